Source: an optimization exercise on an open RTL-to-GDS flow (aim: small area). Production flows keep margins and buffers that such runs may drop. Where RTL was checked, it was by simulation tests only, not by an equivalence proof against the original. Order is by start time. A run may have started before the one above it ended, and the first run may already hold edits. Some runs may be left out. An edit can pass the tests and still lose a function that they never use. No functional check of the RTL was part of runs 3 to 20, 29, 31 to 35 and 39 to 41. The clock cells of runs 15 to 43 come from the design's own scripts or RTL, not from TritonCTS. No driver is modelled on the clock port, so clock power and skew are understated where the tree is cut down; a real chip needs a root buffer or a tree. Power is estimated from default activity; no workload was simulated.

**design.v**
```verilog
module i2s(
    input               rst_i,
    input               mck_i,
    input               lrck_i,
    input               bck_i,
    input               data_i,
    output              mck_o,
    output              lrck_o,
    output              data_o,
    output reg          sdo,
    output reg          sync
);
localparam  BIT = 24;
localparam  B= 0;
localparam  E = B+BIT;
localparam  IDLE = 0;
localparam  R_START = 1;
localparam  R_TRANSFER = 2;
localparam  R_DONE = 3;
localparam  L_START = 4;
localparam  L_TRANSFER = 5;
localparam  L_DONE = 6;
localparam  FLASH = 7;
wire    rstn;
assign  rstn = rst_i;
assign  mck_o = mck_i;
assign  lrck_o = lrck_i;
assign  data_o = data_i;
reg     lrck_r;
reg     lrck_rr;
wire    left_start;
wire    right_start;
assign  left_start = lrck_r & ~lrck_rr;
assign  right_start = ~lrck_r & lrck_rr;
always @(negedge bck_i) begin
    if (!rstn) begin
        lrck_r <= 0;
        lrck_rr <= 0;
    end
    else begin
        lrck_r <= lrck_i;
        lrck_rr <= lrck_r;
    end
end
reg             data_r;
reg[3:0]        state_r;
reg[8:0]        count;
reg[BIT-1:0]    val;
reg[BIT-1:0]    val_r;
reg[BIT-1:0]    val_rr;
reg[BIT-1:0]    l_val;
reg[BIT-1:0]    r_val;
always @(negedge bck_i) begin
    if (!rstn) begin
        state_r <= IDLE;
        count <= 0;
        val <= 0;
        val_r <= 0;
        val_rr <= 0;
        l_val <= 0;
        r_val <= 0;
        data_r <= 0;
    end
    else begin
        data_r <= data_i;
        if (right_start)
            state_r <= R_TRANSFER;
        else if (left_start)
            state_r <= L_TRANSFER;
        else begin
            case(state_r)
                IDLE:
                    val <= 0;
                R_TRANSFER: begin
                    if (count == E) begin
                        count <= 0;
                        state_r <= R_DONE;
                    end
                    else if (count < E) begin
                        val <= {val, data_i};
                        count <= count + 1;
                    end
                end
                R_DONE: begin
                    val_r <= val;
                    val_rr <= val_r;
                    r_val <= {~val[BIT-1], val[BIT-2:0]};
                    state_r <= IDLE;
                end
                L_TRANSFER: begin
                    if (count == E) begin
                        count <= 0;
                        state_r <= L_DONE;
                    end
                    else if (count < E) begin
                        val <= {val, data_i};
                        count <= count + 1;
                    end
                end
                L_DONE: begin
                    l_val <= {~val[BIT-1], val[BIT-2:0]};
                    state_r <= IDLE;
                end
            endcase
        end
    end
end
localparam  WORD = 24;
reg [3:0]       state_w;
reg [5:0]       count_w;
reg [31:0]      key;
always @(posedge bck_i) begin
    if (!rstn)  begin
        count_w <= 0;
        key <= {8'h06, 24'hffffff};
        state_w <= FLASH;
    end
    else if (left_start) begin
        key <= {8'h08, l_val};
        state_w <= FLASH;
        sync <= 0;
    end
    else if (right_start) begin
        key <= {8'h09, r_val};
        state_w <= FLASH;
        sync <= 0;
    end
    else if (state_w == FLASH) begin
        if (count_w == WORD) begin
            state_w <= IDLE;
            count_w <= 0;
            sync <= 1;
            sdo <= 0;
        end
        else begin
            sync <= 0;
            sdo <= key[31 - count_w];
            count_w <= count_w + 1;
        end
    end
end
endmodule
```
**run.sh**
```bash
#!/bin/bash
# synth_recipe.tcl (not shown) runs the flow's synth.tcl, then flattens the netlist and writes it again
# the make line also repeats each setting of config.mk as NAME=value (left out here)
make -C /OpenROAD-flow-scripts/flow DESIGN_CONFIG=/design/flow/config.mk WORK_HOME=/design/flow/orfs CLKGATE_MAP_FILE= SYNTH_SCRIPT=/design/flow/synth_recipe.tcl finish
```
**config.mk**
```make
export PLATFORM = sky130hd
export DESIGN_NAME = i2s
export DESIGN_NICKNAME = i2s
export VERILOG_FILES = /design/flow/design.v
export SDC_FILE = /design/flow/constraint.sdc
export NUM_CORES = 4
export LEC_CHECK = 0
export CAP_MARGIN = 20
export CORE_MARGIN = 2
export CORE_UTILIZATION = 40
export SLEW_MARGIN = 20
```
**constraint.sdc**
```tcl
create_clock -name core_clock -period 10.0 [get_ports {bck_i}]
set_input_delay 2.0000 -clock core_clock [delete_from_list [all_inputs] [get_ports {bck_i}]]
set_output_delay 2.0000 -clock core_clock [all_outputs]
set_load 0.01 [all_outputs]
```
==> results of run 1 <==
## synth_stat cells, drive strengths merged, types with 12 or more instances
cell type and count:
nand2 207, dfxtp 120, a21boi 50, nor2 40
clkbuf 30, mux2i 29, a21oi 26, o211ai 25
buf 23, and2 13, inv 12
## metal layers
metal / up-vias / GRT usage [%]
met1: 2136 / 21.0
met2: 76 / 29.5
met3: 9 / 6.23
li1: 2284 / -
met4: 0 / 9.16
met5: - / 0
## layout make-up
cell class	count	area, um^2
Tap cell	176	220
Inverter	11	41.3
Clock inverter	99	444
Sequential cell	122	2460
Clock buffer	19	475
Timing Repair Buffer	11	95.1
Multi-Input combinational cell	461	2650
Fill cell	1293	6860
## sequential cells by signal, indices dropped and copies added, names as in the netlist
name and count:
key 27, l_val 24, r_val 24, val 24, count 9, count_w 6
state_r 3, lrck_r 1, lrck_rr 1, sdo 1, state_w 1, sync 1
## worst min-delay path, cell delays in order, from the launching register on
cell,delay [ps]
dfxtp_1,300
nand2_1,50
a21boi_1,50
## power groups by stage
stage / Sequential (mW) / Clock, mW / Combinational (mW)
4_1_cts: 0.520 / 0.761 / 0.0925
5_1_grt: 0.522 / 0.814 / 0.102
2_1_floorplan: 0.518 / 0.0527 / 0.0842
3_3_place_gp: 0.526 / 0.0527 / 0.0896
3_5_place_dp: 0.527 / 0.0527 / 0.0916
6_report: 0.520 / 0.741 / 0.0916
## final timing paths
path | from | to | cells past startpoint
setup / recovery | rst_i | val[18] | 4
hold / removal | l_val[13] | l_val[13] | 2
setup reg to reg | lrck_r | count_w[5] | 8
hold reg to reg | l_val[13] | l_val[13] | 2
## cells by family (layout without fill, tap and decap cells)
| family | Yosys count | in the layout |
|---|---|---|
| AOI/OAI and AO/OA | 120 | 120 |
| DFF | 122 | 122 |
| buffers and inverters | 65 | 140 |
| xor gates and xnor gates | 8 | 8 |
| muxes | 34 | 34 |
| adders and majority gates | 6 | 6 |
| and+or+nand+nor | 293 | 293 |
==> impl_metrics.csv, run 1 <==
group,metric,value,unit
run_status,status,"no timing/DRC/antenna violations",
synth,synth-seq-cells,122,
place,dp_worst_setup_slack,1390,ps
cts,htreeDepth,4,
layout,diodes,0,
sta,slew_viol_final,0,
global_route,grt_pass1_vias,4608,
cts,cts_hold_buffers,0,
sta,maxSlewHeadroom,27.2,%
synth,synth_edf_count,2,
place,io_buffers,7,
layout,stdcell_area,6390,um^2
sta,fin_tns_setup,0,ps
sta,worst_slew_pin_slew,1090,ps
die,floorplan.initialDensity,40.9,%
cts,cts_sinks,122,
routing,drt.antenna.violating_nets,0,
worst_setup_path,cp_top_family,"simple AND/OR/NAND/NOR gates",
worst_setup_path,arrival,3530,ps
worst_setup_path,critPathBufInv,1,
routing,firstDrtPassIters,5,
global_route,grtUsageTotal,18.1,%
routing,wl_per_cell,13.5,um
cts,cts.repair.resized,0,
sta,hold_viol,0,
worst_setup_path,cp_cell_sequence,"buf_2 -> and2_1 -> nand2_1 -> mux2i_1",
synth,synthArstFlopShare,0,%
routing,vias,4505,
synth,synth_seq_area_share,45.4,%
global_route,overflow,0,
worst_setup_path,startpoint_type,"input port",
sta,fin_hold_ws,448,ps
worst_setup_path,crit_fanout,24,
synth,synth_mux_area_share,7.43,%
die,fp.coreArea,13200,um^2
job,cap_viol_max_count,0,
cts,clockBufferDepth,2,
layout,final_common_cell,"nand2_1",
routing,viasPerCell,5.01,
layout,final_cell_mix,"nand2_1, dfxtp_1, inv_1, nor2_1, a21boi_0",
routing,dr_wl_met2,6030,um
synth,synth_top_family_by_area,"simple AND/OR/NAND/NOR gates",
synth,synth-simple-area-share,22.9,%
cts,worstSkewPairLatency,450,ps
synth,synth_ff_type,"dfxtp_1",
place,placed_area,5470,um^2
synth,synth_cells,648,
pwr,p_per_area,212,nW/um^2
cts,cts_buffers,17,
pwr,seq_power_share,38.4,%
worst_setup_path,critical_path_class,"in -> reg",
die,die_x,120,um
synth,syn_nets,659,
synth,synthTopCellsByArea,"dfxtp_1, nand2_1, mux2i_1",
die,chipHeight,120,um
routing,met1Wirelength,5570,um
pwr,clockPowerShare,54.8,%
cts,path_clk_slew,30,ps
pwr,power_frac_comb,6.8,%
layout,drive_above_1_share,7.88,%
global_route,grt_max_degree,96,
cts,cts_tree,"built",
die,die-area,14500,um^2
synth,syn_area,5420,um^2
sta,grt_setup_unrepaired,"false",
sta,setup_viol,0,
pwr,internal-power,0.963,mW
place,place.gp.congestion,0.743,
layout,nets,721,
synth,yosys_warnings,1,
die,ios,10,
hold_path,min_path_type,"reg -> reg",
place,hpwl,6750,um
layout,layoutNonFillerInstCount,899,
die,rows,42,
pwr,p_sw_share,28.8,%
sta,fin_skew,39.5,ps
routing,met3WireLength,463,um
cts,cts-root-buf,"clkbuf_16",
synth,synth-adder-area-share,1.39,%
sta,setup_slack,1830,ps
pwr,p_total,1.35,mW
pwr,leakage,2.65,nW
layout,areaGrowthSynthToFinish,17.8,%
routing,top_layer_used,"met4",
synth,synth_top_area_share,44.3,%
routing,drt-initial-drc-count,232,
worst_setup_path,cp-end-kind,"flop",
synth,synth_compound_area_share,15.6,%
global_route,grt_pass1_wl,20900,um
worst_setup_path,cp_slowest_cell,"and2_1",
pwr,p_sw,0.389,mW
synth,yosys.area.top_type,"dfxtp_1",
synth,syn_avg_cell_area,8.36,um^2
worst_setup_path,worstPathRequired,5360,ps
synth,yosysUniqueCellTypes,51,
pwr,ir_drop,132,uV
routing,routed_wl,12100,um
place,dpl.cell_count,782,
routing,drc,0,
worst_setup_path,critPathMaxStageDelay,900,ps
global_route,grt_antenna_before_repair,0,
cts,postCtsSetupRepairBufs,0,
synth,synth_xor_area_share,1.29,%
worst_setup_path,r2r_setup_slack,2860,ps
layout,finish.utilization,48.2,%
==> run 2, diff against run 1 <==
==> design.v (replaced) <==
module i2s(
    input               rst_i,
    input               mck_i,
    input               lrck_i,
    input               bck_i,
    input               data_i,
    output              mck_o,
    output              lrck_o,
    output              data_o,
    output reg          sdo,
    output reg          sync
);
assign  mck_o = mck_i;
assign  lrck_o = lrck_i;
assign  data_o = data_i;
reg     lr1;
reg     d0;
always @(negedge bck_i) begin
    lr1 <= rst_i & lrck_i;
    d0 <= data_i;
end
reg         lr2;
reg [6:0]   dl;
reg [31:0]  sh;
reg [4:0]   cnt;     
reg [1:0]   m;       
wire start = lr1 ^ lr2;
wire pu = &m;
wire dbit = pu | (~|m & sh[31]);
wire [2:0] k = cnt[2:0];
wire cbit = pu ? (k == 3'd5 || k == 3'd6) : (k == 3'd4 || (k == 3'd7 && !lr1));
always @(posedge bck_i) begin
    lr2 <= lr1;
    dl <= {dl[5:0], d0};
    if (cnt[4])
        sh <= {sh[30:0], dl[6] ^ ~|cnt[3:0]};
    if (!rst_i || start)
        cnt <= 5'd8;
    else if (cnt[4] || cnt[3])
        cnt <= cnt + 5'd1;
    if (!rst_i)
        m <= 2'd3;
    else if (start && m != 2'd0)
        m <= m - 2'd1;
    if (rst_i) begin
        if (start)
            sync <= 1'b0;
        else begin
            sync <= ~(cnt[4] | cnt[3]);
            sdo <= cnt[4] ? dbit : (cnt[3] & cbit);
        end
    end
end
endmodule
==> run 2 against run 1 <==
  * Hold slack worse by 120 ps
  * Total power decreased by 74%
  * Non-clock buffer count down 3
  * Critical endpoint is now lr1
  * Largest cell class is now registers
  * Largest power group is now registers
==> impl_metrics.csv, run 2 <==
group,metric,value,unit
cts,cts.repair.resized,0,
global_route,use_met3,4.94,%
sta,fin_skew,60.6,ps
die,rows,23,
run_status,status,"no timing/DRC/antenna violations",
pwr,leakage,0.694,nW
job,cap_viol_max_count,0,
pwr,ir_drop,89.7,uV
layout,drive_above_1_share,10.3,%
global_route,grtUsageMet2,13.8,%
cts,cts_buffers,5,
synth,synth-seq-cells,51,
global_route,grtUsageTotal,10.1,%
layout,fillerInstances,340,
layout,largest_reg_flops,32,
routing,viasPerCell,4.66,
synth,synthTopCellsByArea,"edfxtp_1, dfxtp_1, ha_1",
layout,nets,128,
cts,clockBufferDepth,2,
layout,top_regs,"sh: 32 flops, dl: 7 flops, cnt: 5 flops",
cts,worstSkewPairLatency,350,ps
synth,syn_area,1710,um^2
die,floorplan.initialDensity,42.2,%
sta,maxSlewHeadroom,71.7,%
pwr,p_per_area,186,nW/um^2
pwr,internal-power,0.283,mW
layout,layoutNonFillerInstCount,167,
worst_setup_path,crit_start,"rst_i",
synth,yosysUniqueCellTypes,24,
synth,synth_ff_type,"edfxtp_1",
pwr,p_sw_share,20.7,%
die,die-area,4820,um^2
place,io_buffers,7,
hold_path,min_from,"dl[5]",
worst_setup_path,critPathBufInv,1,
synth,synth_edf_count,34,
global_route,grt_antenna_before_repair,0,
sta,setup_viol,0,
synth,synth_top_area_share,59.6,%
place,dpl.cell_count,158,
global_route,top_usage_layer,"met2",
routing,vias,779,
cts,path_clk_slew,90,ps
worst_setup_path,cp_top_family,"buffers and inverters",
worst_setup_path,arrival,2730,ps
routing,wl_per_cell,13.3,um
routing,firstDrtPassIters,4,
layout,areaGrowthSynthToFinish,12.1,%
synth,yosys_warnings,1,
layout,final_cell_mix,"edfxtp_1, dfxtp_1, inv_1, ha_1, clkdlybuf4s50_1",
synth,syn_avg_cell_area,16.6,um^2
worst_setup_path,startpoint_type,"input port",
hold_path,min_path_type,"reg -> reg",
synth,synthTopCellsByCount,"edfxtp_1, dfxtp_1, ha_1, inv_1",
synth,syn_nets,115,
cts,cts_hold_buffers,0,
place,hpwl,1370,um
global_route,grt_pass1_vias,739,
pwr,seq_power_share,64.1,%
synth,synth_seq_area_share,79.5,%
worst_setup_path,timing.rr.start,"lr1",
synth,yosysMostFrequentCell,"edfxtp_1",
layout,top_register,"sh",
routing,drt-initial-drc-count,64,
synth,synthArstFlopShare,0,%
sta,grt_setup_unrepaired,"false",
sta,slew_viol_final,0,
worst_setup_path,crit_fanout,6,
worst_setup_path,cp_cell_sequence,"clkdlybuf4s50_1 -> and2_1",
global_route,grt_pass1_wl,3620,um
synth,synth_cells,103,
place,place.gp.congestion,0.887,
sta,hold_viol,0,
cts,cts_tree,"built",
sta,worst_slew_pin_slew,425,ps
pwr,clockPowerShare,32.2,%
die,die_x,69.4,um
global_route,use_met1,13.4,%
routing,drc,0,
pwr,p_sw,0.0739,mW
die,fp.coreArea,4060,um^2
sta,fin_tns_setup,0,ps
worst_setup_path,worstPathRequired,5240,ps
worst_setup_path,critical_path_class,"in -> reg",
layout,regArea,1360,um^2
cts,postCtsSetupRepairBufs,0,
cts,cts-root-buf,"clkbuf_8",
global_route,overflow,0,
routing,routed_wl,2210,um
layout,final_common_cell,"edfxtp_1",
layout,diodes,0,
cts,cts_sinks,51,
die,ios,10,
layout,multiInputGateArea,303,um^2
global_route,grt_max_degree,38,
worst_setup_path,cp_slowest_cell,"clkdlybuf4s50_1",
synth,yosys.area.top_type,"edfxtp_1",
worst_setup_path,critPathMaxStageDelay,520,ps
pwr,power_frac_comb,3.7,%
routing,drt.antenna.violating_nets,0,
cts,htreeDepth,2,
worst_setup_path,cp-end-kind,"flop",
die,chipHeight,69.4,um
==> run 2: area by class of cell <==
type	count	share of cell area, %
clock buffer	5	3.59
tap	50	3.26
timing repair buffer	8	4.04
sequential	51	70.9
clock inverter	5	1.24
multi-input combinational	42	15.8
inverter	6	1.17
==> run 2: metal layers <==
metal  up-vias  share of wire [%]
met5         -                  0
met4         0                1.6
met3         6                5.3
met2        17                 45
met1       368                 48
li1        388                  -
==> run 2: path summary, 6_finish.rpt <==
kind           end  slack [ps]  depth (start not counted)
max reg2reg    sdo        3840                          3
min          dl[6]         330                          0
min reg2reg  dl[6]         330                          0
max            lr1        2510                          2
==> run 2: logic make-up (layout without fill, tap and decap cells) <==
| group | Yosys count | in the layout | share of synthesized area (%) |
|---|---|---|---|
| and+or+nand+nor | 19 | 19 | 5.99 |
| adders and majority gates | 7 | 7 | 5.11 |
| buffers and inverters | 10 | 24 | 2.85 |
| DFF | 51 | 51 | 79.5 |
| xor gates and xnor gates | 4 | 4 | 2.48 |
| AOI/OAI and AO/OA | 12 | 12 | 4.09 |
==> run 2: power groups by stage <==
| stage | sequential [mW] | combinational, mW | clock [mW] |
|---|---|---|---|
| floorplan | 0.233 | 0.00904 | 0.00188 |
| global placement | 0.233 | 0.0126 | 0.00188 |
| detailed placement | 0.233 | 0.0131 | 0.00188 |
| CTS | 0.229 | 0.0133 | 0.120 |
| global route | 0.229 | 0.0154 | 0.127 |
| finish | 0.229 | 0.0132 | 0.115 |
==> run 2: through the flow <==
step / util, % / power [mW] / setup WS (ps) / cell area [um^2] / hold WS (ps)
after floorplan: - / 0.244 / 2760 / 1710 / 310
after global placement: 45.1 / 0.248 / 2190 / 1830 / 315
after detailed placement: 45.1 / 0.248 / 2150 / 1830 / 313
after CTS: 47.3 / 0.361 / 2510 / 1920 / 328
after global routing: 47.3 / 0.372 / 2490 / 1920 / 333
final: 47.3 / 0.356 / 2510 / 1920 / 325
==> run 3, diff against run 2 <==
--- a/design.v
+++ b/design.v
@@ -25,6 +25,7 @@
 reg [4:0]   cnt;     
 reg [1:0]   m;       
 wire start = lr1 ^ lr2;
+wire [3:0] cy = {cy[2:0] & cnt[2:0], 1'b1};
 wire pu = &m;
 wire dbit = pu | (~|m & sh[31]);
 wire [2:0] k = cnt[2:0];
@@ -36,12 +37,12 @@
         sh <= {sh[30:0], dl[6] ^ ~|cnt[3:0]};
     if (!rst_i || start)
         cnt <= 5'd8;
-    else if (cnt[4] || cnt[3])
-        cnt <= cnt + 5'd1;
+    else
+        cnt <= cnt ^ {cy[3:0] & cnt[3:0], 1'b1} & {5{cnt[4] | cnt[3]}};
     if (!rst_i)
         m <= 2'd3;
     else if (start && m != 2'd0)
-        m <= m - 2'd1;
+        m <= {m[1] & m[0], ~m[0]};
     if (rst_i) begin
         if (start)
             sync <= 1'b0;
==> run 3 against run 2 <==
  * Critical endpoint unchanged
  * Global-route usage up 0.33 points
  * Setup slack better by 48 ps
  * Total power down 0.72%
  * Routed wire length down 8.9%
  * Largest cell class unchanged
  * Largest power group unchanged
  * Register-to-register slack worse by 30 ps
  * Critical path depth unchanged
==> impl_metrics.csv, run 3 <==
group,metric,value,unit
run_status,status,"no timing/DRC/antenna violations",
place,dpl.cell_count,145,
routing,drc,0,
worst_setup_path,arrival,2680,ps
layout,diodes,0,
job,cap_viol_max_count,0,
layout,layoutNonFillerInstCount,154,
synth,yosysUniqueCellTypes,28,
routing,drt-initial-drc-count,74,
cts,cts_hold_buffers,0,
place,placed_area,1750,um^2
worst_setup_path,cp_top_family,"buffers and inverters",
synth,synth-seq-cells,51,
hold_path,min_path_type,"reg -> reg",
global_route,grtUsageTotal,10.4,%
layout,largest_reg_flops,32,
worst_setup_path,cp-end-kind,"flop",
worst_setup_path,cp_slowest_cell,"clkdlybuf4s50_1",
place,io_buffers,7,
worst_setup_path,crit_fanout,6,
worst_setup_path,critPathBufInv,1,
global_route,grt_pass1_vias,687,
layout,areaGrowthSynthToFinish,12.1,%
layout,finish.utilization,46.3,%
pwr,ir_drop,97.6,uV
routing,wl_per_cell,13.1,um
pwr,p_total,0.354,mW
place,hpwl,1180,um
die,die-area,4630,um^2
sta,slew_viol_final,0,
sta,fin_skew,56.0,ps
synth,synth_ff_type,"edfxtp_1",
synth,synth_edf_count,34,
layout,top_register,"sh",
sta,maxSlewHeadroom,71.6,%
cts,clockBufferDepth,2,
synth,synthTopCellsByCount,"edfxtp_1, dfxtp_1, nand2_1, xor2_1",
routing,viasPerCell,4.66,
die,rows,23,
worst_setup_path,critPathMaxStageDelay,490,ps
pwr,p_per_area,192,nW/um^2
global_route,grt_max_degree,38,
synth,synth_cells,91,
cts,worstSkewPairLatency,350,ps
synth,synth_top_area_share,62.2,%
cts,cts_tree,"built",
layout,final_common_cell,"edfxtp_1",
synth,syn_avg_cell_area,18.0,um^2
routing,drt.antenna.violating_nets,0,
routing,firstDrtPassIters,4,
cts,cts_buffers,5,
synth,synthArstFlopShare,0,%
sta,grt_setup_unrepaired,"false",
die,floorplan.initialDensity,41.3,%
pwr,leakage,0.633,nW
place,dp_worst_setup_slack,2190,ps
die,chipHeight,68.0,um
worst_setup_path,startpoint_type,"input port",
global_route,overflow,0,
synth,yosys_warnings,1,
cts,postCtsSetupRepairBufs,0,
worst_setup_path,cp_cell_sequence,"clkdlybuf4s50_1 -> and2_1",
cts,cts_sinks,51,
die,fp.coreArea,3970,um^2
sta,hold_viol,0,
routing,vias,717,
synth,syn_nets,97,
layout,drive_above_1_share,12.5,%
die,die_x,68.0,um
synth,yosys.area.top_type,"edfxtp_1",
routing,routed_wl,2020,um
global_route,grt_antenna_before_repair,0,
cts,htreeDepth,2,
worst_setup_path,critical_path_class,"in -> reg",
cts,cts-root-buf,"clkbuf_8",
global_route,grt_pass1_wl,3280,um
cts,cts.repair.resized,0,
layout,nets,109,
sta,fin_tns_setup,0,ps
worst_setup_path,worstPathRequired,5240,ps
die,ios,10,
sta,worst_slew_pin_slew,426,ps
synth,synth_seq_area_share,83.0,%
sta,setup_slack,2560,ps
layout,top_regs,"sh: 32 flops, dl: 7 flops, cnt: 5 flops",
synth,syn_area,1640,um^2
layout,final_cell_mix,"edfxtp_1, dfxtp_1, clkdlybuf4s50_1, clkbuf_8",
synth,synthTopCellsByArea,"edfxtp_1, dfxtp_1, xor2_1",
sta,fin_hold_ws,332,ps
sta,setup_viol,0,
place,place.gp.congestion,0.662,
layout,stdcell_area,1840,um^2
cts,path_clk_slew,80,ps
synth,yosysMostFrequentCell,"edfxtp_1",
-- run 3: changes by cell type in the layout (fill, tap and decap cells not counted), sizes merged, moves of 2 or more --
cell     change
inv          -5
ha           -6
o2bb2ai      +2
nand3        -3
o21ai        -3
a21oi        -4
xor2         +3
-- run 3: path summary, 6_finish.rpt --
check                           startpoint  endpoint  slack (ps)  depth (start not counted)
worst min-delay path                 dl[4]     dl[5]         330                          0
worst max-delay path                 rst_i       lr1        2560                          2
worst max register to register         lr1       sdo        3810                          3
worst min register to register       dl[4]     dl[5]         330                          0
-- run 3: kinds of logic (layout without fill, tap and decap cells) --
logic type | after synthesis | in the layout | synth area share, %
XOR/XNOR | 6 | 6 | 3.66
flip-flops | 51 | 51 | 83.0
adder cells (fa/ha/maj) | 1 | 1 | 0.763
buffers and inverters | 6 | 19 | 2.14
AND/OR/NAND/NOR | 20 | 20 | 7.40
AO/OA/AOI/OAI | 7 | 7 | 3.05
-- run 3: per-layer routing --
layer / vias to the layer above / share of wire, % / GRT usage [%]
met1: 354 / 51 / 14.3
met2: 12 / 44 / 13.2
met5: - / 0 / 0
li1: 349 / - / -
met4: 0 / 0.60 / 4.50
met3: 2 / 4.6 / 5.92
-- run 3: layout make-up --
class,count,area (um^2)
Clock inverter,5,21.3
Inverter,1,3.75
Fill cell,348,2130
Sequential cell,51,1360
Clock buffer,5,68.8
Multi-Input combinational cell,34,244
Tap cell,50,62.6
Timing Repair Buffer,8,77.6
-- run 3: power by group --
part	internal (mW)	switching [mW]	leakage, nW
Combinational	0.00620	0.00443	0.126
Sequential	0.226	0.00369	0.449
Clock	0.0490	0.0644	0.0569
Total	0.281	0.0726	0.633
==> run 4, diff against run 3 <==
--- a/config.mk
+++ b/config.mk
@@ -8,4 +8,7 @@
 export CAP_MARGIN = 20
 export CORE_MARGIN = 2
 export CORE_UTILIZATION = 40
+export CTS_BUF_LIST = sky130_fd_sc_hd__clkbuf_8
+export CTS_CLUSTER_DIAMETER = 500
+export CTS_CLUSTER_SIZE = 60
 export SLEW_MARGIN = 20
==> run 4 against run 3 <==
  * Still clean on timing, DRC and antenna
  * Count of clock-buffer cells in the layout did not move
  * Register-to-register slack barely moved
  * Via count did not move
  * Clock power barely moved
  * Hold slack did not move
  * Total power did not move
  * Highest routed layer unchanged
==> impl_metrics.csv, run 4 <==
group,metric,value,unit
routing,routed_wl,2020,um
layout,nets,109,
cts,clockBufferDepth,2,
sta,setup_viol,0,
synth,synth_top_family_by_area,"simple AND/OR/NAND/NOR gates",
place,hpwl,1180,um
synth,synthTopCellsByCount,"edfxtp_1, dfxtp_1, nand2_1, xor2_1",
cts,cts.repair.resized,0,
pwr,p_sw,0.0726,mW
layout,final_cell_mix,"edfxtp_1, dfxtp_1, clkdlybuf4s50_1, clkbuf_8",
worst_setup_path,r2r_setup_slack,3810,ps
pwr,ir_drop,97.6,uV
routing,firstDrtPassIters,4,
synth,yosys_warnings,1,
sta,maxSlewHeadroom,71.6,%
synth,synth_top_area_share,62.2,%
synth,synth_seq_area_share,83.0,%
synth,synth-seq-cells,51,
cts,cts_buffers,5,
layout,top_regs,"sh: 32 flops, dl: 7 flops, cnt: 5 flops",
layout,fillerInstances,348,
worst_setup_path,critPathBufInv,1,
synth,synth_edf_count,34,
hold_path,min_from,"dl[4]",
synth,synth_ff_type,"edfxtp_1",
layout,top_register,"sh",
synth,synth_xor_area_share,3.66,%
cts,htreeDepth,2,
layout,areaGrowthSynthToFinish,12.1,%
layout,final_common_cell,"edfxtp_1",
worst_setup_path,critPathMaxStageDelay,490,ps
cts,cts_tree,"built",
routing,viasPerCell,4.66,
die,floorplan.initialDensity,41.3,%
synth,syn_nets,97,
pwr,internal-power,0.281,mW
worst_setup_path,cp-end-kind,"flop",
cts,postCtsSetupRepairBufs,0,
layout,stdcell_area,1840,um^2
worst_setup_path,arrival,2680,ps
global_route,grtUsageTotal,10.4,%
cts,path_clk_slew,80,ps
layout,diodes,0,
worst_setup_path,worstPathRequired,5240,ps
pwr,clockPowerShare,32.1,%
worst_setup_path,cp_slowest_cell,"clkdlybuf4s50_1",
layout,largest_reg_flops,32,
cts,cts_sinks,51,
global_route,grt_antenna_before_repair,0,
die,fp.coreArea,3970,um^2
routing,drc,0,
synth,syn_avg_cell_area,18.0,um^2
synth,synth_mux_area_share,0,%
synth,synthTopCellsByArea,"edfxtp_1, dfxtp_1, xor2_1",
job,cap_viol_max_count,0,
sta,fin_tns_setup,0,ps
cts,cts_hold_buffers,0,
place,placed_area,1750,um^2
pwr,power_frac_comb,3.0,%
layout,drive_above_1_share,12.5,%
pwr,p_per_area,192,nW/um^2
worst_setup_path,crit_start,"rst_i",
worst_setup_path,timing.rr.start,"lr1",
synth,yosysUniqueCellTypes,28,
routing,wl_per_cell,13.1,um
worst_setup_path,startpoint_type,"input port",
cts,worstSkewPairLatency,350,ps
global_route,grt_max_degree,38,
pwr,seq_power_share,64.9,%
cts,cts-root-buf,"clkbuf_8",
run_status,status,"no timing/DRC/antenna violations",
synth,synth_compound_area_share,3.05,%
global_route,grt_pass1_vias,687,
place,place.gp.congestion,0.662,
die,chipHeight,68.0,um
sta,hold_viol,0,
sta,fin_skew,56.0,ps
worst_setup_path,critical_path_class,"in -> reg",
die,rows,23,
place,io_buffers,7,
synth,synth-simple-area-share,7.40,%
die,die_x,68.0,um
worst_setup_path,cp_cell_sequence,"clkdlybuf4s50_1 -> and2_1",
routing,drt-initial-drc-count,74,
synth,syn_area,1640,um^2
global_route,overflow,0,
sta,grt_setup_unrepaired,"false",
synth,yosys.area.top_type,"edfxtp_1",
worst_setup_path,crit_fanout,6,
die,ios,10,
synth,synth-adder-area-share,0.763,%
global_route,grt_pass1_wl,3280,um
synth,synth_cells,91,
pwr,leakage,0.633,nW
pwr,p_total,0.354,mW
pwr,p_sw_share,20.5,%
synth,synthArstFlopShare,0,%
synth,yosysMostFrequentCell,"edfxtp_1",
routing,drt.antenna.violating_nets,0,
sta,worst_slew_pin_slew,426,ps
routing,vias,717,
die,die-area,4630,um^2
hold_path,min_path_type,"reg -> reg",
worst_setup_path,cp_top_family,"buffers and inverters",
sta,slew_viol_final,0,
[run 4: cell counts after synthesis]
No cell type changed its count.
[run 4: kinds of logic after synthesis]
group,after synthesis
compound gates,7
flops,51
xor+xnor,6
simple gates,20
buf+inv,6
fa+ha+maj,1
[run 4: cell type report]
type	instances	area (um^2)	share of cell area, %
inverter	1	3.75	0.204
timing repair buffer	8	77.6	4.22
sequential	51	1360	74.0
tap	50	62.6	3.40
clock inverter	5	21.3	1.16
clock buffer	5	68.8	3.74
multi-input combinational	34	244	13.3
[run 4: power by group through the flow]
stage / Sequential (mW) / Combinational [mW] / Clock, mW
2_1_floorplan: 0.233 / 0.00847 / 0.00188
3_3_place_gp: 0.234 / 0.0103 / 0.00188
3_5_place_dp: 0.235 / 0.0107 / 0.00188
4_1_cts: 0.230 / 0.0108 / 0.118
5_1_grt: 0.230 / 0.0121 / 0.125
6_report: 0.230 / 0.0106 / 0.113
[run 4: worst paths after layout]
kind / to / depth (start not counted)
min reg2reg: dl[5] / 0
max reg2reg: sdo / 3
min: dl[5] / 0
max: lr1 / 2
[run 4: routing by layer]
metal	track usage [%]	wire length [um]
met1	14.3	1030
met2	13.2	884
met3	5.92	92
met4	4.50	12
met5	0	0
[run 4: through the flow]
step | utilization [%] | worst slack, ps | hold WS [ps] | std cells
after floorplan | - | 2760 | 310 | 91
final | 46.3 | 2560 | 332 | 154
after CTS | 46.3 | 2560 | 335 | 154
after global routing | 46.3 | 2550 | 342 | 154
after detailed placement | 44.1 | 2190 | 314 | 145
after global placement | 44.1 | 2220 | 312 | 145
==> run 5, diff against run 4 <==
--- a/config.mk
+++ b/config.mk
@@ -8,7 +8,7 @@
 export CAP_MARGIN = 20
 export CORE_MARGIN = 2
 export CORE_UTILIZATION = 40
-export CTS_BUF_LIST = sky130_fd_sc_hd__clkbuf_8
+export CTS_BUF_LIST = sky130_fd_sc_hd__clkbuf_16
 export CTS_CLUSTER_DIAMETER = 500
 export CTS_CLUSTER_SIZE = 60
 export SLEW_MARGIN = 20
==> run 5 against run 4 <==
  * Still clean on timing, DRC and antenna
  * Non-clock buffer count unchanged
  * Critical path depth unchanged
  * Combinational power about the same
  * Total power increased by 14%
==> impl_metrics.csv, run 5 <==
group,metric,value,unit
synth,yosysMostFrequentCell,"edfxtp_1",
routing,vias,716,
global_route,grt_antenna_before_repair,0,
synth,syn_nets,97,
worst_setup_path,worst-r2r-cell-count,3,
synth,syn_avg_cell_area,18.0,um^2
worst_setup_path,critPathMaxStageDelay,490,ps
layout,fillerInstances,340,
die,rows,23,
routing,routed_wl,2070,um
cts,cts_buffers,5,
place,dp_worst_setup_slack,2190,ps
layout,top_register,"sh",
cts,postCtsSetupRepairBufs,0,
routing,drc,0,
layout,largest_reg_flops,32,
sta,setup_slack,2560,ps
hold_path,worstHoldEndpoint,"dl[5]",
worst_setup_path,arrival,2680,ps
synth,synth_ff_type,"edfxtp_1",
sta,fin_tns_setup,0,ps
routing,wl_per_cell,13.4,um
cts,htreeDepth,2,
cts,cts-root-buf,"clkbuf_16",
routing,drt-initial-drc-count,61,
layout,drive_above_1_share,12.5,%
synth,synth-seq-cells,51,
sta,hold_viol,0,
global_route,grt_max_degree,38,
synth,synth_edf_count,34,
sta,grt_setup_unrepaired,"false",
pwr,p_per_area,212,nW/um^2
global_route,grt_pass1_vias,690,
sta,fin_skew,69.8,ps
global_route,grtUsageTotal,10.6,%
layout,areaGrowthSynthToFinish,15.6,%
synth,yosys_warnings,1,
cts,cts_sinks,51,
synth,synth_seq_area_share,83.0,%
global_route,grt_pass1_wl,3280,um
pwr,leakage,0.658,nW
place,io_buffers,7,
run_status,status,"no timing/DRC/antenna violations",
routing,viasPerCell,4.65,
worst_setup_path,crit_start,"rst_i",
cts,cts_tree,"built",
pwr,p_total,0.402,mW
worst_setup_path,startpoint_type,"input port",
place,place.gp.congestion,0.662,
sta,maxSlewHeadroom,71.8,%
sta,worst_slew_pin_slew,423,ps
worst_setup_path,cp_slowest_cell,"clkdlybuf4s50_1",
layout,final_common_cell,"edfxtp_1",
die,die-area,4630,um^2
synth,synthTopCellsByArea,"edfxtp_1, dfxtp_1, xor2_1",
cts,path_clk_slew,60,ps
die,floorplan.initialDensity,41.3,%
sta,slew_viol_final,0,
worst_setup_path,cp_cell_sequence,"clkdlybuf4s50_1 -> and2_1",
worst_setup_path,timing.rr.start,"lr1",
worst_setup_path,crit_fanout,6,
die,die_x,68.0,um
sta,setup_viol,0,
layout,top_regs,"sh: 32 flops, dl: 7 flops, cnt: 5 flops",
routing,drt.antenna.violating_nets,0,
layout,nets,109,
routing,firstDrtPassIters,3,
synth,synthArstFlopShare,0,%
worst_setup_path,rr_endpoint,"sdo",
synth,synth_cells,91,
die,chipHeight,68.0,um
synth,yosys.area.top_type,"edfxtp_1",
layout,final_cell_mix,"edfxtp_1, dfxtp_1, clkdlybuf4s50_1, clkbuf_16",
worst_setup_path,r2r_setup_slack,3790,ps
worst_setup_path,cp-end-kind,"flop",
cts,cts_hold_buffers,0,
synth,synthTopCellsByCount,"edfxtp_1, dfxtp_1, nand2_1, xor2_1",
cts,cts.repair.resized,0,
layout,finish.utilization,47.7,%
pwr,ir_drop,113,uV
hold_path,min_path_type,"reg -> reg",
sta,fin_hold_ws,326,ps
die,ios,10,
worst_setup_path,critPathBufInv,1,
die,fp.coreArea,3970,um^2
global_route,overflow,0,
cts,clockBufferDepth,2,
job,cap_viol_max_count,0,
cts,worstSkewPairLatency,350,ps
hold_path,hold_depth,0,
synth,syn_area,1640,um^2
synth,yosysUniqueCellTypes,28,
layout,diodes,0,
worst_setup_path,cp_top_family,"buffers and inverters",
hold_path,min_from,"dl[4]",
place,hpwl,1180,um
synth,synth_top_area_share,62.2,%
worst_setup_path,worstPathRequired,5240,ps
worst_setup_path,critical_path_class,"in -> reg",
run 5: how the worst max path moves through the flow:
| stage | endpoint | slack (ps) | cells after the start |
|---|---|---|---|
| CTS | lr1 | 2560 | 2 |
| global placement | lr1 | 2220 | 2 |
| global route | lr1 | 2550 | 2 |
| floorplan | lr1 | 2760 | 1 |
| detailed placement | lr1 | 2190 | 2 |
| finish | lr1 | 2560 | 2 |
run 5: layer usage:
layer / up-vias / share of wire [%] / routed length, um / global-route usage (%)
met1: 353 / 50 / 1040 / 13.9
met2: 10 / 45 / 935 / 13.6
li1: 351 / - / - / -
met4: 0 / 0.87 / 18 / 5.25
met5: - / 0 / 0 / 0
met3: 2 / 3.8 / 78 / 6.41
run 5: area by class of cell:
| type | instances | area [um^2] | area share, % |
|---|---|---|---|
| multi-input combinational | 34 | 244 | 12.9 |
| inverter | 1 | 3.75 | 0.198 |
| clock inverter | 5 | 21.3 | 1.12 |
| timing repair buffer | 8 | 77.6 | 4.09 |
| sequential | 51 | 1360 | 71.8 |
| clock buffer | 5 | 125 | 6.60 |
| tap | 50 | 62.6 | 3.30 |
run 5: worst register-to-register path: stages (launching register included):
cell and delay [ps]:
dfxtp_1 330, xnor2_2 240, nand2_1 190, inv_1 100
run 5: per-stage QoR:
| step | std cells | area, um^2 |
|---|---|---|
| final | 154 | 1900 |
| after global routing | 154 | 1900 |
| after CTS | 154 | 1900 |
| after detailed placement | 145 | 1750 |
| after global placement | 145 | 1750 |
| after floorplan | 91 | 1640 |
run 5: report_power, final:
part	total [mW]	switching [mW]	internal, mW
sequential	0.230	0.00368	0.226
combinational	0.0108	0.00456	0.00624
clock	0.161	0.0687	0.0922
run 5: kinds of logic after synthesis:
kind of cell | count (synthesis) | synth area share (%)
AOI/OAI and AO/OA | 7 | 3.05
and+or+nand+nor | 20 | 7.40
buffers and inverters | 6 | 2.14
DFF | 51 | 83.0
xor gates and xnor gates | 6 | 3.66
adders and majority gates | 1 | 0.763
==> run 6, diff against run 5 <==
==> flow/run.sh (new file) <==
#!/bin/bash
# Standard layout, with small port buffers and a lighter clock tree.
set -euo pipefail
export BUFFER_PORTS_ARGS="-buffer_cell sky130_fd_sc_hd__buf_1"
export CTS_ARGS="-sink_clustering_enable -repair_clock_nets -dont_use_dummy_load -buf_list sky130_fd_sc_hd__clkbuf_16 -root_buf sky130_fd_sc_hd__clkbuf_16 -sink_clustering_size 60 -sink_clustering_max_diameter 500"
bash standard.sh > standard.log 2>&1
==> standard.sh (new file) <==
#!/bin/bash
# synth_recipe.tcl (not shown) runs the flow's synth.tcl, then flattens the netlist and writes it again
# the make line also repeats each setting of config.mk as NAME=value (left out here)
make -C /OpenROAD-flow-scripts/flow DESIGN_CONFIG=/design/flow/config.mk WORK_HOME=/design/flow/orfs CLKGATE_MAP_FILE= SYNTH_SCRIPT=/design/flow/synth_recipe.tcl "${@:-finish}"
--- a/config.mk
+++ b/config.mk
@@ -8,7 +8,4 @@
 export CAP_MARGIN = 20
 export CORE_MARGIN = 2
 export CORE_UTILIZATION = 40
-export CTS_BUF_LIST = sky130_fd_sc_hd__clkbuf_16
-export CTS_CLUSTER_DIAMETER = 500
-export CTS_CLUSTER_SIZE = 60
 export SLEW_MARGIN = 20
removed: run.sh
==> run 6 against run 5 <==
  * Still clean
  * First-iteration DRC count is 8.2% higher
  * Routed wire length fell by 4.8%
  * Critical path depth unchanged
  * Hold slack improved by 2.9 ps
  * Largest cell class unchanged
  * Highest routed layer unchanged
==> impl_metrics.csv, run 6 <==
group,metric,value,unit
die,floorplan.initialDensity,41.3,%
layout,stdcell_area,1840,um^2
routing,drc,0,
layout,diodes,0,
sta,maxSlewHeadroom,70.8,%
layout,drive_above_1_share,10.9,%
sta,setup_viol,0,
hold_path,hold_depth,0,
sta,hold_viol,0,
pwr,p_per_area,213,nW/um^2
sta,fin_skew,70.3,ps
worst_setup_path,startpoint_type,"input port",
worst_setup_path,worst-r2r-cell-count,3,
die,die_x,68.0,um
worst_setup_path,arrival,2300,ps
global_route,grtUsageTotal,9.98,%
cts,htreeDepth,2,
die,rows,23,
synth,syn_area,1640,um^2
cts,cts_sinks,51,
routing,firstDrtPassIters,2,
job,cap_viol_max_count,0,
layout,areaGrowthSynthToFinish,12.1,%
worst_setup_path,cp_num_cells,2,
worst_setup_path,timing.rr.start,"lr1",
cts,path_clk_slew,60,ps
run_status,status,"no timing/DRC/antenna violations",
worst_setup_path,critPathMaxStageDelay,170,ps
hold_path,min_path_type,"reg -> reg",
cts,cts_tree,"built",
global_route,grt_max_degree,39,
cts,worstSkewPairLatency,340,ps
worst_setup_path,cp_top_family,"simple AND/OR/NAND/NOR gates",
global_route,grt_pass1_wl,3130,um
synth,synthTopCellsByArea,"edfxtp_1, dfxtp_1, xor2_1",
layout,nets,109,
sta,setup_slack,2930,ps
synth,synth_top_area_share,62.2,%
global_route,grt_antenna_before_repair,0,
worst_setup_path,cp_cell_sequence,"buf_1 -> and2_1",
synth,synth_edf_count,34,
routing,viasPerCell,4.70,
synth,synth_ff_type,"edfxtp_1",
worst_setup_path,crit_fanout,6,
worst_setup_path,crit_start,"rst_i",
place,placed_area,1710,um^2
layout,final_cell_mix,"edfxtp_1, dfxtp_1, buf_1, clkbuf_16",
global_route,overflow,0,
routing,routed_wl,1970,um
worst_setup_path,worstPathRequired,5240,ps
routing,wl_per_cell,13.0,um
die,ios,10,
routing,drt.antenna.violating_nets,0,
synth,synth_seq_area_share,83.0,%
hold_path,min_from,"dl[4]",
cts,cts_hold_buffers,0,
worst_setup_path,critical_path_class,"in -> reg",
synth,synth-seq-cells,51,
synth,synthArstFlopShare,0,%
pwr,ir_drop,119,uV
sta,worst_slew_pin_slew,439,ps
synth,yosysUniqueCellTypes,28,
synth,synth_cells,91,
synth,syn_avg_cell_area,18.0,um^2
worst_setup_path,cp_slowest_cell,"and2_1",
die,chipHeight,68.0,um
routing,vias,710,
cts,postCtsSetupRepairBufs,0,
worst_setup_path,cp-end-kind,"flop",
layout,top_register,"sh",
sta,fin_tns_setup,0,ps
cts,clockBufferDepth,2,
layout,largest_reg_flops,32,
synth,syn_nets,97,
synth,yosys.area.top_type,"edfxtp_1",
cts,cts_buffers,5,
sta,slew_viol_final,0,
synth,yosys_warnings,1,
sta,grt_setup_unrepaired,"false",
place,hpwl,1140,um
cts,cts-root-buf,"clkbuf_16",
worst_setup_path,critPathBufInv,1,
layout,final_common_cell,"edfxtp_1",
synth,yosysMostFrequentCell,"edfxtp_1",
die,die-area,4630,um^2
layout,top_regs,"sh: 32 flops, dl: 7 flops, cnt: 5 flops",
place,io_buffers,7,
routing,drt-initial-drc-count,66,
place,dp_worst_setup_slack,2570,ps
cts,cts.repair.resized,0,
global_route,grt_pass1_vias,653,
synth,synthTopCellsByCount,"edfxtp_1, dfxtp_1, nand2_1, xor2_1",
die,fp.coreArea,3970,um^2
pwr,leakage,0.629,nW
place,place.gp.congestion,0.681,
-- run 6: cell counts after synthesis --
No cell type changed its count.
-- run 6: routing by layer --
layer | part of all wire [%] | wire length (um) | up-vias | track usage, %
met1 | 51 | 1000 | 347 | 14.1
met5 | 0 | 0 | - | 0
met3 | 4.0 | 79 | 5 | 4.44
li1 | - | - | 348 | -
met2 | 43 | 845 | 10 | 12.4
met4 | 2.0 | 40 | 0 | 6.00
-- run 6: path summary, 6_finish.rpt --
path / end / slack, ps
worst min register to register: dl[5] / 330
worst max-delay path: lr1 / 2930
worst min-delay path: dl[5] / 330
worst max register to register: cnt[3] / 3800
-- run 6: cell families after synthesis --
logic type	count (synthesis)	share of synthesized area, %
flops	51	83.0
simple gates	20	7.40
compound gates	7	3.05
xor+xnor	6	3.66
buf+inv	6	2.14
fa+ha+maj	1	0.763
-- run 6: cell type report --
| type | instances | area, um^2 |
|---|---|---|
| well taps | 50 | 62.6 |
| clock buffers | 5 | 125 |
| multi-input cells | 34 | 244 |
| fillers | 349 | 2130 |
| clock inverters | 2 | 7.51 |
| inverters | 1 | 3.75 |
| repair buffers | 8 | 33.8 |
| flip-flops and latches | 51 | 1360 |
-- run 6: through the flow --
step | hold WS [ps] | util (%) | instances | power [mW]
finish | 329 | 46.3 | 151 | 0.391
CTS | 331 | 46.3 | 151 | 0.397
floorplan | 310 | - | 91 | 0.244
detailed placement | 315 | 43.0 | 145 | 0.245
global route | 337 | 46.3 | 151 | 0.407
global placement | 314 | 43.0 | 145 | 0.245
-- run 6: worst register-to-register path, cell delays in order, from the launching register on --
cell     delay [ps]
dfxtp_1         320
xnor2_2         240
nand2_1         190
a211o_1         270
-- run 6: where the power goes --
part | switching (mW) | internal [mW]
clock | 0.0630 | 0.0894
sequential | 0.00352 | 0.226
combinational | 0.00449 | 0.00450
==> run 7, diff against run 6 <==
==> flow/run.sh (replaced) <==
#!/bin/bash
# Standard layout, with small port buffers and a lighter clock tree.
set -euo pipefail
export BUFFER_PORTS_ARGS="-buffer_cell sky130_fd_sc_hd__buf_1"
export CTS_ARGS="-sink_clustering_enable -repair_clock_nets -dont_use_dummy_load -buf_list sky130_fd_sc_hd__clkbuf_4 -root_buf sky130_fd_sc_hd__clkbuf_8"
bash standard.sh > standard.log 2>&1
==> run 7 against run 6 <==
  * Still clean
  * Via count shrank 0.70%
  * Routed wire length grew 0.30%
  * Global-route usage rose by 0.21 points
  * Critical endpoint unchanged
==> impl_metrics.csv, run 7 <==
group,metric,value,unit
place,place.gp.congestion,0.681,
cts,cts_sinks,51,
die,die-area,4630,um^2
cts,path_clk_slew,80,ps
routing,viasPerCell,4.67,
routing,vias,705,
cts,htreeDepth,2,
synth,synth_seq_area_share,83.0,%
sta,fin_hold_ws,331,ps
synth,yosysUniqueCellTypes,28,
routing,wl_per_cell,13.1,um
synth,synth_top_area_share,62.2,%
die,fp.coreArea,3970,um^2
global_route,grt_pass1_vias,664,
hold_path,min_from,"dl[4]",
sta,maxSlewHeadroom,71.0,%
sta,grt_setup_unrepaired,"false",
cts,cts_buffers,5,
pwr,ir_drop,105,uV
layout,final_cell_mix,"edfxtp_1, dfxtp_1, buf_1, clkbuf_8",
worst_setup_path,timing.rr.start,"lr1",
layout,multiInputGateArea,244,um^2
layout,regArea,1360,um^2
layout,final_common_cell,"edfxtp_1",
worst_setup_path,startpoint_type,"input port",
global_route,grt_antenna_before_repair,0,
routing,drt.antenna.violating_nets,0,
die,chipHeight,68.0,um
die,floorplan.initialDensity,41.3,%
global_route,grt_pass1_wl,3150,um
layout,top_regs,"sh: 32 flops, dl: 7 flops, cnt: 5 flops",
worst_setup_path,critPathMaxStageDelay,170,ps
global_route,grt_max_degree,39,
synth,synth_ff_type,"edfxtp_1",
synth,synth-seq-cells,51,
worst_setup_path,worstPathRequired,5240,ps
cts,worstSkewPairLatency,350,ps
cts,postCtsSetupRepairBufs,0,
routing,drt-initial-drc-count,67,
cts,cts.repair.resized,0,
worst_setup_path,cp_cell_sequence,"buf_1 -> and2_1",
sta,worst_slew_pin_slew,435,ps
routing,firstDrtPassIters,2,
synth,synthTopCellsByArea,"edfxtp_1, dfxtp_1, xor2_1",
layout,areaGrowthSynthToFinish,8.62,%
sta,setup_slack,2930,ps
layout,drive_above_1_share,10.9,%
place,dp_worst_setup_slack,2570,ps
synth,syn_area,1640,um^2
worst_setup_path,cp_slowest_cell,"and2_1",
pwr,leakage,0.603,nW
job,cap_viol_max_count,0,
worst_setup_path,critPathBufInv,1,
sta,fin_skew,62.1,ps
routing,routed_wl,1970,um
die,rows,23,
synth,synthTopCellsByCount,"edfxtp_1, dfxtp_1, nand2_1, xor2_1",
synth,yosys.area.top_type,"edfxtp_1",
routing,drc,0,
sta,fin_tns_setup,0,ps
synth,synth_edf_count,34,
cts,cts_tree,"built",
pwr,p_total,0.344,mW
run_status,status,"no timing/DRC/antenna violations",
cts,clockBufferDepth,2,
hold_path,min_path_type,"reg -> reg",
synth,yosysMostFrequentCell,"edfxtp_1",
global_route,grtUsageTotal,10.2,%
layout,top_register,"sh",
sta,hold_viol,0,
synth,synthArstFlopShare,0,%
layout,fillerInstances,357,
layout,largest_reg_flops,32,
synth,yosys_warnings,1,
worst_setup_path,crit_fanout,6,
global_route,overflow,0,
cts,cts_hold_buffers,0,
sta,setup_viol,0,
worst_setup_path,cp-end-kind,"flop",
synth,synth_cells,91,
place,io_buffers,7,
layout,nets,109,
worst_setup_path,critical_path_class,"in -> reg",
synth,syn_nets,97,
pwr,p_per_area,193,nW/um^2
sta,slew_viol_final,0,
die,ios,10,
worst_setup_path,cp_top_family,"simple AND/OR/NAND/NOR gates",
layout,diodes,0,
worst_setup_path,crit_start,"rst_i",
cts,cts-root-buf,"clkbuf_8",
die,die_x,68.0,um
place,hpwl,1140,um
worst_setup_path,arrival,2310,ps
synth,syn_avg_cell_area,18.0,um^2
==> run 7: cell counts after synthesis <==
Identical to the previous run, type by type.
==> run 7: layout make-up <==
class,instances,share of cell area [%]
tap,50,3.51
clock buffer,5,3.86
clock inverter,2,0.421
multi-input combinational,34,13.7
inverter,1,0.211
sequential,51,76.4
timing repair buffer,8,1.90
==> run 7: worst paths after layout <==
check | endpoint | slack (ps) | cells past startpoint
setup reg to reg | cnt[3] | 3820 | 3
hold / removal | dl[5] | 330 | 0
hold reg to reg | dl[5] | 330 | 0
setup / recovery | lr1 | 2930 | 2
==> run 7: logic make-up (layout without fill, tap and decap cells) <==
group / after synthesis / in the layout / synth area share (%)
DFF: 51 / 51 / 83.0
adders and majority gates: 1 / 1 / 0.763
xor gates and xnor gates: 6 / 6 / 3.66
and+or+nand+nor: 20 / 20 / 7.40
AOI/OAI and AO/OA: 7 / 7 / 3.05
buffers and inverters: 6 / 16 / 2.14
==> run 7: metrics by stage <==
step,instances,cell area [um^2],utilization (%)
2_1_floorplan,91,1640,-
3_3_place_gp,145,1710,43.0
3_5_place_dp,145,1710,43.0
4_1_cts,151,1780,44.9
5_1_grt,151,1780,44.9
6_report,151,1780,44.9
==> run 7: power breakdown <==
part	switching (mW)	internal (mW)
Clock	0.0588	0.0462
Sequential	0.00355	0.226
Combinational	0.00449	0.00450
Total	0.0668	0.277
==> run 7: routing by layer <==
metal | GRT usage [%] | part of all wire, % | vias up
li1 | - | - | 347
met1 | 13.9 | 50 | 339
met2 | 12.6 | 43 | 11
met3 | 4.44 | 4.4 | 8
met4 | 7.50 | 2.9 | 0
met5 | 0 | 0 | -
==> run 8, diff against run 7 <==
==> flow/run.sh (replaced) <==
#!/bin/bash
# Standard layout, with small port buffers and a lighter clock tree.
set -euo pipefail
export BUFFER_PORTS_ARGS="-buffer_cell sky130_fd_sc_hd__buf_1"
export CTS_ARGS="-sink_clustering_enable -repair_clock_nets -dont_use_dummy_load"
bash standard.sh > standard.log 2>&1
==> run 8 against run 7 <==
  * Combinational power is essentially flat
  * Via count unchanged
  * Still clean on timing, DRC and antenna
  * Total power unchanged
  * Sequential power barely moved
  * Hold slack unchanged
  * Critical endpoint unchanged
==> impl_metrics.csv, run 8 <==
group,metric,value,unit
synth,synth_compound_area_share,3.05,%
place,dp_worst_setup_slack,2570,ps
synth,synth-simple-area-share,7.40,%
place,io_buffers,7,
synth,synth-adder-area-share,0.763,%
die,fp.coreArea,3970,um^2
synth,yosys.area.top_type,"edfxtp_1",
routing,firstDrtPassIters,2,
sta,setup_slack,2930,ps
global_route,grt_antenna_before_repair,0,
synth,syn_avg_cell_area,18.0,um^2
synth,synth_ff_type,"edfxtp_1",
layout,multiInputGateArea,244,um^2
synth,synth-seq-cells,51,
global_route,grt_pass1_wl,3150,um
sta,grt_setup_unrepaired,"false",
sta,fin_hold_ws,331,ps
synth,yosys_warnings,1,
sta,hold_viol,0,
layout,largest_reg_flops,32,
place,hpwl,1140,um
die,floorplan.initialDensity,41.3,%
die,die-area,4630,um^2
routing,vias,705,
synth,synth_edf_count,34,
place,place.gp.congestion,0.681,
global_route,grt_max_degree,39,
sta,fin_tns_setup,0,ps
pwr,leakage,0.603,nW
layout,fillerInstances,357,
synth,synth_top_area_share,62.2,%
synth,synth_top_family_by_area,"simple AND/OR/NAND/NOR gates",
job,cap_viol_max_count,0,
worst_setup_path,arrival,2310,ps
worst_setup_path,crit_fanout,6,
pwr,seq_power_share,66.8,%
routing,drc,0,
synth,synth_cells,91,
layout,final_cell_mix,"edfxtp_1, dfxtp_1, buf_1, clkbuf_8",
layout,top_regs,"sh: 32 flops, dl: 7 flops, cnt: 5 flops",
cts,cts_hold_buffers,0,
synth,synth_seq_area_share,83.0,%
cts,clockBufferDepth,2,
cts,cts_tree,"built",
cts,cts.repair.resized,0,
worst_setup_path,cp_cell_sequence,"buf_1 -> and2_1",
worst_setup_path,critical_path_class,"in -> reg",
die,rows,23,
pwr,p_sw,0.0668,mW
worst_setup_path,critPathBufInv,1,
routing,drt.antenna.violating_nets,0,
cts,cts_sinks,51,
routing,wl_per_cell,13.1,um
global_route,grt_pass1_vias,664,
routing,viasPerCell,4.67,
sta,fin_skew,62.1,ps
pwr,power_frac_comb,2.6,%
layout,nets,109,
synth,synthTopCellsByArea,"edfxtp_1, dfxtp_1, xor2_1",
synth,synthArstFlopShare,0,%
synth,yosysMostFrequentCell,"edfxtp_1",
cts,cts-root-buf,"clkbuf_8",
sta,setup_viol,0,
synth,synthTopCellsByCount,"edfxtp_1, dfxtp_1, nand2_1, xor2_1",
hold_path,min_path_type,"reg -> reg",
synth,synth_mux_area_share,0,%
pwr,p_per_area,193,nW/um^2
pwr,clockPowerShare,30.6,%
layout,final_common_cell,"edfxtp_1",
die,die_x,68.0,um
sta,slew_viol_final,0,
die,ios,10,
global_route,grtUsageTotal,10.2,%
synth,synth_xor_area_share,3.66,%
cts,worstSkewPairLatency,350,ps
run_status,status,"no timing/DRC/antenna violations",
global_route,overflow,0,
synth,yosysUniqueCellTypes,28,
die,chipHeight,68.0,um
pwr,internal-power,0.277,mW
worst_setup_path,critPathMaxStageDelay,170,ps
cts,path_clk_slew,80,ps
worst_setup_path,cp-end-kind,"flop",
pwr,p_total,0.344,mW
layout,areaGrowthSynthToFinish,8.62,%
cts,htreeDepth,2,
sta,maxSlewHeadroom,71.0,%
layout,regArea,1360,um^2
layout,top_register,"sh",
pwr,ir_drop,105,uV
pwr,p_sw_share,19.4,%
synth,syn_nets,97,
worst_setup_path,cp_top_family,"simple AND/OR/NAND/NOR gates",
layout,diodes,0,
sta,worst_slew_pin_slew,435,ps
cts,postCtsSetupRepairBufs,0,
layout,drive_above_1_share,10.9,%
routing,drt-initial-drc-count,67,
cts,cts_buffers,5,
worst_setup_path,startpoint_type,"input port",
worst_setup_path,worstPathRequired,5240,ps
routing,routed_wl,1970,um
worst_setup_path,cp_slowest_cell,"and2_1",
synth,syn_area,1640,um^2
run 8: power groups by stage:
stage | clock network, mW | registers, mW | logic [mW]
after floorplan | 0.00188 | 0.233 | 0.00847
after global placement | 0.00188 | 0.234 | 0.00875
after detailed placement | 0.00188 | 0.235 | 0.00905
after CTS | 0.110 | 0.230 | 0.00913
after global routing | 0.118 | 0.230 | 0.0100
final | 0.105 | 0.230 | 0.00898
run 8: layout make-up:
type	count	area share, %
Clock buffer	5	3.86
Clock inverter	2	0.421
Inverter	1	0.211
Multi-Input combinational cell	34	13.7
Sequential cell	51	76.4
Tap cell	50	3.51
Timing Repair Buffer	8	1.90
run 8: path summary, 6_finish.rpt:
kind	start	end	slack, ps	depth (start not counted)
max	rst_i	lr1	2930	2
min	dl[4]	dl[5]	330	0
min reg2reg	dl[4]	dl[5]	330	0
max reg2reg	lr1	cnt[3]	3820	3
run 8: logic make-up (layout without fill, tap and decap cells):
| family | count (synthesis) | count (layout) |
|---|---|---|
| xor gates and xnor gates | 6 | 6 |
| buffers and inverters | 6 | 16 |
| adders and majority gates | 1 | 1 |
| DFF | 51 | 51 |
| and+or+nand+nor | 20 | 20 |
| AOI/OAI and AO/OA | 7 | 7 |
run 8: stage by stage:
stage	area (um^2)	utilization (%)	cells
final	1780	44.9	151
after global routing	1780	44.9	151
after CTS	1780	44.9	151
after detailed placement	1710	43.0	145
after global placement	1710	43.0	145
after floorplan	1640	-	91
run 8: routing by layer:
metal	GRT usage [%]	part of all wire, %	up-vias
met1	13.9	50	339
met4	7.50	2.9	0
li1	-	-	347
met2	12.6	43	11
met5	0	0	-
met3	4.44	4.4	8
==> run 9, diff against run 8 <==
==> flow/run.sh (replaced) <==
#!/bin/bash
# Standard layout, with small port buffers and a lighter clock tree.
set -euo pipefail
export BUFFER_PORTS_ARGS="-buffer_cell sky130_fd_sc_hd__buf_1"
export CTS_ARGS="-sink_clustering_enable -repair_clock_nets -dont_use_dummy_load -buf_list sky130_fd_sc_hd__clkbuf_16 -root_buf sky130_fd_sc_hd__clkbuf_16 -sink_buffer_max_cap_derate 1.0 -sink_clustering_size 60 -sink_clustering_max_diameter 500"
bash standard.sh > standard.log 2>&1
==> run 9 against run 8 <==
  * Synthesized cell count did not move
  * Setup slack better by 0.79 ps
  * Routed wire length fell by 0.30%
  * Final area rose by 3.2%
  * Sequential cell count is the same
  * Utilization up 1.4 points
  * Final cell count stayed put
  * Hold slack got worse by 2.1 ps
  * Critical path type unchanged
  * Die area unchanged
  * Still clean
  * Count of clock-buffer cells in the layout is the same
  * Global-route usage decreased by 0.21 points
==> impl_metrics.csv, run 9 <==
group,metric,value,unit
synth,syn_avg_cell_area,18.0,um^2
synth,syn_nets,97,
worst_setup_path,cp_slowest_cell,"and2_1",
pwr,clockPowerShare,38.9,%
layout,top_regs,"sh: 32 flops, dl: 7 flops, cnt: 5 flops",
sta,maxSlewHeadroom,70.8,%
synth,synth_cells,91,
global_route,overflow,0,
pwr,p_sw_share,18.2,%
cts,cts_sinks,51,
layout,final_cell_mix,"edfxtp_1, dfxtp_1, buf_1, clkbuf_16",
die,die-area,4630,um^2
die,fp.coreArea,3970,um^2
run_status,status,"no timing/DRC/antenna violations",
place,hpwl,1140,um
synth,synth_seq_area_share,83.0,%
cts,cts.repair.resized,0,
synth,synthTopCellsByArea,"edfxtp_1, dfxtp_1, xor2_1",
place,io_buffers,7,
sta,hold_viol,0,
routing,routed_wl,1970,um
pwr,seq_power_share,58.8,%
cts,clockBufferDepth,2,
synth,yosysUniqueCellTypes,28,
sta,setup_viol,0,
die,rows,23,
layout,drive_above_1_share,10.9,%
cts,cts_tree,"built",
die,die_x,68.0,um
routing,firstDrtPassIters,2,
pwr,p_per_area,213,nW/um^2
synth,synth_top_area_share,62.2,%
layout,diodes,0,
worst_setup_path,cp_top_family,"simple AND/OR/NAND/NOR gates",
cts,cts_hold_buffers,0,
hold_path,hold_depth,0,
hold_path,min_path_type,"reg -> reg",
cts,cts-root-buf,"clkbuf_16",
synth,synth_edf_count,34,
pwr,internal-power,0.320,mW
die,ios,10,
synth,syn_area,1640,um^2
worst_setup_path,crit_fanout,6,
layout,final_common_cell,"edfxtp_1",
routing,wl_per_cell,13.0,um
cts,postCtsSetupRepairBufs,0,
sta,worst_slew_pin_slew,439,ps
pwr,p_sw,0.0710,mW
layout,nets,109,
synth,yosysMostFrequentCell,"edfxtp_1",
routing,drt-initial-drc-count,66,
place,place.gp.congestion,0.681,
synth,yosys.area.top_type,"edfxtp_1",
global_route,grt_antenna_before_repair,0,
job,cap_viol_max_count,0,
synth,yosys_warnings,1,
hold_path,min_from,"dl[4]",
global_route,grtUsageTotal,9.98,%
routing,viasPerCell,4.70,
cts,worstSkewPairLatency,340,ps
routing,vias,710,
global_route,grt_pass1_wl,3130,um
routing,drc,0,
worst_setup_path,worst-r2r-cell-count,3,
worst_setup_path,startpoint_type,"input port",
pwr,power_frac_comb,2.3,%
worst_setup_path,critical_path_class,"in -> reg",
layout,finish.utilization,46.3,%
synth,synthArstFlopShare,0,%
layout,largest_reg_flops,32,
worst_setup_path,arrival,2300,ps
sta,grt_setup_unrepaired,"false",
cts,htreeDepth,2,
cts,cts_buffers,5,
worst_setup_path,worstPathRequired,5240,ps
cts,path_clk_slew,60,ps
worst_setup_path,cp-end-kind,"flop",
worst_setup_path,cp_cell_sequence,"buf_1 -> and2_1",
synth,synthTopCellsByCount,"edfxtp_1, dfxtp_1, nand2_1, xor2_1",
worst_setup_path,cp_num_cells,2,
worst_setup_path,critPathBufInv,1,
pwr,leakage,0.629,nW
global_route,grt_max_degree,39,
layout,top_register,"sh",
sta,slew_viol_final,0,
global_route,grt_pass1_vias,653,
routing,drt.antenna.violating_nets,0,
sta,fin_skew,70.3,ps
pwr,ir_drop,119,uV
worst_setup_path,timing.rr.start,"lr1",
layout,areaGrowthSynthToFinish,12.1,%
synth,synth_ff_type,"edfxtp_1",
synth,synth-seq-cells,51,
die,chipHeight,68.0,um
worst_setup_path,crit_start,"rst_i",
die,floorplan.initialDensity,41.3,%
worst_setup_path,critPathMaxStageDelay,170,ps
sta,fin_tns_setup,0,ps
-- run 9: cell counts after synthesis --
No cell type changed its count.
-- run 9: path summary, 6_finish.rpt --
kind	endpoint	slack [ps]
max	lr1	2930
max reg2reg	cnt[3]	3800
min reg2reg	dl[5]	330
min	dl[5]	330
-- run 9: final cells by class --
cell class,instances,area (um^2)
clock buffer,5,125
clock inverter,2,7.51
fill,349,2130
inverter,1,3.75
multi-input combinational,34,244
sequential,51,1360
tap,50,62.6
timing repair buffer,8,33.8
-- run 9: power groups by stage --
stage / clock network (mW) / logic [mW] / registers (mW)
final: 0.152 / 0.00898 / 0.230
after global routing: 0.166 / 0.0100 / 0.230
after CTS: 0.158 / 0.00913 / 0.230
after detailed placement: 0.00188 / 0.00905 / 0.235
after global placement: 0.00188 / 0.00875 / 0.234
after floorplan: 0.00188 / 0.00847 / 0.233
-- run 9: through the flow --
step / area (um^2) / cells / setup slack [ps] / total power [mW] / hold slack, ps
floorplan: 1640 / 91 / 2760 / 0.244 / 310
global placement: 1710 / 145 / 2600 / 0.245 / 314
detailed placement: 1710 / 145 / 2570 / 0.245 / 315
CTS: 1840 / 151 / 2930 / 0.397 / 331
global route: 1840 / 151 / 2920 / 0.407 / 337
finish: 1840 / 151 / 2930 / 0.391 / 329
-- run 9: kinds of logic after synthesis --
kind of cell             synth area share [%]
adder cells (fa/ha/maj)                 0.763
AO/OA/AOI/OAI                            3.05
XOR/XNOR                                 3.66
flip-flops                               83.0
AND/OR/NAND/NOR                          7.40
buffers and inverters                    2.14
-- run 9: metal layers --
layer	vias to the layer above	GRT usage (%)	share of wire [%]
met5	-	0	0
met4	0	6.00	2.0
met3	5	4.44	4.0
met2	10	12.4	43
met1	347	14.1	51
li1	348	-	-
==> run 10, diff against run 9 <==
==> flow/run.sh (replaced) <==
#!/bin/bash
# Standard layout, with small port buffers and a lighter clock tree.
set -euo pipefail
export BUFFER_PORTS_ARGS="-buffer_cell sky130_fd_sc_hd__buf_1"
export CTS_ARGS="-sink_clustering_enable -repair_clock_nets -dont_use_dummy_load -sink_clustering_levels 1 -sink_clustering_size 60 -sink_clustering_max_diameter 500"
bash standard.sh > standard.log 2>&1
==> run 10 against run 9 <==
  * Die area stayed put
  * Synthesized cell count stayed put
  * Non-clock buffer count stayed put
  * Via count is 0.70% lower
  * Clock skew is 8.2 ps lower
  * Critical path type unchanged
  * Critical endpoint unchanged
  * Largest power group unchanged
==> impl_metrics.csv, run 10 <==
group,metric,value,unit
run_status,status,"no timing/DRC/antenna violations",
layout,areaGrowthSynthToFinish,8.62,%
synth,synth-seq-cells,51,
worst_setup_path,cp_slowest_cell,"and2_1",
sta,hold_viol,0,
sta,setup_viol,0,
synth,synth_ff_type,"edfxtp_1",
routing,drt.antenna.violating_nets,0,
global_route,use_met3,4.44,%
worst_setup_path,arrival,2310,ps
global_route,grtUsageMet2,12.6,%
place,io_buffers,7,
sta,fin_skew,62.1,ps
sta,fin_tns_setup,0,ps
routing,drc,0,
synth,synthTopCellsByCount,"edfxtp_1, dfxtp_1, nand2_1, xor2_1",
synth,syn_area,1640,um^2
layout,fillerInstances,357,
cts,worstSkewPairLatency,350,ps
synth,yosysUniqueCellTypes,28,
layout,final_common_cell,"edfxtp_1",
synth,synthArstFlopShare,0,%
layout,largest_reg_flops,32,
synth,synthTopCellsByArea,"edfxtp_1, dfxtp_1, xor2_1",
global_route,grt_max_degree,39,
cts,cts.repair.resized,0,
die,ios,10,
global_route,grtUsageTotal,10.2,%
job,cap_viol_max_count,0,
synth,syn_avg_cell_area,18.0,um^2
layout,regArea,1360,um^2
cts,cts-root-buf,"clkbuf_8",
worst_setup_path,cp-end-kind,"flop",
place,hpwl,1140,um
routing,vias,705,
layout,top_register,"sh",
die,die-area,4630,um^2
routing,wl_per_cell,13.1,um
layout,multiInputGateArea,244,um^2
worst_setup_path,startpoint_type,"input port",
worst_setup_path,critPathBufInv,1,
worst_setup_path,cp_num_cells,2,
die,floorplan.initialDensity,41.3,%
hold_path,min_path_type,"reg -> reg",
die,die_x,68.0,um
worst_setup_path,worst-r2r-cell-count,3,
synth,yosys.area.top_type,"edfxtp_1",
cts,cts_tree,"built",
sta,grt_setup_unrepaired,"false",
cts,postCtsSetupRepairBufs,0,
synth,synth_xor_area_share,3.66,%
cts,cts_buffers,5,
die,rows,23,
layout,diodes,0,
routing,drt-initial-drc-count,67,
sta,worst_slew_pin_slew,435,ps
cts,path_clk_slew,80,ps
cts,htreeDepth,2,
synth,syn_nets,97,
synth,yosys_warnings,1,
worst_setup_path,worstPathRequired,5240,ps
global_route,top_usage_layer,"met1",
global_route,use_met1,13.9,%
global_route,grt_pass1_vias,664,
worst_setup_path,critical_path_class,"in -> reg",
layout,finish.utilization,44.9,%
place,place.gp.congestion,0.681,
synth,synth-simple-area-share,7.40,%
synth,synth_edf_count,34,
cts,cts_hold_buffers,0,
worst_setup_path,crit_fanout,6,
global_route,grt_antenna_before_repair,0,
cts,cts_sinks,51,
synth,synth_cells,91,
pwr,p_per_area,193,nW/um^2
place,placed_area,1710,um^2
synth,synth_top_family_by_area,"simple AND/OR/NAND/NOR gates",
die,fp.coreArea,3970,um^2
layout,top_regs,"sh: 32 flops, dl: 7 flops, cnt: 5 flops",
cts,clockBufferDepth,2,
synth,synth_mux_area_share,0,%
synth,yosysMostFrequentCell,"edfxtp_1",
layout,drive_above_1_share,10.9,%
worst_setup_path,cp_top_family,"simple AND/OR/NAND/NOR gates",
hold_path,hold_depth,0,
synth,synth_compound_area_share,3.05,%
pwr,ir_drop,105,uV
routing,routed_wl,1970,um
synth,synth-adder-area-share,0.763,%
sta,slew_viol_final,0,
worst_setup_path,cp_cell_sequence,"buf_1 -> and2_1",
global_route,grt_pass1_wl,3150,um
sta,fin_hold_ws,331,ps
layout,stdcell_area,1780,um^2
layout,nets,109,
sta,maxSlewHeadroom,71.0,%
layout,final_cell_mix,"edfxtp_1, dfxtp_1, buf_1, clkbuf_8",
pwr,leakage,0.603,nW
die,chipHeight,68.0,um
routing,viasPerCell,4.67,
routing,firstDrtPassIters,2,
global_route,overflow,0,
worst_setup_path,critPathMaxStageDelay,170,ps
synth,synth_seq_area_share,83.0,%
synth,synth_top_area_share,62.2,%
[run 10: changes by cell type in the layout (fill, tap and decap cells not counted)]
cell / before / now
clkbuf_8: 0 / 5
clkbuf_16: 5 / 0
[run 10: cells by family after synthesis]
logic type / after synthesis
compound gates: 7
buf+inv: 6
flops: 51
fa+ha+maj: 1
simple gates: 20
xor+xnor: 6
[run 10: layout make-up]
class	instances	share of cell area, %
flip-flops and latches	51	76.4
inverters	1	0.211
repair buffers	8	1.90
clock inverters	2	0.421
clock buffers	5	3.86
well taps	50	3.51
multi-input cells	34	13.7
[run 10: final timing paths]
check	startpoint	endpoint	slack, ps
min	dl[4]	dl[5]	330
max reg2reg	lr1	cnt[3]	3820
max	rst_i	lr1	2930
min reg2reg	dl[4]	dl[5]	330
[run 10: where the power goes]
part | switching [mW] | internal [mW]
clock | 0.0588 | 0.0462
sequential | 0.00355 | 0.226
combinational | 0.00449 | 0.00450
[run 10: routing by layer]
| metal | vias up | routed length, um |
|---|---|---|
| li1 | 347 | - |
| met3 | 8 | 86 |
| met1 | 339 | 980 |
| met4 | 0 | 57 |
| met5 | - | 0 |
| met2 | 11 | 850 |
[run 10: per-stage QoR]
stage / power, mW / worst slack, ps / cells
5_1_grt: 0.358 / 2930 / 151
6_report: 0.344 / 2930 / 151
2_1_floorplan: 0.244 / 2760 / 91
3_3_place_gp: 0.245 / 2600 / 145
3_5_place_dp: 0.245 / 2570 / 145
4_1_cts: 0.349 / 2940 / 151
==> run 11, diff against run 10 <==
==> design.v (replaced) <==
module i2s(
    input               rst_i,
    input               mck_i,
    input               lrck_i,
    input               bck_i,
    input               data_i,
    output              mck_o,
    output              lrck_o,
    output              data_o,
    output reg          sdo,
    output reg          sync
);
assign  mck_o = mck_i;
assign  lrck_o = lrck_i;
assign  data_o = data_i;
reg     lr1;
reg     d0;
always @(negedge bck_i) begin
    lr1 <= rst_i & lrck_i;
    d0 <= data_i;
end
reg         lr2;
reg [6:0]   dl;
reg [31:0]  sh;
reg [1:0]   ph;      
reg [2:0]   k;       
reg [1:0]   m;       
wire start = lr1 ^ lr2;
wire load = !rst_i || start;
wire k7 = &k;
wire dbit = m[0] & (m[1] | sh[31]);
wire pu = m[1] & m[0];
wire cbit = k[2] & (pu ? (k[1] ^ k[0]) : (~k[1] & ~k[0]) | (k[1] & k[0] & ~lr1));
always @(posedge bck_i) begin
    lr2 <= lr1;
    dl <= {dl[5:0], d0};
    if (ph[1])
        sh <= {sh[30:0], dl[6] ^ (~ph[0] & ~|k)};
    if (load) begin
        k <= 3'd0;
        ph <= 2'b01;
    end
    else begin
        k <= {k[2] ^ (k[1] & k[0]), k[1] ^ k[0], ~k[0]};
        ph <= {ph[1] ^ (k7 & ph[0]), ph[0] ^ (k7 & (ph[1] | ph[0]))};
    end
    if (!rst_i)
        m <= 2'b11;
    else if (start)
        m <= {m[1] & m[0], ~m[1]};
    if (rst_i) begin
        sync <= ~(start | ph[1] | ph[0]);
        sdo <= ph[1] ? dbit : (ph[0] & cbit);
    end
end
endmodule
==> flow/run.sh (replaced) <==
#!/bin/bash
# Standard layout, with small port buffers and a lighter clock tree.
set -euo pipefail
export BUFFER_PORTS_ARGS="-buffer_cell sky130_fd_sc_hd__buf_1"
export CTS_ARGS="-repair_clock_nets -dont_use_dummy_load -buf_list sky130_fd_sc_hd__clkbuf_8 -root_buf sky130_fd_sc_hd__clkbuf_8 -wire_unit 200 -sink_clustering_enable -sink_clustering_size 30 -sink_clustering_max_diameter 200"
bash standard.sh > standard.log 2>&1
==> run 11 against run 10 <==
  * Final cell count fell by 2.0%
  * Clock power barely moved
  * Still clean on timing, DRC and antenna
  * Global-route usage rose by 0.41 points
  * Highest routed layer unchanged
  * Combinational power fell by 18%
  * Setup slack got worse by 92 ps
  * Synthesized area fell by 2.3%
  * Total power fell by 1.6%
  * Die area fell by 2.1%
==> impl_metrics.csv, run 11 <==
group,metric,value,unit
die,rows,23,
hold_path,min_path_type,"reg -> reg",
synth,synth_top_area_share,63.7,%
sta,setup_viol,0,
place,io_buffers,7,
cts,worstSkewPairLatency,350,ps
die,die-area,4530,um^2
worst_setup_path,cp_top_family,"buffers and inverters",
synth,yosys_warnings,1,
routing,viasPerCell,4.55,
die,fp.coreArea,3910,um^2
die,floorplan.initialDensity,41.0,%
hold_path,min_from,"dl[5]",
routing,drt.antenna.violating_nets,0,
synth,syn_nets,95,
synth,synthArstFlopShare,0,%
pwr,p_total,0.338,mW
routing,firstDrtPassIters,4,
sta,maxSlewHeadroom,75.7,%
run_status,status,"no timing/DRC/antenna violations",
synth,synth_compound_area_share,3.20,%
worst_setup_path,critPathMaxStageDelay,270,ps
cts,cts_buffers,5,
job,cap_viol_max_count,0,
synth,synth_xor_area_share,2.11,%
pwr,p_per_area,193,nW/um^2
synth,syn_avg_cell_area,18.4,um^2
pwr,ir_drop,111,uV
cts,cts_tree,"built",
synth,yosys.area.top_type,"edfxtp_1",
global_route,grt_antenna_before_repair,0,
pwr,leakage,0.606,nW
synth,synth_cells,87,
layout,final_common_cell,"edfxtp_1",
sta,setup_slack,2840,ps
die,chipHeight,67.3,um
cts,cts-root-buf,"clkbuf_8",
sta,fin_hold_ws,330,ps
synth,synth_ff_type,"edfxtp_1",
layout,layoutNonFillerInstCount,148,
layout,finish.utilization,44.7,%
layout,drive_above_1_share,10.2,%
worst_setup_path,critical_path_class,"in -> reg",
synth,synth_edf_count,34,
place,dp_worst_setup_slack,2490,ps
synth,yosysUniqueCellTypes,17,
die,die_x,67.3,um
cts,clockBufferDepth,2,
cts,cts_sinks,51,
die,ios,10,
cts,cts_hold_buffers,0,
worst_setup_path,cp_slowest_cell,"buf_1",
synth,synth-adder-area-share,2.34,%
synth,synthTopCellsByCount,"edfxtp_1, dfxtp_1, nand2_1",
worst_setup_path,crit_start,"rst_i",
cts,postCtsSetupRepairBufs,0,
layout,diodes,0,
routing,vias,674,
sta,grt_setup_unrepaired,"false",
layout,areaGrowthSynthToFinish,9.13,%
synth,synth_mux_area_share,0,%
cts,path_clk_slew,70,ps
cts,cts.repair.resized,0,
sta,fin_skew,57.9,ps
layout,top_register,"sh",
sta,worst_slew_pin_slew,364,ps
place,place.gp.congestion,0.694,
layout,final_cell_mix,"edfxtp_1, dfxtp_1, nand2_1, buf_1, inv_1",
sta,hold_viol,0,
routing,routed_wl,1830,um
layout,stdcell_area,1750,um^2
global_route,grt_pass1_vias,663,
layout,nets,108,
worst_setup_path,timing.rr.start,"lr1",
cts,htreeDepth,2,
layout,top_regs,"sh: 32 flops, dl: 7 flops, k: 3 flops",
routing,wl_per_cell,12.4,um
routing,drt-initial-drc-count,57,
global_route,overflow,0,
synth,synth-simple-area-share,4.84,%
synth,synth_seq_area_share,84.9,%
worst_setup_path,startpoint_type,"input port",
global_route,grt_pass1_wl,3190,um
sta,slew_viol_final,0,
sta,fin_tns_setup,0,ps
worst_setup_path,arrival,2450,ps
synth,syn_area,1600,um^2
global_route,grtUsageTotal,10.6,%
global_route,grt_max_degree,29,
place,placed_area,1680,um^2
synth,synth-seq-cells,51,
place,dpl.cell_count,142,
place,hpwl,1090,um
routing,drc,0,
worst_setup_path,crit_fanout,9,
synth,synth_top_family_by_area,"simple AND/OR/NAND/NOR gates",
synth,yosysMostFrequentCell,"edfxtp_1",
worst_setup_path,cp_cell_sequence,"buf_1 -> and2_1",
worst_setup_path,cp-end-kind,"flop",
synth,synthTopCellsByArea,"edfxtp_1, dfxtp_1, ha_1",
layout,largest_reg_flops,32,
worst_setup_path,worstPathRequired,5290,ps
worst_setup_path,critPathBufInv,1,
[run 11: changes by cell type in the layout (fill, tap and decap cells not counted), moves of 2 or more]
cell       previous run  this run
ha_1                  1         3
inv_1                 3         6
nand2_1               4         7
nand3_1               2         0
o2111ai_1             0         2
o2bb2ai_1             2         0
xor2_1                4         0
[run 11: cell families (layout without fill, tap and decap cells)]
family                   Yosys count  after routing
flip-flops                        51             51
adder cells (fa/ha/maj)            3              3
buffers and inverters              8             19
AO/OA/AOI/OAI                      7              7
XOR/XNOR                           3              3
AND/OR/NAND/NOR                   15             15
[run 11: worst paths after layout]
| kind | slack [ps] | end | depth (start not counted) |
|---|---|---|---|
| worst min register to register | 330 | dl[6] | 0 |
| worst min-delay path | 330 | dl[6] | 0 |
| worst max register to register | 3870 | sdo | 3 |
| worst max-delay path | 2840 | lr1 | 2 |
[run 11: where the power goes]
part           internal [mW]  switching (mW)  leakage [nW]  total, mW
Sequential             0.226         0.00243         0.450      0.229
Clock                 0.0461          0.0563        0.0466      0.102
Combinational        0.00332         0.00405         0.110    0.00738
Total                  0.276          0.0628         0.606      0.338
[run 11: area by class of cell]
class	instances	area, um^2
Clock buffer	5	68.8
Clock inverter	2	7.51
Fill cell	359	2160
Inverter	4	15.0
Multi-Input combinational cell	28	200
Sequential cell	51	1360
Tap cell	50	62.6
Timing Repair Buffer	8	33.8
[run 11: metal layers]
metal,global-route usage [%],vias to the layer above,part of all wire [%]
li1,-,331,-
met1,13.6,323,50
met2,13.5,13,41
met3,4.00,7,4.9
met4,9.95,0,4.3
met5,0,-,0
==> run 12, diff against run 11 <==
==> flow/run.sh (replaced) <==
#!/bin/bash
# Standard layout, with small port buffers and a lighter clock tree.
set -euo pipefail
export BUFFER_PORTS_ARGS="-buffer_cell sky130_fd_sc_hd__buf_1"
export CTS_ARGS="-repair_clock_nets -dont_use_dummy_load -buf_list sky130_fd_sc_hd__clkbuf_8 -root_buf sky130_fd_sc_hd__clkbuf_8 -wire_unit 100 -sink_clustering_enable -sink_clustering_size 20"
bash standard.sh > standard.log 2>&1
==> run 12 against run 11 <==
  * Still clean
  * Final area stayed put
  * Clock power hardly changed
  * Utilization stayed put
  * Sequential share of layout area stayed put
  * Synthesized cell count stayed put
  * Count of clock-buffer cells in the layout stayed put
  * Critical path depth stayed put
  * Hold slack better by 0.84 ps
  * Via count is 1.2% lower
  * Global-route usage is 0.65 points lower
  * Critical path type unchanged
  * Critical endpoint unchanged
  * Largest power group unchanged
  * Highest routed layer unchanged
==> impl_metrics.csv, run 12 <==
group,metric,value,unit
run_status,status,"no timing/DRC/antenna violations",
synth,synth_seq_area_share,84.9,%
global_route,use_met1,13.5,%
worst_setup_path,cp_cell_sequence,"buf_1 -> and2_1",
sta,setup_viol,0,
die,ios,10,
global_route,overflow,0,
cts,cts_sinks,51,
sta,hold_viol,0,
worst_setup_path,worst-r2r-cell-count,3,
synth,yosysMostFrequentCell,"edfxtp_1",
routing,vias,666,
layout,final_cell_mix,"edfxtp_1, dfxtp_1, nand2_1, buf_1, inv_1",
layout,areaGrowthSynthToFinish,9.13,%
worst_setup_path,cp-end-kind,"flop",
sta,fin_tns_setup,0,ps
pwr,p_per_area,192,nW/um^2
routing,drc,0,
routing,drt-initial-drc-count,47,
place,hpwl,1090,um
synth,synth_xor_area_share,2.11,%
global_route,grt_pass1_wl,3130,um
synth,yosys.area.top_type,"edfxtp_1",
cts,path_clk_slew,70,ps
cts,cts_buffers,5,
pwr,ir_drop,119,uV
hold_path,min_path_type,"reg -> reg",
global_route,grt_antenna_before_repair,0,
pwr,leakage,0.606,nW
layout,finish.utilization,44.7,%
synth,synth_cells,87,
layout,drive_above_1_share,10.2,%
synth,synth_compound_area_share,3.20,%
layout,top_regs,"sh: 32 flops, dl: 7 flops, k: 3 flops",
synth,synth_mux_area_share,0,%
global_route,use_met3,4.00,%
cts,cts-root-buf,"clkbuf_8",
sta,worst_slew_pin_slew,363,ps
worst_setup_path,timing.rr.start,"lr1",
synth,synthArstFlopShare,0,%
cts,htreeDepth,2,
synth,synthTopCellsByArea,"edfxtp_1, dfxtp_1, ha_1",
die,fp.coreArea,3910,um^2
worst_setup_path,crit_fanout,9,
pwr,p_total,0.336,mW
synth,synth-adder-area-share,2.34,%
worst_setup_path,crit_start,"rst_i",
synth,yosys_warnings,1,
worst_setup_path,endpoint,"lr1",
job,cap_viol_max_count,0,
cts,cts_hold_buffers,0,
worst_setup_path,startpoint_type,"input port",
synth,synth_top_family_by_area,"simple AND/OR/NAND/NOR gates",
layout,top_register,"sh",
cts,worstSkewPairLatency,340,ps
sta,fin_hold_ws,331,ps
layout,nets,108,
global_route,grtUsageTotal,9.95,%
worst_setup_path,critPathBufInv,1,
layout,final_common_cell,"edfxtp_1",
synth,synth_top_area_share,63.7,%
die,die-area,4530,um^2
routing,viasPerCell,4.50,
place,place.gp.congestion,0.694,
global_route,top_usage_layer,"met2",
place,placed_area,1680,um^2
sta,fin_skew,61.8,ps
worst_setup_path,r2r_setup_slack,3870,ps
die,die_x,67.3,um
worst_setup_path,critical_path_class,"in -> reg",
sta,grt_setup_unrepaired,"false",
synth,synth-seq-cells,51,
synth,synthTopCellsByCount,"edfxtp_1, dfxtp_1, nand2_1",
worst_setup_path,critPathMaxStageDelay,270,ps
worst_setup_path,rr_endpoint,"sdo",
synth,yosysUniqueCellTypes,17,
worst_setup_path,cp_num_cells,2,
global_route,grtUsageMet2,13.6,%
worst_setup_path,cp_top_family,"buffers and inverters",
synth,synth-simple-area-share,4.84,%
cts,cts.repair.resized,0,
synth,synth_ff_type,"edfxtp_1",
sta,maxSlewHeadroom,75.7,%
synth,syn_area,1600,um^2
routing,routed_wl,1780,um
place,io_buffers,7,
die,floorplan.initialDensity,41.0,%
worst_setup_path,cp_slowest_cell,"buf_1",
cts,clockBufferDepth,2,
global_route,grt_max_degree,29,
global_route,grt_pass1_vias,654,
routing,firstDrtPassIters,4,
routing,wl_per_cell,12.0,um
layout,fillerInstances,356,
routing,drt.antenna.violating_nets,0,
die,rows,23,
cts,postCtsSetupRepairBufs,0,
layout,stdcell_area,1750,um^2
worst_setup_path,worstPathRequired,5280,ps
synth,synth_edf_count,34,
layout,diodes,0,
worst_setup_path,arrival,2450,ps
cts,cts_tree,"built",
synth,syn_nets,95,
sta,slew_viol_final,0,
die,chipHeight,67.3,um
layout,largest_reg_flops,32,
synth,syn_avg_cell_area,18.4,um^2
[run 12: kinds of logic after synthesis]
family          count (synthesis)
flops                          51
xor+xnor                        3
buf+inv                         8
simple gates                   15
compound gates                  7
fa+ha+maj                       3
[run 12: worst min-delay path by stage]
stage           from    end  cells after the start  slack (ps)
2_1_floorplan  dl[0]  dl[1]                      0         310
3_3_place_gp   dl[5]  dl[6]                      0         310
3_5_place_dp   dl[5]  dl[6]                      0         320
4_1_cts        dl[5]  dl[6]                      0         330
5_1_grt        dl[4]  dl[5]                      0         340
6_report       dl[5]  dl[6]                      0         330
[run 12: routing by layer]
layer,vias to the layer above,wire length (um)
met3,2,82
li1,331,-
met5,-,0
met2,12,756
met1,321,918
met4,0,21
[run 12: power by group]
group	internal, mW	switching [mW]	leakage, nW
combinational	0.00332	0.00406	0.110
sequential	0.226	0.00242	0.450
clock	0.0461	0.0541	0.0466
total	0.276	0.0606	0.606
[run 12: area by class of cell]
class	instances	area, um^2	share of cell area [%]
inverters	4	15.0	0.858
well taps	50	62.6	3.58
multi-input cells	28	200	11.4
clock buffers	5	68.8	3.93
repair buffers	8	33.8	1.93
clock inverters	2	7.51	0.429
flip-flops and latches	51	1360	77.8
[run 12: worst reg2reg max path, delay by kind of cell, from the launching register on]
family	cells	cell delay, ps
DFF	1	390
AOI/OAI and AO/OA	2	380
buffers and inverters	1	60
[run 12: stage by stage]
stage | cells | setup slack (ps)
final | 148 | 2830
after global routing | 148 | 2790
after CTS | 148 | 2840
after detailed placement | 142 | 2490
after global placement | 142 | 2520
after floorplan | 87 | 2760
==> run 13, diff against run 12 <==
==> flow/run.sh (replaced) <==
#!/bin/bash
# Standard layout, with small port buffers and a lighter clock tree.
set -euo pipefail
export BUFFER_PORTS_ARGS="-buffer_cell sky130_fd_sc_hd__buf_1"
export CTS_ARGS="-sink_clustering_enable -repair_clock_nets -dont_use_dummy_load"
bash standard.sh > standard.log 2>&1
==> run 13 against run 12 <==
  * Still clean on timing, DRC and antenna
  * Routed wire length is 2.8% higher
  * Die area stayed put
  * Final area stayed put
  * Count of clock-buffer cells in the layout stayed put
  * Critical path depth stayed put
  * Hold slack worse by 0.84 ps
  * Synthesized cell count stayed put
  * Total power is 0.66% higher
  * Synthesized area stayed put
  * Sequential share of layout area stayed put
  * Clock skew is 3.8 ps lower
  * Highest routed layer unchanged
==> impl_metrics.csv, run 13 <==
group,metric,value,unit
run_status,status,"no timing/DRC/antenna violations",
global_route,grtUsageTotal,10.6,%
synth,synth_ff_type,"edfxtp_1",
synth,yosysUniqueCellTypes,17,
sta,maxSlewHeadroom,75.7,%
pwr,ir_drop,111,uV
place,hpwl,1090,um
worst_setup_path,critPathBufInv,1,
routing,drt-initial-drc-count,57,
sta,fin_hold_ws,330,ps
sta,fin_tns_setup,0,ps
worst_setup_path,startpoint_type,"input port",
cts,postCtsSetupRepairBufs,0,
synth,synthArstFlopShare,0,%
place,dpl.cell_count,142,
pwr,p_total,0.338,mW
pwr,leakage,0.606,nW
cts,clockBufferDepth,2,
cts,cts_buffers,5,
global_route,overflow,0,
worst_setup_path,timing.rr.start,"lr1",
worst_setup_path,rr_endpoint,"sdo",
place,place.gp.congestion,0.694,
routing,routed_wl,1830,um
layout,top_register,"sh",
synth,synth_cells,87,
sta,worst_slew_pin_slew,364,ps
hold_path,worstHoldEndpoint,"dl[6]",
pwr,power_frac_comb,2.2,%
worst_setup_path,critical_path_class,"in -> reg",
sta,hold_viol,0,
layout,nets,108,
place,placed_area,1680,um^2
layout,areaGrowthSynthToFinish,9.13,%
place,dp_worst_setup_slack,2490,ps
cts,htreeDepth,2,
layout,diodes,0,
synth,yosys_warnings,1,
hold_path,min_from,"dl[5]",
pwr,clockPowerShare,30.3,%
hold_path,hold_depth,0,
job,cap_viol_max_count,0,
cts,cts-root-buf,"clkbuf_8",
cts,path_clk_slew,70,ps
hold_path,min_path_type,"reg -> reg",
synth,synth_edf_count,34,
sta,setup_slack,2840,ps
die,die_x,67.3,um
routing,wl_per_cell,12.4,um
synth,synthTopCellsByCount,"edfxtp_1, dfxtp_1, nand2_1",
routing,vias,674,
worst_setup_path,critPathMaxStageDelay,270,ps
layout,final_common_cell,"edfxtp_1",
layout,stdcell_area,1750,um^2
worst_setup_path,crit_fanout,9,
worst_setup_path,worst-r2r-cell-count,3,
pwr,p_per_area,193,nW/um^2
routing,viasPerCell,4.55,
synth,syn_area,1600,um^2
synth,synth-seq-cells,51,
cts,worstSkewPairLatency,350,ps
layout,largest_reg_flops,32,
cts,cts_hold_buffers,0,
pwr,p_sw_share,18.6,%
routing,drc,0,
synth,yosysMostFrequentCell,"edfxtp_1",
die,chipHeight,67.3,um
global_route,grt_antenna_before_repair,0,
sta,fin_skew,57.9,ps
synth,syn_avg_cell_area,18.4,um^2
worst_setup_path,r2r_setup_slack,3870,ps
sta,slew_viol_final,0,
global_route,grt_max_degree,29,
pwr,seq_power_share,67.5,%
die,fp.coreArea,3910,um^2
cts,cts_tree,"built",
routing,firstDrtPassIters,4,
synth,synth_top_area_share,63.7,%
die,ios,10,
layout,final_cell_mix,"edfxtp_1, dfxtp_1, nand2_1, buf_1, inv_1",
worst_setup_path,cp_slowest_cell,"buf_1",
die,rows,23,
layout,finish.utilization,44.7,%
synth,synthTopCellsByArea,"edfxtp_1, dfxtp_1, ha_1",
cts,cts.repair.resized,0,
routing,drt.antenna.violating_nets,0,
die,die-area,4530,um^2
worst_setup_path,cp-end-kind,"flop",
layout,drive_above_1_share,10.2,%
worst_setup_path,cp_cell_sequence,"buf_1 -> and2_1",
global_route,grt_pass1_vias,663,
place,io_buffers,7,
pwr,internal-power,0.276,mW
die,floorplan.initialDensity,41.0,%
synth,synth_seq_area_share,84.9,%
worst_setup_path,arrival,2450,ps
pwr,p_sw,0.0628,mW
layout,layoutNonFillerInstCount,148,
sta,grt_setup_unrepaired,"false",
synth,yosys.area.top_type,"edfxtp_1",
cts,cts_sinks,51,
sta,setup_viol,0,
worst_setup_path,worstPathRequired,5290,ps
global_route,grt_pass1_wl,3190,um
worst_setup_path,cp_top_family,"buffers and inverters",
layout,top_regs,"sh: 32 flops, dl: 7 flops, k: 3 flops",
synth,syn_nets,95,
==> run 13: cell counts after synthesis <==
Identical to the previous run, type by type.
==> run 13: layout make-up <==
class | instances | area (um^2)
inverters | 4 | 15.0
clock buffers | 5 | 68.8
well taps | 50 | 62.6
multi-input cells | 28 | 200
repair buffers | 8 | 33.8
clock inverters | 2 | 7.51
flip-flops and latches | 51 | 1360
fillers | 359 | 2160
==> run 13: worst max-delay path by stage <==
| stage | from | to | slack (ps) | cells past startpoint |
|---|---|---|---|---|
| finish | rst_i | lr1 | 2840 | 2 |
| global route | rst_i | lr1 | 2800 | 2 |
| CTS | rst_i | lr1 | 2850 | 2 |
| detailed placement | rst_i | lr1 | 2490 | 2 |
| global placement | rst_i | lr1 | 2520 | 2 |
| floorplan | rst_i | lr1 | 2760 | 1 |
==> run 13: logic make-up (layout without fill, tap and decap cells) <==
family                     after synthesis  count (layout)  synth area share [%]
AOI/OAI and AO/OA                        7               7                  3.20
xor gates and xnor gates                 3               3                  2.11
adders and majority gates                3               3                  2.34
buffers and inverters                    8              19                  2.58
DFF                                     51              51                  84.9
and+or+nand+nor                         15              15                  4.84
==> run 13: routing by layer <==
| layer | GRT usage (%) | wire, um |
|---|---|---|
| met5 | 0 | 0 |
| met1 | 13.6 | 914 |
| met2 | 13.5 | 745 |
| met4 | 9.95 | 79 |
| met3 | 4.00 | 89 |
==> run 13: power groups by stage <==
stage,clock network [mW],logic [mW],registers [mW]
detailed placement,0.00188,0.00748,0.233
global route,0.116,0.00885,0.229
global placement,0.00188,0.00733,0.233
finish,0.102,0.00738,0.229
floorplan,0.00188,0.00589,0.233
CTS,0.107,0.00751,0.228
==> run 14, diff against run 13 <==
==> flow/run.sh (replaced) <==
#!/bin/bash
# Standard layout, with small port buffers and a lighter clock tree.
set -euo pipefail
export BUFFER_PORTS_ARGS="-buffer_cell sky130_fd_sc_hd__buf_1"
export CTS_ARGS="-repair_clock_nets -dont_use_dummy_load -buf_list sky130_fd_sc_hd__clkbuf_16 -root_buf sky130_fd_sc_hd__clkbuf_16 -wire_unit 200 -sink_clustering_enable -sink_clustering_size 60 -sink_clustering_max_diameter 500"
bash standard.sh > standard.log 2>&1
==> run 14 against run 13 <==
  * Highest routed layer unchanged
  * Critical endpoint unchanged
  * Synthesized area stayed put
  * Critical path type unchanged
  * Via count stayed put
  * Final area is 3.2% higher
  * Largest cell class unchanged
==> impl_metrics.csv, run 14 <==
group,metric,value,unit
routing,drt.antenna.violating_nets,0,
worst_setup_path,cp-end-kind,"flop",
routing,drc,0,
synth,synth_seq_area_share,84.9,%
place,placed_area,1680,um^2
worst_setup_path,timing.rr.start,"lr1",
synth,synthArstFlopShare,0,%
cts,cts.repair.resized,0,
sta,setup_slack,2840,ps
routing,wl_per_cell,12.4,um
synth,synthTopCellsByCount,"edfxtp_1, dfxtp_1, nand2_1",
synth,synth_cells,87,
pwr,p_per_area,214,nW/um^2
synth,synth-seq-cells,51,
worst_setup_path,critical_path_class,"in -> reg",
place,place.gp.congestion,0.694,
worst_setup_path,crit_fanout,9,
synth,synth_top_area_share,63.7,%
layout,stdcell_area,1810,um^2
hold_path,min_from,"dl[5]",
pwr,ir_drop,105,uV
cts,htreeDepth,2,
layout,top_register,"sh",
synth,synth_ff_type,"edfxtp_1",
layout,finish.utilization,46.1,%
die,fp.coreArea,3910,um^2
worst_setup_path,cp_cell_sequence,"buf_1 -> and2_1",
global_route,grtUsageTotal,10.8,%
synth,yosys.area.top_type,"edfxtp_1",
worst_setup_path,worst-r2r-cell-count,3,
die,rows,23,
die,die_x,67.3,um
routing,firstDrtPassIters,4,
pwr,leakage,0.632,nW
hold_path,hold_depth,0,
sta,setup_viol,0,
cts,cts-root-buf,"clkbuf_16",
synth,yosys_warnings,1,
global_route,grt_pass1_vias,659,
cts,cts_buffers,5,
layout,diodes,0,
hold_path,min_path_type,"reg -> reg",
global_route,grt_pass1_wl,3240,um
routing,vias,674,
synth,syn_nets,95,
global_route,grt_max_degree,29,
synth,yosysMostFrequentCell,"edfxtp_1",
cts,cts_sinks,51,
synth,syn_area,1600,um^2
synth,yosysUniqueCellTypes,17,
cts,cts_hold_buffers,0,
cts,postCtsSetupRepairBufs,0,
global_route,overflow,0,
worst_setup_path,arrival,2450,ps
die,die-area,4530,um^2
sta,maxSlewHeadroom,74.4,%
place,dpl.cell_count,142,
sta,worst_slew_pin_slew,383,ps
worst_setup_path,worstPathRequired,5290,ps
place,dp_worst_setup_slack,2490,ps
cts,clockBufferDepth,2,
worst_setup_path,rr_endpoint,"sdo",
cts,cts_tree,"built",
worst_setup_path,cp_top_family,"buffers and inverters",
worst_setup_path,cp_slowest_cell,"buf_1",
routing,viasPerCell,4.55,
synth,syn_avg_cell_area,18.4,um^2
synth,synth_edf_count,34,
layout,final_common_cell,"edfxtp_1",
sta,slew_viol_final,0,
worst_setup_path,startpoint_type,"input port",
cts,worstSkewPairLatency,350,ps
die,floorplan.initialDensity,41.0,%
die,chipHeight,67.3,um
global_route,grt_antenna_before_repair,0,
layout,final_cell_mix,"edfxtp_1, dfxtp_1, nand2_1, buf_1, inv_1",
synth,synthTopCellsByArea,"edfxtp_1, dfxtp_1, ha_1",
pwr,p_total,0.387,mW
sta,fin_skew,71.2,ps
hold_path,worstHoldEndpoint,"dl[6]",
cts,path_clk_slew,50,ps
sta,grt_setup_unrepaired,"false",
layout,layoutNonFillerInstCount,148,
sta,fin_hold_ws,327,ps
layout,areaGrowthSynthToFinish,12.6,%
sta,hold_viol,0,
run_status,status,"no timing/DRC/antenna violations",
layout,nets,108,
job,cap_viol_max_count,0,
place,io_buffers,7,
die,ios,10,
worst_setup_path,critPathMaxStageDelay,280,ps
layout,largest_reg_flops,32,
routing,drt-initial-drc-count,50,
layout,top_regs,"sh: 32 flops, dl: 7 flops, k: 3 flops",
sta,fin_tns_setup,0,ps
layout,drive_above_1_share,10.2,%
place,hpwl,1090,um
worst_setup_path,r2r_setup_slack,3860,ps
worst_setup_path,critPathBufInv,1,
routing,routed_wl,1840,um
run 14: changes by cell type in the layout (fill, tap and decap cells not counted):
cell and delta:
clkbuf_16 +5, clkbuf_8 -5
run 14: cell type report:
cell class | count | area (um^2)
multi-input combinational | 28 | 200
clock inverter | 2 | 7.51
tap | 50 | 62.6
inverter | 4 | 15.0
fill | 352 | 2110
clock buffer | 5 | 125
timing repair buffer | 8 | 33.8
sequential | 51 | 1360
run 14: worst max-delay path by stage:
stage | startpoint | to | slack (ps) | depth (start not counted)
2_1_floorplan | rst_i | lr1 | 2760 | 1
3_3_place_gp | rst_i | lr1 | 2520 | 2
3_5_place_dp | rst_i | lr1 | 2490 | 2
4_1_cts | rst_i | lr1 | 2850 | 2
5_1_grt | rst_i | lr1 | 2800 | 2
6_report | rst_i | lr1 | 2840 | 2
run 14: routing by layer:
metal	track usage (%)	wire, um
met5	0	0
met4	7.65	66
met3	6.00	97
met2	14.4	772
met1	13.3	901
run 14: logic make-up (layout without fill, tap and decap cells):
logic type      after synthesis  after routing  share of synthesized area [%]
compound gates                7              7                           3.20
simple gates                 15             15                           4.84
fa+ha+maj                     3              3                           2.34
xor+xnor                      3              3                           2.11
flops                        51             51                           84.9
buf+inv                       8             19                           2.58
run 14: worst register-to-register path, cell delays in order, from the launching register on:
cell      delay [ps]
dfxtp_1          390
inv_1             60
a221oi_1         250
o21ai_0          130
run 14: where the power goes:
part	switching (mW)	internal (mW)
clock	0.0617	0.0893
sequential	0.00239	0.226
combinational	0.00407	0.00333
==> run 15, diff against run 14 <==
==> flow/run.sh (replaced) <==
#!/bin/bash
# The standard layout (standard.sh), with three changes:
#  - ports are buffered with buf_1 instead of the default clkdlybuf4s50_1;
#  - the clock tree is a flat one (flow/flat_cts.tcl): the clock port drives
#    3 sky130_fd_sc_hd__clkbuf_8 cells, each driving a cluster of nearby clock sinks;
#  - power recovery (downsizing off the critical paths) after global routing.
# make's output goes to standard.log, each step's log to orfs/logs/.
set -euo pipefail
export BUFFER_PORTS_ARGS="-buffer_cell sky130_fd_sc_hd__buf_1"
export PRE_CTS_TCL="$PWD/flow/flat_cts.tcl"
export FLAT_CTS_N=3
export FLAT_CTS_CELL=sky130_fd_sc_hd__clkbuf_8
export FLAT_CTS_NET=bck_i
export RECOVER_POWER=0
bash standard.sh > standard.log 2>&1
==> flow/flat_cts.tcl (new file) <==
# Flat clock tree used in place of TritonCTS (sourced as PRE_CTS_TCL).
# The clock port drives FLAT_CTS_N buffers of type FLAT_CTS_CELL directly; the
# clock sinks are split into FLAT_CTS_N groups by k-means on their placed
# locations, and each buffer, placed at its group's centre, drives one group.
proc clock_tree_synthesis { args } {
  set block [ord::get_db_block]
  set db [ord::get_db]
  set n $::env(FLAT_CTS_N)
  set master [$db findMaster $::env(FLAT_CTS_CELL)]
  set clk [$block findNet $::env(FLAT_CTS_NET)]
  set sinks {}
  foreach it [$clk getITerms] {
    set inst [$it getInst]
    set bb [$inst getBBox]
    set x [expr {([$bb xMin] + [$bb xMax]) / 2.0}]
    set y [expr {([$bb yMin] + [$bb yMax]) / 2.0}]
    lappend sinks [list $it $x $y]
  }
  set m [llength $sinks]
  puts "flat_cts: $m sinks on [$clk getName], $n buffers of [$master getName]"
  # initial centres: sinks spread along x
  set sorted [lsort -real -index 1 $sinks]
  set cx {}; set cy {}
  for {set i 0} {$i < $n} {incr i} {
    set s [lindex $sorted [expr {int(($i + 0.5) * $m / $n)}]]
    lappend cx [lindex $s 1]; lappend cy [lindex $s 2]
  }
  set cap [expr {int(ceil(double($m) / $n))}]
  for {set iter 0} {$iter < 30} {incr iter} {
    # balanced assignment: sinks take their nearest centre with room left,
    # most constrained (largest gap between best and worst) first
    set order {}
    foreach s $sinks {
      set ds {}
      for {set i 0} {$i < $n} {incr i} {
        lappend ds [expr {abs([lindex $s 1] - [lindex $cx $i]) + abs([lindex $s 2] - [lindex $cy $i])}]
      }
      set mn [tcl::mathfunc::min {*}$ds]; set mx [tcl::mathfunc::max {*}$ds]
      lappend order [list [expr {$mx - $mn}] $s $ds]
    }
    set order [lsort -real -decreasing -index 0 $order]
    set cnt [lrepeat $n 0]
    set groups [lrepeat $n {}]
    foreach o $order {
      set s [lindex $o 1]; set ds [lindex $o 2]
      set best -1
      set idx {}
      for {set i 0} {$i < $n} {incr i} { lappend idx [list $i [lindex $ds $i]] }
      foreach p [lsort -real -index 1 $idx] {
        set i [lindex $p 0]
        if {[lindex $cnt $i] < $cap} { set best $i; break }
      }
      lset cnt $best [expr {[lindex $cnt $best] + 1}]
      lset groups $best [concat [lindex $groups $best] [list $s]]
    }
    set ncx {}; set ncy {}
    for {set i 0} {$i < $n} {incr i} {
      set sx 0.0; set sy 0.0; set g [lindex $groups $i]
      foreach s $g { set sx [expr {$sx + [lindex $s 1]}]; set sy [expr {$sy + [lindex $s 2]}] }
      lappend ncx [expr {$sx / [llength $g]}]; lappend ncy [expr {$sy / [llength $g]}]
    }
    set cx $ncx; set cy $ncy
  }
  for {set i 0} {$i < $n} {incr i} {
    set buf [odb::dbInst_create $block $master "flatcts_buf_$i"]
    set w [[$buf getMaster] getWidth]; set h [[$buf getMaster] getHeight]
    $buf setLocation [expr {int([lindex $cx $i] - $w / 2)}] [expr {int([lindex $cy $i] - $h / 2)}]
    $buf setPlacementStatus PLACED
    set net [odb::dbNet_create $block "flatcts_net_$i"]
    $net setSigType CLOCK
    foreach s [lindex $groups $i] {
      set it [lindex $s 0]
      $it disconnect
      $it connect $net
    }
    [$buf findITerm A] connect $clk
    [$buf findITerm X] connect $net
    puts "flat_cts: buffer $i at ([lindex $cx $i], [lindex $cy $i]) drives [llength [lindex $groups $i]] sinks"
  }
  set_propagated_clock [all_clocks]
}
==> run 15 against run 14 <==
  * Routed wire length down 7.3%
  * Via count down 2.8%
  * Setup slack worse by 150 ps
  * Clock power down 52%
  * Combinational power about the same
  * Total power down 20%
  * Clock skew down 15 ps
  * Sequential power about the same
  * Utilization down 2.1 points
  * Final cell count down 1.4%
  * Critical path depth unchanged
  * Critical path type unchanged
  * Critical endpoint unchanged
  * Largest cell class unchanged
  * Largest power group unchanged
  * Highest routed layer unchanged
==> impl_metrics.csv, run 15 <==
group,metric,value,unit
synth,synthTopCellsByCount,"edfxtp_1, dfxtp_1, nand2_1",
worst_setup_path,arrival,2450,ps
die,die-area,4530,um^2
synth,syn_avg_cell_area,18.4,um^2
layout,drive_above_1_share,8.33,%
worst_setup_path,cp_cell_sequence,"buf_1 -> and2_1",
layout,top_regs,"sh: 32 flops, dl: 7 flops, k: 3 flops",
die,rows,23,
worst_setup_path,cp-end-kind,"flop",
die,ios,10,
synth,syn_nets,95,
cts,cts_hold_buffers,0,
routing,drc,0,
job,cap_viol_max_count,0,
layout,finish.utilization,44.0,%
layout,stdcell_area,1720,um^2
cts,path_clk_slew,90,ps
synth,synthArstFlopShare,0,%
sta,setup_viol,0,
sta,grt_setup_unrepaired,"false",
sta,worst_slew_pin_slew,364,ps
global_route,overflow,0,
global_route,grt_max_degree,29,
worst_setup_path,cp_top_family,"buffers and inverters",
layout,nets,106,
die,fp.coreArea,3910,um^2
routing,wl_per_cell,11.7,um
synth,synth-seq-cells,51,
sta,fin_skew,55.9,ps
worst_setup_path,timing.rr.start,"lr1",
sta,maxSlewHeadroom,75.7,%
place,hpwl,1090,um
hold_path,min_path_type,"reg -> reg",
synth,syn_area,1600,um^2
worst_setup_path,critPathBufInv,1,
worst_setup_path,startpoint_type,"input port",
layout,top_register,"sh",
cts,cts.repair.resized,0,
global_route,grt_pass1_wl,3040,um
worst_setup_path,worst-r2r-cell-count,3,
synth,yosysUniqueCellTypes,17,
cts,postCtsSetupRepairBufs,0,
pwr,leakage,0.591,nW
sta,fin_tns_setup,0,ps
global_route,grt_antenna_before_repair,0,
synth,synth_top_area_share,63.7,%
layout,diodes,0,
global_route,grtUsageTotal,8.55,%
sta,hold_viol,0,
layout,areaGrowthSynthToFinish,7.42,%
routing,vias,655,
sta,fin_hold_ws,336,ps
routing,firstDrtPassIters,3,
worst_setup_path,crit_fanout,9,
layout,final_common_cell,"edfxtp_1",
pwr,ir_drop,119,uV
synth,synth_edf_count,34,
layout,largest_reg_flops,32,
place,place.gp.congestion,0.694,
routing,drt.antenna.violating_nets,0,
die,floorplan.initialDensity,41.0,%
synth,synth_seq_area_share,84.9,%
worst_setup_path,cp_slowest_cell,"buf_1",
cts,worstSkewPairLatency,200,ps
worst_setup_path,worstPathRequired,5140,ps
routing,viasPerCell,4.49,
worst_setup_path,critPathMaxStageDelay,270,ps
synth,synthTopCellsByArea,"edfxtp_1, dfxtp_1, ha_1",
worst_setup_path,critical_path_class,"in -> reg",
global_route,grt_pass1_vias,632,
layout,layoutNonFillerInstCount,146,
pwr,p_per_area,179,nW/um^2
hold_path,hold_depth,0,
sta,slew_viol_final,0,
synth,yosys.area.top_type,"edfxtp_1",
synth,synth_ff_type,"edfxtp_1",
synth,yosys_warnings,1,
run_status,status,"no timing/DRC/antenna violations",
place,io_buffers,7,
routing,routed_wl,1700,um
routing,drt-initial-drc-count,60,
worst_setup_path,rr_endpoint,"sdo",
layout,final_cell_mix,"edfxtp_1, dfxtp_1, nand2_1, buf_1, inv_1",
place,placed_area,1680,um^2
die,die_x,67.3,um
place,dpl.cell_count,142,
hold_path,min_from,"dl[5]",
hold_path,worstHoldEndpoint,"dl[6]",
synth,yosysMostFrequentCell,"edfxtp_1",
synth,synth_cells,87,
die,chipHeight,67.3,um
worst_setup_path,r2r_setup_slack,3880,ps
[run 15: cell counts after synthesis]
No cell type changed its count.
[run 15: routing by layer]
metal | share of wire (%) | global-route usage (%) | up-vias | wire [um]
met5 | 0 | 0 | - | 0
met4 | 1.8 | 1.53 | 0 | 31
met3 | 3.4 | 1.17 | 4 | 58
met2 | 43 | 14.0 | 8 | 739
met1 | 51 | 12.4 | 316 | 874
li1 | - | - | 327 | -
[run 15: cell type report]
class	instances	area [um^2]
Buffer	3	41.3
Clock inverter	2	7.51
Fill cell	357	2190
Inverter	4	15.0
Multi-Input combinational cell	28	200
Sequential cell	51	1360
Tap cell	50	62.6
Timing Repair Buffer	8	33.8
[run 15: cells by family (layout without fill, tap and decap cells)]
logic type	count (synthesis)	count (layout)	share of synthesized area [%]
buffers and inverters	8	17	2.58
and+or+nand+nor	15	15	4.84
adders and majority gates	3	3	2.34
DFF	51	51	84.9
AOI/OAI and AO/OA	7	7	3.20
xor gates and xnor gates	3	3	2.11
[run 15: how the worst max path moves through the flow]
stage | startpoint | to | slack (ps) | cells past startpoint
after floorplan | rst_i | lr1 | 2760 | 1
after global placement | rst_i | lr1 | 2520 | 2
after detailed placement | rst_i | lr1 | 2490 | 2
after CTS | rst_i | lr1 | 2700 | 2
after global routing | rst_i | lr1 | 2650 | 2
final | rst_i | lr1 | 2690 | 2
[run 15: power breakdown]
group,switching (mW),internal [mW]
sequential,0.00243,0.226
combinational,0.00407,0.00332
clock,0.0434,0.0287
total,0.0499,0.258
[run 15: per-stage QoR]
step	worst slack, ps	power (mW)
after detailed placement	2490	0.243
after CTS	2700	0.312
after global placement	2520	0.242
after floorplan	2760	0.240
final	2690	0.308
after global routing	2650	0.322
==> run 16, diff against run 15 <==
==> flow/run.sh (replaced) <==
#!/bin/bash
# The standard layout (standard.sh), with three changes:
#  - ports are buffered with buf_1 instead of the default clkdlybuf4s50_1;
#  - the clock tree is a flat one (flow/flat_cts.tcl): the clock port drives
#    4 sky130_fd_sc_hd__clkbuf_4 cells, each driving a cluster of nearby clock sinks;
#  - power recovery (downsizing off the critical paths) after global routing.
# make's output goes to standard.log, each step's log to orfs/logs/.
set -euo pipefail
export BUFFER_PORTS_ARGS="-buffer_cell sky130_fd_sc_hd__buf_1"
export PRE_CTS_TCL="$PWD/flow/flat_cts.tcl"
export FLAT_CTS_N=4
export FLAT_CTS_CELL=sky130_fd_sc_hd__clkbuf_4
export FLAT_CTS_NET=bck_i
export RECOVER_POWER=100
bash standard.sh > standard.log 2>&1
==> run 16 against run 15 <==
  * Register-to-register slack got worse by 80 ps
  * Critical path type unchanged
  * Sequential cell count unchanged
  * Clock power decreased by 8.9%
  * Highest routed layer unchanged
  * Largest power group unchanged
  * Still clean
  * Routed wire length increased by 3.6%
  * Synthesized cell count unchanged
  * Sequential share of layout area increased by 1.3 points
  * Final cell count increased by 0.68%
==> impl_metrics.csv, run 16 <==
group,metric,value,unit
run_status,status,"no timing/DRC/antenna violations",
layout,drive_above_1_share,6.19,%
routing,wl_per_cell,12.0,um
synth,synth_mux_area_share,0,%
synth,synth-simple-area-share,4.84,%
synth,yosys.area.top_type,"edfxtp_1",
pwr,p_sw,0.0518,mW
routing,routed_wl,1770,um
layout,top_register,"sh",
global_route,grt_max_degree,29,
pwr,ir_drop,99.7,uV
worst_setup_path,cp_num_cells,2,
job,cap_viol_max_count,0,
worst_setup_path,cp_cell_sequence,"clkbuf_1 -> and2_1",
pwr,clockPowerShare,21.8,%
routing,drc,0,
layout,final_cell_mix,"edfxtp_1, dfxtp_1, nand2_1, inv_1, buf_1",
global_route,overflow,0,
worst_setup_path,arrival,2450,ps
die,die-area,4530,um^2
synth,synth-adder-area-share,2.34,%
synth,synth_cells,87,
place,io_buffers,7,
worst_setup_path,timing.rr.start,"lr1",
synth,synth_seq_area_share,84.9,%
layout,areaGrowthSynthToFinish,5.70,%
sta,worst_slew_pin_slew,1320,ps
worst_setup_path,startpoint_type,"input port",
worst_setup_path,cp-end-kind,"flop",
cts,postCtsSetupRepairBufs,0,
sta,fin_skew,52.5,ps
worst_setup_path,r2r_setup_slack,3800,ps
synth,synth_compound_area_share,3.20,%
synth,synth-seq-cells,51,
sta,fin_tns_setup,0,ps
global_route,grt_pass1_wl,3110,um
pwr,p_sw_share,17.2,%
place,dp_worst_setup_slack,2490,ps
synth,synth_top_family_by_area,"simple AND/OR/NAND/NOR gates",
synth,synth_xor_area_share,2.11,%
die,ios,10,
layout,regArea,1360,um^2
synth,synth_ff_type,"edfxtp_1",
routing,firstDrtPassIters,3,
place,place.gp.congestion,0.694,
pwr,leakage,0.578,nW
routing,viasPerCell,4.55,
synth,yosys_warnings,1,
synth,synthArstFlopShare,0,%
global_route,grt_antenna_before_repair,0,
cts,cts_hold_buffers,0,
worst_setup_path,cp_slowest_cell,"clkbuf_1",
cts,cts.repair.resized,0,
pwr,p_total,0.301,mW
global_route,grtUsageTotal,8.80,%
layout,fillerInstances,364,
synth,yosysUniqueCellTypes,17,
layout,final_common_cell,"edfxtp_1",
die,rows,23,
layout,nets,107,
sta,grt_setup_unrepaired,"false",
worst_setup_path,endpoint,"lr1",
sta,setup_slack,2710,ps
pwr,p_per_area,178,nW/um^2
synth,yosysMostFrequentCell,"edfxtp_1",
synth,synthTopCellsByArea,"edfxtp_1, dfxtp_1, ha_1",
sta,maxSlewHeadroom,12.2,%
routing,drt.antenna.violating_nets,0,
die,floorplan.initialDensity,41.0,%
sta,hold_viol,0,
layout,diodes,0,
place,hpwl,1090,um
synth,synth_edf_count,34,
synth,syn_avg_cell_area,18.4,um^2
routing,vias,669,
sta,slew_viol_final,0,
worst_setup_path,worst-r2r-cell-count,2,
synth,syn_area,1600,um^2
sta,fin_hold_ws,339,ps
routing,drt-initial-drc-count,35,
worst_setup_path,critical_path_class,"in -> reg",
die,die_x,67.3,um
cts,path_clk_slew,110,ps
pwr,internal-power,0.249,mW
worst_setup_path,crit_start,"rst_i",
worst_setup_path,critPathMaxStageDelay,270,ps
hold_path,min_path_type,"reg -> reg",
worst_setup_path,critPathBufInv,1,
synth,syn_nets,95,
layout,largest_reg_flops,32,
sta,setup_viol,0,
die,chipHeight,67.3,um
worst_setup_path,cp_top_family,"buffers and inverters",
layout,layoutNonFillerInstCount,147,
cts,worstSkewPairLatency,220,ps
layout,multiInputGateArea,188,um^2
die,fp.coreArea,3910,um^2
global_route,grt_pass1_vias,658,
pwr,power_frac_comb,2.3,%
synth,synth_top_area_share,63.7,%
pwr,seq_power_share,75.8,%
worst_setup_path,crit_fanout,9,
synth,synthTopCellsByCount,"edfxtp_1, dfxtp_1, nand2_1",
worst_setup_path,rr_endpoint,"sync",
worst_setup_path,worstPathRequired,5160,ps
place,dpl.cell_count,142,
layout,top_regs,"sh: 32 flops, dl: 7 flops, k: 3 flops",
run 16: routing by layer:
metal / GRT usage, % / vias to the layer above / wire length [um]
met3: 1.00 / 6 / 65
met5: 0 / - / 0
met2: 14.1 / 8 / 759
met4: 2.30 / 0 / 53
li1: - / 329 / -
met1: 12.8 / 326 / 888
run 16: metrics by stage:
stage,area (um^2),util (%)
finish,1690,43.3
global route,1690,43.3
CTS,1710,43.7
detailed placement,1680,42.8
global placement,1680,42.8
floorplan,1600,-
run 16: cell families after synthesis:
logic type / Yosys count
DFF: 51
and+or+nand+nor: 15
buffers and inverters: 8
AOI/OAI and AO/OA: 7
xor gates and xnor gates: 3
adders and majority gates: 3
run 16: worst min path at each step:
stage             to  cells past startpoint  start
5_1_grt        dl[6]                      0  dl[5]
3_3_place_gp   dl[6]                      0  dl[5]
4_1_cts        dl[5]                      0  dl[4]
6_report       dl[6]                      0  dl[5]
3_5_place_dp   dl[6]                      0  dl[5]
2_1_floorplan  dl[1]                      0  dl[0]
run 16: area by class of cell:
cell class,count,area share (%)
plain buffers,4,1.77
clock inverters,2,0.443
flip-flops and latches,51,80.4
repair buffers,8,1.77
inverters,4,0.886
well taps,50,3.69
multi-input cells,28,11.1
run 16: power groups by stage:
stage / logic [mW] / registers [mW] / clock network, mW
after floorplan: 0.00589 / 0.233 / 0.00188
after global placement: 0.00733 / 0.233 / 0.00188
after detailed placement: 0.00748 / 0.233 / 0.00188
after CTS: 0.00751 / 0.229 / 0.0693
after global routing: 0.00854 / 0.229 / 0.0769
final: 0.00706 / 0.228 / 0.0657
==> run 17, diff against run 16 <==
==> flow/run.sh (replaced) <==
#!/bin/bash
# The standard layout (standard.sh), with three changes:
#  - ports are buffered with buf_1 instead of the default clkdlybuf4s50_1;
#  - the clock tree is a flat one (flow/flat_cts.tcl): the clock port drives
#    3 sky130_fd_sc_hd__clkbuf_8 cells, each driving a cluster of nearby clock sinks;
#  - power recovery (downsizing off the critical paths) after global routing.
# make's output goes to standard.log, each step's log to orfs/logs/.
set -euo pipefail
export BUFFER_PORTS_ARGS="-buffer_cell sky130_fd_sc_hd__buf_1"
export PRE_CTS_TCL="$PWD/flow/flat_cts.tcl"
export FLAT_CTS_N=3
export FLAT_CTS_CELL=sky130_fd_sc_hd__clkbuf_8
export FLAT_CTS_NET=bck_i
export RECOVER_POWER=100
bash standard.sh > standard.log 2>&1
==> run 17 against run 16 <==
  * Clock skew grew 3.5 ps
  * Routed wire length fell by 3.2%
  * First-iteration DRC count increased by 86%
  * Synthesized cell count did not move
  * Total power up 2.1%
  * Sequential power about the same
  * Via count fell by 1.3%
  * Sequential cell count is the same
  * Die area is the same
  * Global-route usage is 0.25 points lower
==> impl_metrics.csv, run 17 <==
group,metric,value,unit
die,fp.coreArea,3910,um^2
worst_setup_path,critPathMaxStageDelay,270,ps
cts,worstSkewPairLatency,200,ps
worst_setup_path,cp_cell_sequence,"clkbuf_1 -> and2_1",
synth,syn_nets,95,
worst_setup_path,cp-end-kind,"flop",
sta,fin_tns_setup,0,ps
synth,synth_edf_count,34,
cts,cts.repair.resized,0,
synth,synth_ff_type,"edfxtp_1",
run_status,status,"no timing/DRC/antenna violations",
pwr,leakage,0.582,nW
global_route,grt_pass1_vias,632,
global_route,grtUsageTotal,8.55,%
synth,yosys_warnings,1,
synth,synth_top_area_share,63.7,%
layout,nets,106,
worst_setup_path,cp_slowest_cell,"clkbuf_1",
synth,syn_avg_cell_area,18.4,um^2
synth,synthTopCellsByArea,"edfxtp_1, dfxtp_1, ha_1",
synth,yosys.area.top_type,"edfxtp_1",
job,cap_viol_max_count,0,
routing,firstDrtPassIters,4,
routing,drt-initial-drc-count,65,
layout,diodes,0,
synth,syn_area,1600,um^2
layout,finish.utilization,43.6,%
layout,drive_above_1_share,5.21,%
sta,worst_slew_pin_slew,1330,ps
routing,viasPerCell,4.52,
die,die-area,4530,um^2
place,dp_worst_setup_slack,2490,ps
worst_setup_path,cp_top_family,"buffers and inverters",
synth,synthTopCellsByCount,"edfxtp_1, dfxtp_1, nand2_1",
global_route,grt_pass1_wl,3040,um
worst_setup_path,critPathBufInv,1,
synth,yosysUniqueCellTypes,17,
worst_setup_path,arrival,2450,ps
layout,largest_reg_flops,32,
routing,wl_per_cell,11.7,um
synth,synth_cells,87,
sta,fin_hold_ws,336,ps
die,rows,23,
place,dpl.cell_count,142,
place,place.gp.congestion,0.694,
layout,layoutNonFillerInstCount,146,
global_route,overflow,0,
synth,synthArstFlopShare,0,%
layout,top_register,"sh",
layout,areaGrowthSynthToFinish,6.40,%
layout,fillerInstances,358,
die,die_x,67.3,um
cts,cts_hold_buffers,0,
synth,yosysMostFrequentCell,"edfxtp_1",
sta,setup_slack,2690,ps
sta,fin_skew,55.9,ps
sta,hold_viol,0,
sta,slew_viol_final,0,
hold_path,min_path_type,"reg -> reg",
sta,maxSlewHeadroom,11.2,%
pwr,p_per_area,180,nW/um^2
worst_setup_path,startpoint_type,"input port",
cts,path_clk_slew,90,ps
routing,vias,660,
cts,postCtsSetupRepairBufs,0,
die,ios,10,
routing,drt.antenna.violating_nets,0,
routing,routed_wl,1710,um
worst_setup_path,crit_fanout,9,
die,chipHeight,67.3,um
die,floorplan.initialDensity,41.0,%
sta,setup_viol,0,
place,io_buffers,7,
pwr,ir_drop,119,uV
synth,synth_seq_area_share,84.9,%
place,hpwl,1090,um
layout,final_common_cell,"edfxtp_1",
routing,drc,0,
global_route,grt_max_degree,29,
synth,synth-seq-cells,51,
layout,final_cell_mix,"edfxtp_1, dfxtp_1, nand2_1, inv_1, buf_1",
layout,top_regs,"sh: 32 flops, dl: 7 flops, k: 3 flops",
worst_setup_path,critical_path_class,"in -> reg",
worst_setup_path,worstPathRequired,5140,ps
global_route,grt_antenna_before_repair,0,
sta,grt_setup_unrepaired,"false",
==> run 17: cell count changes in the layout (fill, tap and decap cells not counted), sizes merged <==
cell	change
clkbuf	-1
==> run 17: metal layers <==
layer	share of wire, %	global-route usage (%)	up-vias
met5	0	0	-
met4	1.8	1.53	0
met3	3.4	1.17	4
met2	44	14.0	8
met1	51	12.4	322
li1	-	-	326
==> run 17: worst paths after layout <==
path | from | to | slack (ps) | cells past startpoint
max | rst_i | lr1 | 2690 | 2
min | dl[5] | dl[6] | 340 | 0
max reg2reg | lr1 | sync | 3790 | 2
min reg2reg | dl[5] | dl[6] | 340 | 0
==> run 17: cells by family (layout without fill, tap and decap cells) <==
logic type | after synthesis | count (layout) | synth area share, %
DFF | 51 | 51 | 84.9
and+or+nand+nor | 15 | 15 | 4.84
buffers and inverters | 8 | 17 | 2.58
AOI/OAI and AO/OA | 7 | 7 | 3.20
adders and majority gates | 3 | 3 | 2.34
xor gates and xnor gates | 3 | 3 | 2.11
==> run 17: stage by stage <==
| step | power [mW] | cell area [um^2] |
|---|---|---|
| finish | 0.307 | 1710 |
| global route | 0.321 | 1710 |
| CTS | 0.312 | 1720 |
| detailed placement | 0.243 | 1680 |
| global placement | 0.242 | 1680 |
| floorplan | 0.240 | 1600 |
==> run 17: layout make-up <==
| class | count | area [um^2] | area share [%] |
|---|---|---|---|
| sequential | 51 | 1360 | 79.8 |
| multi-input combinational | 28 | 188 | 11.0 |
| tap | 50 | 62.6 | 3.67 |
| buffer | 3 | 41.3 | 2.42 |
| timing repair buffer | 8 | 30.0 | 1.76 |
| inverter | 4 | 15.0 | 0.880 |
| clock inverter | 2 | 7.51 | 0.440 |
==> run 17: worst reg2reg max path, stage by stage, from the launching register on <==
cell and delay (ps):
dfxtp_1 330, xnor2_1 420, nor3b_1 250
==> run 17: power breakdown <==
| part | internal (mW) | switching, mW | leakage (nW) |
|---|---|---|---|
| registers | 0.226 | 0.00232 | 0.450 |
| clock network | 0.0287 | 0.0434 | 0.0322 |
| logic | 0.00304 | 0.00403 | 0.0998 |
| total | 0.258 | 0.0497 | 0.582 |
==> run 18, diff against run 17 <==
==> flow/run.sh (replaced) <==
#!/bin/bash
# The standard layout (standard.sh), with three changes:
#  - ports are buffered with buf_1 instead of the default clkdlybuf4s50_1;
#  - the clock tree is a flat one (flow/flat_cts.tcl): the clock port drives
#    2 sky130_fd_sc_hd__clkbuf_16 cells, each driving a cluster of nearby clock sinks;
#  - power recovery (downsizing off the critical paths) after global routing.
# make's output goes to standard.log, each step's log to orfs/logs/.
set -euo pipefail
export BUFFER_PORTS_ARGS="-buffer_cell sky130_fd_sc_hd__buf_1"
export PRE_CTS_TCL="$PWD/flow/flat_cts.tcl"
export FLAT_CTS_N=2
export FLAT_CTS_CELL=sky130_fd_sc_hd__clkbuf_16
export FLAT_CTS_NET=bck_i
export RECOVER_POWER=100
bash standard.sh > standard.log 2>&1
==> run 18 against run 17 <==
  * Sequential cell count stayed put
  * Via count is 0.15% higher
  * First-iteration DRC count is 38% lower
  * Final area is 0.51% higher
  * Largest cell class unchanged
  * Total power is 3.7% higher
  * Register-to-register slack hardly changed
  * Global-route usage hardly changed
  * Die area stayed put
  * Hold slack worse by 0.90 ps
  * Still clean on timing, DRC and antenna
==> impl_metrics.csv, run 18 <==
group,metric,value,unit
run_status,status,"no timing/DRC/antenna violations",
pwr,ir_drop,122,uV
layout,regArea,1360,um^2
synth,yosys.area.top_type,"edfxtp_1",
worst_setup_path,startpoint_type,"input port",
hold_path,hold_depth,0,
hold_path,worstHoldEndpoint,"dl[6]",
synth,synth-seq-cells,51,
pwr,p_per_area,186,nW/um^2
layout,final_cell_mix,"edfxtp_1, dfxtp_1, nand2_1, inv_1, buf_1",
sta,fin_skew,61.5,ps
sta,setup_viol,0,
worst_setup_path,rr_endpoint,"sync",
cts,cts_hold_buffers,0,
die,die_x,67.3,um
pwr,p_sw,0.0521,mW
place,io_buffers,7,
pwr,clockPowerShare,26.1,%
global_route,grt_pass1_vias,629,
die,floorplan.initialDensity,41.0,%
layout,top_register,"sh",
synth,synthTopCellsByCount,"edfxtp_1, dfxtp_1, nand2_1",
synth,syn_nets,95,
routing,drt-initial-drc-count,40,
die,die-area,4530,um^2
routing,drt.antenna.violating_nets,0,
place,dp_worst_setup_slack,2490,ps
routing,routed_wl,1720,um
die,rows,23,
synth,synth_top_area_share,63.7,%
synth,yosys_warnings,1,
worst_setup_path,critical_path_class,"in -> reg",
sta,maxSlewHeadroom,12.2,%
worst_setup_path,arrival,2450,ps
worst_setup_path,worstPathRequired,5150,ps
routing,viasPerCell,4.56,
pwr,leakage,0.585,nW
synth,synthArstFlopShare,0,%
pwr,p_sw_share,16.3,%
worst_setup_path,cp_cell_sequence,"clkbuf_1 -> and2_1",
cts,postCtsSetupRepairBufs,0,
die,ios,10,
global_route,grt_antenna_before_repair,0,
synth,synth_cells,87,
routing,firstDrtPassIters,2,
layout,drive_above_1_share,4.21,%
layout,multiInputGateArea,188,um^2
sta,setup_slack,2700,ps
pwr,internal-power,0.267,mW
sta,grt_setup_unrepaired,"false",
worst_setup_path,r2r_setup_slack,3790,ps
layout,largest_reg_flops,32,
sta,fin_tns_setup,0,ps
sta,slew_viol_final,0,
worst_setup_path,crit_fanout,9,
synth,synth_ff_type,"edfxtp_1",
synth,synth_seq_area_share,84.9,%
die,fp.coreArea,3910,um^2
global_route,grtUsageTotal,8.58,%
place,hpwl,1090,um
global_route,grt_pass1_wl,3040,um
layout,fillerInstances,357,
worst_setup_path,timing.rr.start,"lr1",
synth,syn_area,1600,um^2
cts,cts.repair.resized,0,
layout,top_regs,"sh: 32 flops, dl: 7 flops, k: 3 flops",
global_route,grt_max_degree,29,
sta,hold_viol,0,
sta,worst_slew_pin_slew,1320,ps
die,chipHeight,67.3,um
job,cap_viol_max_count,0,
place,place.gp.congestion,0.694,
layout,nets,105,
routing,wl_per_cell,11.9,um
worst_setup_path,critPathBufInv,1,
synth,synthTopCellsByArea,"edfxtp_1, dfxtp_1, ha_1",
worst_setup_path,cp-end-kind,"flop",
pwr,power_frac_comb,2.2,%
layout,areaGrowthSynthToFinish,6.95,%
hold_path,min_path_type,"reg -> reg",
worst_setup_path,worst-r2r-cell-count,2,
synth,yosysUniqueCellTypes,17,
cts,worstSkewPairLatency,210,ps
global_route,overflow,0,
layout,final_common_cell,"edfxtp_1",
pwr,seq_power_share,71.6,%
layout,diodes,0,
synth,yosysMostFrequentCell,"edfxtp_1",
routing,vias,661,
routing,drc,0,
worst_setup_path,cp_top_family,"buffers and inverters",
worst_setup_path,critPathMaxStageDelay,270,ps
cts,path_clk_slew,90,ps
hold_path,min_from,"dl[5]",
layout,finish.utilization,43.8,%
synth,synth_edf_count,34,
synth,syn_avg_cell_area,18.4,um^2
worst_setup_path,cp_slowest_cell,"clkbuf_1",
[run 18: cell counts after synthesis]
No cell type changed its count.
[run 18: cells by family after synthesis]
logic type / after synthesis / synth area share, %
adders and majority gates: 3 / 2.34
AOI/OAI and AO/OA: 7 / 3.20
and+or+nand+nor: 15 / 4.84
DFF: 51 / 84.9
buffers and inverters: 8 / 2.58
xor gates and xnor gates: 3 / 2.11
[run 18: area by class of cell]
class / instances / share of cell area [%]
sequential: 51 / 79.4
timing repair buffer: 8 / 1.75
buffer: 2 / 2.92
inverter: 4 / 0.876
multi-input combinational: 28 / 10.9
clock inverter: 2 / 0.438
tap: 50 / 3.65
[run 18: worst max path at each step]
stage / to / from / slack (ps) / cells past startpoint
2_1_floorplan: lr1 / rst_i / 2760 / 1
3_3_place_gp: lr1 / rst_i / 2520 / 2
3_5_place_dp: lr1 / rst_i / 2490 / 2
4_1_cts: lr1 / rst_i / 2710 / 2
5_1_grt: lr1 / rst_i / 2660 / 2
6_report: lr1 / rst_i / 2700 / 2
[run 18: layer usage]
metal / wire [um] / GRT usage (%)
met4: 21 / 1.02
met1: 881 / 12.9
met5: 0 / 0
met2: 755 / 13.9
met3: 62 / 1.00
[run 18: power groups by stage]
stage	combinational, mW	sequential, mW	clock (mW)
6_report	0.00707	0.228	0.0833
5_1_grt	0.00854	0.229	0.0943
4_1_cts	0.00751	0.228	0.0861
3_5_place_dp	0.00748	0.233	0.00188
3_3_place_gp	0.00733	0.233	0.00188
2_1_floorplan	0.00589	0.233	0.00188
[run 18: through the flow]
stage | total power, mW | std cells | hold slack [ps] | area [um^2]
2_1_floorplan | 0.240 | 87 | 310 | 1600
3_3_place_gp | 0.242 | 142 | 312 | 1680
3_5_place_dp | 0.243 | 142 | 316 | 1680
4_1_cts | 0.322 | 145 | 337 | 1730
5_1_grt | 0.332 | 145 | 343 | 1710
6_report | 0.319 | 145 | 335 | 1710
==> run 19, diff against run 18 <==
--- a/design.v
+++ b/design.v
@@ -24,18 +24,18 @@
 reg [31:0]  sh;
 reg [1:0]   ph;      
 reg [2:0]   k;       
-reg [1:0]   m;       
+reg         f;
 wire start = lr1 ^ lr2;
 wire load = !rst_i || start;
 wire k7 = &k;
-wire dbit = m[0] & (m[1] | sh[31]);
-wire pu = m[1] & m[0];
+wire pu = f & ~lr1;
+wire dbit = f ? ~lr1 : sh[31];
 wire cbit = k[2] & (pu ? (k[1] ^ k[0]) : (~k[1] & ~k[0]) | (k[1] & k[0] & ~lr1));
 always @(posedge bck_i) begin
     lr2 <= lr1;
     dl <= {dl[5:0], d0};
     if (ph[1])
-        sh <= {sh[30:0], dl[6] ^ (~ph[0] & ~|k)};
+        sh <= {sh[30:16], sh[15] & ~f, sh[14:0], dl[6] ^ (~ph[0] & ~|k)};
     if (load) begin
         k <= 3'd0;
         ph <= 2'b01;
@@ -45,9 +45,9 @@
         ph <= {ph[1] ^ (k7 & ph[0]), ph[0] ^ (k7 & (ph[1] | ph[0]))};
     end
     if (!rst_i)
-        m <= 2'b11;
-    else if (start)
-        m <= {m[1] & m[0], ~m[1]};
+        f <= 1'b1;
+    else if (start && !lr1)
+        f <= 1'b0;
     if (rst_i) begin
         sync <= ~(start | ph[1] | ph[0]);
         sdo <= ph[1] ? dbit : (ph[0] & cbit);
==> flow/run.sh (replaced) <==
#!/bin/bash
# The standard layout (standard.sh), with three changes:
#  - ports are buffered with buf_1 instead of the default clkdlybuf4s50_1;
#  - the clock tree is a flat one (flow/flat_cts.tcl): the clock port drives
#    4 sky130_fd_sc_hd__clkbuf_4 cells, each driving a cluster of nearby clock sinks;
#  - power recovery (downsizing off the critical paths) after global routing.
# make's output goes to standard.log, each step's log to orfs/logs/.
set -euo pipefail
export BUFFER_PORTS_ARGS="-buffer_cell sky130_fd_sc_hd__buf_1"
export PRE_CTS_TCL="$PWD/flow/flat_cts.tcl"
export FLAT_CTS_N=4
export FLAT_CTS_CELL=sky130_fd_sc_hd__clkbuf_4
export FLAT_CTS_NET=bck_i
export RECOVER_POWER=100
bash standard.sh > standard.log 2>&1
==> run 19 against run 18 <==
  * Now fails the layout checks on max-capacitance violations, max-slew violations
  * Final area decreased by 1.4%
  * Synthesized area decreased by 0.62%
  * Hold slack improved by 6.1 ps
  * Routed wire length increased by 9.0%
  * First-iteration DRC count increased by 33%
  * Utilization increased by 1.4 points
  * Largest power group unchanged
==> impl_metrics.csv, run 19 <==
group,metric,value,unit
run_status,status,"complete, but fails checks",
run_status,violatedChecks,"max-capacitance violations, max-slew violations",
die,fp.coreArea,3740,um^2
worst_setup_path,critical_path_class,"in -> reg",
cts,cts_hold_buffers,0,
worst_setup_path,critPathBufInv,1,
global_route,grtUsageTotal,9.03,%
layout,largest_reg_flops,32,
synth,synthTopCellsByArea,"edfxtp_1, dfxtp_1, ha_1",
die,chipHeight,67.1,um
worst_setup_path,crit_fanout,8,
synth,synthTopCellsByCount,"edfxtp_1, dfxtp_1, ha_1, inv_1, nor2_1",
routing,drc,0,
pwr,clockPowerShare,22.5,%
synth,synth_cells,85,
layout,top_regs,"sh: 32 flops, dl: 7 flops, k: 3 flops",
layout,stdcell_area,1690,um^2
cts,worstSkewPairLatency,220,ps
layout,layoutNonFillerInstCount,143,
sta,hold_viol,0,
pwr,p_sw,0.0527,mW
routing,routed_wl,1880,um
place,io_buffers,7,
hold_path,min_path_type,"reg -> reg",
worst_setup_path,startpoint_type,"input port",
layout,nets,106,
die,die-area,4500,um^2
die,floorplan.initialDensity,42.5,%
layout,final_common_cell,"edfxtp_1",
synth,yosysUniqueCellTypes,22,
global_route,grt_max_degree,33,
synth,synth_ff_type,"edfxtp_1",
place,dpl.cell_count,138,
pwr,seq_power_share,74.8,%
cts,path_clk_slew,120,ps
pwr,p_sw_share,17.7,%
global_route,overflow,0,
sta,setup_slack,2740,ps
die,ios,10,
routing,firstDrtPassIters,4,
synth,yosys_warnings,1,
synth,syn_nets,94,
routing,drt-initial-drc-count,53,
synth,synthArstFlopShare,0,%
place,placed_area,1660,um^2
pwr,p_per_area,176,nW/um^2
place,hpwl,1170,um
routing,viasPerCell,4.58,
synth,synth_top_area_share,64.1,%
routing,wl_per_cell,13.1,um
place,dp_worst_setup_slack,2500,ps
layout,diodes,0,
global_route,grt_pass1_wl,3150,um
worst_setup_path,worstPathRequired,5160,ps
worst_setup_path,cp_top_family,"buffers and inverters",
synth,synth_edf_count,34,
job,cap_viol_max_count,1,
sta,worst_slew_pin_slew,1620,ps
synth,synth-seq-cells,50,
die,die_x,67.1,um
worst_setup_path,arrival,2420,ps
layout,final_cell_mix,"edfxtp_1, dfxtp_1, buf_1, inv_1",
sta,maxSlewHeadroom,-8.32,%
pwr,ir_drop,103,uV
cts,postCtsSetupRepairBufs,0,
sta,slew_viol_final,33,
sta,fin_skew,54.5,ps
sta,fin_tns_setup,0,ps
place,place.gp.congestion,0.763,
global_route,grt_pass1_vias,665,
routing,vias,655,
layout,drive_above_1_share,9.47,%
worst_setup_path,critPathMaxStageDelay,250,ps
pwr,internal-power,0.246,mW
layout,fillerInstances,379,
pwr,leakage,0.595,nW
synth,syn_area,1590,um^2
synth,synth_seq_area_share,84.2,%
layout,areaGrowthSynthToFinish,6.13,%
synth,syn_avg_cell_area,18.7,um^2
die,rows,22,
synth,yosys.area.top_type,"edfxtp_1",
worst_setup_path,cp_cell_sequence,"clkbuf_1 -> and2_0",
sta,grt_setup_unrepaired,"false",
layout,top_register,"sh",
synth,yosysMostFrequentCell,"edfxtp_1",
cts,cts.repair.resized,0,
pwr,power_frac_comb,2.6,%
worst_setup_path,cp-end-kind,"flop",
global_route,grt_antenna_before_repair,0,
worst_setup_path,cp_slowest_cell,"clkbuf_1",
sta,setup_viol,0,
routing,drt.antenna.violating_nets,0,
run 19: power by group through the flow:
stage	sequential, mW	combinational (mW)	clock, mW
after floorplan	0.228	0.00652	0.00188
after CTS	0.223	0.00844	0.0708
final	0.223	0.00790	0.0672
after detailed placement	0.228	0.00841	0.00188
after global placement	0.228	0.00790	0.00188
after global routing	0.224	0.00900	0.0797
run 19: area by class of cell:
class                           instances  area [um^2]  area share [%]
Sequential cell                        50         1340            79.3
Multi-Input combinational cell         26          203            12.0
Tap cell                               48         60.1            3.55
Timing Repair Buffer                    8         30.0            1.78
Buffer                                  4         30.0            1.78
Inverter                                5         18.8            1.11
Clock inverter                          2         7.51           0.444
run 19: cells by family (layout without fill, tap and decap cells):
group | after synthesis | after routing | synth area share, %
AND/OR/NAND/NOR | 15 | 15 | 5.89
AO/OA/AOI/OAI | 4 | 4 | 1.89
flip-flops | 50 | 50 | 84.2
buffers and inverters | 9 | 19 | 2.83
adder cells (fa/ha/maj) | 4 | 4 | 3.14
XOR/XNOR | 2 | 2 | 1.10
multiplexers | 1 | 1 | 0.942
run 19: metrics by stage:
step           power, mW  utilization, %  hold WS (ps)
6_report           0.298            45.2           341
5_1_grt            0.312            45.2           347
4_1_cts            0.303            45.4           346
3_5_place_dp       0.238            44.5           314
3_3_place_gp       0.238            44.5           314
2_1_floorplan      0.236               -           310
run 19: per-layer routing:
layer	part of all wire, %	up-vias	global-route usage (%)
li1	-	322	-
met1	49	318	13.5
met2	45	9	14.4
met3	3.6	6	1.18
met4	1.8	0	1.53
met5	0	-	0
run 19: worst paths after layout:
path / start / endpoint / slack (ps) / depth (start not counted)
hold / removal: dl[4] / dl[5] / 340 / 0
setup / recovery: rst_i / lr1 / 2740 / 2
hold reg to reg: dl[4] / dl[5] / 340 / 0
setup reg to reg: lr1 / sync / 3750 / 3
==> run 20, diff against run 19 <==
--- a/config.mk
+++ b/config.mk
@@ -5,6 +5,7 @@
 export SDC_FILE = /design/flow/constraint.sdc
 export NUM_CORES = 4
 export LEC_CHECK = 0
+export ABC_AREA = 1
 export CAP_MARGIN = 20
 export CORE_MARGIN = 2
 export CORE_UTILIZATION = 40
==> run 20 against run 19 <==
  * Still fails the layout checks on max-capacitance violations, max-slew violations
  * Synthesized area shrank 0.39%
  * Highest routed layer unchanged
  * Setup slack improved by 78 ps
  * Register-to-register slack better by 20 ps
  * Combinational power up 1%
  * Sequential cell count is the same
  * Routed wire length shrank 5.8%
  * Clock skew rose by 3.5 ps
  * Critical endpoint unchanged
  * Critical path type unchanged
==> impl_metrics.csv, run 20 <==
group,metric,value,unit
job,cap_viol_max_count,1,
worst_setup_path,critical_path_class,"in -> reg",
place,io_buffers,7,
place,dp_worst_setup_slack,2570,ps
sta,setup_slack,2820,ps
die,rows,22,
layout,diodes,0,
run_status,violatedChecks,"max-capacitance violations, max-slew violations",
routing,drt.antenna.violating_nets,0,
worst_setup_path,worstPathRequired,5170,ps
synth,synth_top_family_by_area,"simple AND/OR/NAND/NOR gates",
worst_setup_path,r2r_setup_slack,3770,ps
synth,synth-adder-area-share,3.15,%
synth,yosys.area.top_type,"edfxtp_1",
synth,syn_avg_cell_area,16.2,um^2
synth,synth_xor_area_share,0.552,%
layout,areaGrowthSynthToFinish,6.23,%
layout,fillerInstances,367,
sta,maxSlewHeadroom,-12.7,%
layout,top_register,"sh",
sta,slew_viol_final,35,
hold_path,min_from,"dl[3]",
routing,drc,0,
cts,worstSkewPairLatency,230,ps
pwr,p_per_area,177,nW/um^2
run_status,status,"complete, but fails checks",
synth,synth_seq_area_share,84.5,%
synth,synth-simple-area-share,5.76,%
synth,synth-seq-cells,50,
sta,worst_slew_pin_slew,1690,ps
layout,drive_above_1_share,3.70,%
global_route,overflow,0,
sta,grt_setup_unrepaired,"false",
place,hpwl,1070,um
hold_path,min_path_type,"reg -> reg",
place,place.gp.congestion,0.767,
hold_path,hold_depth,0,
sta,fin_tns_setup,0,ps
synth,synth_ff_type,"edfxtp_1",
sta,fin_skew,58.0,ps
cts,cts_hold_buffers,0,
cts,postCtsSetupRepairBufs,0,
global_route,grtUsageTotal,8.90,%
die,ios,10,
worst_setup_path,timing.rr.start,"lr1",
pwr,leakage,0.621,nW
layout,final_cell_mix,"edfxtp_1, dfxtp_1, inv_1, nand2_1, nor2_1",
synth,synth_top_area_share,64.4,%
cts,path_clk_slew,120,ps
die,fp.coreArea,3740,um^2
routing,firstDrtPassIters,4,
worst_setup_path,crit_start,"rst_i",
hold_path,worstHoldEndpoint,"dl[4]",
worst_setup_path,crit_fanout,6,
synth,synth_edf_count,34,
global_route,grt_pass1_wl,3130,um
synth,yosysUniqueCellTypes,13,
synth,syn_area,1590,um^2
synth,syn_nets,107,
synth,yosys_warnings,1,
synth,yosysMostFrequentCell,"edfxtp_1",
die,die-area,4490,um^2
worst_setup_path,worst-r2r-cell-count,5,
routing,viasPerCell,4.24,
cts,cts.repair.resized,0,
synth,synthTopCellsByCount,"edfxtp_1, dfxtp_1, inv_1, nand2_1, nor2_1",
synth,synth_cells,98,
synth,synthTopCellsByArea,"edfxtp_1, dfxtp_1, ha_1",
worst_setup_path,rr_endpoint,"ph[1]",
die,floorplan.initialDensity,42.4,%
synth,synthArstFlopShare,0,%
synth,synth_compound_area_share,1.74,%
die,die_x,67.0,um
synth,synth_mux_area_share,0,%
sta,setup_viol,0,
routing,routed_wl,1770,um
layout,largest_reg_flops,32,
worst_setup_path,cp-end-kind,"flop",
pwr,ir_drop,144,uV
global_route,grt_max_degree,35,
global_route,grt_pass1_vias,665,
layout,stdcell_area,1690,um^2
routing,drt-initial-drc-count,77,
worst_setup_path,startpoint_type,"input port",
routing,wl_per_cell,11.3,um
global_route,grt_antenna_before_repair,0,
layout,final_common_cell,"edfxtp_1",
sta,hold_viol,0,
layout,top_regs,"sh: 32 flops, dl: 7 flops, k: 3 flops",
layout,nets,119,
place,placed_area,1660,um^2
worst_setup_path,arrival,2350,ps
die,chipHeight,67.0,um
routing,vias,662,
==> run 20: cell count changes in the layout (fill, tap and decap cells not counted), sizes merged, moves of 2 or more <==
cell | before | now
and3 | 2 | 0
inv | 7 | 13
nand2 | 3 | 13
nor2 | 4 | 8
a21oi | 0 | 2
nor3b | 2 | 0
==> run 20: cell type report <==
type	instances	area [um^2]	share of cell area, %
Sequential cell	50	1340	79.6
Multi-Input combinational cell	33	175	10.4
Tap cell	48	60.1	3.56
Inverter	11	41.3	2.45
Timing Repair Buffer	8	30.0	1.78
Buffer	4	30.0	1.78
Clock inverter	2	7.51	0.445
==> run 20: how the worst max path moves through the flow <==
stage               slack (ps)  cells after the start  end
finish                    2820                      3  lr1
global route              2790                      3  lr1
CTS                       2800                      3  lr1
detailed placement        2570                      3  lr1
global placement          2600                      3  lr1
floorplan                 2820                      2  lr1
==> run 20: logic make-up after synthesis <==
logic type / Yosys count
compound gates: 5
xor+xnor: 1
fa+ha+maj: 4
buf+inv: 15
flops: 50
simple gates: 23
==> run 20: power breakdown <==
group,total [mW],internal (mW),switching (mW)
Combinational,0.00799,0.00316,0.00483
Clock,0.0675,0.0203,0.0472
Sequential,0.223,0.222,0.00138
==> run 20: critical path, stage by stage <==
cell and delay [ps]:
clkbuf_1 220, nand2_1 90, inv_1 50
==> run 20: per-stage QoR <==
step	utilization, %	total power, mW	std cells	hold slack [ps]
finish	45.0	0.298	156	343
global route	45.0	0.314	156	349
CTS	45.2	0.302	156	348
detailed placement	44.3	0.238	151	315
global placement	44.3	0.238	151	313
floorplan	-	0.236	98	310
==> run 20: metal layers <==
metal  global-route usage (%)  share of wire, %  up-vias
met5                        0                 0        -
met1                     12.7                53      304
met3                     1.01               3.9        3
met2                     15.0                42       10
met4                     1.28               1.2        0
li1                         -                 -      345
==> run 21, diff against run 20 <==
--- a/design.v
+++ b/design.v
@@ -27,22 +27,23 @@
 reg         f;
 wire start = lr1 ^ lr2;
 wire load = !rst_i || start;
-wire k7 = &k;
+wire trans = k == 3'd2;     
 wire pu = f & ~lr1;
 wire dbit = f ? ~lr1 : sh[31];
-wire cbit = k[2] & (pu ? (k[1] ^ k[0]) : (~k[1] & ~k[0]) | (k[1] & k[0] & ~lr1));
+wire cbit = pu ? (k == 3'd0 || k == 3'd1)
+               : (k == 3'd4 || (trans && !lr1));
 always @(posedge bck_i) begin
     lr2 <= lr1;
     dl <= {dl[5:0], d0};
     if (ph[1])
-        sh <= {sh[30:16], sh[15] & ~f, sh[14:0], dl[6] ^ (~ph[0] & ~|k)};
+        sh <= {sh[30:16], sh[15] & ~f, sh[14:0], dl[6] ^ (ph[0] && k == 3'd5)};
     if (load) begin
-        k <= 3'd0;
+        k <= 3'd5;
         ph <= 2'b01;
     end
     else begin
-        k <= {k[2] ^ (k[1] & k[0]), k[1] ^ k[0], ~k[0]};
-        ph <= {ph[1] ^ (k7 & ph[0]), ph[0] ^ (k7 & (ph[1] | ph[0]))};
+        k <= {k[1:0], k[2] ^ (k[1] | ~k[0])};
+        ph <= {ph[1] ^ (trans & (ph[1] ^ ph[0])), ph[0] & ~(trans & ph[1])};
     end
     if (!rst_i)
         f <= 1'b1;
==> flow/run.sh (replaced) <==
#!/bin/bash
# The standard layout (standard.sh), with these changes:
#  - ports are buffered with buf_1 instead of the default clkdlybuf4s50_1;
#  - the clock tree is a flat one (flow/flat_cts.tcl): the clock port drives
#    4 sky130_fd_sc_hd__clkbuf_4 cells, each driving a cluster of nearby clock sinks;
#  - power recovery (downsizing off the critical paths) after global routing,
#    followed by another design repair (flow/post_grt.tcl).
# make's output goes to standard.log, each step's log to orfs/logs/.
set -euo pipefail
export BUFFER_PORTS_ARGS="-buffer_cell sky130_fd_sc_hd__buf_1"
export PRE_CTS_TCL="$PWD/flow/flat_cts.tcl"
export POST_GLOBAL_ROUTE_TCL="$PWD/flow/post_grt.tcl"
export FLAT_CTS_N=4
export FLAT_CTS_CELL=sky130_fd_sc_hd__clkbuf_4
export FLAT_CTS_NET=bck_i
export RECOVER_POWER=100
bash standard.sh > standard.log 2>&1
==> flow/post_grt.tcl (new file) <==
# Sourced as POST_GLOBAL_ROUTE_TCL: power recovery may have downsized a driver
# past its slew or capacitance limit, so repair the design again afterwards.
log_cmd global_route -start_incremental
log_cmd estimate_parasitics -global_routing
repair_design_helper
log_cmd detailed_placement
log_cmd global_route -end_incremental
log_cmd estimate_parasitics -global_routing
--- a/config.mk
+++ b/config.mk
@@ -5,7 +5,6 @@
 export SDC_FILE = /design/flow/constraint.sdc
 export NUM_CORES = 4
 export LEC_CHECK = 0
-export ABC_AREA = 1
 export CAP_MARGIN = 20
 export CORE_MARGIN = 2
 export CORE_UTILIZATION = 40
==> run 21 against run 20 <==
  * The run now finishes clean
  * Critical path type unchanged
  * Clock power decreased by 2%
  * Final area did not move
  * Die area decreased by 1.4%
  * Utilization rose by 0.33 points
  * Synthesized area down 1.5%
  * Hold slack worse by 0.61 ps
==> impl_metrics.csv, run 21 <==
group,metric,value,unit
die,floorplan.initialDensity,42.1,%
synth,synthArstFlopShare,0,%
worst_setup_path,cp-end-kind,"flop",
synth,syn_nets,90,
place,hpwl,1180,um
place,io_buffers,7,
synth,synthTopCellsByArea,"edfxtp_1, dfxtp_1, ha_1",
routing,drc,0,
global_route,grt_max_degree,37,
layout,top_regs,"sh: 32 flops, dl: 7 flops, k: 3 flops",
layout,largest_reg_flops,32,
worst_setup_path,critPathMaxStageDelay,220,ps
synth,synth_ff_type,"edfxtp_1",
synth,synth_top_area_share,65.3,%
synth,synth_seq_area_share,85.8,%
hold_path,min_path_type,"reg -> reg",
sta,fin_tns_setup,0,ps
routing,viasPerCell,4.56,
place,placed_area,1630,um^2
layout,fillerInstances,341,
die,die_x,66.5,um
die,chipHeight,66.5,um
global_route,grt_antenna_before_repair,0,
sta,hold_viol,0,
die,fp.coreArea,3720,um^2
sta,setup_slack,2780,ps
synth,synth_edf_count,34,
global_route,grt_pass1_vias,631,
cts,postCtsSetupRepairBufs,0,
sta,setup_viol,0,
layout,final_cell_mix,"edfxtp_1, dfxtp_1, buf_1, inv_1, clkbuf_4",
pwr,p_per_area,180,nW/um^2
layout,diodes,0,
routing,routed_wl,1870,um
die,ios,10,
layout,finish.utilization,45.4,%
synth,synth_cells,83,
synth,syn_area,1560,um^2
layout,drive_above_1_share,8.51,%
global_route,grt_pass1_wl,3150,um
sta,slew_viol_final,0,
cts,path_clk_slew,110,ps
sta,fin_skew,57.0,ps
synth,yosys.area.top_type,"edfxtp_1",
routing,wl_per_cell,13.2,um
worst_setup_path,critPathBufInv,1,
sta,fin_hold_ws,342,ps
pwr,ir_drop,120,uV
layout,areaGrowthSynthToFinish,7.85,%
die,die-area,4420,um^2
worst_setup_path,startpoint_type,"input port",
routing,drt.antenna.violating_nets,0,
synth,yosysMostFrequentCell,"edfxtp_1",
layout,stdcell_area,1690,um^2
worst_setup_path,arrival,2390,ps
worst_setup_path,cp_top_family,"buffers and inverters",
global_route,grtUsageTotal,9.12,%
synth,yosys_warnings,1,
global_route,overflow,0,
run_status,status,"no timing/DRC/antenna violations",
routing,vias,647,
cts,cts_hold_buffers,0,
layout,nets,103,
cts,cts.repair.resized,0,
pwr,leakage,0.579,nW
worst_setup_path,critical_path_class,"in -> reg",
place,place.gp.congestion,0.680,
synth,yosysUniqueCellTypes,22,
die,rows,22,
routing,drt-initial-drc-count,87,
worst_setup_path,crit_fanout,7,
sta,worst_slew_pin_slew,306,ps
worst_setup_path,worstPathRequired,5160,ps
sta,maxSlewHeadroom,79.5,%
job,cap_viol_max_count,0,
cts,worstSkewPairLatency,230,ps
layout,top_register,"sh",
routing,firstDrtPassIters,3,
synth,synth-seq-cells,50,
synth,syn_avg_cell_area,18.8,um^2
synth,synthTopCellsByCount,"edfxtp_1, dfxtp_1, buf_4, inv_1, nand2_1",
layout,final_common_cell,"edfxtp_1",
worst_setup_path,cp_cell_sequence,"clkbuf_1 -> and2_0",
worst_setup_path,cp_slowest_cell,"clkbuf_1",
place,dp_worst_setup_slack,2540,ps
run 21: cell count changes after synthesis, sizes merged, moves of 2 or more:
cell   delta
nand2    -10
nor3b     +2
nor2      -6
and2b     +2
mux2i     +2
inv       -9
a21oi     -2
nor2b     +2
ha        -2
run 21: logic make-up (layout without fill, tap and decap cells):
group | after synthesis | count (layout) | share of synthesized area [%]
multiplexers | 2 | 2 | 1.28
buffers and inverters | 6 | 17 | 2.16
AND/OR/NAND/NOR | 18 | 18 | 6.97
XOR/XNOR | 1 | 1 | 0.561
flip-flops | 50 | 50 | 85.8
adder cells (fa/ha/maj) | 2 | 2 | 1.60
AO/OA/AOI/OAI | 4 | 4 | 1.60
run 21: power breakdown:
group | switching, mW | internal [mW]
Clock | 0.0457 | 0.0203
Combinational | 0.00533 | 0.00533
Sequential | 0.00292 | 0.224
run 21: metal layers:
metal  wire length [um]  global-route usage (%)
met5                  0                       0
met2                852                    14.4
met4                 48                    2.04
met1                900                    13.5
met3                 68                    1.18
run 21: path summary, 6_finish.rpt:
kind / slack, ps / end / startpoint / cells past startpoint
worst max-delay path: 2780 / lr1 / rst_i / 2
worst min-delay path: 340 / dl[6] / dl[5] / 0
worst max register to register: 3690 / k[2] / lr1 / 4
worst min register to register: 340 / dl[6] / dl[5] / 0
run 21: metrics by stage:
| stage | instances | power, mW |
|---|---|---|
| final | 142 | 0.303 |
| after detailed placement | 136 | 0.244 |
| after CTS | 141 | 0.306 |
| after global placement | 136 | 0.243 |
| after floorplan | 83 | 0.241 |
run 21: cell type report:
class	instances	area [um^2]	share of cell area, %
tap	48	60.1	3.56
multi-input combinational	27	188	11.1
timing repair buffer	9	51.3	3.04
clock inverter	2	7.51	0.445
buffer	4	30.0	1.78
inverter	2	7.51	0.445
sequential	50	1340	79.6
==> run 22, diff against run 21 <==
--- a/flow/run.sh
+++ b/flow/run.sh
@@ -13,5 +13,5 @@
 export FLAT_CTS_N=4
 export FLAT_CTS_CELL=sky130_fd_sc_hd__clkbuf_4
 export FLAT_CTS_NET=bck_i
-export RECOVER_POWER=100
+export RECOVER_POWER=0
 bash standard.sh > standard.log 2>&1
==> run 22 against run 21 <==
  * Still clean
  * Die area unchanged
  * Sequential share of layout area grew 0.84 points
  * Utilization down 0.47 points
  * Routed wire length fell by 1.2%
  * Synthesized area did not move
  * Register-to-register slack about the same
  * Combinational power barely moved
  * Critical path depth unchanged
  * Via count fell by 0.93%
  * Setup slack improved by 8.6 ps
  * Final cell count down 0.70%
  * Largest power group unchanged
==> impl_metrics.csv, run 22 <==
group,metric,value,unit
synth,synthTopCellsByCount,"edfxtp_1, dfxtp_1, buf_4, inv_1, nand2_1",
pwr,leakage,0.573,nW
global_route,overflow,0,
cts,postCtsSetupRepairBufs,0,
layout,nets,102,
layout,areaGrowthSynthToFinish,6.73,%
die,die-area,4420,um^2
hold_path,worstHoldEndpoint,"dl[6]",
die,fp.coreArea,3720,um^2
worst_setup_path,critPathMaxStageDelay,210,ps
cts,path_clk_slew,110,ps
routing,drt.antenna.violating_nets,0,
die,rows,22,
worst_setup_path,crit_fanout,7,
routing,wl_per_cell,13.1,um
worst_setup_path,cp_slowest_cell,"buf_1",
worst_setup_path,worstPathRequired,5160,ps
worst_setup_path,rr_endpoint,"k[2]",
synth,yosysUniqueCellTypes,22,
cts,worstSkewPairLatency,230,ps
layout,final_common_cell,"edfxtp_1",
hold_path,min_from,"dl[5]",
synth,synth_seq_area_share,85.8,%
global_route,use_met1,13.5,%
global_route,grtUsageMet2,14.4,%
worst_setup_path,cp_cell_sequence,"buf_1 -> and2_1",
routing,drt-initial-drc-count,115,
sta,setup_viol,0,
hold_path,hold_depth,0,
pwr,p_per_area,182,nW/um^2
synth,yosysMostFrequentCell,"edfxtp_1",
global_route,grt_pass1_wl,3150,um
layout,largest_reg_flops,32,
synth,synthArstFlopShare,0,%
place,dpl.cell_count,136,
layout,final_cell_mix,"edfxtp_1, dfxtp_1, buf_1, inv_1, clkbuf_4",
synth,synthTopCellsByArea,"edfxtp_1, dfxtp_1, ha_1",
routing,routed_wl,1850,um
sta,fin_tns_setup,0,ps
worst_setup_path,timing.rr.start,"lr1",
routing,firstDrtPassIters,3,
global_route,top_usage_layer,"met2",
layout,top_regs,"sh: 32 flops, dl: 7 flops, k: 3 flops",
sta,maxSlewHeadroom,72.2,%
synth,syn_avg_cell_area,18.8,um^2
die,ios,10,
pwr,p_total,0.303,mW
job,cap_viol_max_count,0,
place,hpwl,1180,um
place,io_buffers,7,
worst_setup_path,worst-r2r-cell-count,4,
synth,yosys_warnings,1,
worst_setup_path,startpoint_type,"input port",
sta,hold_viol,0,
hold_path,min_path_type,"reg -> reg",
synth,syn_nets,90,
cts,cts.repair.resized,0,
global_route,grt_antenna_before_repair,0,
worst_setup_path,cp_top_family,"buffers and inverters",
layout,regArea,1340,um^2
layout,layoutNonFillerInstCount,141,
global_route,grt_pass1_vias,631,
worst_setup_path,critical_path_class,"in -> reg",
layout,drive_above_1_share,7.53,%
synth,synth_top_area_share,65.3,%
global_route,grtUsageTotal,9.12,%
die,chipHeight,66.5,um
layout,multiInputGateArea,188,um^2
die,floorplan.initialDensity,42.1,%
synth,synth_cells,83,
worst_setup_path,r2r_setup_slack,3690,ps
run_status,status,"no timing/DRC/antenna violations",
die,die_x,66.5,um
global_route,use_met3,1.18,%
routing,viasPerCell,4.55,
synth,synth_edf_count,34,
sta,fin_skew,57.0,ps
synth,synth_ff_type,"edfxtp_1",
synth,syn_area,1560,um^2
layout,diodes,0,
pwr,ir_drop,120,uV
layout,top_register,"sh",
layout,fillerInstances,342,
sta,slew_viol_final,0,
synth,yosys.area.top_type,"edfxtp_1",
cts,cts_hold_buffers,0,
global_route,grt_max_degree,37,
routing,drc,0,
sta,worst_slew_pin_slew,417,ps
worst_setup_path,cp-end-kind,"flop",
synth,synth-seq-cells,50,
worst_setup_path,critPathBufInv,1,
place,place.gp.congestion,0.680,
worst_setup_path,arrival,2380,ps
routing,vias,641,
[run 22: final cells by class]
| type | count | area share [%] |
|---|---|---|
| multi-input cells | 27 | 11.3 |
| inverters | 2 | 0.450 |
| clock inverters | 2 | 0.450 |
| repair buffers | 8 | 2.03 |
| flip-flops and latches | 50 | 80.4 |
| well taps | 48 | 3.60 |
| plain buffers | 4 | 1.80 |
[run 22: how the worst max path moves through the flow]
stage	from	end	slack, ps	cells past startpoint
after floorplan	lrck_i	lr1	2760	1
after global placement	rst_i	lr1	2590	2
after detailed placement	rst_i	lr1	2540	2
after CTS	rst_i	lr1	2760	2
final	rst_i	lr1	2780	2
[run 22: metrics by stage]
stage          setup WS, ps  instance area, um^2  hold WS, ps  utilization (%)
3_5_place_dp           2540                 1630          316             44.0
3_3_place_gp           2590                 1630          319             44.0
4_1_cts                2760                 1670          347             44.9
6_report               2780                 1670          342             44.9
2_1_floorplan          2760                 1560          310                -
[run 22: cell families (layout without fill, tap and decap cells)]
kind of cell	after synthesis	after routing	share of synthesized area [%]
compound gates	4	4	1.60
xor+xnor	1	1	0.561
fa+ha+maj	2	2	1.60
buf+inv	6	16	2.16
flops	50	50	85.8
mux	2	2	1.28
simple gates	18	18	6.97
[run 22: routing by layer]
metal  vias to the layer above  routed length [um]
met2                         8                 847
li1                        317                   -
met1                       310                 886
met3                         6                  65
met5                         -                   0
met4                         0                  48
[run 22: where the power goes]
group | switching (mW) | leakage, nW | total (mW) | internal (mW)
sequential | 0.00293 | 0.442 | 0.227 | 0.224
combinational | 0.00524 | 0.102 | 0.0105 | 0.00524
clock | 0.0457 | 0.0291 | 0.0660 | 0.0203
total | 0.0539 | 0.573 | 0.303 | 0.249
==> run 23, diff against run 22 <==
--- a/flow/flat_cts.tcl
+++ b/flow/flat_cts.tcl
@@ -78,4 +78,18 @@
     puts "flat_cts: buffer $i at ([lindex $cx $i], [lindex $cy $i]) drives [llength [lindex $groups $i]] sinks"
   }
   set_propagated_clock [all_clocks]
+  # The buffer synthesis puts on a port-to-port wire (mck_i to mck_o) is a
+  # buf_4; a buf_1 drives the output load as well.
+  set small [$db findMaster sky130_fd_sc_hd__buf_1]
+  foreach inst [$block getInsts] {
+    if {[[$inst getMaster] getName] ne "sky130_fd_sc_hd__buf_4"} { continue }
+    set a [[$inst findITerm A] getNet]
+    set x [[$inst findITerm X] getNet]
+    if {$a eq "NULL" || $x eq "NULL"} { continue }
+    if {[llength [$a getBTerms]] == 1 && [llength [$x getBTerms]] == 1 &&
+        [llength [$a getITerms]] == 1 && [llength [$x getITerms]] == 1} {
+      puts "flat_cts: [$inst getName] ([$a getName] to [$x getName]) becomes buf_1"
+      $inst swapMaster $small
+    }
+  }
 }
==> run 23 against run 22 <==
  * Via count is the same
  * Synthesized area is the same
  * Sequential cell count did not move
  * Hold slack stayed put
  * Clock power about the same
  * Synthesized cell count is the same
  * Sequential power barely moved
  * Largest power group unchanged
==> impl_metrics.csv, run 23 <==
group,metric,value,unit
global_route,grtUsageTotal,9.12,%
run_status,status,"no timing/DRC/antenna violations",
layout,regArea,1340,um^2
routing,drc,0,
global_route,grt_pass1_wl,3150,um
routing,firstDrtPassIters,3,
layout,drive_above_1_share,7.53,%
pwr,ir_drop,120,uV
synth,syn_avg_cell_area,18.8,um^2
synth,synth_ff_type,"edfxtp_1",
die,die_x,66.5,um
global_route,overflow,0,
synth,synth-seq-cells,50,
worst_setup_path,arrival,2380,ps
synth,yosysMostFrequentCell,"edfxtp_1",
cts,worstSkewPairLatency,230,ps
worst_setup_path,cp_top_family,"buffers and inverters",
global_route,grt_pass1_vias,631,
synth,synthTopCellsByArea,"edfxtp_1, dfxtp_1, ha_1",
layout,finish.utilization,44.9,%
sta,setup_viol,0,
cts,cts_hold_buffers,0,
sta,worst_slew_pin_slew,417,ps
synth,syn_nets,90,
synth,yosysUniqueCellTypes,22,
worst_setup_path,cp-end-kind,"flop",
layout,diodes,0,
routing,drt-initial-drc-count,115,
layout,final_cell_mix,"edfxtp_1, dfxtp_1, buf_1, inv_1, clkbuf_4",
place,hpwl,1180,um
cts,cts.repair.resized,0,
layout,final_common_cell,"edfxtp_1",
layout,nets,102,
sta,hold_viol,0,
hold_path,min_path_type,"reg -> reg",
sta,fin_skew,57.0,ps
die,die-area,4420,um^2
worst_setup_path,critPathMaxStageDelay,210,ps
synth,synthArstFlopShare,0,%
die,ios,10,
cts,postCtsSetupRepairBufs,0,
cts,path_clk_slew,110,ps
routing,viasPerCell,4.55,
routing,routed_wl,1850,um
synth,syn_area,1560,um^2
synth,synthTopCellsByCount,"edfxtp_1, dfxtp_1, buf_4, inv_1, nand2_1",
routing,vias,641,
layout,largest_reg_flops,32,
worst_setup_path,cp_num_cells,2,
sta,slew_viol_final,0,
die,fp.coreArea,3720,um^2
worst_setup_path,worst-r2r-cell-count,4,
global_route,grt_max_degree,37,
worst_setup_path,worstPathRequired,5160,ps
die,rows,22,
synth,yosys.area.top_type,"edfxtp_1",
die,floorplan.initialDensity,42.1,%
worst_setup_path,cp_cell_sequence,"buf_1 -> and2_1",
place,dpl.cell_count,136,
routing,drt.antenna.violating_nets,0,
sta,fin_tns_setup,0,ps
global_route,grt_antenna_before_repair,0,
synth,synth_edf_count,34,
worst_setup_path,critical_path_class,"in -> reg",
layout,multiInputGateArea,188,um^2
synth,yosys_warnings,1,
layout,top_register,"sh",
worst_setup_path,startpoint_type,"input port",
die,chipHeight,66.5,um
hold_path,hold_depth,0,
routing,wl_per_cell,13.1,um
worst_setup_path,critPathBufInv,1,
layout,layoutNonFillerInstCount,141,
worst_setup_path,crit_fanout,7,
layout,top_regs,"sh: 32 flops, dl: 7 flops, k: 3 flops",
pwr,p_per_area,182,nW/um^2
synth,synth_top_area_share,65.3,%
synth,synth_seq_area_share,85.8,%
place,io_buffers,7,
pwr,leakage,0.573,nW
worst_setup_path,cp_slowest_cell,"buf_1",
layout,areaGrowthSynthToFinish,6.73,%
job,cap_viol_max_count,0,
sta,maxSlewHeadroom,72.2,%
layout,fillerInstances,342,
place,place.gp.congestion,0.680,
synth,synth_cells,83,
## run 23: kinds of logic after synthesis
family / after synthesis / share of synthesized area, %
DFF: 50 / 85.8
and+or+nand+nor: 18 / 6.97
xor gates and xnor gates: 1 / 0.561
AOI/OAI and AO/OA: 4 / 1.60
buffers and inverters: 6 / 2.16
adders and majority gates: 2 / 1.60
muxes: 2 / 1.28
## run 23: power by group
group / internal (mW) / switching, mW / total [mW]
clock: 0.0203 / 0.0457 / 0.0660
sequential: 0.224 / 0.00293 / 0.227
combinational: 0.00524 / 0.00524 / 0.0105
## run 23: final cells by class
cell class | instances | share of cell area [%]
flip-flops and latches | 50 | 80.4
multi-input cells | 27 | 11.3
well taps | 48 | 3.60
repair buffers | 8 | 2.03
plain buffers | 4 | 1.80
clock inverters | 2 | 0.450
inverters | 2 | 0.450
## run 23: per-stage QoR
step	worst slack (ps)	hold slack [ps]	total power, mW	cell area, um^2
floorplan	2760	310	0.241	1560
global placement	2590	319	0.243	1630
detailed placement	2540	316	0.244	1630
CTS	2760	347	0.306	1670
finish	2780	342	0.303	1670
## run 23: final timing paths
check	startpoint	to	slack, ps
setup reg to reg	lr1	k[2]	3690
hold reg to reg	dl[5]	dl[6]	340
setup / recovery	rst_i	lr1	2780
hold / removal	dl[5]	dl[6]	340
## run 23: per-layer routing
| layer | GRT usage [%] | routed length (um) |
|---|---|---|
| met1 | 13.5 | 886 |
| met2 | 14.4 | 847 |
| met3 | 1.18 | 65 |
| met4 | 2.04 | 48 |
| met5 | 0 | 0 |
==> run 24, diff against run 23 <==
==> flow/run.sh (replaced) <==
#!/bin/bash
# The standard layout (standard.sh, standard synthesis unchanged), with
# two changes:
#  - ports are buffered with buf_1 instead of the default clkdlybuf4s50_1;
#  - the clock tree is a flat one (flow/flat_cts.tcl, run in place of
#    TritonCTS): the clock port drives 4 clkbuf_4 cells, each driving a
#    cluster of nearby clock sinks.
# make's output goes to standard.log, each step's log to orfs/logs/.
set -euo pipefail
export BUFFER_PORTS_ARGS="-buffer_cell sky130_fd_sc_hd__buf_1"
export PRE_CTS_TCL="$PWD/flow/flat_cts.tcl"
export FLAT_CTS_N=4
export FLAT_CTS_CELL=sky130_fd_sc_hd__clkbuf_4
export FLAT_CTS_NET=bck_i
bash standard.sh > standard.log 2>&1
removed: flow/post_grt.tcl
==> run 24 against run 23 <==
  * Clock skew stayed put
  * Via count stayed put
  * Die area stayed put
  * Sequential power hardly changed
  * Hold slack stayed put
  * Largest cell class unchanged
==> impl_metrics.csv, run 24 <==
group,metric,value,unit
routing,wl_per_cell,13.1,um
pwr,leakage,0.573,nW
global_route,grt_max_degree,37,
hold_path,min_path_type,"reg -> reg",
run_status,status,"no timing/DRC/antenna violations",
pwr,power_frac_comb,3.5,%
synth,synth_cells,83,
place,place.gp.congestion,0.680,
worst_setup_path,startpoint_type,"input port",
worst_setup_path,critPathBufInv,1,
die,rows,22,
worst_setup_path,endpoint,"lr1",
synth,syn_area,1560,um^2
place,hpwl,1180,um
cts,cts_hold_buffers,0,
synth,synthArstFlopShare,0,%
sta,maxSlewHeadroom,72.2,%
sta,fin_skew,57.0,ps
global_route,use_met3,1.18,%
layout,top_regs,"sh: 32 flops, dl: 7 flops, k: 3 flops",
worst_setup_path,cp-end-kind,"flop",
cts,postCtsSetupRepairBufs,0,
routing,drc,0,
die,ios,10,
worst_setup_path,cp_slowest_cell,"buf_1",
synth,syn_avg_cell_area,18.8,um^2
routing,drt.antenna.violating_nets,0,
routing,vias,641,
synth,yosys_warnings,1,
cts,worstSkewPairLatency,230,ps
die,floorplan.initialDensity,42.1,%
sta,hold_viol,0,
worst_setup_path,arrival,2380,ps
layout,final_cell_mix,"edfxtp_1, dfxtp_1, buf_1, inv_1, clkbuf_4",
worst_setup_path,rr_endpoint,"k[2]",
layout,layoutNonFillerInstCount,141,
pwr,seq_power_share,74.8,%
synth,yosysMostFrequentCell,"edfxtp_1",
synth,synth_top_area_share,65.3,%
pwr,internal-power,0.249,mW
place,io_buffers,7,
pwr,p_per_area,182,nW/um^2
pwr,p_sw_share,17.8,%
worst_setup_path,critPathMaxStageDelay,210,ps
synth,synth-seq-cells,50,
synth,synthTopCellsByArea,"edfxtp_1, dfxtp_1, ha_1",
place,dpl.cell_count,136,
layout,final_common_cell,"edfxtp_1",
layout,regArea,1340,um^2
worst_setup_path,cp_top_family,"buffers and inverters",
synth,yosysUniqueCellTypes,22,
routing,drt-initial-drc-count,115,
hold_path,hold_depth,0,
worst_setup_path,worst-r2r-cell-count,4,
die,die-area,4420,um^2
global_route,grtUsageMet2,14.4,%
global_route,use_met1,13.5,%
pwr,p_sw,0.0539,mW
routing,viasPerCell,4.55,
job,cap_viol_max_count,0,
die,die_x,66.5,um
worst_setup_path,r2r_setup_slack,3690,ps
routing,firstDrtPassIters,3,
sta,fin_tns_setup,0,ps
global_route,grt_pass1_vias,631,
pwr,clockPowerShare,21.8,%
die,fp.coreArea,3720,um^2
layout,largest_reg_flops,32,
worst_setup_path,crit_start,"rst_i",
synth,synth_seq_area_share,85.8,%
global_route,top_usage_layer,"met2",
global_route,grt_pass1_wl,3150,um
layout,areaGrowthSynthToFinish,6.73,%
worst_setup_path,timing.rr.start,"lr1",
global_route,overflow,0,
cts,path_clk_slew,110,ps
sta,grt_setup_unrepaired,"false",
layout,nets,102,
sta,setup_viol,0,
layout,top_register,"sh",
die,chipHeight,66.5,um
layout,drive_above_1_share,7.53,%
cts,cts.repair.resized,0,
layout,diodes,0,
synth,synth_edf_count,34,
layout,finish.utilization,44.9,%
worst_setup_path,cp_cell_sequence,"buf_1 -> and2_1",
synth,synthTopCellsByCount,"edfxtp_1, dfxtp_1, buf_4, inv_1, nand2_1",
worst_setup_path,crit_fanout,7,
synth,yosys.area.top_type,"edfxtp_1",
routing,routed_wl,1850,um
synth,synth_ff_type,"edfxtp_1",
synth,syn_nets,90,
global_route,grt_antenna_before_repair,0,
sta,slew_viol_final,0,
worst_setup_path,critical_path_class,"in -> reg",
pwr,p_total,0.303,mW
layout,multiInputGateArea,188,um^2
layout,fillerInstances,342,
worst_setup_path,cp_num_cells,2,
pwr,ir_drop,120,uV
worst_setup_path,worstPathRequired,5160,ps
global_route,grtUsageTotal,9.12,%
sta,worst_slew_pin_slew,417,ps
## run 24: cell counts in the layout (fill, tap and decap cells not counted)
No cell type changed its count.
## run 24: power groups by stage
stage	clock network (mW)	registers (mW)	logic, mW
final	0.0660	0.227	0.0105
after global routing	0.0780	0.228	0.0122
after CTS	0.0683	0.227	0.0109
after detailed placement	0.00188	0.231	0.0108
after global placement	0.00188	0.231	0.0104
after floorplan	0.00188	0.231	0.00793
## run 24: per-layer routing
layer	wire length (um)	part of all wire [%]	vias to the layer above
met5	0	0	-
met1	886	48	310
li1	-	-	317
met4	48	2.6	0
met2	847	46	8
met3	65	3.5	6
## run 24: how the worst min path moves through the flow
stage,startpoint,endpoint
global placement,dl[0],dl[1]
floorplan,dl[0],dl[1]
CTS,dl[5],dl[6]
detailed placement,dl[4],dl[5]
finish,dl[5],dl[6]
global route,dl[0],dl[1]
## run 24: cells by family (layout without fill, tap and decap cells)
kind of cell / count (synthesis) / in the layout / share of synthesized area [%]
adder cells (fa/ha/maj): 2 / 2 / 1.60
flip-flops: 50 / 50 / 85.8
XOR/XNOR: 1 / 1 / 0.561
buffers and inverters: 6 / 16 / 2.16
multiplexers: 2 / 2 / 1.28
AO/OA/AOI/OAI: 4 / 4 / 1.60
AND/OR/NAND/NOR: 18 / 18 / 6.97
## run 24: layout make-up
type	count	share of cell area [%]
Buffer	4	1.80
Clock inverter	2	0.450
Inverter	2	0.450
Multi-Input combinational cell	27	11.3
Sequential cell	50	80.4
Tap cell	48	3.60
Timing Repair Buffer	8	2.03
## run 24: through the flow
step           setup WS [ps]  hold WS, ps  cell area (um^2)
4_1_cts                 2760          347              1670
6_report                2780          342              1670
5_1_grt                 2730          350              1670
3_5_place_dp            2540          316              1630
3_3_place_gp            2590          319              1630
2_1_floorplan           2760          310              1560
==> run 25, diff against run 24 <==
==> flow/run.sh (replaced) <==
#!/bin/bash
# The standard layout (standard.sh), with these changes:
#  - ports are buffered with buf_1 instead of the default clkdlybuf4s50_1;
#  - the clock tree is a flat one (flow/flat_cts.tcl): the clock port drives
#    4 sky130_fd_sc_hd__clkbuf_4 cells, each driving a cluster of nearby clock sinks;
#  - power recovery (downsizing off the critical paths) after global routing,
#    followed by another design repair (flow/post_grt.tcl).
# make's output goes to standard.log, each step's log to orfs/logs/.
set -euo pipefail
export BUFFER_PORTS_ARGS="-buffer_cell sky130_fd_sc_hd__buf_1"
export PRE_CTS_TCL="$PWD/flow/flat_cts.tcl"
export POST_GLOBAL_ROUTE_TCL="$PWD/flow/post_grt.tcl"
export FLAT_CTS_N=4
export FLAT_CTS_CELL=sky130_fd_sc_hd__clkbuf_4
export FLAT_CTS_NET=bck_i
export FLAT_CTS_KEEP_INVERTERS=0
export RECOVER_POWER=0
bash standard.sh > standard.log 2>&1
--- a/flow/flat_cts.tcl
+++ b/flow/flat_cts.tcl
@@ -93,3 +93,11 @@
     }
   }
 }
+
+# With the flat tree the inverter of the falling-edge clock is a sink like any
+# other, so it need not be cloned next to each falling-edge register.
+if {[info exists ::env(FLAT_CTS_KEEP_INVERTERS)] && !$::env(FLAT_CTS_KEEP_INVERTERS)} {
+  proc repair_clock_inverters { args } {
+    puts "flat_cts: clock inverters left as they are"
+  }
+}
==> flow/post_grt.tcl (new file) <==
# Sourced as POST_GLOBAL_ROUTE_TCL: power recovery may have downsized a driver
# past its slew or capacitance limit, so repair the design again afterwards.
log_cmd global_route -start_incremental
log_cmd estimate_parasitics -global_routing
repair_design_helper
log_cmd detailed_placement
log_cmd global_route -end_incremental
log_cmd estimate_parasitics -global_routing
--- a/config.mk
+++ b/config.mk
@@ -5,7 +5,7 @@
 export SDC_FILE = /design/flow/constraint.sdc
 export NUM_CORES = 4
 export LEC_CHECK = 0
-export CAP_MARGIN = 20
+export CAP_MARGIN = 0
 export CORE_MARGIN = 2
 export CORE_UTILIZATION = 40
-export SLEW_MARGIN = 20
+export SLEW_MARGIN = 0
==> run 25 against run 24 <==
  * Still clean on timing, DRC and antenna
  * Clock skew is 13 ps higher
  * Die area unchanged
  * Sequential share of layout area is 0.18 points higher
  * Largest cell class unchanged
  * Final area down 0.22%
  * Critical path depth is the same
  * Sequential cell count stayed put
==> impl_metrics.csv, run 25 <==
group,metric,value,unit
cts,worstSkewPairLatency,230,ps
job,cap_viol_max_count,0,
cts,cts.repair.resized,0,
sta,setup_viol,0,
place,hpwl,1180,um
worst_setup_path,critical_path_class,"in -> reg",
worst_setup_path,worstPathRequired,5180,ps
synth,syn_nets,90,
layout,top_register,"sh",
worst_setup_path,cp_num_cells,2,
global_route,grt_pass1_vias,618,
synth,synth_xor_area_share,0.560,%
layout,drive_above_1_share,7.61,%
global_route,overflow,0,
cts,cts_hold_buffers,0,
synth,synthArstFlopShare,0,%
synth,synth_top_area_share,65.3,%
worst_setup_path,cp_cell_sequence,"buf_1 -> and2_1",
worst_setup_path,cp_slowest_cell,"buf_1",
die,die-area,4420,um^2
synth,synth-seq-cells,50,
sta,fin_skew,70.4,ps
place,place.gp.congestion,0.680,
worst_setup_path,worst-r2r-cell-count,4,
synth,yosys_warnings,1,
die,ios,10,
layout,areaGrowthSynthToFinish,6.49,%
sta,fin_hold_ws,339,ps
worst_setup_path,critPathMaxStageDelay,210,ps
hold_path,hold_depth,0,
die,chipHeight,66.5,um
routing,drc,0,
sta,worst_slew_pin_slew,419,ps
synth,synth_ff_type,"edfxtp_1",
die,floorplan.initialDensity,42.1,%
pwr,leakage,0.567,nW
synth,yosysMostFrequentCell,"edfxtp_1",
routing,drt.antenna.violating_nets,0,
run_status,status,"no timing/DRC/antenna violations",
synth,synth-simple-area-share,6.97,%
place,dpl.cell_count,136,
worst_setup_path,crit_fanout,7,
synth,syn_avg_cell_area,18.8,um^2
synth,synth_seq_area_share,85.8,%
synth,synth-adder-area-share,1.60,%
layout,layoutNonFillerInstCount,140,
die,fp.coreArea,3720,um^2
routing,wl_per_cell,13.6,um
synth,yosysUniqueCellTypes,22,
synth,synth_edf_count,34,
sta,maxSlewHeadroom,72.1,%
worst_setup_path,critPathBufInv,1,
synth,synthTopCellsByCount,"edfxtp_1, dfxtp_1, buf_4, inv_1, nand2_1",
pwr,ir_drop,118,uV
sta,hold_viol,0,
global_route,grt_max_degree,37,
worst_setup_path,cp-end-kind,"flop",
synth,yosys.area.top_type,"edfxtp_1",
layout,diodes,0,
routing,firstDrtPassIters,2,
sta,fin_tns_setup,0,ps
routing,routed_wl,1900,um
synth,synth_compound_area_share,1.60,%
place,io_buffers,7,
routing,vias,645,
synth,synth_mux_area_share,1.28,%
cts,path_clk_slew,100,ps
global_route,grt_pass1_wl,3170,um
routing,viasPerCell,4.61,
cts,postCtsSetupRepairBufs,0,
layout,final_cell_mix,"edfxtp_1, dfxtp_1, buf_1, clkbuf_4",
pwr,p_per_area,182,nW/um^2
global_route,grtUsageTotal,9.23,%
die,die_x,66.5,um
synth,syn_area,1560,um^2
synth,synthTopCellsByArea,"edfxtp_1, dfxtp_1, ha_1",
layout,final_common_cell,"edfxtp_1",
sta,slew_viol_final,0,
worst_setup_path,cp_top_family,"buffers and inverters",
layout,nets,101,
layout,top_regs,"sh: 32 flops, dl: 7 flops, k: 3 flops",
synth,synth_cells,83,
worst_setup_path,startpoint_type,"input port",
hold_path,min_path_type,"reg -> reg",
die,rows,22,
global_route,grt_antenna_before_repair,0,
layout,largest_reg_flops,32,
synth,synth_top_family_by_area,"simple AND/OR/NAND/NOR gates",
worst_setup_path,arrival,2380,ps
routing,drt-initial-drc-count,60,
==> run 25: logic make-up after synthesis <==
logic type	Yosys count
flops	50
simple gates	18
buf+inv	6
compound gates	4
mux	2
fa+ha+maj	2
xor+xnor	1
==> run 25: report_power, final <==
group | total, mW | internal [mW] | switching [mW] | leakage (nW)
Clock | 0.0649 | 0.0198 | 0.0452 | 0.0237
Combinational | 0.0106 | 0.00524 | 0.00533 | 0.102
Sequential | 0.227 | 0.224 | 0.00292 | 0.442
==> run 25: cell type report <==
cell class                      count  area [um^2]
Multi-Input combinational cell     27          188
Tap cell                           48         60.1
Timing Repair Buffer                8         33.8
Fill cell                         338         2050
Buffer                              4         30.0
Sequential cell                    50         1340
Inverter                            3         11.3
==> run 25: final timing paths <==
kind | slack [ps] | startpoint | endpoint
setup / recovery | 2800 | rst_i | lr1
hold / removal | 340 | dl[5] | dl[6]
setup reg to reg | 3670 | lr1 | k[2]
hold reg to reg | 340 | dl[5] | dl[6]
==> run 25: routing by layer <==
| metal | track usage, % | wire [um] |
|---|---|---|
| met3 | 1.69 | 77 |
| met1 | 13.3 | 903 |
| met2 | 14.6 | 876 |
| met5 | 0 | 0 |
| met4 | 2.04 | 42 |
==> run 25: through the flow <==
step | power, mW | worst slack [ps] | area [um^2] | util [%]
CTS | 0.306 | 2780 | 1660 | 44.8
finish | 0.302 | 2800 | 1660 | 44.8
floorplan | 0.241 | 2760 | 1560 | -
global placement | 0.243 | 2590 | 1630 | 44.0
detailed placement | 0.244 | 2540 | 1630 | 44.0
==> run 26, diff against run 25 <==
--- a/config.mk
+++ b/config.mk
@@ -5,7 +5,7 @@
 export SDC_FILE = /design/flow/constraint.sdc
 export NUM_CORES = 4
 export LEC_CHECK = 0
-export CAP_MARGIN = 0
+export CAP_MARGIN = 20
 export CORE_MARGIN = 2
 export CORE_UTILIZATION = 40
-export SLEW_MARGIN = 0
+export SLEW_MARGIN = 20
==> run 26 against run 25 <==
  * Synthesized cell count unchanged
  * Hold slack is the same
  * Sequential share of layout area unchanged
  * Routed wire length is the same
  * Global-route usage unchanged
  * Setup slack stayed put
  * Combinational power barely moved
  * Synthesized area stayed put
  * Via count is the same
  * Critical endpoint unchanged
  * Largest power group unchanged
  * Highest routed layer unchanged
==> impl_metrics.csv, run 26 <==
group,metric,value,unit
synth,syn_nets,90,
synth,yosysUniqueCellTypes,22,
pwr,p_per_area,182,nW/um^2
die,rows,22,
synth,synth-seq-cells,50,
routing,dr_wl_met2,876,um
layout,final_common_cell,"edfxtp_1",
layout,regArea,1340,um^2
die,ios,10,
routing,drc,0,
place,io_buffers,7,
routing,viasPerCell,4.61,
sta,slew_viol_final,0,
pwr,leakage,0.567,nW
worst_setup_path,arrival,2380,ps
layout,final_cell_mix,"edfxtp_1, dfxtp_1, buf_1, clkbuf_4",
die,die_x,66.5,um
routing,wl_per_cell,13.6,um
place,dpl.cell_count,136,
routing,met3WireLength,77,um
run_status,status,"no timing/DRC/antenna violations",
synth,syn_avg_cell_area,18.8,um^2
worst_setup_path,critical_path_class,"in -> reg",
global_route,grt_max_degree,37,
sta,fin_skew,70.4,ps
worst_setup_path,startpoint_type,"input port",
worst_setup_path,worstPathRequired,5180,ps
layout,nets,101,
routing,firstDrtPassIters,2,
routing,drt.antenna.violating_nets,0,
sta,setup_viol,0,
global_route,grt_pass1_vias,618,
layout,diodes,0,
sta,maxSlewHeadroom,72.1,%
die,fp.coreArea,3720,um^2
layout,top_regs,"sh: 32 flops, dl: 7 flops, k: 3 flops",
synth,synth_cells,83,
cts,cts.repair.resized,0,
synth,synth_edf_count,34,
layout,largest_reg_flops,32,
global_route,overflow,0,
synth,synthTopCellsByCount,"edfxtp_1, dfxtp_1, buf_4, inv_1, nand2_1",
routing,routed_wl,1900,um
die,floorplan.initialDensity,42.1,%
synth,synth_seq_area_share,85.8,%
worst_setup_path,timing.rr.start,"lr1",
worst_setup_path,critPathBufInv,1,
layout,fillerInstances,338,
worst_setup_path,crit_fanout,7,
place,hpwl,1180,um
layout,top_register,"sh",
layout,drive_above_1_share,7.61,%
die,chipHeight,66.5,um
synth,yosys.area.top_type,"edfxtp_1",
synth,yosys_warnings,1,
die,die-area,4420,um^2
sta,fin_hold_ws,339,ps
layout,areaGrowthSynthToFinish,6.49,%
sta,fin_tns_setup,0,ps
cts,postCtsSetupRepairBufs,0,
synth,synthTopCellsByArea,"edfxtp_1, dfxtp_1, ha_1",
global_route,grt_antenna_before_repair,0,
pwr,ir_drop,118,uV
cts,cts_hold_buffers,0,
worst_setup_path,critPathMaxStageDelay,210,ps
sta,worst_slew_pin_slew,419,ps
global_route,grt_pass1_wl,3170,um
worst_setup_path,cp_top_family,"buffers and inverters",
place,placed_area,1630,um^2
layout,layoutNonFillerInstCount,140,
routing,met1Wirelength,903,um
layout,multiInputGateArea,188,um^2
worst_setup_path,crit_start,"rst_i",
hold_path,min_path_type,"reg -> reg",
synth,synthArstFlopShare,0,%
global_route,grtUsageTotal,9.23,%
hold_path,min_from,"dl[5]",
routing,top_layer_used,"met4",
cts,path_clk_slew,100,ps
worst_setup_path,cp_slowest_cell,"buf_1",
worst_setup_path,cp-end-kind,"flop",
cts,worstSkewPairLatency,230,ps
synth,syn_area,1560,um^2
synth,yosysMostFrequentCell,"edfxtp_1",
worst_setup_path,cp_cell_sequence,"buf_1 -> and2_1",
job,cap_viol_max_count,0,
routing,drt-initial-drc-count,60,
sta,hold_viol,0,
synth,synth_ff_type,"edfxtp_1",
routing,vias,645,
place,place.gp.congestion,0.680,
layout,stdcell_area,1660,um^2
synth,synth_top_area_share,65.3,%
==> run 26: cells by family after synthesis <==
family          Yosys count  synth area share, %
xor+xnor                  1                0.561
mux                       2                 1.28
fa+ha+maj                 2                 1.60
simple gates             18                 6.97
compound gates            4                 1.60
flops                    50                 85.8
buf+inv                   6                 2.16
==> run 26: final timing paths <==
kind / end / slack [ps] / depth (start not counted)
worst max-delay path: lr1 / 2800 / 2
worst min-delay path: dl[6] / 340 / 0
worst max register to register: k[2] / 3670 / 4
worst min register to register: dl[6] / 340 / 0
==> run 26: through the flow <==
stage               worst slack [ps]  power (mW)  utilization [%]
finish                          2800       0.302             44.8
CTS                             2780       0.306             44.8
detailed placement              2540       0.244             44.0
global placement                2590       0.243             44.0
floorplan                       2760       0.241                -
==> run 26: metal layers <==
| layer | track usage, % | vias up |
|---|---|---|
| met4 | 2.04 | 0 |
| met1 | 13.3 | 317 |
| met3 | 1.69 | 5 |
| li1 | - | 313 |
| met5 | 0 | - |
| met2 | 14.6 | 10 |
==> run 26: area by class of cell <==
cell class / instances / area share [%]
inverter: 3 / 0.677
timing repair buffer: 8 / 2.03
buffer: 4 / 1.80
tap: 48 / 3.61
multi-input combinational: 27 / 11.3
sequential: 50 / 80.6
==> run 26: power breakdown <==
group          internal, mW  total [mW]  leakage (nW)  switching (mW)
clock network        0.0198      0.0649        0.0237          0.0452
logic               0.00524      0.0106         0.102         0.00533
registers             0.224       0.227         0.442         0.00292
==> run 27, diff against run 26 <==
--- a/config.mk
+++ b/config.mk
@@ -8,4 +8,5 @@
 export CAP_MARGIN = 20
 export CORE_MARGIN = 2
 export CORE_UTILIZATION = 40
+export GPL_TIMING_DRIVEN = 0
 export SLEW_MARGIN = 20
==> run 27 against run 26 <==
  * Global-route usage fell by 0.67 points
  * Final area up 1.2%
  * Via count decreased by 0.31%
  * Hold slack hardly changed
  * Combinational power barely moved
  * Sequential cell count is the same
  * Setup slack worse by 13 ps
  * Register-to-register slack is essentially flat
  * Routed wire length shrank 9.9%
  * Clock power hardly changed
  * Utilization up 0.54 points
  * Synthesized cell count unchanged
==> impl_metrics.csv, run 27 <==
group,metric,value,unit
place,dp_worst_setup_slack,2520,ps
sta,fin_skew,77.2,ps
worst_setup_path,worstPathRequired,5190,ps
hold_path,min_path_type,"reg -> reg",
synth,syn_avg_cell_area,18.8,um^2
worst_setup_path,critPathMaxStageDelay,240,ps
layout,top_regs,"sh: 32 flops, dl: 7 flops, k: 3 flops",
run_status,status,"no timing/DRC/antenna violations",
cts,path_clk_slew,110,ps
job,cap_viol_max_count,0,
sta,setup_slack,2780,ps
place,place.gp.congestion,0.747,
worst_setup_path,critPathBufInv,1,
sta,maxSlewHeadroom,49.5,%
die,floorplan.initialDensity,42.1,%
die,chipHeight,66.5,um
worst_setup_path,critical_path_class,"in -> reg",
routing,drc,0,
worst_setup_path,cp_top_family,"buffers and inverters",
synth,yosysMostFrequentCell,"edfxtp_1",
layout,drive_above_1_share,10.5,%
pwr,p_per_area,179,nW/um^2
synth,synth_seq_area_share,85.8,%
sta,setup_viol,0,
layout,final_cell_mix,"edfxtp_1, dfxtp_1, buf_1, clkbuf_4",
routing,drt.antenna.violating_nets,0,
global_route,overflow,0,
synth,yosys.area.top_type,"edfxtp_1",
synth,synth_edf_count,34,
synth,yosysUniqueCellTypes,22,
synth,synth_cells,83,
synth,synth_top_area_share,65.3,%
routing,vias,643,
pwr,ir_drop,114,uV
die,fp.coreArea,3720,um^2
synth,synth_ff_type,"edfxtp_1",
routing,wl_per_cell,12.0,um
cts,cts_hold_buffers,0,
worst_setup_path,crit_fanout,7,
die,ios,10,
die,die-area,4420,um^2
layout,diodes,0,
sta,hold_viol,0,
layout,areaGrowthSynthToFinish,7.77,%
synth,synthTopCellsByArea,"edfxtp_1, dfxtp_1, ha_1",
die,die_x,66.5,um
worst_setup_path,arrival,2410,ps
synth,syn_nets,90,
worst_setup_path,startpoint_type,"input port",
synth,syn_area,1560,um^2
global_route,grt_max_degree,38,
layout,top_register,"sh",
die,rows,22,
routing,viasPerCell,4.50,
routing,firstDrtPassIters,4,
worst_setup_path,cp_slowest_cell,"buf_1",
synth,synth-seq-cells,50,
sta,fin_tns_setup,0,ps
global_route,grtUsageTotal,8.55,%
cts,postCtsSetupRepairBufs,0,
place,hpwl,1010,um
worst_setup_path,cp_cell_sequence,"buf_1 -> and2_1",
routing,routed_wl,1710,um
cts,cts.repair.resized,0,
layout,largest_reg_flops,32,
place,io_buffers,8,
layout,final_common_cell,"edfxtp_1",
global_route,grt_pass1_wl,2990,um
sta,worst_slew_pin_slew,758,ps
cts,worstSkewPairLatency,240,ps
global_route,grt_pass1_vias,611,
layout,nets,104,
sta,slew_viol_final,0,
routing,drt-initial-drc-count,62,
layout,fillerInstances,336,
synth,yosys_warnings,1,
worst_setup_path,cp-end-kind,"flop",
synth,synthArstFlopShare,0,%
synth,synthTopCellsByCount,"edfxtp_1, dfxtp_1, buf_4, inv_1, nand2_1",
global_route,grt_antenna_before_repair,0,
pwr,leakage,0.578,nW
==> run 27: cell counts after synthesis <==
No cell type changed its count.
==> run 27: metal layers <==
metal / global-route usage [%] / vias to the layer above / wire length [um]
met5: 0 / - / 0
met4: 1.02 / 0 / 31
met3: 1.86 / 4 / 95
met2: 13.3 / 10 / 727
met1: 12.8 / 309 / 856
li1: - / 320 / -
==> run 27: metrics by stage <==
step | total power, mW | hold WS (ps) | util, % | std cells | area [um^2]
after global placement | 0.244 | 317 | 44.5 | 139 | 1650
after detailed placement | 0.244 | 312 | 44.5 | 139 | 1650
after floorplan | 0.241 | 310 | - | 83 | 1560
final | 0.302 | 339 | 45.3 | 143 | 1680
after CTS | 0.307 | 338 | 45.3 | 143 | 1680
==> run 27: final timing paths <==
path | startpoint | to | slack [ps] | depth (start not counted)
hold / removal | dl[4] | dl[5] | 340 | 0
setup / recovery | rst_i | lr1 | 2780 | 2
hold reg to reg | dl[4] | dl[5] | 340 | 0
setup reg to reg | lr1 | k[2] | 3660 | 4
==> run 27: cell families (layout without fill, tap and decap cells) <==
family | Yosys count | in the layout | synth area share [%]
flip-flops | 50 | 50 | 85.8
AND/OR/NAND/NOR | 18 | 18 | 6.97
buffers and inverters | 6 | 18 | 2.16
AO/OA/AOI/OAI | 4 | 4 | 1.60
adder cells (fa/ha/maj) | 2 | 2 | 1.60
multiplexers | 2 | 2 | 1.28
XOR/XNOR | 1 | 1 | 0.561
==> run 27: layout make-up <==
| class | count | area [um^2] | area share [%] |
|---|---|---|---|
| Tap cell | 48 | 60.1 | 3.57 |
| Multi-Input combinational cell | 27 | 188 | 11.1 |
| Inverter | 3 | 11.3 | 0.669 |
| Sequential cell | 50 | 1340 | 79.7 |
| Timing Repair Buffer | 8 | 30.0 | 1.78 |
| Buffer | 7 | 52.6 | 3.12 |
==> run 27: power breakdown <==
group	internal (mW)	switching, mW	total (mW)
sequential	0.224	0.00297	0.227
combinational	0.00592	0.00501	0.0109
clock	0.0198	0.0448	0.0646
==> run 28, diff against run 27 <==
--- a/config.mk
+++ b/config.mk
@@ -5,8 +5,8 @@
 export SDC_FILE = /design/flow/constraint.sdc
 export NUM_CORES = 4
 export LEC_CHECK = 0
-export CAP_MARGIN = 20
+export CAP_MARGIN = 0
 export CORE_MARGIN = 2
 export CORE_UTILIZATION = 40
 export GPL_TIMING_DRIVEN = 0
-export SLEW_MARGIN = 20
+export SLEW_MARGIN = 0
==> run 28 against run 27 <==
  * Largest cell class unchanged
  * Sequential power about the same
  * Critical path depth unchanged
  * Critical endpoint unchanged
  * Global-route usage decreased by 0.40 points
  * Synthesized cell count stayed put
  * Utilization unchanged
  * Highest routed layer unchanged
  * Total power grew 0.40%
  * Sequential cell count unchanged
==> impl_metrics.csv, run 28 <==
group,metric,value,unit
global_route,grt_pass1_wl,2860,um
layout,diodes,0,
synth,synthArstFlopShare,0,%
synth,synth_cells,83,
worst_setup_path,cp_top_family,"buffers and inverters",
layout,drive_above_1_share,10.5,%
die,rows,22,
worst_setup_path,crit_fanout,7,
synth,syn_area,1560,um^2
routing,firstDrtPassIters,4,
synth,synth_seq_area_share,85.8,%
sta,setup_viol,0,
pwr,p_sw,0.0540,mW
routing,viasPerCell,4.57,
routing,drt-initial-drc-count,54,
cts,postCtsSetupRepairBufs,0,
pwr,leakage,0.578,nW
hold_path,min_from,"dl[2]",
routing,routed_wl,1690,um
worst_setup_path,timing.rr.start,"lr1",
pwr,clockPowerShare,21.7,%
global_route,use_met1,12.5,%
sta,hold_viol,0,
place,io_buffers,8,
place,hpwl,992,um
die,chipHeight,66.5,um
worst_setup_path,crit_start,"rst_i",
worst_setup_path,critPathBufInv,1,
worst_setup_path,cp-end-kind,"flop",
hold_path,min_path_type,"reg -> reg",
layout,layoutNonFillerInstCount,143,
synth,synthTopCellsByArea,"edfxtp_1, dfxtp_1, ha_1",
worst_setup_path,critPathMaxStageDelay,250,ps
layout,nets,104,
pwr,p_sw_share,17.8,%
synth,synth_ff_type,"edfxtp_1",
pwr,seq_power_share,74.7,%
global_route,use_met3,1.35,%
global_route,grtUsageMet2,12.6,%
global_route,grt_max_degree,38,
pwr,p_per_area,180,nW/um^2
routing,vias,653,
global_route,grtUsageTotal,8.15,%
routing,drc,0,
synth,yosys.area.top_type,"edfxtp_1",
sta,fin_tns_setup,0,ps
worst_setup_path,critical_path_class,"in -> reg",
pwr,ir_drop,105,uV
synth,yosysUniqueCellTypes,22,
worst_setup_path,worstPathRequired,5180,ps
layout,areaGrowthSynthToFinish,7.77,%
routing,wl_per_cell,11.8,um
sta,fin_hold_ws,335,ps
worst_setup_path,cp_slowest_cell,"buf_1",
job,cap_viol_max_count,0,
global_route,grt_pass1_vias,594,
pwr,internal-power,0.249,mW
place,dpl.cell_count,139,
synth,syn_avg_cell_area,18.8,um^2
synth,synth_edf_count,34,
global_route,grt_antenna_before_repair,0,
layout,final_cell_mix,"edfxtp_1, dfxtp_1, buf_1, clkbuf_4",
place,place.gp.congestion,0.747,
die,die-area,4420,um^2
cts,path_clk_slew,100,ps
synth,syn_nets,90,
sta,fin_skew,76.6,ps
synth,synthTopCellsByCount,"edfxtp_1, dfxtp_1, buf_4, inv_1, nand2_1",
die,ios,10,
synth,synth-seq-cells,50,
pwr,power_frac_comb,3.6,%
cts,cts_hold_buffers,0,
worst_setup_path,arrival,2420,ps
synth,yosys_warnings,1,
die,floorplan.initialDensity,42.1,%
layout,top_register,"sh",
die,die_x,66.5,um
global_route,overflow,0,
layout,final_common_cell,"edfxtp_1",
die,fp.coreArea,3720,um^2
synth,synth_top_area_share,65.3,%
run_status,status,"no timing/DRC/antenna violations",
layout,largest_reg_flops,32,
sta,slew_viol_final,0,
cts,worstSkewPairLatency,240,ps
cts,cts.repair.resized,0,
routing,drt.antenna.violating_nets,0,
sta,maxSlewHeadroom,49.3,%
sta,worst_slew_pin_slew,761,ps
global_route,top_usage_layer,"met2",
synth,yosysMostFrequentCell,"edfxtp_1",
worst_setup_path,startpoint_type,"input port",
worst_setup_path,cp_cell_sequence,"buf_1 -> and2_1",
layout,top_regs,"sh: 32 flops, dl: 7 flops, k: 3 flops",
[run 28: cell counts after synthesis]
Identical to the previous run, type by type.
[run 28: kinds of logic (layout without fill, tap and decap cells)]
family	after synthesis	in the layout	share of synthesized area [%]
AO/OA/AOI/OAI	4	4	1.60
XOR/XNOR	1	1	0.561
adder cells (fa/ha/maj)	2	2	1.60
buffers and inverters	6	18	2.16
flip-flops	50	50	85.8
multiplexers	2	2	1.28
AND/OR/NAND/NOR	18	18	6.97
[run 28: power by group through the flow]
stage	Sequential, mW	Combinational (mW)	Clock (mW)
after floorplan	0.231	0.00793	0.00188
after global placement	0.231	0.0108	0.00188
after detailed placement	0.232	0.0110	0.00188
after CTS	0.227	0.0112	0.0686
final	0.227	0.0110	0.0658
[run 28: final cells by class]
type | instances | area (um^2)
plain buffers | 7 | 52.6
well taps | 48 | 60.1
multi-input cells | 27 | 188
inverters | 3 | 11.3
repair buffers | 8 | 30.0
fillers | 339 | 2030
flip-flops and latches | 50 | 1340
[run 28: worst paths after layout]
| kind | to | slack [ps] | cells past startpoint |
|---|---|---|---|
| hold reg to reg | dl[3] | 340 | 0 |
| setup / recovery | lr1 | 2760 | 2 |
| hold / removal | dl[3] | 340 | 0 |
| setup reg to reg | k[2] | 3690 | 4 |
[run 28: metal layers]
layer | vias to the layer above | part of all wire [%]
met4 | 0 | 0.77
met5 | - | 0
met3 | 2 | 4.0
li1 | 320 | -
met2 | 9 | 44
met1 | 322 | 51
[run 28: through the flow]
step                      power, mW  setup WS, ps  utilization [%]  area (um^2)
after detailed placement      0.244          2510             44.5         1650
after CTS                     0.307          2750             45.3         1680
after global placement        0.244          2530             44.5         1650
final                         0.303          2760             45.3         1680
after floorplan               0.241          2760                -         1560
==> run 29, diff against run 28 <==
==> design.v (replaced) <==
module i2s(
    input               rst_i,
    input               mck_i,
    input               lrck_i,
    input               bck_i,
    input               data_i,
    output              mck_o,
    output              lrck_o,
    output              data_o,
    output reg          sdo,
    output reg          sync
);
assign  mck_o = mck_i;
assign  lrck_o = lrck_i;
assign  data_o = data_i;
reg     lr1;
reg     d0;
always @(negedge bck_i) begin
    lr1 <= rst_i & lrck_i;
    d0 <= data_i;
end
localparam [1:0] CMD = 2'd1, D1 = 2'd0, D2 = 2'd2, IDLE = 2'd3;
localparam [7:0] FB = 8'b00101101;
reg         lr2;
reg [6:0]   dl;
reg [31:0]  sh;
reg [1:0]   ph;
reg [2:0]   k;       
reg         f;
wire start = lr1 ^ lr2;
wire load = !rst_i || start;
wire trans = k == 3'd0;     
wire data = ph == D1 || ph == D2;
wire pu = f & ~lr1;
wire dbit = f ? ~lr1 : sh[31];
wire cbit = pu ? (k == 3'd6 || k == 3'd4)
               : (k == 3'd7 || (trans && !lr1));
always @(posedge bck_i) begin
    lr2 <= lr1;
    dl <= {dl[5:0], d0};
    if (data)
        sh <= {sh[30:16], sh[15] & ~f, sh[14:0], dl[6] ^ (ph == D1 && k == 3'd1)};
    if (load) begin
        k <= 3'd1;
        ph <= CMD;
    end
    else begin
        k <= {k[1:0], FB[k]};
        if (trans)
            case (ph)
                CMD: ph <= D1;
                D1: ph <= D2;
                D2: ph <= IDLE;
                default: ph <= IDLE;
            endcase
    end
    if (!rst_i)
        f <= 1'b1;
    else if (start && !lr1)
        f <= 1'b0;
    if (rst_i) begin
        sync <= !start && ph == IDLE;
        sdo <= data ? dbit : (ph == CMD && cbit);
    end
end
endmodule
==> config.mk (replaced) <==
export PLATFORM = sky130hd
export DESIGN_NAME = i2s
export DESIGN_NICKNAME = i2s
export VERILOG_FILES = /design/flow/design.v
export SDC_FILE = /design/flow/constraint.sdc
export NUM_CORES = 4
export LEC_CHECK = 0
export CAP_MARGIN = 20
export CORE_MARGIN = 2
export CORE_UTILIZATION = 40
export SLEW_MARGIN = 20
==> run 29 against run 28 <==
  * Critical endpoint unchanged
  * Global-route usage is 0.97 points higher
  * Critical path depth unchanged
  * Register-to-register slack better by 40 ps
  * Routed wire length up 6.7%
  * Largest power group unchanged
  * Setup slack worse by 63 ps
  * Synthesized cell count decreased by 1.2%
  * Clock power fell by 2%
==> impl_metrics.csv, run 29 <==
group,metric,value,unit
synth,yosys_warnings,1,
routing,viasPerCell,4.69,
synth,synth_ff_type,"edfxtp_1",
routing,vias,647,
global_route,grt_pass1_vias,634,
synth,syn_area,1550,um^2
worst_setup_path,cp_slowest_cell,"buf_1",
global_route,grt_antenna_before_repair,0,
synth,syn_nets,88,
cts,cts.repair.resized,0,
routing,drt.antenna.violating_nets,0,
global_route,grt_pass1_wl,3110,um
cts,path_clk_slew,110,ps
worst_setup_path,cp_top_family,"buffers and inverters",
place,hpwl,1120,um
layout,final_common_cell,"edfxtp_1",
worst_setup_path,critPathBufInv,1,
place,dpl.cell_count,134,
worst_setup_path,startpoint_type,"input port",
worst_setup_path,cp_num_cells,2,
die,floorplan.initialDensity,42.0,%
global_route,grt_max_degree,35,
synth,yosysMostFrequentCell,"edfxtp_1",
die,fp.coreArea,3690,um^2
layout,top_register,"sh",
pwr,ir_drop,100,uV
routing,drc,0,
synth,synthTopCellsByCount,"edfxtp_1, dfxtp_1, inv_1",
synth,synth_cells,82,
layout,largest_reg_flops,32,
place,place.gp.congestion,0.703,
pwr,p_per_area,190,nW/um^2
cts,cts_hold_buffers,0,
sta,maxSlewHeadroom,57.1,%
cts,postCtsSetupRepairBufs,0,
routing,firstDrtPassIters,4,
die,chipHeight,66.2,um
layout,finish.utilization,44.5,%
synth,syn_avg_cell_area,18.9,um^2
worst_setup_path,crit_fanout,9,
synth,synth_top_area_share,65.9,%
sta,hold_viol,0,
hold_path,hold_depth,0,
synth,synthTopCellsByArea,"edfxtp_1, dfxtp_1, buf_4",
worst_setup_path,critical_path_class,"in -> reg",
synth,synth_seq_area_share,86.6,%
worst_setup_path,critPathMaxStageDelay,300,ps
sta,worst_slew_pin_slew,642,ps
worst_setup_path,cp-end-kind,"flop",
synth,synth-seq-cells,50,
layout,drive_above_1_share,6.67,%
job,cap_viol_max_count,0,
die,die_x,66.2,um
sta,setup_slack,2700,ps
synth,yosys.area.top_type,"edfxtp_1",
sta,fin_tns_setup,0,ps
global_route,overflow,0,
place,dp_worst_setup_slack,2470,ps
layout,layoutNonFillerInstCount,138,
die,rows,22,
sta,fin_skew,64.9,ps
layout,areaGrowthSynthToFinish,6.06,%
sta,setup_viol,0,
routing,drt-initial-drc-count,30,
layout,top_regs,"sh: 32 flops, dl: 7 flops, k: 3 flops",
place,io_buffers,7,
sta,slew_viol_final,0,
synth,synth_edf_count,34,
global_route,grtUsageTotal,9.12,%
die,die-area,4390,um^2
layout,nets,98,
worst_setup_path,arrival,2470,ps
worst_setup_path,worst-r2r-cell-count,3,
routing,wl_per_cell,13.1,um
layout,diodes,0,
layout,final_cell_mix,"edfxtp_1, dfxtp_1, buf_1, clkbuf_4",
synth,yosysUniqueCellTypes,23,
run_status,status,"no timing/DRC/antenna violations",
cts,worstSkewPairLatency,230,ps
synth,synthArstFlopShare,0,%
hold_path,min_path_type,"reg -> reg",
sta,fin_hold_ws,341,ps
layout,fillerInstances,332,
routing,routed_wl,1800,um
pwr,leakage,0.576,nW
worst_setup_path,worstPathRequired,5170,ps
worst_setup_path,cp_cell_sequence,"buf_1 -> and2_1",
die,ios,10,
==> run 29: layout make-up <==
cell class / instances / area [um^2] / share of cell area [%]
Sequential cell: 50 / 1340 / 81.6
Tap cell: 48 / 60.1 / 3.66
Multi-Input combinational cell: 25 / 170 / 10.4
Inverter: 4 / 15.0 / 0.914
Buffer: 4 / 30.0 / 1.83
Timing Repair Buffer: 7 / 26.3 / 1.60
==> run 29: kinds of logic after synthesis <==
logic type | after synthesis | synth area share (%)
buf+inv | 7 | 2.42
fa+ha+maj | 1 | 0.808
flops | 50 | 86.6
compound gates | 7 | 3.31
xor+xnor | 2 | 1.13
simple gates | 15 | 5.74
==> run 29: per-layer routing <==
metal	vias to the layer above	GRT usage [%]	wire, um
li1	320	-	-
met1	314	13.7	889
met2	9	14.2	781
met3	4	1.70	100
met4	0	1.02	32
met5	-	0	0
==> run 29: path summary, 6_finish.rpt <==
path	endpoint	from	slack, ps
max	lr1	rst_i	2700
min reg2reg	dl[4]	dl[3]	340
max reg2reg	sync	lr1	3730
min	dl[4]	dl[3]	340
==> run 29: power by group <==
part | leakage (nW) | internal, mW | total, mW | switching (mW)
Combinational | 0.108 | 0.00471 | 0.0125 | 0.00777
Clock | 0.0237 | 0.0198 | 0.0643 | 0.0446
Sequential | 0.444 | 0.231 | 0.235 | 0.00432
==> run 29: through the flow <==
stage | instance area (um^2) | power (mW)
final | 1640 | 0.312
after CTS | 1640 | 0.316
after detailed placement | 1610 | 0.255
after global placement | 1610 | 0.254
after floorplan | 1550 | 0.250
==> run 30, diff against run 29 <==
--- a/design.v
+++ b/design.v
@@ -19,8 +19,8 @@
     lr1 <= rst_i & lrck_i;
     d0 <= data_i;
 end
-localparam [1:0] CMD = 2'd1, D1 = 2'd0, D2 = 2'd2, IDLE = 2'd3;
-localparam [7:0] FB = 8'b00101101;
+localparam [1:0] CMD = 2'd0, D1 = 2'd2, D2 = 2'd3, IDLE = 2'd1;
+localparam [7:0] FB = 8'b01001011;
 reg         lr2;
 reg [6:0]   dl;
 reg [31:0]  sh;
@@ -29,19 +29,19 @@
 reg         f;
 wire start = lr1 ^ lr2;
 wire load = !rst_i || start;
-wire trans = k == 3'd0;     
+wire trans = k == 3'd7;     
 wire data = ph == D1 || ph == D2;
 wire pu = f & ~lr1;
 wire dbit = f ? ~lr1 : sh[31];
-wire cbit = pu ? (k == 3'd6 || k == 3'd4)
-               : (k == 3'd7 || (trans && !lr1));
+wire cbit = pu ? (k == 3'd1 || k == 3'd3)
+               : (k == 3'd0 || (trans && !lr1));
 always @(posedge bck_i) begin
     lr2 <= lr1;
     dl <= {dl[5:0], d0};
     if (data)
-        sh <= {sh[30:16], sh[15] & ~f, sh[14:0], dl[6] ^ (ph == D1 && k == 3'd1)};
+        sh <= {sh[30:16], sh[15] & ~f, sh[14:0], dl[6] ^ (ph == D1 && k == 3'd6)};
     if (load) begin
-        k <= 3'd1;
+        k <= 3'd6;
         ph <= CMD;
     end
     else begin
==> run 30 against run 29 <==
  * Highest routed layer unchanged
  * Clock skew grew 4.9 ps
  * Synthesized area shrank 0.32%
  * Critical endpoint unchanged
  * Synthesized cell count is 2.4% higher
==> impl_metrics.csv, run 30 <==
group,metric,value,unit
synth,synth-seq-cells,50,
synth,syn_nets,90,
pwr,ir_drop,119,uV
hold_path,min_from,"dl[3]",
worst_setup_path,critical_path_class,"in -> reg",
synth,synthArstFlopShare,0,%
routing,routed_wl,1700,um
cts,cts.repair.resized,0,
sta,setup_viol,0,
global_route,overflow,0,
routing,wl_per_cell,12.2,um
pwr,seq_power_share,75.0,%
layout,fillerInstances,336,
synth,synth_xor_area_share,1.13,%
layout,areaGrowthSynthToFinish,6.32,%
global_route,grt_max_degree,35,
routing,drc,0,
synth,synth_edf_count,34,
job,cap_viol_max_count,0,
cts,worstSkewPairLatency,230,ps
worst_setup_path,crit_fanout,5,
sta,fin_tns_setup,0,ps
sta,hold_viol,0,
die,rows,22,
worst_setup_path,timing.rr.start,"lr1",
routing,vias,658,
pwr,clockPowerShare,20.9,%
layout,top_register,"sh",
routing,firstDrtPassIters,4,
global_route,grt_pass1_wl,2890,um
pwr,p_sw,0.0576,mW
layout,top_regs,"sh: 32 flops, dl: 7 flops, k: 3 flops",
layout,diodes,0,
global_route,grt_pass1_vias,605,
routing,drt.antenna.violating_nets,0,
pwr,p_per_area,191,nW/um^2
place,hpwl,980,um
die,chipHeight,66.1,um
synth,yosysMostFrequentCell,"edfxtp_1",
worst_setup_path,startpoint_type,"input port",
layout,final_cell_mix,"edfxtp_1, dfxtp_1, buf_1",
worst_setup_path,worstPathRequired,5130,ps
pwr,p_sw_share,18.4,%
layout,final_common_cell,"edfxtp_1",
worst_setup_path,arrival,2310,ps
hold_path,hold_depth,0,
worst_setup_path,cp_slowest_cell,"and2_1",
synth,yosys.area.top_type,"edfxtp_1",
synth,syn_avg_cell_area,18.4,um^2
hold_path,worstHoldEndpoint,"dl[4]",
worst_setup_path,worst-r2r-cell-count,4,
die,die-area,4370,um^2
synth,syn_area,1540,um^2
cts,path_clk_slew,100,ps
layout,largest_reg_flops,32,
layout,finish.utilization,44.5,%
synth,synth_ff_type,"edfxtp_1",
layout,regArea,1340,um^2
sta,fin_skew,69.8,ps
die,ios,10,
synth,synthTopCellsByCount,"edfxtp_1, dfxtp_1, inv_1, nor2_1, buf_4",
synth,synth_seq_area_share,86.9,%
sta,slew_viol_final,0,
routing,viasPerCell,4.70,
pwr,power_frac_comb,4.1,%
worst_setup_path,cp-end-kind,"flop",
layout,nets,100,
die,die_x,66.1,um
synth,yosysUniqueCellTypes,21,
worst_setup_path,r2r_setup_slack,3800,ps
sta,maxSlewHeadroom,73.5,%
die,floorplan.initialDensity,41.9,%
routing,drt-initial-drc-count,30,
die,fp.coreArea,3690,um^2
global_route,grtUsageTotal,8.28,%
synth,synth_mux_area_share,0,%
synth,synthTopCellsByArea,"edfxtp_1, dfxtp_1, buf_4",
sta,worst_slew_pin_slew,398,ps
hold_path,min_path_type,"reg -> reg",
worst_setup_path,cp_top_family,"simple AND/OR/NAND/NOR gates",
place,io_buffers,7,
sta,fin_hold_ws,339,ps
synth,yosys_warnings,1,
synth,synth-simple-area-share,5.59,%
pwr,internal-power,0.255,mW
synth,synth_cells,84,
run_status,status,"no timing/DRC/antenna violations",
pwr,leakage,0.555,nW
layout,drive_above_1_share,5.43,%
global_route,grt_antenna_before_repair,0,
synth,synth_top_family_by_area,"simple AND/OR/NAND/NOR gates",
place,place.gp.congestion,0.789,
synth,synth-adder-area-share,0.810,%
worst_setup_path,rr_endpoint,"k[1]",
synth,synth_compound_area_share,2.92,%
worst_setup_path,critPathBufInv,1,
worst_setup_path,critPathMaxStageDelay,170,ps
layout,multiInputGateArea,161,um^2
synth,synth_top_area_share,66.1,%
worst_setup_path,cp_cell_sequence,"buf_1 -> and2_1",
cts,cts_hold_buffers,0,
cts,postCtsSetupRepairBufs,0,
## run 30: cell families after synthesis
group	after synthesis
adder cells (fa/ha/maj)	1
AND/OR/NAND/NOR	16
buffers and inverters	8
AO/OA/AOI/OAI	7
XOR/XNOR	2
flip-flops	50
## run 30: power groups by stage
stage,clock [mW],sequential [mW],combinational (mW)
after floorplan,0.00188,0.239,0.0101
after detailed placement,0.00188,0.239,0.0129
final,0.0654,0.235,0.0127
after global placement,0.00188,0.239,0.0125
after CTS,0.0681,0.235,0.0129
## run 30: routing by layer
| layer | wire length [um] | vias up | global-route usage (%) |
|---|---|---|---|
| met2 | 719 | 14 | 12.3 |
| li1 | - | 317 | - |
| met4 | 27 | 0 | 1.28 |
| met5 | 0 | - | 0 |
| met1 | 861 | 324 | 12.9 |
| met3 | 94 | 3 | 1.70 |
## run 30: how the worst max path moves through the flow
stage / startpoint / to / slack [ps] / cells past startpoint
2_1_floorplan: rst_i / lr1 / 2760 / 1
3_3_place_gp: rst_i / lr1 / 2600 / 2
3_5_place_dp: rst_i / lr1 / 2570 / 2
4_1_cts: rst_i / lr1 / 2830 / 2
6_report: rst_i / lr1 / 2820 / 2
## run 30: layout make-up
class,count,area share (%)
inverter,4,0.915
timing repair buffer,8,2.06
buffer,4,1.83
sequential,50,81.7
multi-input combinational,26,9.83
tap,48,3.66
## run 30: per-stage QoR
| stage | power, mW | setup slack (ps) | instances | area (um^2) |
|---|---|---|---|---|
| 4_1_cts | 0.316 | 2830 | 140 | 1640 |
| 3_3_place_gp | 0.254 | 2600 | 136 | 1610 |
| 3_5_place_dp | 0.254 | 2570 | 136 | 1610 |
| 6_report | 0.313 | 2820 | 140 | 1640 |
| 2_1_floorplan | 0.251 | 2760 | 84 | 1540 |
==> run 31, diff against run 30 <==
--- a/design.v
+++ b/design.v
@@ -19,7 +19,7 @@
     lr1 <= rst_i & lrck_i;
     d0 <= data_i;
 end
-localparam [1:0] CMD = 2'd0, D1 = 2'd2, D2 = 2'd3, IDLE = 2'd1;
+localparam [1:0] CMD = 2'd3, D1 = 2'd1, D2 = 2'd0, IDLE = 2'd2;
 localparam [7:0] FB = 8'b01001011;
 reg         lr2;
 reg [6:0]   dl;
@@ -37,9 +37,9 @@
                : (k == 3'd0 || (trans && !lr1));
 always @(posedge bck_i) begin
     lr2 <= lr1;
-    dl <= {dl[5:0], d0};
+    dl <= {dl[5] ^ (ph == CMD && trans), dl[4:0], d0};   
     if (data)
-        sh <= {sh[30:16], sh[15] & ~f, sh[14:0], dl[6] ^ (ph == D1 && k == 3'd6)};
+        sh <= {sh[30:16], sh[15] & ~f, sh[14:0], dl[6]};
     if (load) begin
         k <= 3'd6;
         ph <= CMD;
==> run 31 against run 30 <==
  * Final cell count rose by 0.71%
  * Hold slack worse by 5.1 ps
  * Critical path depth is the same
  * Global-route usage increased by 0.21 points
  * Combinational power is 11% higher
  * Still clean
  * Total power rose by 0.36%
==> impl_metrics.csv, run 31 <==
group,metric,value,unit
layout,largest_reg_flops,32,
cts,path_clk_slew,120,ps
cts,postCtsSetupRepairBufs,0,
routing,viasPerCell,4.53,
worst_setup_path,cp_cell_sequence,"buf_1 -> and2_1",
synth,synth_edf_count,34,
cts,worstSkewPairLatency,250,ps
place,place.gp.congestion,0.716,
synth,yosys_warnings,1,
synth,synth_top_area_share,66.1,%
worst_setup_path,crit_fanout,6,
global_route,grt_antenna_before_repair,0,
synth,syn_avg_cell_area,18.4,um^2
cts,cts.repair.resized,0,
synth,yosysMostFrequentCell,"edfxtp_1",
place,io_buffers,7,
synth,synth_seq_area_share,86.9,%
pwr,seq_power_share,75.0,%
sta,fin_skew,96.7,ps
routing,vias,639,
global_route,grt_pass1_vias,586,
synth,syn_area,1540,um^2
layout,fillerInstances,339,
layout,final_cell_mix,"edfxtp_1, dfxtp_1, buf_1, inv_1, clkbuf_4",
routing,drt.antenna.violating_nets,0,
die,chipHeight,66.1,um
sta,setup_viol,0,
worst_setup_path,critPathMaxStageDelay,190,ps
worst_setup_path,worstPathRequired,5150,ps
routing,routed_wl,1730,um
layout,diodes,0,
die,ios,10,
cts,cts_hold_buffers,0,
global_route,grt_pass1_wl,2890,um
pwr,leakage,0.571,nW
layout,regArea,1340,um^2
worst_setup_path,cp_slowest_cell,"and2_1",
synth,syn_nets,90,
place,dp_worst_setup_slack,2560,ps
layout,multiInputGateArea,165,um^2
layout,stdcell_area,1670,um^2
die,floorplan.initialDensity,41.9,%
sta,hold_viol,0,
routing,drc,0,
synth,yosysUniqueCellTypes,22,
layout,nets,101,
layout,top_register,"sh",
routing,wl_per_cell,12.3,um
pwr,clockPowerShare,20.5,%
synth,synthArstFlopShare,0,%
sta,maxSlewHeadroom,58.7,%
global_route,grt_max_degree,20,
hold_path,min_path_type,"reg -> reg",
die,fp.coreArea,3690,um^2
run_status,status,"no timing/DRC/antenna violations",
synth,synth_cells,84,
layout,areaGrowthSynthToFinish,7.86,%
pwr,p_per_area,189,nW/um^2
global_route,overflow,0,
die,die_x,66.1,um
global_route,grtUsageTotal,8.49,%
pwr,ir_drop,97.5,uV
synth,synth_ff_type,"edfxtp_1",
layout,final_common_cell,"edfxtp_1",
worst_setup_path,critPathBufInv,1,
synth,synth-seq-cells,50,
worst_setup_path,cp-end-kind,"flop",
sta,fin_hold_ws,334,ps
worst_setup_path,critical_path_class,"in -> reg",
synth,synthTopCellsByCount,"edfxtp_1, dfxtp_1, inv_1",
job,cap_viol_max_count,0,
worst_setup_path,cp_top_family,"simple AND/OR/NAND/NOR gates",
place,placed_area,1640,um^2
layout,drive_above_1_share,7.53,%
pwr,p_sw_share,18.2,%
die,die-area,4370,um^2
sta,slew_viol_final,0,
sta,worst_slew_pin_slew,620,ps
sta,setup_slack,2820,ps
routing,firstDrtPassIters,3,
synth,yosys.area.top_type,"edfxtp_1",
pwr,power_frac_comb,4.5,%
place,hpwl,1120,um
routing,drt-initial-drc-count,36,
pwr,p_sw,0.0572,mW
worst_setup_path,arrival,2320,ps
pwr,internal-power,0.257,mW
sta,fin_tns_setup,0,ps
die,rows,22,
synth,synthTopCellsByArea,"edfxtp_1, dfxtp_1, buf_4",
layout,top_regs,"sh: 32 flops, dl: 7 flops, k: 3 flops",
worst_setup_path,startpoint_type,"input port",
[run 31: worst paths after layout]
path,startpoint,to,slack (ps),cells after the start
max,rst_i,lr1,2820,2
min,dl[4],dl[5],330,0
max reg2reg,lr1,k[1],3710,4
min reg2reg,dl[4],dl[5],330,0
[run 31: logic make-up after synthesis]
kind of cell	after synthesis	synth area share, %
AO/OA/AOI/OAI	8	3.16
XOR/XNOR	2	1.13
adder cells (fa/ha/maj)	1	0.810
buffers and inverters	7	2.43
flip-flops	50	86.9
AND/OR/NAND/NOR	16	5.59
[run 31: layer usage]
layer	vias to the layer above	track usage [%]	routed length (um)
met5	-	0	0
met3	6	1.02	54
met2	8	12.9	734
li1	318	-	-
met1	307	13.1	892
met4	0	2.04	47
[run 31: cell type report]
type,instances,share of cell area [%]
plain buffers,4,1.80
inverters,4,0.902
well taps,48,3.61
flip-flops and latches,50,80.5
multi-input cells,27,9.92
repair buffers,8,3.23
[run 31: power by group through the flow]
stage / sequential (mW) / combinational (mW) / clock [mW]
after global placement: 0.240 / 0.0122 / 0.00188
final: 0.236 / 0.0141 / 0.0643
after detailed placement: 0.240 / 0.0145 / 0.00188
after floorplan: 0.239 / 0.00991 / 0.00188
after CTS: 0.236 / 0.0145 / 0.0668
[run 31: per-stage QoR]
stage	total power, mW	util, %	instances
after detailed placement	0.257	44.3	137
after CTS	0.317	45.1	141
after floorplan	0.251	-	84
after global placement	0.254	43.6	136
final	0.314	45.1	141
==> run 32, diff against run 31 <==
--- a/design.v
+++ b/design.v
@@ -19,8 +19,8 @@
     lr1 <= rst_i & lrck_i;
     d0 <= data_i;
 end
-localparam [1:0] CMD = 2'd3, D1 = 2'd1, D2 = 2'd0, IDLE = 2'd2;
-localparam [7:0] FB = 8'b01001011;
+localparam [1:0] CMD = 2'd0, D1 = 2'd2, D2 = 2'd3, IDLE = 2'd1;
+localparam [7:0] FB = 8'b00101101;
 reg         lr2;
 reg [6:0]   dl;
 reg [31:0]  sh;
@@ -29,19 +29,19 @@
 reg         f;
 wire start = lr1 ^ lr2;
 wire load = !rst_i || start;
-wire trans = k == 3'd7;     
+wire trans = k == 3'd1;     
 wire data = ph == D1 || ph == D2;
 wire pu = f & ~lr1;
 wire dbit = f ? ~lr1 : sh[31];
-wire cbit = pu ? (k == 3'd1 || k == 3'd3)
-               : (k == 3'd0 || (trans && !lr1));
+wire cbit = pu ? (k == 3'd4 || k == 3'd0)
+               : (k == 3'd6 || (trans && !lr1));
 always @(posedge bck_i) begin
     lr2 <= lr1;
     dl <= {dl[5] ^ (ph == CMD && trans), dl[4:0], d0};   
     if (data)
         sh <= {sh[30:16], sh[15] & ~f, sh[14:0], dl[6]};
     if (load) begin
-        k <= 3'd6;
+        k <= 3'd2;
         ph <= CMD;
     end
     else begin
==> run 32 against run 31 <==
  * Via count grew 1.7%
  * Clock skew shrank 27 ps
  * Sequential cell count is the same
  * Setup slack lost 6.2 ps
  * Hold slack gained 6.2 ps
  * Synthesized area is essentially flat
  * Still clean
  * First-iteration DRC count grew 28%
==> impl_metrics.csv, run 32 <==
group,metric,value,unit
run_status,status,"no timing/DRC/antenna violations",
place,io_buffers,7,
sta,fin_tns_setup,0,ps
synth,yosysMostFrequentCell,"edfxtp_1",
place,placed_area,1610,um^2
sta,fin_skew,69.7,ps
synth,syn_area,1550,um^2
place,hpwl,1180,um
worst_setup_path,cp_top_family,"simple AND/OR/NAND/NOR gates",
hold_path,min_path_type,"reg -> reg",
synth,synthTopCellsByArea,"edfxtp_1, dfxtp_1, buf_4",
sta,slew_viol_final,0,
layout,areaGrowthSynthToFinish,6.32,%
pwr,p_per_area,186,nW/um^2
global_route,grt_pass1_wl,3140,um
layout,top_register,"sh",
die,die_x,66.2,um
global_route,grtUsageTotal,9.05,%
synth,yosys.area.top_type,"edfxtp_1",
global_route,grt_max_degree,29,
routing,drt-initial-drc-count,46,
synth,synthTopCellsByCount,"edfxtp_1, dfxtp_1, inv_1, nor2_1",
pwr,leakage,0.557,nW
worst_setup_path,critical_path_class,"in -> reg",
worst_setup_path,cp-end-kind,"flop",
sta,worst_slew_pin_slew,533,ps
worst_setup_path,worstPathRequired,5130,ps
job,cap_viol_max_count,0,
worst_setup_path,arrival,2320,ps
layout,fillerInstances,331,
synth,syn_nets,91,
layout,nets,101,
sta,fin_hold_ws,341,ps
sta,hold_viol,0,
layout,largest_reg_flops,32,
global_route,grt_antenna_before_repair,0,
pwr,ir_drop,111,uV
routing,drc,0,
worst_setup_path,critPathMaxStageDelay,180,ps
synth,synthArstFlopShare,0,%
cts,path_clk_slew,120,ps
layout,drive_above_1_share,6.45,%
synth,synth_seq_area_share,86.8,%
sta,maxSlewHeadroom,64.4,%
die,rows,22,
layout,finish.utilization,44.5,%
worst_setup_path,critPathBufInv,1,
routing,drt.antenna.violating_nets,0,
synth,yosysUniqueCellTypes,24,
cts,worstSkewPairLatency,240,ps
die,floorplan.initialDensity,41.9,%
synth,synth_top_area_share,66.1,%
cts,postCtsSetupRepairBufs,0,
die,chipHeight,66.2,um
layout,diodes,0,
routing,viasPerCell,4.61,
global_route,grt_pass1_vias,655,
layout,stdcell_area,1640,um^2
sta,setup_viol,0,
worst_setup_path,crit_fanout,5,
layout,top_regs,"sh: 32 flops, dl: 7 flops, k: 3 flops",
worst_setup_path,cp_cell_sequence,"buf_1 -> and2_1",
synth,synth_edf_count,34,
layout,final_common_cell,"edfxtp_1",
place,place.gp.congestion,0.711,
worst_setup_path,startpoint_type,"input port",
die,ios,10,
cts,cts.repair.resized,0,
synth,syn_avg_cell_area,18.2,um^2
die,die-area,4380,um^2
cts,cts_hold_buffers,0,
routing,routed_wl,1870,um
routing,firstDrtPassIters,2,
routing,wl_per_cell,13.3,um
global_route,overflow,0,
worst_setup_path,cp_slowest_cell,"and2_1",
synth,yosys_warnings,1,
synth,synth_cells,85,
synth,synth-seq-cells,50,
die,fp.coreArea,3690,um^2
synth,synth_ff_type,"edfxtp_1",
routing,vias,650,
layout,final_cell_mix,"edfxtp_1, dfxtp_1, buf_1, nor2_1, inv_1",
run 32: metal layers:
| metal | wire, um | vias to the layer above | global-route usage [%] |
|---|---|---|---|
| met5 | 0 | - | 0 |
| met3 | 104 | 2 | 2.04 |
| met4 | 13 | 0 | 1.28 |
| li1 | - | 316 | - |
| met1 | 962 | 320 | 13.2 |
| met2 | 790 | 12 | 14.2 |
run 32: logic make-up (layout without fill, tap and decap cells):
family	Yosys count	after routing	share of synthesized area, %
buffers and inverters	9	17	2.91
adder cells (fa/ha/maj)	1	1	0.810
AO/OA/AOI/OAI	7	7	3.08
XOR/XNOR	1	1	0.567
flip-flops	50	50	86.8
AND/OR/NAND/NOR	17	17	5.83
run 32: through the flow:
step	total power [mW]	std cells	setup WS, ps
4_1_cts	0.307	141	2820
2_1_floorplan	0.242	85	2760
3_3_place_gp	0.244	137	2580
3_5_place_dp	0.245	137	2570
6_report	0.305	141	2820
run 32: final cells by class:
class	count	area [um^2]	share of cell area (%)
Buffer	4	30.0	1.83
Inverter	5	18.8	1.14
Multi-Input combinational cell	26	159	9.67
Sequential cell	50	1340	81.6
Tap cell	48	60.1	3.66
Timing Repair Buffer	8	33.8	2.06
run 32: worst reg2reg max path: cells and delay by family (launching register included):
| family | cells | cell delay (ps) |
|---|---|---|
| adders and majority gates | 1 | 290 |
| buffers and inverters | 1 | 60 |
| DFF | 1 | 360 |
| and+or+nand+nor | 2 | 420 |
run 32: worst paths after layout:
| path | start | end | slack (ps) | cells after the start |
|---|---|---|---|---|
| worst min register to register | dl[4] | dl[5] | 340 | 0 |
| worst max register to register | lr1 | k[1] | 3700 | 4 |
| worst max-delay path | rst_i | lr1 | 2820 | 2 |
| worst min-delay path | dl[4] | dl[5] | 340 | 0 |
run 32: where the power goes:
| part | total (mW) | leakage [nW] | switching [mW] | internal (mW) |
|---|---|---|---|---|
| logic | 0.00909 | 0.0900 | 0.00505 | 0.00403 |
| clock network | 0.0670 | 0.0237 | 0.0472 | 0.0198 |
| registers | 0.229 | 0.443 | 0.00343 | 0.226 |
| total | 0.305 | 0.557 | 0.0557 | 0.250 |
==> run 33, diff against run 32 <==
--- a/design.v
+++ b/design.v
@@ -19,7 +19,7 @@
     lr1 <= rst_i & lrck_i;
     d0 <= data_i;
 end
-localparam [1:0] CMD = 2'd0, D1 = 2'd2, D2 = 2'd3, IDLE = 2'd1;
+localparam [1:0] CMD = 2'd2, D1 = 2'd0, D2 = 2'd1, IDLE = 2'd3;
 localparam [7:0] FB = 8'b00101101;
 reg         lr2;
 reg [6:0]   dl;
@@ -29,19 +29,19 @@
 reg         f;
 wire start = lr1 ^ lr2;
 wire load = !rst_i || start;
-wire trans = k == 3'd1;     
+wire trans = k == 3'd0;     
 wire data = ph == D1 || ph == D2;
 wire pu = f & ~lr1;
 wire dbit = f ? ~lr1 : sh[31];
-wire cbit = pu ? (k == 3'd4 || k == 3'd0)
-               : (k == 3'd6 || (trans && !lr1));
+wire cbit = pu ? (k == 3'd6 || k == 3'd4)
+               : (k == 3'd7 || (trans && !lr1));
 always @(posedge bck_i) begin
     lr2 <= lr1;
-    dl <= {dl[5] ^ (ph == CMD && trans), dl[4:0], d0};   
+    dl <= {dl[5:0], d0};
     if (data)
-        sh <= {sh[30:16], sh[15] & ~f, sh[14:0], dl[6]};
+        sh <= {sh[30:16], sh[15] & ~f, sh[14:0], dl[6] ^ (ph == D1 && k == 3'd1)};
     if (load) begin
-        k <= 3'd2;
+        k <= 3'd1;
         ph <= CMD;
     end
     else begin
==> run 33 against run 32 <==
  * Still clean on timing, DRC and antenna
  * Highest routed layer unchanged
  * Sequential share of layout area did not move
  * Critical endpoint unchanged
  * Sequential cell count did not move
  * Largest power group unchanged
  * Setup slack got worse by 120 ps
  * Die area rose by 0.23%
  * First-iteration DRC count fell by 17%
==> impl_metrics.csv, run 33 <==
group,metric,value,unit
layout,final_cell_mix,"edfxtp_1, dfxtp_1, buf_1, clkbuf_4",
sta,maxSlewHeadroom,56.7,%
routing,drt-initial-drc-count,38,
layout,areaGrowthSynthToFinish,6.06,%
routing,viasPerCell,4.71,
synth,synth_seq_area_share,86.6,%
cts,worstSkewPairLatency,230,ps
sta,worst_slew_pin_slew,648,ps
global_route,grtUsageMet2,14.0,%
worst_setup_path,arrival,2480,ps
layout,drive_above_1_share,6.67,%
global_route,grtUsageTotal,8.54,%
cts,cts.repair.resized,0,
routing,drc,0,
place,hpwl,1110,um
pwr,p_sw_share,18.4,%
job,cap_viol_max_count,0,
worst_setup_path,crit_fanout,9,
routing,wl_per_cell,13.3,um
cts,path_clk_slew,110,ps
pwr,p_per_area,190,nW/um^2
die,die_x,66.2,um
global_route,use_met3,1.02,%
cts,cts_hold_buffers,0,
synth,syn_avg_cell_area,18.9,um^2
worst_setup_path,worstPathRequired,5180,ps
hold_path,min_path_type,"reg -> reg",
run_status,status,"no timing/DRC/antenna violations",
die,die-area,4390,um^2
routing,vias,650,
pwr,clockPowerShare,20.8,%
layout,final_common_cell,"edfxtp_1",
synth,yosys.area.top_type,"edfxtp_1",
global_route,grt_antenna_before_repair,0,
die,ios,10,
synth,synth_ff_type,"edfxtp_1",
global_route,top_usage_layer,"met2",
routing,routed_wl,1830,um
die,floorplan.initialDensity,42.0,%
layout,top_register,"sh",
place,io_buffers,7,
place,place.gp.congestion,0.701,
pwr,internal-power,0.255,mW
synth,synth_top_area_share,65.9,%
worst_setup_path,cp-end-kind,"flop",
worst_setup_path,critical_path_class,"in -> reg",
layout,diodes,0,
pwr,power_frac_comb,4.0,%
sta,setup_viol,0,
pwr,ir_drop,128,uV
worst_setup_path,cp_slowest_cell,"buf_1",
synth,synth-seq-cells,50,
pwr,leakage,0.576,nW
pwr,p_sw,0.0576,mW
sta,fin_tns_setup,0,ps
routing,firstDrtPassIters,4,
global_route,grt_pass1_wl,3000,um
pwr,seq_power_share,75.2,%
die,rows,22,
worst_setup_path,r2r_setup_slack,3730,ps
synth,synthTopCellsByArea,"edfxtp_1, dfxtp_1, buf_4",
global_route,grt_max_degree,35,
worst_setup_path,cp_top_family,"buffers and inverters",
die,fp.coreArea,3690,um^2
place,dp_worst_setup_slack,2460,ps
synth,synthArstFlopShare,0,%
worst_setup_path,cp_cell_sequence,"buf_1 -> and2_1",
synth,synth_cells,82,
sta,setup_slack,2700,ps
layout,top_regs,"sh: 32 flops, dl: 7 flops, k: 3 flops",
die,chipHeight,66.2,um
global_route,grt_pass1_vias,639,
layout,nets,98,
synth,synthTopCellsByCount,"edfxtp_1, dfxtp_1, inv_1",
worst_setup_path,critPathMaxStageDelay,300,ps
layout,largest_reg_flops,32,
synth,synth_edf_count,34,
sta,fin_skew,64.7,ps
worst_setup_path,critPathBufInv,1,
sta,slew_viol_final,0,
routing,drt.antenna.violating_nets,0,
synth,yosysUniqueCellTypes,23,
synth,yosys_warnings,1,
worst_setup_path,startpoint_type,"input port",
synth,syn_area,1550,um^2
global_route,use_met1,12.6,%
cts,postCtsSetupRepairBufs,0,
global_route,overflow,0,
sta,hold_viol,0,
pwr,p_total,0.313,mW
synth,syn_nets,88,
synth,yosysMostFrequentCell,"edfxtp_1",
## run 33: cell type report
type	count	area, um^2
buffer	4	30.0
multi-input combinational	25	170
inverter	4	15.0
timing repair buffer	7	26.3
sequential	50	1340
fill	337	2050
tap	48	60.1
## run 33: per-stage QoR
stage | util, % | instance area (um^2) | cells | hold slack [ps]
final | 44.5 | 1640 | 138 | 339
after floorplan | - | 1550 | 82 | 310
after CTS | 44.5 | 1640 | 138 | 343
after global placement | 43.7 | 1610 | 134 | 313
after detailed placement | 43.7 | 1610 | 134 | 314
## run 33: cell families (layout without fill, tap and decap cells)
logic type | count (synthesis) | after routing | synth area share (%)
compound gates | 7 | 7 | 3.31
xor+xnor | 2 | 2 | 1.13
fa+ha+maj | 1 | 1 | 0.808
buf+inv | 7 | 15 | 2.42
flops | 50 | 50 | 86.6
simple gates | 15 | 15 | 5.74
## run 33: power groups by stage
stage	Combinational (mW)	Sequential [mW]	Clock [mW]
after floorplan	0.00985	0.239	0.00188
final	0.0125	0.235	0.0650
after global placement	0.0119	0.240	0.00188
after detailed placement	0.0128	0.240	0.00188
after CTS	0.0128	0.236	0.0670
## run 33: final timing paths
kind / endpoint / startpoint / depth (start not counted)
max: lr1 / rst_i / 2
min reg2reg: dl[6] / dl[5] / 0
max reg2reg: sync / lr1 / 3
min: dl[6] / dl[5] / 0
## run 33: metal layers
layer | vias up | wire [um]
met5 | - | 0
met4 | 0 | 17
met3 | 3 | 89
met2 | 16 | 819
met1 | 316 | 907
li1 | 315 | -
==> run 34, diff against run 33 <==
--- a/design.v
+++ b/design.v
@@ -19,8 +19,8 @@
     lr1 <= rst_i & lrck_i;
     d0 <= data_i;
 end
-localparam [1:0] CMD = 2'd2, D1 = 2'd0, D2 = 2'd1, IDLE = 2'd3;
-localparam [7:0] FB = 8'b00101101;
+localparam [1:0] CMD = 2'd0, D1 = 2'd2, D2 = 2'd3, IDLE = 2'd1;
+localparam [7:0] FB = 8'b01001011;
 reg         lr2;
 reg [6:0]   dl;
 reg [31:0]  sh;
@@ -29,19 +29,19 @@
 reg         f;
 wire start = lr1 ^ lr2;
 wire load = !rst_i || start;
-wire trans = k == 3'd0;     
+wire trans = k == 3'd7;     
 wire data = ph == D1 || ph == D2;
 wire pu = f & ~lr1;
 wire dbit = f ? ~lr1 : sh[31];
-wire cbit = pu ? (k == 3'd6 || k == 3'd4)
-               : (k == 3'd7 || (trans && !lr1));
+wire cbit = pu ? (k == 3'd1 || k == 3'd3)
+               : (k == 3'd0 || (trans && !lr1));
 always @(posedge bck_i) begin
     lr2 <= lr1;
-    dl <= {dl[5:0], d0};
+    dl <= {dl[5] ^ (ph == CMD && trans), dl[4:0], d0};   
     if (data)
-        sh <= {sh[30:16], sh[15] & ~f, sh[14:0], dl[6] ^ (ph == D1 && k == 3'd1)};
+        sh <= {sh[30:16], sh[15] & ~f, sh[14:0], dl[6]};
     if (load) begin
-        k <= 3'd1;
+        k <= 3'd6;
         ph <= CMD;
     end
     else begin
==> run 34 against run 33 <==
  * Die area is 0.23% lower
  * Total power is 0.82% higher
  * Sequential cell count stayed put
  * Sequential share of layout area stayed put
  * Global-route usage is 0.27 points lower
  * Clock skew is 14 ps higher
  * Hold slack worse by 0.97 ps
  * Register-to-register slack worse by 70 ps
  * Clock power is 2% higher
  * Critical path type unchanged
==> impl_metrics.csv, run 34 <==
group,metric,value,unit
sta,fin_hold_ws,338,ps
routing,drt.antenna.violating_nets,0,
place,dpl.cell_count,136,
global_route,top_usage_layer,"met1",
layout,nets,100,
sta,fin_skew,79.1,ps
synth,synthArstFlopShare,0,%
sta,maxSlewHeadroom,74.4,%
synth,synth_seq_area_share,86.8,%
layout,diodes,0,
global_route,grtUsageTotal,8.27,%
layout,top_regs,"sh: 32 flops, dl: 7 flops, k: 3 flops",
die,die-area,4380,um^2
synth,yosysUniqueCellTypes,24,
synth,syn_area,1550,um^2
worst_setup_path,startpoint_type,"input port",
synth,synth_top_area_share,66.1,%
sta,setup_viol,0,
routing,routed_wl,1790,um
die,chipHeight,66.2,um
worst_setup_path,crit_fanout,6,
worst_setup_path,cp_cell_sequence,"buf_1 -> and2_1",
synth,synthTopCellsByArea,"edfxtp_1, dfxtp_1, buf_4",
synth,syn_avg_cell_area,18.4,um^2
synth,yosysMostFrequentCell,"edfxtp_1",
synth,yosys_warnings,1,
worst_setup_path,cp_top_family,"buffers and inverters",
worst_setup_path,r2r_setup_slack,3660,ps
run_status,status,"no timing/DRC/antenna violations",
global_route,use_met3,1.36,%
synth,synth_ff_type,"edfxtp_1",
routing,drt-initial-drc-count,69,
cts,worstSkewPairLatency,250,ps
routing,viasPerCell,4.64,
sta,worst_slew_pin_slew,384,ps
worst_setup_path,worstPathRequired,5200,ps
global_route,overflow,0,
place,io_buffers,7,
global_route,grt_pass1_vias,583,
layout,largest_reg_flops,32,
cts,postCtsSetupRepairBufs,0,
place,dp_worst_setup_slack,2540,ps
die,fp.coreArea,3690,um^2
global_route,use_met1,13.3,%
place,placed_area,1610,um^2
sta,slew_viol_final,0,
routing,vias,650,
routing,wl_per_cell,12.8,um
global_route,grt_max_degree,33,
pwr,leakage,0.555,nW
pwr,p_per_area,192,nW/um^2
synth,yosys.area.top_type,"edfxtp_1",
global_route,grt_antenna_before_repair,0,
sta,fin_tns_setup,0,ps
synth,syn_nets,90,
worst_setup_path,cp_slowest_cell,"buf_1",
global_route,grt_pass1_wl,2900,um
synth,synth_cells,84,
synth,synthTopCellsByCount,"edfxtp_1, dfxtp_1, nor2_1",
worst_setup_path,critPathMaxStageDelay,230,ps
worst_setup_path,cp-end-kind,"flop",
sta,setup_slack,2800,ps
synth,synth-seq-cells,50,
worst_setup_path,critical_path_class,"in -> reg",
die,floorplan.initialDensity,41.9,%
job,cap_viol_max_count,0,
routing,firstDrtPassIters,4,
cts,cts_hold_buffers,0,
layout,final_cell_mix,"edfxtp_1, dfxtp_1, buf_1, nor2_1",
pwr,ir_drop,101,uV
routing,drc,0,
die,die_x,66.2,um
die,ios,10,
layout,final_common_cell,"edfxtp_1",
layout,top_register,"sh",
worst_setup_path,critPathBufInv,1,
worst_setup_path,arrival,2400,ps
cts,cts.repair.resized,0,
layout,areaGrowthSynthToFinish,6.32,%
sta,hold_viol,0,
layout,layoutNonFillerInstCount,140,
die,rows,22,
pwr,p_total,0.316,mW
layout,stdcell_area,1640,um^2
place,hpwl,1070,um
global_route,grtUsageMet2,11.9,%
layout,drive_above_1_share,8.70,%
place,place.gp.congestion,0.711,
cts,path_clk_slew,110,ps
hold_path,min_path_type,"reg -> reg",
synth,synth_edf_count,34,
layout,finish.utilization,44.5,%
run 34: cell count changes in the layout (fill, tap and decap cells not counted), moves of 2 or more:
cell	before	now
and3_1	3	0
nor2_1	0	5
nor2b_1	2	0
nor4_1	2	0
run 34: kinds of logic (layout without fill, tap and decap cells):
kind of cell	after synthesis	in the layout	synth area share, %
compound gates	7	7	3.00
xor+xnor	2	2	1.13
fa+ha+maj	1	1	0.810
buf+inv	8	16	2.67
flops	50	50	86.8
mux	1	1	0.729
simple gates	15	15	4.86
run 34: area by class of cell:
cell class,instances,area [um^2]
tap,48,60.1
sequential,50,1340
timing repair buffer,8,33.8
inverter,4,15.0
buffer,4,30.0
fill,331,2050
multi-input combinational,26,163
run 34: report_power, final:
part	internal (mW)	switching, mW	total (mW)
Sequential	0.231	0.00413	0.235
Combinational	0.00527	0.00822	0.0135
Clock	0.0198	0.0468	0.0666
run 34: layer usage:
layer | vias up | part of all wire [%]
met4 | 0 | 2.2
met2 | 9 | 40
met3 | 6 | 4.0
met5 | - | 0
met1 | 321 | 54
li1 | 314 | -
run 34: final timing paths:
check / start / cells after the start / to
worst max register to register: lr1 / 4 / k[2]
worst min register to register: dl[3] / 0 / dl[4]
worst min-delay path: dl[3] / 0 / dl[4]
worst max-delay path: rst_i / 2 / lr1
==> run 35, diff against run 34 <==
--- a/design.v
+++ b/design.v
@@ -20,7 +20,7 @@
     d0 <= data_i;
 end
 localparam [1:0] CMD = 2'd0, D1 = 2'd2, D2 = 2'd3, IDLE = 2'd1;
-localparam [7:0] FB = 8'b01001011;
+localparam [7:0] FB = 8'b00101101;
 reg         lr2;
 reg [6:0]   dl;
 reg [31:0]  sh;
@@ -29,19 +29,19 @@
 reg         f;
 wire start = lr1 ^ lr2;
 wire load = !rst_i || start;
-wire trans = k == 3'd7;     
+wire trans = k == 3'd1;     
 wire data = ph == D1 || ph == D2;
 wire pu = f & ~lr1;
 wire dbit = f ? ~lr1 : sh[31];
-wire cbit = pu ? (k == 3'd1 || k == 3'd3)
-               : (k == 3'd0 || (trans && !lr1));
+wire cbit = pu ? (k == 3'd4 || k == 3'd0)
+               : (k == 3'd6 || (trans && !lr1));
 always @(posedge bck_i) begin
     lr2 <= lr1;
-    dl <= {dl[5] ^ (ph == CMD && trans), dl[4:0], d0};   
+    dl <= {dl[5:3], dl[2] ^ (ph == CMD && k == 3'd6), dl[1:0], d0};   
     if (data)
         sh <= {sh[30:16], sh[15] & ~f, sh[14:0], dl[6]};
     if (load) begin
-        k <= 3'd6;
+        k <= 3'd2;
         ph <= CMD;
     end
     else begin
==> run 35 against run 34 <==
  * Clock power decreased by 4.1%
  * Utilization about the same
  * Register-to-register slack better by 90 ps
  * First-iteration DRC count fell by 5.8%
  * Sequential power decreased by 2%
  * Synthesized cell count is the same
  * Final cell count unchanged
  * Total power decreased by 3.4%
  * Combinational power decreased by 23%
  * Sequential cell count stayed put
  * Clock skew decreased by 2.7 ps
==> impl_metrics.csv, run 35 <==
group,metric,value,unit
run_status,status,"no timing/DRC/antenna violations",
synth,yosys.area.top_type,"edfxtp_1",
sta,hold_viol,0,
place,hpwl,1010,um
die,die-area,4380,um^2
layout,multiInputGateArea,160,um^2
layout,diodes,0,
worst_setup_path,worstPathRequired,5180,ps
synth,synth_top_area_share,66.0,%
synth,syn_area,1550,um^2
synth,synth-seq-cells,50,
die,die_x,66.2,um
place,io_buffers,7,
die,ios,10,
hold_path,worstHoldEndpoint,"dl[5]",
place,dp_worst_setup_slack,2490,ps
synth,synth_seq_area_share,86.7,%
cts,cts.repair.resized,0,
layout,nets,100,
worst_setup_path,r2r_setup_slack,3750,ps
routing,vias,644,
layout,largest_reg_flops,32,
worst_setup_path,cp_cell_sequence,"buf_1 -> and2_1",
cts,cts_hold_buffers,0,
die,fp.coreArea,3690,um^2
worst_setup_path,rr_endpoint,"sync",
cts,path_clk_slew,110,ps
place,dpl.cell_count,136,
pwr,p_per_area,185,nW/um^2
pwr,leakage,0.555,nW
worst_setup_path,arrival,2430,ps
worst_setup_path,worst-r2r-cell-count,3,
pwr,ir_drop,149,uV
synth,syn_nets,90,
hold_path,hold_depth,0,
global_route,overflow,0,
synth,synth_edf_count,34,
synth,syn_avg_cell_area,18.4,um^2
sta,fin_tns_setup,0,ps
synth,synthTopCellsByArea,"edfxtp_1, dfxtp_1, buf_4",
layout,layoutNonFillerInstCount,140,
routing,drt-initial-drc-count,65,
routing,firstDrtPassIters,6,
worst_setup_path,cp_top_family,"buffers and inverters",
layout,top_register,"sh",
worst_setup_path,cp_slowest_cell,"buf_1",
routing,drt.antenna.violating_nets,0,
sta,setup_viol,0,
place,place.gp.congestion,0.738,
synth,synth_cells,84,
sta,slew_viol_final,0,
worst_setup_path,crit_start,"rst_i",
global_route,grt_pass1_vias,613,
die,chipHeight,66.2,um
worst_setup_path,critPathMaxStageDelay,250,ps
layout,final_common_cell,"edfxtp_1",
sta,worst_slew_pin_slew,421,ps
layout,areaGrowthSynthToFinish,6.31,%
layout,top_regs,"sh: 32 flops, dl: 7 flops, k: 3 flops",
die,floorplan.initialDensity,41.9,%
layout,drive_above_1_share,7.61,%
worst_setup_path,critical_path_class,"in -> reg",
worst_setup_path,timing.rr.start,"lr1",
synth,synth_ff_type,"edfxtp_1",
global_route,grt_antenna_before_repair,0,
hold_path,min_path_type,"reg -> reg",
synth,synthTopCellsByCount,"edfxtp_1, dfxtp_1, inv_1",
die,rows,22,
worst_setup_path,crit_fanout,7,
synth,yosysMostFrequentCell,"edfxtp_1",
routing,routed_wl,1680,um
layout,regArea,1340,um^2
cts,worstSkewPairLatency,240,ps
global_route,grtUsageTotal,8.33,%
layout,fillerInstances,346,
worst_setup_path,cp-end-kind,"flop",
routing,drc,0,
synth,yosysUniqueCellTypes,24,
sta,fin_hold_ws,340,ps
routing,wl_per_cell,12.0,um
hold_path,min_from,"dl[4]",
sta,fin_skew,76.4,ps
worst_setup_path,critPathBufInv,1,
global_route,grt_pass1_wl,2910,um
synth,yosys_warnings,1,
cts,postCtsSetupRepairBufs,0,
layout,final_cell_mix,"edfxtp_1, dfxtp_1, buf_1, inv_1",
job,cap_viol_max_count,0,
global_route,grt_max_degree,37,
worst_setup_path,startpoint_type,"input port",
sta,setup_slack,2750,ps
routing,viasPerCell,4.60,
synth,synthArstFlopShare,0,%
sta,maxSlewHeadroom,71.9,%
==> run 35: stage by stage <==
stage,cell area (um^2),power (mW),util [%]
final,1640,0.305,44.6
after CTS,1640,0.308,44.6
after global placement,1610,0.247,43.8
after floorplan,1550,0.244,-
after detailed placement,1610,0.247,43.8
==> run 35: power by group <==
group          switching [mW]  internal, mW
registers             0.00306         0.227
clock network          0.0442        0.0198
logic                 0.00601       0.00438
total                  0.0532         0.251
==> run 35: worst max-delay path by stage <==
stage | to | slack [ps] | cells past startpoint
floorplan | lr1 | 2760 | 1
global placement | lr1 | 2530 | 2
detailed placement | lr1 | 2490 | 2
CTS | lr1 | 2750 | 2
finish | lr1 | 2750 | 2
==> run 35: cells by family (layout without fill, tap and decap cells) <==
kind of cell	Yosys count	in the layout	share of synthesized area, %
fa+ha+maj	1	1	0.809
compound gates	7	7	2.91
simple gates	16	16	6.07
flops	50	50	86.7
buf+inv	9	17	2.91
xor+xnor	1	1	0.566
==> run 35: final cells by class <==
| cell class | instances | share of cell area (%) |
|---|---|---|
| plain buffers | 4 | 1.83 |
| well taps | 48 | 3.65 |
| multi-input cells | 25 | 9.74 |
| inverters | 5 | 1.14 |
| flip-flops and latches | 50 | 81.6 |
| repair buffers | 8 | 2.05 |
==> run 35: layer usage <==
| metal | GRT usage [%] | vias up | share of wire (%) |
|---|---|---|---|
| met5 | 0 | - | 0 |
| met4 | 1.53 | 0 | 2.3 |
| met3 | 1.02 | 5 | 4.8 |
| met2 | 11.6 | 12 | 39 |
| met1 | 14.0 | 313 | 54 |
| li1 | - | 314 | - |
==> run 36, diff against run 35 <==
--- a/design.v
+++ b/design.v
@@ -20,7 +20,7 @@
     d0 <= data_i;
 end
 localparam [1:0] CMD = 2'd0, D1 = 2'd2, D2 = 2'd3, IDLE = 2'd1;
-localparam [7:0] FB = 8'b00101101;
+localparam [7:0] FB = 8'b01001011;
 reg         lr2;
 reg [6:0]   dl;
 reg [31:0]  sh;
@@ -29,19 +29,19 @@
 reg         f;
 wire start = lr1 ^ lr2;
 wire load = !rst_i || start;
-wire trans = k == 3'd1;     
+wire trans = k == 3'd7;     
 wire data = ph == D1 || ph == D2;
 wire pu = f & ~lr1;
 wire dbit = f ? ~lr1 : sh[31];
-wire cbit = pu ? (k == 3'd4 || k == 3'd0)
-               : (k == 3'd6 || (trans && !lr1));
+wire cbit = pu ? (k == 3'd1 || k == 3'd3)
+               : (k == 3'd0 || (trans && !lr1));
 always @(posedge bck_i) begin
     lr2 <= lr1;
-    dl <= {dl[5:3], dl[2] ^ (ph == CMD && k == 3'd6), dl[1:0], d0};   
+    dl <= {dl[5:0], d0};
     if (data)
-        sh <= {sh[30:16], sh[15] & ~f, sh[14:0], dl[6]};
+        sh <= {sh[30:16], sh[15] & ~f, sh[14:0], dl[6] ^ (ph == D1 && k == 3'd6)};
     if (load) begin
-        k <= 3'd2;
+        k <= 3'd6;
         ph <= CMD;
     end
     else begin
==> flow/run.sh (replaced) <==
#!/bin/bash
# The standard layout (standard.sh, standard synthesis unchanged), with
# two changes:
#  - ports are buffered with buf_1 instead of the default clkdlybuf4s50_1;
#  - the clock tree is a flat one (flow/flat_cts.tcl, run in place of
#    TritonCTS): the clock port drives 4 clkbuf_4 cells, each driving a
#    cluster of nearby clock sinks; the falling-edge clock inverter is one of
#    the sinks and is not cloned.
# make's output goes to standard.log, each step's log to orfs/logs/.
set -euo pipefail
export BUFFER_PORTS_ARGS="-buffer_cell sky130_fd_sc_hd__buf_1"
export PRE_CTS_TCL="$PWD/flow/flat_cts.tcl"
export FLAT_CTS_N=4
export FLAT_CTS_CELL=sky130_fd_sc_hd__clkbuf_4
export FLAT_CTS_NET=bck_i
export FLAT_CTS_KEEP_INVERTERS=0
bash standard.sh > standard.log 2>&1
removed: flow/post_grt.tcl
==> run 36 against run 35 <==
  * Die area is 0.15% lower
  * Utilization is 0.068 points lower
  * Clock skew is 6.6 ps lower
  * Sequential cell count stayed put
  * Largest power group unchanged
  * Synthesized cell count stayed put
  * Total power is 2.8% higher
  * Sequential power is 2% higher
  * Hold slack worse by 0.91 ps
  * Still clean
==> impl_metrics.csv, run 36 <==
group,metric,value,unit
sta,slew_viol_final,0,
synth,synth_seq_area_share,86.9,%
job,cap_viol_max_count,0,
routing,routed_wl,1700,um
synth,synthTopCellsByCount,"edfxtp_1, dfxtp_1, inv_1, nor2_1, buf_4",
cts,cts_hold_buffers,0,
worst_setup_path,critPathBufInv,1,
synth,synth-simple-area-share,5.59,%
die,rows,22,
global_route,grt_antenna_before_repair,0,
pwr,p_per_area,191,nW/um^2
synth,synth_edf_count,34,
synth,synth_top_area_share,66.1,%
pwr,p_total,0.313,mW
worst_setup_path,critPathMaxStageDelay,170,ps
worst_setup_path,cp_top_family,"simple AND/OR/NAND/NOR gates",
sta,hold_viol,0,
layout,diodes,0,
routing,viasPerCell,4.70,
synth,synth-adder-area-share,0.810,%
synth,synth_top_family_by_area,"simple AND/OR/NAND/NOR gates",
cts,worstSkewPairLatency,230,ps
worst_setup_path,crit_start,"rst_i",
worst_setup_path,cp_cell_sequence,"buf_1 -> and2_1",
worst_setup_path,critical_path_class,"in -> reg",
routing,drt-initial-drc-count,30,
sta,maxSlewHeadroom,73.5,%
routing,drc,0,
synth,synth-seq-cells,50,
sta,fin_skew,69.8,ps
layout,fillerInstances,336,
pwr,leakage,0.555,nW
die,die_x,66.1,um
place,io_buffers,7,
synth,synth_ff_type,"edfxtp_1",
sta,grt_setup_unrepaired,"false",
cts,path_clk_slew,100,ps
synth,syn_nets,90,
synth,yosysUniqueCellTypes,21,
synth,yosys_warnings,1,
die,chipHeight,66.1,um
routing,vias,658,
die,fp.coreArea,3690,um^2
synth,synth_mux_area_share,0,%
worst_setup_path,crit_fanout,5,
worst_setup_path,arrival,2310,ps
place,place.gp.congestion,0.789,
global_route,grtUsageTotal,8.28,%
run_status,status,"no timing/DRC/antenna violations",
place,dp_worst_setup_slack,2570,ps
synth,synth_xor_area_share,1.13,%
worst_setup_path,worst-r2r-cell-count,4,
hold_path,min_path_type,"reg -> reg",
synth,syn_area,1540,um^2
sta,setup_slack,2820,ps
synth,synthTopCellsByArea,"edfxtp_1, dfxtp_1, buf_4",
synth,synthArstFlopShare,0,%
worst_setup_path,r2r_setup_slack,3800,ps
layout,areaGrowthSynthToFinish,6.32,%
hold_path,worstHoldEndpoint,"dl[4]",
worst_setup_path,startpoint_type,"input port",
die,ios,10,
routing,firstDrtPassIters,4,
global_route,overflow,0,
sta,worst_slew_pin_slew,398,ps
hold_path,hold_depth,0,
place,hpwl,980,um
synth,synth_cells,84,
die,die-area,4370,um^2
die,floorplan.initialDensity,41.9,%
layout,top_register,"sh",
sta,fin_tns_setup,0,ps
synth,yosys.area.top_type,"edfxtp_1",
cts,cts.repair.resized,0,
global_route,grt_max_degree,35,
synth,synth_compound_area_share,2.92,%
synth,syn_avg_cell_area,18.4,um^2
routing,drt.antenna.violating_nets,0,
cts,postCtsSetupRepairBufs,0,
layout,top_regs,"sh: 32 flops, dl: 7 flops, k: 3 flops",
worst_setup_path,timing.rr.start,"lr1",
sta,setup_viol,0,
worst_setup_path,cp-end-kind,"flop",
synth,yosysMostFrequentCell,"edfxtp_1",
global_route,grt_pass1_wl,2890,um
pwr,ir_drop,119,uV
layout,final_common_cell,"edfxtp_1",
layout,drive_above_1_share,5.43,%
layout,final_cell_mix,"edfxtp_1, dfxtp_1, buf_1",
global_route,grt_pass1_vias,605,
hold_path,min_from,"dl[3]",
worst_setup_path,worstPathRequired,5130,ps
routing,wl_per_cell,12.2,um
worst_setup_path,rr_endpoint,"k[1]",
worst_setup_path,cp_slowest_cell,"and2_1",
layout,largest_reg_flops,32,
layout,nets,100,
-- run 36: cell families after synthesis --
kind of cell,Yosys count
buf+inv,8
simple gates,16
fa+ha+maj,1
flops,50
xor+xnor,2
compound gates,7
-- run 36: report_power, final --
group	total, mW	leakage, nW	internal (mW)	switching, mW
clock	0.0654	0.0237	0.0198	0.0456
combinational	0.0127	0.0873	0.00485	0.00784
sequential	0.235	0.444	0.231	0.00415
-- run 36: worst max path at each step --
stage | to | slack [ps] | cells past startpoint
finish | lr1 | 2820 | 2
global route | lr1 | 2780 | 2
CTS | lr1 | 2830 | 2
detailed placement | lr1 | 2570 | 2
global placement | lr1 | 2600 | 2
floorplan | lr1 | 2760 | 1
-- run 36: per-stage QoR --
step / util, % / hold slack, ps / cell area [um^2] / std cells
floorplan: - / 310 / 1540 / 84
global placement: 43.7 / 313 / 1610 / 136
detailed placement: 43.7 / 315 / 1610 / 136
CTS: 44.5 / 345 / 1640 / 140
global route: 44.5 / 348 / 1640 / 140
finish: 44.5 / 339 / 1640 / 140
-- run 36: area by class of cell --
cell class                      instances  area [um^2]  share of cell area (%)
Tap cell                               48         60.1                    3.66
Buffer                                  4         30.0                    1.83
Multi-Input combinational cell         26          161                    9.83
Sequential cell                        50         1340                    81.7
Timing Repair Buffer                    8         33.8                    2.06
Inverter                                4         15.0                   0.915
-- run 36: layer usage --
layer  wire length, um  part of all wire (%)  track usage, %
met2               719                    42            12.3
met5                 0                     0               0
met1               861                    51            12.9
met3                94                   5.5            1.70
met4                27                   1.6            1.28
==> run 37, diff against run 36 <==
==> flow/run.sh (replaced) <==
#!/bin/bash
# The standard layout (standard.sh), with these changes:
#  - ports are buffered with buf_1 instead of the default clkdlybuf4s50_1;
#  - the clock tree is a flat one (flow/flat_cts.tcl): the clock port drives
#    4 sky130_fd_sc_hd__clkbuf_4 cells, each driving a cluster of nearby clock sinks;
#  - power recovery (downsizing off the critical paths) after global routing,
#    followed by another design repair (flow/post_grt.tcl).
# make's output goes to standard.log, each step's log to orfs/logs/.
set -euo pipefail
export BUFFER_PORTS_ARGS="-buffer_cell sky130_fd_sc_hd__buf_1"
export PRE_CTS_TCL="$PWD/flow/flat_cts.tcl"
export POST_GLOBAL_ROUTE_TCL="$PWD/flow/post_grt.tcl"
export FLAT_CTS_N=4
export FLAT_CTS_CELL=sky130_fd_sc_hd__clkbuf_4
export FLAT_CTS_NET=bck_i
export FLAT_CTS_KEEP_INVERTERS=0
export FLAT_CTS_UNBUFFER=1
export RECOVER_POWER=0
bash standard.sh > standard.log 2>&1
--- a/flow/flat_cts.tcl
+++ b/flow/flat_cts.tcl
@@ -101,3 +101,40 @@
     puts "flat_cts: clock inverters left as they are"
   }
 }
+
+# Timing-driven placement buffers a register output with a high fanout (the
+# data-phase bit, which enables all 32 shift-register bits). A register of
+# twice the drive strength drives that load within its limits on its own, for
+# less area than the buffer: remove such buffers and upsize the register.
+proc flat_cts_unbuffer_registers { } {
+  set block [ord::get_db_block]
+  set db [ord::get_db]
+  foreach inst [$block getInsts] {
+    if {![string match "place*" [$inst getName]]} { continue }
+    set mname [[$inst getMaster] getName]
+    if {![regexp {^sky130_fd_sc_hd__(clk)?buf_[0-9]+$} $mname]} { continue }
+    set in [[$inst findITerm A] getNet]
+    set out [[$inst findITerm X] getNet]
+    if {$in eq "NULL" || $out eq "NULL"} { continue }
+    if {[llength [$in getBTerms]] || [llength [$out getBTerms]]} { continue }
+    set drv NULL
+    foreach it [$in getITerms] {
+      if {[$it isOutputSignal]} { set drv $it }
+    }
+    if {$drv eq "NULL"} { continue }
+    set dname [[[$drv getInst] getMaster] getName]
+    if {$dname ne "sky130_fd_sc_hd__dfxtp_1"} { continue }
+    foreach it [$out getITerms] {
+      if {[$it getInst] eq $inst} { continue }
+      $it disconnect
+      $it connect $in
+    }
+    puts "flat_cts: removed $mname [$inst getName]; [[$drv getInst] getName] becomes dfxtp_2"
+    odb::dbInst_destroy $inst
+    odb::dbNet_destroy $out
+    [$drv getInst] swapMaster [$db findMaster sky130_fd_sc_hd__dfxtp_2]
+  }
+}
+if {[info exists ::env(FLAT_CTS_UNBUFFER)] && $::env(FLAT_CTS_UNBUFFER)} {
+  flat_cts_unbuffer_registers
+}
==> flow/post_grt.tcl (new file) <==
# Sourced as POST_GLOBAL_ROUTE_TCL: power recovery may have downsized a driver
# past its slew or capacitance limit, so repair the design again afterwards.
log_cmd global_route -start_incremental
log_cmd estimate_parasitics -global_routing
repair_design_helper
log_cmd detailed_placement
log_cmd global_route -end_incremental
log_cmd estimate_parasitics -global_routing
==> run 37 against run 36 <==
  * Still clean
  * Sequential power hardly changed
  * Register-to-register slack hardly changed
  * Sequential share of layout area is 0.39 points higher
  * Hold slack hardly changed
  * Total power is 0.29% lower
  * Final cell count is 0.71% lower
  * Routed wire length is 0.47% lower
  * Sequential cell count stayed put
  * Largest cell class unchanged
  * Highest routed layer unchanged
==> impl_metrics.csv, run 37 <==
group,metric,value,unit
run_status,status,"no timing/DRC/antenna violations",
global_route,grt_pass1_vias,597,
job,cap_viol_max_count,0,
synth,synth_top_area_share,66.1,%
cts,worstSkewPairLatency,230,ps
worst_setup_path,cp_slowest_cell,"and2_1",
hold_path,worstHoldEndpoint,"dl[4]",
synth,synth_cells,84,
layout,final_common_cell,"edfxtp_1",
die,die-area,4370,um^2
synth,yosysUniqueCellTypes,21,
worst_setup_path,cp_top_family,"simple AND/OR/NAND/NOR gates",
pwr,p_sw_share,18.2,%
hold_path,min_path_type,"reg -> reg",
pwr,p_sw,0.0569,mW
synth,yosys_warnings,1,
layout,drive_above_1_share,5.49,%
layout,nets,99,
routing,drc,0,
layout,stdcell_area,1640,um^2
routing,routed_wl,1700,um
die,die_x,66.1,um
worst_setup_path,worst-r2r-cell-count,4,
global_route,grt_antenna_before_repair,0,
synth,yosysMostFrequentCell,"edfxtp_1",
pwr,internal-power,0.255,mW
worst_setup_path,crit_fanout,5,
cts,path_clk_slew,100,ps
layout,fillerInstances,338,
global_route,overflow,0,
worst_setup_path,timing.rr.start,"lr1",
place,io_buffers,7,
routing,vias,647,
synth,synth_ff_type,"edfxtp_1",
place,place.gp.congestion,0.789,
synth,syn_area,1540,um^2
synth,synthTopCellsByCount,"edfxtp_1, dfxtp_1, inv_1, nor2_1, buf_4",
place,dpl.cell_count,136,
sta,slew_viol_final,0,
synth,synth-seq-cells,50,
hold_path,hold_depth,0,
place,hpwl,980,um
synth,synthArstFlopShare,0,%
die,fp.coreArea,3690,um^2
worst_setup_path,arrival,2310,ps
pwr,clockPowerShare,20.8,%
layout,areaGrowthSynthToFinish,5.92,%
global_route,grtUsageTotal,8.32,%
layout,layoutNonFillerInstCount,139,
place,placed_area,1610,um^2
synth,synth_seq_area_share,86.9,%
global_route,grt_pass1_wl,2900,um
worst_setup_path,critPathBufInv,1,
layout,final_cell_mix,"edfxtp_1, dfxtp_1, buf_1",
layout,finish.utilization,44.3,%
cts,cts_hold_buffers,0,
synth,synthTopCellsByArea,"edfxtp_1, dfxtp_1, buf_4",
sta,worst_slew_pin_slew,775,ps
routing,drt-initial-drc-count,50,
die,ios,10,
worst_setup_path,r2r_setup_slack,3800,ps
synth,syn_avg_cell_area,18.4,um^2
pwr,ir_drop,119,uV
worst_setup_path,critical_path_class,"in -> reg",
layout,diodes,0,
routing,viasPerCell,4.65,
die,chipHeight,66.1,um
sta,fin_skew,69.0,ps
pwr,p_total,0.312,mW
worst_setup_path,startpoint_type,"input port",
sta,hold_viol,0,
worst_setup_path,cp-end-kind,"flop",
worst_setup_path,rr_endpoint,"k[1]",
sta,maxSlewHeadroom,48.3,%
layout,top_register,"sh",
global_route,grt_max_degree,38,
pwr,leakage,0.551,nW
layout,top_regs,"sh: 32 flops, dl: 7 flops, k: 3 flops",
synth,yosys.area.top_type,"edfxtp_1",
synth,syn_nets,90,
pwr,p_per_area,191,nW/um^2
sta,setup_viol,0,
sta,fin_tns_setup,0,ps
worst_setup_path,worstPathRequired,5130,ps
cts,cts.repair.resized,0,
worst_setup_path,cp_cell_sequence,"buf_1 -> and2_1",
pwr,power_frac_comb,3.0,%
routing,drt.antenna.violating_nets,0,
cts,postCtsSetupRepairBufs,0,
layout,largest_reg_flops,32,
routing,firstDrtPassIters,4,
hold_path,min_from,"dl[3]",
worst_setup_path,critPathMaxStageDelay,170,ps
die,rows,22,
routing,wl_per_cell,12.2,um
pwr,seq_power_share,76.2,%
synth,synth_edf_count,34,
die,floorplan.initialDensity,41.9,%
-- run 37: cell count changes in the layout (fill, tap and decap cells not counted) --
cell     delta
buf_4       -1
dfxtp_1     -1
dfxtp_2     +1
-- run 37: routing by layer --
| layer | part of all wire (%) | GRT usage [%] | up-vias |
|---|---|---|---|
| met1 | 51 | 13.3 | 316 |
| met2 | 41 | 11.9 | 15 |
| li1 | - | - | 313 |
| met4 | 1.6 | 1.28 | 0 |
| met3 | 5.9 | 1.70 | 3 |
| met5 | 0 | 0 | - |
-- run 37: per-stage QoR --
step	setup slack (ps)	hold slack [ps]
2_1_floorplan	2760	310
3_3_place_gp	2600	313
3_5_place_dp	2570	315
4_1_cts	2830	345
6_report	2820	339
-- run 37: cells by family (layout without fill, tap and decap cells) --
kind of cell | after synthesis | in the layout | share of synthesized area (%)
AOI/OAI and AO/OA | 7 | 7 | 2.92
xor gates and xnor gates | 2 | 2 | 1.13
adders and majority gates | 1 | 1 | 0.810
buffers and inverters | 8 | 15 | 2.67
DFF | 50 | 50 | 86.9
and+or+nand+nor | 16 | 16 | 5.59
-- run 37: worst max-delay path by stage --
stage / from / to / slack (ps) / cells past startpoint
after global placement: rst_i / lr1 / 2600 / 2
final: rst_i / lr1 / 2820 / 2
after CTS: rst_i / lr1 / 2830 / 2
after detailed placement: rst_i / lr1 / 2570 / 2
after floorplan: rst_i / lr1 / 2760 / 1
-- run 37: power groups by stage --
stage                     Clock (mW)  Combinational [mW]  Sequential (mW)
after CTS                     0.0681             0.00955            0.238
final                         0.0648             0.00944            0.238
after floorplan              0.00188              0.0101            0.239
after global placement       0.00188              0.0125            0.239
after detailed placement     0.00188              0.0129            0.239
-- run 37: final cells by class --
type | count | area, um^2 | area share [%]
Buffer | 4 | 30.0 | 1.84
Sequential cell | 50 | 1340 | 82.1
Timing Repair Buffer | 7 | 26.3 | 1.61
Inverter | 4 | 15.0 | 0.918
Multi-Input combinational cell | 26 | 161 | 9.87
Tap cell | 48 | 60.1 | 3.67
==> run 38, diff against run 37 <==
--- a/config.mk
+++ b/config.mk
@@ -5,6 +5,7 @@
 export SDC_FILE = /design/flow/constraint.sdc
 export NUM_CORES = 4
 export LEC_CHECK = 0
+export ABC_AREA = 1
 export CAP_MARGIN = 20
 export CORE_MARGIN = 2
 export CORE_UTILIZATION = 40
==> run 38 against run 37 <==
  * Synthesized area is 2.6% higher
  * Via count is 5.4% higher
  * Die area is 2.4% higher
  * Utilization is 0.42 points higher
  * Largest power group unchanged
  * Highest routed layer unchanged
  * Hold slack better by 2.3 ps
==> impl_metrics.csv, run 38 <==
group,metric,value,unit
worst_setup_path,crit_fanout,5,
layout,top_regs,"sh: 32 flops, dl: 7 flops, k: 3 flops",
synth,synthArstFlopShare,0,%
sta,maxSlewHeadroom,49.9,%
synth,synth-seq-cells,50,
synth,yosys.area.top_type,"edfxtp_1",
synth,synth_seq_area_share,84.7,%
synth,syn_area,1580,um^2
worst_setup_path,critical_path_class,"in -> reg",
synth,synth_ff_type,"edfxtp_1",
layout,final_cell_mix,"edfxtp_1, dfxtp_1, nand2_1, inv_1, buf_1",
synth,synth_top_area_share,64.5,%
die,rows,22,
layout,final_common_cell,"edfxtp_1",
layout,drive_above_1_share,7.48,%
die,die-area,4480,um^2
pwr,ir_drop,85.2,uV
worst_setup_path,cp_cell_sequence,"buf_1 -> nand2_1 -> inv_1",
sta,worst_slew_pin_slew,752,ps
cts,cts_hold_buffers,0,
worst_setup_path,rr_endpoint,"ph[1]",
worst_setup_path,cp-end-kind,"flop",
worst_setup_path,critPathBufInv,2,
synth,yosysUniqueCellTypes,16,
layout,areaGrowthSynthToFinish,5.77,%
routing,wl_per_cell,11.7,um
cts,worstSkewPairLatency,240,ps
sta,fin_hold_ws,342,ps
synth,syn_nets,106,
worst_setup_path,r2r_setup_slack,3740,ps
global_route,grt_pass1_vias,662,
place,hpwl,1150,um
layout,top_register,"sh",
die,fp.coreArea,3740,um^2
synth,synthTopCellsByCount,"edfxtp_1, dfxtp_1, nand2_1",
sta,fin_skew,79.8,ps
global_route,grt_antenna_before_repair,0,
worst_setup_path,cp_num_cells,3,
routing,drc,0,
routing,drt.antenna.violating_nets,0,
synth,syn_avg_cell_area,15.8,um^2
sta,slew_viol_final,0,
routing,firstDrtPassIters,2,
die,floorplan.initialDensity,42.3,%
cts,cts.repair.resized,0,
synth,yosysMostFrequentCell,"edfxtp_1",
layout,diodes,0,
global_route,grt_max_degree,36,
hold_path,min_path_type,"reg -> reg",
global_route,grtUsageTotal,8.74,%
synth,synth_cells,100,
place,place.gp.congestion,0.864,
die,die_x,66.9,um
routing,viasPerCell,4.40,
global_route,grt_pass1_wl,3060,um
die,chipHeight,66.9,um
worst_setup_path,cp_slowest_cell,"buf_1",
layout,nets,115,
place,io_buffers,7,
run_status,status,"no timing/DRC/antenna violations",
worst_setup_path,crit_start,"rst_i",
synth,synthTopCellsByArea,"edfxtp_1, dfxtp_1, nand2_1",
sta,setup_viol,0,
worst_setup_path,timing.rr.start,"lr1",
routing,routed_wl,1810,um
worst_setup_path,endpoint,"lr1",
sta,fin_tns_setup,0,ps
worst_setup_path,startpoint_type,"input port",
cts,postCtsSetupRepairBufs,0,
worst_setup_path,critPathMaxStageDelay,210,ps
pwr,leakage,0.631,nW
job,cap_viol_max_count,0,
cts,path_clk_slew,120,ps
layout,largest_reg_flops,32,
sta,hold_viol,0,
worst_setup_path,cp_top_family,"buffers and inverters",
routing,vias,682,
synth,yosys_warnings,1,
synth,synth_edf_count,34,
worst_setup_path,arrival,2340,ps
die,ios,10,
routing,drt-initial-drc-count,43,
global_route,overflow,0,
pwr,p_per_area,187,nW/um^2
worst_setup_path,worst-r2r-cell-count,6,
worst_setup_path,worstPathRequired,5190,ps
## run 38: per-layer routing
metal / up-vias / track usage, % / part of all wire [%]
met5: - / 0 / 0
met1: 322 / 12.6 / 51
met3: 6 / 1.18 / 3.6
li1: 346 / - / -
met2: 8 / 14.4 / 43
met4: 0 / 1.53 / 2.3
## run 38: worst min path at each step
stage	start	cells after the start	slack (ps)	endpoint
after floorplan	dl[0]	0	310	dl[1]
after global placement	dl[4]	0	310	dl[5]
after detailed placement	dl[2]	0	320	dl[3]
after CTS	dl[3]	0	350	dl[4]
final	dl[3]	0	340	dl[4]
## run 38: logic make-up after synthesis
kind of cell	share of synthesized area (%)
AO/OA/AOI/OAI	2.05
flip-flops	84.7
buffers and inverters	4.74
AND/OR/NAND/NOR	6.71
XOR/XNOR	1.03
adder cells (fa/ha/maj)	0.790
## run 38: report_power, final
group          total, mW  internal (mW)  switching [mW]
logic             0.0105        0.00407         0.00641
registers          0.237          0.230         0.00638
clock network     0.0656         0.0198          0.0458
total              0.313          0.254          0.0586
## run 38: through the flow
step | power, mW | setup WS, ps | cells | util [%] | cell area (um^2)
after floorplan | 0.250 | 2820 | 100 | - | 1580
after global placement | 0.253 | 2620 | 152 | 44.1 | 1650
after detailed placement | 0.254 | 2600 | 152 | 44.1 | 1650
after CTS | 0.316 | 2850 | 155 | 44.8 | 1680
final | 0.313 | 2850 | 155 | 44.8 | 1680
## run 38: final cells by class
cell class | count | area, um^2
Multi-Input combinational cell | 33 | 168
Buffer | 4 | 30.0
Inverter | 13 | 48.8
Fill cell | 353 | 2070
Timing Repair Buffer | 7 | 26.3
Sequential cell | 50 | 1340
Tap cell | 48 | 60.1
==> run 39, diff against run 38 <==
--- a/design.v
+++ b/design.v
@@ -20,7 +20,7 @@
     d0 <= data_i;
 end
 localparam [1:0] CMD = 2'd0, D1 = 2'd2, D2 = 2'd3, IDLE = 2'd1;
-localparam [7:0] FB = 8'b01001011;
+localparam [7:0] FB = 8'b00101101;
 reg         lr2;
 reg [6:0]   dl;
 reg [31:0]  sh;
@@ -29,19 +29,19 @@
 reg         f;
 wire start = lr1 ^ lr2;
 wire load = !rst_i || start;
-wire trans = k == 3'd7;     
+wire trans = k == 3'd1;     
 wire data = ph == D1 || ph == D2;
 wire pu = f & ~lr1;
 wire dbit = f ? ~lr1 : sh[31];
-wire cbit = pu ? (k == 3'd1 || k == 3'd3)
-               : (k == 3'd0 || (trans && !lr1));
+wire cbit = pu ? (k == 3'd4 || k == 3'd0)
+               : (k == 3'd6 || (trans && !lr1));
 always @(posedge bck_i) begin
     lr2 <= lr1;
-    dl <= {dl[5:0], d0};
+    dl <= {dl[5] ^ (ph == CMD && trans), dl[4:0], d0};   
     if (data)
-        sh <= {sh[30:16], sh[15] & ~f, sh[14:0], dl[6] ^ (ph == D1 && k == 3'd6)};
+        sh <= {sh[30:16], sh[15] & ~f, sh[14:0], dl[6]};
     if (load) begin
-        k <= 3'd6;
+        k <= 3'd2;
         ph <= CMD;
     end
     else begin
--- a/config.mk
+++ b/config.mk
@@ -5,7 +5,6 @@
 export SDC_FILE = /design/flow/constraint.sdc
 export NUM_CORES = 4
 export LEC_CHECK = 0
-export ABC_AREA = 1
 export CAP_MARGIN = 20
 export CORE_MARGIN = 2
 export CORE_UTILIZATION = 40
==> run 39 against run 38 <==
  * First-iteration DRC count grew 93%
  * Final cell count shrank 9.7%
  * Clock skew down 14 ps
==> impl_metrics.csv, run 39 <==
group,metric,value,unit
place,place.gp.congestion,0.711,
cts,path_clk_slew,110,ps
global_route,grtUsageTotal,8.98,%
cts,postCtsSetupRepairBufs,0,
sta,hold_viol,0,
sta,slew_viol_final,0,
global_route,grt_pass1_vias,648,
synth,yosys.area.top_type,"edfxtp_1",
synth,synth_edf_count,34,
job,cap_viol_max_count,0,
global_route,overflow,0,
worst_setup_path,critPathBufInv,1,
layout,drive_above_1_share,6.52,%
worst_setup_path,cp_cell_sequence,"buf_1 -> and2_1",
worst_setup_path,startpoint_type,"input port",
synth,synth-seq-cells,50,
routing,viasPerCell,4.56,
synth,yosysMostFrequentCell,"edfxtp_1",
pwr,ir_drop,111,uV
sta,fin_skew,66.2,ps
layout,layoutNonFillerInstCount,140,
layout,diodes,0,
pwr,p_per_area,187,nW/um^2
worst_setup_path,cp_top_family,"simple AND/OR/NAND/NOR gates",
worst_setup_path,arrival,2310,ps
sta,maxSlewHeadroom,49.0,%
hold_path,min_path_type,"reg -> reg",
die,ios,10,
synth,yosysUniqueCellTypes,24,
worst_setup_path,critical_path_class,"in -> reg",
die,chipHeight,66.2,um
global_route,use_met3,2.04,%
synth,syn_nets,91,
synth,yosys_warnings,1,
run_status,status,"no timing/DRC/antenna violations",
pwr,clockPowerShare,22.0,%
synth,syn_area,1550,um^2
pwr,internal-power,0.250,mW
synth,synthArstFlopShare,0,%
place,io_buffers,7,
global_route,grtUsageMet2,14.1,%
cts,cts.repair.resized,0,
layout,final_cell_mix,"edfxtp_1, dfxtp_1, buf_1, nor2_1, inv_1",
sta,fin_tns_setup,0,ps
layout,top_register,"sh",
synth,synth_compound_area_share,3.08,%
synth,synth-simple-area-share,5.83,%
worst_setup_path,cp-end-kind,"flop",
synth,synth-adder-area-share,0.810,%
cts,worstSkewPairLatency,240,ps
layout,nets,100,
routing,vias,638,
routing,wl_per_cell,13.1,um
global_route,top_usage_layer,"met2",
pwr,p_sw,0.0557,mW
pwr,p_sw_share,18.3,%
routing,drc,0,
worst_setup_path,worstPathRequired,5130,ps
layout,stdcell_area,1640,um^2
routing,drt-initial-drc-count,83,
pwr,seq_power_share,75.4,%
global_route,use_met1,13.1,%
layout,largest_reg_flops,32,
die,floorplan.initialDensity,41.9,%
worst_setup_path,crit_fanout,5,
synth,synthTopCellsByCount,"edfxtp_1, dfxtp_1, inv_1, nor2_1",
synth,synth_mux_area_share,0,%
routing,routed_wl,1830,um
synth,synth_seq_area_share,86.8,%
synth,synth_ff_type,"edfxtp_1",
synth,synthTopCellsByArea,"edfxtp_1, dfxtp_1, buf_4",
global_route,grt_max_degree,38,
global_route,grt_pass1_wl,3120,um
pwr,leakage,0.552,nW
die,die_x,66.2,um
place,hpwl,1180,um
layout,top_regs,"sh: 32 flops, dl: 7 flops, k: 3 flops",
pwr,p_total,0.305,mW
worst_setup_path,critPathMaxStageDelay,180,ps
die,die-area,4380,um^2
synth,synth_top_family_by_area,"simple AND/OR/NAND/NOR gates",
routing,firstDrtPassIters,4,
synth,synth_top_area_share,66.1,%
global_route,grt_antenna_before_repair,0,
pwr,power_frac_comb,2.6,%
layout,final_common_cell,"edfxtp_1",
synth,synth_xor_area_share,0.567,%
die,fp.coreArea,3690,um^2
die,rows,22,
place,placed_area,1610,um^2
place,dpl.cell_count,137,
sta,setup_viol,0,
layout,areaGrowthSynthToFinish,5.91,%
sta,worst_slew_pin_slew,765,ps
cts,cts_hold_buffers,0,
synth,syn_avg_cell_area,18.2,um^2
synth,synth_cells,85,
worst_setup_path,cp_slowest_cell,"and2_1",
layout,fillerInstances,330,
routing,drt.antenna.violating_nets,0,
[run 39: changes by cell type after synthesis, moves of 2 or more]
cell,previous run,this run
nand2_1,14,3
inv_1,13,5
nand3_1,4,1
a21oi_1,3,1
[run 39: routing by layer]
metal	part of all wire [%]	up-vias	wire (um)
met5	0	-	0
li1	-	313	-
met4	0.71	0	13
met3	5.7	2	104
met1	50	309	920
met2	43	14	789
[run 39: worst reg2reg max path, cell delays in order (launching register included)]
cell	delay, ps
dfxtp_1	360
inv_1	60
ha_1	290
nand2_1	120
or2_2	300
[run 39: through the flow]
step / util, % / worst slack (ps) / hold WS [ps]
floorplan: - / 2760 / 310
global placement: 43.7 / 2580 / 313
detailed placement: 43.7 / 2570 / 315
CTS: 44.4 / 2820 / 343
finish: 44.4 / 2820 / 340
[run 39: power by group through the flow]
stage	logic, mW	registers (mW)	clock network, mW
detailed placement	0.00929	0.234	0.00188
finish	0.00803	0.230	0.0671
global placement	0.00888	0.234	0.00188
CTS	0.00820	0.230	0.0682
floorplan	0.00736	0.233	0.00188
[run 39: path summary, 6_finish.rpt]
kind,from,end,slack [ps],cells after the start
worst max-delay path,rst_i,lr1,2820,2
worst min-delay path,dl[4],dl[5],340,0
worst max register to register,lr1,k[1],3700,4
worst min register to register,dl[4],dl[5],340,0
[run 39: cells by family after synthesis]
family | count (synthesis)
xor+xnor | 1
simple gates | 17
fa+ha+maj | 1
flops | 50
compound gates | 7
buf+inv | 9
[run 39: area by class of cell]
type                            count  area (um^2)  share of cell area, %
Tap cell                           48         60.1                   3.67
Inverter                            5         18.8                   1.15
Timing Repair Buffer                7         26.3                   1.61
Buffer                              4         30.0                   1.83
Multi-Input combinational cell     26          159                   9.71
Sequential cell                    50         1340                   82.0
==> run 40, diff against run 39 <==
--- a/design.v
+++ b/design.v
@@ -19,7 +19,7 @@
     lr1 <= rst_i & lrck_i;
     d0 <= data_i;
 end
-localparam [1:0] CMD = 2'd0, D1 = 2'd2, D2 = 2'd3, IDLE = 2'd1;
+localparam [1:0] CMD = 2'd1, D1 = 2'd0, D2 = 2'd2, IDLE = 2'd3;
 localparam [7:0] FB = 8'b00101101;
 reg         lr2;
 reg [6:0]   dl;
@@ -29,19 +29,19 @@
 reg         f;
 wire start = lr1 ^ lr2;
 wire load = !rst_i || start;
-wire trans = k == 3'd1;     
+wire trans = k == 3'd0;     
 wire data = ph == D1 || ph == D2;
 wire pu = f & ~lr1;
 wire dbit = f ? ~lr1 : sh[31];
-wire cbit = pu ? (k == 3'd4 || k == 3'd0)
-               : (k == 3'd6 || (trans && !lr1));
+wire cbit = pu ? (k == 3'd6 || k == 3'd4)
+               : (k == 3'd7 || (trans && !lr1));
 always @(posedge bck_i) begin
     lr2 <= lr1;
-    dl <= {dl[5] ^ (ph == CMD && trans), dl[4:0], d0};   
+    dl <= {dl[5:0], d0};
     if (data)
-        sh <= {sh[30:16], sh[15] & ~f, sh[14:0], dl[6]};
+        sh <= {sh[30:16], sh[15] & ~f, sh[14:0], dl[6] ^ (ph == D1 && k == 3'd1)};
     if (load) begin
-        k <= 3'd2;
+        k <= 3'd1;
         ph <= CMD;
     end
     else begin
==> run 40 against run 39 <==
  * Still clean
  * Setup slack lost 120 ps
  * Sequential power grew 2%
  * Sequential share of layout area shrank 0.39 points
  * Critical endpoint unchanged
  * Largest cell class unchanged
==> impl_metrics.csv, run 40 <==
group,metric,value,unit
die,die_x,66.2,um
synth,synth_cells,82,
global_route,grt_pass1_vias,634,
worst_setup_path,cp_cell_sequence,"buf_1 -> and2_1",
synth,synth_seq_area_share,86.6,%
layout,final_cell_mix,"edfxtp_1, dfxtp_1, buf_1, clkbuf_4",
worst_setup_path,critPathBufInv,1,
synth,synthTopCellsByCount,"edfxtp_1, dfxtp_1, inv_1",
pwr,ir_drop,100,uV
global_route,grtUsageTotal,9.12,%
sta,worst_slew_pin_slew,642,ps
layout,diodes,0,
place,place.gp.congestion,0.703,
run_status,status,"no timing/DRC/antenna violations",
layout,final_common_cell,"edfxtp_1",
place,hpwl,1120,um
cts,postCtsSetupRepairBufs,0,
sta,setup_viol,0,
sta,slew_viol_final,0,
synth,synth_edf_count,34,
sta,maxSlewHeadroom,57.1,%
cts,cts.repair.resized,0,
place,io_buffers,7,
synth,syn_nets,88,
job,cap_viol_max_count,0,
synth,synthTopCellsByArea,"edfxtp_1, dfxtp_1, buf_4",
synth,syn_avg_cell_area,18.9,um^2
cts,worstSkewPairLatency,230,ps
layout,top_regs,"sh: 32 flops, dl: 7 flops, k: 3 flops",
cts,cts_hold_buffers,0,
routing,firstDrtPassIters,4,
hold_path,min_path_type,"reg -> reg",
sta,hold_viol,0,
pwr,leakage,0.576,nW
routing,vias,647,
worst_setup_path,startpoint_type,"input port",
synth,synth_top_area_share,65.9,%
worst_setup_path,cp-end-kind,"flop",
layout,largest_reg_flops,32,
worst_setup_path,worstPathRequired,5170,ps
worst_setup_path,cp_slowest_cell,"buf_1",
synth,yosys_warnings,1,
worst_setup_path,crit_fanout,9,
routing,wl_per_cell,13.1,um
sta,fin_hold_ws,341,ps
synth,synthArstFlopShare,0,%
layout,drive_above_1_share,6.67,%
routing,drt-initial-drc-count,30,
pwr,p_per_area,190,nW/um^2
synth,yosysUniqueCellTypes,23,
die,fp.coreArea,3690,um^2
routing,routed_wl,1800,um
synth,synth-seq-cells,50,
sta,fin_tns_setup,0,ps
die,chipHeight,66.2,um
worst_setup_path,cp_top_family,"buffers and inverters",
synth,yosysMostFrequentCell,"edfxtp_1",
die,floorplan.initialDensity,42.0,%
synth,synth_ff_type,"edfxtp_1",
synth,yosys.area.top_type,"edfxtp_1",
global_route,grt_antenna_before_repair,0,
routing,viasPerCell,4.69,
global_route,overflow,0,
sta,fin_skew,64.9,ps
die,die-area,4390,um^2
layout,areaGrowthSynthToFinish,6.06,%
worst_setup_path,critPathMaxStageDelay,300,ps
worst_setup_path,arrival,2470,ps
layout,nets,98,
synth,syn_area,1550,um^2
global_route,grt_pass1_wl,3110,um
die,rows,22,
routing,drc,0,
routing,drt.antenna.violating_nets,0,
die,ios,10,
global_route,grt_max_degree,35,
cts,path_clk_slew,110,ps
layout,top_register,"sh",
worst_setup_path,critical_path_class,"in -> reg",
==> run 40: cell families (layout without fill, tap and decap cells) <==
logic type / Yosys count / in the layout / share of synthesized area (%)
xor+xnor: 2 / 2 / 1.13
simple gates: 15 / 15 / 5.74
compound gates: 7 / 7 / 3.31
buf+inv: 7 / 15 / 2.42
flops: 50 / 50 / 86.6
fa+ha+maj: 1 / 1 / 0.808
==> run 40: where the power goes <==
| part | total, mW | switching [mW] | internal, mW |
|---|---|---|---|
| Sequential | 0.235 | 0.00432 | 0.231 |
| Clock | 0.0643 | 0.0446 | 0.0198 |
| Combinational | 0.0125 | 0.00777 | 0.00471 |
==> run 40: final cells by class <==
| class | count | area [um^2] |
|---|---|---|
| Buffer | 4 | 30.0 |
| Sequential cell | 50 | 1340 |
| Multi-Input combinational cell | 25 | 170 |
| Tap cell | 48 | 60.1 |
| Timing Repair Buffer | 7 | 26.3 |
| Fill cell | 332 | 2050 |
| Inverter | 4 | 15.0 |
==> run 40: per-layer routing <==
| layer | share of wire [%] | global-route usage (%) |
|---|---|---|
| met2 | 43 | 14.2 |
| met1 | 49 | 13.7 |
| met3 | 5.5 | 1.70 |
| met5 | 0 | 0 |
| met4 | 1.8 | 1.02 |
==> run 40: final timing paths <==
| path | from | endpoint | slack [ps] | cells past startpoint |
|---|---|---|---|---|
| worst min register to register | dl[3] | dl[4] | 340 | 0 |
| worst max register to register | lr1 | sync | 3730 | 3 |
| worst max-delay path | rst_i | lr1 | 2700 | 2 |
| worst min-delay path | dl[3] | dl[4] | 340 | 0 |
==> run 40: through the flow <==
step	std cells	setup WS (ps)	area, um^2	total power, mW	util, %
after floorplan	82	2760	1550	0.250	-
after global placement	134	2510	1610	0.254	43.7
after detailed placement	134	2470	1610	0.255	43.7
after CTS	138	2690	1640	0.316	44.5
final	138	2700	1640	0.312	44.5
==> run 41, diff against run 40 <==
--- a/design.v
+++ b/design.v
@@ -19,7 +19,7 @@
     lr1 <= rst_i & lrck_i;
     d0 <= data_i;
 end
-localparam [1:0] CMD = 2'd1, D1 = 2'd0, D2 = 2'd2, IDLE = 2'd3;
+localparam [1:0] CMD = 2'd2, D1 = 2'd0, D2 = 2'd1, IDLE = 2'd3;
 localparam [7:0] FB = 8'b00101101;
 reg         lr2;
 reg [6:0]   dl;
==> run 41 against run 40 <==
  * Synthesized cell count stayed put
  * Final cell count stayed put
  * Clock skew hardly changed
  * First-iteration DRC count is 27% higher
  * Clock power is 1% higher
  * Critical path type unchanged
  * Critical endpoint unchanged
  * Highest routed layer unchanged
==> impl_metrics.csv, run 41 <==
group,metric,value,unit
run_status,status,"no timing/DRC/antenna violations",
die,die_x,66.2,um
cts,cts_hold_buffers,0,
place,dp_worst_setup_slack,2460,ps
worst_setup_path,critPathBufInv,1,
synth,synth_edf_count,34,
place,dpl.cell_count,134,
routing,viasPerCell,4.71,
worst_setup_path,critical_path_class,"in -> reg",
die,chipHeight,66.2,um
worst_setup_path,crit_fanout,9,
synth,synth_compound_area_share,3.31,%
synth,syn_area,1550,um^2
sta,fin_tns_setup,0,ps
pwr,p_per_area,190,nW/um^2
layout,nets,98,
layout,final_cell_mix,"edfxtp_1, dfxtp_1, buf_1, clkbuf_4",
routing,vias,650,
synth,synth_cells,82,
sta,hold_viol,0,
synth,synth_ff_type,"edfxtp_1",
global_route,grt_pass1_wl,3000,um
pwr,internal-power,0.255,mW
layout,drive_above_1_share,6.67,%
worst_setup_path,worstPathRequired,5180,ps
routing,wl_per_cell,13.3,um
layout,diodes,0,
pwr,p_sw_share,18.4,%
place,io_buffers,7,
die,die-area,4390,um^2
job,cap_viol_max_count,0,
routing,drt-initial-drc-count,38,
synth,synthArstFlopShare,0,%
synth,synth_xor_area_share,1.13,%
cts,cts.repair.resized,0,
layout,top_register,"sh",
worst_setup_path,cp_cell_sequence,"buf_1 -> and2_1",
synth,synth-seq-cells,50,
layout,layoutNonFillerInstCount,138,
worst_setup_path,startpoint_type,"input port",
worst_setup_path,cp-end-kind,"flop",
synth,synth_mux_area_share,0,%
worst_setup_path,cp_slowest_cell,"buf_1",
worst_setup_path,critPathMaxStageDelay,300,ps
sta,worst_slew_pin_slew,648,ps
synth,synthTopCellsByCount,"edfxtp_1, dfxtp_1, inv_1",
global_route,grt_pass1_vias,639,
synth,synthTopCellsByArea,"edfxtp_1, dfxtp_1, buf_4",
place,hpwl,1110,um
sta,fin_hold_ws,339,ps
pwr,p_sw,0.0576,mW
sta,setup_viol,0,
synth,synth_top_family_by_area,"simple AND/OR/NAND/NOR gates",
pwr,clockPowerShare,20.8,%
layout,fillerInstances,337,
synth,syn_nets,88,
layout,largest_reg_flops,32,
global_route,grtUsageTotal,8.54,%
routing,routed_wl,1830,um
cts,worstSkewPairLatency,230,ps
global_route,overflow,0,
sta,slew_viol_final,0,
synth,yosysUniqueCellTypes,23,
sta,setup_slack,2700,ps
synth,synth_seq_area_share,86.6,%
layout,areaGrowthSynthToFinish,6.06,%
synth,synth-simple-area-share,5.74,%
hold_path,min_path_type,"reg -> reg",
synth,yosys_warnings,1,
sta,fin_skew,64.7,ps
synth,synth-adder-area-share,0.808,%
pwr,ir_drop,128,uV
routing,drt.antenna.violating_nets,0,
synth,synth_top_area_share,65.9,%
die,ios,10,
die,rows,22,
routing,drc,0,
die,floorplan.initialDensity,42.0,%
synth,yosysMostFrequentCell,"edfxtp_1",
routing,firstDrtPassIters,4,
cts,postCtsSetupRepairBufs,0,
place,place.gp.congestion,0.701,
synth,yosys.area.top_type,"edfxtp_1",
die,fp.coreArea,3690,um^2
worst_setup_path,arrival,2480,ps
pwr,seq_power_share,75.2,%
global_route,grt_antenna_before_repair,0,
worst_setup_path,cp_top_family,"buffers and inverters",
sta,maxSlewHeadroom,56.7,%
layout,final_common_cell,"edfxtp_1",
pwr,power_frac_comb,4.0,%
synth,syn_avg_cell_area,18.9,um^2
global_route,grt_max_degree,35,
pwr,leakage,0.576,nW
layout,top_regs,"sh: 32 flops, dl: 7 flops, k: 3 flops",
cts,path_clk_slew,110,ps
==> run 41: cell counts after synthesis <==
Identical to the previous run, type by type.
==> run 41: kinds of logic after synthesis <==
group,Yosys count
DFF,50
adders and majority gates,1
AOI/OAI and AO/OA,7
buffers and inverters,7
and+or+nand+nor,15
xor gates and xnor gates,2
==> run 41: area by class of cell <==
type | count | area (um^2) | area share [%]
repair buffers | 7 | 26.3 | 1.60
plain buffers | 4 | 30.0 | 1.83
flip-flops and latches | 50 | 1340 | 81.6
well taps | 48 | 60.1 | 3.66
multi-input cells | 25 | 170 | 10.4
inverters | 4 | 15.0 | 0.914
==> run 41: final timing paths <==
check	slack (ps)	end	cells after the start	from
max	2700	lr1	2	rst_i
min	340	dl[6]	0	dl[5]
max reg2reg	3730	sync	3	lr1
min reg2reg	340	dl[6]	0	dl[5]
==> run 41: stage by stage <==
| stage | instance area (um^2) | util, % | power, mW |
|---|---|---|---|
| 6_report | 1640 | 44.5 | 0.313 |
| 3_3_place_gp | 1610 | 43.7 | 0.254 |
| 2_1_floorplan | 1550 | - | 0.250 |
| 4_1_cts | 1640 | 44.5 | 0.315 |
| 3_5_place_dp | 1610 | 43.7 | 0.255 |
==> run 41: metal layers <==
metal | global-route usage (%) | vias up | part of all wire [%]
met2 | 14.0 | 16 | 45
met4 | 1.02 | 0 | 0.93
met5 | 0 | - | 0
met3 | 1.02 | 3 | 4.9
met1 | 12.6 | 316 | 50
li1 | - | 315 | -
==> run 41: power groups by stage <==
stage / Sequential, mW / Clock (mW) / Combinational [mW]
3_5_place_dp: 0.240 / 0.00188 / 0.0128
3_3_place_gp: 0.240 / 0.00188 / 0.0119
6_report: 0.235 / 0.0650 / 0.0125
4_1_cts: 0.236 / 0.0670 / 0.0128
2_1_floorplan: 0.239 / 0.00188 / 0.00985
==> run 42, diff against run 41 <==
--- a/design.v
+++ b/design.v
@@ -19,8 +19,8 @@
     lr1 <= rst_i & lrck_i;
     d0 <= data_i;
 end
-localparam [1:0] CMD = 2'd2, D1 = 2'd0, D2 = 2'd1, IDLE = 2'd3;
-localparam [7:0] FB = 8'b00101101;
+localparam [1:0] CMD = 2'd0, D1 = 2'd2, D2 = 2'd3, IDLE = 2'd1;
+localparam [7:0] FB = 8'b01001011;
 reg         lr2;
 reg [6:0]   dl;
 reg [31:0]  sh;
@@ -29,19 +29,19 @@
 reg         f;
 wire start = lr1 ^ lr2;
 wire load = !rst_i || start;
-wire trans = k == 3'd0;     
+wire trans = k == 3'd7;     
 wire data = ph == D1 || ph == D2;
 wire pu = f & ~lr1;
 wire dbit = f ? ~lr1 : sh[31];
-wire cbit = pu ? (k == 3'd6 || k == 3'd4)
-               : (k == 3'd7 || (trans && !lr1));
+wire cbit = pu ? (k == 3'd1 || k == 3'd3)
+               : (k == 3'd0 || (trans && !lr1));
 always @(posedge bck_i) begin
     lr2 <= lr1;
     dl <= {dl[5:0], d0};
     if (data)
-        sh <= {sh[30:16], sh[15] & ~f, sh[14:0], dl[6] ^ (ph == D1 && k == 3'd1)};
+        sh <= {sh[30:16], sh[15] & ~f, sh[14:0], dl[6] ^ (ph == D1 && k == 3'd6)};
     if (load) begin
-        k <= 3'd1;
+        k <= 3'd6;
         ph <= CMD;
     end
     else begin
==> flow/run.sh (replaced) <==
#!/bin/bash
# The standard layout (standard.sh, standard synthesis unchanged), with
# three changes:
#  - ports are buffered with buf_1 instead of the default clkdlybuf4s50_1;
#  - the clock tree is a flat one (flow/flat_cts.tcl, run in place of
#    TritonCTS): the clock port drives 4 clkbuf_4 cells, each driving a
#    cluster of nearby clock sinks; the falling-edge clock inverter is one of
#    the sinks and is not cloned;
#  - the buffer that timing-driven placement puts on the data-phase register's
#    output (it enables all 32 shift-register bits) is removed, and that
#    register is upsized to dfxtp_2 instead (flow/flat_cts.tcl).
# make's output goes to standard.log, each step's log to orfs/logs/.
set -euo pipefail
export BUFFER_PORTS_ARGS="-buffer_cell sky130_fd_sc_hd__buf_1"
export PRE_CTS_TCL="$PWD/flow/flat_cts.tcl"
export FLAT_CTS_N=4
export FLAT_CTS_CELL=sky130_fd_sc_hd__clkbuf_4
export FLAT_CTS_NET=bck_i
export FLAT_CTS_KEEP_INVERTERS=0
export FLAT_CTS_UNBUFFER=1
bash standard.sh > standard.log 2>&1
removed: flow/post_grt.tcl
==> run 42 against run 41 <==
  * Via count down 0.46%
  * Synthesized area fell by 0.32%
  * Clock power about the same
  * First-iteration DRC count grew 32%
  * Highest routed layer unchanged
  * Final area decreased by 0.46%
  * Combinational power decreased by 24%
  * Register-to-register slack improved by 70 ps
  * Clock skew grew 4.3 ps
  * Sequential share of layout area grew 0.45 points
  * Critical path type unchanged
==> impl_metrics.csv, run 42 <==
group,metric,value,unit
worst_setup_path,arrival,2310,ps
layout,top_register,"sh",
die,die-area,4370,um^2
routing,top_layer_used,"met4",
place,hpwl,980,um
sta,grt_setup_unrepaired,"false",
layout,nets,99,
routing,wl_per_cell,12.2,um
pwr,p_per_area,191,nW/um^2
sta,worst_slew_pin_slew,775,ps
global_route,grt_pass1_vias,597,
routing,drc,0,
layout,top_regs,"sh: 32 flops, dl: 7 flops, k: 3 flops",
die,rows,22,
worst_setup_path,cp_top_family,"simple AND/OR/NAND/NOR gates",
run_status,status,"no timing/DRC/antenna violations",
synth,synthTopCellsByArea,"edfxtp_1, dfxtp_1, buf_4",
routing,viasPerCell,4.65,
worst_setup_path,worstPathRequired,5130,ps
global_route,overflow,0,
layout,final_common_cell,"edfxtp_1",
worst_setup_path,critPathMaxStageDelay,170,ps
sta,maxSlewHeadroom,48.3,%
worst_setup_path,timing.rr.start,"lr1",
die,floorplan.initialDensity,41.9,%
synth,synthTopCellsByCount,"edfxtp_1, dfxtp_1, inv_1, nor2_1, buf_4",
sta,fin_tns_setup,0,ps
cts,worstSkewPairLatency,230,ps
synth,synth_cells,84,
global_route,grt_antenna_before_repair,0,
global_route,grt_max_degree,38,
layout,fillerInstances,338,
hold_path,min_path_type,"reg -> reg",
cts,path_clk_slew,100,ps
die,ios,10,
synth,synth_seq_area_share,86.9,%
sta,fin_skew,69.0,ps
synth,yosysUniqueCellTypes,21,
synth,synth_top_area_share,66.1,%
routing,met3WireLength,100,um
hold_path,hold_depth,0,
sta,setup_viol,0,
worst_setup_path,crit_fanout,5,
die,die_x,66.1,um
synth,syn_avg_cell_area,18.4,um^2
synth,yosys.area.top_type,"edfxtp_1",
layout,areaGrowthSynthToFinish,5.92,%
worst_setup_path,critPathBufInv,1,
synth,syn_area,1540,um^2
routing,firstDrtPassIters,4,
synth,yosys_warnings,1,
worst_setup_path,cp_cell_sequence,"buf_1 -> and2_1",
synth,yosysMostFrequentCell,"edfxtp_1",
worst_setup_path,critical_path_class,"in -> reg",
worst_setup_path,startpoint_type,"input port",
hold_path,min_from,"dl[3]",
cts,cts_hold_buffers,0,
worst_setup_path,rr_endpoint,"k[1]",
routing,drt.antenna.violating_nets,0,
synth,synth_edf_count,34,
layout,largest_reg_flops,32,
worst_setup_path,r2r_setup_slack,3800,ps
worst_setup_path,worst-r2r-cell-count,4,
cts,postCtsSetupRepairBufs,0,
layout,diodes,0,
routing,met1Wirelength,868,um
die,chipHeight,66.1,um
global_route,grtUsageTotal,8.32,%
place,io_buffers,7,
pwr,ir_drop,119,uV
worst_setup_path,cp_slowest_cell,"and2_1",
layout,finish.utilization,44.3,%
synth,syn_nets,90,
routing,routed_wl,1700,um
hold_path,worstHoldEndpoint,"dl[4]",
die,fp.coreArea,3690,um^2
routing,drt-initial-drc-count,50,
global_route,grt_pass1_wl,2900,um
job,cap_viol_max_count,0,
synth,synthArstFlopShare,0,%
sta,slew_viol_final,0,
layout,final_cell_mix,"edfxtp_1, dfxtp_1, buf_1",
synth,synth_ff_type,"edfxtp_1",
layout,drive_above_1_share,5.49,%
cts,cts.repair.resized,0,
synth,synth-seq-cells,50,
routing,dr_wl_met2,698,um
sta,hold_viol,0,
worst_setup_path,cp-end-kind,"flop",
routing,vias,647,
place,place.gp.congestion,0.789,
pwr,leakage,0.551,nW
-- run 42: cell count changes after synthesis, sizes merged, moves of 2 or more --
cell,previous run,this run
or2,0,2
nor2,0,4
and3,4,2
nor4,2,0
-- run 42: cell type report --
| class | instances | area, um^2 | area share, % |
|---|---|---|---|
| buffer | 4 | 30.0 | 1.84 |
| inverter | 4 | 15.0 | 0.918 |
| multi-input combinational | 26 | 161 | 9.87 |
| sequential | 50 | 1340 | 82.1 |
| tap | 48 | 60.1 | 3.67 |
| timing repair buffer | 7 | 26.3 | 1.61 |
-- run 42: through the flow --
stage	worst slack (ps)	power, mW	hold slack, ps	area, um^2	std cells
global route	2780	0.327	348	1640	139
floorplan	2760	0.251	310	1540	84
CTS	2830	0.316	345	1640	139
finish	2820	0.312	339	1640	139
detailed placement	2570	0.254	315	1610	136
global placement	2600	0.254	313	1610	136
-- run 42: per-layer routing --
layer	vias up	global-route usage (%)
met3	3	1.70
met2	15	11.9
li1	313	-
met4	0	1.28
met5	-	0
met1	316	13.3
-- run 42: power by group --
group          switching (mW)  internal (mW)
registers             0.00701          0.231
clock network          0.0450         0.0198
logic                 0.00490        0.00455
total                  0.0569          0.255
-- run 42: cells by family after synthesis --
logic type / count (synthesis) / share of synthesized area (%)
compound gates: 7 / 2.92
simple gates: 16 / 5.59
fa+ha+maj: 1 / 0.810
buf+inv: 8 / 2.67
xor+xnor: 2 / 1.13
flops: 50 / 86.9
-- run 42: how the worst max path moves through the flow --
stage / from / endpoint / depth (start not counted)
floorplan: rst_i / lr1 / 1
global placement: rst_i / lr1 / 2
detailed placement: rst_i / lr1 / 2
CTS: rst_i / lr1 / 2
global route: rst_i / lr1 / 2
finish: rst_i / lr1 / 2
==> run 43, diff against run 42 <==
==> flow/run.sh (replaced) <==
#!/bin/bash
# The standard layout (standard.sh), with these changes:
#  - ports are buffered with buf_1 instead of the default clkdlybuf4s50_1;
#  - the clock tree is a flat one (flow/flat_cts.tcl): the clock port drives
#    2 sky130_fd_sc_hd__clkbuf_8 cells, each driving a cluster of nearby clock sinks;
#  - power recovery (downsizing off the critical paths) after global routing,
#    followed by another design repair (flow/post_grt.tcl).
# make's output goes to standard.log, each step's log to orfs/logs/.
set -euo pipefail
export BUFFER_PORTS_ARGS="-buffer_cell sky130_fd_sc_hd__buf_1"
export PRE_CTS_TCL="$PWD/flow/flat_cts.tcl"
export POST_GLOBAL_ROUTE_TCL="$PWD/flow/post_grt.tcl"
export FLAT_CTS_N=2
export FLAT_CTS_CELL=sky130_fd_sc_hd__clkbuf_8
export FLAT_CTS_NET=bck_i
export FLAT_CTS_KEEP_INVERTERS=0
export FLAT_CTS_UNBUFFER=1
export RECOVER_POWER=0
bash standard.sh > standard.log 2>&1
==> flow/post_grt.tcl (new file) <==
# Sourced as POST_GLOBAL_ROUTE_TCL: power recovery may have downsized a driver
# past its slew or capacitance limit, so repair the design again afterwards.
log_cmd global_route -start_incremental
log_cmd estimate_parasitics -global_routing
repair_design_helper
log_cmd detailed_placement
log_cmd global_route -end_incremental
log_cmd estimate_parasitics -global_routing
--- a/config.mk
+++ b/config.mk
@@ -7,5 +7,6 @@
 export LEC_CHECK = 0
 export CAP_MARGIN = 20
 export CORE_MARGIN = 2
-export CORE_UTILIZATION = 40
+export CORE_UTILIZATION = 60
+export PLACE_DENSITY = 0.75
 export SLEW_MARGIN = 20
==> run 43 against run 42 <==
  * Still clean on timing, DRC and antenna
  * Routed wire length up 7.1%
  * Final cell count down 14%
  * Critical path depth unchanged
  * Highest routed layer unchanged
==> impl_metrics.csv, run 43 <==
group,metric,value,unit
routing,firstDrtPassIters,4,
layout,top_register,"sh",
synth,yosysMostFrequentCell,"edfxtp_1",
synth,syn_area,1540,um^2
routing,drt.antenna.violating_nets,0,
worst_setup_path,startpoint_type,"input port",
pwr,p_per_area,193,nW/um^2
layout,diodes,0,
layout,final_common_cell,"edfxtp_1",
layout,nets,97,
synth,synthTopCellsByCount,"edfxtp_1, dfxtp_1, inv_1, nor2_1, buf_4",
worst_setup_path,worstPathRequired,5150,ps
worst_setup_path,timing.rr.start,"lr1",
worst_setup_path,crit_fanout,5,
die,rows,18,
synth,synth_cells,84,
synth,synthArstFlopShare,0,%
layout,multiInputGateArea,161,um^2
global_route,grtUsageTotal,13.3,%
cts,worstSkewPairLatency,250,ps
worst_setup_path,worst-r2r-cell-count,4,
worst_setup_path,critPathMaxStageDelay,190,ps
place,dp_worst_setup_slack,2550,ps
global_route,grt_antenna_before_repair,0,
layout,areaGrowthSynthToFinish,4.29,%
synth,synth_seq_area_share,86.9,%
sta,setup_slack,2810,ps
routing,drc,0,
cts,cts.repair.resized,0,
sta,worst_slew_pin_slew,766,ps
die,die-area,2990,um^2
routing,wl_per_cell,15.3,um
hold_path,min_from,"dl[1]",
die,fp.coreArea,2450,um^2
sta,fin_tns_setup,0,ps
synth,synth-seq-cells,50,
layout,largest_reg_flops,32,
sta,setup_viol,0,
die,die_x,54.7,um
place,hpwl,1150,um
synth,yosysUniqueCellTypes,21,
cts,postCtsSetupRepairBufs,0,
worst_setup_path,r2r_setup_slack,3760,ps
place,io_buffers,7,
global_route,grt_pass1_vias,601,
global_route,grt_max_degree,38,
synth,synthTopCellsByArea,"edfxtp_1, dfxtp_1, buf_4",
synth,synth_ff_type,"edfxtp_1",
sta,fin_skew,75.8,ps
synth,synth_top_area_share,66.1,%
worst_setup_path,rr_endpoint,"ph[1]",
synth,synth_edf_count,34,
layout,final_cell_mix,"edfxtp_1, dfxtp_1, buf_1, inv_1, nor2_1",
routing,drt-initial-drc-count,12,
cts,path_clk_slew,120,ps
worst_setup_path,critPathBufInv,1,
routing,viasPerCell,5.43,
sta,hold_viol,0,
worst_setup_path,cp_top_family,"simple AND/OR/NAND/NOR gates",
layout,top_regs,"sh: 32 flops, dl: 7 flops, k: 3 flops",
synth,syn_avg_cell_area,18.4,um^2
run_status,status,"no timing/DRC/antenna violations",
routing,routed_wl,1820,um
global_route,overflow,0,
layout,fillerInstances,165,
pwr,leakage,0.546,nW
die,floorplan.initialDensity,62.9,%
global_route,grt_pass1_wl,2870,um
synth,syn_nets,90,
die,ios,10,
cts,cts_hold_buffers,0,
pwr,ir_drop,166,uV
worst_setup_path,arrival,2330,ps
worst_setup_path,cp_slowest_cell,"and2_1",
hold_path,hold_depth,0,
worst_setup_path,cp_num_cells,2,
worst_setup_path,cp_cell_sequence,"buf_1 -> and2_1",
layout,regArea,1340,um^2
die,chipHeight,54.7,um
sta,slew_viol_final,0,
place,place.gp.congestion,0.666,
synth,yosys_warnings,1,
routing,vias,646,
hold_path,worstHoldEndpoint,"dl[2]",
worst_setup_path,cp-end-kind,"flop",
sta,maxSlewHeadroom,48.9,%
job,cap_viol_max_count,0,
synth,yosys.area.top_type,"edfxtp_1",
hold_path,min_path_type,"reg -> reg",
pwr,p_total,0.312,mW
worst_setup_path,critical_path_class,"in -> reg",
layout,drive_above_1_share,3.37,%
-- run 43: cell count changes in the layout (fill, tap and decap cells not counted), sizes merged --
cell,change
clkbuf,-2
-- run 43: kinds of logic after synthesis --
group	after synthesis	share of synthesized area, %
adder cells (fa/ha/maj)	1	0.810
AND/OR/NAND/NOR	16	5.59
XOR/XNOR	2	1.13
buffers and inverters	8	2.67
AO/OA/AOI/OAI	7	2.92
flip-flops	50	86.9
-- run 43: worst max-delay path by stage --
stage	startpoint	to	slack, ps
3_5_place_dp	rst_i	lr1	2550
2_1_floorplan	rst_i	lr1	2760
6_report	rst_i	lr1	2810
4_1_cts	rst_i	lr1	2820
3_3_place_gp	rst_i	lr1	2570
-- run 43: metrics by stage --
step | area (um^2) | cells | util [%] | hold slack [ps]
global placement | 1590 | 118 | 64.7 | 313
floorplan | 1540 | 84 | - | 310
CTS | 1610 | 119 | 65.6 | 345
finish | 1610 | 119 | 65.6 | 342
detailed placement | 1590 | 118 | 64.7 | 315
-- run 43: power breakdown --
part,internal [mW],total [mW],switching [mW],leakage (nW)
combinational,0.00455,0.00985,0.00530,0.0819
sequential,0.231,0.238,0.00694,0.445
clock,0.0194,0.0638,0.0444,0.0197
total,0.255,0.312,0.0567,0.546
-- run 43: final cells by class --
type / instances / share of cell area [%]
well taps: 30 / 2.33
plain buffers: 2 / 1.71
inverters: 4 / 0.932
flip-flops and latches: 50 / 83.4
repair buffers: 7 / 1.63
multi-input cells: 26 / 10.0
-- run 43: routing by layer --
metal | share of wire (%) | vias to the layer above | GRT usage [%]
met3 | 4.8 | 6 | 1.64
li1 | - | 305 | -
met1 | 49 | 314 | 21.3
met4 | 1.4 | 0 | 1.67
met5 | 0 | - | 0
met2 | 45 | 21 | 20.2
==> run 44, diff against run 43 <==
==> run.sh (new file) <==
#!/bin/bash
# synth_recipe.tcl (not shown) runs the flow's synth.tcl, then flattens the netlist and writes it again
# the make line also repeats each setting of config.mk as NAME=value (left out here)
make -C /OpenROAD-flow-scripts/flow DESIGN_CONFIG=/design/flow/config.mk WORK_HOME=/design/flow/orfs CLKGATE_MAP_FILE= SYNTH_SCRIPT=/design/flow/synth_recipe.tcl finish
--- a/config.mk
+++ b/config.mk
@@ -7,6 +7,5 @@
 export LEC_CHECK = 0
 export CAP_MARGIN = 20
 export CORE_MARGIN = 2
-export CORE_UTILIZATION = 60
-export PLACE_DENSITY = 0.75
+export CORE_UTILIZATION = 40
 export SLEW_MARGIN = 20
removed: flow/run.sh
removed: flow/flat_cts.tcl
removed: flow/post_grt.tcl
removed: standard.sh
==> run 44 against run 43 <==
  * Combinational power rose by 52%
  * Register-to-register slack improved by 70 ps
  * Hold slack got worse by 7.9 ps
  * Synthesized cell count did not move
  * Critical endpoint unchanged
  * Highest routed layer unchanged
==> impl_metrics.csv, run 44 <==
group,metric,value,unit
routing,viasPerCell,4.57,
layout,nets,102,
worst_setup_path,startpoint_type,"input port",
routing,drt.antenna.violating_nets,0,
die,fp.coreArea,3690,um^2
cts,cts_tree,"built",
sta,maxSlewHeadroom,71.0,%
layout,top_regs,"sh: 32 flops, dl: 7 flops, k: 3 flops",
routing,wl_per_cell,12.4,um
layout,fillerInstances,320,
synth,synth-seq-cells,50,
synth,synth_top_area_share,66.1,%
place,io_buffers,7,
place,place.gp.congestion,0.777,
layout,diodes,0,
global_route,grt_antenna_before_repair,0,
place,dpl.cell_count,136,
cts,postCtsSetupRepairBufs,0,
sta,fin_tns_setup,0,ps
sta,setup_slack,2540,ps
worst_setup_path,worstPathRequired,5240,ps
global_route,grt_pass1_wl,2900,um
sta,setup_viol,0,
routing,drc,0,
place,hpwl,1060,um
die,die_x,66.1,um
layout,final_cell_mix,"edfxtp_1, dfxtp_1, clkdlybuf4s50_1, inv_1, clkbuf_8",
layout,layoutNonFillerInstCount,145,
pwr,ir_drop,114,uV
layout,drive_above_1_share,9.28,%
worst_setup_path,r2r_setup_slack,3830,ps
cts,htreeDepth,2,
sta,slew_viol_final,0,
cts,clockBufferDepth,2,
synth,synth_ff_type,"edfxtp_1",
global_route,grtUsageTotal,9.59,%
worst_setup_path,arrival,2690,ps
cts,cts_hold_buffers,0,
die,rows,22,
layout,largest_reg_flops,32,
routing,drt-initial-drc-count,66,
cts,cts_buffers,5,
global_route,overflow,0,
cts,cts_sinks,50,
synth,synth_cells,84,
worst_setup_path,critical_path_class,"in -> reg",
synth,synthTopCellsByCount,"edfxtp_1, dfxtp_1, inv_1, nor2_1, buf_4",
sta,grt_setup_unrepaired,"false",
hold_path,min_path_type,"reg -> reg",
run_status,status,"no timing/DRC/antenna violations",
synth,yosys.area.top_type,"edfxtp_1",
cts,cts.repair.resized,0,
synth,syn_area,1540,um^2
layout,areaGrowthSynthToFinish,14.7,%
worst_setup_path,cp_cell_sequence,"clkdlybuf4s50_1 -> and2_1",
global_route,grt_pass1_vias,622,
synth,synth_seq_area_share,86.9,%
die,chipHeight,66.1,um
routing,firstDrtPassIters,4,
worst_setup_path,critPathMaxStageDelay,500,ps
synth,yosysMostFrequentCell,"edfxtp_1",
worst_setup_path,critPathBufInv,1,
worst_setup_path,cp-end-kind,"flop",
sta,fin_skew,54.4,ps
cts,path_clk_slew,90,ps
synth,syn_nets,90,
layout,final_common_cell,"edfxtp_1",
pwr,p_per_area,215,nW/um^2
worst_setup_path,crit_fanout,5,
routing,vias,662,
global_route,grt_max_degree,38,
layout,top_register,"sh",
synth,yosysUniqueCellTypes,21,
pwr,leakage,0.618,nW
cts,worstSkewPairLatency,350,ps
die,ios,10,
worst_setup_path,cp_top_family,"buffers and inverters",
sta,worst_slew_pin_slew,434,ps
synth,syn_avg_cell_area,18.4,um^2
synth,synthArstFlopShare,0,%
die,die-area,4370,um^2
cts,cts-root-buf,"clkbuf_8",
place,dp_worst_setup_slack,2190,ps
synth,synth_edf_count,34,
die,floorplan.initialDensity,41.9,%
synth,synthTopCellsByArea,"edfxtp_1, dfxtp_1, buf_4",
worst_setup_path,cp_slowest_cell,"clkdlybuf4s50_1",
routing,routed_wl,1790,um
synth,yosys_warnings,1,
sta,hold_viol,0,
job,cap_viol_max_count,0,
[run 44: final cells by class]
type	instances	area [um^2]	area share, %
clock buffer	6	93.8	5.30
clock inverter	4	25.0	1.41
inverter	3	11.3	0.636
multi-input combinational	26	161	9.12
sequential	50	1340	75.8
tap	48	60.1	3.39
timing repair buffer	8	77.6	4.38
[run 44: layer usage]
metal	share of wire [%]	vias up	track usage, %
met5	0	-	0
met4	1.2	0	3.83
met3	4.9	3	5.28
met2	42	12	13.0
met1	52	323	12.7
li1	-	324	-
[run 44: kinds of logic after synthesis]
| logic type | synth area share, % |
|---|---|
| compound gates | 2.92 |
| buf+inv | 2.67 |
| flops | 86.9 |
| xor+xnor | 1.13 |
| fa+ha+maj | 0.810 |
| simple gates | 5.59 |
[run 44: report_power, final]
group | leakage, nW | switching [mW] | internal [mW]
Clock | 0.0672 | 0.0648 | 0.0662
Sequential | 0.444 | 0.00387 | 0.231
Combinational | 0.106 | 0.00816 | 0.00686
Total | 0.618 | 0.0768 | 0.304
[run 44: worst paths after layout]
path | to | cells past startpoint | start
worst max-delay path | lr1 | 2 | rst_i
worst min-delay path | dl[4] | 0 | dl[3]
worst max register to register | sync | 3 | lr1
worst min register to register | dl[4] | 0 | dl[3]
[run 44: stage by stage]
stage                     util (%)  hold slack, ps  instance area [um^2]  power, mW
after global placement        44.9             314                  1660      0.256
after floorplan                  -             310                  1540      0.251
final                         48.0             335                  1770      0.381
after detailed placement      44.9             315                  1660      0.256
after CTS                     48.0             337                  1770      0.387
after global routing          48.0             349                  1770      0.398
